This is an optimization exercise on Yosys and OpenROAD, whose aim is small area and a short achievable clock period, not a production implementation.
At most, simulation tests tie the RTL to the original design; equivalence was not proved.
The runs stand in the order in which they began. Some may have run side by side, so a run need not build on the results above it, and the first need not be the original design.
Not every run is shown, and edits may drop behaviour that the tests do not exercise.
No functional check of the RTL was part of runs 1 to 7, 15, 20, 24, 25 and 41 to 44.
Power is estimated from default activity; no workload was simulated.

==> flow/config.mk <==
export PLATFORM = sky130hd
export DESIGN_NAME = entropy_encode_dc_coefficients
export DESIGN_NICKNAME = entropy_encode_dc_coefficients
export VERILOG_FILES = /design/flow/design.v
export SDC_FILE = /design/flow/constraint.sdc
export NUM_CORES = 4
export LEC_CHECK = 0
export CAP_MARGIN = 20
export CORE_MARGIN = 2
export CORE_UTILIZATION = 40
export SLEW_MARGIN = 20
==> flow/design.v <==
`timescale 1ns / 1ps
module exp_golomb_code(
	input reset_n,
	input clk,
	input [31:0] val,
	input [1:0] is_add_setbit,
	input [2:0]k,
	input is_ac_level,
	input is_ac_minus_n,
	output reg [31:0] sum_n,
	output reg [31:0] codeword_length,
	output reg [31:0] sum,
	output reg [31:0] q,
	output reg  [1:0] is_add_setbit_n,
	output reg [2:0] k_n
);
always @(posedge clk) begin
	if (!reset_n) begin
		k_n <= 3'h0;
		sum_n <= 32'h0;
		is_add_setbit_n <= 2'h0;
	end else begin
		k_n <= k;
		sum_n <= sum;
		is_add_setbit_n <= is_add_setbit;
	end
end
always @(posedge clk) begin
	if (is_ac_level) begin
		if (is_ac_minus_n) begin
			sum <= (val + (1<<k))<<1|1;
		end else begin
			sum <= (val + (1<<k))<<1|0;
		end
	end else begin
		sum <= (val + (1<<k));
	end
end
always @(posedge clk) begin
	if(!reset_n) begin
		q <= 32'h0;
	end else begin
		casez(val + (1<<(k)))
			32'b1???_????_????_????_????_????_????_????: q <= 32'h00_001f - k;
			32'b01??_????_????_????_????_????_????_????: q <= 32'h00_001e - k;
			32'b001?_????_????_????_????_????_????_????: q <= 32'h00_001d - k;
			32'b0001_????_????_????_????_????_????_????: q <= 32'h00_001c - k;
			32'b0000_1???_????_????_????_????_????_????: q <= 32'h00_001b - k;
			32'b0000_01??_????_????_????_????_????_????: q <= 32'h00_001a - k;
			32'b0000_001?_????_????_????_????_????_????: q <= 32'h00_0019 - k;
			32'b0000_0001_????_????_????_????_????_????: q <= 32'h00_0018 - k;
			32'b0000_0000_1???_????_????_????_????_????: q <= 32'h00_0017 - k;
			32'b0000_0000_01??_????_????_????_????_????: q <= 32'h00_0016 - k;
			32'b0000_0000_001?_????_????_????_????_????: q <= 32'h00_0015 - k;
			32'b0000_0000_0001_????_????_????_????_????: q <= 32'h00_0014 - k;
			32'b0000_0000_0000_1???_????_????_????_????: q <= 32'h00_0013 - k;
			32'b0000_0000_0000_01??_????_????_????_????: q <= 32'h00_0012 - k;
			32'b0000_0000_0000_001?_????_????_????_????: q <= 32'h00_0011 - k;
			32'b0000_0000_0000_0001_????_????_????_????: q <= 32'h00_0010 - k;
			32'b0000_0000_0000_0000_1???_????_????_????: q <= 32'h00_000f - k;
			32'b0000_0000_0000_0000_01??_????_????_????: q <= 32'h00_000e - k;
			32'b0000_0000_0000_0000_001?_????_????_????: q <= 32'h00_000d - k;
			32'b0000_0000_0000_0000_0001_????_????_????: q <= 32'h00_000c - k;
			32'b0000_0000_0000_0000_0000_1???_????_????: q <= 32'h00_000b - k;
			32'b0000_0000_0000_0000_0000_01??_????_????: q <= 32'h00_000a - k;
			32'b0000_0000_0000_0000_0000_001?_????_????: q <= 32'h00_0009 - k;
			32'b0000_0000_0000_0000_0000_0001_????_????: q <= 32'h00_0008 - k;
			32'b0000_0000_0000_0000_0000_0000_1???_????: q <= 32'h00_0007 - k;
			32'b0000_0000_0000_0000_0000_0000_01??_????: q <= 32'h00_0006 - k;
			32'b0000_0000_0000_0000_0000_0000_001?_????: q <= 32'h00_0005 - k;
			32'b0000_0000_0000_0000_0000_0000_0001_????: q <= 32'h00_0004 - k;
			32'b0000_0000_0000_0000_0000_0000_0000_1???: q <= 32'h00_0003 - k;
			32'b0000_0000_0000_0000_0000_0000_0000_01??: q <= 32'h00_0002 - k;
			32'b0000_0000_0000_0000_0000_0000_0000_001?: q <= 32'h00_0001 - k;
			32'b0000_0000_0000_0000_0000_0000_0000_0001: q <= 32'h00_0000 - k;
			32'b0000_0000_0000_0000_0000_0000_0000_0000: q <= 32'h00_0000 - k;
		endcase
	end
end
always @(posedge clk) begin
	if (is_ac_level) begin
		codeword_length <= (2 * q) + k_n + 2 + is_add_setbit_n;
	end else begin
		codeword_length <= (2 * q) + k_n + 1 + is_add_setbit_n;
	end
end
endmodule
`timescale 1ns / 1ps
module golomb_rice_code(
	input reset_n,
	input clk,
	input [2:0] k,
	input [31:0] val,
	input is_ac_level,
	input is_minus_n,
	output reg [31:0] sum_n,
	output reg [31:0] codeword_length,
	output reg is_minus_n_n,
	output reg is_ac_level_n,
	output reg [31:0] q,
	output reg  [2:0] k_n,
	output reg [31:0] sum
 );
always @(posedge clk) begin
	if (!reset_n) begin
		is_minus_n_n <= 1'b0;
		is_ac_level_n <= 1'b0;
	end else begin
		is_minus_n_n <= is_minus_n;
		is_ac_level_n <= is_ac_level;		
	end
end
always @(posedge clk) begin
	if (!reset_n) begin
		k_n <= 3'h0;
	end else begin
		k_n <= k;
	end
end
always @(posedge clk) begin
	if (!reset_n) begin
		sum <= 32'h0;
	end else begin
		if (k != 0) begin
			if (is_ac_level) begin
				if (is_minus_n) begin
					sum <= (((1<<k) | (val & ((1<<k) - 1))) << 1)|1;
				end else begin
					sum <= (((1<<k) | (val & ((1<<k) - 1))) << 1)|0;
				end
			end else begin
				sum <= (1<<k) | (val & ((1<<k) - 1));
			end
		end
	end
end
always @(posedge clk) begin
	q <= val >> k;
end
always @(posedge clk) begin
	if (!reset_n) begin
		sum_n <= 32'h0;
		codeword_length <= 32'h0;
	end else begin
		if (k_n==0) begin
			if (is_ac_level_n) begin
				if (is_minus_n_n) begin
					sum_n <= 3;
				end else begin
					sum_n <= 2;
				end
				codeword_length <= q + 2;
			end else begin
				sum_n <= 1;
				codeword_length <= q + 1;
			end
		end else begin
			sum_n <= sum;
			if (is_ac_level_n) begin
				codeword_length <= q + 2 + k_n;
			end else begin
				codeword_length <= q + 1 + k_n;
			end
		end
	end
end
endmodule
`timescale 1ns / 1ps
module entropy_encode_dc_coefficients(
	input clk,
	input reset_n,
	input in_valid,
	input in_first,
	input [15:0] DcCoeff,
	output out_valid,
	output [31:0] codeword,
	output [5:0] codeword_length
);
wire [31:0] DcCoeff32 = {{16{DcCoeff[15]}}, DcCoeff};
reg first_pending;
reg [31:0] previousDCCoeff;
reg [31:0] previousDCDiff;
wire is_first = in_first | first_pending;
wire [31:0] cur_diff = DcCoeff32 - (is_first ? 32'h0 : previousDCCoeff);
always @(posedge clk) begin
	if (!reset_n) begin
		first_pending <= 1'b1;
		previousDCCoeff <= 32'h0;
		previousDCDiff <= 32'h3;
	end else if (in_valid) begin
		first_pending <= 1'b0;
		previousDCCoeff <= DcCoeff32;
		if (is_first) begin
			previousDCDiff <= 3;
		end else begin
			previousDCDiff <= cur_diff;
		end
	end
end
reg [5:0] valid_p;
reg first_1, first_2;
always @(posedge clk) begin
	if (!reset_n) begin
		valid_p <= 6'h0;
	end else begin
		valid_p <= {valid_p[4:0], in_valid};
	end
end
assign out_valid = valid_p[5];
reg [31:0] dc_coeff_difference;
reg [31:0] previousDCDiff_n;
always @(posedge clk) begin
	first_1 <= is_first;
	if (is_first) begin
		previousDCDiff_n <= 32'h3;
		dc_coeff_difference <= cur_diff;
	end else begin
		previousDCDiff_n <= previousDCDiff;
		if (previousDCDiff[31] == 1'b0) begin
			dc_coeff_difference <= cur_diff;
		end else begin
			dc_coeff_difference <= (~cur_diff) + 1;
		end
	end
end
reg [31:0] val;
reg [31:0] abs_previousDCDiff;
always @(posedge clk) begin
	first_2 <= first_1;
	if (dc_coeff_difference[31] != 1'b1) begin
		val <= dc_coeff_difference << 1;
	end else begin
		val <= ((~(dc_coeff_difference - 1)) << 1) -1;
	end
	if (previousDCDiff_n[31] != 1'b1) begin
		abs_previousDCDiff <= previousDCDiff_n;
	end else begin
		abs_previousDCDiff <= (~(previousDCDiff_n - 1));
	end
end
reg is_expo_golomb_code;
reg [1:0] is_add_setbit;
reg [2:0] k;
reg [31:0] val_n;
always @(posedge clk) begin
	if (first_2 == 1'b1) begin
		is_expo_golomb_code <= 1'b1;
		is_add_setbit <= 2'b0;
		k <= 5;
		val_n <= val;
	end else if (abs_previousDCDiff == 0) begin
		is_expo_golomb_code <= 1'b1;
		is_add_setbit <= 2'b0;
		k <= 0;
		val_n <= val;
	end else if (abs_previousDCDiff == 1) begin
		is_expo_golomb_code <= 1'b1;
		is_add_setbit <= 2'b0;
		k <= 1;
		val_n <= val;
	end else if (abs_previousDCDiff == 2) begin
		if (val < 8) begin
			is_expo_golomb_code <= 1'b0;
			is_add_setbit <= 2'b0;
			k <= 2;
			val_n <= val;
		end else begin
			is_expo_golomb_code <= 1'b1;
			is_add_setbit <= 2'b10;
			k <= 3;
			val_n <= val -8;
		end
	end else begin
		is_expo_golomb_code <= 1'b1;
		is_add_setbit <= 2'b0;
		k <= 3;
		val_n <= val;
	end
end
reg is_expo_golomb_code_n;
reg is_expo_golomb_code_n_n;
always @(posedge clk) begin
	is_expo_golomb_code_n <= is_expo_golomb_code;
	is_expo_golomb_code_n_n <= is_expo_golomb_code_n;
end
wire [31:0] exp_golomb_sum;
wire [31:0] exp_golomb_codeword_length;
exp_golomb_code exp_golomb_code_inst(
	.reset_n(reset_n),
	.clk(clk),
	.val(val_n),
	.is_add_setbit(is_add_setbit),
	.k(k),
	.is_ac_level(1'b0),
	.is_ac_minus_n(1'b0),
	.sum_n(exp_golomb_sum),
	.codeword_length(exp_golomb_codeword_length),
	.sum(),
	.q(),
	.is_add_setbit_n(),
	.k_n()
);
wire [31:0] rice_sum;
wire [31:0] rice_codeword_length;
golomb_rice_code golomb_rice_code_inst(
	.reset_n(reset_n),
	.clk(clk),
	.k(k),
	.val(val_n),
	.is_ac_level(1'b0),
	.is_minus_n(1'b0),
	.sum_n(rice_sum),
	.codeword_length(rice_codeword_length),
	.is_minus_n_n(),
	.is_ac_level_n(),
	.q(),
	.k_n(),
	.sum()
);
reg [31:0] sum_n_n;
reg [31:0] codeword_length_n;
always @(posedge clk) begin
	if (is_expo_golomb_code_n_n == 1'b0) begin
		sum_n_n <= rice_sum;
		codeword_length_n <= rice_codeword_length;
	end else begin
		sum_n_n <= exp_golomb_sum;
		codeword_length_n <= exp_golomb_codeword_length;
	end
end
assign codeword = sum_n_n;
assign codeword_length = codeword_length_n[5:0];
endmodule
==> flow/constraint.sdc <==
create_clock -name core_clock -period 5.0 [get_ports {clk}]
set_input_delay 1.0000 -clock core_clock [delete_from_list [all_inputs] [get_ports {clk}]]
set_output_delay 1.0000 -clock core_clock [all_outputs]
set_load 0.01 [all_outputs]
==> flow/run.sh <==
#!/bin/bash
# synth_recipe.tcl (not shown) runs the flow's synth.tcl, then flattens the netlist and writes it again
# the make line also repeats each setting of config.mk as NAME=value (left out here)
make -C /OpenROAD-flow-scripts/flow DESIGN_CONFIG=/design/flow/config.mk WORK_HOME=/design/flow/orfs CLKGATE_MAP_FILE= SYNTH_SCRIPT=/design/flow/synth_recipe.tcl finish
==> results of run 1 <==
==> layout by cell type, fill, tap and decap left out, drive strengths merged, types with 60 or more instances in the layout <==
| master | n |
|---|---|
| nor2 | 97 |
| inv | 79 |
| nor2b | 80 |
| xnor2 | 104 |
| xor2 | 62 |
| and2 | 125 |
| nand2 | 128 |
| a21oi | 60 |
| o21ai | 81 |
| buf | 70 |
| dfxtp | 417 |
==> cell type report <==
class / instances / area (um^2) / area share, %
Timing Repair Buffer: 126 / 1100 / 5.01
Sequential cell: 417 / 8350 / 38.1
Tap cell: 607 / 759 / 3.46
Clock buffer: 56 / 1230 / 5.59
Multi-Input combinational cell: 1399 / 9920 / 45.2
Clock inverter: 19 / 270 / 1.23
Inverter: 79 / 299 / 1.36
==> logic make-up after synthesis <==
| group | Yosys count | share of synthesized area [%] |
|---|---|---|
| simple gates | 699 | 20.5 |
| buf+inv | 169 | 3.53 |
| mux | 79 | 4.49 |
| compound gates | 396 | 15.2 |
| xor+xnor | 167 | 7.94 |
| flops | 417 | 44.2 |
| fa+ha+maj | 58 | 4.16 |
==> power by group through the flow <==
stage | combinational [W] | clock, W | sequential [W]
6_report | 0.00158 | 0.00331 | 0.00407
5_1_grt | 0.00174 | 0.00354 | 0.00412
4_1_cts | 0.00157 | 0.00340 | 0.00407
3_5_place_dp | 0.00156 | 0 | 0.00414
3_3_place_gp | 0.00155 | 0 | 0.00413
2_1_floorplan | 0.00112 | 0 | 0.00400
==> timing repair <==
| action | 4_1_cts | 5_1_grt |
|---|---|---|
| endpoints found under the hold margin | 0 | 0 |
| setup endpoints to repair | 0 | 4 |
| buffers inserted | 0 | 1 |
| resized for setup | 0 | 13 |
==> through the flow <==
step	setup TNS, ps	power, W	setup WS [ps]	hold WS, ps
after floorplan	0	0.00511	12.1	310
after global routing	-6.80	0.00940	-6.80	334
after global placement	-1090	0.00569	-98.5	310
final	0	0.00896	256	326
after detailed placement	-2400	0.00571	-170	312
after CTS	0	0.00904	82.4	326
==> critical path: cells and delay by family (launching register included) <==
kind / cells / cell delay (ps)
flops: 1 / 330
fa+ha+maj: 6 / 1740
buf+inv: 2 / 190
compound gates: 7 / 1450
simple gates: 4 / 970
==> layer usage <==
metal  global-route usage (%)  up-vias  share of wire [%]
li1                         -     7138                  -
met3                     2.51       87                4.1
met2                     30.8      329                 47
met5                        0        -                  0
met4                     7.12        0                3.2
met1                     23.3     6614                 46
==> worst min path at each step <==
stage / to / cells after the start / startpoint / slack, ps
2_1_floorplan: first_2 / 0 / first_1 / 310
3_3_place_gp: is_expo_golomb_code_n / 0 / is_expo_golomb_code / 310
3_5_place_dp: is_expo_golomb_code_n / 0 / is_expo_golomb_code / 310
4_1_cts: is_expo_golomb_code_n / 0 / is_expo_golomb_code / 330
5_1_grt: val_n[0] / 0 / val[0] / 330
6_report: is_expo_golomb_code_n / 0 / is_expo_golomb_code / 330
==> state kept, by name (all words and copies together), names as in the netlist, 16 cells and up <==
signal                       cells
dc_coeff_difference             32
golomb_rice_code_inst.sum       32
previousDCCoeff                 16
golomb_rice_code_inst.sum_n     32
exp_golomb_code_inst.sum_n      32
previousDCDiff                  32
exp_golomb_code_inst.sum        32
abs_previousDCDiff              32
val_n                           32
sum_n_n                         32
val                             32
previousDCDiff_n                32
==> impl_results.md, run 1 <==
- DRT antenna net count: 0
- Dpl cell area: 0.0204 mm^2
- Vias in the first global route: 13800
- Maxcap violations: 0
- Clock Skew: 29.8 ps
- Top area cells in the synthesized netlist: dfxtp_1 (44%), xnor2_1 (4.8%), and2_1 (4.1%), ha_1 (3.2%), xor2_1 (2.8%)
- Initial antenna violation count: 0
- Synth unique cells: 107
- Rows: 79
- Type of the worst min-delay path: flop to flop
- Worst EP arrival: 5270 ps
- Sequential area share after synthesis: 44.2%
- CTS Hold Buffers Added: 0
- Crit path max fanout: 6
- # setup viols final: 0
- Post-Syn Instances: 1985
- Core Region: 0.0466 mm^2
- Syn. warnings: 3
- DP HPWL: 33.3 mm
- Slew Viols, Final: 0
- Req. time, crit path: 5530 ps
- Worst path slowest cell: fa_1
- # clock sinks: 417
- Critical path class: flop to flop
- Die H: 221 um
- GR Overflow Total: 0
- Final GP Congestion: 0.924
- Clock latency (worst-skew pair): 590 ps
- Maximum vdd drop: 297 uV
- Power Internal: 0.00642 W
- Final hold vios: 0
- Min Tclk post-route: 4740 ps
- Worst flop-to-flop path endpoint: exp_golomb_code_inst.q[2]
- Cell Chain, Critical Path: clkinv_1 > ha_1 > ha_1 > ha_1 > ha_1 > a21oi_2 > o32ai_4 > and4_2 > o2111ai_2 > nor2_2 > or3_1 > a2111oi_4 > and2_4 > o21ai_1 > fa_1 > inv_1 > fa_1 > o22ai_1 > o311a_1
- Initial core utilization: 40.6%
- Most frequent cells after synthesis: dfxtp_1 (417), nand2_1 (127), and2_1 (125)
- Clk slew on worst S/H paths: 60 ps
- Global-route wire length before repair: 73.3 mm
- EDFF count, synth: 0
- DR vias/cell: 5.24
- Drt first pass iters: 5
- Total number of vias: 14200
- Synth Register Bits: 417
- Switching share of total power: 28.4%
- Setup crit end: exp_golomb_code_inst.q[2]
- Most common cell on crit path: ha_1
- Synth Area per Inst: 9.51 um^2
- Post-Syn Area: 0.0189 mm^2
- Clock Power Share: 37.0%
- # H-tree levels: 2
- Worst R2R Setup Slack: 260 ps
- Wirelength per Cell: 16.6 um
- Finished Layout Cells: 2703
- CP peak stage delay: 410 ps
- Critical Path Source Type: flop
- Fill cell count: 4398
- Root buffer cell: clkbuf_16
- Total CTS buffers: 44
- Ant diodes: 0
- Post-layout util: 47.1%
- Final instance area: 0.0219 mm^2
- PwrDens: 409 mW/mm^2
- Crit path launch: k[0]
- IO buf count: 58
- Measured slew at the worst slew-check pin: 1090 ps
- Combinational Power Share: 17.6%
- Crit end category: flop
- Share of cells above drive strength 1: 12.6%
- Part of the power in registers: 45.5%
- Most frequent cell after synthesis: dfxtp_1
- Die area: 0.0490 mm^2
- Fmax: 211 MHz
- Synth Flop Type: dfxtp_1
- Period Utilization, post-route: 94.9%
- Area delta synth->final: 16.2%
- Asr flop ratio synth: 0%
- Die W: 221 um
- Status: finished clean
- Clock Path Buffers: 3
- Leakage: 8.51 nW
- Final net count: 2144
- Residual DRC: 0
- WL final: 45.0 mm
- Placed cells: 2627
- All-layer global routing usage: 18.2%
- Pin count of the biggest net entering global routing: 85
- Top-area cell type share of the netlist area: 44.2%
- Boundary pin count: 59
- RR Startpoint: k[0]
- DR iter-0 viols: 752
- Switching power: 0.00254 W
- TritonCTS clock tree: built
- Rel. slew slack: 26.7%
- Worst reg-to-reg path cell count: 19
- Cell taking the most area after synthesis: dfxtp_1
==> run 2, diff against run 1 <==
==> flow/design.v (replaced) <==
`timescale 1ns / 1ps
module entropy_encode_dc_coefficients(
	input clk,
	input reset_n,
	input in_valid,
	input in_first,
	input [15:0] DcCoeff,
	output out_valid,
	output [31:0] codeword,
	output [5:0] codeword_length
);
reg first_pending;
wire is_first = in_first | first_pending;
wire take_first = in_valid & is_first;
reg [15:0] x1;
reg [15:0] prev1;      
reg        sgn1;       
reg        v1, f1;
always @(posedge clk) begin
	if (!reset_n) begin
		first_pending <= 1'b1;
		v1 <= 1'b0;
	end else begin
		if (in_valid) first_pending <= 1'b0;
		v1 <= in_valid;
	end
	x1 <= DcCoeff;
	f1 <= is_first;
end
wire [16:0] xs = {x1[15], x1} ^ {17{sgn1}};
wire [16:0] ps = {prev1[15], prev1} ^ {17{sgn1}};
wire [16:0] e = xs - ps;
wire [16:0] m = {e[15:0] ^ {16{e[16]}}, e[16]};
wire d_neg = $signed(x1) < $signed(prev1);
always @(posedge clk) begin
	if (take_first) begin
		prev1 <= 16'h0;
		sgn1 <= 1'b0;
	end else if (v1) begin
		prev1 <= x1;
		sgn1 <= d_neg & ~f1;
	end
end
reg [16:0] m2;
reg        v2, f2;
reg [1:0]  cls;    
always @(posedge clk) begin
	if (!reset_n) v2 <= 1'b0;
	else v2 <= v1;
	m2 <= m;
	f2 <= f1;
end
wire [1:0] mcls = (m2 == 17'd0) ? 2'd0 :
                  (m2 <= 17'd2) ? 2'd1 :
                  (m2 <= 17'd4) ? 2'd2 : 2'd3;
always @(posedge clk) begin
	if (v2) cls <= f2 ? 2'd3 : mcls;
end
reg [17:0] add;
reg signed [3:0] c;
always @(*) begin
	if (f2) begin
		add = 18'd32; c = -4'sd4;
	end else begin
		case (cls)
		2'd0: begin add = 18'd1; c = 4'sd1; end
		2'd1: begin add = 18'd2; c = 4'sd0; end
		2'd2: begin
			if (m2 < 17'd4) begin add = 18'd4; c = -4'sd1; end
			else begin add = 18'd0; c = 4'sd0; end
		end
		default: begin add = 18'd8; c = -4'sd2; end
		endcase
	end
end
wire [17:0] s = {1'b0, m2} + add;
reg [4:0] fl;
integer i;
always @(*) begin
	fl = 5'd0;
	for (i = 1; i < 18; i = i + 1)
		if (s[i]) fl = i;
end
wire [5:0] len = {fl, 1'b0} + {{2{c[3]}}, c};
reg        v3;
reg [17:0] cw3;
reg [5:0]  len3;
always @(posedge clk) begin
	if (!reset_n) v3 <= 1'b0;
	else v3 <= v2;
	cw3 <= s;
	len3 <= len;
end
assign out_valid = v3;
assign codeword = {14'h0, cw3};
assign codeword_length = len3;
endmodule
==> run 2 against run 1 <==
Die area fell by 74%. Wire length fell by 79%. Via count fell by 73%. Sequential power fell by 77%. Worst hold slack improved by 50 ps. Combinational power fell by about 40%. Critical path type unchanged. Critical path depth fell by 1.
==> impl_results.md, run 2 <==
- Dpl cell area: 0.00524 mm^2 (-74%)
- Crit path max fanout: 9 (+3)
- DR vias/cell: 5.23 (-0.25%)
- Clock Path Buffers: 2 (-1)
- Critical path class: flop to flop
- Ant diodes: 0 (unchanged)
- RR Startpoint: m2[6]
- DR iter-0 viols: 167 (-78%)
- Power Internal: 0.00169 W (-74%)
- Wirelength per Cell: 13.2 um (-21%)
- Core Region: 0.0115 mm^2 (-75%)
- Top-area cell type share of the netlist area: 33.7% (-11 points)
- Top reg by flops: cw3
- # setup viols final: 0 (unchanged)
- Synth Register Bits: 82 (-80%)
- Critical path's top delay family: compound AO/OA/AOI/OAI gates
- Most frequent cells after synthesis: dfxtp_1 (80), nor2_1 (46), inv_1 (39)
- Crit path launch: m2[6]
- Clock latency (worst-skew pair): 340 ps (-250 ps)
- Top area cells in the synthesized netlist: dfxtp_1 (34%), ha_1 (7.1%), xnor2_1 (6.3%), nor2_1 (3.6%), mux2i_1 (3.6%)
- DRT antenna net count: 0 (unchanged)
- Total CTS buffers: 9 (-80%)
- Clock Skew: 6.27 ps (-23.5 ps)
- CTS Hold Buffers Added: 0 (unchanged)
- Synth Flop Type: dfxtp_1
- Cell count along the critical path: 18 (-1)
- GR Overflow Total: 0 (unchanged)
- Synth unique cells: 70 (-35%)
- Post-layout util: 48.1% (+0.96 points)
- Max reg flops: 18
- Final GP Congestion: 0.848 (-8.2%)
- Top Registers: cw3: 18 flops, m2: 17 flops
- Final instance area: 0.00554 mm^2 (-75%)
- Vias in the first global route: 3679 (-73%)
- Part of the power in registers: 37.4% (-8.1 points)
- Final hold vios: 0 (unchanged)
- Leakage: 2.17 nW (-74%)
- Buffer and inverter count on the worst path: 0 (-2)
- Pin count of the biggest net entering global routing: 39 (-54%)
- Fmax: 222 MHz (+5.1%)
- Post-cts resize count: 0 (unchanged)
- Residual DRC: 0 (unchanged)
- All-layer global routing usage: 15.8% (-2.3 points)
- Measured slew at the worst slew-check pin: 877 ps (-210 ps)
- IO buf count: 44 (-24%)
- Final net count: 623 (-71%)
- Slew Viols, Final: 0 (unchanged)
- Most frequent cells in the layout: dfxtp_1 (80), nor2_1 (46), clkdlybuf4s50_1 (44), inv_1 (39), xnor2_1 (34)
- Global-route wire length before repair: 16.5 mm (-77%)
- Maxcap violations: 0 (unchanged)
- Synth Area per Inst: 8.83 um^2 (-7.2%)
- PwrDens: 461 mW/mm^2 (+13%)
- Worst EP arrival: 4780 ps (-490 ps)
- Status: finished clean
- Most frequent cell after synthesis: dfxtp_1
- Post-Syn Area: 0.00475 mm^2 (-75%)
- Rel. slew slack: 41.5% (+15 points)
- TritonCTS clock tree: built
- Worst reg-to-reg path cell count: 18 (-1)
- Post-Syn Instances: 538 (-73%)
- Hold Slack: 375 ps (+49.6 ps)
- Commonest non-fill, non-tap cell in the layout: dfxtp_1
- WL final: 9.53 mm (-79%)
- Cell Chain, Critical Path: nor4_1 > nand4_1 > nor2_1 > and3_1 > ha_1 > nand2b_1 > a211oi_1 > or3_1 > nand2_1 > a211o_1 > a221oi_1 > o211ai_1 > ha_1 > fa_1 > a21o_1 > a21oi_1 > xnor2_1 > xor2_1
- Cell taking the most area after synthesis: dfxtp_1
- Initial core utilization: 41.3% (+0.70 points)
- Die W: 113 um (-49%)
- # H-tree levels: 3 (+1)
- Critical Path Source Type: flop
- RSZ-0062 raised after global routing: false
- Setup crit end: len3[5]
- Maximum vdd drop: 145 uV (-51%)
- Initial antenna violation count: 0 (unchanged)
- Clk slew on worst S/H paths: 60 ps (about the same)
- Root buffer cell: clkbuf_16
- Placed cells: 706 (-73%)
- Sequential area share after synthesis: 35.0% (-9.2 points)
- Finished Layout Cells: 722 (-73%)
- DP HPWL: 7.32 mm (-78%)
- Post-CTS setup buffer count: 0 (unchanged)
- Setup TNS: 0 ps (unchanged)
- Area delta synth->final: 16.5%
- Clock Power Share: 25.6% (-11 points)
- Type of the worst min-delay path: flop to flop
- Switching power: 0.000867 W (-66%)
- Min Tclk post-route: 4510 ps (-231 ps)
- Worst R2R Setup Slack: 490 ps (+230 ps)
- Crit end category: flop
- Period Utilization, post-route: 90.3% (-4.6 points)
- Die H: 113 um (-49%)
- Switching share of total power: 33.9% (+5.6 points)
- Asr flop ratio synth: 0% (unchanged)
- Combinational Power Share: 37.0% (+19 points)
- Syn. warnings: 1 (-2)
- Total number of vias: 3775 (-73%)
- EDFF count, synth: 2 (+2)
- # clock sinks: 82 (-80%)
- Most common cell on crit path: ha_1
- Rows: 39 (-51%)
- Boundary pin count: 59 (unchanged)
- Share of cells above drive strength 1: 5.18% (-7.4 points)
- Worst flop-to-flop path endpoint: len3[5]
- Drt first pass iters: 16 (+11)
- Worst path slowest cell: a211oi_1
- CP peak stage delay: 500 ps (+90 ps)
- Die area: 0.0128 mm^2 (-74%)
- Req. time, crit path: 5270 ps (-260 ps)
run 2: routing by layer:
layer	routed length (um)	global-route usage, %
met1	4340	19.4
met3	426	3.64
met2	4560	25.9
met4	202	8.54
met5	0	0
run 2: kinds of logic (layout without fill, tap and decap cells):
logic type | Yosys count | after routing | synth area share, %
AOI/OAI and AO/OA | 112 | 112 | 17.4
xor gates and xnor gates | 48 | 48 | 8.85
adders and majority gates | 29 | 29 | 7.95
buffers and inverters | 73 | 101 | 7.19
DFF | 82 | 82 | 35.0
muxes | 18 | 18 | 3.82
other | 1 | 14 | 0.0789
and+or+nand+nor | 175 | 175 | 19.7
run 2: worst register-to-register path, cell delays in order, from the launching register on:
cell      delay, ps
dfxtp_1         390
nor4_1          320
nand4_1         200
nor2_1          190
and3_1          180
ha_1            240
nand2b_1        150
a211oi_1        500
or3_1           210
nand2_1         100
a211o_1         290
a221oi_1        280
o211ai_1        120
ha_1            230
fa_1            400
a21o_1          190
a21oi_1         170
xnor2_1         150
xor2_1          140
run 2: layout make-up:
cell class              instances  area (um^2)
inverters                      39          146
clock buffers                  10          229
well taps                     143          179
clock inverters                 6         67.6
flip-flops and latches         82         1660
repair buffers                 46          455
fillers                      1135         5980
multi-input cells             396         2800
run 2: worst min path at each step:
stage / from / end / slack [ps] / cells after the start
CTS: f1 / f2 / 390 / 0
finish: f1 / f2 / 380 / 0
floorplan: f1 / f2 / 320 / 0
global placement: f1 / f2 / 380 / 0
detailed placement: f1 / f2 / 380 / 0
global route: f1 / f2 / 400 / 0
run 2: power by group through the flow:
stage / Sequential (W) / Clock [W] / Combinational (W)
CTS: 0.000957 / 0.000678 / 0.000950
floorplan: 0.000975 / 0 / 0.000623
global placement: 0.000963 / 0 / 0.000934
finish: 0.000956 / 0.000654 / 0.000944
global route: 0.000982 / 0.000709 / 0.00106
detailed placement: 0.000971 / 0 / 0.000944
run 2: through the flow:
step | setup slack, ps | power, W
floorplan | 924 | 0.00160
global placement | 622 | 0.00190
detailed placement | 527 | 0.00192
CTS | 491 | 0.00258
global route | 31.0 | 0.00275
finish | 487 | 0.00255
==> run 3, diff against run 2 <==
--- a/flow/config.mk
+++ b/flow/config.mk
@@ -7,2 +7,3 @@
 export LEC_CHECK = 0
+export ABC_AREA = 1
 export CAP_MARGIN = 20
@@ -10,2 +11,3 @@
 export CORE_UTILIZATION = 40
+export SETUP_SLACK_MARGIN = 2.5
 export SLEW_MARGIN = 20
==> run 3 against run 2 <==
Still clean on timing, DRC and antenna. Combinational power rose by 18%. Via count is 11% higher. Clock-buffer cell count down 1. Global-route usage grew 0.76 points. Final area rose by 9.8%. Sequential power down 5.5%. Worst hold slack got worse by 1.5 ps. Largest power group is now combinational logic. Highest routed layer unchanged.
==> impl_results.md, run 3 <==
- Crit end category: flop
- Most frequent cell after synthesis: nand2_1
- Initial antenna violation count: 0 (unchanged)
- # clock sinks: 82 (unchanged)
- Setup TNS: 0 ps (unchanged)
- Final net count: 812 (+30%)
- Placed cells: 863 (+22%)
- Part of the power in registers: 33.2% (-4.2 points)
- Total number of vias: 4174 (+11%)
- Synth unique cells: 39 (-44%)
- Post-Syn Area: 0.00471 mm^2 (-0.79%)
- Fill cell count: 1058 (-6.8%)
- # setup viols final: 0 (unchanged)
- All-layer global routing usage: 16.6% (+0.76 points)
- Worst reg-to-reg path cell count: 26 (+8)
- Synth Register Bits: 82 (unchanged)
- Top reg by flops: cw3
- Power Internal: 0.00176 W (+4.3%)
- Total CTS buffers: 9 (unchanged)
- Measured slew at the worst slew-check pin: 723 ps (-154 ps)
- Synth Flop Type: dfxtp_1
- EDFF count, synth: 2 (unchanged)
- Boundary pin count: 59 (unchanged)
- Top-area cell type share of the netlist area: 34.0% (+0.27 points)
- Rows: 39 (unchanged)
- DR vias/cell: 4.58 (-12%)
- Wirelength per Cell: 11.3 um (-14%)
- Hold Path Depth: 0 (unchanged)
- Post-Syn Instances: 687 (+28%)
- Clock Power Share: 26.1% (+0.5 points)
- Critical Path Source Type: flop
- Clk slew on worst S/H paths: 60 ps (about the same)
- Req. time, crit path: 5270 ps (about the same)
- Critical path class: flop to flop
- Area delta synth->final: 29.0%
- Switching share of total power: 35.4% (+1.4 points)
- Most frequent cells in the layout: nand2_1 (214), inv_1 (117), dfxtp_1 (70), clkdlybuf4s50_1 (44), o21ai_0 (42)
- PwrDens: 448 mW/mm^2 (-3.0%)
- Asr flop ratio synth: 0% (unchanged)
- RSZ-0062 raised after global routing: true
- Commonest non-fill, non-tap cell in the layout: nand2_1
- Leakage: 3.16 nW (+45%)
- TritonCTS clock tree: built
- Initial core utilization: 41.1% (-0.15 points)
- Cell taking the most area after synthesis: dfxtp_1
- Combinational Power Share: 40.7% (+3.7 points)
- Top Registers: cw3: 18 flops, m2: 17 flops
- Switching power: 0.000962 W (+11%)
- Pin count of the biggest net entering global routing: 35 (-10%)
- Drt first pass iters: 4 (-12)
- Sequential area share after synthesis: 35.3% (+0.28 points)
- Maximum vdd drop: 345 uV (+140%)
- DRT antenna net count: 0 (unchanged)
- Core Region: 0.0115 mm^2 (-0.42%)
- Top area cells in the synthesized netlist: dfxtp_1 (34%), nand2_1 (18%), inv_1 (10%), ha_1 (7.2%), o21ai_0 (4.6%)
- Crit path max fanout: 4 (-5)
- Period Utilization, post-route: 74.6% (-16 points)
- Finished Layout Cells: 911 (+26%)
- Worst EP arrival: 4000 ps (-780 ps)
- Final hold vios: 0 (unchanged)
- WL final: 10.3 mm (+8.4%)
- Most frequent cells after synthesis: nand2_1 (224), inv_1 (125), dfxtp_1 (80)
- Residual DRC: 0 (unchanged)
- Fmax: 268 MHz (+21%)
- Maxcap violations: 0 (unchanged)
- GR Overflow Total: 0 (unchanged)
- Clock Path Buffers: 2 (unchanged)
- Rel. slew slack: 51.7% (+10 points)
- Type of the worst min-delay path: flop to flop
- Ant diodes: 0 (unchanged)
- Die W: 113 um (-0.38%)
- DP HPWL: 7.39 mm (+0.85%)
- Multi-input logic area: 0.00271 mm^2 (-3.0%)
- Clock latency (worst-skew pair): 350 ps (about the same)
- Synth Area per Inst: 6.86 um^2 (-22%)
- Max reg flops: 18 (unchanged)
- Vias in the first global route: 3910 (+6.3%)
- DR iter-0 viols: 122 (-27%)
- Clock Skew: 4.82 ps (-1.45 ps)
- Global-route wire length before repair: 17.0 mm (+3.2%)
- CTS Hold Buffers Added: 0 (unchanged)
- Root buffer cell: clkbuf_16
- # H-tree levels: 3 (unchanged)
- Final GP Congestion: 0.822 (-3.1%)
- IO buf count: 44 (unchanged)
- Status: finished clean
- Die H: 113 um (-0.38%)
- Register area: 0.00169 mm^2 (+1.5%)
- Slew Viols, Final: 0 (unchanged)
- Min Tclk post-route: 3730 ps (-785 ps)
- Syn. warnings: 1 (unchanged)
- Die area: 0.0127 mm^2 (-0.76%)
- Share of cells above drive strength 1: 16.5% (+11 points)
run 3: cell count changes after synthesis, moves of 16 or more:
cell	before	now
o21ai_0	13	43
inv_1	39	125
mux2i_1	17	0
xnor2_1	34	3
nand2b_1	16	0
nand2_1	25	224
nand3_1	7	28
run 3: layout make-up:
cell class,count,share of cell area (%)
Multi-Input combinational cell,466,44.6
Sequential cell,82,27.7
Timing Repair Buffer,75,11.2
Inverter,129,8.29
Clock buffer,9,3.70
Tap cell,143,2.94
Clock inverter,7,1.52
run 3: cells by family (layout without fill, tap and decap cells):
group           after synthesis  count (layout)  share of synthesized area, %
xor+xnor                     22              22                          4.09
buf+inv                     153             220                          14.3
fa+ha+maj                    29              29                          8.02
flops                        82              82                          35.3
other cells                   1              14                        0.0796
compound gates               84              84                          10.1
simple gates                316             317                          28.1
run 3: through the flow:
step                util, %  power [W]  worst slack (ps)  hold WS, ps  area (um^2)
floorplan                 -    0.00152              1570          332         4830
global placement       45.9    0.00180              1310          373         5270
detailed placement     45.9    0.00182              1180          372         5270
CTS                    50.9    0.00264              1320          377         5830
global route           53.0    0.00293               938          382         6080
finish                 53.0    0.00272              1270          374         6080
run 3: layer usage:
metal  track usage, %  up-vias  routed length [um]
met5                0        -                   0
met4             9.19        0                 348
met3             3.02       19                 301
met2             29.2       68                5240
met1             18.9     1842                4440
li1                 -     2245                   -
run 3: path summary, 6_finish.rpt:
check | from | to | slack, ps
min | f1 | f2 | 370
min reg2reg | f1 | f2 | 370
max reg2reg | m2[14] | len3[5] | 1270
max | m2[14] | len3[5] | 1270
run 3: timing repair:
| action | 4_1_cts | 5_1_grt |
|---|---|---|
| endpoints found under the setup margin | 25 | 29 |
| gates cloned | 0 | 1 |
| resized for setup | 31 | 35 |
| buffers inserted | 20 | 11 |
| pin swaps | 11 | 19 |
run 3: power groups by stage:
stage	Sequential (W)	Clock [W]	Combinational [W]
4_1_cts	0.000900	0.000735	0.00101
6_report	0.000903	0.000711	0.00111
2_1_floorplan	0.000942	0	0.000579
5_1_grt	0.000922	0.000761	0.00124
3_5_place_dp	0.000921	0	0.000896
3_3_place_gp	0.000916	0	0.000884
run 3: critical path: stages, from the launching register on:
cell     delay, ps
dfxtp_1        350
nor2_1         110
nand4_1        160
nor3_2         240
inv_2           80
nor4_4         190
ha_4           230
nor2_4          40
nand2_2        110
nand3_4         90
nand2_4         90
nand4_1        160
nor2_2         190
xor2_2         120
inv_1           60
nand2_1         50
nand2_1         50
nand2_1         50
nand2_1         70
nand2_2         60
ha_4           170
fa_2           380
nand2_1         70
nand2_1         60
a21oi_2        140
xnor2_1        160
xor2_1         170
==> run 4, diff against run 3 <==
--- a/flow/config.mk
+++ b/flow/config.mk
@@ -11,3 +11,2 @@
 export CORE_UTILIZATION = 40
-export SETUP_SLACK_MARGIN = 2.5
 export SLEW_MARGIN = 20
==> run 4 against run 3 <==
Still clean. Worst setup slack got worse by 420 ps. Maximum frequency shrank 10%. Core utilization decreased by 5.1 points. Critical path type unchanged. Largest power group is now registers.
==> impl_results.md, run 4 <==
- Most frequent cells after synthesis: nand2_1 (224), inv_1 (125), dfxtp_1 (80)
- Synth Area per Inst: 6.86 um^2 (unchanged)
- Crit path max fanout: 5 (+1)
- Wirelength per Cell: 10.7 um (-5.8%)
- Sequential area share after synthesis: 35.3% (unchanged)
- Finished Layout Cells: 879 (-3.5%)
- Final net count: 780 (-3.9%)
- Pin count of the biggest net entering global routing: 35 (unchanged)
- DP HPWL: 7.43 mm (+0.65%)
- Rel. slew slack: 55.8% (+4.1 points)
- Post-Syn Area: 0.00471 mm^2 (unchanged)
- Initial antenna violation count: 0 (unchanged)
- Post-CTS setup buffer count: 0 (-100%)
- Top reg by flops: cw3
- Multi-input logic area: 0.00243 mm^2 (-11%)
- # H-tree levels: 3 (unchanged)
- Most frequent cells in the layout: nand2_1 (224), inv_1 (125), dfxtp_1 (79), clkdlybuf4s50_1 (44), o21ai_0 (43)
- # setup viols final: 0 (unchanged)
- Slew Viols, Final: 0 (unchanged)
- All-layer global routing usage: 16.2% (-0.38 points)
- Post-cts resize count: 0 (-100%)
- Crit end category: flop
- Hold Slack: 367 ps (-7.22 ps)
- Die W: 113 um (unchanged)
- Fill cell count: 1171 (+11%)
- Maxcap violations: 0 (unchanged)
- Period Utilization, post-route: 83.0% (+8.4 points)
- Worst EP arrival: 4380 ps (+380 ps)
- Req. time, crit path: 5230 ps (-40 ps)
- Min Tclk post-route: 4150 ps (+422 ps)
- Total CTS buffers: 9 (unchanged)
- Register area: 0.00166 mm^2 (-1.4%)
- Cell taking the most area after synthesis: dfxtp_1
- Total number of vias: 4017 (-3.8%)
- Maximum vdd drop: 340 uV (-1.4%)
- Critical Path Source Type: flop
- Clk slew on worst S/H paths: 60 ps (about the same)
- Synth Register Bits: 82 (unchanged)
- Ant diodes: 0 (unchanged)
- Die area: 0.0127 mm^2 (unchanged)
- WL final: 9.39 mm (-9.1%)
- Synth Flop Type: dfxtp_1
- Asr flop ratio synth: 0% (unchanged)
- Top-area cell type share of the netlist area: 34.0% (unchanged)
- Syn. warnings: 1 (unchanged)
- Global-route wire length before repair: 16.6 mm (-2.3%)
- Top area cells in the synthesized netlist: dfxtp_1 (34%), nand2_1 (18%), inv_1 (10%), ha_1 (7.2%), o21ai_0 (4.6%)
- DR vias/cell: 4.57 (-0.26%)
- CTS Hold Buffers Added: 0 (unchanged)
- GR Overflow Total: 0 (unchanged)
- Synth unique cells: 39 (unchanged)
- Rows: 39 (unchanged)
- Max reg flops: 18 (unchanged)
- Clock Skew: 8.70 ps (+3.89 ps)
- Boundary pin count: 59 (unchanged)
- Type of the worst min-delay path: flop to flop
- Final GP Congestion: 0.842 (+2.5%)
- Vias in the first global route: 3887 (-0.59%)
- Die H: 113 um (unchanged)
- Status: finished clean
- Setup TNS: 0 ps (unchanged)
- Clock latency (worst-skew pair): 350 ps (about the same)
- Post-Syn Instances: 687 (unchanged)
- Commonest non-fill, non-tap cell in the layout: nand2_1
- Fmax: 241 MHz (-10%)
- EDFF count, synth: 2 (unchanged)
- Measured slew at the worst slew-check pin: 661 ps (-62.1 ps)
- Residual DRC: 0 (unchanged)
- Placed cells: 863 (unchanged)
- RSZ-0062 raised after global routing: false
- DR iter-0 viols: 165 (+35%)
- Leakage: 2.93 nW (-7.3%)
- TritonCTS clock tree: built
- Final hold vios: 0 (unchanged)
- IO buf count: 44 (unchanged)
- Top Registers: cw3: 18 flops, m2: 17 flops
- Drt first pass iters: 4 (unchanged)
- Initial core utilization: 41.1% (unchanged)
- Root buffer cell: clkbuf_16
- # clock sinks: 82 (unchanged)
- Clock Path Buffers: 2 (unchanged)
- Core Region: 0.0115 mm^2 (unchanged)
- DRT antenna net count: 0 (unchanged)
- Share of cells above drive strength 1: 4.62% (-12 points)
- Most frequent cell after synthesis: nand2_1
- Area delta synth->final: 16.7%
- PwrDens: 444 mW/mm^2 (-0.71%)
- Critical path class: flop to flop
-- run 4: routing by layer --
| metal | track usage, % | wire length, um | up-vias |
|---|---|---|---|
| met5 | 0 | 0 | - |
| met4 | 7.48 | 214 | 0 |
| met1 | 18.3 | 4300 | 1751 |
| li1 | - | - | 2187 |
| met2 | 28.6 | 4520 | 67 |
| met3 | 4.16 | 349 | 12 |
-- run 4: kinds of logic after synthesis --
| family | Yosys count | share of synthesized area [%] |
|---|---|---|
| adder cells (fa/ha/maj) | 29 | 8.02 |
| other | 1 | 0.0796 |
| XOR/XNOR | 22 | 4.09 |
| AO/OA/AOI/OAI | 84 | 10.1 |
| buffers and inverters | 153 | 14.3 |
| AND/OR/NAND/NOR | 316 | 28.1 |
| flip-flops | 82 | 35.3 |
-- run 4: layout make-up --
type                       count  area share (%)
clock buffer                  10            4.16
clock inverter                 6            1.23
inverter                     129            8.99
multi-input combinational    465            44.1
sequential                    82            30.2
tap                          143            3.25
timing repair buffer          44            8.01
-- run 4: per-stage QoR --
stage	setup slack, ps	utilization, %	area (um^2)	power, W
CTS	894	47.9	5500	0.00247
finish	851	48.0	5500	0.00244
floorplan	1420	-	4760	0.00150
global route	410	48.0	5500	0.00264
global placement	1110	45.4	5200	0.00178
detailed placement	915	45.4	5200	0.00180
-- run 4: power breakdown --
group | total [W] | internal, W | switching, W | leakage, nW
clock | 0.000660 | 0.000388 | 0.000272 | 0.139
sequential | 0.000904 | 0.000812 | 0.0000921 | 0.681
combinational | 0.000880 | 0.000380 | 0.000500 | 2.11
-- run 4: path summary, 6_finish.rpt --
path	from	to	slack (ps)	depth (start not counted)
hold reg to reg	f1	f2	370	0
hold / removal	f1	f2	370	0
setup / recovery	m2[12]	len3[5]	850	26
setup reg to reg	m2[12]	len3[5]	850	26
-- run 4: critical path, stage by stage, from the launching register on --
cell and delay (ps):
dfxtp_1 360, nor2_1 120, nand4_1 150, nor3_1 200, inv_1 100, nor4_1 270
ha_1 270, inv_1 90, nand2_1 120, nand3_1 100, nand2_1 140, nand4_1 150
nor2_1 220, xor2_1 150, inv_1 80, nand2_1 60, nand2_1 60, nand2_1 50
nand2_1 60, nand2_1 50, ha_1 210, fa_1 410, nand2_1 100, nand2_1 60
a21oi_1 150, xnor2_1 100, xor2_1 170
==> run 5, diff against run 4 <==
==> flow/design.v (replaced) <==
`timescale 1ns / 1ps
module entropy_encode_dc_coefficients(
	input clk,
	input reset_n,
	input in_valid,
	input in_first,
	input [15:0] DcCoeff,
	output out_valid,
	output [31:0] codeword,
	output [5:0] codeword_length
);
reg first_pending;
wire is_first = in_first | first_pending;
reg [15:0] prev;
reg        sgn;       
wire        s_eff = sgn & ~is_first;
wire [15:0] p_eff = prev & {16{~is_first}};
wire [16:0] xs = {DcCoeff[15], DcCoeff} ^ {17{s_eff}};
wire [16:0] ps = {p_eff[15], p_eff} ^ {17{s_eff}};
wire [16:0] e = xs - ps;
wire [16:0] m = {e[15:0] ^ {16{e[16]}}, e[16]};
wire d_neg = $signed(DcCoeff) < $signed(prev);
always @(posedge clk) begin
	if (!reset_n) first_pending <= 1'b1;
	else if (in_valid) first_pending <= 1'b0;
	if (in_valid) begin
		prev <= DcCoeff;
		sgn <= d_neg & ~is_first;
	end
end
reg [16:0] m2;
reg        v2, f2;
reg [1:0]  cls;    
always @(posedge clk) begin
	if (!reset_n) v2 <= 1'b0;
	else v2 <= in_valid;
	m2 <= m;
	f2 <= is_first;
end
wire [1:0] mcls = (m2 == 17'd0) ? 2'd0 :
                  (m2 <= 17'd2) ? 2'd1 :
                  (m2 <= 17'd4) ? 2'd2 : 2'd3;
always @(posedge clk) begin
	if (v2) cls <= f2 ? 2'd3 : mcls;
end
wire cF = f2;
wire c0 = ~f2 & (cls == 2'd0);
wire c1 = ~f2 & (cls == 2'd1);
wire c2 = ~f2 & (cls == 2'd2);
wire c3 = ~f2 & (cls == 2'd3);
wire mlt4 = (m2[16:2] == 15'd0);      
wire [17:0] lowk;     
assign lowk = cF ? 18'h1f : c1 ? 18'h1 : c3 ? 18'h7 : 18'h0;
wire [16:0] mm = m2 | lowk[16:0];
wire [17:0] cin;      
assign cin[0] = 1'b1;
genvar j;
generate for (j = 1; j < 18; j = j + 1) begin : g_carry
	assign cin[j] = &mm[j-1:0];
end endgenerate
wire inc = ~c2;
wire [17:0] s;
assign s[16:0] = m2 ^ (cin[16:0] & ~lowk[16:0] & {17{inc}});
assign s[17] = inc & cin[17];
wire [17:0] cw = {s[17:3], s[2] | (c2 & mlt4), s[1:0]};
wire [17:0] t;
generate for (j = 1; j < 18; j = j + 1) begin : g_therm
	if (j < 17) begin : g_or
		assign t[j] = (|m2[16:j]) | (inc & cin[j]) | (c2 & (j <= 2));
	end else begin : g_top
		assign t[j] = inc & cin[j];
	end
end endgenerate
assign t[0] = 1'b1;
wire [1:0] sh = cF ? 2'd2 : (c3 | (c2 & mlt4)) ? 2'd1 : 2'd0;
wire [19:0] tx = {2'b00, t};
wire [17:0] u = (sh == 2'd2) ? tx[19:2] : (sh == 2'd1) ? tx[18:1] : tx[17:0];
reg [4:0] half;
integer i;
always @(*) begin
	half = 5'd0;
	for (i = 1; i < 18; i = i + 1)
		if (u[i] & ~u[(i < 17) ? i + 1 : 17] | (i == 17 & u[17])) half = i;
end
wire [5:0] len = {half, c0 | (c2 & mlt4)};
reg        v3;
reg [17:0] cw3;
reg [5:0]  len3;
always @(posedge clk) begin
	if (!reset_n) v3 <= 1'b0;
	else v3 <= v2;
	cw3 <= cw;
	len3 <= len;
end
assign out_valid = v3;
assign codeword = {14'h0, cw3};
assign codeword_length = len3;
endmodule
==> run 5 against run 4 <==
Combinational power decreased by 2.6%. Total power decreased by 7.1%. Cell count decreased by 7.2%. Register-to-register slack improved by 470 ps. Critical endpoint is now m2[15]. Largest power group is now combinational logic. Highest routed layer unchanged.
==> impl_results.md, run 5 <==
- Status: finished clean
- Ant diodes: 0 (unchanged)
- Post-cts resize count: 0 (unchanged)
- Top area cells in the synthesized netlist: dfxtp_1 (19%), edfxtp_1 (12%), nand2_1 (12%), ha_1 (8.6%), xor2_1 (7.0%)
- Area delta synth->final: 17.4%
- # clock sinks: 64 (-22%)
- Final worst slack: 1030 ps (+176 ps)
- Finished Layout Cells: 816 (-7.2%)
- Clk slew on worst S/H paths: 50 ps (about the same)
- Syn. warnings: 1 (unchanged)
- Rel. slew slack: 44.0% (-12 points)
- Leakage: 2.54 nW (-13%)
- Crit end category: flop
- Post-Syn Instances: 623 (-9.3%)
- Period Utilization, post-route: 79.5% (-3.5 points)
- M1 GR Usage: 17.9% (-0.32 points)
- WL final: 9.31 mm (-0.80%)
- Commonest non-fill, non-tap cell in the layout: nand2_1
- Root buffer cell: clkbuf_16
- Vias in the first global route: 3615 (-7.0%)
- Total number of vias: 3837 (-4.5%)
- Post-layout util: 47.8% (-0.14 points)
- Clock Path Buffers: 2 (unchanged)
- Die W: 112 um (-0.85%)
- Max reg flops: 18 (unchanged)
- DP HPWL: 7.69 mm (+3.5%)
- DR iter-0 viols: 118 (-28%)
- Die area: 0.0125 mm^2 (-1.7%)
- DRT antenna net count: 0 (unchanged)
- Setup TNS: 0 ps (unchanged)
- Most frequent cells in the layout: nand2_1 (146), inv_1 (73), nand3_1 (48), nor2_1 (46), dfxtp_1 (45)
- Met2 GRT Util: 27.4% (-1.2 points)
- Boundary pin count: 59 (unchanged)
- Top reg by flops: cw3
- Maxcap violations: 0 (unchanged)
- Critical path class: primary input to flop
- # setup viols final: 0 (unchanged)
- Total CTS buffers: 9 (unchanged)
- Share of cells above drive strength 1: 9.06% (+4.4 points)
- Placed cells: 801 (-7.2%)
- Final hold vios: 0 (unchanged)
- Rows: 39 (unchanged)
- Min Tclk post-route: 3970 ps (-176 ps)
- Pin count of the biggest net entering global routing: 20 (-43%)
- Most frequent cells after synthesis: nand2_1 (146), inv_1 (73), nand3_1 (48)
- EDFF count, synth: 19 (+17)
- Wirelength per Cell: 11.4 um (+6.9%)
- # H-tree levels: 3 (unchanged)
- IO buf count: 44 (unchanged)
- Asr flop ratio synth: 0% (unchanged)
- M3 GR Usage: 4.30% (+0.14 points)
- Slew Viols, Final: 0 (unchanged)
- Post-Syn Area: 0.00463 mm^2 (-1.8%)
- Sequential area share after synthesis: 31.8% (-3.5 points)
- Global-route wire length before repair: 15.8 mm (-4.9%)
- Final net count: 722 (-7.4%)
- Residual DRC: 0 (unchanged)
- Most frequent cell after synthesis: nand2_1
- Clock latency (worst-skew pair): 340 ps (about the same)
- Hold Slack: 467 ps (+101 ps)
- Post-CTS setup buffer count: 0 (unchanged)
- Initial core utilization: 40.7% (-0.37 points)
- Initial antenna violation count: 0 (unchanged)
- Clock Skew: 7.40 ps (-1.30 ps)
- PwrDens: 418 mW/mm^2 (-6.0%)
- Synth unique cells: 45 (+15%)
- Maximum vdd drop: 225 uV (-34%)
- RSZ-0062 raised after global routing: false
- CTS Hold Buffers Added: 0 (unchanged)
- Drt first pass iters: 4 (unchanged)
- TritonCTS clock tree: built
- Synth Flop Type: dfxtp_1
- Synth Register Bits: 64 (-22%)
- Core Region: 0.0114 mm^2 (-0.85%)
- Critical Path Source Type: primary input
- Type of the worst min-delay path: flop to flop
- Crit path max fanout: 19 (+14)
- Die H: 112 um (-0.85%)
- Pre-CTS WS: 635 ps (-281 ps)
- Gr busiest metal: met2
- Synth Area per Inst: 7.43 um^2 (+8.3%)
- DR vias/cell: 4.70 (+2.9%)
- Cell taking the most area after synthesis: dfxtp_1
- Req. time, crit path: 5200 ps (-30 ps)
- Final GP Congestion: 0.913 (+8.4%)
- GR Overflow Total: 0 (unchanged)
- Fmax: 252 MHz (+4.4%)
- Top-area cell type share of the netlist area: 19.5% (-15 points)
- All-layer global routing usage: 15.7% (-0.54 points)
- Top Registers: cw3: 18 flops, m2: 17 flops, prev: 16 flops
- Measured slew at the worst slew-check pin: 839 ps (+178 ps)
- Worst EP arrival: 4180 ps (-200 ps)
==> run 5: cell types whose count changed after synthesis, sizes merged, moves of 26 or more <==
| cell | previous run | this run |
|---|---|---|
| nor2 | 33 | 59 |
| o21ai | 54 | 21 |
| dfxtp | 80 | 45 |
| nand2 | 226 | 159 |
| inv | 129 | 80 |
| nand3 | 28 | 55 |
==> run 5: final timing paths <==
| check | from | endpoint | slack, ps | cells after the start |
|---|---|---|---|---|
| worst max-delay path | in_first | m2[15] | 1030 | 17 |
| worst min-delay path | first_pending | first_pending | 470 | 2 |
| worst max register to register | sgn | m2[15] | 1320 | 13 |
| worst min register to register | first_pending | first_pending | 470 | 2 |
==> run 5: logic make-up (layout without fill, tap and decap cells) <==
| kind of cell | Yosys count | in the layout | share of synthesized area [%] |
|---|---|---|---|
| other | 1 | 14 | 0.0810 |
| buffers and inverters | 105 | 142 | 10.5 |
| XOR/XNOR | 56 | 56 | 10.6 |
| flip-flops | 64 | 64 | 31.8 |
| AND/OR/NAND/NOR | 291 | 291 | 29.1 |
| AO/OA/AOI/OAI | 73 | 73 | 8.92 |
| adder cells (fa/ha/maj) | 33 | 33 | 9.08 |
==> run 5: routing by layer <==
metal / share of wire (%) / wire length (um) / vias to the layer above
met4: 2.1 / 197 / 0
met1: 46 / 4250 / 1662
met2: 48 / 4450 / 83
met3: 4.5 / 416 / 15
li1: - / - / 2077
met5: 0 / 0 / -
==> run 5: stage by stage <==
step	total power, W	instance area [um^2]
final	0.00227	5440
after global routing	0.00244	5440
after CTS	0.00230	5440
after detailed placement	0.00167	5130
after global placement	0.00166	5130
after floorplan	0.00139	4680
==> run 5: cell type report <==
cell class	count	area, um^2
clock buffers	13	292
clock inverters	2	10.0
fillers	1128	5930
inverters	81	307
multi-input cells	467	2720
flip-flops and latches	64	1470
well taps	143	179
repair buffers	46	455
==> run 5: critical path, cell delays in order <==
cell,delay [ps]
clkdlybuf4s50_1,460
nor2_1,40
buf_4,190
nand2_1,70
buf_4,270
xor2_1,170
ha_1,190
inv_1,60
fa_1,400
a21oi_1,130
o21ai_0,190
a21o_1,260
nand3_1,100
nand2_1,60
nand2_1,70
nand2_2,260
xor2_1,260
==> run 5: where the power goes <==
part           internal, W  leakage (nW)  switching (W)
clock             0.000401         0.153       0.000215
combinational     0.000382          1.83       0.000475
sequential        0.000702         0.560      0.0000956
total              0.00148          2.54       0.000785
==> run 6, diff against run 5 <==
==> flow/flow/run.sh (new file) <==
#!/bin/bash
# The standard layout, except that the input and output ports are buffered
# with plain buffers instead of the delay buffers buffer_ports picks by default.
# make's full output goes to make.log in the work folder; ORFS keeps each tool's
# log under orfs/logs/.
set -euo pipefail
cd "$(dirname "$0")/.."
bash standard.sh "BUFFER_PORTS_ARGS=-buffer_cell sky130_fd_sc_hd__buf_2" finish > make.log 2>&1
==> flow/standard.sh (new file) <==
#!/bin/bash
# synth_recipe.tcl (not shown) runs the flow's synth.tcl, then flattens the netlist and writes it again
# the make line also repeats each setting of config.mk as NAME=value (left out here)
make -C /OpenROAD-flow-scripts/flow DESIGN_CONFIG=/design/flow/config.mk WORK_HOME=/design/flow/orfs CLKGATE_MAP_FILE= SYNTH_SCRIPT=/design/flow/synth_recipe.tcl "${@:-finish}"
--- a/flow/config.mk
+++ b/flow/config.mk
@@ -11,2 +11,3 @@
 export CORE_UTILIZATION = 40
+export SETUP_SLACK_MARGIN = 3.0
 export SLEW_MARGIN = 20
removed: flow/run.sh
==> run 6 against run 5 <==
Still clean on timing, DRC and antenna. Non-clock buffer count grew 44. Critical path depth down 3. Synthesized area is the same. Clock-buffer cell count fell by 3. Highest routed layer unchanged.
==> impl_results.md, run 6 <==
- Status: finished clean
- GR Overflow Total: 0 (unchanged)
- Rows: 39 (unchanged)
- Syn. warnings: 1 (unchanged)
- Global-route wire length before repair: 18.7 mm (+18%)
- Top Registers: cw3: 18 flops, m2: 17 flops, prev: 16 flops
- Top-area cell type share of the netlist area: 19.5% (unchanged)
- Ant diodes: 0 (unchanged)
- Initial core utilization: 40.7% (unchanged)
- M1 GR Usage: 21.1% (+3.2 points)
- EDFF count, synth: 19 (unchanged)
- Clock Path Buffers: 2 (unchanged)
- Cell Chain, Critical Path: buf_6 > nor2_4 > nand2_8 > xor2_2 > ha_2 > inv_2 > fa_2 > a21oi_2 > o21ai_2 > a21o_1 > a21o_1 > a21oi_2 > xor2_1 > xor2_1
- Crit end category: flop
- Core Region: 0.0114 mm^2 (unchanged)
- DR vias/cell: 4.89 (+4.1%)
- Most frequent cells in the layout: nand2_1 (129), inv_1 (70), dfxtp_1 (43), nand3_1 (41)
- Critical Path Source Type: primary input
- Min Tclk post-route: 3000 ps (-976 ps)
- Crit path max fanout: 9 (-10)
- Synth Flop Type: dfxtp_1
- Share of cells above drive strength 1: 33.3% (+24 points)
- Maxcap violations: 0 (unchanged)
- Worst EP arrival: 3270 ps (-910 ps)
- Boundary pin count: 59 (unchanged)
- Worst path slowest cell: fa_2
- Root buffer cell: clkbuf_16
- Gr busiest metal: met2
- Wirelength per Cell: 13.1 um (+15%)
- Synth Register Bits: 64 (unchanged)
- Die H: 112 um (unchanged)
- M3 GR Usage: 4.57% (+0.27 points)
- # H-tree levels: 3 (unchanged)
- Setup TNS: 0 ps (unchanged)
- Maximum vdd drop: 196 uV (-13%)
- Die area: 0.0125 mm^2 (unchanged)
- # setup viols final: 0 (unchanged)
- Max reg flops: 18 (unchanged)
- Total number of vias: 4213 (+9.8%)
- Final net count: 768 (+6.4%)
- Most frequent cells after synthesis: nand2_1 (146), inv_1 (73), nand3_1 (48)
- TritonCTS clock tree: built
- Synth Area per Inst: 7.43 um^2 (unchanged)
- RSZ-0062 raised after global routing: true
- Period Utilization, post-route: 59.9% (-20 points)
- WL final: 11.3 mm (+22%)
- Die W: 112 um (unchanged)
- Post-Syn Area: 0.00463 mm^2 (unchanged)
- Critical path class: primary input to flop
- DR iter-0 viols: 116 (-1.7%)
- Area delta synth->final: 33.0%
- All-layer global routing usage: 18.5% (+2.8 points)
- Drt first pass iters: 4 (unchanged)
- Worst R2R Setup Slack: 2370 ps (+1050 ps)
- CTS Hold Buffers Added: 0 (unchanged)
- IO buf count: 44 (unchanged)
- Met2 GRT Util: 32.8% (+5.3 points)
- Slew Viols, Final: 0 (unchanged)
- Commonest non-fill, non-tap cell in the layout: nand2_1
- Sequential area share after synthesis: 31.8% (unchanged)
- Total CTS buffers: 9 (unchanged)
- PwrDens: 381 mW/mm^2 (-8.8%)
- DRT antenna net count: 0 (unchanged)
- Hold Slack: 490 ps (+22.9 ps)
- Final GP Congestion: 0.870 (-4.7%)
- Critical path's top delay family: compound AO/OA/AOI/OAI gates
- Multi-input logic area: 0.00329 mm^2 (+21%)
- Clk slew on worst S/H paths: 60 ps (about the same)
- Buffer and inverter count on the worst path: 2 (-2)
- Type of the worst min-delay path: flop to flop
- Residual DRC: 0 (unchanged)
- Pin count of the biggest net entering global routing: 20 (unchanged)
- Clock latency (worst-skew pair): 350 ps (about the same)
- Top area cells in the synthesized netlist: dfxtp_1 (19%), edfxtp_1 (12%), nand2_1 (12%), ha_1 (8.6%), xor2_1 (7.0%)
- Most frequent cell after synthesis: nand2_1
- Fmax: 334 MHz (+33%)
- Cell taking the most area after synthesis: dfxtp_1
- Asr flop ratio synth: 0% (unchanged)
- Leakage: 2.88 nW (+13%)
- CP peak stage delay: 340 ps (-120 ps)
- Req. time, crit path: 5280 ps (+80 ps)
- Register area: 0.00148 mm^2 (+0.34%)
- Post-Syn Instances: 623 (unchanged)
- DP HPWL: 7.92 mm (+2.9%)
- Clock Skew: 10.5 ps (+3.08 ps)
- Final hold vios: 0 (unchanged)
- Initial antenna violation count: 0 (unchanged)
- Fill cell count: 1040 (-7.8%)
- Vias in the first global route: 4112 (+14%)
- # clock sinks: 64 (unchanged)
- Top reg by flops: cw3
- Synth unique cells: 45 (unchanged)
-- run 6: changes by cell type in the layout (fill, tap and decap cells not counted), sizes merged --
cell | before | now
clkbuf | 13 | 12
clkinv | 3 | 4
clkdlybuf4s50 | 44 | 0
inv | 80 | 81
nand2 | 159 | 161
buf | 2 | 88
-- run 6: repair_timing --
action | CTS | global route
cloned | 1 | 2
setup endpoints to repair | 33 | 23
setup buffers | 33 | 12
hold endpoints to repair | 0 | 0
gates resized for setup | 48 | 61
pin swaps | 39 | 49
-- run 6: report_power, final --
group          switching, W  internal (W)
Sequential        0.0000958      0.000702
Clock              0.000235      0.000340
Combinational      0.000581      0.000393
Total              0.000912       0.00144
-- run 6: cells by family after synthesis --
family          count (synthesis)  share of synthesized area [%]
buf+inv                       105                           10.5
xor+xnor                       56                           10.6
flops                          64                           31.8
simple gates                  291                           29.1
compound gates                 73                           8.92
other cells                     1                         0.0810
fa+ha+maj                      33                           9.08
-- run 6: metal layers --
| layer | vias up | wire length [um] |
|---|---|---|
| met2 | 124 | 5760 |
| li1 | 2170 | - |
| met1 | 1882 | 4620 |
| met5 | - | 0 |
| met4 | 0 | 413 |
| met3 | 37 | 528 |
-- run 6: cell type report --
type	instances	area share, %
multi-input cells	469	53.5
flip-flops and latches	64	24.0
well taps	143	2.90
clock inverters	4	0.345
inverters	81	5.00
clock buffers	10	3.88
repair buffers	90	10.5
-- run 6: final timing paths --
path                  from             to  depth (start not counted)
max               in_first         m2[11]                         14
min          first_pending  first_pending                          2
max reg2reg            sgn         m2[11]                         13
min reg2reg  first_pending  first_pending                          2
-- run 6: per-stage QoR --
step | total power [W] | cell area [um^2] | instances | utilization (%) | setup WS (ps)
final | 0.00235 | 6160 | 861 | 54.2 | 2000
after global routing | 0.00252 | 6160 | 861 | 54.2 | 1870
after CTS | 0.00227 | 5760 | 847 | 50.7 | 2000
after detailed placement | 0.00161 | 5000 | 799 | 44.0 | 1240
after global placement | 0.00160 | 5000 | 799 | 44.0 | 1310
after floorplan | 0.00141 | 4800 | 636 | - | 1860
-- run 6: worst register-to-register path, cell delays in order, from the launching register on --
cell      delay, ps
edfxtp_1        430
buf_4           190
nand2_8         110
xor2_2          160
ha_2            210
inv_2            40
fa_2            340
a21oi_2         140
o21ai_2          80
a21o_1          200
a21o_1          200
a21oi_2         140
xor2_1          180
xor2_1          150
==> run 7, diff against run 6 <==
--- a/flow/design.v
+++ b/flow/design.v
@@ -1,3 +1,3 @@
 `timescale 1ns / 1ps
-module entropy_encode_dc_coefficients(
+module entropy_encode_dc_coefficients #(parameter ADDER = 0) (
 	input clk,
@@ -17,7 +17,60 @@
 wire [15:0] p_eff = prev & {16{~is_first}};
-wire [16:0] xs = {DcCoeff[15], DcCoeff} ^ {17{s_eff}};
-wire [16:0] ps = {p_eff[15], p_eff} ^ {17{s_eff}};
-wire [16:0] e = xs - ps;
-wire [16:0] m = {e[15:0] ^ {16{e[16]}}, e[16]};
-wire d_neg = $signed(DcCoeff) < $signed(prev);
+wire [15:0] pp = ~(DcCoeff ^ p_eff);                         
+wire [15:0] gg = s_eff ? (~DcCoeff & p_eff) : (DcCoeff & ~p_eff);  
+wire        eq = &pp;                                         
+wire [15:0] g0 = {gg[15:1], gg[0] | pp[0]};
+wire [16:0] c;
+assign c[0] = 1'b1;
+genvar b;
+generate
+	if (ADDER == 1) begin : g_ripple
+		for (b = 0; b < 16; b = b + 1) begin : g_r
+			assign c[b+1] = g0[b] | (pp[b] & c[b]);
+		end
+	end else begin : g_sklansky
+		wire [15:0] G0 = g0, P0 = pp;
+		wire [15:0] G1, P1, G2, P2, G3, P3, G4, P4;
+		for (b = 0; b < 16; b = b + 1) begin : g_l0
+			if (b & 1) begin : g_node
+				assign G1[b] = G0[b] | (P0[b] & G0[((b >> 0) << 0) - 1]);
+				assign P1[b] = P0[b] & P0[((b >> 0) << 0) - 1];
+			end else begin : g_pass
+				assign G1[b] = G0[b];
+				assign P1[b] = P0[b];
+			end
+		end
+		for (b = 0; b < 16; b = b + 1) begin : g_l1
+			if (b & 2) begin : g_node
+				assign G2[b] = G1[b] | (P1[b] & G1[((b >> 1) << 1) - 1]);
+				assign P2[b] = P1[b] & P1[((b >> 1) << 1) - 1];
+			end else begin : g_pass
+				assign G2[b] = G1[b];
+				assign P2[b] = P1[b];
+			end
+		end
+		for (b = 0; b < 16; b = b + 1) begin : g_l2
+			if (b & 4) begin : g_node
+				assign G3[b] = G2[b] | (P2[b] & G2[((b >> 2) << 2) - 1]);
+				assign P3[b] = P2[b] & P2[((b >> 2) << 2) - 1];
+			end else begin : g_pass
+				assign G3[b] = G2[b];
+				assign P3[b] = P2[b];
+			end
+		end
+		for (b = 0; b < 16; b = b + 1) begin : g_l3
+			if (b & 8) begin : g_node
+				assign G4[b] = G3[b] | (P3[b] & G3[((b >> 3) << 3) - 1]);
+				assign P4[b] = P3[b] & P3[((b >> 3) << 3) - 1];
+			end else begin : g_pass
+				assign G4[b] = G3[b];
+				assign P4[b] = P3[b];
+			end
+		end
+		assign c[16:1] = G4;
+	end
+endgenerate
+wire [15:0] e = pp ^ c[15:0];
+wire        e16 = pp[15] ^ c[16];
+wire [16:0] m = {e ^ {16{e16}}, e16};
+wire d_neg = s_eff ? (~e16 & ~eq) : e16;
 always @(posedge clk) begin
==> run 7 against run 6 <==
Final area fell by 1.7%. Sequential share of layout area rose by 0.40 points. Cell count rose by 2.8%. Highest routed layer unchanged. Critical path depth rose by 1. Register-to-register slack improved by 190 ps. Worst hold slack got worse by 22 ps. Combinational power fell by 28%. Clock power fell by 2%. Wire length fell by 2.0%. First-iteration DRC count rose by 55%. Worst setup slack improved by 190 ps. Maximum frequency rose by 6.7%.
==> impl_results.md, run 7 <==
- Synth Area per Inst: 7.10 um^2 (-4.4%)
- Cell Chain, Critical Path: buf_6 > nor2_4 > buf_12 > buf_12 > nand2_1 > ha_4 > clkinvlp_4 > nor4_4 > nand2_4 > nand2_4 > nand2_4 > nand2_8 > nand2_2 > nand2_1 > nor2_1
- Switching power: 0.000734 W (-20%)
- Leakage: 3.17 nW (+9.8%)
- Met2 GRT Util: 30.7% (-2.1 points)
- HP Start: v2
- M1 GR Usage: 20.7% (-0.44 points)
- WL final: 11.1 mm (-2.0%)
- Root buffer cell: clkbuf_16
- Ant diodes: 0 (unchanged)
- Final net count: 794 (+3.4%)
- Clock Power Share: 28.3% (+3.8 points)
- Combinational Power Share: 35.0% (-6.5 points)
- Rows: 39 (unchanged)
- Synth Flop Type: dfxtp_1
- TritonCTS clock tree: built
- Pin count of the biggest net entering global routing: 24 (+20%)
- Wirelength per Cell: 12.5 um (-4.6%)
- Die H: 112 um (+0.30%)
- Crit end category: flop
- Top-area cell type share of the netlist area: 19.3% (-0.12 points)
- Cell taking the most area after synthesis: dfxtp_1
- Top Registers: cw3: 18 flops, m2: 17 flops, prev: 16 flops
- Boundary pin count: 59 (unchanged)
- Synth Register Bits: 64 (unchanged)
- Req. time, crit path: 5110 ps (-170 ps)
- Clock Path Buffers: 2 (unchanged)
- Switching share of total power: 36.7% (-2.2 points)
- Clock latency (worst-skew pair): 350 ps (about the same)
- Hold Path Depth: 2 (unchanged)
- # setup viols final: 0 (unchanged)
- Final hold vios: 0 (unchanged)
- Pre-CTS WS: 1270 ps (+28.8 ps)
- Sequential area share after synthesis: 31.6% (-0.20 points)
- All-layer global routing usage: 17.8% (-0.69 points)
- DRT antenna net count: 0 (unchanged)
- Vias in the first global route: 3954 (-3.8%)
- Most frequent cells after synthesis: nand2_1 (190), inv_1 (102), nor2_1 (57)
- Status: finished clean
- Crit path launch: in_first
- Critical Path Source Type: primary input
- Asr flop ratio synth: 0% (unchanged)
- IO buf count: 44 (unchanged)
- Drt first pass iters: 5 (+1)
- Most frequent cells in the layout: nand2_1 (163), inv_1 (96), nor2_1 (53), dfxtp_1 (44), buf_2 (43)
- Clk slew on worst S/H paths: 60 ps (about the same)
- Part of the power in registers: 36.8% (+2.8 points)
- Initial antenna violation count: 0 (unchanged)
- Die W: 112 um (+0.30%)
- Worst EP arrival: 2920 ps (-350 ps)
- Type of the worst min-delay path: flop to flop
- Commonest non-fill, non-tap cell in the layout: nand2_1
- DR iter-0 viols: 180 (+55%)
- Critical path class: primary input to flop
- Final worst slack: 2190 ps (+188 ps)
- Worst reg-to-reg path cell count: 17 (+4)
- Residual DRC: 0 (unchanged)
- PwrDens: 331 mW/mm^2 (-13%)
- Synth unique cells: 41 (-8.9%)
- DP HPWL: 7.80 mm (-1.5%)
- Pwr Total: 0.00200 W (-15%)
- # clock sinks: 64 (unchanged)
- WHS Endpoint: v3
- Top reg by flops: cw3
- Core Region: 0.0114 mm^2 (unchanged)
- Most frequent cell after synthesis: nand2_1
- Period Utilization, post-route: 56.2% (-3.8 points)
- Area delta synth->final: 29.9%
- Post-Syn Instances: 656 (+5.3%)
- Die area: 0.0125 mm^2 (+0.60%)
- Fmax: 356 MHz (+6.7%)
- Worst path slowest cell: nor4_4
- Most common cell on crit path: nand2_4
- Initial core utilization: 41.0% (+0.25 points)
- Crit path max fanout: 7 (-2)
- Maximum vdd drop: 294 uV (+50%)
- RSZ-0062 raised after global routing: true
- Slew Viols, Final: 0 (unchanged)
- RR Startpoint: first_pending
- M3 GR Usage: 5.55% (+0.98 points)
- Setup TNS: 0 ps (unchanged)
- Max reg flops: 18 (unchanged)
- Top area cells in the synthesized netlist: dfxtp_1 (19%), nand2_1 (15%), edfxtp_1 (12%), ha_1 (9.9%), inv_1 (8.2%)
- GR Overflow Total: 0 (unchanged)
- Post-Syn Area: 0.00466 mm^2 (+0.62%)
- # H-tree levels: 3 (unchanged)
- Share of cells above drive strength 1: 27.6% (-5.7 points)
- Global-route wire length before repair: 18.0 mm (-4.0%)
- Worst R2R Setup Slack: 2560 ps (+190 ps)
- Clock Skew: 10.5 ps (-0.0155 ps)
- CP peak stage delay: 340 ps (about the same)
- Worst flop-to-flop path endpoint: m2[3]
- Gr busiest metal: met2
- Total number of vias: 4224 (+0.26%)
- Hold Slack: 469 ps (-21.7 ps)
- Power Internal: 0.00127 W (-12%)
- Total CTS buffers: 9 (unchanged)
- Syn. warnings: 1 (unchanged)
- Maxcap violations: 0 (unchanged)
- Final GP Congestion: 0.953 (+9.5%)
- EDFF count, synth: 19 (unchanged)
- DR vias/cell: 4.77 (-2.5%)
- Min Tclk post-route: 2810 ps (-188 ps)
## run 7: cell types whose count changed after synthesis, moves of 6 or more
cell	change
a21o_1	-6
a21oi_1	-23
inv_1	+29
nand2_1	+44
nor2_1	+11
o21ai_0	-7
o21ai_1	+7
xnor2_1	-18
xor2_1	-12
## run 7: area by class of cell
class / instances / area [um^2]
clock buffer: 10 / 229
clock inverter: 6 / 35.0
fill: 1039 / 5320
inverter: 109 / 413
multi-input combinational: 476 / 3210
sequential: 64 / 1480
tap: 143 / 179
timing repair buffer: 77 / 515
## run 7: logic make-up after synthesis
group / after synthesis / share of synthesized area [%]
XOR/XNOR: 30 / 6.28
AO/OA/AOI/OAI: 46 / 6.10
buffers and inverters: 131 / 12.5
adder cells (fa/ha/maj): 37 / 9.94
AND/OR/NAND/NOR: 347 / 33.5
other: 1 / 0.0805
flip-flops: 64 / 31.6
## run 7: worst max-delay path, delay by kind of cell
family                   cells  cell delay (ps)
AND/OR/NAND/NOR             10             1070
buffers and inverters        4              500
adder cells (fa/ha/maj)      1              320
## run 7: power by group through the flow
stage          clock network (W)  registers (W)  logic [W]
6_report                0.000565       0.000736   0.000700
5_1_grt                 0.000599       0.000750   0.000781
4_1_cts                 0.000586       0.000734   0.000651
3_5_place_dp                   0       0.000745   0.000585
3_3_place_gp                   0       0.000744   0.000580
2_1_floorplan                  0       0.000762   0.000407
## run 7: routing by layer
layer  vias up  routed length, um
met5         -                  0
met4         0                237
met3        26                521
met2       108               5580
met1      1896               4760
li1       2194                  -
## run 7: stage by stage
step	area, um^2	util, %	instances
after CTS	5730	50.4	872
final	6050	53.3	885
after global routing	6050	53.3	885
after floorplan	4830	-	669
after detailed placement	5050	44.4	834
after global placement	5050	44.4	834
## run 7: worst max-delay path by stage
| stage | end | cells after the start | slack (ps) |
|---|---|---|---|
| 3_3_place_gp | sgn | 19 | 1320 |
| 4_1_cts | sgn | 20 | 2240 |
| 2_1_floorplan | sgn | 19 | 1920 |
| 3_5_place_dp | sgn | 19 | 1270 |
| 5_1_grt | sgn | 15 | 2090 |
| 6_report | sgn | 15 | 2190 |
## run 7: what timing repair did
| action | in CTS | in global routing |
|---|---|---|
| pin swaps | 31 | 31 |
| endpoints found under the setup margin | 32 | 23 |
| gates cloned | 2 | 0 |
| hold buffers | 0 | 0 |
| hold endpoints to repair | 0 | 0 |
| gates resized for setup | 44 | 47 |
| setup buffers | 20 | 13 |
==> run 8, diff against run 7 <==
--- a/flow/design.v
+++ b/flow/design.v
@@ -13,9 +13,21 @@
 wire is_first = in_first | first_pending;
+wire take_first = in_valid & is_first;
+reg [15:0] x1;
+reg        v1, f1;
+always @(posedge clk) begin
+	if (!reset_n) begin
+		first_pending <= 1'b1;
+		v1 <= 1'b0;
+	end else begin
+		if (in_valid) first_pending <= 1'b0;
+		v1 <= in_valid;
+	end
+	x1 <= DcCoeff;
+	f1 <= is_first;
+end
 reg [15:0] prev;
 reg        sgn;       
-wire        s_eff = sgn & ~is_first;
-wire [15:0] p_eff = prev & {16{~is_first}};
-wire [15:0] pp = ~(DcCoeff ^ p_eff);                         
-wire [15:0] gg = s_eff ? (~DcCoeff & p_eff) : (DcCoeff & ~p_eff);  
-wire        eq = &pp;                                         
+wire [15:0] pp = ~(x1 ^ prev);                           
+wire [15:0] gg = sgn ? (~x1 & prev) : (x1 & ~prev);      
+wire        eq = &pp;                                    
 wire [15:0] g0 = {gg[15:1], gg[0] | pp[0]};
@@ -74,9 +86,10 @@
 wire [16:0] m = {e ^ {16{e16}}, e16};
-wire d_neg = s_eff ? (~e16 & ~eq) : e16;
+wire d_neg = sgn ? (~e16 & ~eq) : e16;
 always @(posedge clk) begin
-	if (!reset_n) first_pending <= 1'b1;
-	else if (in_valid) first_pending <= 1'b0;
-	if (in_valid) begin
-		prev <= DcCoeff;
-		sgn <= d_neg & ~is_first;
+	if (take_first) begin
+		prev <= 16'h0;
+		sgn <= 1'b0;
+	end else if (v1) begin
+		prev <= x1;
+		sgn <= d_neg & ~f1;
 	end
@@ -88,5 +101,5 @@
 	if (!reset_n) v2 <= 1'b0;
-	else v2 <= in_valid;
+	else v2 <= v1;
 	m2 <= m;
-	f2 <= is_first;
+	f2 <= f1;
 end
==> run 8 against run 7 <==
Global-route usage shrank 0.34 points. Synthesized cell count grew 4.0%. Combinational power grew 14%. Non-clock buffer count grew 6. Maximum frequency grew 35%. Clock power grew 16%. Clock skew shrank 1.6 ps. Register-to-register slack gained 370 ps. Sequential cell count grew 18. Final area grew 2.5%. Clock-buffer cell count grew 1.
==> impl_results.md, run 8 <==
- Status: finished clean
- Clock Skew: 8.86 ps (-1.60 ps)
- Fmax: 482 MHz (+35%)
- Crit path max fanout: 5 (-2)
- Xor/xnor cell area share of the yosys netlist: 5.68% (-0.60 points)
- Worst EP arrival: 2330 ps (-590 ps)
- Post-Syn Instances: 682 (+4.0%)
- Crit end category: flop
- Clk slew on worst S/H paths: 60 ps (about the same)
- Maxcap violations: 0 (unchanged)
- Simple-gate share of the synthesized area: 29.2% (-4.3 points)
- Top area cells in the synthesized netlist: dfxtp_1 (34%), nand2_1 (15%), ha_1 (9.7%), inv_1 (9.5%), xor2_1 (4.4%)
- Rel. slew slack: 31.6%
- Root buffer cell: clkbuf_16
- Synth Area in Adders: 9.69% (-0.24 points)
- Most frequent cell after synthesis: nand2_1
- Final hold vios: 0 (unchanged)
- Final net count: 823 (+3.7%)
- # H-tree levels: 3 (unchanged)
- # clock sinks: 82 (+28%)
- Max reg flops: 18 (unchanged)
- Worst reg-to-reg path cell count: 16 (-1)
- Mux share of post-synthesis cell area: 0% (unchanged)
- Wirelength per Cell: 12.3 um (-2.2%)
- Register area: 0.00168 mm^2 (+14%)
- IO buf count: 44 (unchanged)
- Drt first pass iters: 4 (-1)
- RR Startpoint: x1[1]
- Pin count of the biggest net entering global routing: 35 (+46%)
- Worst flop-to-flop path endpoint: sgn
- Ant diodes: 0 (unchanged)
- Period Utilization, post-route: 41.5% (-15 points)
- Syn. warnings: 1 (unchanged)
- Type of the worst min-delay path: flop to flop
- Most frequent cells in the layout: nand2_1 (152), inv_1 (113), dfxtp_1 (68), nor2_1 (47), buf_2 (44)
- Measured slew at the worst slew-check pin: 1020 ps
- Compound-Gate Fraction of Synth Area: 7.12% (+1.0 points)
- Initial antenna violation count: 0 (unchanged)
- Leakage: 3.22 nW (+1.6%)
- Cell taking the most area after synthesis: dfxtp_1
- Cell Chain, Critical Path: inv_1 > ha_1 > ha_4 > inv_2 > nand3_2 > nand3_2 > nand3_2 > nand2_2 > nand2_4 > nand2_4 > nand2_4 > nand2_4 > nand2_4 > nand2_1 > nand3_2 > a21boi_1
- Slew Viols, Final: 0 (unchanged)
- Hold Path Depth: 0 (-2)
- WHS Endpoint: f2
- DR vias/cell: 4.65 (-2.6%)
- Critical Path Source Type: flop
- Die H: 113 um (+1.2%)
- # setup viols final: 0 (unchanged)
- Vias in the first global route: 4052 (+2.5%)
- DP HPWL: 7.69 mm (-1.4%)
- Final GP Congestion: 0.914 (-4.0%)
- Most common cell on crit path: nand2_4
- Top-area cell type share of the netlist area: 33.5% (+14 points)
- Boundary pin count: 59 (unchanged)
- Worst path slowest cell: dfxtp_2
- Asr flop ratio synth: 0% (unchanged)
- Post-Syn Area: 0.00478 mm^2 (+2.5%)
- GR Overflow Total: 0 (unchanged)
- Total CTS buffers: 9 (unchanged)
- Sequential area share after synthesis: 34.8% (+3.2 points)
- Synth Area per Inst: 7.00 um^2 (-1.4%)
- Global-route wire length before repair: 17.8 mm (-0.73%)
- Residual DRC: 0 (unchanged)
- Maximum vdd drop: 230 uV (-22%)
- Die area: 0.0128 mm^2 (+2.4%)
- Critical path class: flop to flop
- Commonest non-fill, non-tap cell in the layout: nand2_1
- Fill cell count: 1074 (+3.4%)
- Pwr Total: 0.00237 W (+19%)
- Synth Register Bits: 82 (+28%)
- Multi-input logic area: 0.00303 mm^2 (-5.7%)
- CP peak stage delay: 340 ps (about the same)
- Synth unique cells: 39 (-4.9%)
- TritonCTS clock tree: built
- Most frequent cells after synthesis: nand2_1 (185), inv_1 (121), dfxtp_1 (80)
- Top reg by flops: cw3
- Total number of vias: 4250 (+0.62%)
- DR iter-0 viols: 207 (+15%)
- RSZ-0062 raised after global routing: true
- EDFF count, synth: 2 (-17)
- Min Tclk post-route: 2070 ps (-735 ps)
- Die W: 113 um (+1.2%)
- Main combinational cell family by area after synthesis: simple AND/OR/NAND/NOR gates
- Setup TNS: 0 ps (unchanged)
- Area delta synth->final: 29.9% (about the same)
- Initial core utilization: 41.5% (+0.50 points)
- Top Registers: cw3: 18 flops, m2: 17 flops
- Req. time, crit path: 5260 ps (+150 ps)
- Clock latency (worst-skew pair): 340 ps (about the same)
- All-layer global routing usage: 17.4% (-0.34 points)
- DRT antenna net count: 0 (unchanged)
- Synth Flop Type: dfxtp_1
- WL final: 11.2 mm (+1.0%)
- Rows: 39 (unchanged)
- Share of cells above drive strength 1: 29.8% (+2.2 points)
- Worst R2R Setup Slack: 2930 ps (+370 ps)
- Core Region: 0.0115 mm^2 (+1.3%)
- PwrDens: 383 mW/mm^2 (+16%)
- Clock Path Buffers: 2 (unchanged)
- HP Start: f1
run 8: cell types whose count changed after synthesis, moves of 6 or more:
| cell | before | now |
|---|---|---|
| inv_1 | 102 | 121 |
| xnor2_1 | 1 | 7 |
| edfxtp_1 | 19 | 2 |
| nand2_2 | 7 | 14 |
| dfxtp_1 | 45 | 80 |
| o21ai_0 | 10 | 29 |
| nand3_1 | 51 | 32 |
run 8: worst max-delay path: cells and delay by family, from the launching register on:
kind	cells	cell delay, ps
buf+inv	2	90
compound gates	1	140
simple gates	11	900
flops	1	340
fa+ha+maj	2	520
run 8: timing repair:
| item | 4_1_cts | 5_1_grt |
|---|---|---|
| buffers inserted | 31 | 8 |
| cloned | 3 | 0 |
| gates resized for setup | 58 | 71 |
| setup endpoints to repair | 24 | 22 |
| hold buffers | 0 | 0 |
| pin swaps | 31 | 35 |
run 8: cells by family (layout without fill, tap and decap cells):
family / count (synthesis) / count (layout)
other: 1 / 14
DFF: 82 / 82
xor gates and xnor gates: 31 / 31
buffers and inverters: 150 / 223
adders and majority gates: 37 / 37
and+or+nand+nor: 320 / 323
AOI/OAI and AO/OA: 61 / 61
run 8: how the worst max path moves through the flow:
stage / endpoint / slack [ps] / from / cells after the start
2_1_floorplan: len3[3] / 2950 / cls[1] / 16
3_5_place_dp: sgn / 2360 / sgn / 16
4_1_cts: m2[6] / 2980 / x1[0] / 14
6_report: sgn / 2930 / x1[1] / 16
3_3_place_gp: sgn / 2430 / sgn / 16
5_1_grt: sgn / 2800 / sgn / 13
run 8: power breakdown:
| group | internal, W | total [W] | switching [W] | leakage (nW) |
|---|---|---|---|---|
| clock network | 0.000399 | 0.000658 | 0.000260 | 0.149 |
| logic | 0.000313 | 0.000797 | 0.000484 | 2.39 |
| registers | 0.000822 | 0.000919 | 0.0000975 | 0.682 |
| total | 0.00153 | 0.00237 | 0.000841 | 3.22 |
run 8: layer usage:
metal  vias to the layer above  global-route usage [%]  routed length, um  share of wire, %
li1                       2220                       -                  -                 -
met3                        20                    4.02                386               3.4
met2                        86                    32.2               5810                52
met5                         -                       0                  0                 0
met1                      1924                    18.9               4700                42
met4                         0                    7.80                308               2.7
run 8: final cells by class:
| type | count | share of cell area, % |
|---|---|---|
| well taps | 143 | 2.88 |
| repair buffers | 83 | 8.77 |
| inverters | 124 | 7.62 |
| multi-input cells | 466 | 48.8 |
| flip-flops and latches | 82 | 27.1 |
| clock buffers | 11 | 3.91 |
| clock inverters | 5 | 0.867 |
run 8: per-stage QoR:
stage                     util [%]  instance area [um^2]  hold slack, ps  setup slack, ps  instances
final                         53.9                  6200             355             2930        914
after detailed placement      44.3                  5100             356             2360        856
after floorplan                  -                  4870             331             2950        695
after global routing          53.9                  6200             364             2800        914
after CTS                     51.0                  5870             363             2980        906
after global placement        44.3                  5100             363             2430        856
==> run 9, diff against run 8 <==
==> flow/flow/run.sh (replaced) <==
#!/bin/bash
# The standard layout with two changes:
#  - the input and output ports are buffered with plain buffers instead of
#    the delay buffers buffer_ports picks by default;
#  - synthesis leaves adders to ABC instead of mapping them to full/half-adder
#    cells first (ADDER_MAP_FILE empty); registers are unchanged.
# make's full output goes to make.log in the work folder; ORFS keeps each
# tool's log under orfs/logs/.
set -euo pipefail
cd "$(dirname "$0")/.."
bash standard.sh "BUFFER_PORTS_ARGS=-buffer_cell sky130_fd_sc_hd__buf_2" "ADDER_MAP_FILE=" finish > make.log 2>&1
--- a/flow/config.mk
+++ b/flow/config.mk
@@ -11,2 +11,3 @@
 export CORE_UTILIZATION = 40
+export CTS_BUF_LIST = sky130_fd_sc_hd__clkbuf_8
 export SETUP_SLACK_MARGIN = 3.0
==> run 9 against run 8 <==
Clock skew increased by 4.4 ps. Global-route usage shrank 0.97 points. Worst hold slack better by 12 ps. Critical path depth fell by 3. Clock power shrank 24%. Combinational power shrank 7.8%. Total power shrank 9.8%. Sequential power shrank 1%. Largest power group unchanged.
==> impl_results.md, run 9 <==
- Status: finished clean
- RR Startpoint: cls[0]
- Initial core utilization: 40.7% (-0.75 points)
- Top reg by flops: cw3
- GR Overflow Total: 0 (unchanged)
- Final hold vios: 0 (unchanged)
- Min Tclk post-route: 1960 ps (-112 ps)
- Worst flop-to-flop path endpoint: len3[1]
- Compound-Gate Fraction of Synth Area: 6.97% (-0.15 points)
- Die W: 111 um (-1.7%)
- Xor/xnor cell area share of the yosys netlist: 4.94% (-0.74 points)
- Worst EP arrival: 2240 ps (-90 ps)
- Hold Path Depth: 0 (unchanged)
- Core Region: 0.0113 mm^2 (-1.7%)
- Area delta synth->final: 25.6%
- Hold Slack: 368 ps (+12.5 ps)
- DP HPWL: 7.43 mm (-3.4%)
- Total CTS buffers: 9 (unchanged)
- Residual DRC: 0 (unchanged)
- Vias in the first global route: 3816 (-5.8%)
- Slew Viols, Final: 0 (unchanged)
- Worst reg-to-reg path cell count: 13 (-3)
- PwrDens: 370 mW/mm^2 (-3.4%)
- Syn. warnings: 1 (unchanged)
- Critical Path Source Type: flop
- Setup TNS: 0 ps (unchanged)
- HP Start: f1
- Max reg flops: 18 (unchanged)
- Die H: 111 um (-1.7%)
- Most frequent cells in the layout: nand2_1 (189), inv_1 (109), dfxtp_1 (65), nor2_1 (55), buf_2 (44)
- Simple-gate share of the synthesized area: 37.7% (+8.5 points)
- IO buf count: 44 (unchanged)
- Commonest non-fill, non-tap cell in the layout: nand2_1
- Post-Syn Area: 0.00461 mm^2 (-3.5%)
- Top Registers: cw3: 18 flops, m2: 17 flops
- Top-area cell type share of the netlist area: 34.7% (+1.2 points)
- Post-Syn Instances: 714 (+4.7%)
- Crit path max fanout: 5 (unchanged)
- DR iter-0 viols: 110 (-47%)
- All-layer global routing usage: 16.4% (-0.97 points)
- Leakage: 2.97 nW (-7.6%)
- Type of the worst min-delay path: flop to flop
- Final GP Congestion: 0.866 (-5.3%)
- Fmax: 510 MHz (+5.7%)
- # H-tree levels: 3 (unchanged)
- Global-route wire length before repair: 16.6 mm (-6.8%)
- Drt first pass iters: 6 (+2)
- Total number of vias: 4379 (+3.0%)
- Share of cells above drive strength 1: 28.2% (-1.7 points)
- Synth Register Bits: 82 (unchanged)
- Pin count of the biggest net entering global routing: 36 (+2.9%)
- Rows: 39 (unchanged)
- EDFF count, synth: 2 (unchanged)
- Ant diodes: 0 (unchanged)
- Boundary pin count: 59 (unchanged)
- Main combinational cell family by area after synthesis: simple AND/OR/NAND/NOR gates
- DRT antenna net count: 0 (unchanged)
- Cell taking the most area after synthesis: dfxtp_1
- Critical path class: flop to flop
- Synth unique cells: 36 (-7.7%)
- Synth Flop Type: dfxtp_1
- Initial antenna violation count: 0 (unchanged)
- WHS Endpoint: f2
- Clock latency (worst-skew pair): 380 ps (+40 ps)
- Clk slew on worst S/H paths: 100 ps (+40 ps)
- CTS Hold Buffers Added: 0 (unchanged)
- RSZ-0062 raised after global routing: true
- Top area cells in the synthesized netlist: dfxtp_1 (35%), nand2_1 (17%), inv_1 (9.3%), nor2_1 (6.8%), nand3_1 (5.9%)
- Most frequent cell after synthesis: nand2_1
- Synth Area in Adders: 0% (-9.7 points)
- Measured slew at the worst slew-check pin: 640 ps (-384 ps)
- WL final: 10.8 mm (-3.8%)
- Mux share of post-synthesis cell area: 0% (unchanged)
- Synth Area per Inst: 6.46 um^2 (-7.8%)
- Crit end category: flop
- Maxcap violations: 0 (unchanged)
- Worst R2R Setup Slack: 3040 ps (+110 ps)
- Clock Skew: 13.3 ps (+4.44 ps)
- Sequential area share after synthesis: 36.0% (+1.3 points)
- # setup viols final: 0 (unchanged)
- Wirelength per Cell: 11.5 um (-5.9%)
- Die area: 0.0124 mm^2 (-3.4%)
- Period Utilization, post-route: 39.2% (-2.2 points)
- Root buffer cell: clkbuf_8
- # clock sinks: 82 (unchanged)
- Rel. slew slack: 57.2% (+26 points)
- Clock Path Buffers: 2 (unchanged)
- Most frequent cells after synthesis: nand2_1 (210), inv_1 (114), nor2_1 (83)
- Asr flop ratio synth: 0% (unchanged)
- Final net count: 807 (-1.9%)
- Maximum vdd drop: 181 uV (-22%)
- Req. time, crit path: 5270 ps (about the same)
- TritonCTS clock tree: built
- DR vias/cell: 4.68 (+0.72%)
[run 9: changes by cell type in the layout (fill, tap and decap cells not counted), moves of 6 or more]
cell	delta
clkbuf_16	-9
nand2_4	-6
nor2_2	+21
o21ai_0	+10
nand2_2	-18
o21ai_1	-6
clkbuf_8	+8
ha_1	-31
buf_4	-6
nor2_1	+8
xor2_1	-6
nand3_1	+26
nand2_1	+37
[run 9: how the worst max path moves through the flow]
stage                     slack [ps]  depth (start not counted)     start      end
final                           3040                         13    cls[0]  len3[1]
after detailed placement        2420                         14       sgn   m2[10]
after CTS                       3000                         10       sgn   m2[10]
after floorplan                 3120                          5  in_first  prev[0]
after global placement          2450                         15        f2  len3[3]
after global routing            2900                         14    m2[15]  len3[1]
[run 9: kinds of logic after synthesis]
| kind of cell | Yosys count |
|---|---|
| AO/OA/AOI/OAI | 60 |
| XOR/XNOR | 26 |
| buffers and inverters | 150 |
| flip-flops | 82 |
| other | 1 |
| AND/OR/NAND/NOR | 395 |
[run 9: critical path, cell delays in order, from the launching register on]
cell	delay [ps]
edfxtp_1	410
inv_2	100
nand2_4	70
nor2_4	190
buf_6	130
nand3_4	90
nand2_4	120
clkinvlp_4	190
nor2_4	140
nor2_2	50
nand2_1	100
nand3_2	80
nor2_2	120
nand3_1	70
[run 9: timing repair]
action / CTS / global route
setup buffers: 9 / 23
pin swaps: 3 / 36
endpoints found under the setup margin: 31 / 19
gates resized for setup: 16 / 115
[run 9: layer usage]
| metal | up-vias | share of wire, % | GRT usage, % |
|---|---|---|---|
| li1 | 2297 | - | - |
| met1 | 1951 | 43 | 19.4 |
| met2 | 105 | 50 | 27.7 |
| met3 | 26 | 4.5 | 3.81 |
| met4 | 0 | 3.1 | 9.05 |
| met5 | - | 0 | 0 |
[run 9: area by class of cell]
cell class	instances	area (um^2)
Timing Repair Buffer	76	505
Multi-Input combinational cell	495	2740
Tap cell	143	179
Fill cell	1112	5530
Inverter	123	475
Clock buffer	9	124
Clock inverter	7	78.8
Sequential cell	82	1690
[run 9: through the flow]
stage / setup slack [ps] / total power [W] / instance area (um^2) / instances / util (%)
after floorplan: 3120 / 0.00134 / 4660 / 727 / -
after global placement: 2450 / 0.00149 / 4870 / 887 / 43.0
after detailed placement: 2420 / 0.00150 / 4870 / 887 / 43.0
after CTS: 3000 / 0.00202 / 5200 / 912 / 46.0
after global routing: 2900 / 0.00229 / 5790 / 935 / 51.1
final: 3040 / 0.00214 / 5790 / 935 / 51.1
[run 9: report_power, final]
part	internal [W]	total (W)	switching [W]
combinational	0.000285	0.000735	0.000450
clock	0.000234	0.000500	0.000267
sequential	0.000803	0.000906	0.000103
==> run 10, diff against run 9 <==
--- a/flow/config.mk
+++ b/flow/config.mk
@@ -11,3 +11,2 @@
 export CORE_UTILIZATION = 40
-export CTS_BUF_LIST = sky130_fd_sc_hd__clkbuf_8
 export SETUP_SLACK_MARGIN = 3.0
==> run 10 against run 9 <==
Wire length decreased by 3.6%. Largest cell class unchanged. Combinational power fell by 3.1%. Synthesized cell count did not move. Worst hold slack lost 4.4 ps. Die area unchanged. Sequential share of layout area fell by 0.067 points. Critical path depth rose by 2. First-iteration DRC count increased by 19%. Worst setup slack better by 17 ps. Still clean. Maximum frequency is 0.88% higher. Core utilization is 0.11 points lower.
==> impl_results.md, run 10 <==
- Status: finished clean
- GR Overflow Total: 0 (unchanged)
- Buffer and inverter count on the worst path: 2 (-1)
- RR Startpoint: cls[1]
- TritonCTS clock tree: built
- Cell count along the critical path: 15 (+2)
- Crit end category: flop
- Leakage: 2.97 nW (-0.16%)
- Most frequent cell after synthesis: nand2_1
- Clock latency (worst-skew pair): 350 ps (-30 ps)
- Pin count of the biggest net entering global routing: 36 (unchanged)
- Worst path slowest cell: edfxtp_1
- RSZ-0062 raised after global routing: true
- Max reg flops: 18 (unchanged)
- Initial core utilization: 40.7% (unchanged)
- CTS Hold Buffers Added: 0 (unchanged)
- Rel. slew slack: 62.2% (+4.9 points)
- Setup TNS: 0 ps (unchanged)
- DP HPWL: 7.43 mm (unchanged)
- Type of the worst min-delay path: flop to flop
- Critical path's top delay family: simple AND/OR/NAND/NOR gates
- Min Tclk post-route: 1950 ps (-17.2 ps)
- Final net count: 798 (-1.1%)
- Critical path class: flop to flop
- Synth Flop Type: dfxtp_1
- Clock Skew: 8.30 ps (-4.99 ps)
- IO buf count: 44 (unchanged)
- Post-Syn Area: 0.00461 mm^2 (unchanged)
- Critical Path Source Type: flop
- Most common cell on crit path: nand2_1
- # setup viols final: 0 (unchanged)
- Asr flop ratio synth: 0% (unchanged)
- Die area: 0.0124 mm^2 (unchanged)
- Global-route wire length before repair: 16.6 mm (-0.25%)
- Boundary pin count: 59 (unchanged)
- Fmax: 514 MHz (+0.88%)
- Top area cells in the synthesized netlist: dfxtp_1 (35%), nand2_1 (17%), inv_1 (9.3%), nor2_1 (6.8%), nand3_1 (5.9%)
- Req. time, crit path: 5240 ps (-30 ps)
- Die H: 111 um (unchanged)
- Final hold vios: 0 (unchanged)
- Crit path launch: cls[1]
- Worst EP arrival: 2190 ps (-50 ps)
- Maxcap violations: 0 (unchanged)
- Worst flop-to-flop path endpoint: len3[1]
- DRT antenna net count: 0 (unchanged)
- Post-Syn Instances: 714 (unchanged)
- Root buffer cell: clkbuf_16
- Crit path max fanout: 7 (+2)
- Maximum vdd drop: 283 uV (+56%)
- Synth Area per Inst: 6.46 um^2 (unchanged)
- Total number of vias: 4282 (-2.2%)
- Residual DRC: 0 (unchanged)
- Measured slew at the worst slew-check pin: 567 ps (-72.7 ps)
- Final GP Congestion: 0.866 (unchanged)
- Cell Chain, Critical Path: nand2_1 > inv_2 > nor2_4 > nand2_2 > nand2_4 > nor2_4 > buf_12 > nand2_2 > nand3_4 > o21ai_2 > nor2_1 > nand2_1 > nand2_1 > nor2_1 > nand3_1
- PwrDens: 393 mW/mm^2 (+6.3%)
- CP peak stage delay: 400 ps (about the same)
- Most frequent cells in the layout: nand2_1 (188), inv_1 (110), dfxtp_1 (69), nor2_1 (58)
- Initial antenna violation count: 0 (unchanged)
- Period Utilization, post-route: 38.9% (-0.34 points)
- Area delta synth->final: 25.3%
- Die W: 111 um (unchanged)
- Top reg by flops: cw3
- Ant diodes: 0 (unchanged)
- Synth Register Bits: 82 (unchanged)
- Clk slew on worst S/H paths: 70 ps (-30 ps)
- Setup crit end: len3[1]
- DR iter-0 viols: 131 (+19%)
- # H-tree levels: 3 (unchanged)
- Commonest non-fill, non-tap cell in the layout: nand2_1
- Slew Viols, Final: 0 (unchanged)
- Synth unique cells: 36 (unchanged)
- Syn. warnings: 1 (unchanged)
- Top Registers: cw3: 18 flops, m2: 17 flops
- EDFF count, synth: 2 (unchanged)
- WL final: 10.4 mm (-3.6%)
- Share of cells above drive strength 1: 26.4% (-1.7 points)
- Rows: 39 (unchanged)
- Vias in the first global route: 3807 (-0.24%)
- Top-area cell type share of the netlist area: 34.7% (unchanged)
- Worst reg-to-reg path cell count: 15 (+2)
- # clock sinks: 82 (unchanged)
- Drt first pass iters: 5 (-1)
- Sequential area share after synthesis: 36.0% (unchanged)
- Total CTS buffers: 9 (unchanged)
- Worst R2R Setup Slack: 3050 ps (+20 ps)
- Most frequent cells after synthesis: nand2_1 (210), inv_1 (114), nor2_1 (83)
- Clock Path Buffers: 2 (unchanged)
- Post-layout util: 51.0% (-0.11 points)
- Cell taking the most area after synthesis: dfxtp_1
- All-layer global routing usage: 16.5% (+0.034 points)
- DR vias/cell: 4.62 (-1.3%)
- Wirelength per Cell: 11.2 um (-2.7%)
- Core Region: 0.0113 mm^2 (unchanged)
## run 10: cell counts after synthesis
Identical to the previous run, type by type.
## run 10: routing by layer
layer,global-route usage (%),part of all wire (%),wire [um],vias up
met4,7.74,2.7,284,0
met2,27.8,50,5150,73
li1,-,-,-,2282
met3,4.57,3.8,398,19
met1,19.5,44,4560,1908
met5,0,0,0,-
## run 10: worst min path at each step
| stage | cells past startpoint | startpoint | end |
|---|---|---|---|
| after floorplan | 0 | f1 | f2 |
| after global placement | 0 | f1 | f2 |
| after detailed placement | 0 | f1 | f2 |
| after CTS | 0 | f1 | f2 |
| after global routing | 0 | f1 | f2 |
| final | 0 | f1 | f2 |
## run 10: layout make-up
cell class,instances,area [um^2]
Sequential cell,82,1680
Clock buffer,10,250
Inverter,123,480
Tap cell,143,179
Clock inverter,6,48.8
Timing Repair Buffer,67,438
Multi-Input combinational cell,495,2700
Fill cell,1124,5540
## run 10: cells by family after synthesis
| kind of cell | Yosys count | share of synthesized area, % |
|---|---|---|
| buf+inv | 150 | 14.2 |
| other cells | 1 | 0.0813 |
| flops | 82 | 36.0 |
| simple gates | 395 | 37.7 |
| xor+xnor | 26 | 4.94 |
| compound gates | 60 | 6.97 |
## run 10: metrics by stage
stage	hold slack (ps)	instances	area, um^2	power (W)	worst slack (ps)
floorplan	331	727	4660	0.00134	3120
global placement	373	887	4870	0.00149	2450
detailed placement	372	887	4870	0.00150	2420
CTS	373	912	5300	0.00218	3000
global route	375	926	5780	0.00242	2900
finish	364	926	5780	0.00227	3050
## run 10: where the power goes
part | leakage (nW) | switching, W | internal (W)
clock | 0.136 | 0.000288 | 0.000370
combinational | 2.15 | 0.000436 | 0.000276
sequential | 0.681 | 0.000100 | 0.000802
total | 2.97 | 0.000824 | 0.00145
## run 10: timing repair
item | in CTS | in global routing
setup buffers | 9 | 14
resized for setup | 16 | 103
gates cloned | 0 | 0
setup endpoints to repair | 31 | 19
pin swaps | 3 | 26
==> run 11, diff against run 10 <==
--- a/flow/config.mk
+++ b/flow/config.mk
@@ -11,3 +11,3 @@
 export CORE_UTILIZATION = 40
-export SETUP_SLACK_MARGIN = 3.0
+export SETUP_SLACK_MARGIN = 3.3
 export SLEW_MARGIN = 20
==> run 11 against run 10 <==
Still clean. Wire length grew 13%. Sequential power rose by 1%. Register-to-register slack improved by 30 ps. Die area is the same. Final area grew 14%. Via count grew 5.1%. Cell count is 4.4% higher. Sequential share of layout area decreased by 3.1 points. Worst hold slack worse by 20 ps. Non-clock buffer count rose by 39. Clock-buffer cell count grew 1. Largest cell class unchanged.
==> impl_results.md, run 11 <==
- Status: finished clean
- Die W: 111 um (unchanged)
- Core Region: 0.0113 mm^2 (unchanged)
- DR iter-0 viols: 202 (+54%)
- Switching share of total power: 35.5% (-0.75 points)
- Crit end category: flop
- Maxcap violations: 0 (unchanged)
- WL final: 11.7 mm (+13%)
- All-layer global routing usage: 17.4% (+0.92 points)
- Die area: 0.0124 mm^2 (unchanged)
- HP Start: f1
- Leakage: 3.35 nW (+13%)
- Clk slew on worst S/H paths: 60 ps (about the same)
- Fmax: 521 MHz (+1.4%)
- Top-area cell type share of the netlist area: 34.7% (unchanged)
- DP HPWL: 7.29 mm (-1.9%)
- RR Startpoint: m2[16]
- Pin count of the biggest net entering global routing: 36 (unchanged)
- Drt first pass iters: 4 (-1)
- Top reg by flops: cw3
- Boundary pin count: 59 (unchanged)
- Worst path slowest cell: dfxtp_2
- Period Utilization, post-route: 38.4% (-0.54 points)
- Most frequent cells after synthesis: nand2_1 (210), inv_1 (114), nor2_1 (83)
- Rows: 39 (unchanged)
- Clock Skew: 6.09 ps (-2.21 ps)
- CTS Hold Buffers Added: 0 (unchanged)
- Sequential area share after synthesis: 36.0% (unchanged)
- DRT antenna net count: 0 (unchanged)
- Synth Area per Inst: 6.46 um^2 (unchanged)
- Residual DRC: 0 (unchanged)
- Global-route wire length before repair: 17.7 mm (+6.7%)
- Synth Flop Type: dfxtp_1
- Req. time, crit path: 5230 ps (about the same)
- Post-Syn Instances: 714 (unchanged)
- Post-Syn Area: 0.00461 mm^2 (unchanged)
- RSZ-0062 raised after global routing: true
- Area delta synth->final: 42.6%
- Fill cell count: 999 (-11%)
- DR vias/cell: 4.65 (+0.66%)
- Total number of vias: 4501 (+5.1%)
- Worst reg-to-reg path cell count: 14 (-1)
- Type of the worst min-delay path: flop to flop
- Max reg flops: 18 (unchanged)
- Buffer and inverter count on the worst path: 2 (unchanged)
- CP peak stage delay: 330 ps (-70 ps)
- Wirelength per Cell: 12.1 um (+8.0%)
- Initial antenna violation count: 0 (unchanged)
- Part of the power in registers: 37.0% (-2.7 points)
- Hold Path Depth: 0 (unchanged)
- Initial core utilization: 40.7% (unchanged)
- Synth unique cells: 36 (unchanged)
- Root buffer cell: clkbuf_16
- Die H: 111 um (unchanged)
- Ant diodes: 0 (unchanged)
- Final GP Congestion: 0.864 (-0.24%)
- # setup viols final: 0 (unchanged)
- Critical path's top delay family: simple AND/OR/NAND/NOR gates
- Pwr Total: 0.00247 W (+8.8%)
- Total CTS buffers: 9 (unchanged)
- TritonCTS clock tree: built
- Power Internal: 0.00159 W (+10%)
- Most frequent cells in the layout: nand2_1 (154), inv_1 (103), nor2_1 (53), dfxtp_1 (49), buf_4 (48)
- Synth Register Bits: 82 (unchanged)
- Maximum vdd drop: 215 uV (-24%)
- Final hold vios: 0 (unchanged)
- # clock sinks: 82 (unchanged)
- IO buf count: 44 (unchanged)
- Top Registers: cw3: 18 flops, m2: 17 flops
- Slew Viols, Final: 0 (unchanged)
- Share of cells above drive strength 1: 40.5% (+14 points)
- PwrDens: 376 mW/mm^2 (-4.4%)
- Switching power: 0.000878 W (+6.5%)
- Combinational Power Share: 36.1% (+4.8 points)
- Rel. slew slack: 61.3% (-0.89 points)
- Commonest non-fill, non-tap cell in the layout: nand2_1
- Vias in the first global route: 4161 (+9.3%)
- Setup TNS: 0 ps (unchanged)
- Post-layout util: 58.1% (+7.1 points)
- WHS Endpoint: f2
- Worst EP arrival: 2150 ps (-40 ps)
- EDFF count, synth: 2 (unchanged)
- Hold Slack: 343 ps (-20.5 ps)
- Clock Power Share: 26.8% (-2.1 points)
- Critical path class: flop to flop
- Worst flop-to-flop path endpoint: len3[1]
- Syn. warnings: 1 (unchanged)
- Most common cell on crit path: nand2_2
- Clock latency (worst-skew pair): 350 ps (about the same)
- Most frequent cell after synthesis: nand2_1
- Cell count along the critical path: 14 (-1)
- Critical Path Source Type: flop
- Final net count: 839 (+5.1%)
- Cell Chain, Critical Path: nor2_2 > nand2_2 > inv_2 > nand2_2 > nor2_4 > nand3_4 > nand2_4 > inv_1 > nor2_1 > nor2_1 > nand2_2 > nand3_2 > nor2_4 > nand3_1
- Min Tclk post-route: 1920 ps (-27.2 ps)
- GR Overflow Total: 0 (unchanged)
- Measured slew at the worst slew-check pin: 581 ps (+13.3 ps)
- # H-tree levels: 3 (unchanged)
- Clock Path Buffers: 2 (unchanged)
- Worst R2R Setup Slack: 3080 ps (+30 ps)
- Asr flop ratio synth: 0% (unchanged)
- Crit path max fanout: 5 (-2)
- Top area cells in the synthesized netlist: dfxtp_1 (35%), nand2_1 (17%), inv_1 (9.3%), nor2_1 (6.8%), nand3_1 (5.9%)
- Cell taking the most area after synthesis: dfxtp_1
==> run 11: cell counts after synthesis <==
Identical to the previous run, type by type.
==> run 11: power by group through the flow <==
| stage | sequential, W | combinational [W] | clock [W] |
|---|---|---|---|
| 2_1_floorplan | 0.000921 | 0.000422 | 0 |
| 3_3_place_gp | 0.000903 | 0.000589 | 0 |
| 3_5_place_dp | 0.000906 | 0.000596 | 0 |
| 4_1_cts | 0.000892 | 0.000717 | 0.000685 |
| 5_1_grt | 0.000933 | 0.000977 | 0.000710 |
| 6_report | 0.000915 | 0.000893 | 0.000663 |
==> run 11: worst max path at each step <==
stage / start / to / slack [ps]
after floorplan: f2 / len3[1] / 3280
after CTS: cls[0] / len3[2] / 3090
after global routing: m2[16] / len3[3] / 2950
after global placement: sgn / m2[8] / 2500
after detailed placement: sgn / m2[8] / 2430
final: m2[16] / len3[1] / 3080
==> run 11: cell families after synthesis <==
kind of cell	count (synthesis)	synth area share (%)
buffers and inverters	150	14.2
AO/OA/AOI/OAI	60	6.97
XOR/XNOR	26	4.94
flip-flops	82	36.0
other	1	0.0813
AND/OR/NAND/NOR	395	37.7
==> run 11: cell type report <==
cell class | instances | area (um^2) | area share [%]
Clock inverter | 5 | 55.1 | 0.837
Inverter | 123 | 487 | 7.40
Tap cell | 143 | 179 | 2.72
Clock buffer | 11 | 243 | 3.69
Timing Repair Buffer | 106 | 827 | 12.6
Sequential cell | 82 | 1710 | 25.9
Timing Repair inverter | 1 | 8.76 | 0.133
Multi-Input combinational cell | 496 | 3070 | 46.7
==> run 11: metal layers <==
layer	vias to the layer above	routed length [um]	track usage, %	part of all wire [%]
li1	2359	-	-	-
met3	21	403	4.52	3.4
met2	83	6200	30.8	53
met4	0	240	8.31	2.0
met5	-	0	0	0
met1	2038	4880	19.5	42
==> run 11: stage by stage <==
step | cell area (um^2) | cells | setup slack [ps]
6_report | 6580 | 967 | 3080
5_1_grt | 6580 | 967 | 2950
4_1_cts | 5900 | 948 | 3090
3_5_place_dp | 4880 | 887 | 2430
3_3_place_gp | 4880 | 887 | 2500
2_1_floorplan | 4690 | 727 | 3280
==> run 11: timing repair <==
action	4_1_cts	5_1_grt
pin swaps	50	67
buffers inserted	43	19
cloned	2	0
endpoints found under the setup margin	62	57
gates resized for setup	100	159
==> run 11: worst register-to-register path: stages (launching register included) <==
cell and delay [ps]:
dfxtp_2 330, nor2_2 130, nand2_2 100, inv_2 80, nand2_2 90, nor2_4 140, nand3_4 130, nand2_4 120
inv_1 110, nor2_1 130, nor2_1 70, nand2_2 80, nand3_2 90, nor2_4 120, nand3_1 70
==> run 12, diff against run 11 <==
--- a/flow/config.mk
+++ b/flow/config.mk
@@ -11,3 +11,3 @@
 export CORE_UTILIZATION = 40
-export SETUP_SLACK_MARGIN = 3.3
+export SETUP_SLACK_MARGIN = 2.7
 export SLEW_MARGIN = 20
==> run 12 against run 11 <==
Core utilization is 12 points lower. Combinational power decreased by 32%. Worst setup slack got worse by 160 ps. Clock power fell by 0.8%. Die area unchanged. Critical endpoint is now len3[4]. First-iteration DRC count fell by 38%.
==> impl_results.md, run 12 <==
- CTS Hold Buffers Added: 0 (unchanged)
- Die area: 0.0124 mm^2 (unchanged)
- Main combinational cell family by area after synthesis: simple AND/OR/NAND/NOR gates
- CP peak stage delay: 330 ps (about the same)
- Compound-Gate Fraction of Synth Area: 6.97% (unchanged)
- Ant diodes: 0 (unchanged)
- Synth Register Bits: 82 (unchanged)
- Switching power: 0.000758 W (-14%)
- # clock sinks: 82 (unchanged)
- Switching share of total power: 35.3% (-0.28 points)
- Fill cell count: 1182 (+18%)
- Worst EP arrival: 2320 ps (+170 ps)
- Final worst slack: 2920 ps (-157 ps)
- Total CTS buffers: 9 (unchanged)
- Maxcap violations: 0 (unchanged)
- Slew Viols, Final: 0 (unchanged)
- Global-route wire length before repair: 16.1 mm (-8.9%)
- Clock Skew: 7.77 ps (+1.68 ps)
- DR iter-0 viols: 125 (-38%)
- Rows: 39 (unchanged)
- Initial antenna violation count: 0 (unchanged)
- GR Overflow Total: 0 (unchanged)
- IO buf count: 44 (unchanged)
- RSZ-0062 raised after global routing: false
- Mux share of post-synthesis cell area: 0% (unchanged)
- Status: finished clean
- Top area cells in the synthesized netlist: dfxtp_1 (35%), nand2_1 (17%), inv_1 (9.3%), nor2_1 (6.8%), nand3_1 (5.9%)
- Post-Syn Area: 0.00461 mm^2 (unchanged)
- Residual DRC: 0 (unchanged)
- TritonCTS clock tree: built
- Maximum vdd drop: 267 uV (+25%)
- Part of the power in registers: 41.2% (+4.2 points)
- PwrDens: 410 mW/mm^2 (+9.0%)
- Wirelength per Cell: 10.7 um (-12%)
- Max reg flops: 18 (unchanged)
- Critical path's top delay family: simple AND/OR/NAND/NOR gates
- Boundary pin count: 59 (unchanged)
- Vias in the first global route: 3715 (-11%)
- Cell Chain, Critical Path: nor2_2 > nand2_2 > inv_2 > nand2_2 > nor2_4 > nand3_2 > nand2_2 > inv_2 > nand3_1 > nand2_1 > nor2_1 > or2_1 > nand2_1 > nor2_1 > nand2_1
- Post-Syn Instances: 714 (unchanged)
- Root buffer cell: clkbuf_16
- Die W: 111 um (unchanged)
- Die H: 111 um (unchanged)
- Final hold vios: 0 (unchanged)
- Share of cells above drive strength 1: 15.0% (-26 points)
- Final net count: 782 (-6.8%)
- Min Tclk post-route: 2080 ps (+157 ps)
- Period Utilization, post-route: 41.5% (+3.1 points)
- Area delta synth->final: 13.8%
- # H-tree levels: 3 (unchanged)
- Asr flop ratio synth: 0% (unchanged)
- Req. time, crit path: 5240 ps (about the same)
- All-layer global routing usage: 16.0% (-1.4 points)
- Total number of vias: 4145 (-7.9%)
- Final instance area: 0.00525 mm^2 (-20%)
- Power Internal: 0.00139 W (-13%)
- Setup TNS: 0 ps (unchanged)
- # setup viols final: 0 (unchanged)
- Synth Area per Inst: 6.46 um^2 (unchanged)
- Worst path slowest cell: dfxtp_1
- Synth Area in Adders: 0% (unchanged)
- Clk slew on worst S/H paths: 60 ps (about the same)
- Syn. warnings: 1 (unchanged)
- Sequential area share after synthesis: 36.0% (unchanged)
- Fmax: 482 MHz (-7.6%)
- Simple-gate share of the synthesized area: 37.7% (unchanged)
- Pin count of the biggest net entering global routing: 36 (unchanged)
- Pre-CTS WS: 2420 ps (-15.6 ps)
- Type of the worst min-delay path: flop to flop
- Top reg by flops: cw3
- Most frequent cells after synthesis: nand2_1 (210), inv_1 (114), nor2_1 (83)
- Crit path max fanout: 10 (+5)
- Critical path class: flop to flop
- Core Region: 0.0113 mm^2 (unchanged)
- Dpl cell area: 0.00487 mm^2 (-0.38%)
- Xor/xnor cell area share of the yosys netlist: 4.94% (unchanged)
- Measured slew at the worst slew-check pin: 641 ps (+60.1 ps)
- EDFF count, synth: 2 (unchanged)
- Rel. slew slack: 57.2% (-4.1 points)
- Top Registers: cw3: 18 flops, m2: 17 flops
- Clock Power Share: 30.6% (+3.8 points)
- Synth unique cells: 36 (unchanged)
- Critical Path Source Type: flop
- WL final: 9.71 mm (-17%)
- Top-area cell type share of the netlist area: 34.7% (unchanged)
- DP HPWL: 7.43 mm (+1.9%)
- Commonest non-fill, non-tap cell in the layout: nand2_1
- Most frequent cell after synthesis: nand2_1
- Combinational Power Share: 28.2% (-7.9 points)
- Cell taking the most area after synthesis: dfxtp_1
- Initial core utilization: 40.7% (unchanged)
- Leakage: 2.79 nW (-17%)
- Drt first pass iters: 6 (+2)
- Most frequent cells in the layout: nand2_1 (209), inv_1 (114), nor2_1 (83), dfxtp_1 (77), nand3_1 (54)
- Crit end category: flop
- Clock latency (worst-skew pair): 350 ps (about the same)
- DRT antenna net count: 0 (unchanged)
- Synth Flop Type: dfxtp_1
- DR vias/cell: 4.55 (-2.1%)
- Buffer and inverter count on the worst path: 2 (unchanged)
- Final GP Congestion: 0.866 (+0.24%)
- Clock Path Buffers: 2 (unchanged)
[run 12: cell count changes in the layout (fill, tap and decap cells not counted), sizes merged]
cell	delta
inv	+1
clkinv	-1
clkbuf	-1
bufinv	-1
clkinvlp	+1
buf	-56
[run 12: cell families after synthesis]
kind of cell | Yosys count
flops | 82
buf+inv | 150
simple gates | 395
other cells | 1
xor+xnor | 26
compound gates | 60
[run 12: layout make-up]
class / instances / area (um^2) / area share, %
Tap cell: 143 / 179 / 3.41
Inverter: 123 / 464 / 8.85
Sequential cell: 82 / 1670 / 31.8
Clock buffer: 10 / 250 / 4.77
Multi-Input combinational cell: 496 / 2370 / 45.1
Clock inverter: 6 / 48.8 / 0.930
Timing Repair Buffer: 50 / 265 / 5.06
[run 12: layer usage]
layer	vias to the layer above	share of wire (%)	global-route usage, %	routed length (um)
met3	19	4.1	4.30	394
met5	-	0	0	0
met4	0	2.5	6.58	238
met2	86	48	27.5	4630
met1	1792	46	18.9	4440
li1	2248	-	-	-
[run 12: worst register-to-register path, cell delays in order (launching register included)]
cell     delay [ps]
dfxtp_1         330
nor2_2          170
nand2_2         100
inv_2            70
nand2_2          70
nor2_4          150
nand3_2         160
nand2_2         170
inv_2           120
nand3_1          80
nand2_1          50
nor2_1          130
or2_1           120
nand2_1          40
nor2_1          140
nand2_1          70
[run 12: path summary, 6_finish.rpt]
kind	start	end	slack (ps)	cells past startpoint
worst max-delay path	m2[16]	len3[4]	2920	15
worst min-delay path	f1	f2	360	0
worst max register to register	m2[16]	len3[4]	2920	15
worst min register to register	f1	f2	360	0
[run 12: power groups by stage]
stage	combinational, W	sequential [W]	clock (W)
3_3_place_gp	0.000590	0.000900	0
5_1_grt	0.000692	0.000903	0.000709
2_1_floorplan	0.000418	0.000920	0
3_5_place_dp	0.000595	0.000903	0
6_report	0.000606	0.000885	0.000658
4_1_cts	0.000597	0.000889	0.000680
[run 12: timing repair]
action / CTS / global route
endpoints found under the setup margin: 21 / 15
buffers inserted: 0 / 6
resized for setup: 3 / 5
pin swaps: 0 / 1
gates cloned: 0 / 1
hold endpoints to repair: 0 / 0
[run 12: metrics by stage]
stage          util, %  hold slack [ps]  std cells  total power, W
2_1_floorplan        -              331        727         0.00134
3_3_place_gp      43.0              373        887         0.00149
3_5_place_dp      43.0              372        887         0.00150
4_1_cts           45.7              373        903         0.00217
5_1_grt           46.3              375        910         0.00230
6_report          46.3              361        910         0.00215
==> run 13, diff against run 12 <==
--- a/flow/config.mk
+++ b/flow/config.mk
@@ -11,3 +11,3 @@
 export CORE_UTILIZATION = 40
-export SETUP_SLACK_MARGIN = 2.7
+export SETUP_SLACK_MARGIN = 2.3
 export SLEW_MARGIN = 20
==> run 13 against run 12 <==
Die area unchanged. Clock skew about the same. Core utilization shrank 0.69 points. Worst setup slack got worse by 260 ps. Register-to-register slack worse by 260 ps. Clock-buffer cell count is the same. Via count down 0.89%. Synthesized area unchanged. Worst hold slack better by 2.5 ps. Global-route usage is essentially flat. Critical path depth stayed put.
==> impl_results.md, run 13 <==
- Status: finished clean
- Synth Register Bits: 82 (unchanged)
- Top Registers: cw3: 18 flops, m2: 17 flops
- # clock sinks: 82 (unchanged)
- Rel. slew slack: 56.6% (-0.60 points)
- Dpl cell area: 0.00487 mm^2 (unchanged)
- Crit path max fanout: 16 (+6)
- Maximum vdd drop: 269 uV (+0.50%)
- DP HPWL: 7.43 mm (unchanged)
- Clock Path Buffers: 2 (unchanged)
- Req. time, crit path: 5240 ps (about the same)
- IO buf count: 44 (unchanged)
- Clock Skew: 7.83 ps (+0.0593 ps)
- Clk slew on worst S/H paths: 70 ps (about the same)
- Hold Path Depth: 0 (unchanged)
- RR Startpoint: f2
- Ant diodes: 0 (unchanged)
- DR vias/cell: 4.55 (-0.12%)
- Initial core utilization: 40.7% (unchanged)
- Max reg flops: 18 (unchanged)
- Most frequent cell after synthesis: nand2_1
- Commonest non-fill, non-tap cell in the layout: nand2_1
- Top area cells in the synthesized netlist: dfxtp_1 (35%), nand2_1 (17%), inv_1 (9.3%), nor2_1 (6.8%), nand3_1 (5.9%)
- Post-cts resize count: 0 (-3)
- EDFF count, synth: 2 (unchanged)
- Clock latency (worst-skew pair): 350 ps (about the same)
- Leakage: 2.76 nW (-1.1%)
- Final hold vios: 0 (unchanged)
- Worst R2R Setup Slack: 2660 ps (-260 ps)
- Boundary pin count: 59 (unchanged)
- Post-Syn Instances: 714 (unchanged)
- Critical Path Source Type: flop
- Sequential area share after synthesis: 36.0% (unchanged)
- Die area: 0.0124 mm^2 (unchanged)
- Synth unique cells: 36 (unchanged)
- PwrDens: 413 mW/mm^2 (+0.80%)
- # setup viols final: 0 (unchanged)
- Vias in the first global route: 3715 (unchanged)
- Initial antenna violation count: 0 (unchanged)
- Final GP Congestion: 0.866 (unchanged)
- Critical path class: flop to flop
- Maxcap violations: 0 (unchanged)
- Area delta synth->final: 12.1%
- Synth Flop Type: dfxtp_1
- Share of cells above drive strength 1: 13.9% (-1.0 points)
- DR iter-0 viols: 143 (+14%)
- Root buffer cell: clkbuf_16
- Cell taking the most area after synthesis: dfxtp_1
- Final net count: 775 (-0.90%)
- Type of the worst min-delay path: flop to flop
- Synth Area per Inst: 6.46 um^2 (unchanged)
- GR Overflow Total: 0 (unchanged)
- Post-CTS setup buffer count: 0 (unchanged)
- Die H: 111 um (unchanged)
- Total number of vias: 4108 (-0.89%)
- Drt first pass iters: 5 (-1)
- Pin count of the biggest net entering global routing: 36 (unchanged)
- Min Tclk post-route: 2340 ps (+265 ps)
- Most frequent cells in the layout: nand2_1 (210), inv_1 (114), nor2_1 (83), dfxtp_1 (77), nand3_1 (54)
- Final instance area: 0.00517 mm^2 (-1.5%)
- Rows: 39 (unchanged)
- Worst reg-to-reg path cell count: 15 (unchanged)
- Setup TNS: 0 ps (unchanged)
- Asr flop ratio synth: 0% (unchanged)
- Core Region: 0.0113 mm^2 (unchanged)
- Slew Viols, Final: 0 (unchanged)
- Post-layout util: 45.7% (-0.69 points)
- WHS Endpoint: f2
- Post-Syn Area: 0.00461 mm^2 (unchanged)
- HP Start: f1
- # H-tree levels: 3 (unchanged)
- Global-route wire length before repair: 16.1 mm (unchanged)
- Crit end category: flop
- Top-area cell type share of the netlist area: 34.7% (unchanged)
- Fmax: 427 MHz (-11%)
- Wirelength per Cell: 10.4 um (-2.6%)
- Die W: 111 um (unchanged)
- RSZ-0062 raised after global routing: false
- WL final: 9.38 mm (-3.3%)
- Total CTS buffers: 9 (unchanged)
- CTS Hold Buffers Added: 0 (unchanged)
- Most frequent cells after synthesis: nand2_1 (210), inv_1 (114), nor2_1 (83)
- Worst EP arrival: 2580 ps (+260 ps)
- Measured slew at the worst slew-check pin: 650 ps (+8.97 ps)
- Residual DRC: 0 (unchanged)
- DRT antenna net count: 0 (unchanged)
- Worst flop-to-flop path endpoint: len3[4]
- TritonCTS clock tree: built
- Syn. warnings: 1 (unchanged)
- All-layer global routing usage: 16.0% (about the same)
- Period Utilization, post-route: 46.8% (+5.3 points)
- Top reg by flops: cw3
## run 13: area by class of cell
| class | instances | area, um^2 |
|---|---|---|
| clock inverters | 6 | 48.8 |
| well taps | 143 | 179 |
| fillers | 1194 | 6150 |
| flip-flops and latches | 82 | 1670 |
| inverters | 123 | 464 |
| multi-input cells | 495 | 2340 |
| clock buffers | 10 | 250 |
| repair buffers | 44 | 220 |
## run 13: cell families (layout without fill, tap and decap cells)
group	count (synthesis)	after routing	synth area share, %
AOI/OAI and AO/OA	60	60	6.97
other	1	14	0.0813
buffers and inverters	150	183	14.2
DFF	82	82	36.0
and+or+nand+nor	395	395	37.7
xor gates and xnor gates	26	26	4.94
## run 13: stage by stage
stage / total power (W) / cells / setup slack (ps) / hold slack (ps)
2_1_floorplan: 0.00134 / 727 / 3120 / 331
3_3_place_gp: 0.00149 / 887 / 2450 / 373
3_5_place_dp: 0.00150 / 887 / 2420 / 372
4_1_cts: 0.00217 / 903 / 2410 / 382
5_1_grt: 0.00229 / 903 / 2420 / 376
6_report: 0.00213 / 903 / 2660 / 364
## run 13: worst max-delay path, cell delays in order, from the launching register on
cell	delay, ps
dfxtp_2	560
inv_4	100
nand2_4	110
nor2_4	50
nor2_4	110
nand2_2	80
nor2_4	290
nand2_1	160
nor2_2	150
nand3_1	100
nand2_1	120
inv_2	40
nand2_1	50
nand2_1	70
nor2_1	160
nand2_1	70
## run 13: worst max-delay path by stage
stage | start | to | slack [ps] | cells after the start
after floorplan | in_first | prev[0] | 3120 | 5
after global placement | f2 | len3[3] | 2450 | 15
after detailed placement | sgn | m2[10] | 2420 | 14
after CTS | sgn | m2[10] | 2410 | 14
after global routing | f2 | len3[3] | 2420 | 15
final | f2 | len3[4] | 2660 | 15
## run 13: power breakdown
part           leakage, nW  switching, W  internal [W]
Sequential           0.681     0.0000892      0.000798
Combinational         1.95      0.000372      0.000217
Clock                0.136      0.000288      0.000370
Total                 2.76      0.000749       0.00139
## run 13: layer usage
layer / part of all wire, % / GRT usage (%)
met2: 47 / 27.5
met1: 46 / 18.9
met3: 4.1 / 4.30
met5: 0 / 0
met4: 2.5 / 6.58
==> run 14, diff against run 13 <==
--- a/flow/design.v
+++ b/flow/design.v
@@ -13,4 +13,4 @@
 wire is_first = in_first | first_pending;
-wire take_first = in_valid & is_first;
 reg [15:0] x1;
+reg [15:0] pp;        
 reg        v1, f1;
@@ -24,9 +24,8 @@
 	end
-	x1 <= DcCoeff;
+	if (in_valid) x1 <= DcCoeff;
+	pp <= ~(DcCoeff ^ (x1 & {16{~is_first}}));
 	f1 <= is_first;
 end
-reg [15:0] prev;
 reg        sgn;       
-wire [15:0] pp = ~(x1 ^ prev);                           
-wire [15:0] gg = sgn ? (~x1 & prev) : (x1 & ~prev);      
+wire [15:0] gg = ~pp & (x1 ^ {16{sgn}});
 wire        eq = &pp;                                    
@@ -88,9 +87,4 @@
 always @(posedge clk) begin
-	if (take_first) begin
-		prev <= 16'h0;
-		sgn <= 1'b0;
-	end else if (v1) begin
-		prev <= x1;
-		sgn <= d_neg & ~f1;
-	end
+	if (in_valid & is_first) sgn <= 1'b0;
+	else if (v1) sgn <= d_neg & ~f1;
 end
--- a/flow/config.mk
+++ b/flow/config.mk
@@ -11,3 +11,3 @@
 export CORE_UTILIZATION = 40
-export SETUP_SLACK_MARGIN = 2.3
+export SETUP_SLACK_MARGIN = 2.7
 export SLEW_MARGIN = 20
==> run 14 against run 13 <==
Sequential share of layout area increased by 3.6 points. Worst setup slack improved by 200 ps. Cell count decreased by 11%. Core utilization increased by 1.1 points. Final area decreased by 1.1%. Combinational power decreased by 6.1%. Total power decreased by 0.87%. Register-to-register slack improved by 200 ps. Maximum frequency increased by 9.5%.
==> impl_results.md, run 14 <==
- Die H: 110 um (-0.93%)
- Total number of vias: 3626 (-12%)
- Critical Path Source Type: flop
- DR vias/cell: 4.52 (-0.62%)
- Crit path launch: m2[16]
- All-layer global routing usage: 15.7% (-0.29 points)
- # H-tree levels: 3 (unchanged)
- HP Start: f1
- Final hold vios: 0 (unchanged)
- Cell taking the most area after synthesis: dfxtp_1
- Finished Layout Cells: 802 (-11%)
- Post-Syn Instances: 611 (-14%)
- EDFF count, synth: 18 (+16)
- Die W: 110 um (-0.93%)
- Rows: 38 (-2.6%)
- Crit path max fanout: 13 (-3)
- Pwr Total: 0.00212 W (-0.87%)
- WL final: 8.67 mm (-7.6%)
- TritonCTS clock tree: built
- IO buf count: 44 (unchanged)
- Power Internal: 0.00141 W (+1.8%)
- Residual DRC: 0 (unchanged)
- Initial core utilization: 41.4% (+0.62 points)
- Fmax: 468 MHz (+9.5%)
- Total CTS buffers: 9 (unchanged)
- Core Region: 0.0109 mm^2 (-3.4%)
- Commonest non-fill, non-tap cell in the layout: nand2_1
- Drt first pass iters: 4 (-1)
- Part of the power in registers: 44.1% (+2.5 points)
- Max reg flops: 18 (unchanged)
- Switching share of total power: 33.4% (-1.7 points)
- Synth unique cells: 41 (+14%)
- Top-area cell type share of the netlist area: 28.3% (-6.4 points)
- Top area cells in the synthesized netlist: dfxtp_1 (28%), nand2_1 (14%), edfxtp_1 (12%), xor2_1 (7.6%), nand3_1 (6.1%)
- Status: finished clean
- Most frequent cells after synthesis: nand2_1 (168), nor2_1 (70), inv_1 (67)
- RSZ-0062 raised after global routing: true
- Final net count: 677 (-13%)
- RR Startpoint: m2[16]
- Setup TNS: 0 ps (unchanged)
- Global-route wire length before repair: 14.8 mm (-8.0%)
- Die area: 0.0122 mm^2 (-1.8%)
- Root buffer cell: clkbuf_16
- DP HPWL: 6.79 mm (-8.6%)
- Req. time, crit path: 5210 ps (-30 ps)
- Clock latency (worst-skew pair): 340 ps (about the same)
- Maxcap violations: 0 (unchanged)
- Switching power: 0.000707 W (-5.7%)
- Most frequent cell after synthesis: nand2_1
- Rel. slew slack: 56.9% (+0.36 points)
- Syn. warnings: 1 (unchanged)
- DR iter-0 viols: 119 (-17%)
- GR Overflow Total: 0 (unchanged)
- Crit end category: flop
- Synth Register Bits: 82 (unchanged)
- Wirelength per Cell: 10.8 um (+4.0%)
- Final GP Congestion: 0.877 (+1.3%)
- Worst EP arrival: 2350 ps (-230 ps)
- Clk slew on worst S/H paths: 60 ps (about the same)
- Pin count of the biggest net entering global routing: 23 (-36%)
- Combinational Power Share: 26.2% (-1.4 points)
- Asr flop ratio synth: 0% (unchanged)
- Share of cells above drive strength 1: 16.3% (+2.4 points)
- Top Registers: cw3: 18 flops, m2: 17 flops
- Vias in the first global route: 3469 (-6.6%)
- Critical path class: flop to flop
- Type of the worst min-delay path: flop to flop
- Initial antenna violation count: 0 (unchanged)
- Period Utilization, post-route: 42.7% (-4.0 points)
- # clock sinks: 82 (unchanged)
- Min Tclk post-route: 2140 ps (-202 ps)
- Synth Flop Type: dfxtp_1
- Placed cells: 786 (-11%)
- Boundary pin count: 59 (unchanged)
- Clock Skew: 5.35 ps (-2.48 ps)
- Clock Path Buffers: 2 (unchanged)
- Sequential area share after synthesis: 40.3% (+4.2 points)
- Area delta synth->final: 13.1%
- Synth Area per Inst: 7.40 um^2 (+15%)
- CTS Hold Buffers Added: 0 (unchanged)
- Most frequent cells in the layout: nand2_1 (167), nor2_1 (70), inv_1 (67), dfxtp_1 (62), nand3_1 (55)
- PwrDens: 414 mW/mm^2 (+0.20%)
- # setup viols final: 0 (unchanged)
- Slew Viols, Final: 0 (unchanged)
- Clock Power Share: 29.7% (-1.1 points)
- Leakage: 2.49 nW (-9.8%)
- Maximum vdd drop: 240 uV (-11%)
- Top reg by flops: cw3
- Post-Syn Area: 0.00452 mm^2 (-1.9%)
- DRT antenna net count: 0 (unchanged)
- Ant diodes: 0 (unchanged)
- Measured slew at the worst slew-check pin: 639 ps (-10.7 ps)
## run 14: path summary, 6_finish.rpt
kind                            endpoint  slack, ps  depth (start not counted)
worst max register to register   len3[1]       2860                         12
worst min-delay path                  f2        350                          0
worst max-delay path             len3[1]       2860                         12
worst min register to register        f2        350                          0
## run 14: critical path, cell delays in order (launching register included)
cell	delay [ps]
dfxtp_1	350
nor2_1	150
nand2_1	150
nor2_2	240
nand3_2	180
nand2_4	180
inv_1	120
nor2_1	140
nor2_1	60
nand2_1	80
nand2_1	50
nor3_1	190
nand3_1	110
## run 14: cell type report
class | instances | area [um^2]
fillers | 1117 | 5820
multi-input cells | 440 | 2300
flip-flops and latches | 82 | 1830
inverters | 79 | 299
clock buffers | 13 | 262
repair buffers | 45 | 228
well taps | 140 | 175
clock inverters | 3 | 22.5
## run 14: what timing repair did
item	CTS	global route
hold endpoints to repair	0	0
resized for setup	4	3
endpoints found under the setup margin	21	6
setup buffers	0	0
## run 14: logic make-up (layout without fill, tap and decap cells)
kind of cell | after synthesis | after routing | share of synthesized area (%)
other cells | 1 | 14 | 0.0829
simple gates | 344 | 344 | 34.1
compound gates | 32 | 32 | 4.23
flops | 82 | 82 | 40.3
xor+xnor | 50 | 50 | 11.0
buf+inv | 102 | 140 | 10.3
## run 14: routing by layer
| metal | share of wire (%) | GRT usage (%) | vias to the layer above |
|---|---|---|---|
| met5 | 0 | 0 | - |
| met4 | 1.7 | 5.98 | 0 |
| met3 | 3.7 | 4.41 | 15 |
| met2 | 48 | 27.1 | 56 |
| met1 | 46 | 18.4 | 1588 |
| li1 | - | - | 1967 |
## run 14: stage by stage
| stage | hold WS [ps] | utilization, % | setup slack [ps] | instance area, um^2 |
|---|---|---|---|---|
| finish | 350 | 46.8 | 2860 | 5110 |
| floorplan | 331 | - | 3040 | 4570 |
| global placement | 350 | 43.9 | 2440 | 4800 |
| detailed placement | 356 | 43.9 | 2330 | 4810 |
| CTS | 360 | 46.6 | 2790 | 5100 |
| global route | 374 | 46.8 | 2620 | 5110 |
## run 14: power by group through the flow
stage               Clock, W  Combinational [W]  Sequential, W
global route        0.000670           0.000632       0.000955
global placement           0           0.000550       0.000942
detailed placement         0           0.000556       0.000948
CTS                 0.000648           0.000558       0.000934
finish              0.000629           0.000554       0.000933
floorplan                  0           0.000388       0.000956
==> run 15, diff against run 14 <==
--- a/flow/design.v
+++ b/flow/design.v
@@ -105,42 +105,28 @@
 end
-wire cF = f2;
-wire c0 = ~f2 & (cls == 2'd0);
-wire c1 = ~f2 & (cls == 2'd1);
-wire c2 = ~f2 & (cls == 2'd2);
-wire c3 = ~f2 & (cls == 2'd3);
-wire mlt4 = (m2[16:2] == 15'd0);      
-wire [17:0] lowk;     
-assign lowk = cF ? 18'h1f : c1 ? 18'h1 : c3 ? 18'h7 : 18'h0;
-wire [16:0] mm = m2 | lowk[16:0];
-wire [17:0] cin;      
-assign cin[0] = 1'b1;
-genvar j;
-generate for (j = 1; j < 18; j = j + 1) begin : g_carry
-	assign cin[j] = &mm[j-1:0];
-end endgenerate
-wire inc = ~c2;
-wire [17:0] s;
-assign s[16:0] = m2 ^ (cin[16:0] & ~lowk[16:0] & {17{inc}});
-assign s[17] = inc & cin[17];
-wire [17:0] cw = {s[17:3], s[2] | (c2 & mlt4), s[1:0]};
-wire [17:0] t;
-generate for (j = 1; j < 18; j = j + 1) begin : g_therm
-	if (j < 17) begin : g_or
-		assign t[j] = (|m2[16:j]) | (inc & cin[j]) | (c2 & (j <= 2));
-	end else begin : g_top
-		assign t[j] = inc & cin[j];
+reg [17:0] add;
+reg signed [3:0] cc;
+always @(*) begin
+	if (f2) begin
+		add = 18'd32; cc = -4'sd4;
+	end else begin
+		case (cls)
+		2'd0: begin add = 18'd1; cc = 4'sd1; end
+		2'd1: begin add = 18'd2; cc = 4'sd0; end
+		2'd2: begin
+			if (m2 < 17'd4) begin add = 18'd4; cc = -4'sd1; end
+			else begin add = 18'd0; cc = 4'sd0; end
+		end
+		default: begin add = 18'd8; cc = -4'sd2; end
+		endcase
 	end
-end endgenerate
-assign t[0] = 1'b1;
-wire [1:0] sh = cF ? 2'd2 : (c3 | (c2 & mlt4)) ? 2'd1 : 2'd0;
-wire [19:0] tx = {2'b00, t};
-wire [17:0] u = (sh == 2'd2) ? tx[19:2] : (sh == 2'd1) ? tx[18:1] : tx[17:0];
-reg [4:0] half;
+end
+wire [17:0] s = {1'b0, m2} + add;
+reg [4:0] fl;
 integer i;
 always @(*) begin
-	half = 5'd0;
+	fl = 5'd0;
 	for (i = 1; i < 18; i = i + 1)
-		if (u[i] & ~u[(i < 17) ? i + 1 : 17] | (i == 17 & u[17])) half = i;
+		if (s[i]) fl = i;
 end
-wire [5:0] len = {half, c0 | (c2 & mlt4)};
+wire [5:0] len = {fl, 1'b0} + {{2{cc[3]}}, cc};
 reg        v3;
@@ -151,3 +137,3 @@
 	else v3 <= v2;
-	cw3 <= cw;
+	cw3 <= s;
 	len3 <= len;
==> run 15 against run 14 <==
Clock-buffer cell count fell by 1. Sequential share of layout area fell by 0.61 points. Critical path type unchanged. Global-route usage fell by 1.7 points. Worst hold slack barely moved. Wire length fell by 12%. Highest routed layer unchanged. Core utilization rose by 7.1 points.
==> impl_results.md, run 15 <==
- Fill cell count: 909 (-19%)
- Most frequent cell after synthesis: nand2_1
- Crit end category: flop
- Top area cells in the synthesized netlist: dfxtp_1 (32%), edfxtp_1 (13%), nand2_1 (12%), xor2_1 (7.2%), xnor2_1 (6.1%)
- Die area: 0.0109 mm^2 (-10%)
- Clock Path Buffers: 2 (unchanged)
- PwrDens: 457 mW/mm^2 (+10%)
- Pwr Total: 0.00240 W (+13%)
- Most frequent cells in the layout: nand2_1 (105), dfxtp_1 (50), inv_1 (47), buf_2 (44), buf_4 (41)
- # setup viols final: 0 (unchanged)
- Clk slew on worst S/H paths: 80 ps (+20 ps)
- Crit path max fanout: 4 (-9)
- Rel. slew slack: 54.1% (-2.9 points)
- Share of cells above drive strength 1: 38.9% (+23 points)
- Multi-input logic area: 0.00221 mm^2 (-3.7%)
- CP peak stage delay: 340 ps (about the same)
- Type of the worst min-delay path: flop to flop
- Total CTS buffers: 9 (unchanged)
- Final hold vios: 0 (unchanged)
- HP Start: f1
- DR iter-0 viols: 81 (-32%)
- Root buffer cell: clkbuf_8
- Die H: 104 um (-5.4%)
- Maximum vdd drop: 202 uV (-16%)
- Rows: 36 (-5.3%)
- Hold Slack: 350 ps (+0.263 ps)
- DRT antenna net count: 0 (unchanged)
- Req. time, crit path: 5250 ps (+40 ps)
- Clock latency (worst-skew pair): 360 ps (+20 ps)
- Cell Chain, Critical Path: nor2_4 > nand2_2 > nor2_4 > nand4_4 > nand2_4 > nand2_4 > o21ai_4 > nand3_4 > nor2_4 > inv_2 > nor3_2 > nand2_1 > nand2_1 > nand2_2 > nor2_4 > inv_2 > nor2_4 > nand2_2 > nand2_1 > nor2_1 > nand2_1 > nand2_1 > nand2_1 > nand2_1
- Synth Flop Type: dfxtp_1
- # H-tree levels: 3 (unchanged)
- Worst flop-to-flop path endpoint: len3[5]
- Initial antenna violation count: 0 (unchanged)
- Ant diodes: 0 (unchanged)
- Syn. warnings: 1 (unchanged)
- Critical path class: flop to flop
- Most frequent cells after synthesis: nand2_1 (130), dfxtp_1 (64), inv_1 (53)
- IO buf count: 44 (unchanged)
- Setup TNS: 0 ps (unchanged)
- Leakage: 2.45 nW (-1.6%)
- TritonCTS clock tree: built
- Measured slew at the worst slew-check pin: 688 ps (+49.0 ps)
- Buffer and inverter count on the worst path: 2 (+1)
- RSZ-0062 raised after global routing: true
- Boundary pin count: 59 (unchanged)
- DR vias/cell: 4.37 (-3.3%)
- Worst reg-to-reg path cell count: 24 (+12)
- Vias in the first global route: 2972 (-14%)
- GR Overflow Total: 0 (unchanged)
- Synth Register Bits: 82 (unchanged)
- Top reg by flops: cw3
- WHS Endpoint: f2
- Initial core utilization: 41.2% (-0.12 points)
- Final net count: 607 (-10%)
- Critical Path Source Type: flop
- Hold Path Depth: 0 (unchanged)
- Pin count of the biggest net entering global routing: 19 (-17%)
- Post-Syn Instances: 491 (-20%)
- Wirelength per Cell: 10.5 um (-2.8%)
- Final GP Congestion: 0.823 (-6.2%)
- Asr flop ratio synth: 0% (unchanged)
- Worst R2R Setup Slack: 2300 ps (-560 ps)
- Die W: 104 um (-5.4%)
- Worst path slowest cell: dfxtp_2
- Worst EP arrival: 2950 ps (+600 ps)
- Post-Syn Area: 0.00403 mm^2 (-11%)
- Maxcap violations: 0 (unchanged)
- Synth Area per Inst: 8.21 um^2 (+11%)
- EDFF count, synth: 18 (unchanged)
- Top Registers: cw3: 18 flops, m2: 17 flops
- Global-route wire length before repair: 12.4 mm (-16%)
- Fmax: 370 MHz (-21%)
- DP HPWL: 5.12 mm (-25%)
- Register area: 0.00185 mm^2 (+1.1%)
- WL final: 7.62 mm (-12%)
- All-layer global routing usage: 14.0% (-1.7 points)
- Total number of vias: 3169 (-13%)
- Critical path's top delay family: simple AND/OR/NAND/NOR gates
- RR Startpoint: m2[12]
- Commonest non-fill, non-tap cell in the layout: nand2_1
- Clock Skew: 12.7 ps (+7.35 ps)
- Residual DRC: 0 (unchanged)
- Sequential area share after synthesis: 45.2% (+4.9 points)
- Synth unique cells: 40 (-2.4%)
- Period Utilization, post-route: 54.0% (+11 points)
- Min Tclk post-route: 2700 ps (+564 ps)
- Area delta synth->final: 30.5%
- Cell taking the most area after synthesis: dfxtp_1
- Most common cell on crit path: nand2_1
- Slew Viols, Final: 0 (unchanged)
- Drt first pass iters: 6 (+2)
- Core Region: 0.00977 mm^2 (-11%)
- Max reg flops: 18 (unchanged)
- Top-area cell type share of the netlist area: 31.8% (+3.5 points)
- Status: finished clean
- # clock sinks: 82 (unchanged)
==> run 15: cell count changes in the layout (fill, tap and decap cells not counted), moves of 11 or more <==
| cell | change |
|---|---|
| nand3_1 | -41 |
| nand2_2 | +23 |
| nor2_4 | +11 |
| dfxtp_1 | -12 |
| xnor2_1 | +22 |
| buf_4 | +40 |
| inv_1 | -20 |
| nand2_1 | -62 |
| nor2_1 | -50 |
==> run 15: worst register-to-register path, cell delays in order (launching register included) <==
cell and delay, ps:
dfxtp_2 340, nor2_4 120, nand2_2 100, nor2_4 150, nand4_4 110, nand2_4 100
nand2_4 60, o21ai_4 190, nand3_4 110, nor2_4 140, inv_2 80, nor3_2 160
nand2_1 70, nand2_1 70, nand2_2 70, nor2_4 120, inv_2 60, nor2_4 110
nand2_2 80, nand2_1 100, nor2_1 50, nand2_1 60, nand2_1 50, nand2_1 60
nand2_1 40
==> run 15: where the power goes <==
part | leakage, nW | internal, W | switching (W)
clock | 0.0872 | 0.000194 | 0.000230
combinational | 1.66 | 0.000454 | 0.000564
sequential | 0.708 | 0.000858 | 0.000102
total | 2.45 | 0.00151 | 0.000896
==> run 15: final cells by class <==
cell class              instances  area share [%]
inverters                      66            4.80
repair buffers                 91            11.6
well taps                     133            3.16
flip-flops and latches         82            35.2
multi-input cells             337            42.1
clock buffers                  12            2.76
clock inverters                 4           0.476
==> run 15: per-layer routing <==
metal	global-route usage, %	up-vias	wire (um)
li1	-	1689	-
met1	16.1	1405	3330
met2	24.9	63	3920
met3	3.07	12	257
met4	5.79	0	119
met5	0	-	0
==> run 15: cells by family after synthesis <==
logic type,after synthesis,share of synthesized area (%)
buffers and inverters,85,9.41
muxes,1,0.248
AOI/OAI and AO/OA,40,6.18
and+or+nand+nor,221,25.6
DFF,82,45.2
other,1,0.0930
xor gates and xnor gates,61,13.3
==> run 15: worst max-delay path by stage <==
stage / startpoint / to / slack (ps) / cells past startpoint
after CTS: m2[11] / len3[5] / 2310 / 23
after floorplan: m2[12] / len3[5] / 2530 / 23
after global placement: sgn / sgn / 1850 / 19
final: m2[12] / len3[5] / 2300 / 24
after global routing: m2[12] / len3[5] / 2030 / 22
after detailed placement: sgn / sgn / 1760 / 19
==> run 15: through the flow <==
stage | std cells | util, % | cell area, um^2 | worst slack, ps
after floorplan | 504 | - | 4110 | 2530
after global placement | 662 | 44.6 | 4360 | 1850
after detailed placement | 662 | 44.6 | 4360 | 1760
after CTS | 708 | 49.7 | 4860 | 2310
after global routing | 725 | 53.8 | 5260 | 2030
final | 725 | 53.8 | 5260 | 2300
==> run 15: what timing repair did <==
item,CTS,global route
hold buffers,0,0
gates resized for setup,41,70
setup endpoints to repair,23,23
setup buffers,30,17
endpoints found under the hold margin,0,0
pin swaps,22,27
==> run 16, diff against run 15 <==
--- a/flow/design.v
+++ b/flow/design.v
@@ -105,28 +105,42 @@
 end
-reg [17:0] add;
-reg signed [3:0] cc;
-always @(*) begin
-	if (f2) begin
-		add = 18'd32; cc = -4'sd4;
-	end else begin
-		case (cls)
-		2'd0: begin add = 18'd1; cc = 4'sd1; end
-		2'd1: begin add = 18'd2; cc = 4'sd0; end
-		2'd2: begin
-			if (m2 < 17'd4) begin add = 18'd4; cc = -4'sd1; end
-			else begin add = 18'd0; cc = 4'sd0; end
-		end
-		default: begin add = 18'd8; cc = -4'sd2; end
-		endcase
+wire cF = f2;
+wire c0 = ~f2 & (cls == 2'd0);
+wire c1 = ~f2 & (cls == 2'd1);
+wire c2 = ~f2 & (cls == 2'd2);
+wire c3 = ~f2 & (cls == 2'd3);
+wire mlt4 = (m2[16:2] == 15'd0);      
+wire [17:0] lowk;     
+assign lowk = cF ? 18'h1f : c1 ? 18'h1 : c3 ? 18'h7 : 18'h0;
+wire [16:0] mm = m2 | lowk[16:0];
+wire [17:0] cin;      
+assign cin[0] = 1'b1;
+genvar j;
+generate for (j = 1; j < 18; j = j + 1) begin : g_carry
+	assign cin[j] = &mm[j-1:0];
+end endgenerate
+wire inc = ~c2;
+wire [17:0] s;
+assign s[16:0] = m2 ^ (cin[16:0] & ~lowk[16:0] & {17{inc}});
+assign s[17] = inc & cin[17];
+wire [17:0] cw = {s[17:3], s[2] | (c2 & mlt4), s[1:0]};
+wire [17:0] t;
+generate for (j = 1; j < 18; j = j + 1) begin : g_therm
+	if (j < 17) begin : g_or
+		assign t[j] = (|m2[16:j]) | (inc & cin[j]) | (c2 & (j <= 2));
+	end else begin : g_top
+		assign t[j] = inc & cin[j];
 	end
-end
-wire [17:0] s = {1'b0, m2} + add;
-reg [4:0] fl;
+end endgenerate
+assign t[0] = 1'b1;
+wire [1:0] sh = cF ? 2'd2 : (c3 | (c2 & mlt4)) ? 2'd1 : 2'd0;
+wire [19:0] tx = {2'b00, t};
+wire [17:0] u = (sh == 2'd2) ? tx[19:2] : (sh == 2'd1) ? tx[18:1] : tx[17:0];
+reg [4:0] half;
 integer i;
 always @(*) begin
-	fl = 5'd0;
+	half = 5'd0;
 	for (i = 1; i < 18; i = i + 1)
-		if (s[i]) fl = i;
+		if (u[i] & ~u[(i < 17) ? i + 1 : 17] | (i == 17 & u[17])) half = i;
 end
-wire [5:0] len = {fl, 1'b0} + {{2{cc[3]}}, cc};
+wire [5:0] len = {half, c0 | (c2 & mlt4)};
 reg        v3;
@@ -137,3 +151,3 @@
 	else v3 <= v2;
-	cw3 <= s;
+	cw3 <= cw;
 	len3 <= len;
--- a/flow/config.mk
+++ b/flow/config.mk
@@ -11,3 +11,3 @@
 export CORE_UTILIZATION = 40
-export SETUP_SLACK_MARGIN = 2.7
+export SETUP_SLACK_MARGIN = 2.9
 export SLEW_MARGIN = 20
==> run 16 against run 15 <==
Clock-buffer cell count increased by 1. Highest routed layer unchanged. Worst setup slack improved by 720 ps. Register-to-register slack improved by 720 ps. Clock skew decreased by 7.2 ps. Sequential share of layout area decreased by 0.94 points. Maximum frequency increased by 36%. Synthesized cell count increased by 24%. Final area increased by 2.1%. First-iteration DRC count increased by 31%. Largest power group is now registers. Cell count increased by 13%.
==> impl_results.md, run 16 <==
- IO buf count: 44 (unchanged)
- Cell Chain, Critical Path: o21ai_4 > nand2_4 > nor2_8 > nand2_8 > nor2_8 > a21oi_1 > nand2_1 > nand2_1 > nor2_4 > o21ai_1 > nor2_2 > nand2_1
- Critical path's top delay family: simple AND/OR/NAND/NOR gates
- Worst reg-to-reg path cell count: 12 (-50%)
- # clock sinks: 82 (unchanged)
- DR vias/cell: 4.58 (+4.8%)
- Met2 GRT Util: 27.1% (+2.2 points)
- # H-tree levels: 3 (unchanged)
- Worst R2R Setup Slack: 3020 ps (+720 ps)
- RR Startpoint: cls[1]
- Measured slew at the worst slew-check pin: 641 ps (-47.2 ps)
- Post-Syn Area: 0.00452 mm^2 (+12%)
- HP Start: f1
- GR Overflow Total: 0 (unchanged)
- Critical Path Source Type: flop
- Power Internal: 0.00144 W (-4.3%)
- CP peak stage delay: 450 ps (+110 ps)
- Part of the power in registers: 43.3% (+3.3 points)
- Vias in the first global route: 3477 (+17%)
- Switching share of total power: 33.5% (-3.8 points)
- Maximum vdd drop: 241 uV (+19%)
- Initial antenna violation count: 0 (unchanged)
- Top area cells in the synthesized netlist: dfxtp_1 (28%), nand2_1 (14%), edfxtp_1 (12%), xor2_1 (7.6%), nand3_1 (6.1%)
- Rel. slew slack: 56.8% (+2.7 points)
- Total number of vias: 3767 (+19%)
- All-layer global routing usage: 15.7% (+1.7 points)
- Status: finished clean
- WHS Endpoint: f2
- Hold Path Depth: 0 (unchanged)
- Final instance area: 0.00537 mm^2 (+2.1%)
- DR iter-0 viols: 106 (+31%)
- Residual DRC: 0 (unchanged)
- Most frequent cells after synthesis: nand2_1 (168), nor2_1 (70), inv_1 (67)
- Fill cell count: 1110 (+22%)
- Core Region: 0.0109 mm^2 (+12%)
- Leakage: 2.62 nW (+6.7%)
- Clock Skew: 5.50 ps (-7.19 ps)
- Hold Slack: 351 ps (+1.33 ps)
- Worst flop-to-flop path endpoint: len3[4]
- TritonCTS clock tree: built
- Post-layout util: 49.1% (-4.7 points)
- Fmax: 504 MHz (+36%)
- Area delta synth->final: 18.8%
- Die H: 110 um (+5.7%)
- Global-route wire length before repair: 14.8 mm (+19%)
- Multi-input logic area: 0.00237 mm^2 (+7.1%)
- Most frequent cell after synthesis: nand2_1
- Critical path class: flop to flop
- Wirelength per Cell: 11.0 um (+4.6%)
- Most frequent cells in the layout: nand2_1 (164), nor2_1 (69), inv_1 (67), dfxtp_1 (57), nand3_1 (53)
- Worst EP arrival: 2210 ps (-740 ps)
- WL final: 9.04 mm (+19%)
- Cell taking the most area after synthesis: dfxtp_1
- Final hold vios: 0 (unchanged)
- Asr flop ratio synth: 0% (unchanged)
- Die area: 0.0122 mm^2 (+12%)
- Commonest non-fill, non-tap cell in the layout: nand2_1
- M3 GR Usage: 4.41% (+1.3 points)
- Max reg flops: 18 (unchanged)
- Synth Register Bits: 82 (unchanged)
- Post-Syn Instances: 611 (+24%)
- Rows: 38 (+5.6%)
- Top reg by flops: cw3
- Total CTS buffers: 9 (unchanged)
- Final GP Congestion: 0.877 (+6.6%)
- Drt first pass iters: 5 (-1)
- Boundary pin count: 59 (unchanged)
- Sequential area share after synthesis: 40.3% (-4.9 points)
- Clock Power Share: 29.1% (+11 points)
- Setup TNS: 0 ps (unchanged)
- Ant diodes: 0 (unchanged)
- Crit path launch: cls[1]
- Synth Area per Inst: 7.40 um^2 (-9.8%)
- Most common cell on crit path: nand2_1
- Top Registers: cw3: 18 flops, m2: 17 flops
- EDFF count, synth: 18 (unchanged)
- Combinational Power Share: 27.7% (-15 points)
- Slew Viols, Final: 0 (unchanged)
- Synth unique cells: 41 (+2.5%)
- Share of cells above drive strength 1: 20.7% (-18 points)
- RSZ-0062 raised after global routing: true
- Pwr Total: 0.00217 W (-9.8%)
- Min Tclk post-route: 1980 ps (-718 ps)
- Syn. warnings: 1 (unchanged)
- Req. time, crit path: 5230 ps (-20 ps)
- Dpl cell area: 0.00481 mm^2 (+10%)
- Worst path slowest cell: edfxtp_1
- Switching power: 0.000726 W (-19%)
- Buffer and inverter count on the worst path: 0 (-2)
- PwrDens: 403 mW/mm^2 (-12%)
- Period Utilization, post-route: 39.7% (-14 points)
- Initial core utilization: 41.4% (+0.12 points)
- Maxcap violations: 0 (unchanged)
- Clock latency (worst-skew pair): 340 ps (-20 ps)
- # setup viols final: 0 (unchanged)
- Root buffer cell: clkbuf_16
- DP HPWL: 6.79 mm (+33%)
- Register area: 0.00184 mm^2 (-0.61%)
- Type of the worst min-delay path: flop to flop
- Pin count of the biggest net entering global routing: 23 (+4)
- M1 GR Usage: 18.4% (+2.3 points)
- Crit path max fanout: 8 (+4)
- Die W: 110 um (+5.7%)
- Top-area cell type share of the netlist area: 28.3% (-3.5 points)
- Final net count: 697 (+15%)
- Synth Flop Type: dfxtp_1
- Clk slew on worst S/H paths: 60 ps (-20 ps)
- Clock Path Buffers: 2 (unchanged)
- Gr busiest metal: met2
- DRT antenna net count: 0 (unchanged)
- Crit end category: flop
## run 16: cell count changes in the layout (fill, tap and decap cells not counted), moves of 10 or more
cell	change
nor2_1	+49
nand3_1	+39
xnor2_1	-22
buf_4	-24
clkbuf_8	-10
clkbuf_16	+10
nand2_1	+59
inv_1	+20
nand2_2	-20
## run 16: worst max path at each step
stage / endpoint / slack (ps) / depth (start not counted)
floorplan: pp[10] / 3040 / 4
global placement: m2[15] / 2440 / 15
CTS: len3[4] / 2900 / 15
global route: len3[4] / 2860 / 14
detailed placement: m2[14] / 2330 / 15
finish: len3[4] / 3020 / 12
## run 16: cells by family after synthesis
logic type                Yosys count  synth area share, %
AOI/OAI and AO/OA                  32                 4.23
xor gates and xnor gates           50                 11.0
buffers and inverters             102                 10.3
DFF                                82                 40.3
other                               1               0.0829
and+or+nand+nor                   344                 34.1
## run 16: cell type report
cell class	count	share of cell area (%)
multi-input cells	441	44.1
well taps	140	3.26
clock buffers	13	4.87
inverters	79	5.66
flip-flops and latches	82	34.2
clock inverters	3	0.419
repair buffers	64	7.43
## run 16: timing repair
action                     4_1_cts  5_1_grt
gates resized for setup          8       20
hold buffers                     0        0
setup endpoints to repair       22       21
setup buffers                    0       19
pin swaps                        0        5
cloned                           0        1
## run 16: metrics by stage
step	instances	setup WS, ps
6_report	822	3020
5_1_grt	822	2860
4_1_cts	802	2900
3_5_place_dp	786	2330
3_3_place_gp	785	2440
2_1_floorplan	624	3040
## run 16: power groups by stage
stage / clock network (W) / logic (W) / registers (W)
floorplan: 0 / 0.000388 / 0.000956
global placement: 0 / 0.000550 / 0.000942
detailed placement: 0 / 0.000556 / 0.000948
CTS: 0.000648 / 0.000562 / 0.000933
global route: 0.000670 / 0.000679 / 0.000959
finish: 0.000630 / 0.000599 / 0.000938
## run 16: per-layer routing
| layer | up-vias | wire length [um] | part of all wire, % |
|---|---|---|---|
| met2 | 74 | 4440 | 49 |
| met1 | 1664 | 4080 | 45 |
| met5 | - | 0 | 0 |
| li1 | 2014 | - | - |
| met3 | 15 | 374 | 4.1 |
| met4 | 0 | 144 | 1.6 |
==> run 17, diff against run 16 <==
--- a/flow/config.mk
+++ b/flow/config.mk
@@ -10,3 +10,5 @@
 export CORE_MARGIN = 2
-export CORE_UTILIZATION = 40
+export CORE_UTILIZATION = 65
+export CTS_CLUSTER_DIAMETER = 200
+export CTS_CLUSTER_SIZE = 50
 export SETUP_SLACK_MARGIN = 2.9
==> run 17 against run 16 <==
Still clean. Core utilization rose by 26 points. Synthesized area did not move. Critical path depth did not move. Worst hold slack got worse by 5.0 ps. Sequential cell count did not move. First-iteration DRC count rose by 50%. Non-clock buffer count fell by 9. Sequential power fell by 1%. Cell count fell by 8.4%. Combinational power fell by 4.5%. Clock skew rose by 5.5 ps. Critical endpoint unchanged.
==> impl_results.md, run 17 <==
- Vias in the first global route: 3411 (-1.9%)
- Final GP Congestion: 0.900 (+2.7%)
- Worst R2R Setup Slack: 2960 ps (-60 ps)
- Top-area cell type share of the netlist area: 28.3% (unchanged)
- Final hold vios: 0 (unchanged)
- Total CTS buffers: 9 (unchanged)
- Global-route wire length before repair: 14.1 mm (-4.8%)
- Post-Syn Instances: 611 (unchanged)
- Crit path max fanout: 8 (unchanged)
- Area delta synth->final: 12.3%
- Leakage: 2.51 nW (-4.0%)
- Synth Area per Inst: 7.40 um^2 (unchanged)
- Wirelength per Cell: 11.4 um (+3.4%)
- Synth unique cells: 41 (unchanged)
- Critical Path Source Type: flop
- Req. time, crit path: 5240 ps (about the same)
- Crit path launch: cls[1]
- Ant diodes: 0 (unchanged)
- Worst path slowest cell: edfxtp_1
- Drt first pass iters: 5 (unchanged)
- CP peak stage delay: 460 ps (about the same)
- Worst EP arrival: 2280 ps (+70 ps)
- DP HPWL: 6.30 mm (-7.2%)
- Most frequent cell after synthesis: nand2_1
- Top area cells in the synthesized netlist: dfxtp_1 (28%), nand2_1 (14%), edfxtp_1 (12%), xor2_1 (7.6%), nand3_1 (6.1%)
- DRT antenna net count: 0 (unchanged)
- Slew Viols, Final: 0 (unchanged)
- Initial core utilization: 66.9% (+26 points)
- Die area: 0.00764 mm^2 (-37%)
- Hold Slack: 346 ps (-5.04 ps)
- Die W: 87.4 um (-21%)
- Clock Path Buffers: 2 (unchanged)
- Setup crit end: len3[4]
- # H-tree levels: 3 (unchanged)
- Fmax: 490 MHz (-2.8%)
- Min Tclk post-route: 2040 ps (+57.8 ps)
- Maximum vdd drop: 221 uV (-8.3%)
- Synth Flop Type: dfxtp_1
- Boundary pin count: 59 (unchanged)
- Setup TNS: 0 ps (unchanged)
- Sequential area share after synthesis: 40.3% (unchanged)
- Cell taking the most area after synthesis: dfxtp_1
- DR iter-0 viols: 159 (+50%)
- Core Region: 0.00676 mm^2 (-38%)
- Top reg by flops: cw3
- EDFF count, synth: 18 (unchanged)
- Pre-CTS WS: 2420 ps (+91.5 ps)
- Most frequent cells after synthesis: nand2_1 (168), nor2_1 (70), inv_1 (67)
- Commonest non-fill, non-tap cell in the layout: nand2_1
- Initial antenna violation count: 0 (unchanged)
- Synth Register Bits: 82 (unchanged)
- PwrDens: 386 mW/mm^2 (-4.4%)
- Final worst slack: 2960 ps (-57.8 ps)
- Fill cell count: 548 (-51%)
- Crit end category: flop
- Share of cells above drive strength 1: 19.2% (-1.5 points)
- Period Utilization, post-route: 40.8% (+1.2 points)
- Critical path class: flop to flop
- Post-layout util: 75.1% (+26 points)
- Most common cell on crit path: nand2_1
- TritonCTS clock tree: built
- Asr flop ratio synth: 0% (unchanged)
- Root buffer cell: clkbuf_8
- RR Startpoint: cls[1]
- Multi-input logic area: 0.00234 mm^2 (-1.1%)
- Residual DRC: 0 (unchanged)
- Clock latency (worst-skew pair): 360 ps (+20 ps)
- RSZ-0062 raised after global routing: true
- Type of the worst min-delay path: flop to flop
- Worst flop-to-flop path endpoint: len3[4]
- GR Overflow Total: 0 (unchanged)
- Post-Syn Area: 0.00452 mm^2 (unchanged)
- Syn. warnings: 1 (unchanged)
- Final net count: 688 (-1.3%)
- Top Registers: cw3: 18 flops, m2: 17 flops
- Maxcap violations: 0 (unchanged)
- Clock Skew: 11.0 ps (+5.45 ps)
- IO buf count: 44 (unchanged)
- Total number of vias: 3789 (+0.58%)
- Die H: 87.4 um (-21%)
- Clk slew on worst S/H paths: 80 ps (+20 ps)
- Worst reg-to-reg path cell count: 12 (unchanged)
- # setup viols final: 0 (unchanged)
- Rows: 30 (-21%)
- Most frequent cells in the layout: nand2_1 (164), nor2_1 (68), inv_1 (67), dfxtp_1 (61), nand3_1 (54)
- WL final: 8.56 mm (-5.3%)
- Pin count of the biggest net entering global routing: 23 (unchanged)
- DR vias/cell: 5.03 (+9.8%)
- Hold Path Depth: 0 (unchanged)
- Max reg flops: 18 (unchanged)
- Measured slew at the worst slew-check pin: 687 ps (+46.2 ps)
- Rel. slew slack: 54.1% (-2.7 points)
- Status: finished clean
- # clock sinks: 82 (unchanged)
- Register area: 0.00183 mm^2 (-0.27%)
- All-layer global routing usage: 23.2% (+7.5 points)
- Cell Chain, Critical Path: o21ai_4 > nand2_4 > nor2_8 > nand2_8 > nor2_8 > a21oi_2 > nand2_1 > nand2_1 > nor2_2 > o21ai_1 > nor2_2 > nand2_1
-- run 17: cell counts after synthesis --
No cell type changed its count.
-- run 17: worst min-delay path by stage --
stage | startpoint | slack [ps] | endpoint
CTS | f1 | 340 | f2
floorplan | f1 | 330 | f2
detailed placement | f1 | 340 | f2
global placement | f1 | 350 | f2
finish | f1 | 350 | f2
global route | f1 | 340 | f2
-- run 17: power by group --
part / internal [W] / switching, W / leakage, nW
Sequential: 0.000828 / 0.000101 / 0.707
Combinational: 0.000220 / 0.000352 / 1.72
Clock: 0.000212 / 0.000245 / 0.0871
Total: 0.00126 / 0.000698 / 2.51
-- run 17: timing repair --
action                     4_1_cts  5_1_grt
gates resized for setup          8       12
hold endpoints to repair         0        0
buffers inserted                 0       11
gates cloned                     0        1
pin swaps                        0        8
setup endpoints to repair       23       15
hold buffers                     0        0
-- run 17: stage by stage --
step / total power (W) / cell area, um^2 / instances
floorplan: 0.00134 / 4570 / 624
global placement: 0.00148 / 4720 / 725
detailed placement: 0.00149 / 4720 / 725
CTS: 0.00195 / 4930 / 741
global route: 0.00210 / 5080 / 753
finish: 0.00196 / 5080 / 753
-- run 17: cell type report --
| cell class | instances | area share (%) |
|---|---|---|
| clock buffers | 11 | 3.01 |
| well taps | 80 | 1.97 |
| flip-flops and latches | 82 | 36.1 |
| multi-input cells | 441 | 46.2 |
| repair buffers | 55 | 6.04 |
| inverters | 79 | 5.99 |
| clock inverters | 5 | 0.715 |
-- run 17: kinds of logic after synthesis --
logic type,after synthesis,share of synthesized area (%)
xor+xnor,50,11.0
other cells,1,0.0829
buf+inv,102,10.3
simple gates,344,34.1
compound gates,32,4.23
flops,82,40.3
-- run 17: worst max-delay path: cells and delay by family, from the launching register on --
kind               cells  cell delay [ps]
and+or+nand+nor        9             1070
DFF                    1              460
AOI/OAI and AO/OA      3              380
-- run 17: routing by layer --
metal	wire (um)	track usage (%)	share of wire (%)	vias up
li1	-	-	-	1989
met1	3770	27.2	44	1695
met2	4370	41.3	51	92
met3	310	5.78	3.6	13
met4	109	7.55	1.3	0
met5	0	0	0	-
==> run 18, diff against run 17 <==
--- a/flow/config.mk
+++ b/flow/config.mk
@@ -10,6 +10,4 @@
 export CORE_MARGIN = 2
-export CORE_UTILIZATION = 65
-export CTS_CLUSTER_DIAMETER = 200
-export CTS_CLUSTER_SIZE = 50
-export SETUP_SLACK_MARGIN = 2.9
+export CORE_UTILIZATION = 40
+export SETUP_SLACK_MARGIN = 3.05
 export SLEW_MARGIN = 20
==> run 18 against run 17 <==
Total power grew 16%. Sequential cell count is the same. Register-to-register slack gained 40 ps. Cell count grew 8.5%. Global-route usage shrank 7.1 points. Via count shrank 1.3%. Synthesized area is the same. Non-clock buffer count grew 4. Final area grew 8.5%. Worst setup slack gained 41 ps. Largest power group unchanged.
==> impl_results.md, run 18 <==
- Worst flop-to-flop path endpoint: len3[3]
- PwrDens: 411 mW/mm^2 (+6.5%)
- Maxcap violations: 0 (unchanged)
- Top-area cell type share of the netlist area: 28.3% (unchanged)
- Vias in the first global route: 3414 (+0.088%)
- Post-Syn Area: 0.00452 mm^2 (unchanged)
- Critical path class: flop to flop
- Top Registers: cw3: 18 flops, m2: 17 flops
- Boundary pin count: 59 (unchanged)
- Crit end category: flop
- Top area cells in the synthesized netlist: dfxtp_1 (28%), nand2_1 (14%), edfxtp_1 (12%), xor2_1 (7.6%), nand3_1 (6.1%)
- Ant diodes: 0 (unchanged)
- RR Startpoint: cls[0]
- DP HPWL: 6.78 mm (+7.6%)
- Max reg flops: 18 (unchanged)
- Setup TNS: 0 ps (unchanged)
- Syn. warnings: 1 (unchanged)
- Clock latency (worst-skew pair): 340 ps (-20 ps)
- Most frequent cell after synthesis: nand2_1
- Post-Syn Instances: 611 (unchanged)
- Synth unique cells: 41 (unchanged)
- All-layer global routing usage: 16.1% (-7.1 points)
- Fmax: 500 MHz (+2.0%)
- Clk slew on worst S/H paths: 60 ps (-20 ps)
- Leakage: 2.66 nW (+6.0%)
- Synth Flop Type: dfxtp_1
- Commonest non-fill, non-tap cell in the layout: nand2_1
- Top reg by flops: cw3
- DRT antenna net count: 0 (unchanged)
- GR Overflow Total: 0 (unchanged)
- Total number of vias: 3738 (-1.3%)
- Critical Path Source Type: flop
- Fill cell count: 1075 (+96%)
- Die area: 0.0122 mm^2 (+59%)
- # clock sinks: 82 (unchanged)
- Synth Area per Inst: 7.40 um^2 (unchanged)
- Rows: 38 (+27%)
- Final GP Congestion: 0.962 (+6.9%)
- Drt first pass iters: 4 (-1)
- Sequential area share after synthesis: 40.3% (unchanged)
- Die W: 110 um (+26%)
- Slew Viols, Final: 0 (unchanged)
- HP Start: f1
- EDFF count, synth: 18 (unchanged)
- Type of the worst min-delay path: flop to flop
- Root buffer cell: clkbuf_16
- Cell taking the most area after synthesis: dfxtp_1
- Clock Skew: 6.97 ps (-3.99 ps)
- Share of cells above drive strength 1: 22.2% (+3.0 points)
- Synth Register Bits: 82 (unchanged)
- Period Utilization, post-route: 40.0% (-0.81 points)
- RSZ-0062 raised after global routing: true
- Worst reg-to-reg path cell count: 13 (+1)
- Status: finished clean
- Crit path max fanout: 7 (-1)
- Clock Path Buffers: 2 (unchanged)
- IO buf count: 44 (unchanged)
- # setup viols final: 0 (unchanged)
- WL final: 9.27 mm (+8.3%)
- Wirelength per Cell: 11.3 um (-0.21%)
- Initial antenna violation count: 0 (unchanged)
- Min Tclk post-route: 2000 ps (-40.6 ps)
- Global-route wire length before repair: 15.2 mm (+7.6%)
- Worst EP arrival: 2230 ps (-50 ps)
- Hold Path Depth: 0 (unchanged)
- Worst R2R Setup Slack: 3000 ps (+40 ps)
- Die H: 110 um (+26%)
- Core Region: 0.0109 mm^2 (+62%)
- Req. time, crit path: 5230 ps (about the same)
- Hold Slack: 344 ps (-2.15 ps)
- TritonCTS clock tree: built
- # H-tree levels: 3 (unchanged)
- DR iter-0 viols: 123 (-23%)
- CTS Hold Buffers Added: 0 (unchanged)
- WHS Endpoint: f2
- Initial core utilization: 41.4% (-26 points)
- Maximum vdd drop: 187 uV (-15%)
- Pwr Total: 0.00226 W (+16%)
- Most frequent cells after synthesis: nand2_1 (168), nor2_1 (70), inv_1 (67)
- Final hold vios: 0 (unchanged)
- Measured slew at the worst slew-check pin: 773 ps (+86.2 ps)
- Area delta synth->final: 21.8%
- Rel. slew slack: 48.1% (-6.0 points)
- Most frequent cells in the layout: nand2_1 (160), nor2_1 (67), inv_1 (66), dfxtp_1 (61), nand3_1 (50)
- DR vias/cell: 4.58 (-9.1%)
- Asr flop ratio synth: 0% (unchanged)
- Residual DRC: 0 (unchanged)
- Final net count: 692 (+0.58%)
- Pin count of the biggest net entering global routing: 23 (unchanged)
- Total CTS buffers: 9 (unchanged)
## run 18: layer usage
| layer | global-route usage [%] | part of all wire, % | wire [um] |
|---|---|---|---|
| met1 | 20.1 | 46 | 4260 |
| met2 | 25.8 | 47 | 4350 |
| met3 | 4.94 | 4.9 | 456 |
| met4 | 6.70 | 2.1 | 198 |
| met5 | 0 | 0 | 0 |
## run 18: kinds of logic (layout without fill, tap and decap cells)
logic type | count (synthesis) | in the layout | synth area share, %
AOI/OAI and AO/OA | 32 | 32 | 4.23
xor gates and xnor gates | 50 | 50 | 11.0
buffers and inverters | 102 | 154 | 10.3
DFF | 82 | 82 | 40.3
other | 1 | 14 | 0.0829
and+or+nand+nor | 344 | 345 | 34.1
## run 18: through the flow
step	setup WS [ps]	instances	instance area (um^2)	utilization [%]
2_1_floorplan	3150	624	4570	-
3_3_place_gp	2740	786	4810	44.0
3_5_place_dp	2670	786	4810	44.0
4_1_cts	3010	808	5270	48.2
5_1_grt	2860	817	5510	50.4
6_report	3000	817	5510	50.4
## run 18: final cells by class
type | count | area (um^2) | share of cell area, %
clock inverters | 3 | 40.0 | 0.727
flip-flops and latches | 82 | 1830 | 33.2
well taps | 140 | 175 | 3.18
multi-input cells | 441 | 2480 | 45.1
inverters | 79 | 312 | 5.66
clock buffers | 13 | 303 | 5.50
repair buffers | 59 | 363 | 6.59
## run 18: power by group
group / switching (W) / internal (W)
Sequential: 0.0000982 / 0.000829
Combinational: 0.000376 / 0.000232
Clock: 0.000254 / 0.000472
Total: 0.000728 / 0.00153
## run 18: timing repair
action,in CTS,in global routing
gates resized for setup,17,38
buffers inserted,5,8
endpoints found under the setup margin,24,21
cloned,1,1
pin swaps,4,22
endpoints found under the hold margin,0,0
## run 18: critical path, cell delays in order, from the launching register on
cell,delay (ps)
edfxtp_1,480
nand2_4,160
nand2_4,70
nor2_4,150
nor2_8,80
buf_4,140
o21ai_0,100
nand2_1,140
nand2_1,110
nand3_1,90
o21ai_0,90
nand2_1,70
nor2_1,130
nand2_1,60
## run 18: worst max path at each step
stage | from | to | slack [ps] | depth (start not counted)
after floorplan | in_first | pp[10] | 3150 | 4
after global placement | f2 | len3[4] | 2740 | 15
after detailed placement | f2 | len3[1] | 2670 | 13
after CTS | cls[1] | len3[1] | 3010 | 12
after global routing | cls[1] | len3[1] | 2860 | 12
final | cls[0] | len3[3] | 3000 | 13
==> run 19, diff against run 18 <==
--- a/flow/config.mk
+++ b/flow/config.mk
@@ -7,7 +7,9 @@
 export LEC_CHECK = 0
-export ABC_AREA = 1
+export ABC_AREA = 0
 export CAP_MARGIN = 20
 export CORE_MARGIN = 2
-export CORE_UTILIZATION = 40
-export SETUP_SLACK_MARGIN = 3.05
+export CORE_UTILIZATION = 65
+export CTS_CLUSTER_DIAMETER = 200
+export CTS_CLUSTER_SIZE = 50
+export SETUP_SLACK_MARGIN = 2.9
 export SLEW_MARGIN = 20
==> run 19 against run 18 <==
Synthesized cell count down 18%. Largest cell class unchanged. Critical path depth fell by 4. Clock-buffer cell count decreased by 4. Non-clock buffer count grew 42. Final area is 9.9% higher. Still clean. Sequential cell count did not move. Synthesized area increased by 3.1%. Wire length grew 48%.
==> impl_results.md, run 19 <==
- Buffer and inverter count on the worst path: 2 (+1)
- Synth Register Bits: 82 (unchanged)
- Total CTS buffers: 9 (unchanged)
- Vias in the first global route: 3775 (+11%)
- Type of the worst min-delay path: flop to flop
- Status: finished clean
- Top area cells in the synthesized netlist: dfxtp_1 (27%), edfxtp_1 (12%), xnor2_1 (6.6%), xor2_1 (5.4%), nand2_1 (4.1%)
- Critical Path Source Type: flop
- Maxcap violations: 0 (unchanged)
- Clock latency (worst-skew pair): 370 ps (+30 ps)
- Clock Skew: 15.6 ps (+8.64 ps)
- Setup TNS: 0 ps (unchanged)
- Critical path's top delay family: simple AND/OR/NAND/NOR gates
- Pin count of the biggest net entering global routing: 21 (-8.7%)
- Ant diodes: 0 (unchanged)
- Post-Syn Instances: 504 (-18%)
- Most common cell on crit path: buf_4
- # clock sinks: 82 (unchanged)
- Crit path max fanout: 6 (-1)
- Area delta synth->final: 29.8%
- Asr flop ratio synth: 0% (unchanged)
- Synth Area per Inst: 9.25 um^2 (+25%)
- Share of cells above drive strength 1: 37.8% (+16 points)
- DP HPWL: 6.70 mm (-1.1%)
- DRT antenna net count: 0 (unchanged)
- Clk slew on worst S/H paths: 90 ps (+30 ps)
- Wirelength per Cell: 20.0 um (+76%)
- Measured slew at the worst slew-check pin: 515 ps (-258 ps)
- Critical path class: flop to flop
- Fmax: 407 MHz (-19%)
- # H-tree levels: 3 (unchanged)
- Die area: 0.00787 mm^2 (-35%)
- Commonest non-fill, non-tap cell in the layout: nand2_1
- Worst EP arrival: 2700 ps (+470 ps)
- Final net count: 608 (-12%)
- Synth unique cells: 79 (+93%)
- CP peak stage delay: 500 ps (+20 ps)
- Final instance area: 0.00605 mm^2 (+9.9%)
- IO buf count: 44 (unchanged)
- Fill cell count: 315 (-71%)
- Max reg flops: 18 (unchanged)
- CTS Hold Buffers Added: 0 (unchanged)
- Pwr Total: 0.00248 W (+9.7%)
- All-layer global routing usage: 28.7% (+13 points)
- Global-route wire length before repair: 17.4 mm (+15%)
- Final GP Congestion: 0.922 (-4.2%)
- Drt first pass iters: 6 (+2)
- Req. time, crit path: 5250 ps (+20 ps)
- Cell Chain, Critical Path: nand2b_4 > buf_4 > a211oi_4 > buf_4 > a31oi_1 > nand3b_1 > o311ai_2 > nor4_4 > nand4b_1
- Synth Flop Type: dfxtp_1
- RSZ-0062 raised after global routing: true
- Total number of vias: 4458 (+19%)
- GR Overflow Total: 0 (unchanged)
- PwrDens: 410 mW/mm^2 (-0.20%)
- Core Region: 0.00687 mm^2 (-37%)
- Die H: 88.7 um (-20%)
- Slew Viols, Final: 0 (unchanged)
- Maximum vdd drop: 217 uV (+16%)
- WL final: 13.8 mm (+48%)
- Boundary pin count: 59 (unchanged)
- Period Utilization, post-route: 49.1% (+9.1 points)
- Rows: 30 (-21%)
- Cell taking the most area after synthesis: dfxtp_1
- Most frequent cell after synthesis: dfxtp_1
- TritonCTS clock tree: built
- Final hold vios: 0 (unchanged)
- Worst R2R Setup Slack: 2540 ps (-460 ps)
- Residual DRC: 0 (unchanged)
- Initial antenna violation count: 0 (unchanged)
- Post-Syn Area: 0.00466 mm^2 (+3.1%)
- # setup viols final: 0 (unchanged)
- Root buffer cell: clkbuf_8
- Leakage: 2.37 nW (-11%)
- DR iter-0 viols: 445 (+260%)
- Top Registers: cw3: 18 flops, m2: 17 flops
- Min Tclk post-route: 2460 ps (+456 ps)
- Dpl cell area: 0.00477 mm^2 (-0.70%)
- Die W: 88.7 um (-20%)
- DR vias/cell: 6.47 (+41%)
- Initial core utilization: 67.9% (+27 points)
- EDFF count, synth: 18 (unchanged)
- Most frequent cells in the layout: nand2_1 (51), dfxtp_1 (47), buf_2 (44), buf_4 (44), nor2_1 (34)
- Top-area cell type share of the netlist area: 27.5% (-0.85 points)
- Crit end category: flop
- Syn. warnings: 1 (unchanged)
- Worst path slowest cell: edfxtp_1
- Rel. slew slack: 65.5% (+17 points)
- Most frequent cells after synthesis: dfxtp_1 (64), nand2_1 (51), nor2_1 (36)
- Clock Path Buffers: 2 (unchanged)
- Sequential area share after synthesis: 39.1% (-1.2 points)
- Top reg by flops: cw3
-- run 19: cell count changes in the layout (fill, tap and decap cells not counted), sizes merged, moves of 7 or more --
cell / previous run / this run
inv: 77 / 21
and2: 3 / 10
xnor2: 3 / 35
nor2b: 0 / 7
nor2: 80 / 37
nand2: 182 / 52
a21oi: 11 / 35
xor2: 47 / 29
a31oi: 1 / 10
a211oi: 0 / 9
buf: 58 / 100
nand3: 58 / 17
-- run 19: kinds of logic after synthesis --
group,Yosys count,synth area share (%)
xor+xnor,66,13.0
buf+inv,60,8.08
flops,82,39.1
mux,2,0.456
simple gates,180,20.5
compound gates,113,18.8
other cells,1,0.0804
-- run 19: stage by stage --
step	hold slack, ps	utilization [%]	worst slack [ps]	instances
6_report	380	88.1	2540	689
2_1_floorplan	331	-	2850	517
5_1_grt	375	88.1	2470	689
3_5_place_dp	351	69.5	1920	617
4_1_cts	356	80.8	2710	669
3_3_place_gp	353	69.5	2010	617
-- run 19: power breakdown --
group | leakage [nW] | internal, W | switching [W]
Combinational | 1.55 | 0.000411 | 0.000442
Clock | 0.115 | 0.000286 | 0.000269
Sequential | 0.707 | 0.000844 | 0.000228
-- run 19: final timing paths --
kind	startpoint	to	cells past startpoint
worst min-delay path	f1	f2	0
worst min register to register	f1	f2	0
worst max-delay path	cls[1]	len3[1]	9
worst max register to register	cls[1]	len3[1]	9
-- run 19: layout make-up --
type	instances	area (um^2)	share of cell area (%)
clock buffers	9	124	2.05
clock inverters	7	97.6	1.61
inverters	19	82.6	1.36
multi-input cells	375	3030	50.0
flip-flops and latches	82	1850	30.6
well taps	96	120	1.99
repair buffers	101	748	12.4
-- run 19: timing repair --
| action | in CTS | in global routing |
|---|---|---|
| buffers inserted | 35 | 20 |
| resized for setup | 57 | 63 |
| endpoints found under the hold margin | 0 | 0 |
| pin swaps | 23 | 27 |
| gates cloned | 1 | 0 |
| setup endpoints to repair | 39 | 22 |
-- run 19: per-layer routing --
metal | routed length (um) | track usage (%)
met5 | 0 | 0
met4 | 800 | 15.0
met3 | 1180 | 8.12
met2 | 6740 | 47.8
met1 | 5040 | 33.5
-- run 19: worst reg2reg max path: cells and delay by family (launching register included) --
kind | cells | cell delay [ps]
AND/OR/NAND/NOR | 4 | 810
AO/OA/AOI/OAI | 3 | 650
buffers and inverters | 2 | 360
flip-flops | 1 | 500
==> run 20, diff against run 19 <==
--- a/flow/design.v
+++ b/flow/design.v
@@ -102,2 +102,3 @@
                   (m2 <= 17'd4) ? 2'd2 : 2'd3;
+wire [1:0] ncls = ~v2 ? cls : f2 ? 2'd3 : mcls;
 always @(posedge clk) begin
@@ -105,7 +106,10 @@
 end
+reg c0, c1, c2, c3;
+always @(posedge clk) begin
+	c0 <= ~f1 & (ncls == 2'd0);
+	c1 <= ~f1 & (ncls == 2'd1);
+	c2 <= ~f1 & (ncls == 2'd2);
+	c3 <= ~f1 & (ncls == 2'd3);
+end
 wire cF = f2;
-wire c0 = ~f2 & (cls == 2'd0);
-wire c1 = ~f2 & (cls == 2'd1);
-wire c2 = ~f2 & (cls == 2'd2);
-wire c3 = ~f2 & (cls == 2'd3);
 wire mlt4 = (m2[16:2] == 15'd0);      
--- a/flow/config.mk
+++ b/flow/config.mk
@@ -7,3 +7,3 @@
 export LEC_CHECK = 0
-export ABC_AREA = 0
+export ABC_AREA = 1
 export CAP_MARGIN = 20
@@ -13,3 +13,3 @@
 export CTS_CLUSTER_SIZE = 50
-export SETUP_SLACK_MARGIN = 2.9
+export SETUP_SLACK_MARGIN = 2.8
 export SLEW_MARGIN = 20
==> run 20 against run 19 <==
Core utilization shrank 12 points. Total power shrank 15%. Maximum frequency grew 20%. Critical endpoint is now len3[2]. Die area shrank 0.16%. Combinational power shrank 23%. First-iteration DRC count shrank 64%. Synthesized cell count grew 28%. Still clean. Clock power shrank 12%.
==> impl_results.md, run 20 <==
- Status: finished clean
- Post-Syn Instances: 647 (+28%)
- Worst EP arrival: 2360 ps (-340 ps)
- Share of cells above drive strength 1: 16.9% (-21 points)
- Min Tclk post-route: 2050 ps (-411 ps)
- Most common cell on crit path: nand2_1
- Root buffer cell: clkbuf_8
- Vias in the first global route: 3950 (+4.6%)
- Commonest non-fill, non-tap cell in the layout: nand2_1
- Pin count of the biggest net entering global routing: 19 (-9.5%)
- Synth Register Bits: 86 (+4.9%)
- Period Utilization, post-route: 40.9% (-8.2 points)
- Synth unique cells: 39 (-51%)
- # setup viols final: 0 (unchanged)
- Top-area cell type share of the netlist area: 30.1% (+2.6 points)
- DRT antenna net count: 0 (unchanged)
- Sequential area share after synthesis: 40.4% (+1.4 points)
- Type of the worst min-delay path: flop to flop
- DR iter-0 viols: 160 (-64%)
- Crit end category: flop
- Top Registers: cw3: 18 flops, m2: 17 flops
- Wirelength per Cell: 12.8 um (-36%)
- Most frequent cells in the layout: nand2_1 (193), inv_1 (80), nor2_1 (67), dfxtp_1 (66)
- Initial antenna violation count: 0 (unchanged)
- Area delta synth->final: 12.5%
- Most frequent cell after synthesis: nand2_1
- Most frequent cells after synthesis: nand2_1 (195), inv_1 (81), nor2_1 (73)
- Fill cell count: 535 (+70%)
- Critical path class: flop to flop
- Post-Syn Area: 0.00465 mm^2 (-0.16%)
- M1 GR Usage: 32.1% (-1.4 points)
- Max reg flops: 18 (unchanged)
- Top reg by flops: cw3
- DR vias/cell: 5.15 (-20%)
- Critical path's top delay family: simple AND/OR/NAND/NOR gates
- Clock Skew: 15.6 ps (-0.0129 ps)
- CTS Hold Buffers Added: 0 (unchanged)
- M3 GR Usage: 4.85% (-3.3 points)
- Worst path slowest cell: dfxtp_4
- Cell Chain, Critical Path: clkinvlp_4 > nand3_2 > nand2_2 > nor2_1 > nand3_1 > nand2_1 > nor2_1 > nor3_1 > nand2_1 > nand2_1 > inv_1 > nand3_1
- Residual DRC: 0 (unchanged)
- Slew Viols, Final: 0 (unchanged)
- Final GP Congestion: 0.971 (+5.3%)
- Core Region: 0.00687 mm^2 (unchanged)
- Hold Slack: 393 ps (+12.9 ps)
- PwrDens: 404 mW/mm^2 (-1.5%)
- Cell taking the most area after synthesis: dfxtp_1
- GR Overflow Total: 0 (unchanged)
- Boundary pin count: 59 (unchanged)
- IO buf count: 44 (unchanged)
- Clock Path Buffers: 2 (unchanged)
- Final instance area: 0.00524 mm^2 (-13%)
- Met2 GRT Util: 50.1% (+2.4 points)
- Maxcap violations: 0 (unchanged)
- Initial core utilization: 67.8% (-0.11 points)
- Pwr Total: 0.00211 W (-15%)
- TritonCTS clock tree: built
- Crit path max fanout: 10 (+4)
- Clk slew on worst S/H paths: 110 ps (+20 ps)
- Synth Flop Type: dfxtp_1
- # H-tree levels: 3 (unchanged)
- Final worst slack: 2950 ps (+411 ps)
- Syn. warnings: 1 (unchanged)
- Global-route wire length before repair: 17.1 mm (-1.7%)
- Die H: 88.6 um (about the same)
- EDFF count, synth: 16 (-2)
- DP HPWL: 7.77 mm (+16%)
- Rows: 30 (unchanged)
- Pre-CTS WS: 2140 ps (+222 ps)
- CP peak stage delay: 440 ps (-60 ps)
- WL final: 10.3 mm (-25%)
- Top area cells in the synthesized netlist: dfxtp_1 (30%), nand2_1 (16%), edfxtp_1 (10%), xor2_1 (6.8%), inv_1 (6.5%)
- Fmax: 489 MHz (+20%)
- All-layer global routing usage: 27.9% (-0.76 points)
- Final net count: 724 (+19%)
- Drt first pass iters: 5 (-1)
- Gr busiest metal: met2
- Leakage: 2.63 nW (+11%)
- Clock latency (worst-skew pair): 370 ps (about the same)
- RSZ-0062 raised after global routing: true
- # clock sinks: 86 (+4.9%)
- Critical Path Source Type: flop
- Asr flop ratio synth: 0% (unchanged)
- Die area: 0.00785 mm^2 (-0.16%)
- Total number of vias: 4143 (-7.1%)
- Rel. slew slack: 51.8% (-14 points)
- Ant diodes: 0 (unchanged)
- Final hold vios: 0 (unchanged)
- Total CTS buffers: 9 (unchanged)
- Die W: 88.6 um (about the same)
- Req. time, crit path: 5310 ps (+60 ps)
- Buffer and inverter count on the worst path: 2 (unchanged)
- Setup TNS: 0 ps (unchanged)
- Measured slew at the worst slew-check pin: 723 ps (+207 ps)
- Synth Area per Inst: 7.19 um^2 (-22%)
- Maximum vdd drop: 321 uV (+48%)
- Dpl cell area: 0.00488 mm^2 (+2.2%)
-- run 20: changes by cell type in the layout (fill, tap and decap cells not counted), sizes merged, moves of 22 or more --
cell | previous run | this run
nand3 | 17 | 51
nor2 | 37 | 80
nand2 | 52 | 201
inv | 21 | 90
a21oi | 35 | 13
buf | 100 | 55
-- run 20: report_power, final --
group | internal, W | total, W | switching (W)
logic | 0.000246 | 0.000657 | 0.000411
clock network | 0.000197 | 0.000487 | 0.000290
registers | 0.000864 | 0.000970 | 0.000106
total | 0.00131 | 0.00211 | 0.000806
-- run 20: final cells by class --
| class | instances | area [um^2] | share of cell area [%] |
|---|---|---|---|
| Multi-Input combinational cell | 466 | 2400 | 45.8 |
| Sequential cell | 86 | 1890 | 36.1 |
| Inverter | 86 | 330 | 6.31 |
| Timing Repair Buffer | 55 | 303 | 5.78 |
| Clock buffer | 9 | 124 | 2.37 |
| Tap cell | 96 | 120 | 2.29 |
| Clock inverter | 7 | 68.8 | 1.31 |
-- run 20: routing by layer --
layer / up-vias / share of wire [%]
li1: 2095 / -
met1: 1863 / 41
met2: 152 / 51
met3: 33 / 5.0
met4: 0 / 2.9
met5: - / 0
-- run 20: final timing paths --
kind         startpoint       to  slack [ps]  depth (start not counted)
max                  f2  len3[2]        2950                         12
min                  f1       f2         390                          0
max reg2reg          f2  len3[2]        2950                         12
min reg2reg          f1       f2         390                          0
-- run 20: through the flow --
| step | utilization (%) | cells |
|---|---|---|
| after floorplan | - | 660 |
| after global placement | 71.0 | 778 |
| after detailed placement | 71.0 | 778 |
| after CTS | 74.7 | 800 |
| after global routing | 76.2 | 805 |
| final | 76.2 | 805 |
-- run 20: repair_timing --
item / in CTS / in global routing
pin swaps: 1 / 1
gates resized for setup: 6 / 18
endpoints found under the setup margin: 24 / 20
buffers inserted: 6 / 5
-- run 20: cells by family after synthesis --
kind of cell	synth area share, %
buffers and inverters	10.5
other	0.0806
and+or+nand+nor	33.6
xor gates and xnor gates	10.7
DFF	40.4
AOI/OAI and AO/OA	4.65
==> run 21, diff against run 20 <==
--- a/flow/design.v
+++ b/flow/design.v
@@ -102,3 +102,2 @@
                   (m2 <= 17'd4) ? 2'd2 : 2'd3;
-wire [1:0] ncls = ~v2 ? cls : f2 ? 2'd3 : mcls;
 always @(posedge clk) begin
@@ -106,10 +105,7 @@
 end
-reg c0, c1, c2, c3;
-always @(posedge clk) begin
-	c0 <= ~f1 & (ncls == 2'd0);
-	c1 <= ~f1 & (ncls == 2'd1);
-	c2 <= ~f1 & (ncls == 2'd2);
-	c3 <= ~f1 & (ncls == 2'd3);
-end
 wire cF = f2;
+wire c0 = ~f2 & (cls == 2'd0);
+wire c1 = ~f2 & (cls == 2'd1);
+wire c2 = ~f2 & (cls == 2'd2);
+wire c3 = ~f2 & (cls == 2'd3);
 wire mlt4 = (m2[16:2] == 15'd0);      
--- a/flow/config.mk
+++ b/flow/config.mk
@@ -13,3 +13,3 @@
 export CTS_CLUSTER_SIZE = 50
-export SETUP_SLACK_MARGIN = 2.8
+export SETUP_SLACK_MARGIN = 2.6
 export SLEW_MARGIN = 20
==> run 21 against run 20 <==
Critical endpoint is now len3[4]. Largest cell class unchanged. First-iteration DRC count shrank 6.3%. Critical path depth grew 3. Global-route usage shrank 4.7 points. Clock power shrank 6.2%. Cell count shrank 8.0%. Highest routed layer unchanged.
==> impl_results.md, run 21 <==
- Status: finished clean
- Clk slew on worst S/H paths: 80 ps (-30 ps)
- Top-area cell type share of the netlist area: 28.3% (-1.8 points)
- # setup viols final: 0 (unchanged)
- Total number of vias: 3648 (-12%)
- IO buf count: 44 (unchanged)
- DRT antenna net count: 0 (unchanged)
- Post-CTS setup buffer count: 0 (-6)
- Core Region: 0.00676 mm^2 (-1.6%)
- Initial core utilization: 66.9% (-0.83 points)
- Min Tclk post-route: 2150 ps (+105 ps)
- Synth Area per Inst: 7.40 um^2 (+2.9%)
- Vias in the first global route: 3414 (-14%)
- Final net count: 676 (-6.6%)
- Top reg by flops: cw3
- DP HPWL: 6.30 mm (-19%)
- Synth Register Bits: 82 (-4.7%)
- Clock Path Buffers: 2 (unchanged)
- Leakage: 2.44 nW (-7.3%)
- Global-route wire length before repair: 14.1 mm (-18%)
- WL final: 8.15 mm (-21%)
- Post-layout util: 72.9% (-3.3 points)
- Fmax: 465 MHz (-4.9%)
- Multi-input logic area: 0.00229 mm^2 (-4.5%)
- Type of the worst min-delay path: flop to flop
- Measured slew at the worst slew-check pin: 700 ps (-22.3 ps)
- Synth Flop Type: dfxtp_1
- Sequential area share after synthesis: 40.3% (-0.14 points)
- EDFF count, synth: 18 (+2)
- Top area cells in the synthesized netlist: dfxtp_1 (28%), nand2_1 (14%), edfxtp_1 (12%), xor2_1 (7.6%), nand3_1 (6.1%)
- Slew Viols, Final: 0 (unchanged)
- Share of cells above drive strength 1: 16.6% (-0.28 points)
- Critical path class: flop to flop
- Cell taking the most area after synthesis: dfxtp_1
- DR vias/cell: 4.92 (-4.3%)
- Boundary pin count: 59 (unchanged)
- Rows: 30 (unchanged)
- Residual DRC: 0 (unchanged)
- DR iter-0 viols: 150 (-6.3%)
- Initial antenna violation count: 0 (unchanged)
- Most frequent cells after synthesis: nand2_1 (168), nor2_1 (70), inv_1 (67)
- Wirelength per Cell: 11.0 um (-14%)
- Period Utilization, post-route: 43.0% (+2.1 points)
- Clock latency (worst-skew pair): 360 ps (about the same)
- Crit end category: flop
- Pin count of the biggest net entering global routing: 23 (+4)
- Critical Path Source Type: flop
- All-layer global routing usage: 23.2% (-4.7 points)
- Area delta synth->final: 8.97%
- Synth unique cells: 41 (+5.1%)
- Die H: 87.4 um (-1.4%)
- Maximum vdd drop: 222 uV (-31%)
- Root buffer cell: clkbuf_8
- Register area: 0.00183 mm^2 (-3.4%)
- Most frequent cell after synthesis: nand2_1
- Post-Syn Area: 0.00452 mm^2 (-2.8%)
- Final GP Congestion: 0.900 (-7.3%)
- Syn. warnings: 1 (unchanged)
- Fill cell count: 577 (+7.9%)
- # clock sinks: 82 (-4.7%)
- Most frequent cells in the layout: nand2_1 (167), nor2_1 (69), inv_1 (67), dfxtp_1 (62), nand3_1 (55)
- Post-Syn Instances: 611 (-5.6%)
- Setup TNS: 0 ps (unchanged)
- Die W: 87.4 um (-1.4%)
- Clock Skew: 9.97 ps (-5.62 ps)
- Req. time, crit path: 5250 ps (-60 ps)
- Total CTS buffers: 9 (unchanged)
- Ant diodes: 0 (unchanged)
- Rel. slew slack: 53.3% (+1.5 points)
- Asr flop ratio synth: 0% (unchanged)
- Commonest non-fill, non-tap cell in the layout: nand2_1
- Maxcap violations: 0 (unchanged)
- Top Registers: cw3: 18 flops, m2: 17 flops
- Crit path max fanout: 16 (+6)
- Max reg flops: 18 (unchanged)
- CTS Hold Buffers Added: 0 (unchanged)
- Worst EP arrival: 2400 ps (+40 ps)
- Final hold vios: 0 (unchanged)
- Die area: 0.00764 mm^2 (-2.7%)
- GR Overflow Total: 0 (unchanged)
- Drt first pass iters: 4 (-1)
- RSZ-0062 raised after global routing: false
- PwrDens: 392 mW/mm^2 (-2.9%)
- # H-tree levels: 3 (unchanged)
- TritonCTS clock tree: built
## run 21: area by class of cell
class	instances	area share, %
multi-input cells	440	46.5
flip-flops and latches	82	37.1
inverters	79	6.07
repair buffers	44	4.47
clock buffers	11	3.10
well taps	80	2.03
clock inverters	5	0.736
## run 21: critical path, cell delays in order (launching register included)
cell	delay, ps
dfxtp_2	560
inv_4	130
nand3_2	130
nand2_4	90
nor2_8	160
nand2_4	120
inv_2	140
nand2_1	110
nand2_1	100
nand2_1	70
o21ai_2	70
inv_2	40
nand2_2	70
nand2_1	60
nor2_2	120
nand2_1	50
## run 21: through the flow
step                      total power (W)  setup slack, ps  instances  area, um^2  hold WS (ps)
after floorplan                   0.00134             3040        624        4570           331
after global placement            0.00148             2510        725        4720           347
after detailed placement          0.00149             2420        725        4720           340
after CTS                         0.00194             2600        741        4910           350
after global routing              0.00207             2620        741        4930           341
final                             0.00193             2850        741        4930           347
## run 21: what timing repair did
action	CTS	global route
gates resized for setup	1	4
hold endpoints to repair	0	0
endpoints found under the setup margin	16	6
## run 21: layer usage
| metal | wire (um) | global-route usage, % |
|---|---|---|
| met1 | 3640 | 27.0 |
| met2 | 4100 | 41.3 |
| met3 | 306 | 5.50 |
| met4 | 109 | 8.25 |
| met5 | 0 | 0 |
## run 21: kinds of logic (layout without fill, tap and decap cells)
group                  count (synthesis)  count (layout)  synth area share, %
AND/OR/NAND/NOR                      344             344                 34.1
other                                  1              14               0.0829
flip-flops                            82              82                 40.3
XOR/XNOR                              50              50                 11.0
buffers and inverters                102             139                 10.3
AO/OA/AOI/OAI                         32              32                 4.23
## run 21: report_power, final
group / switching [W] / internal (W)
logic: 0.000336 / 0.000211
registers: 0.0000990 / 0.000828
clock network: 0.000246 / 0.000212
## run 21: worst paths after layout
kind	startpoint	to	slack, ps	cells after the start
hold / removal	f1	f2	350	0
hold reg to reg	f1	f2	350	0
setup reg to reg	f2	len3[4]	2850	15
setup / recovery	f2	len3[4]	2850	15
==> run 22, diff against run 21 <==
--- a/flow/flow/run.sh
+++ b/flow/flow/run.sh
@@ -10,2 +10,2 @@
 cd "$(dirname "$0")/.."
-bash standard.sh "BUFFER_PORTS_ARGS=-buffer_cell sky130_fd_sc_hd__buf_2" "ADDER_MAP_FILE=" finish > make.log 2>&1
+bash standard.sh "BUFFER_PORTS_ARGS=-buffer_cell sky130_fd_sc_hd__buf_1" "ADDER_MAP_FILE=" finish > make.log 2>&1
--- a/flow/config.mk
+++ b/flow/config.mk
@@ -13,3 +13,3 @@
 export CTS_CLUSTER_SIZE = 50
-export SETUP_SLACK_MARGIN = 2.6
+export SETUP_SLACK_MARGIN = 2.8
 export SLEW_MARGIN = 20
==> run 22 against run 21 <==
Still clean on timing, DRC and antenna. Via count grew 3.9%. Combinational power is essentially flat. Sequential share of layout area shrank 0.47 points. Core utilization grew 1.1 points. Final area grew 1.5%. Clock power grew 4%. Clock skew shrank 1.7 ps. Critical path depth shrank 2. First-iteration DRC count shrank 5.3%. Maximum frequency grew 8.3%. Synthesized cell count is the same. Total power grew 0.97%. Highest routed layer unchanged.
==> impl_results.md, run 22 <==
- Status: finished clean
- Fmax: 504 MHz (+8.3%)
- Combinational Power Share: 27.9% (-0.4 points)
- Setup TNS: 0 ps (unchanged)
- PwrDens: 390 mW/mm^2 (-0.52%)
- CP peak stage delay: 400 ps (-160 ps)
- Hold Slack: 351 ps (+3.38 ps)
- Sequential area share after synthesis: 40.3% (unchanged)
- # H-tree levels: 3 (unchanged)
- Most frequent cell after synthesis: nand2_1
- Measured slew at the worst slew-check pin: 978 ps (+278 ps)
- Clock Power Share: 24.4% (+0.7 points)
- Rel. slew slack: 34.8% (-18 points)
- Worst EP arrival: 2220 ps (-180 ps)
- Boundary pin count: 59 (unchanged)
- Type of the worst min-delay path: flop to flop
- Asr flop ratio synth: 0% (unchanged)
- Part of the power in registers: 47.7% (-0.3 points)
- Clock latency (worst-skew pair): 360 ps (about the same)
- Share of cells above drive strength 1: 11.9% (-4.7 points)
- Pwr Total: 0.00195 W (+0.97%)
- Maxcap violations: 0 (unchanged)
- Critical path's top delay family: simple AND/OR/NAND/NOR gates
- EDFF count, synth: 18 (unchanged)
- Vias in the first global route: 3320 (-2.8%)
- Min Tclk post-route: 1990 ps (-165 ps)
- # setup viols final: 0 (unchanged)
- Crit path max fanout: 8 (-8)
- Global-route wire length before repair: 14.2 mm (+0.93%)
- Pin count of the biggest net entering global routing: 23 (unchanged)
- Leakage: 2.37 nW (-2.6%)
- # clock sinks: 82 (unchanged)
- Clock Skew: 8.22 ps (-1.75 ps)
- Final net count: 685 (+1.3%)
- Cell Chain, Critical Path: inv_2 > o21ai_4 > nand2_4 > nor2_8 > nand2_8 > nor2_8 > a21oi_1 > nand2_1 > nand2_1 > nor2_2 > nor2_1 > nor2_1 > nand3_1
- Root buffer cell: clkbuf_8
- Synth unique cells: 41 (unchanged)
- Worst R2R Setup Slack: 3010 ps (+160 ps)
- Synth Area per Inst: 7.40 um^2 (unchanged)
- WL final: 8.49 mm (+4.1%)
- Die W: 87.4 um (unchanged)
- Final GP Congestion: 0.901 (about the same)
- Clock Path Buffers: 2 (unchanged)
- Pre-CTS WS: 2420 ps (-4.30 ps)
- Buffer and inverter count on the worst path: 1 (-2)
- Critical path class: flop to flop
- TritonCTS clock tree: built
- GR Overflow Total: 0 (unchanged)
- Top area cells in the synthesized netlist: dfxtp_1 (28%), nand2_1 (14%), edfxtp_1 (12%), xor2_1 (7.6%), nand3_1 (6.1%)
- Top-area cell type share of the netlist area: 28.3% (unchanged)
- Worst flop-to-flop path endpoint: len3[1]
- Die area: 0.00764 mm^2 (unchanged)
- Slew Viols, Final: 0 (unchanged)
- Area delta synth->final: 10.6%
- Critical Path Source Type: flop
- Core Region: 0.00676 mm^2 (unchanged)
- Max reg flops: 18 (unchanged)
- Worst path slowest cell: dfxtp_2
- Top Registers: cw3: 18 flops, m2: 17 flops
- DR iter-0 viols: 142 (-5.3%)
- Maximum vdd drop: 290 uV (+31%)
- Residual DRC: 0 (unchanged)
- DR vias/cell: 5.05 (+2.7%)
- IO buf count: 44 (unchanged)
- HP Start: f1
- Placed cells: 725 (unchanged)
- Clk slew on worst S/H paths: 90 ps (about the same)
- Worst reg-to-reg path cell count: 13 (-2)
- DRT antenna net count: 0 (unchanged)
- RR Startpoint: m2[0]
- Cell taking the most area after synthesis: dfxtp_1
- Syn. warnings: 1 (unchanged)
- Most frequent cells in the layout: nand2_1 (164), nor2_1 (69), inv_1 (67), dfxtp_1 (61), nand3_1 (55)
- Req. time, crit path: 5240 ps (about the same)
- Final hold vios: 0 (unchanged)
- Period Utilization, post-route: 39.7% (-3.3 points)
- All-layer global routing usage: 23.5% (+0.27 points)
- Synth Flop Type: dfxtp_1
- Synth Register Bits: 82 (unchanged)
- Total CTS buffers: 9 (unchanged)
- Most frequent cells after synthesis: nand2_1 (168), nor2_1 (70), inv_1 (67)
- Drt first pass iters: 7 (+3)
- Switching power: 0.000698 W (+2.6%)
- Ant diodes: 0 (unchanged)
- Wirelength per Cell: 11.3 um (+2.9%)
- Finished Layout Cells: 750 (+1.2%)
- Die H: 87.4 um (unchanged)
- Initial core utilization: 66.9% (unchanged)
- Crit end category: flop
- Switching share of total power: 35.8% (+0.58 points)
- Rows: 30 (unchanged)
- RSZ-0062 raised after global routing: false
- Final worst slack: 3010 ps (+165 ps)
- DP HPWL: 6.39 mm (+1.5%)
- Top reg by flops: cw3
- Post-Syn Area: 0.00452 mm^2 (unchanged)
- Total number of vias: 3791 (+3.9%)
- WHS Endpoint: f2
- Initial antenna violation count: 0 (unchanged)
- Hold Path Depth: 0 (unchanged)
- CTS Hold Buffers Added: 0 (unchanged)
- Power Internal: 0.00125 W (about the same)
- Fill cell count: 541 (-6.2%)
- Commonest non-fill, non-tap cell in the layout: nand2_1
- Post-Syn Instances: 611 (unchanged)
-- run 22: cell count changes in the layout (fill, tap and decap cells not counted), sizes merged --
cell | previous run | this run
buf | 44 | 51
nor2 | 80 | 81
clkbuf | 11 | 13
clkinvlp | 3 | 2
-- run 22: cell families (layout without fill, tap and decap cells) --
logic type / after synthesis / count (layout) / share of synthesized area (%)
compound gates: 32 / 32 / 4.23
xor+xnor: 50 / 50 / 11.0
buf+inv: 102 / 147 / 10.3
flops: 82 / 82 / 40.3
other cells: 1 / 14 / 0.0829
simple gates: 344 / 345 / 34.1
-- run 22: per-stage QoR --
stage	utilization, %	cell area, um^2
global placement	69.1	4670
floorplan	-	4570
detailed placement	69.1	4670
finish	74.0	5000
CTS	72.1	4870
global route	74.0	5000
-- run 22: layer usage --
| metal | up-vias | share of wire, % | GRT usage (%) |
|---|---|---|---|
| met3 | 20 | 3.9 | 4.27 |
| met4 | 0 | 2.0 | 8.95 |
| met1 | 1691 | 43 | 28.7 |
| li1 | 1982 | - | - |
| met5 | - | 0 | 0 |
| met2 | 98 | 51 | 40.8 |
-- run 22: repair_timing --
item | in CTS | in global routing
endpoints found under the setup margin | 21 | 7
pin swaps | 0 | 5
setup buffers | 0 | 8
resized for setup | 4 | 11
gates cloned | 0 | 1
-- run 22: final cells by class --
type                    count  area, um^2  share of cell area (%)
well taps                  80         100                    2.00
clock inverters             4        32.5                   0.650
clock buffers              12         166                    3.33
multi-input cells         441        2340                    46.8
inverters                  79         302                    6.03
flip-flops and latches     82        1830                    36.6
repair buffers             52         231                    4.63
-- run 22: power groups by stage --
stage          sequential, W  clock [W]  combinational, W
2_1_floorplan       0.000956          0          0.000388
3_3_place_gp        0.000940          0          0.000518
3_5_place_dp        0.000947          0          0.000528
4_1_cts             0.000931   0.000487          0.000531
5_1_grt             0.000949   0.000511          0.000623
6_report            0.000930   0.000475          0.000544
-- run 22: worst max-delay path by stage --
stage | start | end | slack, ps | cells after the start
2_1_floorplan | in_first | pp[10] | 3040 | 4
3_5_place_dp | sgn | m2[14] | 2420 | 15
3_3_place_gp | sgn | m2[14] | 2480 | 15
5_1_grt | cls[1] | len3[1] | 2800 | 12
6_report | m2[0] | len3[1] | 3010 | 13
4_1_cts | m2[16] | len3[1] | 2810 | 12
-- run 22: worst register-to-register path, cell delays in order (launching register included) --
cell and delay (ps):
dfxtp_2 400, inv_2 80, o21ai_4 170, nand2_4 110
nor2_8 210, nand2_8 120, nor2_8 170, a21oi_1 110
nand2_1 90, nand2_1 60, nor2_2 120, nor2_1 60
nor2_1 100, nand3_1 70
==> run 23, diff against run 22 <==
--- a/flow/flow/run.sh
+++ b/flow/flow/run.sh
@@ -10,2 +10,2 @@
 cd "$(dirname "$0")/.."
-bash standard.sh "BUFFER_PORTS_ARGS=-buffer_cell sky130_fd_sc_hd__buf_1" "ADDER_MAP_FILE=" finish > make.log 2>&1
+bash standard.sh "BUFFER_PORTS_ARGS=-buffer_cell sky130_fd_sc_hd__buf_2" "ADDER_MAP_FILE=" finish > make.log 2>&1
==> run 23 against run 22 <==
Still clean. Cell count shrank 0.80%. Critical path depth shrank 1. Sequential share of layout area grew 0.096 points. Register-to-register slack lost 40 ps. Global-route usage shrank 0.27 points. Clock skew grew 1.8 ps. Combinational power grew 3%. Clock-buffer cell count shrank 1. Via count shrank 2.4%. Total power shrank 0.42%. Core utilization shrank 0.093 points. First-iteration DRC count grew 2.1%. Critical path type unchanged.
==> impl_results.md, run 23 <==
- Status: finished clean
- Die W: 87.4 um (unchanged)
- Die H: 87.4 um (unchanged)
- Crit path max fanout: 13 (+5)
- Period Utilization, post-route: 40.5% (+0.75 points)
- # clock sinks: 82 (unchanged)
- Pin count of the biggest net entering global routing: 23 (unchanged)
- Slew Viols, Final: 0 (unchanged)
- Drt first pass iters: 4 (-3)
- PwrDens: 389 mW/mm^2 (-0.29%)
- Combinational Power Share: 28.8% (+0.9 points)
- Min Tclk post-route: 2020 ps (+37.4 ps)
- Clock Path Buffers: 2 (unchanged)
- All-layer global routing usage: 23.2% (-0.27 points)
- Part of the power in registers: 47.7% (about the same)
- Residual DRC: 0 (unchanged)
- Critical Path Source Type: flop
- Most frequent cells after synthesis: nand2_1 (168), nor2_1 (70), inv_1 (67)
- Clock Skew: 10.0 ps (+1.78 ps)
- Asr flop ratio synth: 0% (unchanged)
- GR Overflow Total: 0 (unchanged)
- Root buffer cell: clkbuf_8
- Most frequent cell after synthesis: nand2_1
- Post-Syn Instances: 611 (unchanged)
- Measured slew at the worst slew-check pin: 700 ps (-278 ps)
- Finished Layout Cells: 744 (-0.80%)
- Top Registers: cw3: 18 flops, m2: 17 flops
- Clk slew on worst S/H paths: 80 ps (about the same)
- Rows: 30 (unchanged)
- Area delta synth->final: 10.5%
- Core Region: 0.00676 mm^2 (unchanged)
- Top reg by flops: cw3
- Maxcap violations: 0 (unchanged)
- Maximum vdd drop: 222 uV (-23%)
- Final GP Congestion: 0.900 (about the same)
- IO buf count: 44 (unchanged)
- Setup TNS: 0 ps (unchanged)
- Die area: 0.00764 mm^2 (unchanged)
- Total CTS buffers: 9 (unchanged)
- DR vias/cell: 4.97 (-1.6%)
- Clock Power Share: 23.5% (-0.9 points)
- Global-route wire length before repair: 14.1 mm (-0.92%)
- Total number of vias: 3699 (-2.4%)
- Req. time, crit path: 5230 ps (about the same)
- Crit end category: flop
- Initial antenna violation count: 0 (unchanged)
- Ant diodes: 0 (unchanged)
- Final net count: 679 (-0.88%)
- Switching power: 0.000687 W (-1.6%)
- Initial core utilization: 66.9% (unchanged)
- Synth Area per Inst: 7.40 um^2 (unchanged)
- Synth Register Bits: 82 (unchanged)
- DP HPWL: 6.30 mm (-1.5%)
- Post-Syn Area: 0.00452 mm^2 (unchanged)
- Fmax: 494 MHz (-1.8%)
- Cell taking the most area after synthesis: dfxtp_1
- Multi-input logic area: 0.00234 mm^2 (-0.11%)
- Critical path class: flop to flop
- Final hold vios: 0 (unchanged)
- Syn. warnings: 1 (unchanged)
- Switching share of total power: 35.4% (-0.44 points)
- Worst R2R Setup Slack: 2980 ps (-40 ps)
- Boundary pin count: 59 (unchanged)
- Top-area cell type share of the netlist area: 28.3% (unchanged)
- Synth unique cells: 41 (unchanged)
- Most frequent cells in the layout: nand2_1 (165), nor2_1 (69), inv_1 (67), dfxtp_1 (61), nand3_1 (55)
- Type of the worst min-delay path: flop to flop
- DR iter-0 viols: 145 (+2.1%)
- Vias in the first global route: 3414 (+2.8%)
- TritonCTS clock tree: built
- Share of cells above drive strength 1: 17.6% (+5.7 points)
- # setup viols final: 0 (unchanged)
- Top area cells in the synthesized netlist: dfxtp_1 (28%), nand2_1 (14%), edfxtp_1 (12%), xor2_1 (7.6%), nand3_1 (6.1%)
- EDFF count, synth: 18 (unchanged)
- Power Internal: 0.00125 W (+0.26%)
- Max reg flops: 18 (unchanged)
- Commonest non-fill, non-tap cell in the layout: nand2_1
- # H-tree levels: 3 (unchanged)
- CTS Hold Buffers Added: 0 (unchanged)
- Wirelength per Cell: 11.0 um (-2.4%)
- DRT antenna net count: 0 (unchanged)
- Register area: 0.00183 mm^2 (+0.14%)
- Sequential area share after synthesis: 40.3% (unchanged)
- Placed cells: 725 (unchanged)
- Rel. slew slack: 53.3% (+19 points)
- RSZ-0062 raised after global routing: true
- Worst EP arrival: 2250 ps (+30 ps)
- Fill cell count: 559 (+3.3%)
- Clock latency (worst-skew pair): 360 ps (about the same)
- Synth Flop Type: dfxtp_1
- Leakage: 2.46 nW (+3.5%)
- WL final: 8.22 mm (-3.2%)
==> run 23: layout make-up <==
cell class,count,area share (%)
tap,80,2.00
sequential,82,36.7
inverter,79,6.04
multi-input combinational,441,46.8
timing repair buffer,46,4.71
clock buffer,11,3.06
clock inverter,5,0.726
==> run 23: final timing paths <==
check / from / to / depth (start not counted)
max: m2[16] / len3[1] / 12
min: f1 / f2 / 0
max reg2reg: m2[16] / len3[1] / 12
min reg2reg: f1 / f2 / 0
==> run 23: through the flow <==
step                      total power, W  cell area [um^2]  setup WS, ps  utilization, %  hold slack (ps)
final                            0.00194              4990          2980            73.9              346
after global routing             0.00208              4990          2760            73.9              339
after CTS                        0.00194              4920          2820            72.8              343
after detailed placement         0.00149              4720          2420            69.9              340
after global placement           0.00148              4720          2510            69.9              347
after floorplan                  0.00134              4570          3040               -              331
==> run 23: worst max-delay path, stage by stage (launching register included) <==
cell	delay (ps)
dfxtp_1	350
nor2_1	180
nand2_2	130
nor2_4	170
nand3_2	150
nand2_4	170
inv_1	130
nor2_1	150
nor2_1	60
nand2_1	90
nand2_1	50
nor3_1	170
nand3_1	90
==> run 23: logic make-up (layout without fill, tap and decap cells) <==
| logic type | after synthesis | in the layout | share of synthesized area [%] |
|---|---|---|---|
| XOR/XNOR | 50 | 50 | 11.0 |
| AND/OR/NAND/NOR | 344 | 345 | 34.1 |
| AO/OA/AOI/OAI | 32 | 32 | 4.23 |
| buffers and inverters | 102 | 141 | 10.3 |
| other | 1 | 14 | 0.0829 |
| flip-flops | 82 | 82 | 40.3 |
==> run 23: power groups by stage <==
stage          logic, W  clock network, W  registers [W]
2_1_floorplan  0.000388                 0       0.000956
3_3_place_gp   0.000539                 0       0.000937
3_5_place_dp   0.000549                 0       0.000942
4_1_cts        0.000551          0.000466       0.000927
5_1_grt        0.000643          0.000493       0.000948
6_report       0.000559          0.000456       0.000926
==> run 23: routing by layer <==
layer / part of all wire [%] / up-vias / routed length [um] / global-route usage [%]
met4: 1.4 / 0 / 113 / 8.25
met2: 51 / 83 / 4160 / 41.3
met3: 4.1 / 13 / 339 / 5.50
li1: - / 1967 / - / -
met1: 44 / 1636 / 3600 / 27.0
met5: 0 / - / 0 / 0
==> run 23: what timing repair did <==
item	4_1_cts	5_1_grt
gates resized for setup	4	11
setup endpoints to repair	21	6
pin swaps	0	2
gates cloned	0	1
setup buffers	0	2
==> run 24, diff against run 23 <==
--- a/flow/design.v
+++ b/flow/design.v
@@ -125,21 +125,13 @@
 wire [17:0] cw = {s[17:3], s[2] | (c2 & mlt4), s[1:0]};
-wire [17:0] t;
-generate for (j = 1; j < 18; j = j + 1) begin : g_therm
-	if (j < 17) begin : g_or
-		assign t[j] = (|m2[16:j]) | (inc & cin[j]) | (c2 & (j <= 2));
-	end else begin : g_top
-		assign t[j] = inc & cin[j];
-	end
-end endgenerate
-assign t[0] = 1'b1;
-wire [1:0] sh = cF ? 2'd2 : (c3 | (c2 & mlt4)) ? 2'd1 : 2'd0;
-wire [19:0] tx = {2'b00, t};
-wire [17:0] u = (sh == 2'd2) ? tx[19:2] : (sh == 2'd1) ? tx[18:1] : tx[17:0];
-reg [4:0] half;
+wire [16:0] w = m2 | {12'b0, cF, cF, cF | c3 | c2, cF | c3, cF | c3 | c1};
+wire all1 = inc & w[0] & (&(~w[16:1] | w[15:0]));
+reg [4:0] flw;
 integer i;
 always @(*) begin
-	half = 5'd0;
-	for (i = 1; i < 18; i = i + 1)
-		if (u[i] & ~u[(i < 17) ? i + 1 : 17] | (i == 17 & u[17])) half = i;
+	flw = 5'd0;
+	for (i = 1; i < 17; i = i + 1)
+		if (w[i]) flw = i;
 end
+wire [1:0] sh = cF ? 2'd2 : (c3 | (c2 & mlt4)) ? 2'd1 : 2'd0;
+wire [4:0] half = flw + {4'b0, all1} - {3'b0, sh};
 wire [5:0] len = {half, c0 | (c2 & mlt4)};
==> run 24 against run 23 <==
Maximum frequency down 9.8%. Core utilization is 4.8 points higher. Combinational power grew 23%. Critical endpoint is now len3[3]. Die area is 11% lower. Sequential share of layout area increased by 2.5 points. Largest cell class unchanged. First-iteration DRC count increased by 4.1%. Synthesized area down 11%. Total power is 9.2% higher. Critical path depth rose by 14. Sequential cell count stayed put. Cell count fell by 16%.
==> impl_results.md, run 24 <==
- Status: finished clean
- Clock Path Buffers: 2 (unchanged)
- Syn. warnings: 1 (unchanged)
- Setup TNS: 0 ps (unchanged)
- Max reg flops: 18 (unchanged)
- Cell taking the most area after synthesis: dfxtp_1
- DP HPWL: 5.28 mm (-16%)
- Worst flop-to-flop path endpoint: len3[3]
- Period Utilization, post-route: 44.8% (+4.4 points)
- Type of the worst min-delay path: flop to flop
- Share of cells above drive strength 1: 23.9% (+6.2 points)
- Worst EP arrival: 2490 ps (+240 ps)
- Clock Skew: 8.64 ps (-1.36 ps)
- # clock sinks: 82 (unchanged)
- Core Region: 0.00592 mm^2 (-12%)
- Part of the power in registers: 45.6% (-2.1 points)
- Rel. slew slack: 53.7% (+0.42 points)
- Most frequent cells in the layout: nand2_1 (102), dfxtp_1 (62), nor2_1 (50), inv_1 (48), buf_2 (44)
- WL final: 7.54 mm (-8.3%)
- Drt first pass iters: 4 (unchanged)
- Measured slew at the worst slew-check pin: 693 ps (-6.23 ps)
- Synth Flop Type: dfxtp_1
- Die H: 82.5 um (-5.6%)
- Switching power: 0.000768 W (+12%)
- Vias in the first global route: 2816 (-18%)
- Critical path class: flop to flop
- Dpl cell area: 0.00420 mm^2 (-11%)
- DRT antenna net count: 0 (unchanged)
- HP Start: f1
- Top area cells in the synthesized netlist: dfxtp_1 (32%), edfxtp_1 (14%), nand2_1 (10%), xor2_1 (8.3%), xnor2_1 (5.0%)
- Boundary pin count: 59 (unchanged)
- Ant diodes: 0 (unchanged)
- Worst R2R Setup Slack: 2760 ps (-220 ps)
- Critical Path Source Type: flop
- Global-route wire length before repair: 11.8 mm (-16%)
- Worst reg-to-reg path cell count: 26 (+14)
- Worst path slowest cell: edfxtp_1
- Post-Syn Area: 0.00400 mm^2 (-11%)
- Combinational Power Share: 32.4% (+3.6 points)
- Final hold vios: 0 (unchanged)
- IO buf count: 44 (unchanged)
- Final instance area: 0.00466 mm^2 (-6.7%)
- WHS Endpoint: f2
- Commonest non-fill, non-tap cell in the layout: nand2_1
- Slew Viols, Final: 0 (unchanged)
- Fmax: 446 MHz (-9.8%)
- Power Internal: 0.00135 W (+7.8%)
- Switching share of total power: 36.2% (+0.85 points)
- Root buffer cell: clkbuf_8
- Crit path max fanout: 4 (-9)
- Wirelength per Cell: 12.1 um (+9.3%)
- Synth Area per Inst: 8.27 um^2 (+12%)
- Synth Register Bits: 82 (unchanged)
- RSZ-0062 raised after global routing: true
- EDFF count, synth: 18 (unchanged)
- Top-area cell type share of the netlist area: 32.0% (+3.7 points)
- Final net count: 564 (-17%)
- Rows: 28 (-6.7%)
- CTS Hold Buffers Added: 0 (unchanged)
- Die area: 0.00680 mm^2 (-11%)
- Synth unique cells: 39 (-4.9%)
- Residual DRC: 0 (unchanged)
- Clk slew on worst S/H paths: 90 ps (about the same)
- Most common cell on crit path: nand2_1
- Crit end category: flop
- PwrDens: 455 mW/mm^2 (+17%)
- Req. time, crit path: 5250 ps (+20 ps)
- DR vias/cell: 4.99 (+0.44%)
- Post-Syn Instances: 484 (-21%)
- Hold Path Depth: 0 (unchanged)
- Clock latency (worst-skew pair): 350 ps (about the same)
- # H-tree levels: 3 (unchanged)
- Most frequent cells after synthesis: nand2_1 (109), dfxtp_1 (64), nor2_1 (53)
- Initial core utilization: 67.6% (+0.68 points)
- Die W: 82.5 um (-5.6%)
- DR iter-0 viols: 151 (+4.1%)
- Maxcap violations: 0 (unchanged)
- Min Tclk post-route: 2240 ps (+219 ps)
- Most frequent cell after synthesis: nand2_1
- Initial antenna violation count: 0 (unchanged)
- CP peak stage delay: 420 ps (+70 ps)
- GR Overflow Total: 0 (unchanged)
- Maximum vdd drop: 260 uV (+17%)
- Clock Power Share: 22.0% (-1.5 points)
- Top Registers: cw3: 18 flops, m2: 17 flops
- RR Startpoint: cls[0]
- Asr flop ratio synth: 0% (unchanged)
- Pin count of the biggest net entering global routing: 20 (-13%)
- Post-layout util: 78.7% (+4.8 points)
- Final GP Congestion: 0.897 (-0.39%)
- Area delta synth->final: 16.5%
- # setup viols final: 0 (unchanged)
- All-layer global routing usage: 22.7% (-0.49 points)
- Total CTS buffers: 9 (unchanged)
- Sequential area share after synthesis: 45.5% (+5.2 points)
- Leakage: 2.17 nW (-12%)
- Total number of vias: 3116 (-16%)
- Top reg by flops: cw3
- TritonCTS clock tree: built
[run 24: per-layer routing]
metal  part of all wire (%)  up-vias  global-route usage, %  wire [um]
met3                    3.9       14                   5.22        291
li1                       -     1616                      -          -
met2                     52       80                   40.6       3900
met4                    1.8        0                   8.83        133
met1                     43     1406                   26.1       3210
met5                      0        -                      0          0
[run 24: what timing repair did]
item	in CTS	in global routing
endpoints found under the setup margin	24	24
buffers inserted	9	6
pin swaps	5	13
resized for setup	10	26
[run 24: layout make-up]
| cell class | instances | area (um^2) |
|---|---|---|
| well taps | 75 | 93.8 |
| clock buffers | 11 | 131 |
| clock inverters | 5 | 55.1 |
| flip-flops and latches | 82 | 1830 |
| fillers | 416 | 1260 |
| repair buffers | 59 | 349 |
| multi-input cells | 333 | 1970 |
| inverters | 59 | 231 |
[run 24: critical path: cells and delay by family, from the launching register on]
family        cells  cell delay (ps)
buf+inv           1               50
flops             1              420
simple gates     25             1650
[run 24: per-stage QoR]
step,total power [W],instances,setup WS (ps),hold WS [ps]
final,0.00212,624,2760,355
after global routing,0.00226,624,2580,363
after CTS,0.00209,618,2800,355
after detailed placement,0.00161,593,2150,344
after global placement,0.00158,593,2250,339
after floorplan,0.00144,497,3000,331
[run 24: cell families after synthesis]
family	count (synthesis)	synth area share, %
and+or+nand+nor	213	24.4
buffers and inverters	82	9.69
AOI/OAI and AO/OA	45	6.91
xor gates and xnor gates	61	13.3
other	1	0.0937
DFF	82	45.5
[run 24: how the worst max path moves through the flow]
stage | from | end | slack, ps | cells after the start
2_1_floorplan | cls[1] | len3[4] | 3000 | 24
3_3_place_gp | sgn | sgn | 2250 | 19
3_5_place_dp | sgn | sgn | 2150 | 19
4_1_cts | cls[0] | len3[5] | 2800 | 23
5_1_grt | cls[0] | len3[5] | 2580 | 23
6_report | cls[0] | len3[3] | 2760 | 26
[run 24: power groups by stage]
stage          clock (W)  sequential (W)  combinational [W]
2_1_floorplan          0        0.000981           0.000458
3_3_place_gp           0        0.000973           0.000612
3_5_place_dp           0        0.000979           0.000629
4_1_cts         0.000478        0.000963           0.000649
5_1_grt         0.000496        0.000995           0.000771
6_report        0.000466        0.000967           0.000686
==> run 25, diff against run 24 <==
--- a/flow/config.mk
+++ b/flow/config.mk
@@ -13,3 +13,3 @@
 export CTS_CLUSTER_SIZE = 50
-export SETUP_SLACK_MARGIN = 2.8
+export SETUP_SLACK_MARGIN = 2.6
 export SLEW_MARGIN = 20
==> run 25 against run 24 <==
Still clean on timing, DRC and antenna. Maximum frequency shrank 1.9%. Worst setup slack lost 43 ps. Synthesized cell count stayed put. Cell count decreased by 1.3%. Global-route usage fell by 0.55 points. Total power fell by 2.1%.
==> impl_results.md, run 25 <==
- Status: finished clean
- M3 GR Usage: 5.43% (+0.22 points)
- EDFF count, synth: 18 (unchanged)
- Multi-input logic area: 0.00188 mm^2 (-4.8%)
- Vias in the first global route: 2767 (-1.7%)
- HP Start: f1
- Compound-Gate Fraction of Synth Area: 6.91% (unchanged)
- Most frequent cells in the layout: nand2_1 (106), dfxtp_1 (62), nor2_1 (51), inv_1 (49), buf_2 (44)
- Commonest non-fill, non-tap cell in the layout: nand2_1
- RSZ-0062 raised after global routing: true
- Wirelength per Cell: 11.4 um (-5.6%)
- Leakage: 2.10 nW (-3.3%)
- Register area: 0.00183 mm^2 (-0.14%)
- GR Overflow Total: 0 (unchanged)
- DR vias/cell: 4.94 (-1.0%)
- Asr flop ratio synth: 0% (unchanged)
- Most frequent cells after synthesis: nand2_1 (109), dfxtp_1 (64), nor2_1 (53)
- Measured slew at the worst slew-check pin: 692 ps (-1.22 ps)
- Crit path launch: cls[0]
- Mux share of post-synthesis cell area: 0% (unchanged)
- Type of the worst min-delay path: flop to flop
- # clock sinks: 82 (unchanged)
- Die W: 82.5 um (unchanged)
- Setup crit end: len3[5]
- Residual DRC: 0 (unchanged)
- Critical Path Source Type: flop
- Share of cells above drive strength 1: 20.1% (-3.7 points)
- Rows: 28 (unchanged)
- Worst R2R Setup Slack: 2710 ps (-40 ps)
- Clock Path Buffers: 2 (unchanged)
- Die area: 0.00680 mm^2 (unchanged)
- All-layer global routing usage: 22.1% (-0.55 points)
- Synth Area per Inst: 8.27 um^2 (unchanged)
- Critical path class: flop to flop
- Drt first pass iters: 5 (+1)
- Ant diodes: 0 (unchanged)
- Main combinational cell family by area after synthesis: simple AND/OR/NAND/NOR gates
- Rel. slew slack: 53.8% (+0.081 points)
- Post-Syn Area: 0.00400 mm^2 (unchanged)
- Total CTS buffers: 9 (unchanged)
- Final net count: 556 (-1.4%)
- Root buffer cell: clkbuf_8
- WL final: 7.02 mm (-6.8%)
- IO buf count: 44 (unchanged)
- Finished Layout Cells: 616 (-1.3%)
- Max reg flops: 18 (unchanged)
- Worst reg-to-reg path cell count: 23 (-12%)
- # H-tree levels: 3 (unchanged)
- RR Startpoint: cls[0]
- Initial core utilization: 67.6% (unchanged)
- DRT antenna net count: 0 (unchanged)
- Final GP Congestion: 0.897 (unchanged)
- Die H: 82.5 um (unchanged)
- Pin count of the biggest net entering global routing: 20 (unchanged)
- Clock latency (worst-skew pair): 350 ps (about the same)
- PwrDens: 463 mW/mm^2 (+1.8%)
- Synth unique cells: 39 (unchanged)
- Clock Power Share: 22.3% (+0.3 points)
- Maxcap violations: 0 (unchanged)
- Crit path max fanout: 4 (unchanged)
- Combinational Power Share: 31.1% (-1.3 points)
- Synth Flop Type: dfxtp_1
- Simple-gate share of the synthesized area: 24.4% (unchanged)
- Xor/xnor cell area share of the yosys netlist: 13.3% (unchanged)
- Core Region: 0.00592 mm^2 (unchanged)
- Req. time, crit path: 5280 ps (+30 ps)
- Setup TNS: 0 ps (unchanged)
- Worst flop-to-flop path endpoint: len3[5]
- Boundary pin count: 59 (unchanged)
- Final hold vios: 0 (unchanged)
- Hold Path Depth: 0 (unchanged)
- Power Internal: 0.00133 W (-1.3%)
- # setup viols final: 0 (unchanged)
- M1 GR Usage: 25.4% (-0.74 points)
- Maximum vdd drop: 258 uV (-0.65%)
- Initial antenna violation count: 0 (unchanged)
- Switching share of total power: 35.7% (-0.52 points)
- Synth Area in Adders: 0% (unchanged)
- Global-route wire length before repair: 11.5 mm (-2.5%)
- Placed cells: 593 (unchanged)
- Most frequent cell after synthesis: nand2_1
- Area delta synth->final: 12.0%
- Cell taking the most area after synthesis: dfxtp_1
- Slew Viols, Final: 0 (unchanged)
- Sequential area share after synthesis: 45.5% (unchanged)
- DP HPWL: 5.28 mm (unchanged)
- Top area cells in the synthesized netlist: dfxtp_1 (32%), edfxtp_1 (14%), nand2_1 (10%), xor2_1 (8.3%), xnor2_1 (5.0%)
- DR iter-0 viols: 156 (+3.3%)
- Crit end category: flop
- Post-Syn Instances: 484 (unchanged)
- Worst EP arrival: 2570 ps (+80 ps)
- Total number of vias: 3045 (-2.3%)
- Clock Skew: 8.15 ps (-0.495 ps)
- Min Tclk post-route: 2290 ps (+43.4 ps)
- Part of the power in registers: 46.6% (+1.0 points)
- TritonCTS clock tree: built
- Top Registers: cw3: 18 flops, m2: 17 flops
- Switching power: 0.000741 W (-3.5%)
- Top-area cell type share of the netlist area: 32.0% (unchanged)
- Fmax: 438 MHz (-1.9%)
- Period Utilization, post-route: 45.7% (+0.87 points)
- Top reg by flops: cw3
- Fill cell count: 455 (+9.4%)
- Clk slew on worst S/H paths: 80 ps (about the same)
- Syn. warnings: 1 (unchanged)
- Met2 GRT Util: 39.1% (-1.5 points)
- Synth Register Bits: 82 (unchanged)
- Gr busiest metal: met2
## run 25: cell counts after synthesis
Identical to the previous run, type by type.
## run 25: how the worst min path moves through the flow
stage,end,slack [ps]
after floorplan,f2,330
after detailed placement,f2,340
final,f2,350
after global placement,f2,340
after CTS,f2,360
after global routing,f2,360
## run 25: critical path, cell delays in order (launching register included)
cell	delay, ps
edfxtp_1	430
nand2_2	150
nand2_4	80
nor2_4	120
nand3_2	70
nand2_1	60
nand2_1	40
nand2_1	60
nand2_1	50
nand2_1	60
nand2_1	50
nand2_1	50
nand2_1	60
nand2_1	60
nand2_1	50
nand2_1	50
nand2_1	60
nand2_2	80
nand3b_1	120
nand2_4	110
nand2_4	70
o21ai_2	160
nand2_1	80
nor2_1	100
## run 25: per-layer routing
layer	part of all wire (%)	wire (um)	up-vias
met1	43	3040	1352
met2	51	3570	80
met5	0	0	-
met3	4.5	315	8
met4	1.4	95	0
li1	-	-	1605
## run 25: timing repair
item	CTS	global route
pin swaps	0	1
hold buffers	0	0
buffers inserted	1	6
setup endpoints to repair	18	15
gates resized for setup	2	10
## run 25: cell families after synthesis
logic type,Yosys count
buf+inv,82
compound gates,45
other cells,1
flops,82
simple gates,213
xor+xnor,61
## run 25: power groups by stage
| stage | combinational (W) | sequential, W | clock [W] |
|---|---|---|---|
| after global placement | 0.000612 | 0.000973 | 0 |
| after global routing | 0.000732 | 0.000994 | 0.000496 |
| after floorplan | 0.000458 | 0.000981 | 0 |
| after detailed placement | 0.000629 | 0.000979 | 0 |
| final | 0.000646 | 0.000966 | 0.000463 |
| after CTS | 0.000633 | 0.000964 | 0.000478 |
## run 25: layout make-up
| class | instances | area share (%) |
|---|---|---|
| inverter | 59 | 5.05 |
| multi-input combinational | 333 | 41.9 |
| clock inverter | 5 | 1.23 |
| sequential | 82 | 40.7 |
| tap | 75 | 2.09 |
| clock buffer | 11 | 2.93 |
| timing repair buffer | 51 | 6.08 |
## run 25: through the flow
| stage | setup slack (ps) | total power (W) | cell area, um^2 | hold WS [ps] | util [%] |
|---|---|---|---|---|---|
| after global placement | 2250 | 0.00158 | 4200 | 339 | 70.9 |
| after detailed placement | 2150 | 0.00161 | 4200 | 344 | 70.9 |
| final | 2710 | 0.00208 | 4480 | 354 | 75.7 |
| after CTS | 2640 | 0.00207 | 4400 | 364 | 74.3 |
| after floorplan | 3000 | 0.00144 | 4050 | 331 | - |
| after global routing | 2550 | 0.00222 | 4480 | 361 | 75.7 |
==> run 26, diff against run 25 <==
--- a/flow/design.v
+++ b/flow/design.v
@@ -127,9 +127,7 @@
 wire all1 = inc & w[0] & (&(~w[16:1] | w[15:0]));
-reg [4:0] flw;
-integer i;
-always @(*) begin
-	flw = 5'd0;
-	for (i = 1; i < 17; i = i + 1)
-		if (w[i]) flw = i;
-end
+wire [3:0] nz = {|w[15:12], |w[11:8], |w[7:4], |w[3:0]};
+wire [1:0] hi = {nz[3] | nz[2], nz[3] | (~nz[2] & nz[1])};
+wire [3:0] nib = nz[3] ? w[15:12] : nz[2] ? w[11:8] : nz[1] ? w[7:4] : w[3:0];
+wire [1:0] lo = {nib[3] | nib[2], nib[3] | (~nib[2] & nib[1])};
+wire [4:0] flw = w[16] ? 5'd16 : {1'b0, hi, lo};
 wire [1:0] sh = cF ? 2'd2 : (c3 | (c2 & mlt4)) ? 2'd1 : 2'd0;
--- a/flow/config.mk
+++ b/flow/config.mk
@@ -13,3 +13,3 @@
 export CTS_CLUSTER_SIZE = 50
-export SETUP_SLACK_MARGIN = 2.6
+export SETUP_SLACK_MARGIN = 2.95
 export SLEW_MARGIN = 20
==> run 26 against run 25 <==
Die area rose by 4.8%. Still clean. Total power rose by 9.5%. Synthesized cell count rose by 1.2%. Sequential cell count did not move. Maximum frequency rose by 13%. Worst setup slack improved by 260 ps. Sequential share of layout area fell by 3.9 points. Critical path depth fell by 11. Clock-buffer cell count fell by 2. Non-clock buffer count rose by 17. Largest power group unchanged. Global-route usage barely moved. Clock power fell by 6.3%.
==> impl_results.md, run 26 <==
- Top reg by flops: cw3
- GR Overflow Total: 0 (unchanged)
- Initial antenna violation count: 0 (unchanged)
- Placed cells: 604 (+1.9%)
- Status: finished clean
- DRT antenna net count: 0 (unchanged)
- Total number of vias: 3369 (+11%)
- Maximum vdd drop: 297 uV (+15%)
- Core Region: 0.00631 mm^2 (+6.6%)
- Worst path slowest cell: dfxtp_4
- Final hold vios: 0 (unchanged)
- Leakage: 2.30 nW (+9.9%)
- Final GP Congestion: 0.898 (+0.12%)
- IO buf count: 44 (unchanged)
- Type of the worst min-delay path: flop to flop
- Crit end category: flop
- Power Internal: 0.00138 W (+3.4%)
- Combinational Power Share: 36.8% (+5.7 points)
- CTS Hold Buffers Added: 0 (unchanged)
- Clk slew on worst S/H paths: 90 ps (about the same)
- Synth Area per Inst: 8.58 um^2 (+3.8%)
- RSZ-0062 raised after global routing: true
- Setup TNS: 0 ps (unchanged)
- Most frequent cell after synthesis: nand2_1
- TritonCTS clock tree: built
- Global-route wire length before repair: 12.6 mm (+9.6%)
- PwrDens: 455 mW/mm^2 (-1.6%)
- Clock Power Share: 19.1% (-3.2 points)
- Share of cells above drive strength 1: 30.3% (+10 points)
- Cell Chain, Critical Path: buf_4 > xnor2_4 > nor2_1 > nor2_1 > inv_1 > nand3_2 > o21ai_2 > a21oi_4 > nand3_4 > nand2_8 > buf_4 > xor2_2
- Max reg flops: 18 (unchanged)
- Top Registers: cw3: 18 flops, m2: 17 flops
- EDFF count, synth: 18 (unchanged)
- # clock sinks: 82 (unchanged)
- Dpl cell area: 0.00440 mm^2 (+4.8%)
- Die H: 84.4 um (+2.4%)
- Clock Skew: 7.63 ps (-0.515 ps)
- Pin count of the biggest net entering global routing: 20 (unchanged)
- Vias in the first global route: 2978 (+7.6%)
- Period Utilization, post-route: 40.4% (-5.3 points)
- Boundary pin count: 59 (unchanged)
- Die area: 0.00713 mm^2 (+4.8%)
- Sequential area share after synthesis: 43.3% (-2.2 points)
- Residual DRC: 0 (unchanged)
- WL final: 8.83 mm (+26%)
- Pwr Total: 0.00227 W (+9.5%)
- Drt first pass iters: 13 (+8)
- All-layer global routing usage: 22.2% (+0.042 points)
- Measured slew at the worst slew-check pin: 742 ps (+50.3 ps)
- DR iter-0 viols: 129 (-17%)
- Worst EP arrival: 2300 ps (-270 ps)
- Slew Viols, Final: 0 (unchanged)
- DR vias/cell: 5.22 (+5.7%)
- Synth unique cells: 48 (+23%)
- Critical Path Source Type: flop
- Post-Syn Area: 0.00421 mm^2 (+5.1%)
- Initial core utilization: 66.6% (-0.98 points)
- DP HPWL: 5.69 mm (+7.7%)
- Total CTS buffers: 9 (unchanged)
- Top-area cell type share of the netlist area: 30.5% (-1.6 points)
- # H-tree levels: 3 (unchanged)
- Most frequent cells after synthesis: nand2_1 (113), dfxtp_1 (64), inv_1 (49)
- Asr flop ratio synth: 0% (unchanged)
- Maxcap violations: 0 (unchanged)
- Top area cells in the synthesized netlist: dfxtp_1 (30%), edfxtp_1 (13%), nand2_1 (10%), xor2_1 (10%), inv_1 (4.4%)
- # setup viols final: 0 (unchanged)
- Die W: 84.4 um (+2.4%)
- Most frequent cells in the layout: nand2_1 (105), dfxtp_1 (55), xor2_1 (46), buf_2 (44), inv_1 (42)
- Syn. warnings: 1 (unchanged)
- Commonest non-fill, non-tap cell in the layout: nand2_1
- Buffer and inverter count on the worst path: 3 (+3)
- Rel. slew slack: 50.4% (-3.4 points)
- Root buffer cell: clkbuf_8
- Part of the power in registers: 44.1% (-2.5 points)
- Post-Syn Instances: 490 (+1.2%)
- Synth Flop Type: dfxtp_1
- Ant diodes: 0 (unchanged)
- Crit path max fanout: 6 (+2)
- Clock Path Buffers: 2 (unchanged)
- Min Tclk post-route: 2020 ps (-263 ps)
- Fmax: 495 MHz (+13%)
- Switching power: 0.000893 W (+20%)
- Rows: 29 (+3.6%)
- CP peak stage delay: 380 ps (-50 ps)
- Final net count: 583 (+4.9%)
- Critical path's top delay family: simple AND/OR/NAND/NOR gates
- Critical path class: flop to flop
- Finished Layout Cells: 645 (+4.7%)
- Switching share of total power: 39.3% (+3.6 points)
- Cell taking the most area after synthesis: dfxtp_1
- Area delta synth->final: 18.6%
- Synth Register Bits: 82 (unchanged)
- Wirelength per Cell: 13.7 um (+20%)
- Req. time, crit path: 5280 ps (about the same)
- Final instance area: 0.00499 mm^2 (+11%)
- Clock latency (worst-skew pair): 350 ps (about the same)
run 26: final timing paths:
path / start / end / slack, ps / cells past startpoint
max: sgn / m2[4] / 2980 / 12
max reg2reg: sgn / m2[4] / 2980 / 12
min: f1 / f2 / 350 / 0
min reg2reg: f1 / f2 / 350 / 0
run 26: final cells by class:
type | count | area, um^2
Clock buffer | 9 | 124
Clock inverter | 7 | 55.1
Fill cell | 434 | 1320
Inverter | 55 | 209
Multi-Input combinational cell | 347 | 2230
Sequential cell | 82 | 1840
Tap cell | 77 | 96.3
Timing Repair Buffer | 68 | 442
run 26: power groups by stage:
stage          sequential [W]  clock, W  combinational (W)
6_report              0.00100  0.000434           0.000837
5_1_grt               0.00102  0.000471           0.000924
4_1_cts              0.000985  0.000440           0.000714
3_5_place_dp          0.00100         0           0.000710
3_3_place_gp         0.000994         0           0.000692
2_1_floorplan         0.00100         0           0.000525
run 26: kinds of logic after synthesis:
group,after synthesis,share of synthesized area (%)
XOR/XNOR,69,16.2
other,1,0.0891
flip-flops,82,43.3
AO/OA/AOI/OAI,46,7.26
AND/OR/NAND/NOR,217,24.1
buffers and inverters,75,8.98
run 26: per-layer routing:
metal / track usage (%) / routed length (um)
met1: 25.3 / 3480
met2: 39.8 / 4540
met3: 5.51 / 439
met4: 9.09 / 374
met5: 0 / 0
run 26: through the flow:
step,util (%),hold slack [ps],worst slack (ps)
after floorplan,-,322,3040
after global placement,69.7,348,2490
after detailed placement,69.7,350,2340
after CTS,72.7,357,2940
after global routing,79.1,374,2810
final,79.1,352,2980
run 26: repair_timing:
action | CTS | global route
gates resized for setup | 5 | 55
pin swaps | 0 | 12
setup buffers | 0 | 24
gates cloned | 0 | 1
endpoints found under the setup margin | 39 | 25
==> run 27, diff against run 26 <==
--- a/flow/config.mk
+++ b/flow/config.mk
@@ -13,3 +13,3 @@
 export CTS_CLUSTER_SIZE = 50
-export SETUP_SLACK_MARGIN = 2.95
+export SETUP_SLACK_MARGIN = 2.8
 export SLEW_MARGIN = 20
==> run 27 against run 26 <==
Critical endpoint is now len3[4]. Still clean. Worst hold slack is essentially flat. Synthesized cell count is the same. Highest routed layer unchanged. Core utilization shrank 5.5 points. Combinational power shrank 14%. Cell count shrank 2.8%.
==> impl_results.md, run 27 <==
- Status: finished clean
- CP peak stage delay: 350 ps (-30 ps)
- # H-tree levels: 3 (unchanged)
- Rows: 29 (unchanged)
- Commonest non-fill, non-tap cell in the layout: nand2_1
- Worst EP arrival: 2280 ps (-20 ps)
- PwrDens: 460 mW/mm^2 (+0.91%)
- IO buf count: 44 (unchanged)
- Final worst slack: 2980 ps (-1.29 ps)
- Sequential area share after synthesis: 43.3% (unchanged)
- Asr flop ratio synth: 0% (unchanged)
- Clk slew on worst S/H paths: 90 ps (about the same)
- GR Overflow Total: 0 (unchanged)
- Period Utilization, post-route: 40.5% (about the same)
- Initial antenna violation count: 0 (unchanged)
- Most common cell on crit path: nand2_1
- # setup viols final: 0 (unchanged)
- Synth Flop Type: dfxtp_1
- EDFF count, synth: 18 (unchanged)
- WL final: 7.49 mm (-15%)
- Leakage: 2.16 nW (-6.2%)
- Min Tclk post-route: 2020 ps (+1.29 ps)
- Area delta synth->final: 10.4%
- Req. time, crit path: 5250 ps (-30 ps)
- Maxcap violations: 0 (unchanged)
- RSZ-0062 raised after global routing: true
- Top area cells in the synthesized netlist: dfxtp_1 (30%), edfxtp_1 (13%), nand2_1 (10%), xor2_1 (10%), inv_1 (4.4%)
- Total CTS buffers: 9 (unchanged)
- Top reg by flops: cw3
- Buffer and inverter count on the worst path: 4 (+1)
- Final net count: 565 (-3.1%)
- Crit end category: flop
- Dpl cell area: 0.00440 mm^2 (unchanged)
- Rel. slew slack: 49.2% (-1.3 points)
- Pin count of the biggest net entering global routing: 20 (unchanged)
- DR iter-0 viols: 152 (+18%)
- Post-Syn Area: 0.00421 mm^2 (unchanged)
- Fmax: 494 MHz (about the same)
- Wirelength per Cell: 12.0 um (-13%)
- Synth Register Bits: 82 (unchanged)
- Synth unique cells: 48 (unchanged)
- Ant diodes: 0 (unchanged)
- Clock Path Buffers: 2 (unchanged)
- Final instance area: 0.00464 mm^2 (-6.9%)
- Setup TNS: 0 ps (unchanged)
- Hold Slack: 352 ps (-0.381 ps)
- Top Registers: cw3: 18 flops, m2: 17 flops
- Core Region: 0.00631 mm^2 (unchanged)
- Syn. warnings: 1 (unchanged)
- # clock sinks: 82 (unchanged)
- Post-Syn Instances: 490 (unchanged)
- Synth Area per Inst: 8.58 um^2 (unchanged)
- Total number of vias: 3163 (-6.1%)
- Cell taking the most area after synthesis: dfxtp_1
- Final GP Congestion: 0.898 (unchanged)
- Initial core utilization: 66.6% (unchanged)
- DR vias/cell: 5.04 (-3.4%)
- Boundary pin count: 59 (unchanged)
- Top-area cell type share of the netlist area: 30.5% (unchanged)
- Critical path class: flop to flop
- Worst path slowest cell: dfxtp_1
- Critical path's top delay family: simple AND/OR/NAND/NOR gates
- Drt first pass iters: 4 (-9)
- Global-route wire length before repair: 12.6 mm (unchanged)
- Pre-CTS WS: 2340 ps (unchanged)
- Measured slew at the worst slew-check pin: 762 ps (+19.2 ps)
- Share of cells above drive strength 1: 20.5% (-9.7 points)
- Die area: 0.00713 mm^2 (unchanged)
- Most frequent cells in the layout: nand2_1 (113), dfxtp_1 (62), inv_1 (48), xor2_1 (48), buf_2 (44)
- Clock latency (worst-skew pair): 350 ps (about the same)
- All-layer global routing usage: 22.2% (unchanged)
- Clock Skew: 8.22 ps (+0.588 ps)
- TritonCTS clock tree: built
- Most frequent cells after synthesis: nand2_1 (113), dfxtp_1 (64), inv_1 (49)
- Type of the worst min-delay path: flop to flop
- CTS Hold Buffers Added: 0 (unchanged)
- Most frequent cell after synthesis: nand2_1
- Critical Path Source Type: flop
- Die H: 84.4 um (unchanged)
- Fill cell count: 498 (+15%)
- Residual DRC: 0 (unchanged)
- Die W: 84.4 um (unchanged)
- Cell Chain, Critical Path: inv_1 > nand2_1 > nor2_1 > nand2_1 > inv_1 > nand4_1 > o21ai_2 > inv_1 > nand3_1 > nand2_2 > nand2_1 > inv_1 > nand3_1 > nand2_1 > nand2_1 > nand2_1
- Slew Viols, Final: 0 (unchanged)
- Max reg flops: 18 (unchanged)
- DRT antenna net count: 0 (unchanged)
- Root buffer cell: clkbuf_8
- DP HPWL: 5.69 mm (unchanged)
- Crit path max fanout: 4 (-2)
- Vias in the first global route: 2978 (unchanged)
- Final hold vios: 0 (unchanged)
- Maximum vdd drop: 291 uV (-2.1%)
-- run 27: cell counts after synthesis --
No cell type changed its count.
-- run 27: final timing paths --
check | slack [ps] | cells after the start | endpoint | startpoint
hold / removal | 350 | 0 | f2 | f1
setup reg to reg | 2980 | 16 | len3[4] | m2[14]
setup / recovery | 2980 | 16 | len3[4] | m2[14]
hold reg to reg | 350 | 0 | f2 | f1
-- run 27: cell families after synthesis --
group	Yosys count	synth area share (%)
and+or+nand+nor	217	24.1
DFF	82	43.3
buffers and inverters	75	8.98
xor gates and xnor gates	69	16.2
AOI/OAI and AO/OA	46	7.26
other	1	0.0891
-- run 27: area by class of cell --
cell class / count / area [um^2] / area share [%]
Clock buffer: 9 / 124 / 2.67
Timing Repair Buffer: 51 / 273 / 5.87
Multi-Input combinational cell: 346 / 2060 / 44.4
Tap cell: 77 / 96.3 / 2.07
Clock inverter: 7 / 55.1 / 1.19
Inverter: 55 / 206 / 4.45
Sequential cell: 82 / 1830 / 39.3
-- run 27: power breakdown --
group,switching [W],total [W],internal (W),leakage (nW)
Clock,0.000249,0.000432,0.000183,0.0820
Combinational,0.000433,0.000718,0.000284,1.37
Sequential,0.000138,0.000985,0.000847,0.706
Total,0.000821,0.00213,0.00131,2.16
-- run 27: through the flow --
step	util [%]	total power, W	cells
after detailed placement	69.7	0.00171	604
after global routing	73.6	0.00229	627
after CTS	72.6	0.00214	620
final	73.6	0.00213	627
after global placement	69.7	0.00169	604
after floorplan	-	0.00153	503
-- run 27: timing repair --
| action | in CTS | in global routing |
|---|---|---|
| gates resized for setup | 3 | 3 |
| endpoints found under the setup margin | 19 | 12 |
| buffers inserted | 0 | 7 |
-- run 27: per-layer routing --
| layer | part of all wire, % | vias up | track usage [%] |
|---|---|---|---|
| li1 | - | 1639 | - |
| met1 | 43 | 1430 | 25.3 |
| met2 | 50 | 78 | 39.8 |
| met3 | 4.3 | 16 | 5.51 |
| met4 | 3.5 | 0 | 9.09 |
| met5 | 0 | - | 0 |
==> run 28, diff against run 27 <==
--- a/flow/config.mk
+++ b/flow/config.mk
@@ -13,3 +13,3 @@
 export CTS_CLUSTER_SIZE = 50
-export SETUP_SLACK_MARGIN = 2.8
+export SETUP_SLACK_MARGIN = 2.7
 export SLEW_MARGIN = 20
==> run 28 against run 27 <==
Worst setup slack got worse by 19 ps. Cell count fell by 1.1%. Clock-buffer cell count did not move. Sequential share of layout area rose by 0.49 points.
==> impl_results.md, run 28 <==
- DR WL met2: 3.69 mm (-1.0%)
- Pin count of the biggest net entering global routing: 20 (unchanged)
- Synth unique cells: 48 (unchanged)
- DR vias/cell: 5.01 (-0.76%)
- Register area: 0.00183 mm^2 (unchanged)
- Most frequent cells in the layout: nand2_1 (113), dfxtp_1 (62), inv_1 (48), xor2_1 (48), buf_2 (44)
- Crit end category: flop
- Most frequent cells after synthesis: nand2_1 (113), dfxtp_1 (64), inv_1 (49)
- TritonCTS clock tree: built
- Clk slew on worst S/H paths: 90 ps (about the same)
- Final hold vios: 0 (unchanged)
- Ant diodes: 0 (unchanged)
- Status: finished clean
- Maxcap violations: 0 (unchanged)
- Most frequent cell after synthesis: nand2_1
- CP peak stage delay: 560 ps (+210 ps)
- Wirelength per Cell: 11.8 um (-1.1%)
- Post-cts resize count: 1 (-2)
- Fmax: 490 MHz (-0.95%)
- Boundary pin count: 59 (unchanged)
- Die W: 84.4 um (unchanged)
- # setup viols final: 0 (unchanged)
- Commonest non-fill, non-tap cell in the layout: nand2_1
- CTS Hold Buffers Added: 0 (unchanged)
- Die area: 0.00713 mm^2 (unchanged)
- Slew Viols, Final: 0 (unchanged)
- WL final: 7.33 mm (-2.2%)
- GR Overflow Total: 0 (unchanged)
- Period Utilization, post-route: 40.9% (+0.39 points)
- Total CTS buffers: 9 (unchanged)
- Req. time, crit path: 5250 ps (about the same)
- Measured slew at the worst slew-check pin: 743 ps (-18.5 ps)
- Synth Register Bits: 82 (unchanged)
- DP HPWL: 5.69 mm (unchanged)
- Synth Flop Type: dfxtp_1
- Max reg flops: 18 (unchanged)
- Finished Layout Cells: 620 (-1.1%)
- Worst EP arrival: 2290 ps (about the same)
- RSZ-0062 raised after global routing: false
- Critical path class: flop to flop
- Vias in the first global route: 2978 (unchanged)
- Area delta synth->final: 9.04%
- Residual DRC: 0 (unchanged)
- Clock Path Buffers: 2 (unchanged)
- Critical path's top delay family: simple AND/OR/NAND/NOR gates
- Critical Path Source Type: flop
- Rows: 29 (unchanged)
- Core Region: 0.00631 mm^2 (unchanged)
- Rel. slew slack: 50.4% (+1.2 points)
- Initial antenna violation count: 0 (unchanged)
- Pwr Total: 0.00212 W (-0.48%)
- Multi-input logic area: 0.00206 mm^2 (-0.24%)
- Post-Syn Area: 0.00421 mm^2 (unchanged)
- Worst R2R Setup Slack: 2960 ps (-20 ps)
- IO buf count: 44 (unchanged)
- Worst path slowest cell: dfxtp_4
- Clock latency (worst-skew pair): 350 ps (about the same)
- Share of cells above drive strength 1: 19.3% (-1.2 points)
- Most common cell on crit path: nand2_1
- Buffer and inverter count on the worst path: 0 (-4)
- Initial core utilization: 66.6% (unchanged)
- Global-route wire length before repair: 12.6 mm (unchanged)
- PwrDens: 463 mW/mm^2 (+0.77%)
- Root buffer cell: clkbuf_8
- Top-area cell type share of the netlist area: 30.5% (unchanged)
- Total number of vias: 3104 (-1.9%)
- Cell taking the most area after synthesis: dfxtp_1
- Post-Syn Instances: 490 (unchanged)
- Crit path max fanout: 19 (+15)
- Syn. warnings: 1 (unchanged)
- Top Registers: cw3: 18 flops, m2: 17 flops
- Placed cells: 604 (unchanged)
- Top reg by flops: cw3
- Top routing layer in use: met4
- Clock Skew: 8.23 ps (+0.0132 ps)
- Setup TNS: 0 ps (unchanged)
- Post-CTS setup buffer count: 0 (unchanged)
- Cell Chain, Critical Path: nand2_1 > a21oi_2 > nand2_1 > nand4_1 > nand2_2 > nand2_2 > nand2_4 > nand3_4 > nand3_4 > nand2_8 > nand2_1 > nand3b_1 > a21oi_1
- # H-tree levels: 3 (unchanged)
- Leakage: 2.12 nW (-1.7%)
- # clock sinks: 82 (unchanged)
- DRT met1 WL: 3.12 mm (-2.0%)
- Top area cells in the synthesized netlist: dfxtp_1 (30%), edfxtp_1 (13%), nand2_1 (10%), xor2_1 (10%), inv_1 (4.4%)
- Final GP Congestion: 0.898 (unchanged)
- All-layer global routing usage: 22.2% (unchanged)
- DR WL met3: 325 um (+1.9%)
- Sequential area share after synthesis: 43.3% (unchanged)
- Drt first pass iters: 4 (unchanged)
- Die H: 84.4 um (unchanged)
- Asr flop ratio synth: 0% (unchanged)
- Maximum vdd drop: 293 uV (+0.59%)
- DR iter-0 viols: 118 (-22%)
- Type of the worst min-delay path: flop to flop
- Min Tclk post-route: 2040 ps (+19.3 ps)
- Fill cell count: 509 (+2.2%)
- DRT antenna net count: 0 (unchanged)
- Synth Area per Inst: 8.58 um^2 (unchanged)
- EDFF count, synth: 18 (unchanged)
- Final net count: 558 (-1.2%)
- Post-layout util: 72.7% (-0.91 points)
## run 28: cell counts after synthesis
No cell type changed its count.
## run 28: final cells by class
class	instances	share of cell area [%]
multi-input cells	346	44.9
flip-flops and latches	82	39.8
repair buffers	44	4.80
inverters	55	4.50
clock buffers	9	2.70
well taps	77	2.10
clock inverters	7	1.20
## run 28: final timing paths
kind | start | endpoint | cells after the start
max | sgn | sgn | 13
min | f1 | f2 | 0
max reg2reg | sgn | sgn | 13
min reg2reg | f1 | f2 | 0
## run 28: metal layers
metal	track usage, %	vias to the layer above
li1	-	1625
met1	25.3	1387
met2	39.8	79
met3	5.51	13
met4	9.09	0
met5	0	-
## run 28: report_power, final
part	internal [W]	total [W]	switching, W
registers	0.000847	0.000986	0.000138
logic	0.000278	0.000706	0.000428
clock network	0.000183	0.000433	0.000250
## run 28: stage by stage
stage | hold slack, ps | instance area, um^2 | worst slack [ps]
after floorplan | 322 | 4260 | 3040
after global placement | 348 | 4400 | 2490
after detailed placement | 350 | 4400 | 2340
after CTS | 365 | 4580 | 2730
after global routing | 376 | 4590 | 2710
final | 357 | 4590 | 2960
## run 28: kinds of logic after synthesis
family,after synthesis,synth area share (%)
DFF,82,43.3
other,1,0.0891
AOI/OAI and AO/OA,46,7.26
buffers and inverters,75,8.98
and+or+nand+nor,217,24.1
xor gates and xnor gates,69,16.2
==> run 29, diff against run 28 <==
--- a/flow/config.mk
+++ b/flow/config.mk
@@ -13,3 +13,3 @@
 export CTS_CLUSTER_SIZE = 50
-export SETUP_SLACK_MARGIN = 2.7
+export SETUP_SLACK_MARGIN = 2.85
 export SLEW_MARGIN = 20
==> run 29 against run 28 <==
Still clean. Worst hold slack lost 0.69 ps. Global-route usage unchanged. Synthesized cell count stayed put. Critical path depth grew 3. Register-to-register slack gained 60 ps. Non-clock buffer count is 8 higher. Combinational power is 3% higher. Worst setup slack improved by 61 ps. Sequential cell count is the same. Via count increased by 1.9%. Core utilization up 1.3 points. Final area is 1.8% higher.
==> impl_results.md, run 29 <==
- Synth Register Bits: 82 (unchanged)
- DP HPWL: 5.69 mm (unchanged)
- Top area cells in the synthesized netlist: dfxtp_1 (30%), edfxtp_1 (13%), nand2_1 (10%), xor2_1 (10%), inv_1 (4.4%)
- DR vias/cell: 5.04 (+0.60%)
- CP peak stage delay: 410 ps (-150 ps)
- Final net count: 566 (+1.4%)
- Synth unique cells: 48 (unchanged)
- Cell taking the most area after synthesis: dfxtp_1
- IO buf count: 44 (unchanged)
- Synth Area per Inst: 8.58 um^2 (unchanged)
- Core Region: 0.00631 mm^2 (unchanged)
- Ant diodes: 0 (unchanged)
- Top Registers: cw3: 18 flops, m2: 17 flops
- Maximum vdd drop: 291 uV (-0.75%)
- Crit end category: flop
- Die W: 84.4 um (unchanged)
- Register area: 0.00183 mm^2 (unchanged)
- Total number of vias: 3163 (+1.9%)
- Critical path class: flop to flop
- Part of the power in registers: 46.2% (-0.2 points)
- Measured slew at the worst slew-check pin: 769 ps (+25.6 ps)
- Commonest non-fill, non-tap cell in the layout: nand2_1
- Pin count of the biggest net entering global routing: 20 (unchanged)
- Share of cells above drive strength 1: 21.4% (+2.1 points)
- Pre-CTS WS: 2340 ps (unchanged)
- Clock Path Buffers: 2 (unchanged)
- EDFF count, synth: 18 (unchanged)
- Multi-input logic area: 0.00208 mm^2 (+1.2%)
- Final worst slack: 3020 ps (+60.8 ps)
- All-layer global routing usage: 22.2% (unchanged)
- Area delta synth->final: 11.0%
- Critical Path Source Type: flop
- Clock Skew: 7.20 ps (-1.03 ps)
- Wirelength per Cell: 11.9 um (+1.0%)
- Switching power: 0.000827 W (+1.3%)
- Leakage: 2.17 nW (+2.3%)
- Status: finished clean
- # setup viols final: 0 (unchanged)
- Die H: 84.4 um (unchanged)
- Worst EP arrival: 2230 ps (-60 ps)
- Min Tclk post-route: 1980 ps (-60.8 ps)
- Fmax: 505 MHz (+3.1%)
- Clock Power Share: 20.1% (-0.3 points)
- Worst reg-to-reg path cell count: 16 (+3)
- Boundary pin count: 59 (unchanged)
- Clk slew on worst S/H paths: 90 ps (about the same)
- Global-route wire length before repair: 12.6 mm (unchanged)
- Hold Path Depth: 0 (unchanged)
- RR Startpoint: f2
- PwrDens: 459 mW/mm^2 (-0.87%)
- RSZ-0062 raised after global routing: true
- Pwr Total: 0.00214 W (+0.94%)
- Maxcap violations: 0 (unchanged)
- Critical path's top delay family: simple AND/OR/NAND/NOR gates
- Vias in the first global route: 2978 (unchanged)
- Buffer and inverter count on the worst path: 1 (+1)
- WHS Endpoint: f2
- Residual DRC: 0 (unchanged)
- Root buffer cell: clkbuf_8
- Asr flop ratio synth: 0% (unchanged)
- Die area: 0.00713 mm^2 (unchanged)
- Syn. warnings: 1 (unchanged)
- Crit path max fanout: 10 (-9)
- Synth Flop Type: dfxtp_1
- Period Utilization, post-route: 39.6% (-1.2 points)
- Most common cell on crit path: nand2_1
- Sequential area share after synthesis: 43.3% (unchanged)
- CTS Hold Buffers Added: 0 (unchanged)
- Rows: 29 (unchanged)
- Req. time, crit path: 5250 ps (about the same)
- Top-area cell type share of the netlist area: 30.5% (unchanged)
- Drt first pass iters: 4 (unchanged)
- # clock sinks: 82 (unchanged)
- Setup TNS: 0 ps (unchanged)
- Power Internal: 0.00132 W (+0.71%)
- Post-Syn Instances: 490 (unchanged)
- Total CTS buffers: 9 (unchanged)
- Cell Chain, Critical Path: inv_2 > nand3_1 > o21ai_1 > nand2_1 > nand2_1 > nand2_1 > nand2_1 > nand2_2 > nand2_1 > nand2_2 > nor2_1 > nor2_2 > nand3_1 > nand2_1 > nand2_1 > nand2_1
- Worst R2R Setup Slack: 3020 ps (+60 ps)
- Post-Syn Area: 0.00421 mm^2 (unchanged)
- GR Overflow Total: 0 (unchanged)
- TritonCTS clock tree: built
- Final GP Congestion: 0.898 (unchanged)
- Most frequent cells after synthesis: nand2_1 (113), dfxtp_1 (64), inv_1 (49)
- Rel. slew slack: 48.7% (-1.7 points)
- Final hold vios: 0 (unchanged)
- Worst flop-to-flop path endpoint: len3[4]
- Clock latency (worst-skew pair): 350 ps (about the same)
- Slew Viols, Final: 0 (unchanged)
- Type of the worst min-delay path: flop to flop
- Top reg by flops: cw3
- Max reg flops: 18 (unchanged)
- WL final: 7.50 mm (+2.3%)
- Switching share of total power: 38.6% (+0.14 points)
- Initial core utilization: 66.6% (unchanged)
- Worst path slowest cell: dfxtp_2
- Initial antenna violation count: 0 (unchanged)
- Most frequent cell after synthesis: nand2_1
- DRT antenna net count: 0 (unchanged)
- HP Start: f1
- Fill cell count: 493 (-3.1%)
- # H-tree levels: 3 (unchanged)
- Most frequent cells in the layout: nand2_1 (112), dfxtp_1 (62), xor2_1 (48), inv_1 (47), buf_2 (44)
- Combinational Power Share: 33.7% (+0.5 points)
- DR iter-0 viols: 140 (+19%)
[run 29: cell counts after synthesis]
No cell type changed its count.
[run 29: layout make-up]
type / count / area share [%]
sequential: 82 / 39.1
multi-input combinational: 346 / 44.6
clock buffer: 9 / 2.65
tap: 77 / 2.06
inverter: 55 / 4.42
clock inverter: 7 / 1.18
timing repair buffer: 52 / 6.00
[run 29: worst max path at each step]
stage,startpoint,endpoint,slack (ps),cells past startpoint
after global routing,m2[14],len3[4],2840,16
final,f2,len3[4],3020,16
after detailed placement,sgn,sgn,2340,13
after CTS,sgn,sgn,2940,13
after global placement,sgn,sgn,2490,13
after floorplan,in_first,pp[10],3040,4
[run 29: per-layer routing]
| layer | global-route usage, % | routed length, um | vias up | part of all wire [%] |
|---|---|---|---|---|
| met5 | 0 | 0 | - | 0 |
| met4 | 9.09 | 191 | 0 | 2.5 |
| met3 | 5.51 | 396 | 12 | 5.3 |
| met2 | 39.8 | 3780 | 92 | 50 |
| met1 | 25.3 | 3130 | 1418 | 42 |
| li1 | - | - | 1641 | - |
[run 29: logic make-up (layout without fill, tap and decap cells)]
group,after synthesis,after routing,synth area share [%]
other cells,1,14,0.0891
xor+xnor,69,69,16.2
simple gates,217,217,24.1
buf+inv,75,123,8.98
compound gates,46,46,7.26
flops,82,82,43.3
[run 29: power by group through the flow]
stage | Combinational [W] | Sequential, W | Clock (W)
2_1_floorplan | 0.000525 | 0.00100 | 0
3_3_place_gp | 0.000692 | 0.000994 | 0
3_5_place_dp | 0.000710 | 0.00100 | 0
4_1_cts | 0.000714 | 0.000984 | 0.000440
5_1_grt | 0.000818 | 0.00101 | 0.000468
6_report | 0.000724 | 0.000990 | 0.000431
[run 29: metrics by stage]
step | utilization (%) | cells | hold slack [ps] | area (um^2)
6_report | 74.0 | 628 | 356 | 4670
5_1_grt | 74.0 | 628 | 376 | 4670
4_1_cts | 72.7 | 620 | 357 | 4590
3_5_place_dp | 69.7 | 604 | 350 | 4400
3_3_place_gp | 69.7 | 604 | 348 | 4400
2_1_floorplan | - | 503 | 322 | 4260
[run 29: repair_timing]
item,4_1_cts,5_1_grt
setup buffers,0,8
resized for setup,4,7
hold endpoints to repair,0,0
setup endpoints to repair,21,9
==> run 30, diff against run 29 <==
--- a/flow/config.mk
+++ b/flow/config.mk
@@ -10,3 +10,3 @@
 export CORE_MARGIN = 2
-export CORE_UTILIZATION = 65
+export CORE_UTILIZATION = 80
 export CTS_CLUSTER_DIAMETER = 200
==> run 30 against run 29 <==
The flow now stops in 5_1_grt. Synthesized area did not move. Synthesized cell count did not move.
==> impl_results.md, run 30 <==
- Most frequent cell after synthesis: nand2_1
- Top-area cell type share of the netlist area: 30.5% (unchanged)
- IO buf count: 44 (unchanged)
- Status: stopped before the end
- Synth Register Bits: 82 (unchanged)
- Initial core utilization: 82.9% (+16 points)
- Rows: 26 (-10%)
- Total CTS buffers: 9 (unchanged)
- Run Error: [ERROR DPL-0038] Utilization greater than 100%, impossible to legalize
- Synth Area per Inst: 8.58 um^2 (unchanged)
- Final GP Congestion: 0.958 (+6.8%)
- Pin count of the biggest net entering global routing: 19
- EDFF count, synth: 18 (unchanged)
- Cell taking the most area after synthesis: dfxtp_1
- Syn. warnings: 1 (unchanged)
- Clock Path Buffers: 2 (unchanged)
- Die H: 76.5 um (-9.4%)
- GRT worst endpoint: len3[5]$_DFF_P_/D
- # clock sinks: 82 (unchanged)
- Asr flop ratio synth: 0% (unchanged)
- DP HPWL: 6.16 mm (+8.2%)
- Most frequent cells after synthesis: nand2_1 (113), dfxtp_1 (64), inv_1 (49)
- Boundary pin count: 59 (unchanged)
- Die W: 76.5 um (-9.4%)
- WEP type: register input
- Sequential area share after synthesis: 43.3% (unchanged)
- Synth unique cells: 48 (unchanged)
- Root buffer cell: clkbuf_8
- Synth Flop Type: dfxtp_1
- Top area cells in the synthesized netlist: dfxtp_1 (30%), edfxtp_1 (13%), nand2_1 (10%), xor2_1 (10%), inv_1 (4.4%)
- # H-tree levels: 3 (unchanged)
- Post-Syn Area: 0.00421 mm^2 (unchanged)
- Post-Syn Instances: 490 (unchanged)
- Fail Step: 5_1_grt
run 30: cell counts after synthesis:
Identical to the previous run, type by type.
run 30: cells by family after synthesis:
logic type / after synthesis / synth area share [%]
buffers and inverters: 75 / 8.98
AND/OR/NAND/NOR: 217 / 24.1
XOR/XNOR: 69 / 16.2
AO/OA/AOI/OAI: 46 / 7.26
other: 1 / 0.0891
flip-flops: 82 / 43.3
run 30: worst max-delay path by stage:
stage                     startpoint  cells after the start  slack (ps)     end
after floorplan             in_first                      4        3040  pp[10]
after global placement           sgn                     13        2500     sgn
after detailed placement         sgn                     13        2330     sgn
after CTS                      x1[8]                     12        2850  m2[14]
run 30: stage by stage:
stage / worst slack, ps / hold slack (ps) / instance area (um^2) / cells
2_1_floorplan: 3040 / 322 / 4260 / 503
3_3_place_gp: 2500 / 335 / 4390 / 597
3_5_place_dp: 2330 / 337 / 4390 / 597
4_1_cts: 2850 / 357 / 4670 / 619
run 30: power groups by stage:
stage          logic [W]  clock network (W)  registers, W
2_1_floorplan   0.000525                  0       0.00100
3_3_place_gp    0.000680                  0      0.000985
3_5_place_dp    0.000716                  0      0.000995
4_1_cts         0.000751           0.000518      0.000978
run 30: timing repair:
item | CTS
resized for setup | 4
setup endpoints to repair | 27
hold buffers | 0
setup buffers | 6
==> run 31, diff against run 30 <==
--- a/flow/config.mk
+++ b/flow/config.mk
@@ -10,5 +10,6 @@
 export CORE_MARGIN = 2
-export CORE_UTILIZATION = 80
-export CTS_CLUSTER_DIAMETER = 200
-export CTS_CLUSTER_SIZE = 50
+export CORE_UTILIZATION = 65
+export CTS_BUF_LIST = sky130_fd_sc_hd__clkbuf_8
+export CTS_CLUSTER_DIAMETER = 300
+export CTS_CLUSTER_SIZE = 100
 export SETUP_SLACK_MARGIN = 2.85
==> run 31 against run 30 <==
The run now finishes clean. Synthesized cell count is the same. Synthesized area is the same.
==> impl_results.md, run 31 <==
- Boundary pin count: 59 (unchanged)
- Top-area cell type share of the netlist area: 30.5% (unchanged)
- CP peak stage delay: 410 ps
- Wirelength per Cell: 11.9 um
- Most common cell on crit path: nand2_1
- EDFF count, synth: 18 (unchanged)
- Post-Syn Area: 0.00421 mm^2 (unchanged)
- Fmax: 505 MHz
- Initial core utilization: 66.6% (-16 points)
- Total number of vias: 3163
- GR Overflow Total: 0
- Commonest non-fill, non-tap cell in the layout: nand2_1
- Most frequent cells after synthesis: nand2_1 (113), dfxtp_1 (64), inv_1 (49)
- Share of cells above drive strength 1: 21.4%
- Crit path max fanout: 10
- # H-tree levels: 3 (unchanged)
- Type of the worst min-delay path: flop to flop
- # setup viols final: 0
- Clk slew on worst S/H paths: 90 ps
- Worst path slowest cell: dfxtp_2
- Leakage: 2.17 nW
- Residual DRC: 0
- Setup TNS: 0 ps
- Post-layout util: 74.0%
- Synth Area per Inst: 8.58 um^2 (unchanged)
- Final hold vios: 0
- Post-Syn Instances: 490 (unchanged)
- Top reg by flops: cw3
- All-layer global routing usage: 22.2%
- Combinational Power Share: 33.7%
- Global-route wire length before repair: 12.6 mm
- Max reg flops: 18
- Part of the power in registers: 46.2%
- Die area: 0.00713 mm^2
- Syn. warnings: 1 (unchanged)
- DR vias/cell: 5.04
- Most frequent cell after synthesis: nand2_1
- Initial antenna violation count: 0
- Status: finished clean
- Final GP Congestion: 0.898 (-6.3%)
- Ant diodes: 0
- Clock latency (worst-skew pair): 350 ps
- Root buffer cell: clkbuf_8
- Pin count of the biggest net entering global routing: 20
- WL final: 7.50 mm
- Total CTS buffers: 9 (unchanged)
- Critical path's top delay family: simple AND/OR/NAND/NOR gates
- DR iter-0 viols: 140
- Clock Power Share: 20.1%
- Rows: 29 (+12%)
- Top Registers: cw3: 18 flops, m2: 17 flops
- Switching share of total power: 38.6%
- RSZ-0062 raised after global routing: true
- Synth Flop Type: dfxtp_1
- # clock sinks: 82 (unchanged)
- Cell taking the most area after synthesis: dfxtp_1
- Worst EP arrival: 2230 ps
- TritonCTS clock tree: built
- Rel. slew slack: 48.7%
- Die W: 84.4 um (+10%)
- Top area cells in the synthesized netlist: dfxtp_1 (30%), edfxtp_1 (13%), nand2_1 (10%), xor2_1 (10%), inv_1 (4.4%)
- Maxcap violations: 0
- Final net count: 566
- Synth unique cells: 48 (unchanged)
- Worst R2R Setup Slack: 3020 ps
- Measured slew at the worst slew-check pin: 769 ps
- Critical path class: flop to flop
- Switching power: 0.000827 W
- Critical Path Source Type: flop
- Clock Path Buffers: 2 (unchanged)
- Synth Register Bits: 82 (unchanged)
- Fill cell count: 493
- DRT antenna net count: 0
- Drt first pass iters: 4
- Min Tclk post-route: 1980 ps
- Power Internal: 0.00132 W
- Period Utilization, post-route: 39.6%
- Clock Skew: 7.20 ps
- Crit end category: flop
- Req. time, crit path: 5250 ps
- Slew Viols, Final: 0
- Core Region: 0.00631 mm^2
- IO buf count: 44 (unchanged)
- Buffer and inverter count on the worst path: 1
- PwrDens: 459 mW/mm^2
- Die H: 84.4 um (+10%)
- Cell Chain, Critical Path: inv_2 > nand3_1 > o21ai_1 > nand2_1 > nand2_1 > nand2_1 > nand2_1 > nand2_2 > nand2_1 > nand2_2 > nor2_1 > nor2_2 > nand3_1 > nand2_1 > nand2_1 > nand2_1
- Vias in the first global route: 2978
- DP HPWL: 5.69 mm (-7.6%)
- Maximum vdd drop: 291 uV
- Sequential area share after synthesis: 43.3% (unchanged)
- Most frequent cells in the layout: nand2_1 (112), dfxtp_1 (62), xor2_1 (48), inv_1 (47), buf_2 (44)
- Asr flop ratio synth: 0% (unchanged)
- Area delta synth->final: 11.0%
## run 31: repair_timing
action / 4_1_cts / 5_1_grt
endpoints found under the setup margin: 21 / 9
hold buffers: 0 / 0
gates resized for setup: 4 / 7
buffers inserted: 0 / 8
## run 31: stage by stage
stage / power, W / std cells / cell area, um^2 / worst slack [ps] / hold WS (ps)
final: 0.00214 / 628 / 4670 / 3020 / 356
after global routing: 0.00230 / 628 / 4670 / 2840 / 376
after CTS: 0.00214 / 620 / 4590 / 2940 / 357
after detailed placement: 0.00171 / 604 / 4400 / 2340 / 350
after global placement: 0.00169 / 604 / 4400 / 2490 / 348
after floorplan: 0.00153 / 503 / 4260 / 3040 / 322
## run 31: path summary, 6_finish.rpt
kind / from / end / depth (start not counted)
setup / recovery: f2 / len3[4] / 16
hold / removal: f1 / f2 / 0
setup reg to reg: f2 / len3[4] / 16
hold reg to reg: f1 / f2 / 0
## run 31: power by group through the flow
stage / logic (W) / registers, W / clock network (W)
after floorplan: 0.000525 / 0.00100 / 0
after global placement: 0.000692 / 0.000994 / 0
after detailed placement: 0.000710 / 0.00100 / 0
after CTS: 0.000714 / 0.000984 / 0.000440
after global routing: 0.000818 / 0.00101 / 0.000468
final: 0.000724 / 0.000990 / 0.000431
## run 31: cell type report
type | count | area, um^2 | share of cell area (%)
sequential | 82 | 1830 | 39.1
inverter | 55 | 206 | 4.42
multi-input combinational | 346 | 2080 | 44.6
clock inverter | 7 | 55.1 | 1.18
clock buffer | 9 | 124 | 2.65
tap | 77 | 96.3 | 2.06
timing repair buffer | 52 | 280 | 6.00
## run 31: cells by family after synthesis
family | count (synthesis) | share of synthesized area (%)
and+or+nand+nor | 217 | 24.1
other | 1 | 0.0891
AOI/OAI and AO/OA | 46 | 7.26
buffers and inverters | 75 | 8.98
DFF | 82 | 43.3
xor gates and xnor gates | 69 | 16.2
## run 31: metal layers
metal / share of wire (%) / GRT usage, % / routed length (um) / up-vias
met1: 42 / 25.3 / 3130 / 1418
met3: 5.3 / 5.51 / 396 / 12
met4: 2.5 / 9.09 / 191 / 0
met5: 0 / 0 / 0 / -
met2: 50 / 39.8 / 3780 / 92
li1: - / - / - / 1641
==> run 32, diff against run 31 <==
--- a/flow/config.mk
+++ b/flow/config.mk
@@ -11,5 +11,5 @@
 export CORE_UTILIZATION = 65
-export CTS_BUF_LIST = sky130_fd_sc_hd__clkbuf_8
-export CTS_CLUSTER_DIAMETER = 300
-export CTS_CLUSTER_SIZE = 100
+export CTS_CLUSTER_DIAMETER = 200
+export CTS_CLUSTER_SIZE = 50
+export PLACE_DENSITY = 0.8
 export SETUP_SLACK_MARGIN = 2.85
==> run 32 against run 31 <==
Still clean on timing, DRC and antenna. Total power is 5.6% higher. Non-clock buffer count fell by 1. Combinational power down 0.6%. Worst hold slack worse by 1.4 ps. Final area is 0.91% higher. Wire length increased by 1.3%. Sequential power shrank 0.6%. Clock skew grew 2.6 ps. Synthesized cell count did not move. Synthesized area unchanged. Via count decreased by 1.0%. Sequential cell count unchanged. Critical endpoint unchanged. Largest power group unchanged.
==> impl_results.md, run 32 <==
- Status: finished clean
- Final net count: 565 (-0.18%)
- Initial antenna violation count: 0 (unchanged)
- Final GP Congestion: 0.888 (-1.1%)
- EDFF count, synth: 18 (unchanged)
- Xor/xnor cell area share of the yosys netlist: 16.2% (unchanged)
- # H-tree levels: 3 (unchanged)
- Crit path max fanout: 5 (-5)
- Compound-Gate Fraction of Synth Area: 7.26% (unchanged)
- DRT met1 WL: 3.22 mm (+2.9%)
- Post-Syn Area: 0.00421 mm^2 (unchanged)
- Critical path class: flop to flop
- Commonest non-fill, non-tap cell in the layout: nand2_1
- Wirelength per Cell: 12.1 um (+1.5%)
- Share of cells above drive strength 1: 21.3% (-0.14 points)
- Boundary pin count: 59 (unchanged)
- Max reg flops: 18 (unchanged)
- Final hold vios: 0 (unchanged)
- Ant diodes: 0 (unchanged)
- Asr flop ratio synth: 0% (unchanged)
- Leakage: 2.19 nW (+0.75%)
- Clock Path Buffers: 2 (unchanged)
- Worst flop-to-flop path endpoint: len3[4]
- # setup viols final: 0 (unchanged)
- DR vias/cell: 4.99 (-0.85%)
- Clk slew on worst S/H paths: 80 ps (about the same)
- Multi-input logic area: 0.00207 mm^2 (-0.42%)
- Slew Viols, Final: 0 (unchanged)
- Drt first pass iters: 4 (unchanged)
- Initial core utilization: 66.6% (unchanged)
- Min Tclk post-route: 2020 ps (+37.9 ps)
- Most frequent cell after synthesis: nand2_1
- Sequential area share after synthesis: 43.3% (unchanged)
- Top reg by flops: cw3
- RSZ-0062 raised after global routing: true
- Total CTS buffers: 9 (unchanged)
- Setup TNS: 0 ps (unchanged)
- Worst reg-to-reg path cell count: 15 (-1)
- Die W: 84.4 um (unchanged)
- Critical Path Source Type: flop
- Synth Register Bits: 82 (unchanged)
- Top area cells in the synthesized netlist: dfxtp_1 (30%), edfxtp_1 (13%), nand2_1 (10%), xor2_1 (10%), inv_1 (4.4%)
- Main combinational cell family by area after synthesis: simple AND/OR/NAND/NOR gates
- Vias in the first global route: 2912 (-2.2%)
- Area delta synth->final: 12.0%
- Top Registers: cw3: 18 flops, m2: 17 flops
- Most frequent cells in the layout: nand2_1 (111), dfxtp_1 (60), xor2_1 (48), inv_1 (46), buf_2 (44)
- Clock latency (worst-skew pair): 350 ps (about the same)
- Core Region: 0.00631 mm^2 (unchanged)
- Top-area cell type share of the netlist area: 30.5% (unchanged)
- Fill cell count: 466 (-5.5%)
- Crit end category: flop
- Pwr Total: 0.00226 W (+5.6%)
- Synth unique cells: 48 (unchanged)
- HP Start: f1
- Most frequent cells after synthesis: nand2_1 (113), dfxtp_1 (64), inv_1 (49)
- Maxcap violations: 0 (unchanged)
- Syn. warnings: 1 (unchanged)
- Die area: 0.00713 mm^2 (unchanged)
- Register area: 0.00183 mm^2 (+0.27%)
- DRT antenna net count: 0 (unchanged)
- IO buf count: 44 (unchanged)
- Total number of vias: 3131 (-1.0%)
- Synth Flop Type: dfxtp_1
- Simple-gate share of the synthesized area: 24.1% (unchanged)
- RR Startpoint: m2[11]
- Worst EP arrival: 2270 ps (+40 ps)
- Mux share of post-synthesis cell area: 0% (unchanged)
- Die H: 84.4 um (unchanged)
- Top routing layer in use: met4
- Period Utilization, post-route: 40.4% (+0.76 points)
- TritonCTS clock tree: built
- DR WL met2: 3.95 mm (+4.5%)
- Measured slew at the worst slew-check pin: 771 ps (+2.02 ps)
- All-layer global routing usage: 22.4% (+0.24 points)
- Synth Area per Inst: 8.58 um^2 (unchanged)
- Type of the worst min-delay path: flop to flop
- Hold Path Depth: 0 (unchanged)
- PwrDens: 480 mW/mm^2 (+4.6%)
- DP HPWL: 5.60 mm (-1.6%)
- Post-Syn Instances: 490 (unchanged)
- Residual DRC: 0 (unchanged)
- Root buffer cell: clkbuf_8
- Maximum vdd drop: 290 uV (-0.39%)
- Crit path launch: m2[11]
- Cell taking the most area after synthesis: dfxtp_1
- WL final: 7.60 mm (+1.3%)
- Clock Skew: 9.78 ps (+2.58 ps)
- WHS Endpoint: f2
- Rows: 29 (unchanged)
- DR iter-0 viols: 143 (+2.1%)
- Fmax: 495 MHz (-1.9%)
- Req. time, crit path: 5250 ps (about the same)
- # clock sinks: 82 (unchanged)
- Worst R2R Setup Slack: 2980 ps (-40 ps)
- Synth Area in Adders: 0% (unchanged)
- GR Overflow Total: 0 (unchanged)
- Pin count of the biggest net entering global routing: 20 (unchanged)
- Global-route wire length before repair: 12.7 mm (+1.3%)
- Rel. slew slack: 48.6% (-0.13 points)
- DR WL met3: 363 um (-8.3%)
run 32: cell counts after synthesis:
No cell type changed its count.
run 32: cells by family after synthesis:
| family | after synthesis |
|---|---|
| xor gates and xnor gates | 69 |
| AOI/OAI and AO/OA | 46 |
| and+or+nand+nor | 217 |
| DFF | 82 |
| buffers and inverters | 75 |
| other | 1 |
run 32: how the worst max path moves through the flow:
stage	slack, ps	to	cells past startpoint
final	2980	len3[4]	15
after detailed placement	2400	sgn	13
after floorplan	3040	pp[10]	4
after CTS	2900	len3[4]	16
after global routing	2760	len3[4]	18
after global placement	2490	sgn	13
run 32: layer usage:
metal  up-vias  global-route usage, %
met1      1403                   27.0
li1       1638                      -
met5         -                      0
met2        84                   39.8
met4         0                   9.52
met3         6                   3.54
run 32: power by group:
| group | switching [W] | total, W | internal [W] |
|---|---|---|---|
| combinational | 0.000433 | 0.000720 | 0.000287 |
| clock | 0.000232 | 0.000560 | 0.000329 |
| sequential | 0.000134 | 0.000984 | 0.000850 |
run 32: final cells by class:
type	instances	area share [%]
Timing Repair Buffer	51	5.79
Clock inverter	6	2.23
Tap cell	77	2.04
Clock buffer	10	2.71
Sequential cell	82	38.9
Inverter	55	4.38
Multi-Input combinational cell	346	44.0
run 32: what timing repair did:
item | in CTS | in global routing
cloned | 0 | 0
hold buffers | 0 | 0
gates resized for setup | 4 | 10
buffers inserted | 0 | 7
setup endpoints to repair | 22 | 7
run 32: critical path, cell delays in order, from the launching register on:
cell,delay (ps)
dfxtp_2,360
or2_1,240
nor2_1,90
nand2_1,110
inv_1,70
nand4_1,170
o21ai_2,170
inv_1,80
nand3_1,110
nand2_2,70
nand2_1,100
inv_1,70
nand3_1,120
nand2_1,70
nand2_1,50
nand2_1,40
run 32: per-stage QoR:
stage                     area, um^2  instances  util, %  setup WS, ps  hold slack, ps
after CTS                       4640        620     73.5          2900             362
after global placement          4400        604     69.7          2490             337
after floorplan                 4260        503        -          3040             322
final                           4710        627     74.7          2980             355
after detailed placement        4400        604     69.7          2400             361
after global routing            4710        627     74.7          2760             366
==> run 33, diff against run 32 <==
--- a/flow/config.mk
+++ b/flow/config.mk
@@ -10,6 +10,5 @@
 export CORE_MARGIN = 2
-export CORE_UTILIZATION = 65
+export CORE_UTILIZATION = 72
 export CTS_CLUSTER_DIAMETER = 200
 export CTS_CLUSTER_SIZE = 50
-export PLACE_DENSITY = 0.8
 export SETUP_SLACK_MARGIN = 2.85
==> run 33 against run 32 <==
Cell count decreased by 0.96%. Global-route usage increased by 3.7 points. Still clean on timing, DRC and antenna. Synthesized cell count unchanged. Sequential share of layout area is 0.36 points higher. Final area is 1.2% lower. Largest power group unchanged. Maximum frequency shrank 4.0%. Largest cell class unchanged. Critical endpoint is now m2[12]. Critical path depth decreased by 2. Total power is 2.3% lower. Worst hold slack got worse by 0.90 ps. First-iteration DRC count grew 89%.
==> impl_results.md, run 33 <==
- Cell Chain, Critical Path: buf_4 > xor2_1 > nand2_1 > o21ai_2 > a31oi_4 > nand2_4 > nand3_1 > nand2_1 > nand2_1 > o21ai_0 > nand2_1 > nand3b_1 > nand2_1
- Most frequent cell after synthesis: nand2_1
- Crit path max fanout: 14 (+9)
- Pin count of the biggest net entering global routing: 20 (unchanged)
- Post-layout util: 83.5% (+8.9 points)
- # clock sinks: 82 (unchanged)
- Total number of vias: 3404 (+8.7%)
- Final GP Congestion: 0.920 (+3.6%)
- TritonCTS clock tree: built
- Rows: 27 (-6.9%)
- Rel. slew slack: 51.7% (+3.1 points)
- GR Overflow Total: 0 (unchanged)
- Vias in the first global route: 3104 (+6.6%)
- Leakage: 2.16 nW (-1.2%)
- M3 GR Usage: 4.72% (+1.2 points)
- Share of cells above drive strength 1: 20.9% (-0.33 points)
- Hold Path Depth: 0 (unchanged)
- Drt first pass iters: 5 (+1)
- Clock Path Buffers: 2 (unchanged)
- Measured slew at the worst slew-check pin: 724 ps (-46.5 ps)
- Top reg by flops: cw3
- Clock Skew: 11.8 ps (+2.07 ps)
- EDFF count, synth: 18 (unchanged)
- Top Registers: cw3: 18 flops, m2: 17 flops
- Top-area cell type share of the netlist area: 30.5% (unchanged)
- Most frequent cells in the layout: nand2_1 (112), dfxtp_1 (62), xor2_1 (48), inv_1 (46), buf_2 (44)
- M1 GR Usage: 28.0% (+1.0 points)
- Clock latency (worst-skew pair): 360 ps (about the same)
- Gr busiest metal: met2
- DR vias/cell: 5.48 (+9.8%)
- IO buf count: 44 (unchanged)
- DP HPWL: 5.89 mm (+5.1%)
- Die area: 0.00647 mm^2 (-9.3%)
- Final net count: 564 (-0.18%)
- Synth Area per Inst: 8.58 um^2 (unchanged)
- Residual DRC: 0 (unchanged)
- Placed cells: 599 (-0.83%)
- Sequential area share after synthesis: 43.3% (unchanged)
- Synth unique cells: 48 (unchanged)
- Cell taking the most area after synthesis: dfxtp_1
- Worst path slowest cell: dfxtp_4
- Clk slew on worst S/H paths: 90 ps (about the same)
- Asr flop ratio synth: 0% (unchanged)
- # H-tree levels: 3 (unchanged)
- WL final: 8.68 mm (+14%)
- Post-Syn Area: 0.00421 mm^2 (unchanged)
- Req. time, crit path: 5250 ps (about the same)
- Max reg flops: 18 (unchanged)
- Met2 GRT Util: 47.5% (+7.7 points)
- Root buffer cell: clkbuf_8
- DRT antenna net count: 0 (unchanged)
- Final hold vios: 0 (unchanged)
- Initial antenna violation count: 0 (unchanged)
- CTS Hold Buffers Added: 0 (unchanged)
- Status: finished clean
- Buffer and inverter count on the worst path: 1 (-2)
- Synth Flop Type: dfxtp_1
- Type of the worst min-delay path: flop to flop
- Ant diodes: 0 (unchanged)
- CP peak stage delay: 470 ps (+110 ps)
- # setup viols final: 0 (unchanged)
- DR iter-0 viols: 270 (+89%)
- Global-route wire length before repair: 12.9 mm (+1.3%)
- Critical path class: flop to flop
- All-layer global routing usage: 26.1% (+3.7 points)
- Initial core utilization: 75.5% (+8.8 points)
- Critical path's top delay family: simple AND/OR/NAND/NOR gates
- Die H: 80.4 um (-4.7%)
- Core Region: 0.00557 mm^2 (-12%)
- Worst EP arrival: 2360 ps (+90 ps)
- Synth Register Bits: 82 (unchanged)
- Syn. warnings: 1 (unchanged)
- Slew Viols, Final: 0 (unchanged)
- Boundary pin count: 59 (unchanged)
- Setup TNS: 0 ps (unchanged)
- Cell count along the critical path: 13 (-2)
- PwrDens: 475 mW/mm^2 (-1.2%)
- Die W: 80.4 um (-4.7%)
- Crit end category: flop
- Fmax: 475 MHz (-4.0%)
- Fill cell count: 348 (-25%)
- RSZ-0062 raised after global routing: true
- Total CTS buffers: 9 (unchanged)
- Most frequent cells after synthesis: nand2_1 (113), dfxtp_1 (64), inv_1 (49)
- Period Utilization, post-route: 42.1% (+1.7 points)
- Commonest non-fill, non-tap cell in the layout: nand2_1
- Finished Layout Cells: 621 (-0.96%)
- Maxcap violations: 0 (unchanged)
- Maximum vdd drop: 290 uV (+0.29%)
- Area delta synth->final: 10.7%
- Post-Syn Instances: 490 (unchanged)
- Top area cells in the synthesized netlist: dfxtp_1 (30%), edfxtp_1 (13%), nand2_1 (10%), xor2_1 (10%), inv_1 (4.4%)
- Most common cell on crit path: nand2_1
- Worst reg-to-reg path cell count: 13 (-2)
- Wirelength per Cell: 14.0 um (+15%)
- Critical Path Source Type: flop
- Min Tclk post-route: 2100 ps (+83.4 ps)
## run 33: cell count changes in the layout (fill, tap and decap cells not counted), sizes merged
cell / delta
inv: +1
bufinv: -2
clkinv: -1
buf: -1
clkinvlp: +2
## run 33: cells by family after synthesis
| family | share of synthesized area [%] |
|---|---|
| AND/OR/NAND/NOR | 24.1 |
| flip-flops | 43.3 |
| buffers and inverters | 8.98 |
| XOR/XNOR | 16.2 |
| AO/OA/AOI/OAI | 7.26 |
| other | 0.0891 |
## run 33: worst paths after layout
check        endpoint  from  slack [ps]
max            m2[12]   sgn        2900
min reg2reg        f2    f1         350
min                f2    f1         350
max reg2reg    m2[12]   sgn        2900
## run 33: through the flow
step / hold slack, ps / cell area, um^2 / setup WS, ps / total power [W]
5_1_grt: 367 / 4660 / 2690 / 0.00235
4_1_cts: 357 / 4600 / 2920 / 0.00218
2_1_floorplan: 322 / 4260 / 3040 / 0.00153
3_5_place_dp: 348 / 4390 / 2350 / 0.00171
6_report: 354 / 4660 / 2900 / 0.00221
3_3_place_gp: 344 / 4390 / 2500 / 0.00168
## run 33: metal layers
layer | wire [um] | part of all wire [%]
met2 | 4430 | 51
met3 | 551 | 6.3
met4 | 374 | 4.3
met1 | 3320 | 38
met5 | 0 | 0
## run 33: power by group
group / leakage [nW] / total (W) / switching [W] / internal, W
sequential: 0.706 / 0.000993 / 0.000145 / 0.000848
clock: 0.0889 / 0.000479 / 0.000248 / 0.000232
combinational: 1.37 / 0.000739 / 0.000454 / 0.000285
## run 33: repair_timing
item	CTS	global route
resized for setup	4	7
buffers inserted	0	6
setup endpoints to repair	20	7
## run 33: layout make-up
cell class | instances | area [um^2] | share of cell area (%)
inverters | 55 | 206 | 4.43
repair buffers | 50 | 265 | 5.70
multi-input cells | 346 | 2070 | 44.5
clock inverters | 6 | 66.3 | 1.42
flip-flops and latches | 82 | 1830 | 39.2
clock buffers | 10 | 128 | 2.74
well taps | 72 | 90.1 | 1.93
==> run 34, diff against run 33 <==
--- a/flow/config.mk
+++ b/flow/config.mk
@@ -10,3 +10,3 @@
 export CORE_MARGIN = 2
-export CORE_UTILIZATION = 72
+export CORE_UTILIZATION = 65
 export CTS_CLUSTER_DIAMETER = 200
@@ -15 +15,2 @@
 export SLEW_MARGIN = 20
+export TNS_END_PERCENT = 20
==> run 34 against run 33 <==
Critical endpoint is now len3[4]. Die area is 10% higher. Global-route usage is 3.9 points lower. Synthesized cell count stayed put. Sequential power hardly changed. Largest power group unchanged. Critical path type unchanged. Total power is 3.0% lower. Still clean. Cell count is 1.1% higher.
==> impl_results.md, run 34 <==
- Slew Viols, Final: 0 (unchanged)
- Synth unique cells: 48 (unchanged)
- Pre-CTS WS: 2340 ps (-13.8 ps)
- Clk slew on worst S/H paths: 90 ps (about the same)
- Cell Chain, Critical Path: nand2_1 > nand3_1 > o21ai_1 > nand2_1 > nand2_1 > nand2_1 > nand2_1 > nand2_2 > nand2_1 > nand2_2 > nor2_1 > nor2_2 > nand3_1 > nand2_1 > nand2_1 > nand2_1
- Clock Power Share: 20.1% (-1.6 points)
- Crit end category: flop
- Status: finished clean
- Maxcap violations: 0 (unchanged)
- Switching share of total power: 38.6% (+0.31 points)
- Synth Area per Inst: 8.58 um^2 (unchanged)
- Core Region: 0.00631 mm^2 (+13%)
- # clock sinks: 82 (unchanged)
- DP HPWL: 5.69 mm (-3.3%)
- Post-Syn Area: 0.00421 mm^2 (unchanged)
- Sequential area share after synthesis: 43.3% (unchanged)
- Final net count: 566 (+0.35%)
- Syn. warnings: 1 (unchanged)
- Synth Flop Type: dfxtp_1
- PwrDens: 459 mW/mm^2 (-3.3%)
- Share of cells above drive strength 1: 21.4% (+0.47 points)
- Commonest non-fill, non-tap cell in the layout: nand2_1
- Critical Path Source Type: flop
- Vias in the first global route: 2978 (-4.1%)
- Fill cell count: 493 (+42%)
- Final worst slack: 3020 ps (+125 ps)
- Setup TNS: 0 ps (unchanged)
- Clock latency (worst-skew pair): 350 ps (about the same)
- WL final: 7.51 mm (-13%)
- Switching power: 0.000829 W (-2.2%)
- Hold Path Depth: 0 (unchanged)
- Final GP Congestion: 0.898 (-2.4%)
- Top reg by flops: cw3
- Clock Path Buffers: 2 (unchanged)
- Pin count of the biggest net entering global routing: 20 (unchanged)
- Top area cells in the synthesized netlist: dfxtp_1 (30%), edfxtp_1 (13%), nand2_1 (10%), xor2_1 (10%), inv_1 (4.4%)
- Root buffer cell: clkbuf_8
- Global-route wire length before repair: 12.6 mm (-2.6%)
- Type of the worst min-delay path: flop to flop
- Power Internal: 0.00132 W (-3.4%)
- Area delta synth->final: 11.1%
- Drt first pass iters: 4 (-1)
- Hold Slack: 349 ps (-5.52 ps)
- Fmax: 505 MHz (+6.3%)
- Combinational Power Share: 33.8% (+0.4 points)
- Worst EP arrival: 2230 ps (-130 ps)
- All-layer global routing usage: 22.2% (-3.9 points)
- Rows: 29 (+7.4%)
- Residual DRC: 0 (unchanged)
- Total CTS buffers: 9 (unchanged)
- CP peak stage delay: 440 ps (-30 ps)
- Most frequent cell after synthesis: nand2_1
- Die W: 84.4 um (+5.0%)
- Boundary pin count: 59 (unchanged)
- RR Startpoint: cls[1]
- WHS Endpoint: f2
- # H-tree levels: 3 (unchanged)
- Worst R2R Setup Slack: 3020 ps (+120 ps)
- Die H: 84.4 um (+5.0%)
- # setup viols final: 0 (unchanged)
- Worst reg-to-reg path cell count: 16 (+3)
- Wirelength per Cell: 12.0 um (-14%)
- GR Overflow Total: 0 (unchanged)
- Top-area cell type share of the netlist area: 30.5% (unchanged)
- Cell taking the most area after synthesis: dfxtp_1
- Asr flop ratio synth: 0% (unchanged)
- Initial core utilization: 66.6% (-8.8 points)
- Synth Register Bits: 82 (unchanged)
- HP Start: f1
- DR iter-0 viols: 131 (-51%)
- Req. time, crit path: 5250 ps (about the same)
- RSZ-0062 raised after global routing: true
- Period Utilization, post-route: 39.6% (-2.5 points)
- EDFF count, synth: 18 (unchanged)
- Final hold vios: 0 (unchanged)
- Part of the power in registers: 46.1% (+1.2 points)
- Maximum vdd drop: 291 uV (+0.32%)
- Worst path slowest cell: edfxtp_1
- Initial antenna violation count: 0 (unchanged)
- Die area: 0.00713 mm^2 (+10%)
- Ant diodes: 0 (unchanged)
- Min Tclk post-route: 1980 ps (-125 ps)
- Total number of vias: 3176 (-6.7%)
- Critical path class: flop to flop
- Most frequent cells in the layout: nand2_1 (112), dfxtp_1 (62), xor2_1 (48), inv_1 (47), buf_2 (44)
- Clock Skew: 7.54 ps (-4.31 ps)
- TritonCTS clock tree: built
- Most frequent cells after synthesis: nand2_1 (113), dfxtp_1 (64), inv_1 (49)
- Max reg flops: 18 (unchanged)
- Post-Syn Instances: 490 (unchanged)
- Leakage: 2.17 nW (+0.52%)
- DRT antenna net count: 0 (unchanged)
- Worst flop-to-flop path endpoint: len3[4]
- Most common cell on crit path: nand2_1
- IO buf count: 44 (unchanged)
- Measured slew at the worst slew-check pin: 763 ps (+38.5 ps)
- Top Registers: cw3: 18 flops, m2: 17 flops
- Crit path max fanout: 4 (-10)
- DR vias/cell: 5.06 (-7.7%)
- Rel. slew slack: 49.1% (-2.6 points)
[run 34: cell counts after synthesis]
Identical to the previous run, type by type.
[run 34: metal layers]
metal	up-vias	GRT usage, %	share of wire, %
met1	1448	25.3	43
met4	0	9.09	2.5
li1	1640	-	-
met2	76	39.8	50
met5	-	0	0
met3	12	5.51	4.2
[run 34: worst max path at each step]
stage / startpoint / to / depth (start not counted)
after floorplan: in_first / pp[10] / 4
after global placement: sgn / sgn / 13
after detailed placement: sgn / sgn / 13
after CTS: in_first / pp[11] / 4
after global routing: m2[14] / len3[4] / 16
final: cls[1] / len3[4] / 16
[run 34: layout make-up]
| class | count | area [um^2] | share of cell area [%] |
|---|---|---|---|
| Multi-Input combinational cell | 346 | 2080 | 44.6 |
| Sequential cell | 82 | 1830 | 39.1 |
| Timing Repair Buffer | 52 | 280 | 6.00 |
| Inverter | 55 | 206 | 4.42 |
| Clock buffer | 9 | 124 | 2.65 |
| Tap cell | 77 | 96.3 | 2.06 |
| Clock inverter | 7 | 55.1 | 1.18 |
[run 34: power groups by stage]
stage	clock network [W]	logic, W	registers [W]
6_report	0.000431	0.000725	0.000990
5_1_grt	0.000468	0.000818	0.00101
4_1_cts	0.000440	0.000714	0.000984
3_5_place_dp	0	0.000710	0.00100
3_3_place_gp	0	0.000692	0.000994
2_1_floorplan	0	0.000525	0.00100
[run 34: through the flow]
step,util (%),cells,power [W],instance area (um^2)
3_5_place_dp,69.7,604,0.00171,4400
4_1_cts,72.6,620,0.00214,4580
3_3_place_gp,69.7,604,0.00169,4400
6_report,74.0,628,0.00215,4670
2_1_floorplan,-,503,0.00153,4260
5_1_grt,74.0,628,0.00230,4670
[run 34: kinds of logic (layout without fill, tap and decap cells)]
group | Yosys count | after routing | synth area share [%]
and+or+nand+nor | 217 | 217 | 24.1
DFF | 82 | 82 | 43.3
buffers and inverters | 75 | 123 | 8.98
xor gates and xnor gates | 69 | 69 | 16.2
AOI/OAI and AO/OA | 46 | 46 | 7.26
other | 1 | 14 | 0.0891
[run 34: critical path, delay by kind of cell (launching register included)]
family / cells / cell delay [ps]
and+or+nand+nor: 15 / 1270
DFF: 1 / 440
AOI/OAI and AO/OA: 1 / 170
[run 34: repair_timing]
item	4_1_cts	5_1_grt
gates resized for setup	2	9
pin swaps	0	0
setup endpoints to repair	21	15
hold buffers	0	0
setup buffers	0	8
hold endpoints to repair	0	0
==> run 35, diff against run 34 <==
--- a/flow/config.mk
+++ b/flow/config.mk
@@ -15,2 +15,2 @@
 export SLEW_MARGIN = 20
-export TNS_END_PERCENT = 20
+export TNS_END_PERCENT = 0
==> run 35 against run 34 <==
Still clean on timing, DRC and antenna. Core utilization about the same. Largest power group unchanged. Critical path type unchanged. Die area unchanged. Global-route usage unchanged.
==> impl_results.md, run 35 <==
- Synth Area in Adders: 0% (unchanged)
- Crit path max fanout: 10 (+6)
- Worst R2R Setup Slack: 3020 ps (about the same)
- Root buffer cell: clkbuf_8
- Share of cells above drive strength 1: 21.4% (unchanged)
- Final hold vios: 0 (unchanged)
- Setup TNS: 0 ps (unchanged)
- Most frequent cell after synthesis: nand2_1
- Status: finished clean
- Die W: 84.4 um (unchanged)
- Die area: 0.00713 mm^2 (unchanged)
- Core Region: 0.00631 mm^2 (unchanged)
- Clock latency (worst-skew pair): 350 ps (about the same)
- Ant diodes: 0 (unchanged)
- Global-route wire length before repair: 12.6 mm (unchanged)
- Post-Syn Area: 0.00421 mm^2 (unchanged)
- Xor/xnor cell area share of the yosys netlist: 16.2% (unchanged)
- WL final: 7.50 mm (-0.12%)
- Type of the worst min-delay path: flop to flop
- Min Tclk post-route: 1980 ps (+3.27 ps)
- Clock Skew: 7.20 ps (-0.338 ps)
- Pin count of the biggest net entering global routing: 20 (unchanged)
- Hold Path Depth: 0 (unchanged)
- Fmax: 505 MHz (-0.17%)
- DR vias/cell: 5.04 (-0.41%)
- Total CTS buffers: 9 (unchanged)
- Crit end category: flop
- Worst EP arrival: 2230 ps (about the same)
- Maximum vdd drop: 291 uV (-0.22%)
- Initial core utilization: 66.6% (unchanged)
- GR Overflow Total: 0 (unchanged)
- Worst flop-to-flop path endpoint: len3[4]
- Post-Syn Instances: 490 (unchanged)
- Slew Viols, Final: 0 (unchanged)
- Synth unique cells: 48 (unchanged)
- Drt first pass iters: 4 (unchanged)
- WHS Endpoint: f2
- RSZ-0062 raised after global routing: true
- Initial antenna violation count: 0 (unchanged)
- Rows: 29 (unchanged)
- CTS Hold Buffers Added: 0 (unchanged)
- Final GP Congestion: 0.898 (unchanged)
- Simple-gate share of the synthesized area: 24.1% (unchanged)
- Worst reg-to-reg path cell count: 16 (unchanged)
- Vias in the first global route: 2978 (unchanged)
- Post-layout util: 74.0% (about the same)
- DR iter-0 viols: 140 (+6.9%)
- Boundary pin count: 59 (unchanged)
- Sequential area share after synthesis: 43.3% (unchanged)
- Most frequent cells after synthesis: nand2_1 (113), dfxtp_1 (64), inv_1 (49)
- # clock sinks: 82 (unchanged)
- Top Registers: cw3: 18 flops, m2: 17 flops
- Req. time, crit path: 5250 ps (about the same)
- Measured slew at the worst slew-check pin: 769 ps (+5.97 ps)
- Leakage: 2.17 nW (about the same)
- Asr flop ratio synth: 0% (unchanged)
- Area delta synth->final: 11.0% (about the same)
- Syn. warnings: 1 (unchanged)
- Top-area cell type share of the netlist area: 30.5% (unchanged)
- Period Utilization, post-route: 39.6% (+0.065 points)
- PwrDens: 459 mW/mm^2 (about the same)
- Total number of vias: 3163 (-0.41%)
- Synth Register Bits: 82 (unchanged)
- All-layer global routing usage: 22.2% (unchanged)
- HP Start: f1
- DRT antenna net count: 0 (unchanged)
- Clk slew on worst S/H paths: 90 ps (about the same)
- DP HPWL: 5.69 mm (unchanged)
- Synth Area per Inst: 8.58 um^2 (unchanged)
- Cell taking the most area after synthesis: dfxtp_1
- # H-tree levels: 3 (unchanged)
- Commonest non-fill, non-tap cell in the layout: nand2_1
- # setup viols final: 0 (unchanged)
- Wirelength per Cell: 11.9 um (-0.12%)
- Critical Path Source Type: flop
- Compound-Gate Fraction of Synth Area: 7.26% (unchanged)
- Die H: 84.4 um (unchanged)
- Critical path class: flop to flop
- Most frequent cells in the layout: nand2_1 (112), dfxtp_1 (62), xor2_1 (48), inv_1 (47), buf_2 (44)
- RR Startpoint: f2
- Residual DRC: 0 (unchanged)
- Clock Path Buffers: 2 (unchanged)
- Top reg by flops: cw3
- Rel. slew slack: 48.7% (-0.40 points)
- Mux share of post-synthesis cell area: 0% (unchanged)
- IO buf count: 44 (unchanged)
- Max reg flops: 18 (unchanged)
- TritonCTS clock tree: built
- Final net count: 566 (unchanged)
- Maxcap violations: 0 (unchanged)
- Synth Flop Type: dfxtp_1
- EDFF count, synth: 18 (unchanged)
- Top area cells in the synthesized netlist: dfxtp_1 (30%), edfxtp_1 (13%), nand2_1 (10%), xor2_1 (10%), inv_1 (4.4%)
- Main combinational cell family by area after synthesis: simple AND/OR/NAND/NOR gates
==> run 35: critical path: stages (launching register included) <==
cell and delay, ps:
dfxtp_2 410, inv_2 150, nand3_1 200, o21ai_1 170, nand2_1 60, nand2_1 60, nand2_1 50, nand2_1 70
nand2_2 60, nand2_1 70, nand2_2 70, nor2_1 180, nor2_2 80, nand3_1 90, nand2_1 60, nand2_1 50
nand2_1 50
==> run 35: logic make-up (layout without fill, tap and decap cells) <==
| group | after synthesis | after routing |
|---|---|---|
| simple gates | 217 | 217 |
| flops | 82 | 82 |
| buf+inv | 75 | 123 |
| xor+xnor | 69 | 69 |
| compound gates | 46 | 46 |
| other cells | 1 | 14 |
==> run 35: worst max-delay path by stage <==
stage / startpoint / end / cells after the start / slack, ps
after floorplan: in_first / pp[10] / 4 / 3040
after global placement: sgn / sgn / 13 / 2490
final: f2 / len3[4] / 16 / 3020
after global routing: m2[14] / len3[4] / 16 / 2840
after CTS: in_first / pp[11] / 4 / 2800
after detailed placement: sgn / sgn / 13 / 2340
==> run 35: cell type report <==
cell class,count,area [um^2]
Multi-Input combinational cell,346,2080
Sequential cell,82,1830
Fill cell,493,1640
Timing Repair Buffer,52,280
Inverter,55,206
Clock buffer,9,124
Tap cell,77,96.3
Clock inverter,7,55.1
==> run 35: power breakdown <==
group / switching [W] / internal (W) / total (W) / leakage [nW]
Combinational: 0.000436 / 0.000288 / 0.000724 / 1.38
Clock: 0.000248 / 0.000183 / 0.000431 / 0.0820
Sequential: 0.000143 / 0.000847 / 0.000990 / 0.706
==> run 35: metal layers <==
| metal | GRT usage, % | vias up | routed length [um] |
|---|---|---|---|
| met2 | 39.8 | 92 | 3780 |
| met3 | 5.51 | 12 | 396 |
| met4 | 9.09 | 0 | 191 |
| met5 | 0 | - | 0 |
| met1 | 25.3 | 1418 | 3130 |
| li1 | - | 1641 | - |
==> run 35: timing repair <==
item                       4_1_cts  5_1_grt
gates resized for setup          2        8
setup buffers                    0        8
setup endpoints to repair       21       15
==> run 35: through the flow <==
stage / setup WS [ps] / hold WS [ps] / instances / total power, W / cell area, um^2
finish: 3020 / 356 / 628 / 0.00214 / 4670
global route: 2840 / 376 / 628 / 0.00230 / 4670
CTS: 2800 / 365 / 620 / 0.00214 / 4580
detailed placement: 2340 / 350 / 604 / 0.00171 / 4400
global placement: 2490 / 348 / 604 / 0.00169 / 4400
floorplan: 3040 / 322 / 503 / 0.00153 / 4260
==> run 36, diff against run 35 <==
==> flow/flow/run.sh (replaced) <==
#!/bin/bash
# The standard layout with these changes:
#  - the input and output ports are buffered with plain buffers instead of
#    the delay buffers buffer_ports picks by default;
#  - synthesis leaves adders to ABC instead of mapping them to full/half-adder
#    cells first (ADDER_MAP_FILE empty);
#  - ABC's area script skips its upsize pass (ORFS's scripts are copied into
#    the work folder and only abc_area.script is changed); the layout's own
#    timing repair sizes the cells instead. Registers are unchanged.
# make's full output goes to make.log in the work folder; ORFS keeps each
# tool's log under orfs/logs/.
set -euo pipefail
cd "$(dirname "$0")/.."
rm -rf scripts_local
cp -r "$FLOW_HOME/scripts" scripts_local
printf 'strash\ndch\nmap -B 0.9\ntopo\nstime -c\nbuffer -c\ndnsize -c\n' > scripts_local/abc_area.script
bash standard.sh "SCRIPTS_DIR=$PWD/scripts_local" "BUFFER_PORTS_ARGS=-buffer_cell sky130_fd_sc_hd__buf_2" "ADDER_MAP_FILE=" finish > make.log 2>&1
--- a/flow/config.mk
+++ b/flow/config.mk
@@ -15,2 +15 @@
 export SLEW_MARGIN = 20
-export TNS_END_PERCENT = 0
==> run 36 against run 35 <==
Still clean. Via count up 2.1%. Clock skew up 3.6 ps. Global-route usage up 1.0 points. Critical path depth down 4. Sequential share of layout area up 0.077 points. Synthesized area down 6.3%. Wire length up 2.4%. Clock-buffer cell count up 1. Critical path type unchanged. Critical endpoint is now m2[11]. Largest cell class unchanged. Largest power group unchanged.
==> impl_results.md, run 36 <==
- Status: finished clean
- Top Registers: cw3: 18 flops, m2: 17 flops
- GR Overflow Total: 0 (unchanged)
- Root buffer cell: clkbuf_8
- Final hold vios: 0 (unchanged)
- Multi-input logic area: 0.00198 mm^2 (-5.0%)
- Maximum vdd drop: 358 uV (+23%)
- Post-Syn Area: 0.00394 mm^2 (-6.3%)
- Wirelength per Cell: 12.1 um (+1.1%)
- Die area: 0.00670 mm^2 (-6.0%)
- Hold Slack: 346 ps (-10.1 ps)
- Critical path class: flop to flop
- Sequential area share after synthesis: 46.2% (+2.9 points)
- Switching share of total power: 35.9% (-2.6 points)
- RSZ-0062 raised after global routing: false
- Switching power: 0.000805 W (-2.6%)
- Final worst slack: 2940 ps (-75.0 ps)
- Pre-CTS WS: 2100 ps (-238 ps)
- Rel. slew slack: 53.1% (+4.4 points)
- Fill cell count: 439 (-11%)
- Most frequent cells after synthesis: nand2_1 (120), dfxtp_1 (64), inv_1 (55), xor2_1 (55), nor2_1 (44)
- Clock Power Share: 22.8% (+2.7 points)
- CTS Hold Buffers Added: 0 (unchanged)
- EDFF count, synth: 18 (unchanged)
- Pin count of the biggest net entering global routing: 19 (-5.0%)
- Rows: 28 (-3.4%)
- Global-route wire length before repair: 11.7 mm (-6.7%)
- Residual DRC: 0 (unchanged)
- # setup viols final: 0 (unchanged)
- Top-area cell type share of the netlist area: 32.5% (+2.0 points)
- Synth Register Bits: 82 (unchanged)
- Most frequent cells in the layout: nand2_1 (114), dfxtp_1 (58), xor2_1 (55), inv_1 (46), buf_2 (44)
- Period Utilization, post-route: 41.1% (+1.5 points)
- Top area cells in the synthesized netlist: dfxtp_1 (33%), edfxtp_1 (14%), xor2_1 (12%), nand2_1 (11%), inv_1 (5.2%)
- Synth Area per Inst: 8.04 um^2 (-6.3%)
- Clk slew on worst S/H paths: 80 ps (about the same)
- All-layer global routing usage: 23.2% (+1.0 points)
- Req. time, crit path: 5230 ps (-20 ps)
- Total CTS buffers: 9 (unchanged)
- Initial antenna violation count: 0 (unchanged)
- Worst EP arrival: 2290 ps (+60 ps)
- Share of cells above drive strength 1: 22.6% (+1.2 points)
- Boundary pin count: 59 (unchanged)
- Crit end category: flop
- Max reg flops: 18 (unchanged)
- Most frequent cell after synthesis: nand2_1
- Power Internal: 0.00144 W (+9.0%)
- Critical Path Source Type: flop
- DP HPWL: 5.42 mm (-4.8%)
- Type of the worst min-delay path: flop to flop
- PwrDens: 479 mW/mm^2 (+4.3%)
- Cell taking the most area after synthesis: dfxtp_1
- Post-Syn Instances: 490 (unchanged)
- Register area: 0.00183 mm^2 (+0.41%)
- Synth unique cells: 31 (-35%)
- Combinational Power Share: 33.6% (about the same)
- Min Tclk post-route: 2060 ps (+75.0 ps)
- DR vias/cell: 5.08 (+0.80%)
- # H-tree levels: 3 (unchanged)
- Measured slew at the worst slew-check pin: 703 ps (-65.4 ps)
- Asr flop ratio synth: 0% (unchanged)
- Clock Skew: 10.8 ps (+3.64 ps)
- DR iter-0 viols: 154 (+10%)
- Final net count: 576 (+1.8%)
- WL final: 7.68 mm (+2.4%)
- Ant diodes: 0 (unchanged)
- Drt first pass iters: 4 (unchanged)
- DRT antenna net count: 0 (unchanged)
- Syn. warnings: 1 (unchanged)
- Final GP Congestion: 0.839 (-6.5%)
- Clock latency (worst-skew pair): 360 ps (about the same)
- Area delta synth->final: 18.8%
- Die W: 81.9 um (-3.0%)
- Part of the power in registers: 43.6% (-2.6 points)
- TritonCTS clock tree: built
- Maxcap violations: 0 (unchanged)
- Core Region: 0.00589 mm^2 (-6.8%)
- Total number of vias: 3229 (+2.1%)
- Synth Flop Type: dfxtp_1
- Clock Path Buffers: 2 (unchanged)
- Commonest non-fill, non-tap cell in the layout: nand2_1
- Slew Viols, Final: 0 (unchanged)
- Top reg by flops: cw3
- Die H: 81.9 um (-3.0%)
- Leakage: 2.22 nW (+2.3%)
- Post-layout util: 79.5% (+5.5 points)
- Initial core utilization: 67.0% (+0.34 points)
- Vias in the first global route: 2925 (-1.8%)
- Fmax: 486 MHz (-3.6%)
- Crit path max fanout: 14 (+4)
- # clock sinks: 82 (unchanged)
- Setup TNS: 0 ps (unchanged)
- IO buf count: 44 (unchanged)
==> run 36: through the flow <==
step | total power, W | std cells | cell area (um^2)
6_report | 0.00224 | 636 | 4680
5_1_grt | 0.00239 | 636 | 4680
4_1_cts | 0.00215 | 629 | 4470
3_5_place_dp | 0.00163 | 602 | 4160
3_3_place_gp | 0.00161 | 602 | 4160
2_1_floorplan | 0.00144 | 503 | 3990
==> run 36: per-layer routing <==
| layer | up-vias | part of all wire, % | track usage, % |
|---|---|---|---|
| met2 | 90 | 53 | 43.1 |
| li1 | 1667 | - | - |
| met5 | - | 0 | 0 |
| met1 | 1462 | 41 | 24.7 |
| met3 | 10 | 4.8 | 5.71 |
| met4 | 0 | 1.3 | 9.83 |
==> run 36: worst max-delay path: stages, from the launching register on <==
cell     delay [ps]
dfxtp_4         380
buf_4           160
xnor2_2         130
o21ai_0         130
o21ai_0         120
nand2_1         130
nand2_1          90
nand2_2         120
nand3_2         130
nand3_4         130
nand2_8         100
buf_4           170
xor2_1          150
==> run 36: final timing paths <==
kind	startpoint	end	slack, ps	depth (start not counted)
setup / recovery	sgn	m2[11]	2940	12
setup reg to reg	sgn	m2[11]	2940	12
hold / removal	f1	f2	350	0
hold reg to reg	f1	f2	350	0
==> run 36: repair_timing <==
action,CTS,global route
cloned,0,0
resized for setup,8,52
setup buffers,11,7
setup endpoints to repair,21,27
pin swaps,1,6
==> run 36: layout make-up <==
type	count	area share, %
Inverter	55	4.41
Multi-Input combinational cell	346	42.3
Tap cell	75	2.00
Sequential cell	82	39.2
Timing Repair Buffer	62	7.67
Clock inverter	6	1.74
Clock buffer	10	2.73
==> run 36: cell families after synthesis <==
| logic type | synth area share [%] |
|---|---|
| DFF | 46.2 |
| other | 0.0951 |
| AOI/OAI and AO/OA | 6.51 |
| buffers and inverters | 8.79 |
| xor gates and xnor gates | 15.3 |
| and+or+nand+nor | 23.0 |
==> run 36: power by group through the flow <==
stage                     clock, W  combinational, W  sequential (W)
after global placement           0          0.000633        0.000973
after CTS                 0.000515          0.000678        0.000961
after global routing      0.000540          0.000849         0.00100
final                     0.000511          0.000753        0.000977
after detailed placement         0          0.000648        0.000978
after floorplan                  0          0.000450        0.000991
==> run 37, diff against run 36 <==
==> flow/flow/run.sh (replaced) <==
#!/bin/bash
# The standard layout with two changes:
#  - the input and output ports are buffered with plain buffers instead of
#    the delay buffers buffer_ports picks by default;
#  - synthesis leaves adders to ABC instead of mapping them to full/half-adder
#    cells first (ADDER_MAP_FILE empty); registers are unchanged.
# make's full output goes to make.log in the work folder; ORFS keeps each
# tool's log under orfs/logs/.
set -euo pipefail
cd "$(dirname "$0")/.."
bash standard.sh "BUFFER_PORTS_ARGS=-buffer_cell sky130_fd_sc_hd__buf_2" "ADDER_MAP_FILE=" finish > make.log 2>&1
--- a/flow/config.mk
+++ b/flow/config.mk
@@ -13,2 +13,3 @@
 export CTS_CLUSTER_SIZE = 50
+export GPL_TIMING_DRIVEN = 0
 export SETUP_SLACK_MARGIN = 2.85
==> run 37 against run 36 <==
Sequential power rose by 0.5%. Still clean on timing, DRC and antenna. Non-clock buffer count grew 4. Clock-buffer cell count increased by 1. Largest power group unchanged. Core utilization down 3.4 points. Worst setup slack gained 63 ps.
==> impl_results.md, run 37 <==
- Boundary pin count: 59 (unchanged)
- Final GP Congestion: 0.887 (+5.7%)
- Part of the power in registers: 45.3% (+1.7 points)
- RSZ-0062 raised after global routing: true
- Clk slew on worst S/H paths: 80 ps (about the same)
- # setup viols final: 0 (unchanged)
- TritonCTS clock tree: built
- DR vias/cell: 5.08 (about the same)
- Top-area cell type share of the netlist area: 30.5% (-2.0 points)
- Most frequent cells after synthesis: nand2_1 (113), dfxtp_1 (64), inv_1 (49)
- Synth Area per Inst: 8.58 um^2 (+6.7%)
- Crit end category: flop
- Synth unique cells: 48 (+55%)
- Setup TNS: 0 ps (unchanged)
- Multi-input logic area: 0.00210 mm^2 (+6.3%)
- Syn. warnings: 1 (unchanged)
- Residual DRC: 0 (unchanged)
- Vias in the first global route: 3032 (+3.7%)
- Maximum vdd drop: 290 uV (-19%)
- Rows: 29 (+3.6%)
- PwrDens: 452 mW/mm^2 (-5.7%)
- Switching share of total power: 38.6% (+2.6 points)
- Share of cells above drive strength 1: 23.5% (+0.90 points)
- CTS Hold Buffers Added: 0 (unchanged)
- Worst EP arrival: 2250 ps (-40 ps)
- # H-tree levels: 3 (unchanged)
- Hold Path Depth: 0 (unchanged)
- Synth Register Bits: 82 (unchanged)
- IO buf count: 44 (unchanged)
- Top area cells in the synthesized netlist: dfxtp_1 (30%), edfxtp_1 (13%), nand2_1 (10%), xor2_1 (10%), inv_1 (4.4%)
- Die area: 0.00713 mm^2 (+6.4%)
- All-layer global routing usage: 23.7% (+0.52 points)
- Critical path class: flop to flop
- Commonest non-fill, non-tap cell in the layout: nand2_1
- Post-Syn Instances: 490 (unchanged)
- Synth Flop Type: dfxtp_1
- Clock latency (worst-skew pair): 360 ps (about the same)
- Period Utilization, post-route: 39.9% (-1.3 points)
- Worst path slowest cell: dfxtp_1
- WL final: 8.21 mm (+7.0%)
- Area delta synth->final: 14.2%
- RR Startpoint: sgn
- Clock Path Buffers: 2 (unchanged)
- Cell Chain, Critical Path: buf_8 > inv_2 > nand2_1 > a21oi_2 > nand2_1 > nand4_1 > nand2_2 > nand2_4 > nand2_4 > nand3_1 > nand2_1 > nand2_2 > o21ai_0 > nand2_1 > nand2_1 > nand2_1 > nand2_1
- Core Region: 0.00631 mm^2 (+7.3%)
- Drt first pass iters: 4 (unchanged)
- Top Registers: cw3: 18 flops, m2: 17 flops
- Crit path max fanout: 10 (-4)
- CP peak stage delay: 320 ps (-60 ps)
- Root buffer cell: clkbuf_8
- GR Overflow Total: 0 (unchanged)
- Most frequent cell after synthesis: nand2_1
- Asr flop ratio synth: 0% (unchanged)
- Max reg flops: 18 (unchanged)
- Worst R2R Setup Slack: 3010 ps (+60 ps)
- Maxcap violations: 0 (unchanged)
- Final hold vios: 0 (unchanged)
- Pin count of the biggest net entering global routing: 19 (unchanged)
- Status: finished clean
- Slew Viols, Final: 0 (unchanged)
- Die W: 84.4 um (+3.1%)
- DR iter-0 viols: 154 (unchanged)
- Initial antenna violation count: 0 (unchanged)
- # clock sinks: 82 (unchanged)
- Initial core utilization: 66.6% (-0.34 points)
- Req. time, crit path: 5250 ps (+20 ps)
- Worst reg-to-reg path cell count: 17 (+5)
- Type of the worst min-delay path: flop to flop
- Worst flop-to-flop path endpoint: m2[12]
- Cell taking the most area after synthesis: dfxtp_1
- Critical Path Source Type: flop
- Sequential area share after synthesis: 43.3% (-2.9 points)
- DRT antenna net count: 0 (unchanged)
- Die H: 84.4 um (+3.1%)
- WHS Endpoint: f2
- Ant diodes: 0 (unchanged)
- Fill cell count: 463 (+5.5%)
- EDFF count, synth: 18 (unchanged)
- Register area: 0.00182 mm^2 (-0.55%)
- Post-Syn Area: 0.00421 mm^2 (+6.7%)
- Clock Skew: 12.4 ps (+1.60 ps)
- Most common cell on crit path: nand2_1
- Wirelength per Cell: 12.8 um (+6.0%)
- Total number of vias: 3260 (+0.96%)
- Switching power: 0.000837 W (+3.9%)
- Total CTS buffers: 9 (unchanged)
- Clock Power Share: 19.5% (-3.3 points)
- Final net count: 580 (+0.69%)
- Min Tclk post-route: 1990 ps (-62.8 ps)
- Leakage: 2.25 nW (+1.2%)
- Global-route wire length before repair: 13.3 mm (+14%)
- Fmax: 501 MHz (+3.1%)
- HP Start: f1
- Combinational Power Share: 35.2% (+1.6 points)
- Most frequent cells in the layout: nand2_1 (111), dfxtp_1 (62), xor2_1 (48), inv_1 (47), buf_2 (44)
- Top reg by flops: cw3
- Hold Slack: 352 ps (+6.07 ps)
- DP HPWL: 6.09 mm (+12%)
- Power Internal: 0.00133 W (-7.2%)
run 37: worst max-delay path by stage:
stage | cells after the start | slack, ps | start | endpoint
finish | 17 | 3010 | sgn | m2[12]
detailed placement | 5 | 2490 | in_first | pp[10]
global placement | 5 | 2650 | in_first | pp[13]
global route | 18 | 2770 | m2[6] | len3[4]
floorplan | 4 | 3040 | in_first | pp[10]
CTS | 5 | 2880 | in_first | pp[10]
run 37: what timing repair did:
action,4_1_cts,5_1_grt
endpoints found under the setup margin,0,15
hold endpoints to repair,0,0
resized for setup,0,17
buffers inserted,0,2
run 37: metal layers:
metal	wire length [um]	track usage, %	vias to the layer above
li1	-	-	1666
met1	3480	27.8	1493
met2	4210	43.0	88
met3	341	3.83	13
met4	184	9.96	0
met5	0	0	-
run 37: critical path: cells and delay by family (launching register included):
family | cells | cell delay, ps
compound gates | 2 | 250
buf+inv | 2 | 250
flops | 1 | 320
simple gates | 13 | 1070
run 37: metrics by stage:
stage	setup WS [ps]	instances	utilization, %	power, W	area (um^2)
final	3010	642	76.1	0.00217	4800
after global routing	2770	642	76.1	0.00231	4800
after CTS	2880	640	75.0	0.00215	4740
after detailed placement	2490	624	72.4	0.00173	4570
after global placement	2650	624	72.4	0.00171	4570
after floorplan	3040	503	-	0.00153	4260
run 37: layout make-up:
type                            count  area share, %
Multi-Input combinational cell    346           43.8
Clock buffer                       11           2.74
Tap cell                           77           2.01
Buffer                             20           3.65
Timing Repair Buffer               46           4.90
Clock inverter                      5          0.677
Sequential cell                    82           38.0
Inverter                           55           4.30
run 37: power by group through the flow:
stage | combinational, W | clock (W) | sequential (W)
finish | 0.000765 | 0.000423 | 0.000982
global route | 0.000859 | 0.000451 | 0.00100
CTS | 0.000751 | 0.000427 | 0.000970
detailed placement | 0.000746 | 0 | 0.000986
global placement | 0.000730 | 0 | 0.000981
floorplan | 0.000525 | 0 | 0.00100
run 37: logic make-up after synthesis:
| family | count (synthesis) | synth area share (%) |
|---|---|---|
| xor+xnor | 69 | 16.2 |
| buf+inv | 75 | 8.98 |
| other cells | 1 | 0.0891 |
| compound gates | 46 | 7.26 |
| simple gates | 217 | 24.1 |
| flops | 82 | 43.3 |
==> run 38, diff against run 37 <==
--- a/flow/config.mk
+++ b/flow/config.mk
@@ -10,6 +10,5 @@
 export CORE_MARGIN = 2
-export CORE_UTILIZATION = 65
+export CORE_UTILIZATION = 55
 export CTS_CLUSTER_DIAMETER = 200
 export CTS_CLUSTER_SIZE = 50
-export GPL_TIMING_DRIVEN = 0
 export SETUP_SLACK_MARGIN = 2.85
==> run 38 against run 37 <==
Total power grew 0.34%. Sequential share of layout area up 0.74 points. Sequential power decreased by 0.5%. Final area shrank 1.8%. Global-route usage down 5.5 points. Combinational power shrank 6.8%. Clock-buffer cell count down 2. Cell count rose by 1.2%.
==> impl_results.md, run 38 <==
- Status: finished clean
- Synth Area per Inst: 8.58 um^2 (unchanged)
- Ant diodes: 0 (unchanged)
- Asr flop ratio synth: 0% (unchanged)
- Final GP Congestion: 0.829 (-6.5%)
- Fmax: 495 MHz (-1.4%)
- Clk slew on worst S/H paths: 90 ps (about the same)
- Pin count of the biggest net entering global routing: 20 (+1)
- Final hold vios: 0 (unchanged)
- Most frequent cells in the layout: nand2_1 (113), dfxtp_1 (62), inv_1 (49), xor2_1 (48), buf_2 (44)
- Top reg by flops: cw3
- Post-Syn Instances: 490 (unchanged)
- RSZ-0062 raised after global routing: true
- Die W: 91.5 um (+8.3%)
- Top Registers: cw3: 18 flops, m2: 17 flops
- Setup TNS: 0 ps (unchanged)
- Core Region: 0.00733 mm^2 (+16%)
- Most frequent cells after synthesis: nand2_1 (113), dfxtp_1 (64), inv_1 (49)
- Maximum vdd drop: 176 uV (-39%)
- Period Utilization, post-route: 40.4% (+0.55 points)
- Req. time, crit path: 5260 ps (about the same)
- Slew Viols, Final: 0 (unchanged)
- Wirelength per Cell: 10.9 um (-15%)
- # H-tree levels: 3 (unchanged)
- Rel. slew slack: 54.7%
- Max reg flops: 18 (unchanged)
- # clock sinks: 82 (unchanged)
- DP HPWL: 5.47 mm (-10%)
- Type of the worst min-delay path: flop to flop
- Leakage: 2.19 nW (-2.5%)
- Synth unique cells: 48 (unchanged)
- Syn. warnings: 1 (unchanged)
- Die area: 0.00836 mm^2 (+17%)
- Drt first pass iters: 4 (unchanged)
- Global-route wire length before repair: 12.3 mm (-7.8%)
- Clock Skew: 10.3 ps (-2.14 ps)
- Cell taking the most area after synthesis: dfxtp_1
- Sequential area share after synthesis: 43.3% (unchanged)
- All-layer global routing usage: 18.2% (-5.5 points)
- Hold Slack: 351 ps (-1.16 ps)
- Synth Register Bits: 82 (unchanged)
- Initial antenna violation count: 0 (unchanged)
- Post-Syn Area: 0.00421 mm^2 (unchanged)
- Measured slew at the worst slew-check pin: 679 ps
- Worst EP arrival: 2280 ps (+30 ps)
- Synth Flop Type: dfxtp_1
- Clock Path Buffers: 2 (unchanged)
- Total number of vias: 3079 (-5.6%)
- IO buf count: 44 (unchanged)
- Crit path max fanout: 8 (-2)
- DR vias/cell: 4.74 (-6.7%)
- Maxcap violations: 0 (unchanged)
- Share of cells above drive strength 1: 20.5% (-3.0 points)
- DR iter-0 viols: 88 (-43%)
- WL final: 7.08 mm (-14%)
- Fill cell count: 634 (+37%)
- Residual DRC: 0 (unchanged)
- Top area cells in the synthesized netlist: dfxtp_1 (30%), edfxtp_1 (13%), nand2_1 (10%), xor2_1 (10%), inv_1 (4.4%)
- TritonCTS clock tree: built
- Clock latency (worst-skew pair): 360 ps (about the same)
- Root buffer cell: clkbuf_8
- GR Overflow Total: 0 (unchanged)
- Final net count: 566 (-2.4%)
- Commonest non-fill, non-tap cell in the layout: nand2_1
- # setup viols final: 0 (unchanged)
- Total CTS buffers: 9 (unchanged)
- Area delta synth->final: 12.2%
- Boundary pin count: 59 (unchanged)
- PwrDens: 461 mW/mm^2 (+2.2%)
- Critical Path Source Type: flop
- EDFF count, synth: 18 (unchanged)
- Min Tclk post-route: 2020 ps (+27.5 ps)
- Critical path class: flop to flop
- Vias in the first global route: 2819 (-7.0%)
- Most frequent cell after synthesis: nand2_1
- Rows: 31 (+6.9%)
- Top-area cell type share of the netlist area: 30.5% (unchanged)
- DRT antenna net count: 0 (unchanged)
- Initial core utilization: 57.4% (-9.2 points)
- Post-layout util: 64.4% (-12 points)
- Die H: 91.5 um (+8.3%)
- Crit end category: flop
## run 38: changes by cell type in the layout (fill, tap and decap cells not counted), sizes merged
cell / previous run / this run
bufinv: 0 / 1
clkinv: 2 / 4
clkinvlp: 3 / 0
inv: 55 / 57
buf: 64 / 52
clkbuf: 13 / 9
## run 38: worst paths after layout
| kind | from | endpoint | slack, ps | cells past startpoint |
|---|---|---|---|---|
| hold / removal | f1 | f2 | 350 | 0 |
| setup reg to reg | m2[16] | len3[4] | 2980 | 16 |
| setup / recovery | m2[16] | len3[4] | 2980 | 16 |
| hold reg to reg | f1 | f2 | 350 | 0 |
## run 38: cells by family after synthesis
group	after synthesis	share of synthesized area [%]
buffers and inverters	75	8.98
other	1	0.0891
AO/OA/AOI/OAI	46	7.26
AND/OR/NAND/NOR	217	24.1
flip-flops	82	43.3
XOR/XNOR	69	16.2
## run 38: metrics by stage
step	area (um^2)	power, W	setup WS [ps]	instances
after floorplan	4260	0.00153	3040	503
after global placement	4430	0.00169	2470	626
after detailed placement	4430	0.00170	2380	626
after CTS	4640	0.00219	2950	642
after global routing	4720	0.00233	2700	650
final	4720	0.00218	2980	650
## run 38: metal layers
metal | track usage, % | share of wire (%) | wire [um] | vias to the layer above
met5 | 0 | 0 | 0 | -
met4 | 8.46 | 1.7 | 120 | 0
met3 | 2.99 | 3.5 | 246 | 11
met2 | 31.1 | 50 | 3520 | 68
met1 | 22.4 | 45 | 3190 | 1359
li1 | - | - | - | 1641
## run 38: area by class of cell
type | instances | area [um^2] | share of cell area [%]
Clock buffer | 9 | 124 | 2.63
Clock inverter | 7 | 76.3 | 1.62
Inverter | 55 | 206 | 4.38
Multi-Input combinational cell | 346 | 2070 | 43.8
Sequential cell | 82 | 1830 | 38.7
Tap cell | 99 | 124 | 2.63
Timing Repair Buffer | 52 | 293 | 6.21
## run 38: what timing repair did
| action | CTS | global route |
|---|---|---|
| hold buffers | 0 | 0 |
| buffers inserted | 0 | 8 |
| cloned | 0 | 0 |
| resized for setup | 3 | 2 |
| endpoints found under the hold margin | 0 | 0 |
| setup endpoints to repair | 19 | 18 |
## run 38: worst max-delay path, stage by stage (launching register included)
cell     delay, ps
dfxtp_1        350
inv_1          190
nand2_1        110
nor2_1         100
nand2_1        120
inv_1           70
nand4_1        160
o21ai_2        160
inv_1           80
nand3_1        100
nand2_2         60
nand2_1         90
inv_1           70
nand3_1        110
nand2_1         60
nand2_1         50
nand2_1         40
## run 38: where the power goes
part,total [W],internal [W],switching (W)
logic,0.000713,0.000287,0.000426
clock network,0.000487,0.000235,0.000252
registers,0.000977,0.000847,0.000130
==> run 39, diff against run 38 <==
--- a/flow/flow/run.sh
+++ b/flow/flow/run.sh
@@ -10,2 +10,2 @@
 cd "$(dirname "$0")/.."
-bash standard.sh "BUFFER_PORTS_ARGS=-buffer_cell sky130_fd_sc_hd__buf_2" "ADDER_MAP_FILE=" finish > make.log 2>&1
+bash standard.sh "BUFFER_PORTS_ARGS=-buffer_cell sky130_fd_sc_hd__buf_1" "ADDER_MAP_FILE=" finish > make.log 2>&1
--- a/flow/config.mk
+++ b/flow/config.mk
@@ -10,3 +10,3 @@
 export CORE_MARGIN = 2
-export CORE_UTILIZATION = 55
+export CORE_UTILIZATION = 65
 export CTS_CLUSTER_DIAMETER = 200
==> run 39 against run 38 <==
Still clean on timing, DRC and antenna. Worst setup slack better by 5.1 ps. Clock power down 7.0%. Via count up 1.8%. Non-clock buffer count up 3. Core utilization up 9.4 points. Global-route usage up 3.6 points. Synthesized area unchanged. Wire length up 7.4%. Die area down 15%. Clock-buffer cell count up 2. Critical path type unchanged. Largest cell class unchanged. Highest routed layer unchanged.
==> impl_results.md, run 39 <==
- Slew Viols, Final: 0 (unchanged)
- Maximum vdd drop: 287 uV (+63%)
- Syn. warnings: 1 (unchanged)
- Share of cells above drive strength 1: 13.7% (-6.8 points)
- Root buffer cell: clkbuf_8
- EDFF count, synth: 18 (unchanged)
- Top area cells in the synthesized netlist: dfxtp_1 (30%), edfxtp_1 (13%), nand2_1 (10%), xor2_1 (10%), inv_1 (4.4%)
- Synth Area per Inst: 8.58 um^2 (unchanged)
- Maxcap violations: 0 (unchanged)
- Vias in the first global route: 2954 (+4.8%)
- Ant diodes: 0 (unchanged)
- WL final: 7.60 mm (+7.4%)
- Pre-CTS WS: 2360 ps (-26.1 ps)
- Final net count: 569 (+0.53%)
- Core Region: 0.00631 mm^2 (-14%)
- Area delta synth->final: 10.7%
- Final worst slack: 2980 ps (+5.10 ps)
- Critical path class: flop to flop
- Top-area cell type share of the netlist area: 30.5% (unchanged)
- Type of the worst min-delay path: flop to flop
- Synth unique cells: 48 (unchanged)
- DR vias/cell: 4.97 (+4.9%)
- Boundary pin count: 59 (unchanged)
- Final GP Congestion: 0.903 (+8.8%)
- Combinational Power Share: 32.7% (about the same)
- DR iter-0 viols: 106 (+20%)
- # setup viols final: 0 (unchanged)
- Power Internal: 0.00133 W (-2.9%)
- Crit path max fanout: 15 (+7)
- Clock Path Buffers: 2 (unchanged)
- Crit end category: flop
- Asr flop ratio synth: 0% (unchanged)
- Part of the power in registers: 46.2% (+1.3 points)
- # H-tree levels: 3 (unchanged)
- Die W: 84.4 um (-7.7%)
- Critical Path Source Type: flop
- Total number of vias: 3135 (+1.8%)
- Clock Power Share: 21.1% (-1.3 points)
- Rows: 29 (-6.5%)
- Clock latency (worst-skew pair): 350 ps (about the same)
- Commonest non-fill, non-tap cell in the layout: nand2_1
- Initial core utilization: 66.6% (+9.2 points)
- PwrDens: 462 mW/mm^2 (+0.15%)
- IO buf count: 44 (unchanged)
- Post-Syn Instances: 490 (unchanged)
- # clock sinks: 82 (unchanged)
- All-layer global routing usage: 21.8% (+3.6 points)
- Global-route wire length before repair: 12.5 mm (+1.3%)
- Most frequent cells after synthesis: nand2_1 (113), dfxtp_1 (64), inv_1 (49)
- Post-Syn Area: 0.00421 mm^2 (unchanged)
- Leakage: 2.07 nW (-5.7%)
- Rel. slew slack: 34.1% (-21 points)
- Die H: 84.4 um (-7.7%)
- Hold Slack: 360 ps (+8.99 ps)
- Status: finished clean
- Finished Layout Cells: 631 (-2.9%)
- Drt first pass iters: 4 (unchanged)
- DRT antenna net count: 0 (unchanged)
- Measured slew at the worst slew-check pin: 989 ps (+310 ps)
- Post-layout util: 73.8% (+9.4 points)
- Min Tclk post-route: 2020 ps (-5.10 ps)
- Setup TNS: 0 ps (unchanged)
- Cell taking the most area after synthesis: dfxtp_1
- Total CTS buffers: 9 (unchanged)
- Placed cells: 604 (-3.5%)
- Top reg by flops: cw3
- Residual DRC: 0 (unchanged)
- Initial antenna violation count: 0 (unchanged)
- Wirelength per Cell: 12.0 um (+11%)
- Pin count of the biggest net entering global routing: 20 (unchanged)
- DP HPWL: 5.58 mm (+2.1%)
- Clock Skew: 7.73 ps (-2.57 ps)
- CTS Hold Buffers Added: 0 (unchanged)
- Switching power: 0.000823 W (+1.8%)
- Synth Register Bits: 82 (unchanged)
- Worst R2R Setup Slack: 2980 ps (about the same)
- RSZ-0062 raised after global routing: true
- Fmax: 496 MHz (+0.25%)
- Most frequent cells in the layout: nand2_1 (112), dfxtp_1 (62), xor2_1 (48), inv_1 (46), buf_1 (44)
- Worst EP arrival: 2260 ps (-20 ps)
- GR Overflow Total: 0 (unchanged)
- Top Registers: cw3: 18 flops, m2: 17 flops
- Switching share of total power: 38.2% (+1.1 points)
- Die area: 0.00713 mm^2 (-15%)
- Sequential area share after synthesis: 43.3% (unchanged)
- Most frequent cell after synthesis: nand2_1
- Max reg flops: 18 (unchanged)
- Synth Flop Type: dfxtp_1
- TritonCTS clock tree: built
- Clk slew on worst S/H paths: 90 ps (about the same)
- Final hold vios: 0 (unchanged)
- Period Utilization, post-route: 40.3% (-0.10 points)
- Req. time, crit path: 5240 ps (-20 ps)
## run 39: routing by layer
metal	vias up	GRT usage, %	share of wire [%]
li1	1641	-	-
met1	1407	25.0	45
met2	79	39.7	50
met3	8	3.54	4.0
met4	0	9.96	1.6
met5	-	0	0
## run 39: worst paths after layout
kind | startpoint | endpoint | depth (start not counted)
max | sgn | m2[12] | 15
min | f1 | f2 | 0
max reg2reg | sgn | m2[12] | 15
min reg2reg | f1 | f2 | 0
## run 39: worst max-delay path, stage by stage (launching register included)
cell	delay [ps]
dfxtp_4	430
buf_4	160
xnor2_1	210
o21ai_1	80
o21ai_1	110
nand2_2	100
nand2_2	90
nand2_4	80
nand3_1	100
nand2_1	80
nand2_1	90
o21ai_0	100
nand2_1	120
nand2_1	60
nand2_1	60
nand2_1	40
## run 39: power groups by stage
stage | sequential (W) | combinational, W | clock (W)
after floorplan | 0.00100 | 0.000525 | 0
after global placement | 0.000997 | 0.000668 | 0
after detailed placement | 0.00100 | 0.000680 | 0
after CTS | 0.000987 | 0.000683 | 0.000465
after global routing | 0.00101 | 0.000800 | 0.000494
final | 0.000994 | 0.000704 | 0.000453
## run 39: kinds of logic (layout without fill, tap and decap cells)
kind of cell	Yosys count	after routing	synth area share (%)
simple gates	217	217	24.1
flops	82	82	43.3
buf+inv	75	126	8.98
xor+xnor	69	69	16.2
compound gates	46	46	7.26
other cells	1	14	0.0891
## run 39: repair_timing
item / in CTS / in global routing
resized for setup: 2 / 9
buffers inserted: 0 / 11
pin swaps: 0 / 1
setup endpoints to repair: 18 / 22
## run 39: layout make-up
cell class	instances	area, um^2
Clock buffer	11	153
Clock inverter	5	37.5
Fill cell	487	1660
Inverter	55	206
Multi-Input combinational cell	346	2080
Sequential cell	82	1830
Tap cell	77	96.3
Timing Repair Buffer	55	260
## run 39: stage by stage
| stage | total power [W] | instance area, um^2 |
|---|---|---|
| 6_report | 0.00215 | 4660 |
| 5_1_grt | 0.00231 | 4660 |
| 4_1_cts | 0.00213 | 4540 |
| 3_5_place_dp | 0.00168 | 4350 |
| 3_3_place_gp | 0.00166 | 4350 |
| 2_1_floorplan | 0.00153 | 4260 |
==> run 40, diff against run 39 <==
--- a/flow/flow/run.sh
+++ b/flow/flow/run.sh
@@ -10,2 +10,2 @@
 cd "$(dirname "$0")/.."
-bash standard.sh "BUFFER_PORTS_ARGS=-buffer_cell sky130_fd_sc_hd__buf_1" "ADDER_MAP_FILE=" finish > make.log 2>&1
+bash standard.sh "BUFFER_PORTS_ARGS=-buffer_cell sky130_fd_sc_hd__buf_2" "ADDER_MAP_FILE=" finish > make.log 2>&1
--- a/flow/config.mk
+++ b/flow/config.mk
@@ -11,4 +11,5 @@
 export CORE_UTILIZATION = 65
-export CTS_CLUSTER_DIAMETER = 200
-export CTS_CLUSTER_SIZE = 50
+export CTS_BUF_LIST = sky130_fd_sc_hd__clkbuf_4 sky130_fd_sc_hd__clkbuf_8
+export CTS_CLUSTER_DIAMETER = 60
+export CTS_CLUSTER_SIZE = 20
 export SETUP_SLACK_MARGIN = 2.85
==> run 40 against run 39 <==
Final area grew 0.30%. Maximum frequency grew 1.7%. Combinational power grew 2.8%. Sequential power shrank 0.4%. Non-clock buffer count shrank 3. Clock-buffer cell count shrank 2. Worst hold slack lost 3.8 ps. Via count grew 0.89%. Core utilization grew 0.22 points. Sequential cell count is the same. Global-route usage grew 0.40 points. Worst setup slack gained 35 ps.
==> impl_results.md, run 40 <==
- Rows: 29 (unchanged)
- Compound-Gate Fraction of Synth Area: 7.26% (unchanged)
- Total number of vias: 3163 (+0.89%)
- DR iter-0 viols: 140 (+32%)
- Top-area cell type share of the netlist area: 30.5% (unchanged)
- Main combinational cell family by area after synthesis: simple AND/OR/NAND/NOR gates
- Sequential area share after synthesis: 43.3% (unchanged)
- Die area: 0.00713 mm^2 (unchanged)
- Type of the worst min-delay path: flop to flop
- Drt first pass iters: 4 (unchanged)
- Wirelength per Cell: 11.9 um (-0.84%)
- Final hold vios: 0 (unchanged)
- Rel. slew slack: 48.7% (+15 points)
- PwrDens: 459 mW/mm^2 (-0.62%)
- Maxcap violations: 0 (unchanged)
- Global-route wire length before repair: 12.6 mm (+1.1%)
- Xor/xnor cell area share of the yosys netlist: 16.2% (unchanged)
- Total CTS buffers: 9 (unchanged)
- TritonCTS clock tree: built
- Measured slew at the worst slew-check pin: 769 ps (-220 ps)
- Setup TNS: 0 ps (unchanged)
- Simple-gate share of the synthesized area: 24.1% (unchanged)
- Crit end category: flop
- WL final: 7.50 mm (-1.3%)
- Synth Flop Type: dfxtp_1
- Clock Skew: 7.20 ps (-0.530 ps)
- Worst reg-to-reg path cell count: 16 (+1)
- Leakage: 2.17 nW (+5.0%)
- Most frequent cells after synthesis: nand2_1 (113), dfxtp_1 (64), inv_1 (49)
- Clock Path Buffers: 2 (unchanged)
- Status: finished clean
- Post-Syn Area: 0.00421 mm^2 (unchanged)
- Pin count of the biggest net entering global routing: 20 (unchanged)
- Pwr Total: 0.00214 W (-0.33%)
- # setup viols final: 0 (unchanged)
- Worst R2R Setup Slack: 3020 ps (+30 ps)
- Initial core utilization: 66.6% (unchanged)
- Cell taking the most area after synthesis: dfxtp_1
- Synth Area in Adders: 0% (unchanged)
- Root buffer cell: clkbuf_8
- Min Tclk post-route: 1980 ps (-34.7 ps)
- CTS Hold Buffers Added: 0 (unchanged)
- Syn. warnings: 1 (unchanged)
- Most frequent cell after synthesis: nand2_1
- Placed cells: 604 (unchanged)
- Post-layout util: 74.0% (+0.22 points)
- Top Registers: cw3: 18 flops, m2: 17 flops
- RR Startpoint: f2
- Crit path launch: f2
- Maximum vdd drop: 291 uV (+1.4%)
- Critical path class: flop to flop
- All-layer global routing usage: 22.2% (+0.40 points)
- Clock latency (worst-skew pair): 350 ps (about the same)
- Synth Register Bits: 82 (unchanged)
- Finished Layout Cells: 628 (-0.48%)
- Die H: 84.4 um (unchanged)
- Share of cells above drive strength 1: 21.4% (+7.7 points)
- Ant diodes: 0 (unchanged)
- Max reg flops: 18 (unchanged)
- Core Region: 0.00631 mm^2 (unchanged)
- Initial antenna violation count: 0 (unchanged)
- Setup crit end: len3[4]
- DP HPWL: 5.69 mm (+1.9%)
- Commonest non-fill, non-tap cell in the layout: nand2_1
- Crit path max fanout: 10 (-5)
- Post-Syn Instances: 490 (unchanged)
- # H-tree levels: 3 (unchanged)
- Req. time, crit path: 5250 ps (about the same)
- DR vias/cell: 5.04 (+1.4%)
- Worst flop-to-flop path endpoint: len3[4]
- IO buf count: 44 (unchanged)
- Worst EP arrival: 2230 ps (-30 ps)
- Final net count: 566 (-0.53%)
- Slew Viols, Final: 0 (unchanged)
- Top reg by flops: cw3
- Asr flop ratio synth: 0% (unchanged)
- Area delta synth->final: 11.0%
- RSZ-0062 raised after global routing: true
- Top area cells in the synthesized netlist: dfxtp_1 (30%), edfxtp_1 (13%), nand2_1 (10%), xor2_1 (10%), inv_1 (4.4%)
- GR Overflow Total: 0 (unchanged)
- Die W: 84.4 um (unchanged)
- EDFF count, synth: 18 (unchanged)
- Fmax: 505 MHz (+1.7%)
- Clk slew on worst S/H paths: 90 ps (about the same)
- DRT antenna net count: 0 (unchanged)
- # clock sinks: 82 (unchanged)
- Period Utilization, post-route: 39.6% (-0.69 points)
- Most frequent cells in the layout: nand2_1 (112), dfxtp_1 (62), xor2_1 (48), inv_1 (47), buf_2 (44)
- Vias in the first global route: 2978 (+0.81%)
- Synth unique cells: 48 (unchanged)
- Fill cell count: 493 (+1.2%)
- Residual DRC: 0 (unchanged)
- Final GP Congestion: 0.898 (-0.54%)
- Mux share of post-synthesis cell area: 0% (unchanged)
- Boundary pin count: 59 (unchanged)
- Critical Path Source Type: flop
- Synth Area per Inst: 8.58 um^2 (unchanged)
-- run 40: cell counts after synthesis --
No cell type changed its count.
-- run 40: metal layers --
metal | up-vias | track usage, % | share of wire [%]
met5 | - | 0 | 0
met4 | 0 | 9.09 | 2.5
met2 | 92 | 39.8 | 50
li1 | 1641 | - | -
met1 | 1418 | 25.3 | 42
met3 | 12 | 5.51 | 5.3
-- run 40: where the power goes --
part / internal (W) / leakage, nW / switching [W]
Clock: 0.000183 / 0.0820 / 0.000248
Combinational: 0.000288 / 1.38 / 0.000436
Sequential: 0.000847 / 0.706 / 0.000143
-- run 40: worst min-delay path by stage --
stage / from / endpoint / slack (ps) / cells past startpoint
after CTS: f1 / f2 / 360 / 0
after detailed placement: f1 / f2 / 350 / 0
after global routing: f1 / f2 / 380 / 0
after global placement: f1 / f2 / 350 / 0
final: f1 / f2 / 360 / 0
after floorplan: f1 / f2 / 320 / 0
-- run 40: per-stage QoR --
| stage | hold slack (ps) | setup WS [ps] | cell area (um^2) |
|---|---|---|---|
| 2_1_floorplan | 322 | 3040 | 4260 |
| 3_3_place_gp | 348 | 2490 | 4400 |
| 3_5_place_dp | 350 | 2340 | 4400 |
| 4_1_cts | 357 | 2940 | 4590 |
| 5_1_grt | 376 | 2840 | 4670 |
| 6_report | 356 | 3020 | 4670 |
-- run 40: worst max-delay path: stages, from the launching register on --
cell and delay [ps]:
dfxtp_2 410, inv_2 150, nand3_1 200, o21ai_1 170, nand2_1 60, nand2_1 60
nand2_1 50, nand2_1 70, nand2_2 60, nand2_1 70, nand2_2 70, nor2_1 180
nor2_2 80, nand3_1 90, nand2_1 60, nand2_1 50, nand2_1 50
-- run 40: cell type report --
cell class                 count  area, um^2  share of cell area, %
clock buffer                   9         124                   2.65
multi-input combinational    346        2080                   44.6
sequential                    82        1830                   39.1
tap                           77        96.3                   2.06
clock inverter                 7        55.1                   1.18
inverter                      55         206                   4.42
timing repair buffer          52         280                   6.00
-- run 40: cell families (layout without fill, tap and decap cells) --
kind of cell           Yosys count  count (layout)
AND/OR/NAND/NOR                217             217
AO/OA/AOI/OAI                   46              46
buffers and inverters           75             123
XOR/XNOR                        69              69
flip-flops                      82              82
other                            1              14
-- run 40: what timing repair did --
action / CTS / global route
gates resized for setup: 4 / 7
setup buffers: 0 / 8
endpoints found under the setup margin: 21 / 9
==> run 41, diff against run 40 <==
--- a/flow/design.v
+++ b/flow/design.v
@@ -14,18 +14,13 @@
 reg [15:0] x1;
-reg [15:0] pp;        
-reg        v1, f1;
 always @(posedge clk) begin
-	if (!reset_n) begin
-		first_pending <= 1'b1;
-		v1 <= 1'b0;
-	end else begin
-		if (in_valid) first_pending <= 1'b0;
-		v1 <= in_valid;
-	end
+	if (!reset_n) first_pending <= 1'b1;
+	else if (in_valid) first_pending <= 1'b0;
 	if (in_valid) x1 <= DcCoeff;
-	pp <= ~(DcCoeff ^ (x1 & {16{~is_first}}));
-	f1 <= is_first;
 end
+wire [15:0] pp = ~(DcCoeff ^ (x1 & {16{~is_first}}));
+wire f1 = is_first;
+wire v1 = in_valid;
+wire [15:0] xin = DcCoeff;
 reg        sgn;       
-wire [15:0] gg = ~pp & (x1 ^ {16{sgn}});
+wire [15:0] gg = ~pp & (xin ^ {16{sgn & ~is_first}});
 wire        eq = &pp;                                    
@@ -95,3 +90,3 @@
 	if (!reset_n) v2 <= 1'b0;
-	else v2 <= v1;
+	else v2 <= in_valid;
 	m2 <= m;
--- a/flow/config.mk
+++ b/flow/config.mk
@@ -11,6 +11,5 @@
 export CORE_UTILIZATION = 65
-export CTS_BUF_LIST = sky130_fd_sc_hd__clkbuf_4 sky130_fd_sc_hd__clkbuf_8
-export CTS_CLUSTER_DIAMETER = 60
-export CTS_CLUSTER_SIZE = 20
-export SETUP_SLACK_MARGIN = 2.85
+export CTS_CLUSTER_DIAMETER = 200
+export CTS_CLUSTER_SIZE = 50
+export SETUP_SLACK_MARGIN = 2.7
 export SLEW_MARGIN = 20
==> run 41 against run 40 <==
Core utilization grew 8.6 points. Final area grew 2.8%. Clock power shrank 8.6%. Maximum frequency shrank 29%. Non-clock buffer count grew 15. Critical path type is now primary input to flop. Sequential power shrank 25%. Highest routed layer unchanged. First-iteration DRC count grew 68%. Synthesized area shrank 8.1%. Still clean.
==> impl_results.md, run 41 <==
- Status: finished clean
- Area delta synth->final: 24.2%
- Total number of vias: 3751 (+19%)
- Most frequent cells after synthesis: nand2_1 (174), inv_1 (62), nor2_1 (52)
- TritonCTS clock tree: built
- Wirelength per Cell: 14.6 um (+22%)
- Top area cells in the synthesized netlist: dfxtp_1 (24%), nand2_1 (17%), edfxtp_1 (14%), xor2_1 (6.6%), inv_1 (6.0%)
- Post-layout util: 82.5% (+8.6 points)
- Initial core utilization: 66.4% (-0.19 points)
- Post-Syn Area: 0.00386 mm^2 (-8.1%)
- Min Tclk post-route: 2790 ps (+812 ps)
- Req. time, crit path: 5240 ps (about the same)
- Ant diodes: 0 (unchanged)
- Max reg flops: 18 (unchanged)
- Maxcap violations: 0 (unchanged)
- Root buffer cell: clkbuf_8
- Fill cell count: 364 (-26%)
- Drt first pass iters: 5 (+1)
- EDFF count, synth: 18 (unchanged)
- Core Region: 0.00582 mm^2 (-7.9%)
- Pin count of the biggest net entering global routing: 19 (-5.0%)
- Post-Syn Instances: 544 (+11%)
- Synth unique cells: 43 (-10%)
- Finished Layout Cells: 697 (+11%)
- Sequential area share after synthesis: 37.8% (-5.5 points)
- GR Overflow Total: 0 (unchanged)
- # clock sinks: 64 (-22%)
- Top Registers: cw3: 18 flops, m2: 17 flops, x1: 16 flops
- Rows: 28 (-3.4%)
- Initial antenna violation count: 0 (unchanged)
- DR iter-0 viols: 235 (+68%)
- DR vias/cell: 5.38 (+6.9%)
- Die H: 81.1 um (-4.0%)
- Period Utilization, post-route: 55.9% (+16 points)
- Register area: 0.00147 mm^2 (-20%)
- DRT antenna net count: 0 (unchanged)
- Most frequent cell after synthesis: nand2_1
- Synth Register Bits: 64 (-22%)
- Die area: 0.00658 mm^2 (-7.8%)
- Leakage: 2.39 nW (+9.9%)
- Vias in the first global route: 3154 (+5.9%)
- Final GP Congestion: 0.888 (-1.1%)
- Final net count: 637 (+13%)
- Cell taking the most area after synthesis: dfxtp_1
- Residual DRC: 0 (unchanged)
- RSZ-0062 raised after global routing: true
- Measured slew at the worst slew-check pin: 538 ps (-231 ps)
- PwrDens: 372 mW/mm^2 (-19%)
- Placed cells: 656 (+8.6%)
- Synth Area per Inst: 7.10 um^2 (-17%)
- Top reg by flops: cw3
- Maximum vdd drop: 317 uV (+9.2%)
- Synth Flop Type: dfxtp_1
- Total CTS buffers: 9 (unchanged)
- Top-area cell type share of the netlist area: 23.8% (-6.6 points)
- Worst EP arrival: 3040 ps (+810 ps)
- # setup viols final: 0 (unchanged)
- Commonest non-fill, non-tap cell in the layout: nand2_1
- Crit end category: flop
- Die W: 81.1 um (-4.0%)
- Hold Slack: 484 ps (+128 ps)
- Fmax: 358 MHz (-29%)
- Share of cells above drive strength 1: 28.5% (+7.0 points)
- Rel. slew slack: 64.1% (+15 points)
- Most frequent cells in the layout: nand2_1 (148), inv_1 (58), dfxtp_1 (45), nor2_1 (43), buf_2 (43)
- Type of the worst min-delay path: flop to flop
- Crit path max fanout: 8 (-2)
- Clock Skew: 9.87 ps (+2.67 ps)
- CTS Hold Buffers Added: 0 (unchanged)
- Clock latency (worst-skew pair): 360 ps (about the same)
- Boundary pin count: 59 (unchanged)
- Global-route wire length before repair: 13.5 mm (+7.5%)
- Clock Path Buffers: 2 (unchanged)
- Critical path class: primary input to flop
- WL final: 10.2 mm (+35%)
- Clk slew on worst S/H paths: 80 ps (about the same)
- Multi-input logic area: 0.00237 mm^2 (+14%)
- Syn. warnings: 1 (unchanged)
- DP HPWL: 5.82 mm (+2.3%)
- Setup TNS: 0 ps (unchanged)
- Final hold vios: 0 (unchanged)
- Asr flop ratio synth: 0% (unchanged)
- Slew Viols, Final: 0 (unchanged)
- IO buf count: 44 (unchanged)
- # H-tree levels: 3 (unchanged)
- All-layer global routing usage: 26.9% (+4.7 points)
- Critical Path Source Type: primary input
-- run 41: changes by cell type after synthesis, moves of 9 or more --
cell and delta:
xnor2_1 -9, xor2_1 -19, nor2_1 +12, inv_1 +13
nand3_1 +11, nand2_1 +61, dfxtp_1 -18
-- run 41: critical path, stage by stage --
cell,delay [ps]
buf_12,110
nor2_4,90
buf_12,140
buf_4,110
nand2_1,70
xor2_2,250
nor2_1,160
o21ai_1,180
o21ai_1,130
a21oi_4,220
nand2_8,110
nand2_8,90
nand2_8,70
buf_4,140
nand2_1,70
nand2_1,80
-- run 41: path summary, 6_finish.rpt --
| path | start | to | slack [ps] | cells after the start |
|---|---|---|---|---|
| worst max-delay path | in_first | m2[14] | 2210 | 16 |
| worst min-delay path | v2 | v3 | 480 | 2 |
| worst max register to register | first_pending | m2[14] | 2400 | 15 |
| worst min register to register | v2 | v3 | 480 | 2 |
-- run 41: logic make-up (layout without fill, tap and decap cells) --
| kind of cell | after synthesis | after routing | synth area share (%) |
|---|---|---|---|
| compound gates | 44 | 44 | 6.35 |
| xor+xnor | 38 | 38 | 9.78 |
| buf+inv | 87 | 150 | 10.8 |
| flops | 64 | 64 | 37.8 |
| other cells | 1 | 14 | 0.0971 |
| simple gates | 310 | 312 | 35.1 |
-- run 41: final cells by class --
class                   count  area share, %
clock inverters             6          0.730
clock buffers              10           2.66
repair buffers             67           9.18
inverters                  67           5.60
flip-flops and latches     64           30.5
multi-input cells         408           49.3
well taps                  75           1.96
-- run 41: per-stage QoR --
step | cell area [um^2] | setup slack [ps] | total power (W)
2_1_floorplan | 3940 | 2320 | 0.00114
3_3_place_gp | 4080 | 1760 | 0.00127
3_5_place_dp | 4080 | 1650 | 0.00128
4_1_cts | 4450 | 2410 | 0.00169
5_1_grt | 4800 | 2120 | 0.00189
6_report | 4800 | 2210 | 0.00179
-- run 41: power by group --
group / total [W] / internal (W) / switching, W / leakage (nW)
combinational: 0.000655 / 0.000244 / 0.000410 / 1.74
sequential: 0.000738 / 0.000660 / 0.0000778 / 0.559
clock: 0.000394 / 0.000177 / 0.000217 / 0.0901
-- run 41: metal layers --
| metal | track usage [%] | up-vias | routed length, um | part of all wire [%] |
|---|---|---|---|---|
| li1 | - | 1839 | - | - |
| met1 | 30.5 | 1680 | 3980 | 39 |
| met2 | 46.6 | 187 | 5080 | 50 |
| met3 | 4.22 | 45 | 617 | 6.1 |
| met4 | 17.6 | 0 | 474 | 4.7 |
| met5 | 0 | - | 0 | 0 |
-- run 41: what timing repair did --
item	CTS	global route
buffers inserted	9	14
gates cloned	2	0
pin swaps	21	20
setup endpoints to repair	20	27
resized for setup	29	55
==> run 42, diff against run 41 <==
--- a/flow/config.mk
+++ b/flow/config.mk
@@ -13,3 +13,3 @@
 export CTS_CLUSTER_SIZE = 50
-export SETUP_SLACK_MARGIN = 2.7
+export SETUP_SLACK_MARGIN = 2.5
 export SLEW_MARGIN = 20
==> run 42 against run 41 <==
Total power grew 13%. Still clean. Cell count up 2.2%. Clock-buffer cell count increased by 2. Synthesized area unchanged. Worst setup slack worse by 65 ps. Register-to-register slack worse by 180 ps. Combinational power grew 9.9%. Largest cell class unchanged. Maximum frequency fell by 2.3%. Core utilization is 5.9 points higher. Sequential share of layout area decreased by 2.0 points. Via count grew 17%. First-iteration DRC count is 92% higher.
==> impl_results.md, run 42 <==
- Area delta synth->final: 33.0%
- Critical Path Source Type: primary input
- Die area: 0.00658 mm^2 (unchanged)
- CP peak stage delay: 430 ps (+180 ps)
- Setup TNS: 0 ps (unchanged)
- # clock sinks: 64 (unchanged)
- All-layer global routing usage: 30.4% (+3.5 points)
- Critical path's top delay family: simple AND/OR/NAND/NOR gates
- TritonCTS clock tree: built
- Die H: 81.1 um (unchanged)
- Die W: 81.1 um (unchanged)
- Measured slew at the worst slew-check pin: 539 ps (+0.939 ps)
- Root buffer cell: clkbuf_8
- Most frequent cells after synthesis: nand2_1 (174), inv_1 (62), nor2_1 (52)
- # H-tree levels: 3 (unchanged)
- RSZ-0062 raised after global routing: true
- Commonest non-fill, non-tap cell in the layout: nand2_1
- DR iter-0 viols: 451 (+92%)
- Part of the power in registers: 36.7% (-4.6 points)
- Final net count: 652 (+2.4%)
- Worst EP arrival: 3120 ps (+80 ps)
- Post-Syn Instances: 544 (unchanged)
- DR vias/cell: 6.16 (+14%)
- Most frequent cells in the layout: nand2_1 (144), inv_1 (56), dfxtp_1 (45), buf_2 (43), nor2_1 (42)
- Main combinational cell family by area after synthesis: simple AND/OR/NAND/NOR gates
- Total CTS buffers: 9 (unchanged)
- Wirelength per Cell: 19.2 um (+32%)
- Clk slew on worst S/H paths: 80 ps (about the same)
- Cell Chain, Critical Path: buf_12 > nor2_4 > buf_12 > nand2_8 > buf_8 > buf_4 > o21ai_1 > o21ai_2 > nand2_4 > o21ai_0 > nand2_1 > nand2_1 > nand2_1 > nand2_1 > nand2_1
- Compound-Gate Fraction of Synth Area: 6.35% (unchanged)
- Hold Slack: 535 ps (+50.7 ps)
- IO buf count: 44 (unchanged)
- # setup viols final: 0 (unchanged)
- Req. time, crit path: 5260 ps (+20 ps)
- Pwr Total: 0.00202 W (+13%)
- Final GP Congestion: 0.883 (-0.50%)
- DP HPWL: 6.00 mm (+3.2%)
- Worst path slowest cell: o21ai_0
- Post-Syn Area: 0.00386 mm^2 (unchanged)
- Top Registers: cw3: 18 flops, m2: 17 flops, x1: 16 flops
- Clock Power Share: 27.7% (+5.6 points)
- Total number of vias: 4387 (+17%)
- Buffer and inverter count on the worst path: 4 (unchanged)
- Clock Skew: 14.1 ps (+4.19 ps)
- Pin count of the biggest net entering global routing: 19 (unchanged)
- Rows: 28 (unchanged)
- Vias in the first global route: 3376 (+7.0%)
- Status: finished clean
- Clock latency (worst-skew pair): 370 ps (about the same)
- Cell taking the most area after synthesis: dfxtp_1
- Sequential area share after synthesis: 37.8% (unchanged)
- Maximum vdd drop: 284 uV (-10%)
- Fmax: 350 MHz (-2.3%)
- Most common cell on crit path: nand2_1
- Power Internal: 0.00125 W (+15%)
- EDFF count, synth: 18 (unchanged)
- Leakage: 2.53 nW (+5.8%)
- Initial core utilization: 66.4% (unchanged)
- CTS Hold Buffers Added: 0 (unchanged)
- Crit end category: flop
- Synth Area per Inst: 7.10 um^2 (unchanged)
- Synth Register Bits: 64 (unchanged)
- PwrDens: 394 mW/mm^2 (+5.7%)
- Rel. slew slack: 63.7% (-0.34 points)
- Residual DRC: 0 (unchanged)
- Boundary pin count: 59 (unchanged)
- Synth Flop Type: dfxtp_1
- Simple-gate share of the synthesized area: 35.1% (unchanged)
- Core Region: 0.00582 mm^2 (unchanged)
- Asr flop ratio synth: 0% (unchanged)
- Mux share of post-synthesis cell area: 0% (unchanged)
- WL final: 13.7 mm (+35%)
- Top-area cell type share of the netlist area: 23.8% (unchanged)
- Max reg flops: 18 (unchanged)
- Switching power: 0.000777 W (+10%)
- Syn. warnings: 1 (unchanged)
- Most frequent cell after synthesis: nand2_1
- Initial antenna violation count: 0 (unchanged)
- Multi-input logic area: 0.00250 mm^2 (+5.6%)
- Switching share of total power: 38.4% (-1.0 points)
- Type of the worst min-delay path: flop to flop
- Maxcap violations: 0 (unchanged)
- Ant diodes: 0 (unchanged)
- Final hold vios: 0 (unchanged)
- Min Tclk post-route: 2860 ps (+64.6 ps)
- GR Overflow Total: 0 (unchanged)
- Combinational Power Share: 35.6% (-1.0 points)
- Crit path max fanout: 8 (unchanged)
- Clock Path Buffers: 2 (unchanged)
- Share of cells above drive strength 1: 32.3% (+3.9 points)
- Top reg by flops: cw3
- Drt first pass iters: 6 (+1)
- Period Utilization, post-route: 57.2% (+1.3 points)
- Synth unique cells: 43 (unchanged)
- Critical path class: primary input to flop
- Synth Area in Adders: 0% (unchanged)
- Register area: 0.00147 mm^2 (unchanged)
- Top area cells in the synthesized netlist: dfxtp_1 (24%), nand2_1 (17%), edfxtp_1 (14%), xor2_1 (6.6%), inv_1 (6.0%)
- Fill cell count: 268 (-26%)
- Xor/xnor cell area share of the yosys netlist: 9.78% (unchanged)
- Slew Viols, Final: 0 (unchanged)
- Global-route wire length before repair: 15.2 mm (+13%)
- DRT antenna net count: 0 (unchanged)
run 42: cell counts after synthesis:
Identical to the previous run, type by type.
run 42: timing repair:
item	4_1_cts	5_1_grt
hold endpoints to repair	0	0
endpoints found under the setup margin	18	25
gates cloned	3	0
resized for setup	33	90
pin swaps	27	38
buffers inserted	13	24
run 42: logic make-up (layout without fill, tap and decap cells):
family | after synthesis | after routing
other | 1 | 14
AND/OR/NAND/NOR | 310 | 313
buffers and inverters | 87 | 164
XOR/XNOR | 38 | 38
flip-flops | 64 | 64
AO/OA/AOI/OAI | 44 | 44
run 42: through the flow:
step	setup slack (ps)	area, um^2	util, %	std cells
after CTS	2420	4600	79.0	688
after detailed placement	1660	4080	70.2	656
final	2140	5140	88.4	712
after global routing	2040	5140	88.4	712
after global placement	1750	4080	70.2	656
after floorplan	2320	3940	-	557
run 42: power by group through the flow:
stage               clock [W]  sequential (W)  combinational (W)
floorplan                   0        0.000768           0.000370
finish               0.000561        0.000742           0.000720
global placement            0        0.000740           0.000533
global route         0.000575        0.000754           0.000774
CTS                  0.000548        0.000733           0.000585
detailed placement          0        0.000743           0.000544
run 42: area by class of cell:
type / count / area share, %
clock buffer: 12 / 3.87
clock inverter: 4 / 1.02
inverter: 67 / 5.45
multi-input combinational: 409 / 48.7
sequential: 64 / 28.5
tap: 75 / 1.83
timing repair buffer: 81 / 10.7
run 42: worst paths after layout:
path	from	endpoint	slack (ps)	cells past startpoint
setup / recovery	in_first	m2[14]	2140	15
hold / removal	m2[15]	cw3[15]	530	1
setup reg to reg	first_pending	m2[14]	2220	14
hold reg to reg	m2[15]	cw3[15]	530	1
run 42: metal layers:
layer / global-route usage, % / part of all wire (%)
met4: 15.3 / 7.5
met1: 34.6 / 34
met3: 5.78 / 11
met2: 54.2 / 47
met5: 0 / 0
run 42: worst reg2reg max path, delay by kind of cell (launching register included):
kind            cells  cell delay (ps)
simple gates        8              880
buf+inv             3              450
flops               1              630
compound gates      3              750
==> run 43, diff against run 42 <==
--- a/flow/design.v
+++ b/flow/design.v
@@ -14,13 +14,18 @@
 reg [15:0] x1;
+reg [15:0] pp;        
+reg        v1, f1;
 always @(posedge clk) begin
-	if (!reset_n) first_pending <= 1'b1;
-	else if (in_valid) first_pending <= 1'b0;
+	if (!reset_n) begin
+		first_pending <= 1'b1;
+		v1 <= 1'b0;
+	end else begin
+		if (in_valid) first_pending <= 1'b0;
+		v1 <= in_valid;
+	end
 	if (in_valid) x1 <= DcCoeff;
+	pp <= ~(DcCoeff ^ (x1 & {16{~is_first}}));
+	f1 <= is_first;
 end
-wire [15:0] pp = ~(DcCoeff ^ (x1 & {16{~is_first}}));
-wire f1 = is_first;
-wire v1 = in_valid;
-wire [15:0] xin = DcCoeff;
 reg        sgn;       
-wire [15:0] gg = ~pp & (xin ^ {16{sgn & ~is_first}});
+wire [15:0] gg = ~pp & (x1 ^ {16{sgn}});
 wire        eq = &pp;                                    
@@ -90,3 +95,3 @@
 	if (!reset_n) v2 <= 1'b0;
-	else v2 <= in_valid;
+	else v2 <= v1;
 	m2 <= m;
@@ -97,2 +102,3 @@
                   (m2 <= 17'd4) ? 2'd2 : 2'd3;
+wire [1:0] ncls = ~v2 ? cls : f2 ? 2'd3 : mcls;
 always @(posedge clk) begin
@@ -100,7 +106,10 @@
 end
+reg c0, c1, c2, c3;
+always @(posedge clk) begin
+	c0 <= ~f1 & (ncls == 2'd0);
+	c1 <= ~f1 & (ncls == 2'd1);
+	c2 <= ~f1 & (ncls == 2'd2);
+	c3 <= ~f1 & (ncls == 2'd3);
+end
 wire cF = f2;
-wire c0 = ~f2 & (cls == 2'd0);
-wire c1 = ~f2 & (cls == 2'd1);
-wire c2 = ~f2 & (cls == 2'd2);
-wire c3 = ~f2 & (cls == 2'd3);
 wire mlt4 = (m2[16:2] == 15'd0);      
--- a/flow/config.mk
+++ b/flow/config.mk
@@ -13,3 +13,3 @@
 export CTS_CLUSTER_SIZE = 50
-export SETUP_SLACK_MARGIN = 2.5
+export SETUP_SLACK_MARGIN = 2.85
 export SLEW_MARGIN = 20
==> run 43 against run 42 <==
Combinational power is 12% lower. Still clean on timing, DRC and antenna. Die area is 6.9% higher. Register-to-register slack better by 780 ps. Largest cell class unchanged. Critical path depth is 4 lower.
==> impl_results.md, run 43 <==
- Status: finished clean
- Top reg by flops: cw3
- Switching share of total power: 35.4% (-3.0 points)
- EDFF count, synth: 16 (-2)
- Wirelength per Cell: 10.8 um (-44%)
- # H-tree levels: 3 (unchanged)
- Die area: 0.00703 mm^2 (+6.9%)
- Sequential area share after synthesis: 45.4% (+7.6 points)
- Rel. slew slack: 53.7% (-10 points)
- Drt first pass iters: 4 (-2)
- Post-Syn Area: 0.00414 mm^2 (+7.2%)
- Hold Path Depth: 0 (-1)
- Core Region: 0.00624 mm^2 (+7.3%)
- Min Tclk post-route: 2000 ps (-858 ps)
- Maxcap violations: 0 (unchanged)
- Slew Viols, Final: 0 (unchanged)
- Worst reg-to-reg path cell count: 11 (-3)
- Combinational Power Share: 30.4% (-5.2 points)
- TritonCTS clock tree: built
- Measured slew at the worst slew-check pin: 693 ps (+154 ps)
- Clock latency (worst-skew pair): 350 ps (-20 ps)
- Rows: 29 (+3.6%)
- Syn. warnings: 1 (unchanged)
- Part of the power in registers: 47.8% (+11 points)
- Power Internal: 0.00135 W (+8.3%)
- # setup viols final: 0 (unchanged)
- Maximum vdd drop: 369 uV (+30%)
- # clock sinks: 86 (+34%)
- Clock Power Share: 21.8% (-5.9 points)
- Post-Syn Instances: 519 (-4.6%)
- Asr flop ratio synth: 0% (unchanged)
- Setup TNS: 0 ps (unchanged)
- Switching power: 0.000740 W (-4.8%)
- DP HPWL: 5.34 mm (-11%)
- Area delta synth->final: 13.6%
- Most frequent cell after synthesis: nand2_1
- GR Overflow Total: 0 (unchanged)
- Period Utilization, post-route: 40.0% (-17 points)
- Crit end category: flop
- Total CTS buffers: 9 (unchanged)
- Fmax: 500 MHz (+43%)
- DR vias/cell: 4.93 (-20%)
- Critical path class: flop to flop
- Clock Skew: 8.34 ps (-5.73 ps)
- Residual DRC: 0 (unchanged)
- Global-route wire length before repair: 12.2 mm (-20%)
- IO buf count: 44 (unchanged)
- Clk slew on worst S/H paths: 90 ps (about the same)
- Req. time, crit path: 5260 ps (about the same)
- Finished Layout Cells: 660 (-7.3%)
- Synth Flop Type: dfxtp_1
- Pin count of the biggest net entering global routing: 19 (unchanged)
- DRT antenna net count: 0 (unchanged)
- WL final: 7.13 mm (-48%)
- Pwr Total: 0.00209 W (+3.3%)
- Final net count: 598 (-8.3%)
- Share of cells above drive strength 1: 18.7% (-14 points)
- Type of the worst min-delay path: flop to flop
- Cell taking the most area after synthesis: dfxtp_1
- Initial antenna violation count: 0 (unchanged)
- Boundary pin count: 59 (unchanged)
- Most frequent cells in the layout: nand2_1 (129), dfxtp_1 (64), inv_1 (62), xor2_1 (49), buf_2 (44)
- Final hold vios: 0 (unchanged)
- Crit path max fanout: 4 (-4)
- Ant diodes: 0 (unchanged)
- PwrDens: 444 mW/mm^2 (+13%)
- Synth Register Bits: 86 (+34%)
- Die H: 83.8 um (+3.4%)
- Vias in the first global route: 3044 (-9.8%)
- Synth unique cells: 36 (-16%)
- Top area cells in the synthesized netlist: dfxtp_1 (34%), nand2_1 (12%), edfxtp_1 (12%), xor2_1 (10%), inv_1 (5.9%)
- Worst EP arrival: 2260 ps (-860 ps)
- Most frequent cells after synthesis: nand2_1 (129), dfxtp_1 (70), inv_1 (65)
- RSZ-0062 raised after global routing: true
- Synth Area per Inst: 7.98 um^2 (+12%)
- Critical Path Source Type: flop
- Leakage: 2.25 nW (-11%)
- Root buffer cell: clkbuf_8
- Top-area cell type share of the netlist area: 33.8% (+10 points)
- All-layer global routing usage: 21.4% (-9.0 points)
- Commonest non-fill, non-tap cell in the layout: nand2_1
- Final GP Congestion: 0.895 (+1.3%)
- Post-layout util: 75.4% (-13 points)
- Hold Slack: 384 ps (-151 ps)
- Initial core utilization: 66.4% (about the same)
- DR iter-0 viols: 83 (-82%)
- Max reg flops: 18 (unchanged)
- Fill cell count: 478 (+78%)
- Placed cells: 635 (-3.2%)
- Die W: 83.8 um (+3.4%)
- Total number of vias: 3255 (-26%)
- Top Registers: cw3: 18 flops, m2: 17 flops
- Clock Path Buffers: 2 (unchanged)
- CTS Hold Buffers Added: 0 (unchanged)
## run 43: worst paths after layout
check,slack [ps],from,end
setup / recovery,3000,m2[1],cw3[16]
setup reg to reg,3000,m2[1],cw3[16]
hold reg to reg,380,f1,f2
hold / removal,380,f1,f2
## run 43: worst max-delay path: stages, from the launching register on
cell     delay [ps]
dfxtp_1         390
inv_1           110
o21ai_2         160
nand2_2          90
nor2_4          140
nand4_4         130
nor2_4          170
nand4_2         130
or2_4           280
nor2_2          100
xor2_1          150
inv_1            50
## run 43: repair_timing
action                     CTS  global route
buffers inserted             1             8
resized for setup            3            23
setup endpoints to repair   18            13
pin swaps                    0             5
## run 43: cells by family (layout without fill, tap and decap cells)
group / count (synthesis) / in the layout / share of synthesized area (%)
flops: 86 / 86 / 45.4
other cells: 1 / 14 / 0.0905
buf+inv: 86 / 137 / 9.51
xor+xnor: 66 / 66 / 14.0
compound gates: 44 / 44 / 5.95
simple gates: 236 / 236 / 25.1
## run 43: metrics by stage
stage	setup WS (ps)	instance area (um^2)
6_report	3000	4710
5_1_grt	2810	4710
4_1_cts	2850	4570
3_5_place_dp	2210	4370
3_3_place_gp	2300	4370
2_1_floorplan	3040	4190
## run 43: layout make-up
| cell class | count | area (um^2) | area share, % |
|---|---|---|---|
| Timing Repair Buffer | 53 | 292 | 6.20 |
| Tap cell | 77 | 96.3 | 2.05 |
| Inverter | 68 | 258 | 5.48 |
| Clock buffer | 12 | 156 | 3.32 |
| Multi-Input combinational cell | 360 | 1980 | 42.2 |
| Sequential cell | 86 | 1890 | 40.2 |
| Clock inverter | 4 | 27.5 | 0.585 |
## run 43: power by group through the flow
| stage | combinational (W) | sequential (W) | clock (W) |
|---|---|---|---|
| finish | 0.000635 | 0.000999 | 0.000456 |
| global route | 0.000721 | 0.00102 | 0.000495 |
| CTS | 0.000613 | 0.000985 | 0.000466 |
| detailed placement | 0.000607 | 0.00100 | 0 |
| global placement | 0.000596 | 0.000994 | 0 |
| floorplan | 0.000417 | 0.00103 | 0 |
## run 43: layer usage
metal,routed length [um],vias to the layer above,GRT usage [%]
met4,145,0,9.82
met1,3060,1455,24.1
met3,268,13,4.95
li1,-,1714,-
met2,3650,73,38.3
met5,0,-,0
==> run 44, diff against run 43 <==
--- a/flow/config.mk
+++ b/flow/config.mk
@@ -13,3 +13,3 @@
 export CTS_CLUSTER_SIZE = 50
-export SETUP_SLACK_MARGIN = 2.85
+export SETUP_SLACK_MARGIN = 2.95
 export SLEW_MARGIN = 20
==> run 44 against run 43 <==
Still clean on timing, DRC and antenna. Wire length is 13% higher. Final area rose by 7.3%. Worst setup slack lost 9.9 ps. Sequential share of layout area shrank 2.3 points. Critical endpoint is now sgn.
==> impl_results.md, run 44 <==
- WL final: 8.05 mm (+13%)
- DRT antenna net count: 0 (unchanged)
- Post-Syn Instances: 519 (unchanged)
- Synth Flop Type: dfxtp_1
- Die H: 83.8 um (unchanged)
- Max reg flops: 18 (unchanged)
- Ant diodes: 0 (unchanged)
- Post-Syn Area: 0.00414 mm^2 (unchanged)
- Crit path max fanout: 7 (+3)
- Clock latency (worst-skew pair): 350 ps (about the same)
- Pwr Total: 0.00221 W (+5.7%)
- Setup crit end: sgn
- Share of cells above drive strength 1: 28.0% (+9.3 points)
- Pre-CTS WS: 2210 ps (unchanged)
- Wirelength per Cell: 11.9 um (+9.9%)
- Fmax: 498 MHz (-0.50%)
- RR Startpoint: sgn
- Syn. warnings: 1 (unchanged)
- Most frequent cells in the layout: nand2_1 (116), inv_1 (59), dfxtp_1 (57), xor2_1 (49), buf_2 (44)
- Leakage: 2.39 nW (+6.1%)
- Status: finished clean
- Cell taking the most area after synthesis: dfxtp_1
- Total CTS buffers: 9 (unchanged)
- GR Overflow Total: 0 (unchanged)
- # setup viols final: 0 (unchanged)
- Worst EP arrival: 2290 ps (+30 ps)
- Final net count: 616 (+3.0%)
- Worst R2R Setup Slack: 2990 ps (about the same)
- Most frequent cell after synthesis: nand2_1
- Clock Skew: 8.96 ps (+0.626 ps)
- Residual DRC: 0 (unchanged)
- Period Utilization, post-route: 40.2% (+0.20 points)
- Crit path launch: sgn
- Crit end category: flop
- Critical path class: flop to flop
- Boundary pin count: 59 (unchanged)
- Top area cells in the synthesized netlist: dfxtp_1 (34%), nand2_1 (12%), edfxtp_1 (12%), xor2_1 (10%), inv_1 (5.9%)
- Global-route wire length before repair: 12.3 mm (+0.51%)
- Final worst slack: 2990 ps (-9.95 ps)
- All-layer global routing usage: 21.5% (+0.084 points)
- Die area: 0.00703 mm^2 (unchanged)
- Min Tclk post-route: 2010 ps (+9.95 ps)
- Rel. slew slack: 53.8% (+0.092 points)
- Initial antenna violation count: 0 (unchanged)
- Maxcap violations: 0 (unchanged)
- Final GP Congestion: 0.895 (unchanged)
- Asr flop ratio synth: 0% (unchanged)
- Measured slew at the worst slew-check pin: 692 ps (-1.38 ps)
- Type of the worst min-delay path: flop to flop
- PwrDens: 437 mW/mm^2 (-1.5%)
- Pin count of the biggest net entering global routing: 19 (unchanged)
- Top reg by flops: cw3
- Slew Viols, Final: 0 (unchanged)
- Die W: 83.8 um (unchanged)
- Clock Path Buffers: 2 (unchanged)
- Maximum vdd drop: 379 uV (+2.8%)
- Most frequent cells after synthesis: nand2_1 (129), dfxtp_1 (70), inv_1 (65)
- Commonest non-fill, non-tap cell in the layout: nand2_1
- Worst flop-to-flop path endpoint: sgn
- Drt first pass iters: 4 (unchanged)
- Worst reg-to-reg path cell count: 16 (+5)
- RSZ-0062 raised after global routing: true
- Top-area cell type share of the netlist area: 33.8% (unchanged)
- TritonCTS clock tree: built
- DR iter-0 viols: 162 (+95%)
- DR vias/cell: 5.01 (+1.5%)
- Top Registers: cw3: 18 flops, m2: 17 flops
- Setup TNS: 0 ps (unchanged)
- # clock sinks: 86 (unchanged)
- Core Region: 0.00624 mm^2 (unchanged)
- Clk slew on worst S/H paths: 80 ps (about the same)
- Area delta synth->final: 21.9%
- # H-tree levels: 3 (unchanged)
- Sequential area share after synthesis: 45.4% (unchanged)
- Final hold vios: 0 (unchanged)
- Vias in the first global route: 3054 (+0.33%)
- Root buffer cell: clkbuf_8
- Total number of vias: 3395 (+4.3%)
- EDFF count, synth: 16 (unchanged)
- Fill cell count: 418 (-13%)
- Req. time, crit path: 5280 ps (+20 ps)
- DP HPWL: 5.34 mm (unchanged)
- Synth unique cells: 36 (unchanged)
- Synth Area per Inst: 7.98 um^2 (unchanged)
- Rows: 29 (unchanged)
- Critical Path Source Type: flop
- Synth Register Bits: 86 (unchanged)
- Initial core utilization: 66.4% (unchanged)
- IO buf count: 44 (unchanged)
-- run 44: cell counts after synthesis --
Identical to the previous run, type by type.
-- run 44: worst min path at each step --
| stage | slack, ps | cells past startpoint | start | end |
|---|---|---|---|---|
| final | 380 | 0 | f1 | f2 |
| after global routing | 400 | 0 | f1 | f2 |
| after CTS | 380 | 0 | f1 | f2 |
| after detailed placement | 380 | 0 | f1 | f2 |
| after global placement | 380 | 0 | f1 | f2 |
| after floorplan | 360 | 0 | f1 | f2 |
-- run 44: critical path, stage by stage (launching register included) --
cell,delay [ps]
dfxtp_4,390
buf_6,140
buf_6,110
nand2_2,40
nand2_1,60
nor2_2,150
nand2_1,100
o21ai_2,80
a31oi_2,130
nand2_4,130
nand2_4,60
nand3_4,90
nand2_4,70
buf_12,140
nand2_4,50
nand3_2,50
a21oi_1,140
-- run 44: routing by layer --
layer  GRT usage [%]  up-vias  routed length, um
met5               0        -                  0
met4            9.82        0                201
li1                -     1750                  -
met2            38.7       90               4050
met3            4.95       20                399
met1            24.0     1535               3400
-- run 44: cell families after synthesis --
group           synth area share [%]
flops                           45.4
xor+xnor                        14.0
compound gates                  5.95
other cells                   0.0905
simple gates                    25.1
buf+inv                         9.51
-- run 44: area by class of cell --
class                      instances  area, um^2  area share (%)
clock buffer                      12         156            3.10
multi-input combinational        360        2130            42.2
sequential                        86        1910            37.9
timing repair buffer              71         468            9.27
clock inverter                     4        27.5           0.545
tap                               77        96.3            1.91
inverter                          68         258            5.11
-- run 44: what timing repair did --
action	CTS	global route
endpoints found under the setup margin	36	22
hold buffers	0	0
gates cloned	0	1
pin swaps	1	27
setup buffers	2	24
hold endpoints to repair	0	0
resized for setup	10	77
-- run 44: per-stage QoR --
stage | instances | hold WS (ps) | utilization [%] | area, um^2
after detailed placement | 635 | 381 | 70.0 | 4370
after CTS | 653 | 384 | 73.9 | 4610
after global placement | 635 | 380 | 70.0 | 4370
final | 678 | 383 | 80.9 | 5050
after floorplan | 532 | 360 | - | 4190
after global routing | 678 | 404 | 80.9 | 5050
-- run 44: power breakdown --
| group | internal (W) | switching (W) |
|---|---|---|
| combinational | 0.000310 | 0.000422 |
| clock | 0.000213 | 0.000246 |
| sequential | 0.000886 | 0.000133 |

==> static timing again, ports no longer ideal <==
No port has a modelled driver above. Below, the same layouts with a new extraction and two added sets of constraints. Step 1 (the two cells are an assumption about what drives the block):
set clk [get_ports {clk}]
set_driving_cell -lib_cell sky130_fd_sc_hd__clkbuf_16 $clk
set_driving_cell -lib_cell sky130_fd_sc_hd__buf_2 [delete_from_list [all_inputs] $clk]
Step 2 also shifts input and output timing later by t, the mid clock arrival at the registers, as if the neighbouring blocks saw the same clock. a / b / c = no drivers / after step 1 / after step 2; a / b = the first two.
| run | t (ns) | slack for setup (ns) | pins driven straight from the clock port |
|---|---|---|---|
| run 1 | 0.629 | 0.256 / 0.256 / -0.177 | 1 |
| run 2 | 0.373 | 0.487 / 0.487 / 0.487 | 1 |
| run 3 | 0.387 | 1.272 / 1.272 / 1.272 | 1 |
| run 4 | 0.388 | 0.851 / 0.851 / 0.851 | 1 |
| run 5 | 0.374 | 1.027 / 1.045 / 0.671 | 1 |
| run 6 | 0.379 | 2.003 / 2.009 / 1.630 | 1 |
| run 7 | 0.378 | 2.191 / 2.195 / 1.817 | 1 |
| run 8 | 0.374 | 2.926 / 2.926 / 2.850 | 1 |
| run 9 | 0.410 | 3.038 / 3.038 / 2.731 | 1 |
| run 10 | 0.384 | 3.055 / 3.055 / 2.957 | 1 |
| run 11 | 0.384 | 3.082 / 3.082 / 2.907 | 1 |
| run 12 | 0.383 | 2.925 / 2.925 / 2.726 | 1 |
| run 13 | 0.384 | 2.660 / 2.660 / 2.660 | 1 |
| run 14 | 0.376 | 2.863 / 2.863 / 2.863 | 1 |
| run 15 | 0.379 | 2.299 / 2.299 / 2.299 | 1 |
| run 16 | 0.376 | 3.017 / 3.017 / 2.949 | 1 |
| run 17 | 0.382 | 2.959 / 2.959 / 2.897 | 1 |
| run 18 | 0.374 | 3.000 / 3.000 / 2.857 | 1 |
| run 19 | 0.393 | 2.544 / 2.544 / 2.544 | 1 |
| run 20 | 0.395 | 2.955 / 2.955 / 2.874 | 1 |
| run 21 | 0.382 | 2.849 / 2.849 / 2.849 | 1 |
| run 22 | 0.379 | 3.014 / 3.014 / 2.807 | 1 |
| run 23 | 0.381 | 2.977 / 2.977 / 2.890 | 1 |
| run 24 | 0.376 | 2.758 / 2.758 / 2.758 | 1 |
| run 25 | 0.371 | 2.714 / 2.714 / 2.714 | 1 |
| run 26 | 0.381 | 2.978 / 2.978 / 2.845 | 1 |
| run 27 | 0.376 | 2.977 / 2.977 / 2.822 | 1 |
| run 28 | 0.377 | 2.957 / 2.957 / 2.839 | 1 |
| run 29 | 0.376 | 3.018 / 3.018 / 2.817 | 1 |
| run 31 | 0.376 | 3.018 / 3.018 / 2.817 | 1 |
| run 32 | 0.379 | 2.980 / 2.980 / 2.848 | 1 |
| run 33 | 0.387 | 2.897 / 2.897 / 2.822 | 1 |
| run 34 | 0.377 | 3.021 / 3.021 / 2.822 | 1 |
| run 35 | 0.376 | 3.018 / 3.018 / 2.817 | 1 |
| run 36 | 0.388 | 2.943 / 2.943 / 2.893 | 1 |
| run 37 | 0.388 | 3.006 / 3.006 / 2.710 | 1 |
| run 38 | 0.381 | 2.978 / 2.978 / 2.935 | 1 |
| run 39 | 0.372 | 2.983 / 2.983 / 2.777 | 1 |
| run 40 | 0.376 | 3.018 / 3.018 / 2.817 | 1 |
| run 41 | 0.385 | 2.206 / 2.185 / 1.800 | 1 |
| run 42 | 0.392 | 2.142 / 2.099 / 1.707 | 1 |
| run 43 | 0.381 | 3.000 / 3.000 / 2.895 | 1 |
| run 44 | 0.380 | 2.990 / 2.990 / 2.891 | 1 |
Met with ideal ports but missed after step 2: setup timing in run 1. The setup slack of run 42, which loses most, moves by -0.043 ns with the drivers and by -0.435 ns with both steps.
